Context: an optimization exercise on an open-source flow, tuned for small area, a short achievable clock period and few clock cycles. The choices shown serve that exercise and are no tape-out recipe. At most, simulation tests tie the RTL to the original design; equivalence was not proved. The runs stand in the order in which they began. Some may have run side by side, so a run need not build on the results above it, and the first need not be the original design. Some runs may be left out. An edit can pass the tests and still lose a function that they never use. Function not checked in runs 1 to 4, 9, 10, 12 to 15, 17 and 18: the RTL went through the layout flow alone. Power is estimated from default activity; no workload was simulated.

==> design/flow/config.mk <==
export PLATFORM = sky130hd
export DESIGN_NAME = CVAE_top
export DESIGN_NICKNAME = CVAE_top
export VERILOG_FILES = /design/flow/design.v
export SDC_FILE = /design/flow/constraint.sdc
export NUM_CORES = 8
export LEC_CHECK = 0
export CAP_MARGIN = 20
export CORE_MARGIN = 2
export CORE_UTILIZATION = 40
export SLEW_MARGIN = 20
==> design/flow/constraint.sdc <==
create_clock -name core_clock -period 13.0 [get_ports {clk}]
set_input_delay 2.6000 -clock core_clock [delete_from_list [all_inputs] [get_ports {clk}]]
set_output_delay 2.6000 -clock core_clock [all_outputs]
set_load 0.01 [all_outputs]
==> design/flow/design.v <==
module CVAE_top #(
    parameter ADDR_WIDTH = 16,
    parameter DATA_WIDTH = 32
)(
    input wire clk,
    input wire rst_n,
    input wire start,
    output reg finish,
    input wire [DATA_WIDTH-1:0] init_data,
    output reg sram_state_wea,
    output reg [ADDR_WIDTH-1:0] sram_state_addr,
    output wire [DATA_WIDTH-1:0] sram_state_wdata,
    output reg [ADDR_WIDTH-1:0] sram_weight_addr,
    input wire [DATA_WIDTH-1:0] sram_weight_rdata,
    output reg [ADDR_WIDTH-1:0] sram_bias_addr,
    input wire [DATA_WIDTH-1:0] sram_bias_rdata,
    output reg [5:0] seq_lens
);
    localparam PH_IDLE = 3'd0, PH_LOAD = 3'd1, PH_L2H = 3'd2, PH_NEUR = 3'd3,
               PH_TAIL = 3'd4, PH_CONF = 3'd5, PH_STATE = 3'd6, PH_DONE = 3'd7;
    localparam MS_HOLD = 3'd0, MS_X = 3'd1, MS_HA = 3'd2, MS_HB = 3'd3,
               MS_COR = 3'd5;
    localparam BS_MEM = 2'd0, BS_A = 2'd1, BS_G = 2'd2;
    localparam TG_A = 2'd0, TG_B = 2'd1, TG_H = 2'd2, TG_R = 2'd3;
    reg rst_q;
    always @(posedge clk) rst_q <= rst_n;
    wire rst = !rst_q;
    reg [2:0] phase;
    reg [8:0] cnt;
    reg [4:0] j;
    reg [9:0] jx19;
    reg       cur;           
    reg [4:0] hidx;          
    reg [4:0] xidx;          
    reg [2:0] ts;            
    reg [2:0] gcnt;
    reg       stop;
    reg [3:0] wrow;
    wire [4:0] hidx2 = hidx + 5'd2;
    wire [4:0] hidx4 = hidx + 5'd4;
    wire [4:0] xidx2 = (xidx >= 5'd17) ? xidx - 5'd17 : xidx + 5'd2;
    reg [19*32-1:0] xr;
    reg [32*32-1:0] ha;
    reg [32*32-1:0] hb;
    wire [31:0] x_head  = xr[31:0];
    wire [31:0] ha_head = ha[31:0];
    wire [31:0] hb_head = hb[31:0];
    wire [31:0] cur_head = cur ? hb_head : ha_head;
    reg [31:0] A, B, G, H;
    reg        o_valid;
    reg [2:0]  o_ms;
    reg [1:0]  o_bs;
    reg        o_bias;
    reg [1:0]  o_tg;
    reg        o_clr;
    reg        o_ctm;     
    reg        o_cun;     
    reg        o_gzm;     
    reg        o_clu;     
    reg        o_clt;     
    reg        o_hdn;     
    reg        o_rdn;     
    reg        o_cmp;     
    reg [15:0] o_wa;
    reg [15:0] o_ba;
    wire [2:0] ms_cur = cur ? MS_HB : MS_HA;
    wire [2:0] ms_new = cur ? MS_HA : MS_HB;
    wire [7:0] l2h_q = cnt[7:0] - 8'd26;
    wire [1:0] l2h_p = (l2h_q < 8'd33) ? 2'd0 : (l2h_q < 8'd66) ? 2'd1 : (l2h_q < 8'd99) ? 2'd2 : 2'd3;
    wire [5:0] l2h_r = l2h_q[5:0] - {l2h_p, 5'd0} - {4'd0, l2h_p};
    always @(*) begin
        o_valid = 1'b0; o_ms = MS_HOLD; o_bs = BS_MEM; o_bias = 1'b0;
        o_tg = TG_A; o_clr = 1'b0; o_ctm = 1'b0; o_cun = 1'b0; o_gzm = 1'b0;
        o_clu = 1'b0; o_clt = 1'b0; o_hdn = 1'b0; o_rdn = 1'b0; o_cmp = 1'b0;
        o_wa = 16'd0; o_ba = 16'd0;
        case (phase)
        PH_L2H: begin
            if (cnt <= 9'd157 && cnt >= 9'd26) begin
                if (l2h_r == 6'd0) begin
                    o_ms = MS_HB;
                end else begin
                    o_valid = 1'b1; o_tg = TG_R; o_clr = (l2h_p == 2'd0); o_bias = (l2h_p == 2'd0);
                    o_wa = {(11'd1347 + {6'd0, hidx4}), l2h_p};
                    o_ba = 16'd207 + {11'd0, hidx4};
                end
            end
        end
        PH_NEUR: begin
            o_valid = 1'b1;
            if (cnt < 9'd32) begin               
                o_ms = ms_cur; o_tg = TG_A; o_clr = (cnt == 9'd0); o_bias = (cnt == 9'd0);
                o_wa = {(11'd121 + {6'd0, j}), hidx2}; o_ba = 16'd160 + {11'd0, j};
            end else if (cnt < 9'd51) begin      
                o_ms = MS_X; o_tg = TG_A; o_bias = (cnt == 9'd32); o_clu = (cnt == 9'd50);
                o_wa = 16'd1216 + {6'd0, jx19} + {11'd0, xidx2}; o_ba = 16'd64 + {11'd0, j};
            end else if (cnt == 9'd51) begin     
                o_valid = (j != 5'd0);
                o_ms = MS_COR; o_ctm = 1'b1; o_bs = BS_G; o_tg = TG_H; o_hdn = (j != 5'd0);
            end else if (cnt < 9'd84) begin      
                o_ms = ms_cur; o_tg = TG_A; o_clr = (cnt == 9'd52); o_bias = (cnt == 9'd52);
                o_wa = {(11'd89 + {6'd0, j}), hidx2}; o_ba = 16'd128 + {11'd0, j};
            end else if (cnt < 9'd103) begin     
                o_ms = MS_X; o_tg = TG_A; o_bias = (cnt == 9'd84); o_clu = (cnt == 9'd102);
                o_wa = 16'd608 + {6'd0, jx19} + {11'd0, xidx2}; o_ba = 16'd32 + {11'd0, j};
            end else if (cnt == 9'd103) begin    
                o_ms = MS_COR; o_bs = BS_G; o_tg = TG_H; o_clr = 1'b1; o_gzm = 1'b1;
            end else if (cnt < 9'd136) begin     
                o_ms = ms_cur; o_tg = TG_A; o_clr = (cnt == 9'd104); o_bias = (cnt == 9'd104);
                o_wa = {(11'd57 + {6'd0, j}), hidx2}; o_ba = 16'd96 + {11'd0, j};
            end else if (cnt < 9'd155) begin     
                o_ms = MS_X; o_tg = TG_B; o_clr = (cnt == 9'd136); o_bias = (cnt == 9'd136);
                o_wa = {6'd0, jx19} + {11'd0, xidx2}; o_ba = {11'd0, j};
            end else begin                       
                o_ms = MS_COR; o_cun = 1'b1; o_bs = BS_A; o_tg = TG_B; o_clt = 1'b1;
            end
        end
        PH_TAIL: begin
            case (ts)
            3'd0, 3'd2: if (cnt >= 9'd2 && xidx2 == 5'd13) begin
                o_valid = 1'b1; o_ms = MS_X; o_tg = ts[1] ? TG_B : TG_A; o_clr = 1'b1; o_bias = 1'b1;
                o_wa = ts[1] ? 16'd5382 : 16'd5344; o_ba = ts[1] ? 16'd206 : 16'd205;
            end
            3'd1, 3'd3: begin
                o_valid = 1'b1; o_ms = MS_X; o_tg = ts[1] ? TG_B : TG_A;
                o_wa = (ts[1] ? 16'd5369 : 16'd5331) + {11'd0, xidx2};
            end
            3'd4: if (cnt >= 9'd42) begin
                o_valid = 1'b1; o_ms = MS_COR; o_ctm = 1'b1; o_bs = BS_G; o_tg = TG_H; o_hdn = 1'b1;
            end
            default: ;
            endcase
        end
        PH_CONF: begin
            o_valid = 1'b1; o_ms = ms_new;
            o_tg = cnt[5] ? TG_B : TG_A;
            o_wa = (cnt[5] ? 16'd5350 : 16'd5312) + {11'd0, hidx2};
            o_cmp = (cnt == 9'd63);
        end
        PH_STATE: begin
            o_valid = 1'b1; o_ms = ms_new;
            o_tg = cnt[5] ? TG_A : TG_B;
            o_clr = (cnt[4:0] == 5'd0); o_bias = (cnt[4:0] == 5'd0);
            o_wa = {(11'd153 + {7'd0, cnt[8:5]}), hidx2};
            o_ba = 16'd192 + {12'd0, cnt[8:5]};
            o_rdn = (cnt[4:0] == 5'd31);
        end
        default: ;
        endcase
    end
    reg hpend; reg [4:0] hslot;
    reg xpend; reg [3:0] xslot; reg xsrc;
    wire h_ins = hpend && (hidx == hslot);
    wire x_ins = xpend && ({1'b0, xslot} == xidx);
    reg        t1_valid, t2_valid, t3_valid, t4_valid;
    reg [2:0]  t1_ms, t2_ms;
    reg [1:0]  t1_bs, t2_bs;
    reg        t1_bias, t2_bias;
    reg [1:0]  t1_tg, t2_tg, t3_tg, t4_tg;
    reg        t1_clr, t2_clr, t3_clr, t4_clr;
    reg        t1_ctm, t2_ctm, t1_cun, t2_cun;
    reg        t1_gzm, t2_gzm, t3_gzm;
    reg [4:0]  t1_ev, t2_ev, t3_ev, t4_ev, t5_ev;    
    always @(posedge clk) begin
        if (rst) begin
            t1_valid <= 1'b0; t2_valid <= 1'b0; t3_valid <= 1'b0; t4_valid <= 1'b0;
            t1_ev <= 5'd0; t2_ev <= 5'd0; t3_ev <= 5'd0; t4_ev <= 5'd0; t5_ev <= 5'd0;
            t1_gzm <= 1'b0; t2_gzm <= 1'b0; t3_gzm <= 1'b0;
            t1_ms <= MS_HOLD; t2_ms <= MS_HOLD;
        end else begin
            t1_valid <= o_valid; t2_valid <= t1_valid; t3_valid <= t2_valid; t4_valid <= t3_valid;
            t1_ev <= {o_cmp, o_rdn, o_hdn, o_clt, o_clu};
            t2_ev <= t1_ev; t3_ev <= t2_ev; t4_ev <= t3_ev; t5_ev <= t4_ev;
            t1_gzm <= o_gzm; t2_gzm <= t1_gzm; t3_gzm <= t2_gzm;
            t1_ms <= o_ms; t2_ms <= t1_ms;
        end
        t1_bs <= o_bs; t2_bs <= t1_bs;
        t1_bias <= o_bias; t2_bias <= t1_bias;
        t1_tg <= o_tg; t2_tg <= t1_tg; t3_tg <= t2_tg; t4_tg <= t3_tg;
        t1_clr <= o_clr; t2_clr <= t1_clr; t3_clr <= t2_clr; t4_clr <= t3_clr;
        t1_ctm <= o_ctm; t2_ctm <= t1_ctm; t1_cun <= o_cun; t2_cun <= t1_cun;
    end
    reg [31:0] cx, cy, cz;
    reg [5:0]  cstep;       
    reg        ctanh;
    wire [23:0] csub_in  = ctanh ? {cz[22:0], 1'b0} : cz[23:0];
    wire [23:0] csub_out = 24'h010000 - csub_in;
    wire [23:0] c_t24    = ctanh ? csub_out : cz[23:0];
    wire [31:0] zm_val   = {csub_out, 8'd0};
    reg [32:0] Mr;
    reg [31:0] Br;
    reg [31:0] biasr;
    always @(posedge clk) begin
        case (t2_ms)
            MS_X:   Mr <= {x_head[31], x_head};
            MS_HA:  Mr <= {ha_head[31], ha_head};
            MS_HB:  Mr <= {hb_head[31], hb_head};
            MS_COR: Mr <= {(t2_cun ? 1'b0 : c_t24[23]), c_t24, 8'd0};
            default: Mr <= Mr;
        endcase
        case (t2_bs)
            BS_A:    Br <= A;
            BS_G:    Br <= G;
            default: Br <= sram_weight_rdata;
        endcase
        biasr <= t2_bias ? sram_bias_rdata : 32'd0;
    end
    wire signed [65:0] prod = $signed(Mr) * $signed(Br);
    reg [31:0] phi;
    always @(posedge clk) phi <= prod[55:24] + biasr;
    reg [31:0] acc_in;
    always @(*) begin
        if (t4_clr) acc_in = 32'd0;
        else case (t4_tg)
            TG_A: acc_in = A;
            TG_B: acc_in = B;
            TG_H: acc_in = H;
            default: acc_in = ha_head;
        endcase
    end
    wire [31:0] acc_out = acc_in + phi;
    wire w_ring = t4_valid && (t4_tg == TG_R);
    always @(posedge clk) begin
        if (t4_valid && t4_tg == TG_A) A <= acc_out;
        if (t4_valid && t4_tg == TG_B) B <= acc_out;
        if (t4_valid && t4_tg == TG_H) H <= acc_out;
    end
    wire g_cap = (phase == PH_NEUR) && (cnt >= 9'd54) && (cnt <= 9'd104) && (hidx == j);
    always @(posedge clk) begin
        if (t3_gzm) G <= zm_val;
        else if (g_cap) G <= cur_head;
    end
    wire ld_x = (phase == PH_LOAD) && (cnt < 9'd19);
    wire ld_z = (phase == PH_LOAD) && (cnt >= 9'd19);
    wire [31:0] x_tail = ld_x ? init_data : x_ins ? (xsrc ? A : B) : x_head;
    wire [31:0] ha_tail = w_ring ? acc_out : (h_ins && cur) ? H : ha_head;
    wire [31:0] hb_tail = ld_z ? init_data : (h_ins && !cur) ? H : hb_head;
    always @(posedge clk) begin
        xr <= {x_tail, xr[19*32-1:32]};
        ha <= {ha_tail, ha[32*32-1:32]};
        hb <= {hb_tail, hb[32*32-1:32]};
    end
    assign sram_state_wdata = xr[19*32-1:18*32];
    reg [4:0]  csh;
    reg [31:0] ccon;
    always @(*) begin
        csh = 5'd0; ccon = 32'd0;
        case (cstep)
            6'd1: begin csh = 5'd16; ccon = 32'd386121; end
            6'd2: begin csh = 5'd8;  ccon = 32'd204353; end
            6'd3: begin csh = 5'd4;  ccon = 32'd112524; end
            6'd4: begin csh = 5'd2;  ccon = 32'd63763;  end
            6'd5: begin csh = 5'd1;  ccon = 32'd35999;  end
            6'd6: begin csh = 5'd2;  ccon = 32'd16738;  end
            6'd7: begin csh = 5'd3;  ccon = 32'd8235;   end
            6'd8: begin csh = 5'd4;  ccon = 32'd4101;   end
            6'd9: begin csh = 5'd4;  ccon = 32'd4101;   end
            6'd10: begin csh = 5'd5;  ccon = 32'd2048; end
            6'd11: begin csh = 5'd6;  ccon = 32'd1024; end
            6'd12: begin csh = 5'd7;  ccon = 32'd512;  end
            6'd13: begin csh = 5'd8;  ccon = 32'd256;  end
            6'd14: begin csh = 5'd9;  ccon = 32'd128;  end
            6'd15: begin csh = 5'd10; ccon = 32'd64;   end
            6'd16: begin csh = 5'd11; ccon = 32'd32;   end
            6'd17: begin csh = 5'd12; ccon = 32'd16;   end
            6'd18: begin csh = 5'd13; ccon = 32'd8;    end
            6'd19: begin csh = 5'd13; ccon = 32'd8;    end
            6'd20: begin csh = 5'd14; ccon = 32'd4;    end
            6'd21: begin csh = 5'd15; ccon = 32'd2;    end
            default: begin
                csh = cstep[4:0] - 5'd23;                   
                ccon = 32'd65536 >> (cstep[4:0] - 5'd23);
            end
        endcase
    end
    wire [31:0] csx = $signed(cx) >>> csh;
    wire [31:0] csy = $signed(cy) >>> csh;
    wire c_np  = (cstep >= 6'd1) && (cstep <= 6'd4);
    wire c_p   = (cstep >= 6'd5) && (cstep <= 6'd21);
    wire c_x22 = (cstep == 6'd22);
    wire c_vlc = (cstep >= 6'd23);
    wire cdz = cz[31];
    wire cdy = cy[31];
    reg [31:0] cxn, cyn, czn;
    always @(*) begin
        cxn = cx; cyn = cy; czn = cz;
        if (c_np) begin
            cxn = cdz ? cx - (cy - csy) : cx + (cy - csy);
            cyn = cdz ? cy - (cx - csx) : cy + (cx - csx);
            czn = cdz ? cz + ccon : cz - ccon;
        end else if (c_p) begin
            cxn = cdz ? cx - csy : cx + csy;
            cyn = cdz ? cy - csx : cy + csx;
            czn = cdz ? cz + ccon : cz - ccon;
        end else if (c_x22) begin
            cxn = cx + cy + 32'd65536;
            cyn = 32'd65536;
            czn = 32'd0;
        end else if (c_vlc) begin
            cyn = cdy ? cy + csx : cy - csx;
            czn = cdy ? cz - ccon : cz + ccon;
        end
    end
    wire c_ld_u = t5_ev[0];
    wire c_ld_t = t5_ev[1];
    wire [31:0] c_src = c_ld_t ? B : A;
    wire [31:0] c_d   = {{8{c_src[31]}}, c_src[31:8]};
    always @(posedge clk) begin
        if (rst) begin
            cstep <= 6'd0;
        end else if (c_ld_u || c_ld_t) begin
            cstep <= 6'd1;
        end else if (cstep != 6'd0) begin
            cstep <= (cstep == 6'd39) ? 6'd0 : cstep + 6'd1;
        end
        if (c_ld_u || c_ld_t) begin
            cx <= 32'd704813465;
            cy <= 32'd0;
            cz <= c_ld_t ? {c_d[30:0], 1'b0} : (~c_d + 32'd1);
            ctanh <= c_ld_t;
        end else if (cstep != 6'd0) begin
            cx <= cxn; cy <= cyn; cz <= czn;
        end
    end
    always @(posedge clk) begin
        sram_weight_addr <= o_wa;
        sram_bias_addr <= o_ba;
    end
    always @(posedge clk) begin
        if (rst) begin
            phase <= PH_IDLE; cnt <= 9'd0; j <= 5'd0; jx19 <= 10'd0; cur <= 1'b0;
            ts <= 3'd0; gcnt <= 3'd0; stop <= 1'b0; wrow <= 4'd0;
            hpend <= 1'b0; xpend <= 1'b0;
            finish <= 1'b0; sram_state_wea <= 1'b0; seq_lens <= 6'd0;
            hidx <= 5'd0; xidx <= 5'd0;
        end else begin
            if (phase == PH_IDLE) begin
                hidx <= 5'd0; xidx <= 5'd0;
            end else begin
                hidx <= hidx + 5'd1;
                xidx <= (xidx == 5'd18) ? 5'd0 : xidx + 5'd1;
            end
            if (t5_ev[2]) begin
                hpend <= 1'b1;
                hslot <= (phase == PH_TAIL) ? j : j - 5'd1;
            end else if (h_ins) hpend <= 1'b0;
            sram_state_wea <= x_ins;
            if (sram_state_wea) sram_state_addr <= sram_state_addr + 16'd1;
            if (t5_ev[3]) begin
                xpend <= 1'b1;
            end else if (x_ins) begin
                xpend <= 1'b0;
                xslot <= xslot + 4'd1;
                xsrc <= ~xsrc;
                wrow <= wrow + 4'd1;
            end
            if (t5_ev[4]) begin
                stop <= ($signed(A) < $signed(B));
                seq_lens <= seq_lens + 6'd1;
            end
            case (phase)
            PH_IDLE: if (start) begin
                phase <= PH_LOAD; cnt <= 9'd0;
                sram_state_addr <= 16'd13;
            end
            PH_LOAD: begin
                cnt <= cnt + 9'd1;
                if (cnt == 9'd22) begin phase <= PH_L2H; cnt <= 9'd0; end
            end
            PH_L2H: begin
                cnt <= cnt + 9'd1;
                if (cnt == 9'd159) begin
                    phase <= PH_NEUR; cnt <= 9'd0; j <= 5'd0; jx19 <= 10'd0; cur <= 1'b0;
                end
            end
            PH_NEUR: begin
                cnt <= cnt + 9'd1;
                if (cnt == 9'd155) begin
                    cnt <= 9'd0;
                    if (j == 5'd31) begin
                        phase <= PH_TAIL; ts <= 3'd0;
                    end else begin
                        j <= j + 5'd1; jx19 <= jx19 + 10'd19;
                    end
                end
            end
            PH_TAIL: begin
                cnt <= cnt + 9'd1;
                case (ts)
                3'd0, 3'd2: if (cnt >= 9'd2 && xidx2 == 5'd13) begin ts <= ts + 3'd1; gcnt <= 3'd1; end
                3'd1, 3'd3: begin
                    gcnt <= gcnt + 3'd1;
                    if (gcnt == 3'd5) ts <= ts + 3'd1;
                end
                3'd4: if (cnt >= 9'd42) begin ts <= 3'd5; gcnt <= 3'd0; end
                3'd5: if (gcnt != 3'd7) gcnt <= gcnt + 3'd1;
                      else if (!hpend) begin
                    phase <= PH_CONF; cnt <= 9'd0;
                end
                default: ;
                endcase
            end
            PH_CONF: begin
                cnt <= cnt + 9'd1;
                if (cnt == 9'd63) begin
                    phase <= PH_STATE; cnt <= 9'd0;
                    wrow <= 4'd0; xslot <= 4'd0; xsrc <= 1'b0;
                end
            end
            PH_STATE: begin
                cnt <= cnt + 9'd1;
                if (cnt == 9'd415) begin
                    cnt <= 9'd0;
                    if (stop) begin
                        phase <= PH_DONE;
                    end else begin
                        phase <= PH_NEUR; j <= 5'd0; jx19 <= 10'd0; cur <= ~cur;
                    end
                end
            end
            PH_DONE: begin
                if (wrow == 4'd13) finish <= 1'b1;
            end
            default: phase <= PH_IDLE;
            endcase
        end
    end
endmodule
==> design/flow/run.sh <==
#!/bin/bash
# synth_recipe.tcl (not shown) runs the flow's synth.tcl, then flattens the netlist and writes it again
# the make line also repeats each setting of config.mk as NAME=value (left out here)
make -C /OpenROAD-flow-scripts/flow DESIGN_CONFIG=/design/flow/config.mk WORK_HOME=/design/flow/orfs CLKGATE_MAP_FILE= SYNTH_SCRIPT=/design/flow/synth_recipe.tcl finish
==> flow_summary.yaml, run 1 <==
critical_path:
  cpPeakStageDelay_ps: 900
  critPathCaptureType: "register"
  r2r_end: "cx[31]$_SDFFE_PN0P_"
  reg2reg_depth: 39
  crit_buf_inv: 2
  worstPathRequired_ps: 13780
  critPathSlowestCell: "mux2_2"
  criticalPathCategory: "register to register"
  r2r_slack_ps: 1150
  r2r_start: "cstep[0]$_SDFFE_PN0P_"
  critical_path.startpoint: "cstep[0]$_SDFFE_PN0P_"
  worstPathMaxFanout: 31
  cp_data_arrival_time_ps: 12630
  startpoint_type: "register"
  crit_family: "simple AND/OR/NAND/NOR gates"
job:
  maxCapViolCount: 0
timing:
  min_period_ps: 11850
  fmax_ghz: 0.0844
  finalHoldWorstSlack_ps: 289
  setup_viol: 0
  worst_pin_slew_ps: 1180
  rsz0062_at_grt: "false"
  finalMaxSlewViolations: 0
  finClkSkew_ps: 78.6
  hold_viol: 0
  fin_crit_sh_pct: 91.2
  setup_tns_ps: 0
  slew_headroom_pct: 20.2
hold_path:
  hp-class: "register to register"
  whs_endpoint: "ha[81]$_DFF_P_"
  whs_path_depth: 0
  hold_start: "ha[113]$_DFF_P_"
routing:
  ant_nets: 0
  wire_per_inst_microns: 21.0
  drt_wl_total_mm: 372
  drt_iter0_markers: 7890
  vias_per_cell: 5.10
  vias: 90400
  dr.pass1.iters: 6
  drc: 0
yosys:
  synth_top_area_share_pct: 42.8
  synthAdderAreaFrac_pct: 20.6
  yosys.area_share.xor_xnor_pct: 3.34
  synth_warnings: 1
  synthArstFlopShare_pct: 0
  yosys.area_share.simple_pct: 11.0
  yosys-top-cells-area: "dfxtp_1 43%, fa_1 15%, ha_1 6.0%"
  yosysMostFrequentCell: "dfxtp_1"
  synthCells: 12700
  syn-cell-area_sq_um: 139000
  syn_area_per_cell_sq_um: 10.9
  ys_seq_area_share_pct: 47.4
  synth_mux_area_share_pct: 2.92
  synth_compound_area_share_pct: 9.75
  ys_seq_elements: 3179
  yosysTopAreaCell: "dfxtp_1"
  synth_ff_type: "dfxtp_1"
  synth_top_family_by_area: "adder cells"
  yosys-top-cells-count: "2967 x dfxtp_1, 1201 x inv_1, 1113 x nand2_1, 1013 x fa_1, 661 x ha_1"
  synth.distinct_cells: 113
  synth_edf_count: 212
clock_tree:
  cts_tree: "done"
  root_buffer: "clkbuf_16"
  insertion_delay_ps: 870
  cts_buffer_depth: 4
  cts_setup_buffers: 0
  cts_hold_buf: 0
  cts_sinks: 3179
  cts_inserted_buffers: 304
  cts_resized: 0
  clkTransAtPathRegs_ps: 60
  cts_max_level: 5
floorplan:
  fp.dieW_microns: 593
  coreArea_sq_um: 346000
  num_rows: 216
  die-area_sq_um: 351000
  io_pins: 187
  die_h_microns: 593
  start_util_pct: 40.1
cells_and_area:
  drive_above_1_share_pct: 6.75
  seqCellArea_sq_um: 65800
  area_growth_pct: 12.3
  multi_input_area_sq_um: 66200
  final_nets: 14600
  final_util_pct: 45.1
  fill_cells: 32100
place:
  dpl.hpwl_mm: 286
  portBuffers: 175
  routabilityCongestion: 0.972
global_routing:
  overflow: 0
  grt-busiest-layer: "met1"
  grt_first_pass_wirelength_mm: 561
  grt_use_met1_pct: 31.0
  grt_max_degree: 93
  use_met3_pct: 3.92
  grt_pass1_vias: 89000
  antenna_found_initial: 39
  grt_use_met2_pct: 30.4
  gr-usage-all-layers_pct: 21.1
run_status:
  status: "timing/DRC/antenna clean"
## routing by layer
| metal | share of wire (%) | vias up |
|---|---|---|
| met1 | 47 | 44400 |
| li1 | - | 42300 |
| met2 | 41 | 3098 |
| met3 | 7.9 | 552 |
| met4 | 4.0 | 8 |
| met5 | 0.011 | - |
## kinds of logic (layout without fill, tap and decap cells)
group / Yosys count / in the layout
other: 1 / 46
adder cells (fa/ha/maj): 1674 / 1674
multiplexers: 357 / 357
AND/OR/NAND/NOR: 3162 / 3162
XOR/XNOR: 527 / 527
flip-flops: 3179 / 3179
AO/OA/AOI/OAI: 2062 / 2062
buffers and inverters: 1776 / 2132
## area by class of cell
type / count / area share [%]
clock inverters: 106 / 0.748
diodes: 35 / 0.0562
clock buffers: 438 / 5.72
inverters: 1204 / 2.90
multi-input cells: 7793 / 42.5
repair buffers: 384 / 2.16
flip-flops and latches: 3179 / 42.2
well taps: 4578 / 3.68
## stage by stage
stage                     setup slack (ps)  instances  area, sq um
after floorplan                       3210      12700       139000
after global placement                1500      17100       146000
after detailed placement              1380      17100       146000
after CTS                             1350      17700       156000
after global routing                   522      17700       156000
final                                 1150      17700       156000
## placed cells by master (no fill, tap or decap), drive strengths merged, types with 145 or more instances in the layout
cell	n
nor2	646
mux2i	301
and2	578
o21ai	440
nand3	152
inv	1221
edfxtp	212
clkbuf	439
nand2	1114
xor2	194
nor3	164
xnor2	332
ha	661
dfxtp	2967
buf	208
a21o	145
a21oi	554
clkdlybuf4s50	175
fa	1013
## flip-flops by register name, indices dropped and copies added (netlist names), 13 cells and up
signal	count
cy	32
cz	32
G	32
sram_state_addr	16
phi	32
hb	1024
B	32
biasr	32
Mr	33
cx	32
A	32
H	32
Br	32
xr	608
ha	1024
sram_weight_addr	13
## how the worst max path moves through the flow
| stage | endpoint | cells past startpoint |
|---|---|---|
| 6_report | cx[31]$_SDFFE_PN0P_ | 39 |
| 2_1_floorplan | cy[30]$_SDFFE_PN0P_ | 43 |
| 4_1_cts | cx[31]$_SDFFE_PN0P_ | 39 |
| 3_3_place_gp | cx[31]$_SDFFE_PN0P_ | 39 |
| 3_5_place_dp | cx[31]$_SDFFE_PN0P_ | 39 |
| 5_1_grt | cx[31]$_SDFFE_PN0P_ | 39 |
Power of run 1 is left out: the tool's default activity adds up to more than one toggle a clock period on the data nets, which glitch-free logic cannot reach.
==> run 2: too many edits to list; what changed since run 1 <==
design/flow/design.v: 427 -> 2505 lines; modules unchanged: 0
  CVAE_top: edited, 427 -> 471 lines
  mul_tree: new, 2034 lines, shown in part
==> module CVAE_top, changes in run 2 <==
@@ -126,3 +126,3 @@
             end
-            3'd4: if (cnt >= 9'd42) begin
+            3'd4: if (cnt >= 9'd43) begin
                 o_valid = 1'b1; o_ms = MS_COR; o_ctm = 1'b1; o_bs = BS_G; o_tg = TG_H; o_hdn = 1'b1;
@@ -189,4 +189,14 @@
     reg [32:0] Mr;
-    reg [31:0] Br;
+    reg [15:0] bneg, bone, btwo;
     reg [31:0] biasr;
+    reg [31:0] bsrc;
+    always @(*) begin
+        case (t2_bs)
+            BS_A:    bsrc = A;
+            BS_G:    bsrc = G;
+            default: bsrc = sram_weight_rdata;
+        endcase
+    end
+    wire [32:0] bsx = {bsrc, 1'b0};
+    integer bi;
     always @(posedge clk) begin
@@ -199,12 +209,16 @@
         endcase
-        case (t2_bs)
-            BS_A:    Br <= A;
-            BS_G:    Br <= G;
-            default: Br <= sram_weight_rdata;
-        endcase
+        for (bi = 0; bi < 16; bi = bi + 1) begin
+            bneg[bi] <= bsx[2*bi+2];
+            bone[bi] <= bsx[2*bi+1] ^ bsx[2*bi];
+            btwo[bi] <= (bsx[2*bi+2] & ~bsx[2*bi+1] & ~bsx[2*bi]) | (~bsx[2*bi+2] & bsx[2*bi+1] & bsx[2*bi]);
+        end
         biasr <= t2_bias ? sram_bias_rdata : 32'd0;
     end
-    wire signed [65:0] prod = $signed(Mr) * $signed(Br);
-    reg [31:0] phi;
-    always @(posedge clk) phi <= prod[55:24] + biasr;
+    wire [55:0] tS, tC;
+    mul_tree mt (.m(Mr), .neg(bneg), .one(bone), .two(btwo), .bias(biasr), .S(tS), .C(tC));
+    reg [55:0] pS, pC;
+    always @(posedge clk) begin
+        pS <= tS;
+        pC <= tC;
+    end
     reg [31:0] acc_in;
@@ -219,3 +233,6 @@
     end
-    wire [31:0] acc_out = acc_in + phi;
+    wire [24:0] plo = {1'b0, pS[23:0]} + {1'b0, pC[23:0]};
+    wire [31:0] q_s = acc_in ^ pS[55:24] ^ pC[55:24];
+    wire [31:0] q_c = (acc_in & pS[55:24]) | (acc_in & pC[55:24]) | (pS[55:24] & pC[55:24]);
+    wire [31:0] acc_out = q_s + {q_c[30:0], plo[24]};
     wire w_ring = t4_valid && (t4_tg == TG_R);
@@ -242,64 +259,80 @@
     assign sram_state_wdata = xr[19*32-1:18*32];
+    function [37:0] cctl;    
+        input [5:0] st;
+        reg [4:0] sh; reg [18:0] cn; reg [2:0] cl;
+        begin
+            sh = 5'd0; cn = 19'd0; cl = 3'd0;
+            case (st)
+                6'd1: begin cn = 19'd386121; cl = 3'd1; end
+                6'd2: begin cn = 19'd204353; cl = 3'd1; end
+                6'd3: begin cn = 19'd112524; cl = 3'd1; end
+                6'd4: begin cn = 19'd63763;  cl = 3'd1; end
+                6'd5: begin sh = 5'd1;  cn = 19'd35999; cl = 3'd2; end
+                6'd6: begin sh = 5'd2;  cn = 19'd16738; cl = 3'd2; end
+                6'd7: begin sh = 5'd3;  cn = 19'd8235;  cl = 3'd2; end
+                6'd8: begin sh = 5'd4;  cn = 19'd4101;  cl = 3'd2; end
+                6'd9: begin sh = 5'd4;  cn = 19'd4101;  cl = 3'd2; end
+                6'd10: begin sh = 5'd5;  cn = 19'd2048; cl = 3'd2; end
+                6'd11: begin sh = 5'd6;  cn = 19'd1024; cl = 3'd2; end
+                6'd12: begin sh = 5'd7;  cn = 19'd512;  cl = 3'd2; end
+                6'd13: begin sh = 5'd8;  cn = 19'd256;  cl = 3'd2; end
+                6'd14: begin sh = 5'd9;  cn = 19'd128;  cl = 3'd2; end
+                6'd15: begin sh = 5'd10; cn = 19'd64;   cl = 3'd2; end
+                6'd16: begin sh = 5'd11; cn = 19'd32;   cl = 3'd2; end
+                6'd17: begin sh = 5'd12; cn = 19'd16;   cl = 3'd2; end
+                6'd18: begin sh = 5'd13; cn = 19'd8;    cl = 3'd2; end
+                6'd19: begin sh = 5'd13; cn = 19'd8;    cl = 3'd2; end
+                6'd20: begin sh = 5'd14; cn = 19'd4;    cl = 3'd2; end
+                6'd21: begin sh = 5'd15; cn = 19'd2;    cl = 3'd2; end
+                6'd22, 6'd23: begin cl = 3'd3; end
+                default: if (st >= 6'd24 && st <= 6'd40) begin
+                    sh = st[4:0] - 5'd24;
+                    cn = 19'd65536 >> (st[4:0] - 5'd24);
+                    cl = 3'd4;
+                end
+            endcase
+            cctl = {11'd0, sh, cn, cl};
+        end
+    endfunction
     reg [4:0]  csh;
-    reg [31:0] ccon;
-    always @(*) begin
-        csh = 5'd0; ccon = 32'd0;
-        case (cstep)
-            6'd1: begin csh = 5'd16; ccon = 32'd386121; end
-            6'd2: begin csh = 5'd8;  ccon = 32'd204353; end
-            6'd3: begin csh = 5'd4;  ccon = 32'd112524; end
-            6'd4: begin csh = 5'd2;  ccon = 32'd63763;  end
-            6'd5: begin csh = 5'd1;  ccon = 32'd35999;  end
-            6'd6: begin csh = 5'd2;  ccon = 32'd16738;  end
-            6'd7: begin csh = 5'd3;  ccon = 32'd8235;   end
-            6'd8: begin csh = 5'd4;  ccon = 32'd4101;   end
-            6'd9: begin csh = 5'd4;  ccon = 32'd4101;   end
-            6'd10: begin csh = 5'd5;  ccon = 32'd2048; end
-            6'd11: begin csh = 5'd6;  ccon = 32'd1024; end
-            6'd12: begin csh = 5'd7;  ccon = 32'd512;  end
-            6'd13: begin csh = 5'd8;  ccon = 32'd256;  end
-            6'd14: begin csh = 5'd9;  ccon = 32'd128;  end
-            6'd15: begin csh = 5'd10; ccon = 32'd64;   end
-            6'd16: begin csh = 5'd11; ccon = 32'd32;   end
-            6'd17: begin csh = 5'd12; ccon = 32'd16;   end
-            6'd18: begin csh = 5'd13; ccon = 32'd8;    end
-            6'd19: begin csh = 5'd13; ccon = 32'd8;    end
-            6'd20: begin csh = 5'd14; ccon = 32'd4;    end
-            6'd21: begin csh = 5'd15; ccon = 32'd2;    end
-            default: begin
-                csh = cstep[4:0] - 5'd23;                   
-                ccon = 32'd65536 >> (cstep[4:0] - 5'd23);
-            end
-        endcase
-    end
+    reg [18:0] ccon;
+    reg [2:0]  ccl;       
+    reg [2:0]  cdsr;      
+    wire c_ld_u = t5_ev[0];
+    wire c_ld_t = t5_ev[1];
+    wire [37:0] cnext = cctl((c_ld_u || c_ld_t) ? 6'd1 : cstep + 6'd1);
     wire [31:0] csx = $signed(cx) >>> csh;
     wire [31:0] csy = $signed(cy) >>> csh;
-    wire c_np  = (cstep >= 6'd1) && (cstep <= 6'd4);
-    wire c_p   = (cstep >= 6'd5) && (cstep <= 6'd21);
-    wire c_x22 = (cstep == 6'd22);
-    wire c_vlc = (cstep >= 6'd23);
     wire cdz = cz[31];
     wire cdy = cy[31];
-    reg [31:0] cxn, cyn, czn;
+    wire c_rot = (ccl == 3'd2);
+    wire c_vec = (ccl == 3'd4);
+    wire c_x22 = (ccl == 3'd3);
+    wire       cx_sub = c_rot & cdz;
+    wire [31:0] cx_add = cx + ((cx_sub ? ~csy : csy)) + {31'd0, cx_sub};
+    wire       cy_sub = c_rot ? cdz : ~cdy;
+    wire [31:0] cy_add = cy + ((cy_sub ? ~csx : csx)) + {31'd0, cy_sub};
+    wire       cz_sub = c_vec ? cdy : ~cdz;
+    wire [31:0] cz_add = cz + (cz_sub ? ~{13'd0, ccon} : {13'd0, ccon}) + {31'd0, cz_sub};
+    reg [63:0] cnp;
     always @(*) begin
-        cxn = cx; cyn = cy; czn = cz;
-        if (c_np) begin
-            cxn = cdz ? cx - (cy - csy) : cx + (cy - csy);
-            cyn = cdz ? cy - (cx - csx) : cy + (cx - csx);
-            czn = cdz ? cz + ccon : cz - ccon;
-        end else if (c_p) begin
-            cxn = cdz ? cx - csy : cx + csy;
-            cyn = cdz ? cy - csx : cy + csx;
-            czn = cdz ? cz + ccon : cz - ccon;
-        end else if (c_x22) begin
-            cxn = cx + cy + 32'd65536;
-            cyn = 32'd65536;
-            czn = 32'd0;
-        end else if (c_vlc) begin
-            cyn = cdy ? cy + csx : cy - csx;
-            czn = cdy ? cz - ccon : cz + ccon;
-        end
+        case ({cdsr, cdz})
+            4'd0:  cnp = {32'h5c52a2a0, 32'h5c52a2a0};
+            4'd1:  cnp = {32'he89e173e, 32'he89e1738};
+            4'd2:  cnp = {32'h092bf4c5, 32'h092bf4b1};
+            4'd3:  cnp = {32'h014f6c61, 32'h014f6bd3};
+            4'd4:  cnp = {32'h008e7130, 32'h008e6fe1};
+            4'd5:  cnp = {32'h00145dce, 32'h001454a1};
+            4'd6:  cnp = {32'h0004ac95, 32'h000483f8};
+            4'd7:  cnp = {32'h00013631, 32'h000019e2};
+            4'd8:  cnp = {32'h00013634, 32'hffffe620};
+            4'd9:  cnp = {32'h0004ac96, 32'hfffb7c08};
+            4'd10: cnp = {32'h00145dce, 32'hffebab5e};
+            4'd11: cnp = {32'h008e7130, 32'hff71901e};
+            4'd12: cnp = {32'h014f6c61, 32'hfeb0942c};
+            4'd13: cnp = {32'h092bf4c5, 32'hf6d40b4e};
+            4'd14: cnp = {32'he89e173d, 32'h1761e8c7};
+            default: cnp = {32'h5c52a29d, 32'ha3ad5d63};
+        endcase
     end
-    wire c_ld_u = t5_ev[0];
-    wire c_ld_t = t5_ev[1];
     wire [31:0] c_src = c_ld_t ? B : A;
@@ -312,7 +345,8 @@
         end else if (cstep != 6'd0) begin
-            cstep <= (cstep == 6'd39) ? 6'd0 : cstep + 6'd1;
+            cstep <= (cstep == 6'd40) ? 6'd0 : cstep + 6'd1;
         end
+        csh <= cnext[26:22];
+        ccon <= cnext[21:3];
+        ccl <= cnext[2:0];
         if (c_ld_u || c_ld_t) begin
-            cx <= 32'd704813465;
-            cy <= 32'd0;
             cz <= c_ld_t ? {c_d[30:0], 1'b0} : (~c_d + 32'd1);
@@ -320,3 +354,13 @@
         end else if (cstep != 6'd0) begin
-            cx <= cxn; cy <= cyn; cz <= czn;
+            if (ccl == 3'd1) begin
+                cdsr <= {cdsr[1:0], cdz};
+                if (cstep == 6'd4) begin
+                    cx <= cnp[63:32];
+                    cy <= cnp[31:0];
+                end
+            end
+            if (c_rot || c_x22) cx <= cx_add;
+            if (c_rot || c_vec) cy <= cy_add;
+            if (c_x22) cy <= 32'd65536;
+            cz <= c_x22 ? 32'd0 : cz_add;
         end
@@ -393,3 +437,3 @@
                 end
-                3'd4: if (cnt >= 9'd42) begin ts <= 3'd5; gcnt <= 3'd0; end
+                3'd4: if (cnt >= 9'd43) begin ts <= 3'd5; gcnt <= 3'd0; end
                 3'd5: if (gcnt != 3'd7) gcnt <= gcnt + 3'd1;
==> module mul_tree as of run 2, first 28 of 2034 lines <==
module mul_tree (
    input wire [32:0] m,
    input wire [15:0] neg, one, two,
    input wire [31:0] bias,
    output wire [55:0] S, C
);
    wire [33:0] mx = {m[32], m};
    wire [33:0] pp0 = (({34{one[0]}} & mx) | ({34{two[0]}} & {mx[32:0], 1'b0})) ^ {34{neg[0]}};
    wire [33:0] pp1 = (({34{one[1]}} & mx) | ({34{two[1]}} & {mx[32:0], 1'b0})) ^ {34{neg[1]}};
    wire [33:0] pp2 = (({34{one[2]}} & mx) | ({34{two[2]}} & {mx[32:0], 1'b0})) ^ {34{neg[2]}};
    wire [33:0] pp3 = (({34{one[3]}} & mx) | ({34{two[3]}} & {mx[32:0], 1'b0})) ^ {34{neg[3]}};
    wire [33:0] pp4 = (({34{one[4]}} & mx) | ({34{two[4]}} & {mx[32:0], 1'b0})) ^ {34{neg[4]}};
    wire [33:0] pp5 = (({34{one[5]}} & mx) | ({34{two[5]}} & {mx[32:0], 1'b0})) ^ {34{neg[5]}};
    wire [33:0] pp6 = (({34{one[6]}} & mx) | ({34{two[6]}} & {mx[32:0], 1'b0})) ^ {34{neg[6]}};
    wire [33:0] pp7 = (({34{one[7]}} & mx) | ({34{two[7]}} & {mx[32:0], 1'b0})) ^ {34{neg[7]}};
    wire [33:0] pp8 = (({34{one[8]}} & mx) | ({34{two[8]}} & {mx[32:0], 1'b0})) ^ {34{neg[8]}};
    wire [33:0] pp9 = (({34{one[9]}} & mx) | ({34{two[9]}} & {mx[32:0], 1'b0})) ^ {34{neg[9]}};
    wire [33:0] pp10 = (({34{one[10]}} & mx) | ({34{two[10]}} & {mx[32:0], 1'b0})) ^ {34{neg[10]}};
    wire [33:0] pp11 = (({34{one[11]}} & mx) | ({34{two[11]}} & {mx[32:0], 1'b0})) ^ {34{neg[11]}};
    wire [33:0] pp12 = (({34{one[12]}} & mx) | ({34{two[12]}} & {mx[32:0], 1'b0})) ^ {34{neg[12]}};
    wire [33:0] pp13 = (({34{one[13]}} & mx) | ({34{two[13]}} & {mx[32:0], 1'b0})) ^ {34{neg[13]}};
    wire [33:0] pp14 = (({34{one[14]}} & mx) | ({34{two[14]}} & {mx[32:0], 1'b0})) ^ {34{neg[14]}};
    wire [33:0] pp15 = (({34{one[15]}} & mx) | ({34{two[15]}} & {mx[32:0], 1'b0})) ^ {34{neg[15]}};
    wire s1;
    wire c2;
    wire s3;
    wire c4;
    wire s5;
==> flow_summary.yaml, run 2 <==
timing:
  min_period_ps: 6180
  setup_tns_ps: 0
  fmax_ghz: 0.162
  finClkSkew_ps: 88.7
  rsz0062_at_grt: "false"
  fin_ws_ps: 6820
  fin_crit_sh_pct: 47.6
  finalMaxSlewViolations: 0
  slew_headroom_pct: 18.2
  finalHoldWorstSlack_ps: 270
  hold_viol: 0
  setup_viol: 0
  worst_pin_slew_ps: 1230
yosys:
  ys_seq_area_share_pct: 57.6
  yosysMostFrequentCell: "dfxtp_1"
  yosys.area_share.simple_pct: 6.07
  yosys.area_share.xor_xnor_pct: 6.43
  synth_top_family_by_area: "adder cells"
  syn_area_per_cell_sq_um: 11.8
  yosys-top-cells-count: "3027 x dfxtp_1, 617 x inv_1, 560 x a22oi_1, 518 x nand2_1, 507 x clkbuf_1"
  synth.distinct_cells: 94
  synthAdderAreaFrac_pct: 11.2
  ys_seq_elements: 3306
  yosys-top-cells-area: "dfxtp_1 51%, fa_1 8.0%, edfxtp_1 7.0%"
  synth_compound_area_share_pct: 10.9
  synth_warnings: 1
  synth_mux_area_share_pct: 3.66
  synth_ff_type: "dfxtp_1"
  synth_top_area_share_pct: 50.6
  synthCells: 10100
  yosysTopAreaCell: "dfxtp_1"
  synth_edf_count: 279
  synthArstFlopShare_pct: 0
  syn-cell-area_sq_um: 120000
place:
  portBuffers: 175
  dp_slack_ps: 6890
  dpl.hpwl_mm: 223
  routabilityCongestion: 0.915
cells_and_area:
  reg_top3: "ha x1024, hb x1024, xr x608"
  area_growth_pct: 13.3
  final_cell_mix: "2982 x dfxtp_1, 617 x inv_1, 560 x a22oi_1, 515 x nand2_1, 480 x fa_1"
  final_common_cell: "dfxtp_1"
  drive_above_1_share_pct: 8.12
  final_nets: 11000
floorplan:
  die_h_microns: 551
  io_pins: 187
  coreArea_sq_um: 298000
  die-area_sq_um: 304000
  start_util_pct: 40.3
  num_rows: 200
  fp.dieW_microns: 551
power_and_ir_drop:
  p_leak_nw: 54.2
  powerDensity_nw_per_um2: 240
  vdd_drop_max_v: 0.000304
clock_tree:
  root_buffer: "clkbuf_16"
  insertion_delay_ps: 930
  cts_sinks: 3306
  cts_setup_buffers: 0
  clkTransAtPathRegs_ps: 60
  cts_max_level: 5
  cts_inserted_buffers: 318
  cts_buffer_depth: 4
  cts_resized: 0
  cts_hold_buf: 0
  cts_tree: "done"
routing:
  vias: 74900
  drt_wl_total_mm: 328
  dr.pass1.iters: 7
  drc: 0
  ant_nets: 0
  vias_per_cell: 5.23
  wire_per_inst_microns: 22.9
  drt_iter0_markers: 7289
critical_path:
  criticalPathCategory: "register to register"
  critPathCaptureType: "register"
  worstPathRequired_ps: 13570
  worstPathMaxFanout: 37
  cp_data_arrival_time_ps: 6750
  startpoint_type: "register"
job:
  maxCapViolCount: 0
global_routing:
  grt_pass1_vias: 75200
  overflow: 0
  grt_max_degree: 85
  antenna_found_initial: 26
  grt_first_pass_wirelength_mm: 486
  gr-usage-all-layers_pct: 21.2
hold_path:
  hp-class: "register to register"
run_status:
  status: "timing/DRC/antenna clean"
[run 2: final timing paths]
check	cells after the start	start	endpoint	slack [ps]
worst max-delay path	18	csh[0]$_DFF_P_	cy[30]$_SDFFCE_PN0P_	6820
worst min-delay path	0	xr[138]$_DFF_P_	xr[106]$_DFF_P_	270
worst max register to register	18	csh[0]$_DFF_P_	cy[30]$_SDFFCE_PN0P_	6820
worst min register to register	0	xr[138]$_DFF_P_	xr[106]$_DFF_P_	270
[run 2: routing by layer]
layer	up-vias	share of wire (%)	global-route usage, %
met5	-	0.039	0.141
met4	12	3.5	7.31
met3	703	7.7	4.45
met2	3111	44	32.6
met1	36900	45	29.7
li1	34200	-	-
[run 2: worst max-delay path: stages, from the launching register on]
cell and delay, ps:
dfxtp_2 810, buf_4 510, inv_2 410, mux2i_1 250, mux4_2 500, nand2_1 90, o21ai_0 170, xnor2_1 210
ha_1 350, and3_1 210, and2_1 180, or4_1 550, o211ai_1 340, and3_1 270, o31ai_1 110, a41o_1 270
o41ai_1 320, xor2_1 200, o21ai_0 90
[run 2: cell type report]
type,count,area (sq um)
inverters,623,2340
flip-flops and latches,3306,69000
multi-input cells,5566,46000
fillers,26800,162000
well taps,3939,4930
diodes,11,27.5
clock buffers,462,9340
clock inverters,108,1200
repair buffers,311,2770
[run 2: power breakdown]
part | switching (mW) | leakage (nW) | internal (mW)
sequential | 0.661 | 27.3 | 12.0
clock | 3.86 | 5.19 | 5.23
combinational | 6.66 | 21.7 | 4.13
[run 2: cell families (layout without fill, tap and decap cells)]
family	count (synthesis)	after routing
multiplexers	348	348
adder cells (fa/ha/maj)	788	788
AND/OR/NAND/NOR	1543	1543
other	1	22
buffers and inverters	1267	1504
flip-flops	3306	3306
XOR/XNOR	879	879
AO/OA/AOI/OAI	1997	1997
[run 2: metrics by stage]
| step | utilization, % | power (mW) | instance area, sq um | instances |
|---|---|---|---|---|
| 2_1_floorplan | - | 19.4 | 120000 | 10100 |
| 3_3_place_gp | 42.0 | 23.4 | 125000 | 13700 |
| 3_5_place_dp | 42.0 | 23.4 | 125000 | 13700 |
| 4_1_cts | 45.6 | 32.8 | 136000 | 14300 |
| 5_1_grt | 45.6 | 34.7 | 136000 | 14300 |
| 6_report | 45.6 | 32.6 | 136000 | 14300 |
--- run 3: outline of the changes from run 2 ---
design/flow/design.v: 2505 -> 2503 lines; modules unchanged: 0
  CVAE_top: edited, 471 -> 469 lines
  mul_tree: edited, 2034 -> 2034 lines, shown in part
==> module CVAE_top, changes in run 3 <==
@@ -55,3 +55,2 @@
     reg        o_clr;
-    reg        o_ctm;     
     reg        o_cun;     
@@ -72,3 +71,3 @@
         o_valid = 1'b0; o_ms = MS_HOLD; o_bs = BS_MEM; o_bias = 1'b0;
-        o_tg = TG_A; o_clr = 1'b0; o_ctm = 1'b0; o_cun = 1'b0; o_gzm = 1'b0;
+        o_tg = TG_A; o_clr = 1'b0; o_cun = 1'b0; o_gzm = 1'b0;
         o_clu = 1'b0; o_clt = 1'b0; o_hdn = 1'b0; o_rdn = 1'b0; o_cmp = 1'b0;
@@ -97,3 +96,3 @@
                 o_valid = (j != 5'd0);
-                o_ms = MS_COR; o_ctm = 1'b1; o_bs = BS_G; o_tg = TG_H; o_hdn = (j != 5'd0);
+                o_ms = MS_COR; o_bs = BS_G; o_tg = TG_H; o_hdn = (j != 5'd0);
             end else if (cnt < 9'd84) begin      
@@ -127,3 +126,3 @@
             3'd4: if (cnt >= 9'd43) begin
-                o_valid = 1'b1; o_ms = MS_COR; o_ctm = 1'b1; o_bs = BS_G; o_tg = TG_H; o_hdn = 1'b1;
+                o_valid = 1'b1; o_ms = MS_COR; o_bs = BS_G; o_tg = TG_H; o_hdn = 1'b1;
             end
@@ -153,3 +152,3 @@
     wire x_ins = xpend && ({1'b0, xslot} == xidx);
-    reg        t1_valid, t2_valid, t3_valid, t4_valid;
+    reg        t1_valid, t2_valid, t3_valid;
     reg [2:0]  t1_ms, t2_ms;
@@ -157,5 +156,7 @@
     reg        t1_bias, t2_bias;
-    reg [1:0]  t1_tg, t2_tg, t3_tg, t4_tg;
-    reg        t1_clr, t2_clr, t3_clr, t4_clr;
-    reg        t1_ctm, t2_ctm, t1_cun, t2_cun;
+    reg [1:0]  t1_tg, t2_tg, t3_tg;
+    reg        t1_clr, t2_clr, t3_clr;
+    reg        t1_cun, t2_cun;
+    reg        t4_sa, t4_sb, t4_sh, t4_sr;       
+    reg        t4_wa, t4_wb, t4_wh, t4_wr;       
     reg        t1_gzm, t2_gzm, t3_gzm;
@@ -164,3 +165,3 @@
         if (rst) begin
-            t1_valid <= 1'b0; t2_valid <= 1'b0; t3_valid <= 1'b0; t4_valid <= 1'b0;
+            t1_valid <= 1'b0; t2_valid <= 1'b0; t3_valid <= 1'b0;
             t1_ev <= 5'd0; t2_ev <= 5'd0; t3_ev <= 5'd0; t4_ev <= 5'd0; t5_ev <= 5'd0;
@@ -169,3 +170,3 @@
         end else begin
-            t1_valid <= o_valid; t2_valid <= t1_valid; t3_valid <= t2_valid; t4_valid <= t3_valid;
+            t1_valid <= o_valid; t2_valid <= t1_valid; t3_valid <= t2_valid;
             t1_ev <= {o_cmp, o_rdn, o_hdn, o_clt, o_clu};
@@ -177,5 +178,13 @@
         t1_bias <= o_bias; t2_bias <= t1_bias;
-        t1_tg <= o_tg; t2_tg <= t1_tg; t3_tg <= t2_tg; t4_tg <= t3_tg;
-        t1_clr <= o_clr; t2_clr <= t1_clr; t3_clr <= t2_clr; t4_clr <= t3_clr;
-        t1_ctm <= o_ctm; t2_ctm <= t1_ctm; t1_cun <= o_cun; t2_cun <= t1_cun;
+        t1_tg <= o_tg; t2_tg <= t1_tg; t3_tg <= t2_tg;
+        t1_clr <= o_clr; t2_clr <= t1_clr; t3_clr <= t2_clr;
+        t1_cun <= o_cun; t2_cun <= t1_cun;
+        t4_sa <= !t3_clr && t3_tg == TG_A;
+        t4_sb <= !t3_clr && t3_tg == TG_B;
+        t4_sh <= !t3_clr && t3_tg == TG_H;
+        t4_sr <= !t3_clr && t3_tg == TG_R;
+        t4_wa <= t3_valid && t3_tg == TG_A;
+        t4_wb <= t3_valid && t3_tg == TG_B;
+        t4_wh <= t3_valid && t3_tg == TG_H;
+        t4_wr <= t3_valid && t3_tg == TG_R;
     end
@@ -184,6 +193,4 @@
     reg        ctanh;
-    wire [23:0] csub_in  = ctanh ? {cz[22:0], 1'b0} : cz[23:0];
-    wire [23:0] csub_out = 24'h010000 - csub_in;
-    wire [23:0] c_t24    = ctanh ? csub_out : cz[23:0];
-    wire [31:0] zm_val   = {csub_out, 8'd0};
+    wire [23:0] c_t24  = cz[23:0];
+    wire [31:0] zm_val = {24'h010000 - cz[23:0], 8'd0};
     reg [32:0] Mr;
@@ -193,7 +200,4 @@
     always @(*) begin
-        case (t2_bs)
-            BS_A:    bsrc = A;
-            BS_G:    bsrc = G;
-            default: bsrc = sram_weight_rdata;
-        endcase
+        bsrc = ({32{t2_bs == BS_MEM}} & sram_weight_rdata) | ({32{t2_bs == BS_A}} & A) |
+               ({32{t2_bs == BS_G}} & G);
     end
@@ -202,9 +206,7 @@
     always @(posedge clk) begin
-        case (t2_ms)
-            MS_X:   Mr <= {x_head[31], x_head};
-            MS_HA:  Mr <= {ha_head[31], ha_head};
-            MS_HB:  Mr <= {hb_head[31], hb_head};
-            MS_COR: Mr <= {(t2_cun ? 1'b0 : c_t24[23]), c_t24, 8'd0};
-            default: Mr <= Mr;
-        endcase
+        Mr <= ({33{t2_ms == MS_X}} & {x_head[31], x_head}) |
+              ({33{t2_ms == MS_HA}} & {ha_head[31], ha_head}) |
+              ({33{t2_ms == MS_HB}} & {hb_head[31], hb_head}) |
+              ({33{t2_ms == MS_COR}} & {(~t2_cun & c_t24[23]), c_t24, 8'd0}) |
+              ({33{t2_ms == MS_HOLD}} & Mr);
         for (bi = 0; bi < 16; bi = bi + 1) begin
@@ -223,12 +225,4 @@
     end
-    reg [31:0] acc_in;
-    always @(*) begin
-        if (t4_clr) acc_in = 32'd0;
-        else case (t4_tg)
-            TG_A: acc_in = A;
-            TG_B: acc_in = B;
-            TG_H: acc_in = H;
-            default: acc_in = ha_head;
-        endcase
-    end
+    wire [31:0] acc_in = ({32{t4_sa}} & A) | ({32{t4_sb}} & B) | ({32{t4_sh}} & H) |
+                         ({32{t4_sr}} & ha_head);
     wire [24:0] plo = {1'b0, pS[23:0]} + {1'b0, pC[23:0]};
@@ -237,7 +231,7 @@
     wire [31:0] acc_out = q_s + {q_c[30:0], plo[24]};
-    wire w_ring = t4_valid && (t4_tg == TG_R);
+    wire w_ring = t4_wr;
     always @(posedge clk) begin
-        if (t4_valid && t4_tg == TG_A) A <= acc_out;
-        if (t4_valid && t4_tg == TG_B) B <= acc_out;
-        if (t4_valid && t4_tg == TG_H) H <= acc_out;
+        if (t4_wa) A <= acc_out;
+        if (t4_wb) B <= acc_out;
+        if (t4_wh) H <= acc_out;
     end
@@ -261,2 +255,3 @@
         input [5:0] st;
+        input tnh;
         reg [4:0] sh; reg [18:0] cn; reg [2:0] cl;
@@ -288,4 +283,3 @@
                 default: if (st >= 6'd24 && st <= 6'd40) begin
-                    sh = st[4:0] - 5'd24;
-                    cn = 19'd65536 >> (st[4:0] - 5'd24);
+                    cn = (tnh ? 19'd131072 : 19'd65536) >> (st[4:0] - 5'd24);
                     cl = 3'd4;
@@ -302,3 +296,3 @@
     wire c_ld_t = t5_ev[1];
-    wire [37:0] cnext = cctl((c_ld_u || c_ld_t) ? 6'd1 : cstep + 6'd1);
+    wire [37:0] cnext = cctl((c_ld_u || c_ld_t) ? 6'd1 : cstep + 6'd1, ctanh);
     wire [31:0] csx = $signed(cx) >>> csh;
@@ -311,7 +305,10 @@
     wire       cx_sub = c_rot & cdz;
-    wire [31:0] cx_add = cx + ((cx_sub ? ~csy : csy)) + {31'd0, cx_sub};
+    wire [32:0] cx_add_w = {cx, 1'b1} + {(cx_sub ? ~csy : csy), cx_sub};
+    wire [31:0] cx_add = cx_add_w[32:1];
     wire       cy_sub = c_rot ? cdz : ~cdy;
-    wire [31:0] cy_add = cy + ((cy_sub ? ~csx : csx)) + {31'd0, cy_sub};
-    wire       cz_sub = c_vec ? cdy : ~cdz;
-    wire [31:0] cz_add = cz + (cz_sub ? ~{13'd0, ccon} : {13'd0, ccon}) + {31'd0, cz_sub};
+    wire [32:0] cy_add_w = {cy, 1'b1} + {(cy_sub ? ~csx : csx), cy_sub};
+    wire [31:0] cy_add = cy_add_w[32:1];
+    wire       cz_sub = c_vec ? (cdy ^ ctanh) : ~cdz;
+    wire [32:0] cz_add_w = {cz, 1'b1} + {(cz_sub ? ~{13'd0, ccon} : {13'd0, ccon}), cz_sub};
+    wire [31:0] cz_add = cz_add_w[32:1];
     reg [63:0] cnp;
@@ -362,5 +359,6 @@
             if (c_rot || c_x22) cx <= cx_add;
+            if (c_vec) cx <= {cx[31], cx[31:1]};
             if (c_rot || c_vec) cy <= cy_add;
             if (c_x22) cy <= 32'd65536;
-            cz <= c_x22 ? 32'd0 : cz_add;
+            cz <= c_x22 ? {15'd0, ctanh, 16'd0} : cz_add;
         end
==> module mul_tree as of run 3, first 27 of 2034 lines <==
module mul_tree (
    input wire [32:0] m,
    input wire [15:0] neg, one, two,
    input wire [31:0] bias,
    output wire [55:0] S, C
);
    wire [33:0] mx = {m[32], m};
    wire [33:0] pp0 = (({34{one[0]}} & mx) | ({34{two[0]}} & {mx[32:0], 1'b0})) ^ {34{neg[0]}};
    wire [33:0] pp1 = (({34{one[1]}} & mx) | ({34{two[1]}} & {mx[32:0], 1'b0})) ^ {34{neg[1]}};
    wire [33:0] pp2 = (({34{one[2]}} & mx) | ({34{two[2]}} & {mx[32:0], 1'b0})) ^ {34{neg[2]}};
    wire [33:0] pp3 = (({34{one[3]}} & mx) | ({34{two[3]}} & {mx[32:0], 1'b0})) ^ {34{neg[3]}};
    wire [33:0] pp4 = (({34{one[4]}} & mx) | ({34{two[4]}} & {mx[32:0], 1'b0})) ^ {34{neg[4]}};
    wire [33:0] pp5 = (({34{one[5]}} & mx) | ({34{two[5]}} & {mx[32:0], 1'b0})) ^ {34{neg[5]}};
    wire [33:0] pp6 = (({34{one[6]}} & mx) | ({34{two[6]}} & {mx[32:0], 1'b0})) ^ {34{neg[6]}};
    wire [33:0] pp7 = (({34{one[7]}} & mx) | ({34{two[7]}} & {mx[32:0], 1'b0})) ^ {34{neg[7]}};
    wire [33:0] pp8 = (({34{one[8]}} & mx) | ({34{two[8]}} & {mx[32:0], 1'b0})) ^ {34{neg[8]}};
    wire [33:0] pp9 = (({34{one[9]}} & mx) | ({34{two[9]}} & {mx[32:0], 1'b0})) ^ {34{neg[9]}};
    wire [33:0] pp10 = (({34{one[10]}} & mx) | ({34{two[10]}} & {mx[32:0], 1'b0})) ^ {34{neg[10]}};
    wire [33:0] pp11 = (({34{one[11]}} & mx) | ({34{two[11]}} & {mx[32:0], 1'b0})) ^ {34{neg[11]}};
    wire [33:0] pp12 = (({34{one[12]}} & mx) | ({34{two[12]}} & {mx[32:0], 1'b0})) ^ {34{neg[12]}};
    wire [33:0] pp13 = (({34{one[13]}} & mx) | ({34{two[13]}} & {mx[32:0], 1'b0})) ^ {34{neg[13]}};
    wire [33:0] pp14 = (({34{one[14]}} & mx) | ({34{two[14]}} & {mx[32:0], 1'b0})) ^ {34{neg[14]}};
    wire [33:0] pp15 = (({34{one[15]}} & mx) | ({34{two[15]}} & {mx[32:0], 1'b0})) ^ {34{neg[15]}};
    wire hs1;
    wire hc1;
    wire hs2;
    wire hc2;
--- a/design/flow/config.mk
+++ b/design/flow/config.mk
@@ -7,5 +7,6 @@
 export LEC_CHECK = 0
-export CAP_MARGIN = 20
+export CAP_MARGIN = 70
 export CORE_MARGIN = 2
 export CORE_UTILIZATION = 40
-export SLEW_MARGIN = 20
+export SETUP_SLACK_MARGIN = 5
+export SLEW_MARGIN = 70
==> flow_summary.yaml, run 3 <==
hold_path:
  hp-class: "register to register"
timing:
  min_period_ps: 5790
  rsz0062_at_grt: "false"
  hold_viol: 0
  finalHoldWorstSlack_ps: 260
  finClkSkew_ps: 104
  fmax_ghz: 0.173
  worst_pin_slew_ps: 542
  setup_viol: 0
  fin_crit_sh_pct: 44.6
  slew_headroom_pct: 63.9
  finalMaxSlewViolations: 0
  setup_tns_ps: 0
clock_tree:
  cts_max_level: 5
  cts_setup_buffers: 0
  cts_buffer_depth: 4
  cts_resized: 0
  cts_sinks: 3309
  root_buffer: "clkbuf_16"
  cts_hold_buf: 0
  cts_tree: "done"
  cts_inserted_buffers: 318
  insertion_delay_ps: 940
  clkTransAtPathRegs_ps: 60
yosys:
  ys_seq_area_share_pct: 58.2
  yosys-top-cells-area: "dfxtp_1 52%, fa_1 8.4%, edfxtp_1 6.3%"
  yosys-top-cells-count: "3063 x dfxtp_1, 573 x inv_1, 545 x a22oi_1, 531 x nand2_1, 512 x clkbuf_1"
  yosysMostFrequentCell: "dfxtp_1"
  synth_edf_count: 246
  synthCells: 9858
  syn-cell-area_sq_um: 118000
  synth_ff_type: "dfxtp_1"
  synth_warnings: 1
  synthArstFlopShare_pct: 0
  ys_seq_elements: 3309
  synth_top_area_share_pct: 51.9
  syn_area_per_cell_sq_um: 12.0
  yosysTopAreaCell: "dfxtp_1"
  synth.distinct_cells: 94
critical_path:
  criticalPathCategory: "register to register"
  worstPathMaxFanout: 4
  critPathSlowestCell: "a221o_1"
  crit_family: "compound AO/OA/AOI/OAI gates"
  cp_data_arrival_time_ps: 6410
  cpPeakStageDelay_ps: 440
  worstPathRequired_ps: 13620
  crit_buf_inv: 1
  path_cells: "ha_1 > a41o_1 > a21oi_1 > nor2b_1 > o21ai_0 > a21oi_1 > nor4_1 > o31a_1 > a211oi_1 > o31ai_2 > a21oi_4 > ha_1 > inv_1 > fa_1 > nor2b_1 > o21a_1 > nor2_1 > o21ai_1 > a221o_1 > a211o_1 > a21oi_2 > o21ai_0 > a31o_2 > and2_1"
  startpoint_type: "register"
  critPathCaptureType: "register"
floorplan:
  coreArea_sq_um: 294000
  fp.dieW_microns: 547
  num_rows: 199
  die-area_sq_um: 300000
  start_util_pct: 40.2
  die_h_microns: 547
  io_pins: 187
routing:
  vias_per_cell: 5.20
  ant_nets: 0
  vias: 73800
  drt_wl_total_mm: 335
  wire_per_inst_microns: 23.6
  dr.pass1.iters: 17
  drc: 0
  drt_iter0_markers: 6680
global_routing:
  grt_max_degree: 65
  gr-usage-all-layers_pct: 22.0
  grt_pass1_vias: 74700
  antenna_found_initial: 20
  overflow: 0
  grt_first_pass_wirelength_mm: 494
cells_and_area:
  layoutNonFillerInstCount: 14200
  final_nets: 10900
  fill_cells: 26200
  final_cell_mix: "2971 x dfxtp_1, 570 x inv_1, 544 x a22oi_1, 524 x nand2_1, 498 x fa_1"
  final_common_cell: "dfxtp_1"
  reg_top3: "ha x1024, hb x1024, xr x608"
  drive_above_1_share_pct: 11.7
  area_growth_pct: 17.0
place:
  routabilityCongestion: 0.940
  dp_cells: 13600
  dpl.hpwl_mm: 236
  portBuffers: 175
power_and_ir_drop:
  vdd_drop_max_v: 0.000127
  p_leak_nw: 53.5
  powerDensity_nw_per_um2: 224
job:
  maxCapViolCount: 0
run_status:
  status: "timing/DRC/antenna clean"
==> run 3: stage by stage <==
stage | instance area (sq um) | setup slack (ps) | total power [mW] | util [%]
after floorplan | 118000 | 7990 | 18.4 | -
after global placement | 123000 | 6830 | 21.3 | 42.0
after detailed placement | 127000 | 7290 | 21.7 | 43.2
after CTS | 138000 | 7200 | 31.1 | 46.8
after global routing | 138000 | 6890 | 32.6 | 47.0
final | 138000 | 7210 | 31.0 | 47.1
==> run 3: worst register-to-register path, delay by kind of cell, from the launching register on <==
family | cells | cell delay (ps)
AO/OA/AOI/OAI | 15 | 3630
AND/OR/NAND/NOR | 5 | 710
adder cells (fa/ha/maj) | 3 | 770
flip-flops | 1 | 300
buffers and inverters | 1 | 90
==> run 3: final cells by class <==
type	count	area [sq um]	share of cell area (%)
Sequential cell	3309	68900	49.8
Multi-Input combinational cell	5349	46400	33.6
Clock buffer	469	9310	6.73
Timing Repair Buffer	437	5090	3.68
Tap cell	3919	4900	3.55
Inverter	581	2200	1.59
Clock inverter	100	1400	1.01
Antenna cell	14	35.0	0.0253
==> run 3: final timing paths <==
kind	startpoint	to	slack, ps	cells after the start
max	pS[2]$_DFF_P_	H[28]$_DFFE_PP_	7210	24
min	hb[459]$_DFF_P_	hb[427]$_DFF_P_	260	0
max reg2reg	pS[2]$_DFF_P_	H[28]$_DFFE_PP_	7210	24
min reg2reg	hb[459]$_DFF_P_	hb[427]$_DFF_P_	260	0
==> run 3: cells by family (layout without fill, tap and decap cells) <==
group | after synthesis | after routing | share of synthesized area, %
AOI/OAI and AO/OA | 1856 | 1856 | 10.4
xor gates and xnor gates | 879 | 879 | 6.52
adders and majority gates | 788 | 788 | 11.5
buffers and inverters | 1210 | 1587 | 3.99
DFF | 3309 | 3309 | 58.2
muxes | 336 | 336 | 3.50
other | 1 | 25 | 0.00317
and+or+nand+nor | 1479 | 1479 | 5.88
==> run 3: report_power, final <==
group / internal [mW] / total [mW] / switching [mW]
clock: 5.36 / 9.22 / 3.86
combinational: 3.58 / 9.24 / 5.66
sequential: 11.9 / 12.5 / 0.626
total: 20.8 / 31.0 / 10.1
==> run 3: metal layers <==
metal  up-vias  GRT usage [%]  wire (microns)
met5         -              0              46
li1      33500              -               -
met4         8           8.59           13500
met1     36200           30.2          146000
met3       824           4.85           28100
met2      3145           33.7          147000
==> inputs of run 4 (changes only) <==
==> design/flow/flow/run.sh (new file) <==
#!/bin/bash
# Standard layout (standard.sh, all steps unchanged) with a larger
# setup-slack target for the resizer's repair_timing passes, so that it
# works on paths well inside the clock period. The SDC is not touched.
set -euo pipefail
bash standard.sh SETUP_SLACK_MARGIN=9 finish > standard_make.log 2>&1
==> design/flow/standard.sh (new file) <==
#!/bin/bash
# synth_recipe.tcl (not shown) runs the flow's synth.tcl, then flattens the netlist and writes it again
# the make line also repeats each setting of config.mk as NAME=value (left out here)
make -C /OpenROAD-flow-scripts/flow DESIGN_CONFIG=/design/flow/config.mk WORK_HOME=/design/flow/orfs CLKGATE_MAP_FILE= SYNTH_SCRIPT=/design/flow/synth_recipe.tcl "${@:-finish}"
--- a/design/flow/config.mk
+++ b/design/flow/config.mk
@@ -7,6 +7,5 @@
 export LEC_CHECK = 0
-export CAP_MARGIN = 70
+export CAP_MARGIN = 20
 export CORE_MARGIN = 2
 export CORE_UTILIZATION = 40
-export SETUP_SLACK_MARGIN = 5
-export SLEW_MARGIN = 70
+export SLEW_MARGIN = 20
removed: design/flow/run.sh
==> flow_summary.yaml, run 4 <==
run_status:
  status: "timing/DRC/antenna clean"
yosys:
  syn-cell-area_sq_um: 118000
  synth.distinct_cells: 94
  yosysTopAreaCell: "dfxtp_1"
  yosys.area_share.simple_pct: 5.88
  synth_warnings: 1
  synthCells: 9858
  yosys-top-cells-area: "dfxtp_1 52%, fa_1 8.4%, edfxtp_1 6.3%"
  ys_seq_elements: 3309
  yosysMostFrequentCell: "dfxtp_1"
  synthArstFlopShare_pct: 0
  synth_top_area_share_pct: 51.9
  synth_top_family_by_area: "adder cells"
  yosys.area_share.xor_xnor_pct: 6.52
  synth_edf_count: 246
  synth_mux_area_share_pct: 3.50
  synth_ff_type: "dfxtp_1"
  ys_seq_area_share_pct: 58.2
  syn_area_per_cell_sq_um: 12.0
  synth_compound_area_share_pct: 10.4
  yosys-top-cells-count: "3063 x dfxtp_1, 573 x inv_1, 545 x a22oi_1, 531 x nand2_1, 512 x clkbuf_1"
  synthAdderAreaFrac_pct: 11.5
timing:
  slew_headroom_pct: 20.8
  worst_pin_slew_ps: 1190
  finalMaxSlewViolations: 0
  rsz0062_at_grt: "true"
  setup_viol: 0
  fmax_ghz: 0.204
  finClkSkew_ps: 116
  setup_tns_ps: 0
  min_period_ps: 4890
  fin_crit_sh_pct: 37.6
  fin_ws_ps: 8110
  hold_viol: 0
critical_path:
  crit_end: "H[28]$_DFFE_PP_"
  r2r_slack_ps: 8110
  crit_buf_inv: 1
  criticalPathCategory: "register to register"
  worstPathRequired_ps: 13640
  crit_cells: 24
  critPathCaptureType: "register"
  startpoint_type: "register"
  critPathSlowestCell: "a221o_2"
  worstPathMaxFanout: 4
  r2r_start: "pS[2]$_DFF_P_"
  critical_path.startpoint: "pS[2]$_DFF_P_"
  path_cells: "ha_4 > a41o_1 > a21oi_2 > nor2b_1 > o21ai_1 > a21oi_2 > nor4_2 > o31a_1 > a211oi_2 > o31ai_4 > a21oi_4 > ha_4 > inv_2 > fa_2 > nor2b_1 > o21a_1 > nor2_2 > o21ai_2 > a221o_2 > a211o_4 > a21oi_4 > o21ai_2 > a31o_2 > and2_4"
  reg2reg_depth: 24
  cp_data_arrival_time_ps: 5540
  cpPeakStageDelay_ps: 430
  crit_family: "compound AO/OA/AOI/OAI gates"
  r2r_end: "H[28]$_DFFE_PP_"
place:
  portBuffers: 175
  routabilityCongestion: 0.917
  dp_slack_ps: 7410
  dpl.hpwl_mm: 227
global_routing:
  grt_pass1_vias: 75500
  gr-usage-all-layers_pct: 22.7
  antenna_found_initial: 20
  grt_first_pass_wirelength_mm: 506
  overflow: 0
  grt_max_degree: 86
cells_and_area:
  final_util_pct: 48.5
  reg_top3: "ha x1024, hb x1024, xr x608"
  area_growth_pct: 20.7
  drive_above_1_share_pct: 18.2
  final_common_cell: "dfxtp_1"
  final_nets: 11200
  final_cell_mix: "2915 x dfxtp_1, 536 x inv_1, 510 x nand2_1, 489 x a22oi_1, 450 x xor2_1"
clock_tree:
  cts_max_level: 5
  insertion_delay_ps: 950
  cts_inserted_buffers: 318
  cts_sinks: 3309
  root_buffer: "clkbuf_16"
  cts_buffer_depth: 4
  clkTransAtPathRegs_ps: 60
  cts_tree: "done"
floorplan:
  start_util_pct: 40.2
  coreArea_sq_um: 294000
  die_h_microns: 547
  num_rows: 199
  die-area_sq_um: 300000
  fp.dieW_microns: 547
  io_pins: 187
routing:
  drt_wl_total_mm: 356
  ant_nets: 0
  drt_iter0_markers: 7828
  vias_per_cell: 5.27
  drc: 0
  dr.pass1.iters: 19
  wire_per_inst_microns: 24.6
  vias: 76200
job:
  maxCapViolCount: 0
hold_path:
  hp-class: "register to register"
  whs_path_depth: 0
power_and_ir_drop:
  vdd_drop_max_v: 0.000157
  p_leak_nw: 55.9
  powerDensity_nw_per_um2: 232
[run 4: how the worst min path moves through the flow]
stage,start,endpoint
2_1_floorplan,ha[32]$_DFF_P_,ha[0]$_DFF_P_
3_3_place_gp,hb[443]$_DFF_P_,hb[411]$_DFF_P_
3_5_place_dp,ha[476]$_DFF_P_,ha[444]$_DFF_P_
4_1_cts,hb[747]$_DFF_P_,hb[715]$_DFF_P_
5_1_grt,hb[107]$_DFF_P_,hb[75]$_DFF_P_
6_report,hb[107]$_DFF_P_,hb[75]$_DFF_P_
[run 4: where the power goes]
group | total, mW | switching [mW] | internal, mW
Clock | 9.18 | 3.93 | 5.25
Combinational | 11.3 | 6.49 | 4.81
Sequential | 12.6 | 0.680 | 11.9
[run 4: area by class of cell]
class	count	area (sq um)
Tap cell	3919	4900
Inverter	581	2240
Antenna cell	25	62.6
Multi-Input combinational cell	5349	47600
Sequential cell	3309	69100
Fill cell	25700	151000
Clock buffer	438	9060
Clock inverter	135	1560
Timing Repair Buffer	707	8080
[run 4: worst reg2reg max path: cells and delay by family (launching register included)]
| kind | cells | cell delay (ps) |
|---|---|---|
| and+or+nand+nor | 5 | 630 |
| AOI/OAI and AO/OA | 15 | 2960 |
| DFF | 1 | 330 |
| buffers and inverters | 1 | 50 |
| adders and majority gates | 3 | 680 |
[run 4: routing by layer]
layer | part of all wire [%] | track usage (%) | vias up
met4 | 5.3 | 10.4 | 10
li1 | - | - | 34100
met3 | 9.5 | 5.27 | 1073
met1 | 42 | 30.8 | 37200
met2 | 43 | 34.4 | 3836
met5 | 0.027 | 0 | -
[run 4: cell families (layout without fill, tap and decap cells)]
logic type,Yosys count,count (layout)
flops,3309,3309
simple gates,1479,1479
fa+ha+maj,788,788
compound gates,1856,1856
xor+xnor,879,879
other cells,1,36
buf+inv,1210,1861
mux,336,336
[run 4: metrics by stage]
step / std cells / total power [mW] / hold slack (ps) / cell area [sq um]
CTS: 14300 / 32.1 / 284 / 139000
global placement: 13500 / 21.4 / 310 / 123000
floorplan: 9868 / 18.5 / 310 / 118000
global route: 14400 / 34.7 / 288 / 143000
detailed placement: 13500 / 21.5 / 312 / 123000
finish: 14500 / 33.1 / 274 / 143000
[run 4: what timing repair did]
action	4_1_cts	5_1_grt
gates resized for setup	988	431
cloned	25	19
endpoints found under the hold margin	0	0
endpoints found under the setup margin	380	253
hold buffers	0	0
pin swaps	199	299
setup buffers	201	162
==> inputs of run 5 (changes only) <==
--- a/design/flow/design.v
+++ b/design/flow/design.v
@@ -40,3 +40,6 @@
     wire [4:0] hidx4 = hidx + 5'd4;
-    wire [4:0] xidx2 = (xidx >= 5'd17) ? xidx - 5'd17 : xidx + 5'd2;
+    reg  [4:0] xidx2;        
+    reg [15:0] row;          
+    reg        row_x;        
+    wire [15:0] row_addr = row + {11'd0, (row_x ? xidx2 : hidx2)};
     reg [19*32-1:0] xr;
@@ -90,6 +93,6 @@
                 o_ms = ms_cur; o_tg = TG_A; o_clr = (cnt == 9'd0); o_bias = (cnt == 9'd0);
-                o_wa = {(11'd121 + {6'd0, j}), hidx2}; o_ba = 16'd160 + {11'd0, j};
+                o_wa = row_addr; o_ba = 16'd160 + {11'd0, j};
             end else if (cnt < 9'd51) begin      
                 o_ms = MS_X; o_tg = TG_A; o_bias = (cnt == 9'd32); o_clu = (cnt == 9'd50);
-                o_wa = 16'd1216 + {6'd0, jx19} + {11'd0, xidx2}; o_ba = 16'd64 + {11'd0, j};
+                o_wa = row_addr; o_ba = 16'd64 + {11'd0, j};
             end else if (cnt == 9'd51) begin     
@@ -99,6 +102,6 @@
                 o_ms = ms_cur; o_tg = TG_A; o_clr = (cnt == 9'd52); o_bias = (cnt == 9'd52);
-                o_wa = {(11'd89 + {6'd0, j}), hidx2}; o_ba = 16'd128 + {11'd0, j};
+                o_wa = row_addr; o_ba = 16'd128 + {11'd0, j};
             end else if (cnt < 9'd103) begin     
                 o_ms = MS_X; o_tg = TG_A; o_bias = (cnt == 9'd84); o_clu = (cnt == 9'd102);
-                o_wa = 16'd608 + {6'd0, jx19} + {11'd0, xidx2}; o_ba = 16'd32 + {11'd0, j};
+                o_wa = row_addr; o_ba = 16'd32 + {11'd0, j};
             end else if (cnt == 9'd103) begin    
@@ -107,6 +110,6 @@
                 o_ms = ms_cur; o_tg = TG_A; o_clr = (cnt == 9'd104); o_bias = (cnt == 9'd104);
-                o_wa = {(11'd57 + {6'd0, j}), hidx2}; o_ba = 16'd96 + {11'd0, j};
+                o_wa = row_addr; o_ba = 16'd96 + {11'd0, j};
             end else if (cnt < 9'd155) begin     
                 o_ms = MS_X; o_tg = TG_B; o_clr = (cnt == 9'd136); o_bias = (cnt == 9'd136);
-                o_wa = {6'd0, jx19} + {11'd0, xidx2}; o_ba = {11'd0, j};
+                o_wa = row_addr; o_ba = {11'd0, j};
             end else begin                       
@@ -119,3 +122,3 @@
                 o_valid = 1'b1; o_ms = MS_X; o_tg = ts[1] ? TG_B : TG_A; o_clr = 1'b1; o_bias = 1'b1;
-                o_wa = ts[1] ? 16'd5382 : 16'd5344; o_ba = ts[1] ? 16'd206 : 16'd205;
+                o_wa = row_addr; o_ba = ts[1] ? 16'd206 : 16'd205;
             end
@@ -123,3 +126,3 @@
                 o_valid = 1'b1; o_ms = MS_X; o_tg = ts[1] ? TG_B : TG_A;
-                o_wa = (ts[1] ? 16'd5369 : 16'd5331) + {11'd0, xidx2};
+                o_wa = row_addr;
             end
@@ -134,3 +137,3 @@
             o_tg = cnt[5] ? TG_B : TG_A;
-            o_wa = (cnt[5] ? 16'd5350 : 16'd5312) + {11'd0, hidx2};
+            o_wa = row_addr;
             o_cmp = (cnt == 9'd63);
@@ -141,3 +144,3 @@
             o_clr = (cnt[4:0] == 5'd0); o_bias = (cnt[4:0] == 5'd0);
-            o_wa = {(11'd153 + {7'd0, cnt[8:5]}), hidx2};
+            o_wa = row_addr;
             o_ba = 16'd192 + {12'd0, cnt[8:5]};
@@ -220,6 +223,9 @@
     mul_tree mt (.m(Mr), .neg(bneg), .one(bone), .two(btwo), .bias(biasr), .S(tS), .C(tC));
-    reg [55:0] pS, pC;
+    wire [16:0] plo16 = {1'b0, tS[15:0]} + {1'b0, tC[15:0]};
+    reg [55:16] pS, pC;
+    reg         pc16;
     always @(posedge clk) begin
-        pS <= tS;
-        pC <= tC;
+        pS <= tS[55:16];
+        pC <= tC[55:16];
+        pc16 <= plo16[16];
     end
@@ -227,6 +233,6 @@
                          ({32{t4_sr}} & ha_head);
-    wire [24:0] plo = {1'b0, pS[23:0]} + {1'b0, pC[23:0]};
+    wire [9:0] plo = {1'b0, pS[23:16], 1'b1} + {1'b0, pC[23:16], pc16};
     wire [31:0] q_s = acc_in ^ pS[55:24] ^ pC[55:24];
     wire [31:0] q_c = (acc_in & pS[55:24]) | (acc_in & pC[55:24]) | (pS[55:24] & pC[55:24]);
-    wire [31:0] acc_out = q_s + {q_c[30:0], plo[24]};
+    wire [31:0] acc_out = q_s + {q_c[30:0], plo[9]};
     wire w_ring = t4_wr;
@@ -345,2 +351,4 @@
         csh <= cnext[26:22];
+        cx <= (ccl == 3'd1) ? cnp[63:32] : c_vec ? {cx[31], cx[31:1]} : cx_add;
+        cy <= (ccl == 3'd1) ? cnp[31:0] : c_x22 ? 32'd65536 : cy_add;
         ccon <= cnext[21:3];
@@ -351,13 +359,3 @@
         end else if (cstep != 6'd0) begin
-            if (ccl == 3'd1) begin
-                cdsr <= {cdsr[1:0], cdz};
-                if (cstep == 6'd4) begin
-                    cx <= cnp[63:32];
-                    cy <= cnp[31:0];
-                end
-            end
-            if (c_rot || c_x22) cx <= cx_add;
-            if (c_vec) cx <= {cx[31], cx[31:1]};
-            if (c_rot || c_vec) cy <= cy_add;
-            if (c_x22) cy <= 32'd65536;
+            if (ccl == 3'd1) cdsr <= {cdsr[1:0], cdz};
             cz <= c_x22 ? {15'd0, ctanh, 16'd0} : cz_add;
@@ -375,6 +373,6 @@
             finish <= 1'b0; sram_state_wea <= 1'b0; seq_lens <= 6'd0;
-            hidx <= 5'd0; xidx <= 5'd0;
+            hidx <= 5'd0; xidx <= 5'd0; xidx2 <= 5'd2;
         end else begin
             if (phase == PH_IDLE) begin
-                hidx <= 5'd0; xidx <= 5'd0;
+                hidx <= 5'd0; xidx <= 5'd0; xidx2 <= 5'd2;
             end else begin
@@ -382,2 +380,3 @@
                 xidx <= (xidx == 5'd18) ? 5'd0 : xidx + 5'd1;
+                xidx2 <= (xidx2 == 5'd18) ? 5'd0 : xidx2 + 5'd1;
             end
@@ -412,2 +411,3 @@
                 cnt <= cnt + 9'd1;
+                row <= {11'd121, 5'd0}; row_x <= 1'b0;
                 if (cnt == 9'd159) begin
@@ -418,2 +418,11 @@
                 cnt <= cnt + 9'd1;
+                case (cnt)
+                    9'd31:  begin row <= 16'd1216 + {6'd0, jx19}; row_x <= 1'b1; end
+                    9'd51:  begin row <= {(11'd89 + {6'd0, j}), 5'd0}; row_x <= 1'b0; end
+                    9'd83:  begin row <= 16'd608 + {6'd0, jx19}; row_x <= 1'b1; end
+                    9'd103: begin row <= {(11'd57 + {6'd0, j}), 5'd0}; row_x <= 1'b0; end
+                    9'd135: begin row <= {6'd0, jx19}; row_x <= 1'b1; end
+                    9'd155: begin row <= (j == 5'd31) ? 16'd5331 : {(11'd122 + {6'd0, j}), 5'd0}; row_x <= (j == 5'd31); end
+                    default: ;
+                endcase
                 if (cnt == 9'd155) begin
@@ -433,3 +442,3 @@
                     gcnt <= gcnt + 3'd1;
-                    if (gcnt == 3'd5) ts <= ts + 3'd1;
+                    if (gcnt == 3'd5) begin ts <= ts + 3'd1; row <= 16'd5369; end
                 end
@@ -438,3 +447,3 @@
                       else if (!hpend) begin
-                    phase <= PH_CONF; cnt <= 9'd0;
+                    phase <= PH_CONF; cnt <= 9'd0; row <= 16'd5312; row_x <= 1'b0;
                 end
@@ -445,2 +454,4 @@
                 cnt <= cnt + 9'd1;
+                if (cnt == 9'd31) row <= 16'd5350;
+                if (cnt == 9'd63) row <= {11'd153, 5'd0};
                 if (cnt == 9'd63) begin
@@ -452,3 +463,5 @@
                 cnt <= cnt + 9'd1;
+                if (cnt[4:0] == 5'd31) row <= row + 16'd32;
                 if (cnt == 9'd415) begin
+                    row <= {11'd121, 5'd0};
                     cnt <= 9'd0;
==> flow_summary.yaml, run 5 <==
run_status:
  status: "timing/DRC/antenna clean"
floorplan:
  num_rows: 198
  start_util_pct: 40.3
  coreArea_sq_um: 291000
  io_pins: 187
  die-area_sq_um: 298000
  die_h_microns: 546
  fp.dieW_microns: 546
hold_path:
  hp-class: "register to register"
critical_path:
  critPathSlowestCell: "mux4_2"
  crit_buf_inv: 4
  critPathCaptureType: "register"
  cp_data_arrival_time_ps: 5230
  crit_family: "compound AO/OA/AOI/OAI gates"
  startpoint_type: "register"
  criticalPathCategory: "register to register"
  path_cells: "buf_12 > buf_12 > buf_16 > mux4_2 > mux4_2 > xnor2_2 > ha_4 > a21o_1 > a221o_1 > a2111oi_4 > nor3_2 > a221oi_2 > buf_4 > xnor2_1 > nor2_1 > a211oi_2 > a21oi_1"
  worstPathMaxFanout: 5
  worstPathRequired_ps: 13770
  cpPeakStageDelay_ps: 570
cells_and_area:
  seqCellArea_sq_um: 68500
  multi_input_area_sq_um: 47900
  layoutNonFillerInstCount: 14500
  reg_top3: "ha x1024, hb x1024, xr x608"
  drive_above_1_share_pct: 19.5
  fill_cells: 25500
  final_cell_mix: "2975 x dfxtp_1, 530 x inv_1, 529 x nand2_1, 448 x a22oi_1, 436 x xor2_1"
  final_nets: 11200
  final_util_pct: 49.3
  area_growth_pct: 22.4
  final_common_cell: "dfxtp_1"
routing:
  vias: 77100
  drt_wl_total_mm: 363
  wire_per_inst_microns: 25.0
  vias_per_cell: 5.31
  ant_nets: 0
  dr.pass1.iters: 9
  drt_iter0_markers: 7522
  drc: 0
power_and_ir_drop:
  powerDensity_nw_per_um2: 234
  swShare_pct: 33.6
  power_frac_seq_pct: 37.3
  p_sw_mw: 11.3
  clockPowerShare_pct: 28.4
  power_report.internal_total_mw: 22.3
  p_leak_nw: 56.5
  vdd_drop_max_v: 0.000200
  p_comb_share_pct: 34.2
clock_tree:
  cts_max_level: 5
  cts_tree: "done"
  root_buffer: "clkbuf_16"
  clkTransAtPathRegs_ps: 70
  insertion_delay_ps: 930
  cts_inserted_buffers: 320
  cts_sinks: 3304
  cts_buffer_depth: 4
timing:
  setup_tns_ps: 0
  finalMaxSlewViolations: 0
  min_period_ps: 4460
  fin_ws_ps: 8540
  fmax_ghz: 0.224
  fin_crit_sh_pct: 34.3
  finClkSkew_ps: 81.8
  slew_headroom_pct: 19.6
  hold_viol: 0
  rsz0062_at_grt: "true"
  worst_pin_slew_ps: 1210
  setup_viol: 0
yosys:
  syn-cell-area_sq_um: 117000
  synth_warnings: 1
  synth_ff_type: "dfxtp_1"
  ys_seq_area_share_pct: 58.1
  synthCells: 9840
  syn_area_per_cell_sq_um: 11.9
  synth_top_area_share_pct: 52.9
  ys_seq_elements: 3304
  synth_edf_count: 200
  yosys-top-cells-area: "dfxtp_1 53%, fa_1 8.5%, edfxtp_1 5.1%"
  synthArstFlopShare_pct: 0
  synth.distinct_cells: 94
  yosysMostFrequentCell: "dfxtp_1"
  yosys-top-cells-count: "3104 x dfxtp_1, 569 x inv_1, 545 x nand2_1, 543 x a22oi_1, 496 x fa_1"
  yosysTopAreaCell: "dfxtp_1"
place:
  dpl.hpwl_mm: 225
  portBuffers: 178
  routabilityCongestion: 0.936
  dp_slack_ps: 7630
  dp_cells: 13400
job:
  maxCapViolCount: 0
global_routing:
  grt_first_pass_wirelength_mm: 521
  grt_max_degree: 83
  gr-usage-all-layers_pct: 23.5
  antenna_found_initial: 22
  grt_pass1_vias: 77300
  overflow: 0
-- run 5: cell types whose count changed in the layout (fill, tap and decap cells not counted), sizes merged, moves of 17 or more --
cell    previous run  this run
o211ai            43        17
edfxtp           246       200
nor3              70        96
buf              571       659
dfxtp           3063      3104
a21oi            350       290
a21o              87       107
o22ai             37        56
xnor2            403       441
clkinv            83        65
xor2             476       459
-- run 5: worst reg2reg max path: stages (launching register included) --
cell and delay [ps]:
dfxtp_4 380, buf_12 110, buf_12 100, buf_16 110
mux4_2 570, mux4_2 530, xnor2_2 210, ha_4 240
a21o_1 180, a221o_1 420, a2111oi_4 430, nor3_2 110
a221oi_2 360, buf_4 180, xnor2_1 130, nor2_1 80
a211oi_2 170, a21oi_1 60
-- run 5: timing repair --
action / in CTS / in global routing
buffers inserted: 314 / 124
hold buffers: 0 / 0
pin swaps: 241 / 296
setup endpoints to repair: 347 / 247
gates cloned: 37 / 9
resized for setup: 1033 / 425
-- run 5: area by class of cell --
| class | instances | share of cell area, % |
|---|---|---|
| antenna | 18 | 0.0314 |
| multi-input combinational | 5350 | 33.3 |
| timing repair buffer | 795 | 6.30 |
| timing repair inverter | 1 | 0.00523 |
| clock buffer | 449 | 6.49 |
| clock inverter | 131 | 1.26 |
| sequential | 3304 | 47.7 |
| inverter | 575 | 1.52 |
| tap | 3900 | 3.40 |
-- run 5: cell families after synthesis --
kind of cell | Yosys count | share of synthesized area [%]
flops | 3304 | 58.1
fa+ha+maj | 784 | 11.5
simple gates | 1498 | 5.93
mux | 337 | 3.48
xor+xnor | 900 | 6.72
other cells | 1 | 0.00319
buf+inv | 1195 | 3.97
compound gates | 1821 | 10.3
-- run 5: worst paths after layout --
check                       start              end  slack [ps]  cells past startpoint
setup / recovery   csh[0]$_DFF_P_   cx[18]$_DFF_P_        8540                     17
hold / removal    xr[489]$_DFF_P_  xr[457]$_DFF_P_         260                      0
hold reg to reg   xr[489]$_DFF_P_  xr[457]$_DFF_P_         260                      0
setup reg to reg   csh[0]$_DFF_P_   cx[18]$_DFF_P_        8540                     17
-- run 5: power groups by stage --
stage / Sequential (mW) / Clock (mW) / Combinational, mW
final: 12.5 / 9.56 / 11.5
after global routing: 12.6 / 10.2 / 12.4
after global placement: 12.7 / 0 / 8.80
after CTS: 12.5 / 9.79 / 10.4
after detailed placement: 12.7 / 0 / 8.83
after floorplan: 12.3 / 0 / 6.18
-- run 5: routing by layer --
metal  routed length [microns]  vias up  track usage, %
li1                          -    34200               -
met1                    150000    37900            31.2
met2                    155000     3975            35.2
met3                     38000     1053            6.84
met4                     19800       12            10.8
met5                       175        -               0
-- run 5: per-stage QoR --
step	hold WS (ps)	total power [mW]	area, sq um
after floorplan	310	18.5	118000
after global placement	310	21.5	123000
after global routing	267	35.3	144000
after CTS	247	32.7	140000
after detailed placement	312	21.5	123000
final	257	33.6	144000
Testbench counts for the RTL of run 5, summed over its fixed seeds: cycles 9,161,276.
==> inputs of run 6 (changes only) <==
--- a/design/flow/config.mk
+++ b/design/flow/config.mk
@@ -10,2 +10,4 @@
 export CORE_UTILIZATION = 40
+export CTS_CLUSTER_DIAMETER = 80
+export CTS_CLUSTER_SIZE = 30
 export SLEW_MARGIN = 20
==> flow_summary.yaml, run 6 <==
clock_tree:
  clkTransAtPathRegs_ps: 100
  cts_tree: "done"
  cts_sinks: 3304
  cts_max_level: 4
  insertion_delay_ps: 920
  cts_inserted_buffers: 163
  cts_buffer_depth: 4
  root_buffer: "clkbuf_16"
critical_path:
  r2r_start: "csh[3]$_DFF_P_"
  reg2reg_depth: 17
  worstPathMaxFanout: 4
  crit_end: "cx[30]$_DFF_P_"
  critPathCaptureType: "register"
  startpoint_type: "register"
  r2r_slack_ps: 8620
  cp_data_arrival_time_ps: 5120
  criticalPathCategory: "register to register"
  r2r_end: "cx[30]$_DFF_P_"
  critical_path.startpoint: "csh[3]$_DFF_P_"
  worstPathRequired_ps: 13740
routing:
  wire_per_inst_microns: 25.4
  ant_nets: 0
  dr.pass1.iters: 7
  vias: 75900
  drt_wl_total_mm: 360
  vias_per_cell: 5.36
  drt_iter0_markers: 8102
  drc: 0
power_and_ir_drop:
  p_sw_mw: 10.7
  power_report.internal_total_mw: 19.3
  powerDensity_nw_per_um2: 217
  power_frac_seq_pct: 41.7
  vdd_drop_max_v: 0.000163
  clockPowerShare_pct: 19.4
  swShare_pct: 35.6
  p_comb_share_pct: 38.9
  p_leak_nw: 53.6
place:
  dpl-instance-area_sq_um: 123000
  dpl.hpwl_mm: 225
  portBuffers: 178
  routabilityCongestion: 0.936
  dp_cells: 13400
  dp_slack_ps: 7630
floorplan:
  die-area_sq_um: 298000
  die_h_microns: 546
  start_util_pct: 40.3
  fp.dieW_microns: 546
  coreArea_sq_um: 291000
  io_pins: 187
  num_rows: 198
cells_and_area:
  drive_above_1_share_pct: 17.8
  reg_top3: "ha x1024, hb x1024, xr x608"
  fill_cells: 26100
  fin_area_sq_um: 138000
  final_cell_mix: "2968 x dfxtp_1, 532 x nand2_1, 522 x inv_1, 445 x a22oi_1, 429 x xor2_1"
  area_growth_pct: 17.6
  final_nets: 11100
  final_common_cell: "dfxtp_1"
  final_util_pct: 47.4
  layoutNonFillerInstCount: 14200
timing:
  finClkSkew_ps: 95.3
  setup_tns_ps: 0
  slew_headroom_pct: 10.4
  fin_crit_sh_pct: 33.7
  fmax_ghz: 0.228
  min_period_ps: 4380
  finalMaxSlewViolations: 0
  rsz0062_at_grt: "true"
  hold_viol: 0
  setup_viol: 0
  worst_pin_slew_ps: 1310
  fin_ws_ps: 8620
yosys:
  yosys-top-cells-count: "3104 x dfxtp_1, 569 x inv_1, 545 x nand2_1, 543 x a22oi_1, 496 x fa_1"
  yosysTopAreaCell: "dfxtp_1"
  ys_seq_area_share_pct: 58.1
  synth_ff_type: "dfxtp_1"
  yosysMostFrequentCell: "dfxtp_1"
  synth_edf_count: 200
  synth.distinct_cells: 94
  ys_seq_elements: 3304
  synth_warnings: 1
  syn-cell-area_sq_um: 117000
  synthArstFlopShare_pct: 0
  synth_top_area_share_pct: 52.9
  yosys-top-cells-area: "dfxtp_1 53%, fa_1 8.5%, edfxtp_1 5.1%"
  syn_area_per_cell_sq_um: 11.9
  synthCells: 9840
hold_path:
  hp-class: "register to register"
  hold_start: "ha[682]$_DFF_P_"
global_routing:
  grt_first_pass_wirelength_mm: 514
  overflow: 0
  antenna_found_initial: 26
  gr-usage-all-layers_pct: 23.2
  grt_pass1_vias: 75000
  grt_max_degree: 83
job:
  maxCapViolCount: 0
run_status:
  status: "timing/DRC/antenna clean"
[run 6: cell counts after synthesis]
No cell type changed its count.
[run 6: worst max-delay path, stage by stage, from the launching register on]
cell and delay (ps):
dfxtp_4 390, buf_12 120, buf_6 90, mux4_2 490
mux4_2 540, xnor2_2 160, ha_1 300, nand3_1 80
o211ai_1 300, a221o_1 320, a21oi_2 70, nand2b_4 170
o41ai_4 360, a221o_1 360, buf_6 150, o2111ai_4 100
mux2i_1 190, nor3_1 60
[run 6: worst min path at each step]
| stage | to | slack (ps) | cells after the start |
|---|---|---|---|
| floorplan | ha[0]$_DFF_P_ | 310 | 0 |
| global placement | hb[265]$_DFF_P_ | 310 | 0 |
| detailed placement | ha[145]$_DFF_P_ | 310 | 0 |
| CTS | ha[650]$_DFF_P_ | 260 | 0 |
| global route | ha[650]$_DFF_P_ | 260 | 0 |
| finish | ha[650]$_DFF_P_ | 260 | 0 |
[run 6: logic make-up after synthesis]
| group | share of synthesized area, % |
|---|---|
| flops | 58.1 |
| compound gates | 10.3 |
| mux | 3.48 |
| buf+inv | 3.97 |
| xor+xnor | 6.72 |
| fa+ha+maj | 11.5 |
| simple gates | 5.93 |
| other cells | 0.00319 |
[run 6: what timing repair did]
action | in CTS | in global routing
resized for setup | 1018 | 522
setup endpoints to repair | 350 | 255
pin swaps | 195 | 330
gates cloned | 41 | 7
setup buffers | 285 | 150
hold buffers | 0 | 0
[run 6: layout make-up]
type,count,area (sq um),share of cell area [%]
diodes,8,20.0,0.0145
repair buffers,794,8970,6.50
flip-flops and latches,3304,68500,49.6
multi-input cells,5350,48300,35.0
clock buffers,181,4330,3.13
repair inverters,1,7.51,0.00544
well taps,3900,4880,3.54
clock inverters,56,825,0.597
inverters,575,2180,1.58
[run 6: metrics by stage]
stage                     hold slack (ps)  power [mW]
after CTS                             256        28.8
after global placement                310        21.5
final                                 265        30.0
after floorplan                       310        18.5
after global routing                  257        31.6
after detailed placement              312        21.5
[run 6: power groups by stage]
| stage | clock network, mW | logic, mW | registers, mW |
|---|---|---|---|
| CTS | 6.02 | 10.3 | 12.5 |
| finish | 5.82 | 11.7 | 12.5 |
| global route | 6.38 | 12.6 | 12.6 |
| floorplan | 0 | 6.18 | 12.3 |
| detailed placement | 0 | 8.83 | 12.7 |
| global placement | 0 | 8.80 | 12.7 |
[run 6: metal layers]
layer	track usage (%)	share of wire (%)	routed length, microns
met1	31.3	42	150000
met2	34.9	43	153000
met3	6.30	10	37100
met4	10.3	5.3	19000
met5	0	0.045	163
==> inputs of run 7 (changes only) <==
--- a/design/flow/flow/run.sh
+++ b/design/flow/flow/run.sh
@@ -5,2 +5,2 @@
 set -euo pipefail
-bash standard.sh SETUP_SLACK_MARGIN=9 finish > standard_make.log 2>&1
+bash standard.sh SETUP_SLACK_MARGIN=8.6 finish > standard_make.log 2>&1
--- a/design/flow/config.mk
+++ b/design/flow/config.mk
@@ -10,4 +10,4 @@
 export CORE_UTILIZATION = 40
-export CTS_CLUSTER_DIAMETER = 80
-export CTS_CLUSTER_SIZE = 30
+export CTS_CLUSTER_DIAMETER = 60
+export CTS_CLUSTER_SIZE = 24
 export SLEW_MARGIN = 20
==> flow_summary.yaml, run 7 <==
job:
  maxCapViolCount: 0
yosys:
  syn_area_per_cell_sq_um: 11.9
  synth_top_family_by_area: "adder cells"
  ys_seq_elements: 3304
  yosysMostFrequentCell: "dfxtp_1"
  yosys.area_share.xor_xnor_pct: 6.72
  ys_seq_area_share_pct: 58.1
  synth_top_area_share_pct: 52.9
  synth.distinct_cells: 94
  synthAdderAreaFrac_pct: 11.5
  synthArstFlopShare_pct: 0
  yosys.area_share.simple_pct: 5.93
  yosys-top-cells-count: "3104 x dfxtp_1, 569 x inv_1, 545 x nand2_1, 543 x a22oi_1, 496 x fa_1"
  synth_compound_area_share_pct: 10.3
  synth_mux_area_share_pct: 3.48
  synthCells: 9840
  yosysTopAreaCell: "dfxtp_1"
  synth_ff_type: "dfxtp_1"
  yosys-top-cells-area: "dfxtp_1 53%, fa_1 8.5%, edfxtp_1 5.1%"
  syn-cell-area_sq_um: 117000
  synth_warnings: 1
  synth_edf_count: 200
critical_path:
  critPathSlowestCell: "fa_1"
  r2r_slack_ps: 8640
  worstPathMaxFanout: 31
  cp_data_arrival_time_ps: 5080
  crit_buf_inv: 4
  critPathCaptureType: "register"
  criticalPathCategory: "register to register"
  worstPathRequired_ps: 13710
  startpoint_type: "register"
  critPathMostFrequentCell: "fa_1"
  path_cells: "clkbuf_8 > a22oi_1 > xor2_1 > fa_1 > fa_1 > fa_1 > inv_1 > fa_1 > inv_1 > fa_1 > inv_1 > fa_2"
  reg2reg_depth: 12
  cpPeakStageDelay_ps: 530
  crit_cells: 12
  crit_family: "adder cells"
power_and_ir_drop:
  vdd_drop_max_v: 0.000120
  powerDensity_nw_per_um2: 220
  p_leak_nw: 51.6
clock_tree:
  cts_inserted_buffers: 216
  cts_max_level: 4
  insertion_delay_ps: 970
  clkTransAtPathRegs_ps: 80
  cts_buffer_depth: 4
  cts_hold_buf: 0
  root_buffer: "clkbuf_16"
  cts_tree: "done"
  cts_sinks: 3304
floorplan:
  fp.dieW_microns: 546
  die-area_sq_um: 298000
  die_h_microns: 546
  start_util_pct: 40.3
  num_rows: 198
  io_pins: 187
  coreArea_sq_um: 291000
routing:
  wire_per_inst_microns: 24.2
  drt_wl_total_mm: 336
  drc: 0
  dr.pass1.iters: 7
  ant_nets: 0
  vias: 73400
  vias_per_cell: 5.29
  drt_iter0_markers: 7440
timing:
  finalHoldWorstSlack_ps: 239
  finalMaxSlewViolations: 0
  fin_crit_sh_pct: 33.6
  rsz0062_at_grt: "true"
  min_period_ps: 4360
  worst_pin_slew_ps: 1240
  fmax_ghz: 0.229
  setup_viol: 0
  finClkSkew_ps: 170
  setup_tns_ps: 0
  slew_headroom_pct: 16.1
  hold_viol: 0
place:
  dpl.hpwl_mm: 223
  dp_cells: 13400
  routabilityCongestion: 0.926
  portBuffers: 178
cells_and_area:
  final_common_cell: "dfxtp_1"
  drive_above_1_share_pct: 9.28
  final_cell_mix: "3027 x dfxtp_1, 564 x inv_1, 541 x nand2_1, 536 x a22oi_1, 493 x fa_1"
  layoutNonFillerInstCount: 13900
  reg_top3: "ha x1024, hb x1024, xr x608"
  final_nets: 10700
  area_growth_pct: 12.9
global_routing:
  antenna_found_initial: 23
  grt_first_pass_wirelength_mm: 481
  grt_max_degree: 83
  gr-usage-all-layers_pct: 21.5
  overflow: 0
  grt_pass1_vias: 72700
run_status:
  status: "timing/DRC/antenna clean"
hold_path:
  hp-class: "register to register"
  whs_path_depth: 0
==> run 7: cell counts after synthesis <==
No cell type changed its count.
==> run 7: metal layers <==
layer,up-vias,wire length (microns),track usage [%]
met5,-,23,0
met4,4,16500,9.04
met3,867,29900,4.22
met2,3432,143000,32.5
met1,36100,147000,30.0
li1,33000,-,-
==> run 7: timing repair <==
| action | CTS | global route |
|---|---|---|
| cloned | 4 | 14 |
| endpoints found under the setup margin | 254 | 127 |
| buffers inserted | 37 | 56 |
| pin swaps | 28 | 57 |
| resized for setup | 232 | 231 |
==> run 7: layout make-up <==
cell class | count | area (sq um)
antenna | 8 | 20.0
clock buffer | 238 | 5670
clock inverter | 98 | 1290
fill | 26600 | 159000
inverter | 575 | 2180
multi-input combinational | 5348 | 45600
sequential | 3304 | 68300
tap | 3900 | 4880
timing repair buffer | 417 | 4510
timing repair inverter | 1 | 7.51
==> run 7: kinds of logic (layout without fill, tap and decap cells) <==
logic type      count (synthesis)  in the layout
compound gates               1821           1821
xor+xnor                      900            900
fa+ha+maj                     784            784
buf+inv                      1195           1329
flops                        3304           3304
mux                           337            337
other cells                     1             16
simple gates                 1498           1498
==> run 7: worst register-to-register path, stage by stage, from the launching register on <==
cell and delay (ps):
dfxtp_2 340, clkbuf_8 270, a22oi_1 400, xor2_1 210, fa_1 480, fa_1 440, fa_1 530, inv_1 60
fa_1 360, inv_1 80, fa_1 430, inv_1 100, fa_2 490
==> run 7: worst paths after layout <==
kind                                   endpoint       startpoint
worst min register to register  ha[323]$_DFF_P_  ha[355]$_DFF_P_
worst min-delay path            ha[323]$_DFF_P_  ha[355]$_DFF_P_
worst max register to register   pC[37]$_DFF_P_   Mr[25]$_DFF_P_
worst max-delay path             pC[37]$_DFF_P_   Mr[25]$_DFF_P_
==> run 7: power breakdown <==
part	total, mW	internal (mW)	leakage (nW)	switching [mW]
clock network	6.93	3.32	3.35	3.61
registers	12.5	11.8	27.1	0.765
logic	9.69	3.81	21.1	5.88
total	29.2	18.9	51.6	10.3
==> run 7: through the flow <==
step	setup slack, ps	power [mW]	area [sq um]	utilization (%)
final	8640	29.2	132000	45.5
after global routing	8480	30.7	132000	45.5
after CTS	8490	28.8	131000	44.8
after detailed placement	7240	21.5	123000	42.1
after global placement	7280	21.5	123000	42.1
after floorplan	8580	18.4	117000	-
==> inputs of run 8 (changes only) <==
--- a/design/flow/flow/run.sh
+++ b/design/flow/flow/run.sh
@@ -5,2 +5,2 @@
 set -euo pipefail
-bash standard.sh SETUP_SLACK_MARGIN=8.6 finish > standard_make.log 2>&1
+bash standard.sh SETUP_SLACK_MARGIN=9 finish > standard_make.log 2>&1
==> flow_summary.yaml, run 8 <==
clock_tree:
  cts_inserted_buffers: 217
  insertion_delay_ps: 940
  cts_buffer_depth: 4
  clkTransAtPathRegs_ps: 90
  cts_max_level: 4
  cts_sinks: 3304
  cts_tree: "done"
  root_buffer: "clkbuf_16"
routing:
  drc: 0
  drt_iter0_markers: 7781
  vias: 76300
  dr.pass1.iters: 8
  ant_nets: 0
  vias_per_cell: 5.35
  wire_per_inst_microns: 25.3
  drt_wl_total_mm: 360
critical_path:
  r2r_slack_ps: 8710
  cp_data_arrival_time_ps: 5040
  critPathCaptureType: "register"
  worstPathMaxFanout: 6
  startpoint_type: "register"
  worstPathRequired_ps: 13750
  criticalPathCategory: "register to register"
place:
  portBuffers: 178
  dpl.hpwl_mm: 225
  routabilityCongestion: 0.936
timing:
  setup_viol: 0
  finalMaxSlewViolations: 0
  finalHoldWorstSlack_ps: 281
  fmax_ghz: 0.233
  worst_pin_slew_ps: 1380
  slew_headroom_pct: 5.03
  fin_crit_sh_pct: 33.0
  rsz0062_at_grt: "true"
  finClkSkew_ps: 135
  hold_viol: 0
  min_period_ps: 4290
  setup_tns_ps: 0
job:
  maxCapViolCount: 0
yosys:
  synth.distinct_cells: 94
  yosysMostFrequentCell: "dfxtp_1"
  synth_top_area_share_pct: 52.9
  synth_ff_type: "dfxtp_1"
  synth_warnings: 1
  ys_seq_area_share_pct: 58.1
  yosys-top-cells-count: "3104 x dfxtp_1, 569 x inv_1, 545 x nand2_1, 543 x a22oi_1, 496 x fa_1"
  synthArstFlopShare_pct: 0
  synthCells: 9840
  yosys-top-cells-area: "dfxtp_1 53%, fa_1 8.5%, edfxtp_1 5.1%"
  yosysTopAreaCell: "dfxtp_1"
  syn-cell-area_sq_um: 117000
  synth_edf_count: 200
  ys_seq_elements: 3304
  syn_area_per_cell_sq_um: 11.9
floorplan:
  die_h_microns: 546
  die-area_sq_um: 298000
  coreArea_sq_um: 291000
  io_pins: 187
  num_rows: 198
  start_util_pct: 40.3
  fp.dieW_microns: 546
cells_and_area:
  final_cell_mix: "2964 x dfxtp_1, 527 x nand2_1, 517 x inv_1, 448 x a22oi_1, 433 x xor2_1"
  area_growth_pct: 19.3
  final_nets: 11100
  final_util_pct: 48.1
  reg_top3: "ha x1024, hb x1024, xr x608"
  final_common_cell: "dfxtp_1"
  fill_cells: 25800
  drive_above_1_share_pct: 18.6
power_and_ir_drop:
  p_leak_nw: 54.5
  power_mw: 31.0
  vdd_drop_max_v: 0.000181
  powerDensity_nw_per_um2: 222
global_routing:
  grt_first_pass_wirelength_mm: 516
  overflow: 0
  gr-usage-all-layers_pct: 23.3
  antenna_found_initial: 19
  grt_max_degree: 83
  grt_pass1_vias: 75600
hold_path:
  hp-class: "register to register"
run_status:
  status: "timing/DRC/antenna clean"
## run 8: cell families after synthesis
| logic type | count (synthesis) | share of synthesized area, % |
|---|---|---|
| buffers and inverters | 1195 | 3.97 |
| flip-flops | 3304 | 58.1 |
| multiplexers | 337 | 3.48 |
| AND/OR/NAND/NOR | 1498 | 5.93 |
| other | 1 | 0.00319 |
| adder cells (fa/ha/maj) | 784 | 11.5 |
| AO/OA/AOI/OAI | 1821 | 10.3 |
| XOR/XNOR | 900 | 6.72 |
## run 8: area by class of cell
class                   instances  area [sq um]  area share [%]
inverters                     575          2180            1.56
repair inverters                2          15.0          0.0107
clock inverters               100          1460            1.04
repair buffers                789          9140            6.53
diodes                         11          27.5          0.0197
well taps                    3900          4880            3.49
flip-flops and latches       3304         68500            48.9
clock buffers                 237          5610            4.01
multi-input cells            5350         48200            34.4
## run 8: through the flow
step	cells	area [sq um]	worst slack, ps
floorplan	9847	118000	9000
finish	14300	140000	8710
CTS	14100	136000	8500
detailed placement	13400	123000	7630
global placement	13400	123000	7520
global route	14300	140000	8560
## run 8: timing repair
action,CTS,global route
pin swaps,207,305
cloned,37,16
hold buffers,0,0
setup buffers,269,158
resized for setup,1061,497
setup endpoints to repair,351,257
## run 8: final timing paths
path,from,end,depth (start not counted)
worst max-delay path,csh[0]$_DFF_P_,cx[30]$_DFF_P_,16
worst min-delay path,ha[682]$_DFF_P_,ha[650]$_DFF_P_,0
worst max register to register,csh[0]$_DFF_P_,cx[30]$_DFF_P_,16
worst min register to register,ha[682]$_DFF_P_,ha[650]$_DFF_P_,0
## run 8: routing by layer
metal	GRT usage, %	wire (microns)	vias to the layer above
li1	-	-	33800
met1	31.6	151000	37600
met2	35.1	155000	3928
met3	5.84	36500	1030
met4	10.2	18700	4
met5	0	20	-
## run 8: worst max-delay path, cell delays in order, from the launching register on
cell and delay [ps]:
dfxtp_4 370, buf_12 120, buf_12 130, mux4_2 560
mux4_2 520, xnor2_2 190, ha_4 240, a21o_1 180
a221o_1 420, a21oi_2 180, nand2b_4 170, o41ai_4 90
a221o_1 410, buf_6 160, o2111ai_4 170, mux2i_1 230
nor3_1 60
## run 8: where the power goes
part / total, mW / internal, mW / switching (mW)
sequential: 12.5 / 11.8 / 0.741
combinational: 11.5 / 4.93 / 6.58
clock: 7.01 / 3.36 / 3.64
==> inputs of run 9 (changes only) <==
--- a/design/flow/design.v
+++ b/design/flow/design.v
@@ -35,2 +35,12 @@
     reg [2:0] ts;            
+    localparam P_HZ = 4'd0, P_IZ = 4'd1, P_TC = 4'd2, P_HR = 4'd3, P_IR = 4'd4,
+               P_ZC = 4'd5, P_HN = 4'd6, P_IN = 4'd7, P_N = 4'd8;
+    reg [3:0] part;
+    reg [4:0] pcnt;
+    reg       pfirst;
+    wire      plast = (pcnt == 5'd0);
+    reg [1:0] lp;            
+    reg [5:0] lq;            
+    reg       l2h_on;
+    reg       tge2, tge43;
     reg [2:0] gcnt;
@@ -69,5 +79,2 @@
     wire [2:0] ms_new = cur ? MS_HA : MS_HB;
-    wire [7:0] l2h_q = cnt[7:0] - 8'd26;
-    wire [1:0] l2h_p = (l2h_q < 8'd33) ? 2'd0 : (l2h_q < 8'd66) ? 2'd1 : (l2h_q < 8'd99) ? 2'd2 : 2'd3;
-    wire [5:0] l2h_r = l2h_q[5:0] - {l2h_p, 5'd0} - {4'd0, l2h_p};
     always @(*) begin
@@ -79,8 +86,8 @@
         PH_L2H: begin
-            if (cnt <= 9'd157 && cnt >= 9'd26) begin
-                if (l2h_r == 6'd0) begin
+            if (l2h_on) begin
+                if (lq == 6'd0) begin
                     o_ms = MS_HB;
                 end else begin
-                    o_valid = 1'b1; o_tg = TG_R; o_clr = (l2h_p == 2'd0); o_bias = (l2h_p == 2'd0);
-                    o_wa = {(11'd1347 + {6'd0, hidx4}), l2h_p};
+                    o_valid = 1'b1; o_tg = TG_R; o_clr = (lp == 2'd0); o_bias = (lp == 2'd0);
+                    o_wa = {(11'd1347 + {6'd0, hidx4}), lp};
                     o_ba = 16'd207 + {11'd0, hidx4};
@@ -91,28 +98,38 @@
             o_valid = 1'b1;
-            if (cnt < 9'd32) begin               
-                o_ms = ms_cur; o_tg = TG_A; o_clr = (cnt == 9'd0); o_bias = (cnt == 9'd0);
+            case (part)
+            P_HZ: begin
+                o_ms = ms_cur; o_tg = TG_A; o_clr = pfirst; o_bias = pfirst;
                 o_wa = row_addr; o_ba = 16'd160 + {11'd0, j};
-            end else if (cnt < 9'd51) begin      
-                o_ms = MS_X; o_tg = TG_A; o_bias = (cnt == 9'd32); o_clu = (cnt == 9'd50);
+            end
+            P_IZ: begin
+                o_ms = MS_X; o_tg = TG_A; o_bias = pfirst; o_clu = plast;
                 o_wa = row_addr; o_ba = 16'd64 + {11'd0, j};
-            end else if (cnt == 9'd51) begin     
+            end
+            P_TC: begin                          
                 o_valid = (j != 5'd0);
                 o_ms = MS_COR; o_bs = BS_G; o_tg = TG_H; o_hdn = (j != 5'd0);
-            end else if (cnt < 9'd84) begin      
-                o_ms = ms_cur; o_tg = TG_A; o_clr = (cnt == 9'd52); o_bias = (cnt == 9'd52);
+            end
+            P_HR: begin
+                o_ms = ms_cur; o_tg = TG_A; o_clr = pfirst; o_bias = pfirst;
                 o_wa = row_addr; o_ba = 16'd128 + {11'd0, j};
-            end else if (cnt < 9'd103) begin     
-                o_ms = MS_X; o_tg = TG_A; o_bias = (cnt == 9'd84); o_clu = (cnt == 9'd102);
+            end
+            P_IR: begin
+                o_ms = MS_X; o_tg = TG_A; o_bias = pfirst; o_clu = plast;
                 o_wa = row_addr; o_ba = 16'd32 + {11'd0, j};
-            end else if (cnt == 9'd103) begin    
+            end
+            P_ZC: begin                          
                 o_ms = MS_COR; o_bs = BS_G; o_tg = TG_H; o_clr = 1'b1; o_gzm = 1'b1;
-            end else if (cnt < 9'd136) begin     
-                o_ms = ms_cur; o_tg = TG_A; o_clr = (cnt == 9'd104); o_bias = (cnt == 9'd104);
+            end
+            P_HN: begin
+                o_ms = ms_cur; o_tg = TG_A; o_clr = pfirst; o_bias = pfirst;
                 o_wa = row_addr; o_ba = 16'd96 + {11'd0, j};
-            end else if (cnt < 9'd155) begin     
-                o_ms = MS_X; o_tg = TG_B; o_clr = (cnt == 9'd136); o_bias = (cnt == 9'd136);
+            end
+            P_IN: begin
+                o_ms = MS_X; o_tg = TG_B; o_clr = pfirst; o_bias = pfirst;
                 o_wa = row_addr; o_ba = {11'd0, j};
-            end else begin                       
+            end
+            default: begin                       
                 o_ms = MS_COR; o_cun = 1'b1; o_bs = BS_A; o_tg = TG_B; o_clt = 1'b1;
             end
+            endcase
         end
@@ -120,3 +137,3 @@
             case (ts)
-            3'd0, 3'd2: if (cnt >= 9'd2 && xidx2 == 5'd13) begin
+            3'd0, 3'd2: if (tge2 && xidx2 == 5'd13) begin
                 o_valid = 1'b1; o_ms = MS_X; o_tg = ts[1] ? TG_B : TG_A; o_clr = 1'b1; o_bias = 1'b1;
@@ -128,3 +145,3 @@
             end
-            3'd4: if (cnt >= 9'd43) begin
+            3'd4: if (tge43) begin
                 o_valid = 1'b1; o_ms = MS_COR; o_bs = BS_G; o_tg = TG_H; o_hdn = 1'b1;
@@ -243,3 +260,3 @@
     end
-    wire g_cap = (phase == PH_NEUR) && (cnt >= 9'd54) && (cnt <= 9'd104) && (hidx == j);
+    wire g_cap = (phase == PH_NEUR) && ((part == P_HR && pcnt < 5'd30) || part == P_IR) && (hidx == j);
     always @(posedge clk) begin
@@ -303,16 +320,14 @@
     wire [37:0] cnext = cctl((c_ld_u || c_ld_t) ? 6'd1 : cstep + 6'd1, ctanh);
-    wire [31:0] csx = $signed(cx) >>> csh;
-    wire [31:0] csy = $signed(cy) >>> csh;
     wire cdz = cz[31];
     wire cdy = cy[31];
-    wire c_rot = (ccl == 3'd2);
-    wire c_vec = (ccl == 3'd4);
-    wire c_x22 = (ccl == 3'd3);
+    reg c_np, c_rot, c_vec, c_x22;       
     wire       cx_sub = c_rot & cdz;
-    wire [32:0] cx_add_w = {cx, 1'b1} + {(cx_sub ? ~csy : csy), cx_sub};
+    wire       cy_sub = (c_rot & cdz) | (~c_rot & ~cdy);
+    wire [31:0] csx = $signed(cx ^ {32{cy_sub}}) >>> csh;
+    wire [31:0] csy = $signed(cy ^ {32{cx_sub}}) >>> csh;
+    wire [32:0] cx_add_w = {cx, 1'b1} + {csy, cx_sub};
     wire [31:0] cx_add = cx_add_w[32:1];
-    wire       cy_sub = c_rot ? cdz : ~cdy;
-    wire [32:0] cy_add_w = {cy, 1'b1} + {(cy_sub ? ~csx : csx), cy_sub};
+    wire [32:0] cy_add_w = {cy, 1'b1} + {csx, cy_sub};
     wire [31:0] cy_add = cy_add_w[32:1];
-    wire       cz_sub = c_vec ? (cdy ^ ctanh) : ~cdz;
+    wire       cz_sub = (c_vec & (cdy ^ ctanh)) | (~c_vec & ~cdz);
     wire [32:0] cz_add_w = {cz, 1'b1} + {(cz_sub ? ~{13'd0, ccon} : {13'd0, ccon}), cz_sub};
@@ -351,6 +366,10 @@
         csh <= cnext[26:22];
-        cx <= (ccl == 3'd1) ? cnp[63:32] : c_vec ? {cx[31], cx[31:1]} : cx_add;
-        cy <= (ccl == 3'd1) ? cnp[31:0] : c_x22 ? 32'd65536 : cy_add;
+        cx <= c_np ? cnp[63:32] : c_vec ? {cx[31], cx[31:1]} : cx_add;
+        cy <= c_np ? cnp[31:0] : c_x22 ? 32'd65536 : cy_add;
         ccon <= cnext[21:3];
         ccl <= cnext[2:0];
+        c_np  <= (cnext[2:0] == 3'd1);
+        c_rot <= (cnext[2:0] == 3'd2);
+        c_x22 <= (cnext[2:0] == 3'd3);
+        c_vec <= (cnext[2:0] == 3'd4);
         if (c_ld_u || c_ld_t) begin
@@ -359,3 +378,3 @@
         end else if (cstep != 6'd0) begin
-            if (ccl == 3'd1) cdsr <= {cdsr[1:0], cdz};
+            if (c_np) cdsr <= {cdsr[1:0], cdz};
             cz <= c_x22 ? {15'd0, ctanh, 16'd0} : cz_add;
@@ -371,2 +390,3 @@
             ts <= 3'd0; gcnt <= 3'd0; stop <= 1'b0; wrow <= 4'd0;
+            l2h_on <= 1'b0; part <= P_HZ; pcnt <= 5'd31; pfirst <= 1'b1;
             hpend <= 1'b0; xpend <= 1'b0;
@@ -401,5 +421,6 @@
             case (phase)
-            PH_IDLE: if (start) begin
-                phase <= PH_LOAD; cnt <= 9'd0;
+            PH_IDLE: begin
+                cnt <= 9'd0;
                 sram_state_addr <= 16'd13;
+                if (start) phase <= PH_LOAD;
             end
@@ -412,2 +433,11 @@
                 row <= {11'd121, 5'd0}; row_x <= 1'b0;
+                part <= P_HZ; pcnt <= 5'd31; pfirst <= 1'b1;
+                if (cnt == 9'd25) begin l2h_on <= 1'b1; lp <= 2'd0; lq <= 6'd0; end
+                if (l2h_on) begin
+                    lq <= (lq == 6'd32) ? 6'd0 : lq + 6'd1;
+                    if (lq == 6'd32) begin
+                        lp <= lp + 2'd1;
+                        if (lp == 2'd3) l2h_on <= 1'b0;
+                    end
+                end
                 if (cnt == 9'd159) begin
@@ -417,19 +447,27 @@
             PH_NEUR: begin
-                cnt <= cnt + 9'd1;
-                case (cnt)
-                    9'd31:  begin row <= 16'd1216 + {6'd0, jx19}; row_x <= 1'b1; end
-                    9'd51:  begin row <= {(11'd89 + {6'd0, j}), 5'd0}; row_x <= 1'b0; end
-                    9'd83:  begin row <= 16'd608 + {6'd0, jx19}; row_x <= 1'b1; end
-                    9'd103: begin row <= {(11'd57 + {6'd0, j}), 5'd0}; row_x <= 1'b0; end
-                    9'd135: begin row <= {6'd0, jx19}; row_x <= 1'b1; end
-                    9'd155: begin row <= (j == 5'd31) ? 16'd5331 : {(11'd122 + {6'd0, j}), 5'd0}; row_x <= (j == 5'd31); end
-                    default: ;
-                endcase
-                if (cnt == 9'd155) begin
-                    cnt <= 9'd0;
-                    if (j == 5'd31) begin
-                        phase <= PH_TAIL; ts <= 3'd0;
-                    end else begin
-                        j <= j + 5'd1; jx19 <= jx19 + 10'd19;
+                pcnt <= pcnt - 5'd1;
+                pfirst <= 1'b0;
+                if (plast) begin
+                    pfirst <= 1'b1;
+                    case (part)
+                    P_HZ: begin part <= P_IZ; pcnt <= 5'd18; row <= 16'd1216 + {6'd0, jx19}; row_x <= 1'b1; end
+                    P_IZ: begin part <= P_TC; pcnt <= 5'd0; row <= {(11'd89 + {6'd0, j}), 5'd0}; row_x <= 1'b0; end
+                    P_TC: begin part <= P_HR; pcnt <= 5'd31; end
+                    P_HR: begin part <= P_IR; pcnt <= 5'd18; row <= 16'd608 + {6'd0, jx19}; row_x <= 1'b1; end
+                    P_IR: begin part <= P_ZC; pcnt <= 5'd0; row <= {(11'd57 + {6'd0, j}), 5'd0}; row_x <= 1'b0; end
+                    P_ZC: begin part <= P_HN; pcnt <= 5'd31; end
+                    P_HN: begin part <= P_IN; pcnt <= 5'd18; row <= {6'd0, jx19}; row_x <= 1'b1; end
+                    P_IN: begin part <= P_N; pcnt <= 5'd0;
+                          row <= (j == 5'd31) ? 16'd5331 : {(11'd122 + {6'd0, j}), 5'd0}; row_x <= (j == 5'd31); end
+                    default: begin
+                        part <= P_HZ; pcnt <= 5'd31;
+                        cnt <= 9'd0;
+                        tge2 <= 1'b0; tge43 <= 1'b0;
+                        if (j == 5'd31) begin
+                            phase <= PH_TAIL; ts <= 3'd0;
+                        end else begin
+                            j <= j + 5'd1; jx19 <= jx19 + 10'd19;
+                        end
                     end
+                    endcase
                 end
@@ -438,2 +476,4 @@
                 cnt <= cnt + 9'd1;
+                if (cnt == 9'd1) tge2 <= 1'b1;
+                if (cnt == 9'd42) tge43 <= 1'b1;
                 case (ts)
@@ -467,2 +507,3 @@
                     cnt <= 9'd0;
+                    part <= P_HZ; pcnt <= 5'd31; pfirst <= 1'b1;
                     if (stop) begin
--- a/design/flow/flow/run.sh
+++ b/design/flow/flow/run.sh
@@ -5,2 +5,2 @@
 set -euo pipefail
-bash standard.sh SETUP_SLACK_MARGIN=9 finish > standard_make.log 2>&1
+bash standard.sh SETUP_SLACK_MARGIN=8.6 finish > standard_make.log 2>&1
==> flow_summary.yaml, run 9 <==
power_and_ir_drop:
  powerDensity_nw_per_um2: 224
  vdd_drop_max_v: 0.000129
  p_leak_nw: 51.5
place:
  portBuffers: 178
  routabilityCongestion: 0.940
  dp_slack_ps: 7250
  dpl.hpwl_mm: 219
  dpl-instance-area_sq_um: 123000
global_routing:
  grt_pass1_vias: 73200
  gr-usage-all-layers_pct: 21.5
  antenna_found_initial: 23
  grt_max_degree: 66
  overflow: 0
  grt_first_pass_wirelength_mm: 483
cells_and_area:
  reg_top3: "ha x1024, hb x1024, xr x608"
  fin_area_sq_um: 133000
  final_nets: 10700
  drive_above_1_share_pct: 8.84
  final_common_cell: "dfxtp_1"
  area_growth_pct: 12.7
  final_cell_mix: "3053 x dfxtp_1, 560 x inv_1, 557 x a22oi_1, 503 x nand2_1, 495 x fa_1"
yosys:
  ys_seq_elements: 3326
  yosysTopAreaCell: "dfxtp_1"
  synth_ff_type: "dfxtp_1"
  synth_warnings: 1
  yosysMostFrequentCell: "dfxtp_1"
  yosys-top-cells-count: "3116 x dfxtp_1, 561 x inv_1, 559 x a22oi_1, 506 x nand2_1, 498 x fa_1"
  synthArstFlopShare_pct: 0
  syn-cell-area_sq_um: 118000
  yosys-top-cells-area: "dfxtp_1 53%, fa_1 8.5%, edfxtp_1 5.4%"
  synth.distinct_cells: 93
  synth_edf_count: 210
  synth_top_area_share_pct: 53.0
  syn_area_per_cell_sq_um: 12.0
  ys_seq_area_share_pct: 58.4
  synthCells: 9819
critical_path:
  cp_data_arrival_time_ps: 5160
  crit_cells: 16
  worstPathRequired_ps: 13720
  reg2reg_depth: 16
  critPathCaptureType: "register"
  cpPeakStageDelay_ps: 490
  startpoint_type: "register"
  criticalPathCategory: "register to register"
  critPathMostFrequentCell: "and3_1"
  path_cells: "buf_16 > buf_4 > mux4_2 > xnor2_1 > mux2i_1 > mux2i_2 > ha_4 > and3_1 > and2_1 > and3_1 > a221oi_4 > o2bb2ai_4 > a21oi_2 > o21ai_2 > a2111oi_4 > mux2_4"
  worstPathMaxFanout: 15
  crit_buf_inv: 2
  critPathSlowestCell: "mux4_2"
  crit_family: "multiplexers"
timing:
  hold_viol: 0
  min_period_ps: 4440
  slew_headroom_pct: 18.8
  finClkSkew_ps: 126
  rsz0062_at_grt: "true"
  fin_crit_sh_pct: 34.2
  worst_pin_slew_ps: 1210
  fmax_ghz: 0.225
  fin_ws_ps: 8560
  finalMaxSlewViolations: 0
  setup_viol: 0
  finalHoldWorstSlack_ps: 269
  setup_tns_ps: 0
clock_tree:
  root_buffer: "clkbuf_16"
  cts_buffer_depth: 4
  cts_sinks: 3326
  cts_tree: "done"
  cts_max_level: 4
  clkTransAtPathRegs_ps: 90
  cts_inserted_buffers: 217
  cts_hold_buf: 0
  insertion_delay_ps: 950
floorplan:
  die-area_sq_um: 299000
  io_pins: 187
  fp.dieW_microns: 546
  coreArea_sq_um: 293000
  die_h_microns: 546
  start_util_pct: 40.1
  num_rows: 199
routing:
  vias: 73300
  wire_per_inst_microns: 23.9
  ant_nets: 0
  drc: 0
  drt_wl_total_mm: 332
  dr.pass1.iters: 7
  vias_per_cell: 5.28
  drt_iter0_markers: 6861
hold_path:
  hp-class: "register to register"
  whs_path_depth: 0
run_status:
  status: "timing/DRC/antenna clean"
job:
  maxCapViolCount: 0
==> run 9: stage by stage <==
step / cells / utilization [%] / power, mW
2_1_floorplan: 9826 / - / 18.7
5_1_grt: 13900 / 45.2 / 31.4
3_3_place_gp: 13500 / 42.0 / 21.8
4_1_cts: 13800 / 44.8 / 29.4
6_report: 13900 / 45.2 / 29.7
3_5_place_dp: 13500 / 42.0 / 21.8
==> run 9: cell type report <==
| type | count | area [sq um] |
|---|---|---|
| Clock buffer | 237 | 5580 |
| Timing Repair Buffer | 405 | 4210 |
| Clock inverter | 107 | 1660 |
| Timing Repair inverter | 1 | 16.3 |
| Multi-Input combinational cell | 5321 | 45300 |
| Antenna cell | 12 | 30.0 |
| Sequential cell | 3326 | 68800 |
| Fill cell | 26800 | 161000 |
| Inverter | 573 | 2170 |
| Tap cell | 3919 | 4900 |
==> run 9: cell families after synthesis <==
kind of cell    share of synthesized area, %
mux                                     3.54
simple gates                            5.88
fa+ha+maj                               11.5
flops                                   58.4
compound gates                          10.2
buf+inv                                 3.90
xor+xnor                                6.68
other cells                          0.00319
==> run 9: where the power goes <==
part | total (mW) | switching, mW | internal (mW)
Sequential | 12.7 | 0.767 | 11.9
Clock | 7.10 | 3.69 | 3.41
Combinational | 9.95 | 5.98 | 3.97
==> run 9: worst paths after layout <==
kind / start / to / slack, ps
min reg2reg: hb[591]$_DFF_P_ / hb[559]$_DFF_P_ / 270
max: csh[0]$_DFF_P_ / cy[31]$_DFF_P_ / 8560
max reg2reg: csh[0]$_DFF_P_ / cy[31]$_DFF_P_ / 8560
min: hb[591]$_DFF_P_ / hb[559]$_DFF_P_ / 270
==> run 9: what timing repair did <==
item,in CTS,in global routing
setup endpoints to repair,233,102
setup buffers,36,40
cloned,8,7
resized for setup,214,204
pin swaps,34,34
==> run 9: metal layers <==
layer	track usage (%)	up-vias	wire length, microns
met3	4.74	804	31100
li1	-	33000	-
met5	0	-	30
met2	31.9	3424	141000
met4	8.37	4	13900
met1	30.5	36100	147000
==> run 9: worst reg2reg max path, cell delays in order, from the launching register on <==
cell and delay (ps):
dfxtp_4 430, buf_16 180, buf_4 140, mux4_2 490
xnor2_1 190, mux2i_1 150, mux2i_2 340, ha_4 280
and3_1 200, and2_1 170, and3_1 200, a221oi_4 370
o2bb2ai_4 120, a21oi_2 180, o21ai_2 110, a2111oi_4 390
mux2_4 330
==> inputs of run 10 (changes only) <==
--- a/design/flow/flow/run.sh
+++ b/design/flow/flow/run.sh
@@ -5,2 +5,2 @@
 set -euo pipefail
-bash standard.sh SETUP_SLACK_MARGIN=8.6 finish > standard_make.log 2>&1
+bash standard.sh SETUP_SLACK_MARGIN=8.4 finish > standard_make.log 2>&1
==> flow_summary.yaml, run 10 <==
critical_path:
  worstPathMaxFanout: 32
  critical_path.startpoint: "Mr[15]$_DFF_P_"
  critPathCaptureType: "register"
  reg2reg_depth: 10
  startpoint_type: "register"
  crit_family: "adder cells"
  cpPeakStageDelay_ps: 580
  crit_buf_inv: 2
  r2r_slack_ps: 8420
  path_cells: "buf_4 > a22oi_1 > xor2_1 > fa_1 > fa_1 > fa_1 > fa_1 > fa_1 > inv_1 > fa_1"
  critPathMostFrequentCell: "fa_1"
  critPathSlowestCell: "fa_1"
  r2r_start: "Mr[15]$_DFF_P_"
  worstPathRequired_ps: 13760
  criticalPathCategory: "register to register"
  r2r_end: "pC[37]$_DFF_P_"
  cp_data_arrival_time_ps: 5340
  crit_cells: 10
yosys:
  ys_seq_area_share_pct: 58.4
  synth_top_family_by_area: "adder cells"
  yosys.area_share.simple_pct: 5.88
  synth_mux_area_share_pct: 3.54
  synthArstFlopShare_pct: 0
  synthCells: 9819
  yosysMostFrequentCell: "dfxtp_1"
  yosysTopAreaCell: "dfxtp_1"
  synth_ff_type: "dfxtp_1"
  synth_compound_area_share_pct: 10.2
  synth_warnings: 1
  syn_area_per_cell_sq_um: 12.0
  synth_top_area_share_pct: 53.0
  yosys-top-cells-count: "3116 x dfxtp_1, 561 x inv_1, 559 x a22oi_1, 506 x nand2_1, 498 x fa_1"
  synth_edf_count: 210
  yosys.area_share.xor_xnor_pct: 6.68
  ys_seq_elements: 3326
  syn-cell-area_sq_um: 118000
  yosys-top-cells-area: "dfxtp_1 53%, fa_1 8.5%, edfxtp_1 5.4%"
  synth.distinct_cells: 93
  synthAdderAreaFrac_pct: 11.5
cells_and_area:
  reg_top3: "ha x1024, hb x1024, xr x608"
  final_cell_mix: "3054 x dfxtp_1, 561 x inv_1, 559 x a22oi_1, 503 x nand2_1, 497 x fa_1"
  layoutNonFillerInstCount: 13800
  final_nets: 10700
  area_growth_pct: 11.9
  fill_cells: 26900
  drive_above_1_share_pct: 8.03
  final_common_cell: "dfxtp_1"
clock_tree:
  cts_max_level: 4
  insertion_delay_ps: 920
  root_buffer: "clkbuf_16"
  cts_buffer_depth: 4
  cts_sinks: 3326
  clkTransAtPathRegs_ps: 90
  cts_inserted_buffers: 220
  cts_tree: "done"
  cts_hold_buf: 0
run_status:
  status: "timing/DRC/antenna clean"
global_routing:
  grt_pass1_vias: 73000
  grt_max_degree: 66
  grt_first_pass_wirelength_mm: 480
  antenna_found_initial: 19
  overflow: 0
  gr-usage-all-layers_pct: 21.3
timing:
  finalMaxSlewViolations: 0
  worst_pin_slew_ps: 1200
  slew_headroom_pct: 20.1
  finalHoldWorstSlack_ps: 280
  fin_ws_ps: 8420
  fin_crit_sh_pct: 35.2
  rsz0062_at_grt: "true"
  hold_viol: 0
  min_period_ps: 4580
  fmax_ghz: 0.219
  setup_tns_ps: 0
  finClkSkew_ps: 72.1
  setup_viol: 0
routing:
  drt_wl_total_mm: 327
  dr.pass1.iters: 8
  vias_per_cell: 5.26
  ant_nets: 0
  vias: 72800
  drt_iter0_markers: 6793
  wire_per_inst_microns: 23.6
  drc: 0
floorplan:
  start_util_pct: 40.1
  fp.dieW_microns: 546
  coreArea_sq_um: 293000
  die-area_sq_um: 299000
  num_rows: 199
  die_h_microns: 546
  io_pins: 187
power_and_ir_drop:
  powerDensity_nw_per_um2: 226
  vdd_drop_max_v: 0.000191
  p_leak_nw: 50.8
job:
  maxCapViolCount: 0
place:
  dp_slack_ps: 6380
  dp_cells: 13500
  portBuffers: 178
  dpl.hpwl_mm: 217
  routabilityCongestion: 0.918
hold_path:
  hp-class: "register to register"
  hold_start: "xr[137]$_DFF_P_"
  whs_path_depth: 0
  whs_endpoint: "xr[105]$_DFF_P_"
[run 10: cell counts after synthesis]
No cell type changed its count.
[run 10: worst max path at each step]
| stage | endpoint |
|---|---|
| global placement | cy[31]$_DFF_P_ |
| finish | pC[37]$_DFF_P_ |
| CTS | cy[31]$_DFF_P_ |
| floorplan | cy[31]$_DFF_P_ |
| detailed placement | cy[31]$_DFF_P_ |
| global route | cy[31]$_DFF_P_ |
[run 10: kinds of logic after synthesis]
group | count (synthesis)
xor+xnor | 898
mux | 357
buf+inv | 1179
other cells | 1
flops | 3326
simple gates | 1462
fa+ha+maj | 782
compound gates | 1814
[run 10: area by class of cell]
class,count,area (sq um),share of cell area [%]
diodes,14,35.0,0.0266
clock buffers,241,5680,4.31
clock inverters,99,1460,1.11
inverters,573,2170,1.65
multi-input cells,5322,45100,34.3
flip-flops and latches,3326,68800,52.2
well taps,3919,4900,3.72
repair buffers,354,3540,2.69
repair inverters,1,6.26,0.00475
[run 10: what timing repair did]
action,in CTS,in global routing
setup endpoints to repair,145,99
gates resized for setup,86,134
gates cloned,5,4
pin swaps,21,28
setup buffers,17,13
[run 10: layer usage]
layer	track usage (%)	vias up	share of wire [%]
li1	-	32900	-
met1	30.2	35900	45
met2	32.0	3231	43
met3	4.73	741	8.8
met4	7.43	0	3.7
met5	0	-	0
[run 10: power by group]
group | leakage, nW | total, mW | internal (mW) | switching [mW]
clock | 3.45 | 7.10 | 3.43 | 3.67
combinational | 20.1 | 9.97 | 3.85 | 6.13
sequential | 27.3 | 12.6 | 11.9 | 0.712
total | 50.8 | 29.7 | 19.2 | 10.5
[run 10: through the flow]
step                      util (%)  power, mW  cell area [sq um]
final                         44.9       29.7             132000
after global routing          44.9       31.4             132000
after CTS                     44.6       29.5             131000
after detailed placement      42.0       21.9             123000
after global placement        42.0       21.9             123000
after floorplan                  -       18.7             118000
==> inputs of run 11 (changes only) <==
--- a/design/flow/design.v
+++ b/design/flow/design.v
@@ -21,3 +21,3 @@
     localparam MS_HOLD = 3'd0, MS_X = 3'd1, MS_HA = 3'd2, MS_HB = 3'd3,
-               MS_COR = 3'd5;
+               MS_COR = 3'd5, MS_H = 3'd6;
     localparam BS_MEM = 2'd0, BS_A = 2'd1, BS_G = 2'd2;
@@ -152,3 +152,3 @@
         PH_CONF: begin
-            o_valid = 1'b1; o_ms = ms_new;
+            o_valid = 1'b1; o_ms = (hidx2 == 5'd31) ? MS_H : ms_new;
             o_tg = cnt[5] ? TG_B : TG_A;
@@ -158,3 +158,3 @@
         PH_STATE: begin
-            o_valid = 1'b1; o_ms = ms_new;
+            o_valid = 1'b1; o_ms = (hidx2 == 5'd31) ? MS_H : ms_new;
             o_tg = cnt[5] ? TG_A : TG_B;
@@ -230,2 +230,3 @@
               ({33{t2_ms == MS_COR}} & {(~t2_cun & c_t24[23]), c_t24, 8'd0}) |
+              ({33{t2_ms == MS_H}} & {H[31], H}) |
               ({33{t2_ms == MS_HOLD}} & Mr);
@@ -404,3 +405,3 @@
                 hpend <= 1'b1;
-                hslot <= (phase == PH_TAIL) ? j : j - 5'd1;
+                hslot <= (phase == PH_NEUR) ? j - 5'd1 : 5'd31;
             end else if (h_ins) hpend <= 1'b0;
@@ -453,3 +454,3 @@
                     P_HZ: begin part <= P_IZ; pcnt <= 5'd18; row <= 16'd1216 + {6'd0, jx19}; row_x <= 1'b1; end
-                    P_IZ: begin part <= P_TC; pcnt <= 5'd0; row <= {(11'd89 + {6'd0, j}), 5'd0}; row_x <= 1'b0; end
+                    P_IZ: begin part <= (j == 5'd0) ? P_HR : P_TC; pcnt <= (j == 5'd0) ? 5'd31 : 5'd0; row <= {(11'd89 + {6'd0, j}), 5'd0}; row_x <= 1'b0; end
                     P_TC: begin part <= P_HR; pcnt <= 5'd31; end
@@ -485,4 +486,4 @@
                 3'd4: if (cnt >= 9'd43) begin ts <= 3'd5; gcnt <= 3'd0; end
-                3'd5: if (gcnt != 3'd7) gcnt <= gcnt + 3'd1;
-                      else if (!hpend) begin
+                3'd5: if (gcnt != 3'd2) gcnt <= gcnt + 3'd1;
+                      else begin
                     phase <= PH_CONF; cnt <= 9'd0; row <= 16'd5312; row_x <= 1'b0;
--- a/design/flow/flow/run.sh
+++ b/design/flow/flow/run.sh
@@ -5,2 +5,2 @@
 set -euo pipefail
-bash standard.sh SETUP_SLACK_MARGIN=8.4 finish > standard_make.log 2>&1
+bash standard.sh SETUP_SLACK_MARGIN=8.6 finish > standard_make.log 2>&1
--- a/design/flow/config.mk
+++ b/design/flow/config.mk
@@ -9,5 +9,6 @@
 export CORE_MARGIN = 2
-export CORE_UTILIZATION = 40
+export CORE_UTILIZATION = 55
 export CTS_CLUSTER_DIAMETER = 60
 export CTS_CLUSTER_SIZE = 24
+export PLACE_DENSITY = 0.75
 export SLEW_MARGIN = 20
==> flow_summary.yaml, run 11 <==
critical_path:
  criticalPathCategory: "register to register"
  crit_family: "compound AO/OA/AOI/OAI gates"
  critPathCaptureType: "register"
  worstPathRequired_ps: 13760
  cp_data_arrival_time_ps: 5240
  critPathMostFrequentCell: "nand2_1"
  path_cells: "a22o_1 > a221oi_1 > fa_1 > inv_1 > ha_1 > nand2_1 > nor3_1 > nor2b_1 > o21a_1 > o41ai_4 > xnor2_2 > nand2_1 > o21ai_0"
  crit_buf_inv: 1
  worstPathMaxFanout: 7
  critPathSlowestCell: "a221oi_1"
  cpPeakStageDelay_ps: 820
  startpoint_type: "register"
cells_and_area:
  reg_top3: "ha x1024, hb x1024, xr x608"
  final_nets: 10700
  drive_above_1_share_pct: 7.95
  layoutNonFillerInstCount: 12700
  area_growth_pct: 10.7
  final_util_pct: 61.3
  final_common_cell: "dfxtp_1"
  final_cell_mix: "3038 x dfxtp_1, 601 x a22oi_1, 564 x inv_1, 496 x fa_1, 485 x nand2_1"
timing:
  fin_crit_sh_pct: 34.5
  finalHoldWorstSlack_ps: 250
  rsz0062_at_grt: "true"
  finClkSkew_ps: 111
  min_period_ps: 4480
  hold_viol: 0
  worst_pin_slew_ps: 1280
  setup_tns_ps: 0
  finalMaxSlewViolations: 0
  setup_viol: 0
  fin_ws_ps: 8520
  slew_headroom_pct: 14.8
  fmax_ghz: 0.223
power_and_ir_drop:
  p_leak_nw: 51.0
  powerDensity_nw_per_um2: 238
  vdd_drop_max_v: 0.000217
yosys:
  ys_seq_area_share_pct: 58.4
  synthCells: 9838
  yosysMostFrequentCell: "dfxtp_1"
  synth_ff_type: "dfxtp_1"
  synth_warnings: 1
  syn-cell-area_sq_um: 118000
  ys_seq_elements: 3326
  synth_top_area_share_pct: 53.1
  synth_edf_count: 210
  synthArstFlopShare_pct: 0
  yosysTopAreaCell: "dfxtp_1"
  syn_area_per_cell_sq_um: 12.0
  yosys-top-cells-area: "dfxtp_1 53%, fa_1 8.5%, edfxtp_1 5.4%"
  synth.distinct_cells: 86
  yosys-top-cells-count: "3116 x dfxtp_1, 601 x a22oi_1, 564 x inv_1, 498 x fa_1, 494 x clkbuf_1"
floorplan:
  fp.dieW_microns: 466
  die_h_microns: 466
  start_util_pct: 55.4
  coreArea_sq_um: 212000
  num_rows: 169
  io_pins: 187
  die-area_sq_um: 218000
place:
  dp_slack_ps: 6620
  dp_cells: 12400
  portBuffers: 178
  routabilityCongestion: 0.953
  dpl.hpwl_mm: 215
job:
  maxCapViolCount: 0
routing:
  vias: 74600
  vias_per_cell: 5.87
  dr.pass1.iters: 7
  wire_per_inst_microns: 26.1
  ant_nets: 0
  drt_wl_total_mm: 333
  drt_iter0_markers: 8719
  drc: 0
global_routing:
  grt_pass1_vias: 76100
  antenna_found_initial: 35
  gr-usage-all-layers_pct: 29.9
  overflow: 0
  grt_first_pass_wirelength_mm: 486
  grt_max_degree: 71
clock_tree:
  cts_tree: "done"
  cts_buffer_depth: 3
  clkTransAtPathRegs_ps: 90
  cts_inserted_buffers: 198
  insertion_delay_ps: 930
  cts_sinks: 3326
  cts_max_level: 4
  cts_hold_buf: 0
  root_buffer: "clkbuf_16"
run_status:
  status: "timing/DRC/antenna clean"
hold_path:
  hp-class: "register to register"
run 11: cell types whose count changed after synthesis, moves of 19 or more:
cell / previous run / this run
a22oi_1: 559 / 601
clkbuf_1: 472 / 494
mux2_2: 35 / 13
mux2i_1: 278 / 239
nand2_1: 506 / 487
nand3_1: 95 / 124
run 11: final timing paths:
path	from	endpoint	slack, ps	depth (start not counted)
hold / removal	ha[270]$_DFF_P_	ha[238]$_DFF_P_	250	0
setup / recovery	A[26]$_DFFE_PP_	ha[1021]$_DFF_P_	8520	13
hold reg to reg	ha[270]$_DFF_P_	ha[238]$_DFF_P_	250	0
setup reg to reg	A[26]$_DFFE_PP_	ha[1021]$_DFF_P_	8520	13
run 11: per-layer routing:
layer / track usage [%] / up-vias / part of all wire (%)
met4: 13.9 / 14 / 5.5
met3: 8.08 / 1127 / 11
met5: 0 / - / 0.023
met1: 39.3 / 36300 / 39
li1: - / 32900 / -
met2: 46.3 / 4268 / 44
run 11: power breakdown:
| group | total [mW] | switching [mW] | internal, mW | leakage (nW) |
|---|---|---|---|---|
| logic | 11.6 | 7.01 | 4.57 | 20.6 |
| clock network | 6.63 | 3.65 | 2.98 | 3.09 |
| registers | 12.8 | 0.787 | 12.0 | 27.3 |
| total | 31.0 | 11.5 | 19.5 | 51.0 |
run 11: area by class of cell:
type / instances / area (sq um)
Sequential cell: 3326 / 68800
Timing Repair inverter: 1 / 11.3
Fill cell: 16400 / 82200
Clock inverter: 85 / 1420
Antenna cell: 10 / 25.0
Tap cell: 2821 / 3530
Clock buffer: 212 / 5010
Inverter: 576 / 2230
Timing Repair Buffer: 371 / 3890
Multi-Input combinational cell: 5324 / 45200
run 11: repair_timing:
action | 4_1_cts | 5_1_grt
gates cloned | 5 | 8
resized for setup | 196 | 188
pin swaps | 10 | 25
setup endpoints to repair | 275 | 111
buffers inserted | 15 | 38
run 11: cells by family after synthesis:
| group | synth area share [%] |
|---|---|
| AOI/OAI and AO/OA | 10.5 |
| xor gates and xnor gates | 6.71 |
| adders and majority gates | 11.5 |
| buffers and inverters | 3.95 |
| DFF | 58.4 |
| muxes | 3.15 |
| other | 0.00319 |
| and+or+nand+nor | 5.70 |
run 11: metrics by stage:
stage,total power [mW],cell area (sq um)
global route,32.5,130000
CTS,30.2,129000
detailed placement,23.2,122000
global placement,23.1,122000
floorplan,19.7,118000
finish,31.0,130000
Testbench counts for the RTL of run 11, summed over its fixed seeds: cycles 9,131,180.
## Run 12: large edit since run 11, in outline
design/flow/design.v: 2558 -> 2425 lines; modules unchanged: 0
  CVAE_top: edited, 524 -> 550 lines
  mul_tree: edited, 2034 -> 1875 lines, shown in part
==> module CVAE_top, changes in run 12 <==
@@ -49,3 +49,3 @@
     wire [4:0] hidx2 = hidx + 5'd2;
-    wire [4:0] hidx4 = hidx + 5'd4;
+    wire [4:0] hidx5 = hidx + 5'd5;
     reg  [4:0] xidx2;        
@@ -91,4 +91,4 @@
                     o_valid = 1'b1; o_tg = TG_R; o_clr = (lp == 2'd0); o_bias = (lp == 2'd0);
-                    o_wa = {(11'd1347 + {6'd0, hidx4}), lp};
-                    o_ba = 16'd207 + {11'd0, hidx4};
+                    o_wa = {(11'd1347 + {6'd0, hidx5}), lp};
+                    o_ba = 16'd207 + {11'd0, hidx5};
                 end
@@ -179,6 +179,8 @@
     reg        t1_cun, t2_cun;
-    reg        t4_sa, t4_sb, t4_sh, t4_sr;       
-    reg        t4_wa, t4_wb, t4_wh, t4_wr;       
+    reg        t4_valid;
+    reg [1:0]  t4_tg;
+    reg        t4_sl, t4_sa, t4_sb, t4_sh, t4_sr;    
+    reg        t5_wa, t5_wb, t5_wh, t5_wr;           
     reg        t1_gzm, t2_gzm, t3_gzm;
-    reg [4:0]  t1_ev, t2_ev, t3_ev, t4_ev, t5_ev;    
+    reg [4:0]  t1_ev, t2_ev, t3_ev, t4_ev, t5_ev, t6_ev;    
     always @(posedge clk) begin
@@ -186,3 +188,5 @@
             t1_valid <= 1'b0; t2_valid <= 1'b0; t3_valid <= 1'b0;
-            t1_ev <= 5'd0; t2_ev <= 5'd0; t3_ev <= 5'd0; t4_ev <= 5'd0; t5_ev <= 5'd0;
+            t1_ev <= 5'd0; t2_ev <= 5'd0; t3_ev <= 5'd0; t4_ev <= 5'd0; t5_ev <= 5'd0; t6_ev <= 5'd0;
+            t4_valid <= 1'b0;
+            t5_wa <= 1'b0; t5_wb <= 1'b0; t5_wh <= 1'b0; t5_wr <= 1'b0;
             t1_gzm <= 1'b0; t2_gzm <= 1'b0; t3_gzm <= 1'b0;
@@ -192,3 +196,8 @@
             t1_ev <= {o_cmp, o_rdn, o_hdn, o_clt, o_clu};
-            t2_ev <= t1_ev; t3_ev <= t2_ev; t4_ev <= t3_ev; t5_ev <= t4_ev;
+            t2_ev <= t1_ev; t3_ev <= t2_ev; t4_ev <= t3_ev; t5_ev <= t4_ev; t6_ev <= t5_ev;
+            t4_valid <= t3_valid;
+            t5_wa <= t4_valid && t4_tg == TG_A;
+            t5_wb <= t4_valid && t4_tg == TG_B;
+            t5_wh <= t4_valid && t4_tg == TG_H;
+            t5_wr <= t4_valid && t4_tg == TG_R;
             t1_gzm <= o_gzm; t2_gzm <= t1_gzm; t3_gzm <= t2_gzm;
@@ -201,10 +210,8 @@
         t1_cun <= o_cun; t2_cun <= t1_cun;
-        t4_sa <= !t3_clr && t3_tg == TG_A;
-        t4_sb <= !t3_clr && t3_tg == TG_B;
-        t4_sh <= !t3_clr && t3_tg == TG_H;
+        t4_tg <= t3_tg;
+        t4_sl <= !t3_clr && t4_valid && t4_tg == t3_tg && t3_tg != TG_R;
+        t4_sa <= !t3_clr && !(t4_valid && t4_tg == t3_tg) && t3_tg == TG_A;
+        t4_sb <= !t3_clr && !(t4_valid && t4_tg == t3_tg) && t3_tg == TG_B;
+        t4_sh <= !t3_clr && !(t4_valid && t4_tg == t3_tg) && t3_tg == TG_H;
         t4_sr <= !t3_clr && t3_tg == TG_R;
-        t4_wa <= t3_valid && t3_tg == TG_A;
-        t4_wb <= t3_valid && t3_tg == TG_B;
-        t4_wh <= t3_valid && t3_tg == TG_H;
-        t4_wr <= t3_valid && t3_tg == TG_R;
     end
@@ -239,6 +246,6 @@
     end
-    wire [55:0] tS, tC;
-    mul_tree mt (.m(Mr), .neg(bneg), .one(bone), .two(btwo), .bias(biasr), .S(tS), .C(tC));
+    wire [55:0] tS, tC, tT;
+    mul_tree mt (.m(Mr), .neg(bneg), .one(bone), .two(btwo), .bias(biasr), .S(tS), .C(tC), .T(tT));
     wire [16:0] plo16 = {1'b0, tS[15:0]} + {1'b0, tC[15:0]};
-    reg [55:16] pS, pC;
+    reg [55:16] pS, pC, pT;
     reg         pc16;
@@ -247,15 +254,30 @@
         pC <= tC[55:16];
+        pT <= tT[55:16];
         pc16 <= plo16[16];
     end
-    wire [31:0] acc_in = ({32{t4_sa}} & A) | ({32{t4_sb}} & B) | ({32{t4_sh}} & H) |
-                         ({32{t4_sr}} & ha_head);
-    wire [9:0] plo = {1'b0, pS[23:16], 1'b1} + {1'b0, pC[23:16], pc16};
-    wire [31:0] q_s = acc_in ^ pS[55:24] ^ pC[55:24];
-    wire [31:0] q_c = (acc_in & pS[55:24]) | (acc_in & pC[55:24]) | (pS[55:24] & pC[55:24]);
-    wire [31:0] acc_out = q_s + {q_c[30:0], plo[9]};
-    wire w_ring = t4_wr;
+    reg [31:0] Ls, Lc;
+    wire [23:16] l3s = pS[23:16] ^ pC[23:16] ^ pT[23:16];
+    wire [23:16] l3c = (pS[23:16] & pC[23:16]) | (pT[23:16] & (pS[23:16] ^ pC[23:16]));
+    wire [9:0]  l8  = {1'b0, l3s, 1'b1} + {1'b0, l3c[22:16], 1'b0, pc16};
+    wire [31:0] h1s = pS[55:24] ^ pC[55:24] ^ pT[55:24];
+    wire [31:0] h1c = (pS[55:24] & pC[55:24]) | (pT[55:24] & (pS[55:24] ^ pC[55:24]));
+    wire [31:0] h1k = {h1c[30:0], l3c[23]};
+    wire [31:0] src_s = ({32{t4_sl}} & Ls) | ({32{t4_sa}} & A) | ({32{t4_sb}} & B) |
+                        ({32{t4_sh}} & H) | ({32{t4_sr}} & ha[63:32]);
+    wire [31:0] src_c = {32{t4_sl}} & Lc;
+    wire [31:0] h2s = h1s ^ h1k ^ src_s;
+    wire [31:0] h2c = (h1s & h1k) | (src_s & (h1s ^ h1k));
+    wire [31:0] h2k = {h2c[30:0], l8[9]};
+    wire [31:0] h3s = h2s ^ h2k ^ src_c;
+    wire [31:0] h3c = (h2s & h2k) | (src_c & (h2s ^ h2k));
     always @(posedge clk) begin
-        if (t4_wa) A <= acc_out;
-        if (t4_wb) B <= acc_out;
-        if (t4_wh) H <= acc_out;
+        Ls <= h3s;
+        Lc <= {h3c[30:0], 1'b0};
+    end
+    wire [31:0] acc_out = Ls + Lc;
+    wire w_ring = t5_wr;
+    always @(posedge clk) begin
+        if (t5_wa) A <= acc_out;
+        if (t5_wb) B <= acc_out;
+        if (t5_wh) H <= acc_out;
     end
@@ -318,4 +340,4 @@
     reg [2:0]  cdsr;      
-    wire c_ld_u = t5_ev[0];
-    wire c_ld_t = t5_ev[1];
+    wire c_ld_u = t6_ev[0];
+    wire c_ld_t = t6_ev[1];
     wire [37:0] cnext = cctl((c_ld_u || c_ld_t) ? 6'd1 : cstep + 6'd1, ctanh);
@@ -324,13 +346,2 @@
     reg c_np, c_rot, c_vec, c_x22;       
-    wire       cx_sub = c_rot & cdz;
-    wire       cy_sub = (c_rot & cdz) | (~c_rot & ~cdy);
-    wire [31:0] csx = $signed(cx ^ {32{cy_sub}}) >>> csh;
-    wire [31:0] csy = $signed(cy ^ {32{cx_sub}}) >>> csh;
-    wire [32:0] cx_add_w = {cx, 1'b1} + {csy, cx_sub};
-    wire [31:0] cx_add = cx_add_w[32:1];
-    wire [32:0] cy_add_w = {cy, 1'b1} + {csx, cy_sub};
-    wire [31:0] cy_add = cy_add_w[32:1];
-    wire       cz_sub = (c_vec & (cdy ^ ctanh)) | (~c_vec & ~cdz);
-    wire [32:0] cz_add_w = {cz, 1'b1} + {(cz_sub ? ~{13'd0, ccon} : {13'd0, ccon}), cz_sub};
-    wire [31:0] cz_add = cz_add_w[32:1];
     reg [63:0] cnp;
@@ -356,2 +367,17 @@
     end
+    wire       cx_sub = c_rot & cdz;
+    wire       cx_en  = c_rot | c_x22;
+    wire       cy_sub = (c_rot & cdz) | (c_vec & ~cdy);
+    wire       cy_en  = c_rot | c_vec;
+    wire [31:0] csx = $signed((cx ^ {32{cy_sub}}) & {32{cy_en}}) >>> csh;
+    wire [31:0] csy = $signed((cy ^ {32{cx_sub}}) & {32{cx_en}}) >>> csh;
+    wire [31:0] cx_a = c_np ? cnp[63:32] : cx;
+    wire [31:0] cy_a = c_np ? cnp[31:0] : c_x22 ? 32'd65536 : cy;
+    wire [32:0] cx_add_w = {cx_a, 1'b1} + {csy, cx_sub};
+    wire [31:0] cx_add = cx_add_w[32:1];
+    wire [32:0] cy_add_w = {cy_a, 1'b1} + {csx, cy_sub};
+    wire [31:0] cy_add = cy_add_w[32:1];
+    wire       cz_sub = (c_vec & (cdy ^ ctanh)) | (~c_vec & ~cdz);
+    wire [32:0] cz_add_w = {cz, 1'b1} + {(cz_sub ? ~{13'd0, ccon} : {13'd0, ccon}), cz_sub};
+    wire [31:0] cz_add = cz_add_w[32:1];
     wire [31:0] c_src = c_ld_t ? B : A;
@@ -367,4 +393,4 @@
         csh <= cnext[26:22];
-        cx <= c_np ? cnp[63:32] : c_vec ? {cx[31], cx[31:1]} : cx_add;
-        cy <= c_np ? cnp[31:0] : c_x22 ? 32'd65536 : cy_add;
+        cx <= c_vec ? {cx[31], cx[31:1]} : cx_add;
+        cy <= cy_add;
         ccon <= cnext[21:3];
@@ -403,3 +429,3 @@
             end
-            if (t5_ev[2]) begin
+            if (t6_ev[2]) begin
                 hpend <= 1'b1;
@@ -409,3 +435,3 @@
             if (sram_state_wea) sram_state_addr <= sram_state_addr + 16'd1;
-            if (t5_ev[3]) begin
+            if (t6_ev[3]) begin
                 xpend <= 1'b1;
@@ -417,3 +443,3 @@
             end
-            if (t5_ev[4]) begin
+            if (t6_ev[4]) begin
                 stop <= ($signed(A) < $signed(B));
@@ -443,3 +469,3 @@
                 end
-                if (cnt == 9'd159) begin
+                if (cnt == 9'd160) begin
                     phase <= PH_NEUR; cnt <= 9'd0; j <= 5'd0; jx19 <= 10'd0; cur <= 1'b0;
@@ -478,3 +504,3 @@
                 if (cnt == 9'd1) tge2 <= 1'b1;
-                if (cnt == 9'd42) tge43 <= 1'b1;
+                if (cnt == 9'd43) tge43 <= 1'b1;
                 case (ts)
@@ -485,3 +511,3 @@
                 end
-                3'd4: if (cnt >= 9'd43) begin ts <= 3'd5; gcnt <= 3'd0; end
+                3'd4: if (tge43) begin ts <= 3'd5; gcnt <= 3'd0; end
                 3'd5: if (gcnt != 3'd2) gcnt <= gcnt + 3'd1;
==> module mul_tree, changes in run 12, first 105 of 2041 lines <==
@@ -4,3 +4,3 @@
     input wire [31:0] bias,
-    output wire [55:0] S, C
+    output wire [55:0] S, C, T
 );
@@ -135,4 +135,4 @@
     wire fc56;
-    wire hs57;
-    wire hc57;
+    wire fs57;
+    wire fc57;
     wire fs58;
@@ -149,6 +149,6 @@
     wire fc63;
-    wire fs64;
-    wire fc64;
-    wire hs65;
-    wire hc65;
+    wire hs64;
+    wire hc64;
+    wire fs65;
+    wire fc65;
     wire fs66;
@@ -163,8 +163,8 @@
     wire fc70;
-    wire fs71;
-    wire fc71;
+    wire hs71;
+    wire hc71;
     wire fs72;
     wire fc72;
-    wire hs73;
-    wire hc73;
+    wire fs73;
+    wire fc73;
     wire fs74;
@@ -179,4 +179,4 @@
     wire fc78;
-    wire fs79;
-    wire fc79;
+    wire hs79;
+    wire hc79;
     wire fs80;
@@ -185,4 +185,4 @@
     wire fc81;
-    wire hs82;
-    wire hc82;
+    wire fs82;
+    wire fc82;
     wire fs83;
@@ -195,4 +195,4 @@
     wire fc86;
-    wire fs87;
-    wire fc87;
+    wire hs87;
+    wire hc87;
     wire fs88;
@@ -203,4 +203,4 @@
     wire fc90;
-    wire hs91;
-    wire hc91;
+    wire fs91;
+    wire fc91;
     wire fs92;
@@ -213,4 +213,4 @@
     wire fc95;
-    wire fs96;
-    wire fc96;
+    wire hs96;
+    wire hc96;
     wire fs97;
@@ -223,4 +223,4 @@
     wire fc100;
-    wire hs101;
-    wire hc101;
+    wire fs101;
+    wire fc101;
     wire fs102;
@@ -231,4 +231,4 @@
     wire fc104;
-    wire fs105;
-    wire fc105;
+    wire hs105;
+    wire hc105;
     wire fs106;
@@ -243,4 +243,4 @@
     wire fc110;
-    wire hs111;
-    wire hc111;
+    wire fs111;
+    wire fc111;
     wire fs112;
@@ -251,4 +251,4 @@
     wire fc114;
-    wire fs115;
-    wire fc115;
+    wire hs115;
+    wire hc115;
     wire fs116;
@@ -265,4 +265,4 @@
     wire fc121;
-    wire hs122;
-    wire hc122;
+    wire fs122;
+    wire fc122;
--- a/design/flow/flow/run.sh
+++ b/design/flow/flow/run.sh
@@ -5,2 +5,2 @@
 set -euo pipefail
-bash standard.sh SETUP_SLACK_MARGIN=8.6 finish > standard_make.log 2>&1
+bash standard.sh SETUP_SLACK_MARGIN=9.0 finish > standard_make.log 2>&1
--- a/design/flow/config.mk
+++ b/design/flow/config.mk
@@ -9,6 +9,5 @@
 export CORE_MARGIN = 2
-export CORE_UTILIZATION = 55
+export CORE_UTILIZATION = 40
 export CTS_CLUSTER_DIAMETER = 60
 export CTS_CLUSTER_SIZE = 24
-export PLACE_DENSITY = 0.75
 export SLEW_MARGIN = 20
==> flow_summary.yaml, run 12 <==
timing:
  setup_viol: 0
  slew_headroom_pct: 15.3
  fin_crit_sh_pct: 32.9
  finalMaxSlewViolations: 0
  rsz0062_at_grt: "true"
  hold_viol: 0
  fmax_ghz: 0.234
  min_period_ps: 4280
  finClkSkew_ps: 111
  worst_pin_slew_ps: 1270
  fin_ws_ps: 8720
  setup_tns_ps: 0
place:
  dpl.hpwl_mm: 232
  routabilityCongestion: 0.917
  portBuffers: 178
  dp_slack_ps: 7260
routing:
  vias_per_cell: 5.31
  ant_nets: 0
  dr.pass1.iters: 9
  drt_iter0_markers: 7965
  wire_per_inst_microns: 24.7
  drc: 0
  drt_wl_total_mm: 354
  vias: 76300
floorplan:
  die-area_sq_um: 306000
  coreArea_sq_um: 300000
  fp.dieW_microns: 553
  num_rows: 201
  die_h_microns: 553
  start_util_pct: 40.2
  io_pins: 187
yosys:
  synthArstFlopShare_pct: 0
  yosys-top-cells-count: "3228 x dfxtp_1, 618 x a22oi_1, 590 x nand2_1, 529 x fa_1, 525 x inv_1"
  syn_area_per_cell_sq_um: 11.9
  synth_edf_count: 210
  synthCells: 10100
  syn-cell-area_sq_um: 121000
  synth_ff_type: "dfxtp_1"
  ys_seq_area_share_pct: 58.8
  yosysTopAreaCell: "dfxtp_1"
  ys_seq_elements: 3438
  yosys-top-cells-area: "dfxtp_1 54%, fa_1 8.8%, edfxtp_1 5.2%"
  synth_top_area_share_pct: 53.6
  synth.distinct_cells: 90
  synth_warnings: 1
  yosysMostFrequentCell: "dfxtp_1"
critical_path:
  critical_path.startpoint: "cz[31]$_DFFE_PP_"
  critPathCaptureType: "register"
  reg2reg_depth: 17
  worstPathRequired_ps: 13790
  criticalPathCategory: "register to register"
  r2r_slack_ps: 8720
  startpoint_type: "register"
  r2r_end: "cx[27]$_DFF_P_"
  r2r_start: "cz[31]$_DFFE_PP_"
  cpPeakStageDelay_ps: 540
  critPathMostFrequentCell: "a21oi_2"
  cp_data_arrival_time_ps: 5060
  critPathSlowestCell: "mux4_2"
  crit_buf_inv: 3
  path_cells: "buf_12 > nand2_8 > clkinvlp_4 > buf_4 > a21oi_2 > mux2i_2 > mux4_2 > ha_4 > a21oi_2 > nor2b_1 > a41oi_1 > o21ai_1 > or3_1 > o221a_4 > o22a_1 > a2111o_1 > o221a_2"
  crit_end: "cx[27]$_DFF_P_"
  crit_family: "compound AO/OA/AOI/OAI gates"
  worstPathMaxFanout: 8
  crit_cells: 17
global_routing:
  overflow: 0
  grt_pass1_vias: 76500
  gr-usage-all-layers_pct: 22.4
  grt_first_pass_wirelength_mm: 513
  antenna_found_initial: 29
  grt_max_degree: 69
clock_tree:
  cts_tree: "done"
  cts_buffer_depth: 4
  cts_max_level: 4
  root_buffer: "clkbuf_16"
  cts_sinks: 3438
  cts_inserted_buffers: 216
  cts_hold_buf: 0
  clkTransAtPathRegs_ps: 90
  insertion_delay_ps: 970
cells_and_area:
  final_nets: 11200
  area_growth_pct: 13.9
  final_common_cell: "dfxtp_1"
  drive_above_1_share_pct: 11.4
  final_cell_mix: "3100 x dfxtp_1, 607 x a22oi_1, 581 x nand2_1, 525 x fa_1, 517 x inv_1"
  reg_top3: "ha x1024, hb x1024, xr x608"
power_and_ir_drop:
  vdd_drop_max_v: 0.000144
  powerDensity_nw_per_um2: 200
  p_leak_nw: 53.6
hold_path:
  hp-class: "register to register"
  whs_path_depth: 0
run_status:
  status: "timing/DRC/antenna clean"
job:
  maxCapViolCount: 0
[run 12: repair_timing]
item | CTS | global route
endpoints found under the hold margin | 0 | 0
setup buffers | 121 | 69
cloned | 21 | 10
endpoints found under the setup margin | 222 | 147
pin swaps | 61 | 65
resized for setup | 713 | 159
[run 12: worst min path at each step]
| stage | start | end | slack [ps] |
|---|---|---|---|
| 2_1_floorplan | ha[132]$_DFF_P_ | ha[100]$_DFF_P_ | 310 |
| 3_3_place_gp | ha[590]$_DFF_P_ | ha[558]$_DFF_P_ | 310 |
| 3_5_place_dp | ha[256]$_DFF_P_ | ha[224]$_DFF_P_ | 310 |
| 4_1_cts | hb[486]$_DFF_P_ | hb[454]$_DFF_P_ | 280 |
| 5_1_grt | hb[582]$_DFF_P_ | hb[550]$_DFF_P_ | 280 |
| 6_report | hb[486]$_DFF_P_ | hb[454]$_DFF_P_ | 250 |
[run 12: kinds of logic (layout without fill, tap and decap cells)]
group	after synthesis	in the layout	share of synthesized area, %
flops	3438	3438	58.8
compound gates	1921	1923	10.6
simple gates	1646	1646	6.25
buf+inv	1159	1408	3.74
xor+xnor	862	862	6.26
fa+ha+maj	795	795	11.5
mux	316	316	2.72
other cells	1	25	0.00311
[run 12: layout make-up]
type / instances / area, sq um
Sequential cell: 3438 / 71200
Multi-Input combinational cell: 5550 / 46400
Tap cell: 3958 / 4950
Antenna cell: 17 / 42.5
Clock inverter: 93 / 1470
Fill cell: 27200 / 163000
Timing Repair inverter: 3 / 22.5
Inverter: 532 / 2020
Timing Repair Buffer: 534 / 5490
Clock buffer: 246 / 5670
[run 12: power breakdown]
part | leakage, nW | switching, mW | internal [mW]
registers | 28.3 | 0.885 | 12.2
clock network | 3.44 | 3.77 | 3.40
logic | 21.9 | 4.31 | 2.84
total | 53.6 | 8.97 | 18.5
[run 12: stage by stage]
step	cells	cell area (sq um)	hold slack (ps)	util [%]	power [mW]
3_3_place_gp	13800	126000	310	42.1	19.8
5_1_grt	14400	137000	281	45.8	28.9
3_5_place_dp	13800	126000	312	42.1	19.9
2_1_floorplan	10100	121000	310	-	17.1
4_1_cts	14300	136000	282	45.3	27.4
6_report	14400	137000	246	45.8	27.4
[run 12: metal layers]
metal,up-vias,routed length [microns],global-route usage (%),share of wire [%]
met4,8,23800,12.7,6.7
met3,1018,29700,4.41,8.4
li1,34300,-,-,-
met1,37600,146000,29.3,41
met2,3385,155000,34.6,44
met5,-,52,0,0.015
==> inputs of run 13 (changes only) <==
--- a/design/flow/flow/run.sh
+++ b/design/flow/flow/run.sh
@@ -5,2 +5,2 @@
 set -euo pipefail
-bash standard.sh SETUP_SLACK_MARGIN=9.0 finish > standard_make.log 2>&1
+bash standard.sh SETUP_SLACK_MARGIN=8.8 finish > standard_make.log 2>&1
==> flow_summary.yaml, run 13 <==
yosys:
  synthCells: 10100
  syn_area_per_cell_sq_um: 11.9
  synth_ff_type: "dfxtp_1"
  ys_seq_elements: 3438
  yosysMostFrequentCell: "dfxtp_1"
  synth_edf_count: 210
  syn-cell-area_sq_um: 121000
  synth_warnings: 1
  yosys-top-cells-count: "3228 x dfxtp_1, 618 x a22oi_1, 590 x nand2_1, 529 x fa_1, 525 x inv_1"
  yosys-top-cells-area: "dfxtp_1 54%, fa_1 8.8%, edfxtp_1 5.2%"
  synth.distinct_cells: 90
  yosysTopAreaCell: "dfxtp_1"
  synth_top_area_share_pct: 53.6
  ys_seq_area_share_pct: 58.8
  synthArstFlopShare_pct: 0
critical_path:
  worstPathMaxFanout: 7
  cp_data_arrival_time_ps: 4960
  startpoint_type: "register"
  worstPathRequired_ps: 13590
  critPathCaptureType: "register"
  criticalPathCategory: "register to register"
routing:
  ant_nets: 0
  vias_per_cell: 5.30
  drc: 0
  drt_iter0_markers: 7535
  vias: 75900
  drt_wl_total_mm: 353
  dr.pass1.iters: 9
  wire_per_inst_microns: 24.7
job:
  maxCapViolCount: 0
cells_and_area:
  drive_above_1_share_pct: 10.2
  final_cell_mix: "3130 x dfxtp_1, 612 x a22oi_1, 586 x nand2_1, 526 x fa_1, 519 x inv_1"
  final_util_pct: 45.7
  final_nets: 11100
  area_growth_pct: 13.5
  reg_top3: "ha x1024, hb x1024, xr x608"
  final_common_cell: "dfxtp_1"
  fin_area_sq_um: 137000
clock_tree:
  insertion_delay_ps: 970
  cts_hold_buf: 0
  root_buffer: "clkbuf_16"
  clkTransAtPathRegs_ps: 90
  cts_sinks: 3438
  cts_buffer_depth: 4
  cts_inserted_buffers: 223
  cts_tree: "done"
  cts_max_level: 4
timing:
  finalMaxSlewViolations: 0
  rsz0062_at_grt: "true"
  fin_crit_sh_pct: 33.6
  worst_pin_slew_ps: 1190
  fin_ws_ps: 8630
  finClkSkew_ps: 120
  setup_tns_ps: 0
  hold_viol: 0
  finalHoldWorstSlack_ps: 250
  min_period_ps: 4370
  fmax_ghz: 0.229
  setup_viol: 0
  slew_headroom_pct: 19.8
place:
  routabilityCongestion: 0.924
  portBuffers: 178
  dpl-instance-area_sq_um: 126000
  dpl.hpwl_mm: 233
  dp_slack_ps: 7040
global_routing:
  grt-busiest-layer: "met2"
  overflow: 0
  grt_use_met1_pct: 28.3
  antenna_found_initial: 27
  grt_use_met2_pct: 35.1
  grt_first_pass_wirelength_mm: 511
  use_met3_pct: 4.81
  grt_pass1_vias: 76600
  grt_max_degree: 67
  gr-usage-all-layers_pct: 22.4
hold_path:
  hp-class: "register to register"
floorplan:
  coreArea_sq_um: 300000
  die-area_sq_um: 306000
  start_util_pct: 40.2
  die_h_microns: 553
  num_rows: 201
  fp.dieW_microns: 553
  io_pins: 187
run_status:
  status: "timing/DRC/antenna clean"
power_and_ir_drop:
  vdd_drop_max_v: 0.000144
  powerDensity_nw_per_um2: 201
  p_leak_nw: 53.2
## run 13: cell counts after synthesis
No cell type changed its count.
## run 13: path summary, 6_finish.rpt
check / start / slack [ps] / endpoint / cells past startpoint
max: cz[31]$_DFFE_PP_ / 8630 / cx[31]$_DFFE_PN_ / 16
min reg2reg: xr[490]$_DFF_P_ / 250 / xr[458]$_DFF_P_ / 0
min: xr[490]$_DFF_P_ / 250 / xr[458]$_DFF_P_ / 0
max reg2reg: cz[31]$_DFFE_PP_ / 8630 / cx[31]$_DFFE_PN_ / 16
## run 13: final cells by class
type | count | area (sq um)
sequential | 3438 | 71100
antenna | 24 | 60.1
clock buffer | 253 | 5860
tap | 3958 | 4950
timing repair buffer | 463 | 4820
inverter | 532 | 2020
fill | 27100 | 163000
multi-input combinational | 5551 | 46300
clock inverter | 108 | 1720
timing repair inverter | 2 | 15.0
## run 13: cells by family (layout without fill, tap and decap cells)
kind of cell	count (synthesis)	in the layout	synth area share, %
simple gates	1646	1646	6.25
mux	316	316	2.72
buf+inv	1159	1358	3.74
fa+ha+maj	795	795	11.5
flops	3438	3438	58.8
compound gates	1921	1924	10.6
other cells	1	32	0.00311
xor+xnor	862	862	6.26
## run 13: report_power, final
group	switching, mW	total (mW)	internal (mW)
Sequential	0.876	13.1	12.2
Combinational	4.28	7.00	2.72
Clock	3.89	7.42	3.54
Total	9.04	27.5	18.5
## run 13: repair_timing
action / CTS / global route
endpoints found under the setup margin: 168 / 75
cloned: 13 / 12
buffers inserted: 69 / 56
gates resized for setup: 480 / 197
pin swaps: 33 / 50
## run 13: per-layer routing
metal	wire length (microns)	up-vias
met3	28400	1050
met1	144000	37200
met5	41	-
met2	157000	3520
met4	24700	6
li1	-	34200
## run 13: metrics by stage
stage	total power, mW	cells
after floorplan	17.1	10100
after global placement	19.8	13800
after detailed placement	19.9	13800
after CTS	27.6	14200
after global routing	28.9	14300
final	27.5	14300
## run 13: worst max-delay path: stages, from the launching register on
cell and delay (ps):
edfxtp_1 400, buf_12 160, buf_4 140, clkinvlp_4 140
ha_2 280, a211oi_2 530, a211oi_1 170, ha_2 250
a2111oi_4 420, o31ai_4 150, a31o_4 290, a21oi_4 170
nor3_4 60, o221a_4 240, o22a_1 240, a211oi_2 260
xnor2_1 110
--- run 14: outline of the changes from run 13 ---
design/flow/design.v: 2425 -> 2562 lines; modules unchanged: 0
  CVAE_top: edited, 550 -> 528 lines
  mul_tree: edited, 1875 -> 2034 lines, shown in part
==> module CVAE_top, changes in run 14 <==
@@ -49,3 +49,3 @@
     wire [4:0] hidx2 = hidx + 5'd2;
-    wire [4:0] hidx5 = hidx + 5'd5;
+    wire [4:0] hidx4 = hidx + 5'd4;
     reg  [4:0] xidx2;        
@@ -91,4 +91,4 @@
                     o_valid = 1'b1; o_tg = TG_R; o_clr = (lp == 2'd0); o_bias = (lp == 2'd0);
-                    o_wa = {(11'd1347 + {6'd0, hidx5}), lp};
-                    o_ba = 16'd207 + {11'd0, hidx5};
+                    o_wa = {(11'd1347 + {6'd0, hidx4}), lp};
+                    o_ba = 16'd207 + {11'd0, hidx4};
                 end
@@ -179,8 +179,6 @@
     reg        t1_cun, t2_cun;
-    reg        t4_valid;
-    reg [1:0]  t4_tg;
-    reg        t4_sl, t4_sa, t4_sb, t4_sh, t4_sr;    
-    reg        t5_wa, t5_wb, t5_wh, t5_wr;           
+    reg        t4_sa, t4_sb, t4_sh, t4_sr;       
+    reg        t4_wa, t4_wb, t4_wh, t4_wr;       
     reg        t1_gzm, t2_gzm, t3_gzm;
-    reg [4:0]  t1_ev, t2_ev, t3_ev, t4_ev, t5_ev, t6_ev;    
+    reg [4:0]  t1_ev, t2_ev, t3_ev, t4_ev, t5_ev;    
     always @(posedge clk) begin
@@ -188,5 +186,3 @@
             t1_valid <= 1'b0; t2_valid <= 1'b0; t3_valid <= 1'b0;
-            t1_ev <= 5'd0; t2_ev <= 5'd0; t3_ev <= 5'd0; t4_ev <= 5'd0; t5_ev <= 5'd0; t6_ev <= 5'd0;
-            t4_valid <= 1'b0;
-            t5_wa <= 1'b0; t5_wb <= 1'b0; t5_wh <= 1'b0; t5_wr <= 1'b0;
+            t1_ev <= 5'd0; t2_ev <= 5'd0; t3_ev <= 5'd0; t4_ev <= 5'd0; t5_ev <= 5'd0;
             t1_gzm <= 1'b0; t2_gzm <= 1'b0; t3_gzm <= 1'b0;
@@ -196,8 +192,3 @@
             t1_ev <= {o_cmp, o_rdn, o_hdn, o_clt, o_clu};
-            t2_ev <= t1_ev; t3_ev <= t2_ev; t4_ev <= t3_ev; t5_ev <= t4_ev; t6_ev <= t5_ev;
-            t4_valid <= t3_valid;
-            t5_wa <= t4_valid && t4_tg == TG_A;
-            t5_wb <= t4_valid && t4_tg == TG_B;
-            t5_wh <= t4_valid && t4_tg == TG_H;
-            t5_wr <= t4_valid && t4_tg == TG_R;
+            t2_ev <= t1_ev; t3_ev <= t2_ev; t4_ev <= t3_ev; t5_ev <= t4_ev;
             t1_gzm <= o_gzm; t2_gzm <= t1_gzm; t3_gzm <= t2_gzm;
@@ -210,8 +201,10 @@
         t1_cun <= o_cun; t2_cun <= t1_cun;
-        t4_tg <= t3_tg;
-        t4_sl <= !t3_clr && t4_valid && t4_tg == t3_tg && t3_tg != TG_R;
-        t4_sa <= !t3_clr && !(t4_valid && t4_tg == t3_tg) && t3_tg == TG_A;
-        t4_sb <= !t3_clr && !(t4_valid && t4_tg == t3_tg) && t3_tg == TG_B;
-        t4_sh <= !t3_clr && !(t4_valid && t4_tg == t3_tg) && t3_tg == TG_H;
+        t4_sa <= !t3_clr && t3_tg == TG_A;
+        t4_sb <= !t3_clr && t3_tg == TG_B;
+        t4_sh <= !t3_clr && t3_tg == TG_H;
         t4_sr <= !t3_clr && t3_tg == TG_R;
+        t4_wa <= t3_valid && t3_tg == TG_A;
+        t4_wb <= t3_valid && t3_tg == TG_B;
+        t4_wh <= t3_valid && t3_tg == TG_H;
+        t4_wr <= t3_valid && t3_tg == TG_R;
     end
@@ -246,6 +239,6 @@
     end
-    wire [55:0] tS, tC, tT;
-    mul_tree mt (.m(Mr), .neg(bneg), .one(bone), .two(btwo), .bias(biasr), .S(tS), .C(tC), .T(tT));
+    wire [55:0] tS, tC;
+    mul_tree mt (.m(Mr), .neg(bneg), .one(bone), .two(btwo), .bias(biasr), .S(tS), .C(tC));
     wire [16:0] plo16 = {1'b0, tS[15:0]} + {1'b0, tC[15:0]};
-    reg [55:16] pS, pC, pT;
+    reg [55:16] pS, pC;
     reg         pc16;
@@ -254,30 +247,15 @@
         pC <= tC[55:16];
-        pT <= tT[55:16];
         pc16 <= plo16[16];
     end
-    reg [31:0] Ls, Lc;
-    wire [23:16] l3s = pS[23:16] ^ pC[23:16] ^ pT[23:16];
-    wire [23:16] l3c = (pS[23:16] & pC[23:16]) | (pT[23:16] & (pS[23:16] ^ pC[23:16]));
-    wire [9:0]  l8  = {1'b0, l3s, 1'b1} + {1'b0, l3c[22:16], 1'b0, pc16};
-    wire [31:0] h1s = pS[55:24] ^ pC[55:24] ^ pT[55:24];
-    wire [31:0] h1c = (pS[55:24] & pC[55:24]) | (pT[55:24] & (pS[55:24] ^ pC[55:24]));
-    wire [31:0] h1k = {h1c[30:0], l3c[23]};
-    wire [31:0] src_s = ({32{t4_sl}} & Ls) | ({32{t4_sa}} & A) | ({32{t4_sb}} & B) |
-                        ({32{t4_sh}} & H) | ({32{t4_sr}} & ha[63:32]);
-    wire [31:0] src_c = {32{t4_sl}} & Lc;
-    wire [31:0] h2s = h1s ^ h1k ^ src_s;
-    wire [31:0] h2c = (h1s & h1k) | (src_s & (h1s ^ h1k));
-    wire [31:0] h2k = {h2c[30:0], l8[9]};
-    wire [31:0] h3s = h2s ^ h2k ^ src_c;
-    wire [31:0] h3c = (h2s & h2k) | (src_c & (h2s ^ h2k));
+    wire [31:0] acc_in = ({32{t4_sa}} & A) | ({32{t4_sb}} & B) | ({32{t4_sh}} & H) |
+                         ({32{t4_sr}} & ha_head);
+    wire [9:0] plo = {1'b0, pS[23:16], 1'b1} + {1'b0, pC[23:16], pc16};
+    wire [31:0] q_s = acc_in ^ pS[55:24] ^ pC[55:24];
+    wire [31:0] q_c = (acc_in & pS[55:24]) | (acc_in & pC[55:24]) | (pS[55:24] & pC[55:24]);
+    wire [31:0] acc_out = q_s + {q_c[30:0], plo[9]};
+    wire w_ring = t4_wr;
     always @(posedge clk) begin
-        Ls <= h3s;
-        Lc <= {h3c[30:0], 1'b0};
-    end
-    wire [31:0] acc_out = Ls + Lc;
-    wire w_ring = t5_wr;
-    always @(posedge clk) begin
-        if (t5_wa) A <= acc_out;
-        if (t5_wb) B <= acc_out;
-        if (t5_wh) H <= acc_out;
+        if (t4_wa) A <= acc_out;
+        if (t4_wb) B <= acc_out;
+        if (t4_wh) H <= acc_out;
     end
@@ -340,4 +318,4 @@
     reg [2:0]  cdsr;      
-    wire c_ld_u = t6_ev[0];
-    wire c_ld_t = t6_ev[1];
+    wire c_ld_u = t5_ev[0];
+    wire c_ld_t = t5_ev[1];
     wire [37:0] cnext = cctl((c_ld_u || c_ld_t) ? 6'd1 : cstep + 6'd1, ctanh);
@@ -429,3 +407,3 @@
             end
-            if (t6_ev[2]) begin
+            if (t5_ev[2]) begin
                 hpend <= 1'b1;
@@ -435,3 +413,3 @@
             if (sram_state_wea) sram_state_addr <= sram_state_addr + 16'd1;
-            if (t6_ev[3]) begin
+            if (t5_ev[3]) begin
                 xpend <= 1'b1;
@@ -443,3 +421,3 @@
             end
-            if (t6_ev[4]) begin
+            if (t5_ev[4]) begin
                 stop <= ($signed(A) < $signed(B));
@@ -469,3 +447,3 @@
                 end
-                if (cnt == 9'd160) begin
+                if (cnt == 9'd159) begin
                     phase <= PH_NEUR; cnt <= 9'd0; j <= 5'd0; jx19 <= 10'd0; cur <= 1'b0;
@@ -504,3 +482,3 @@
                 if (cnt == 9'd1) tge2 <= 1'b1;
-                if (cnt == 9'd43) tge43 <= 1'b1;
+                if (cnt == 9'd42) tge43 <= 1'b1;
                 case (ts)
@@ -511,3 +489,3 @@
                 end
-                3'd4: if (tge43) begin ts <= 3'd5; gcnt <= 3'd0; end
+                3'd4: if (cnt >= 9'd43) begin ts <= 3'd5; gcnt <= 3'd0; end
                 3'd5: if (gcnt != 3'd2) gcnt <= gcnt + 3'd1;
==> module mul_tree, changes in run 14, first 105 of 2041 lines <==
@@ -4,3 +4,3 @@
     input wire [31:0] bias,
-    output wire [55:0] S, C, T
+    output wire [55:0] S, C
 );
@@ -135,4 +135,4 @@
     wire fc56;
-    wire fs57;
-    wire fc57;
+    wire hs57;
+    wire hc57;
     wire fs58;
@@ -149,6 +149,6 @@
     wire fc63;
-    wire hs64;
-    wire hc64;
-    wire fs65;
-    wire fc65;
+    wire fs64;
+    wire fc64;
+    wire hs65;
+    wire hc65;
     wire fs66;
@@ -163,8 +163,8 @@
     wire fc70;
-    wire hs71;
-    wire hc71;
+    wire fs71;
+    wire fc71;
     wire fs72;
     wire fc72;
-    wire fs73;
-    wire fc73;
+    wire hs73;
+    wire hc73;
     wire fs74;
@@ -179,4 +179,4 @@
     wire fc78;
-    wire hs79;
-    wire hc79;
+    wire fs79;
+    wire fc79;
     wire fs80;
@@ -185,4 +185,4 @@
     wire fc81;
-    wire fs82;
-    wire fc82;
+    wire hs82;
+    wire hc82;
     wire fs83;
@@ -195,4 +195,4 @@
     wire fc86;
-    wire hs87;
-    wire hc87;
+    wire fs87;
+    wire fc87;
     wire fs88;
@@ -203,4 +203,4 @@
     wire fc90;
-    wire fs91;
-    wire fc91;
+    wire hs91;
+    wire hc91;
     wire fs92;
@@ -213,4 +213,4 @@
     wire fc95;
-    wire hs96;
-    wire hc96;
+    wire fs96;
+    wire fc96;
     wire fs97;
@@ -223,4 +223,4 @@
     wire fc100;
-    wire fs101;
-    wire fc101;
+    wire hs101;
+    wire hc101;
     wire fs102;
@@ -231,4 +231,4 @@
     wire fc104;
-    wire hs105;
-    wire hc105;
+    wire fs105;
+    wire fc105;
     wire fs106;
@@ -243,4 +243,4 @@
     wire fc110;
-    wire fs111;
-    wire fc111;
+    wire hs111;
+    wire hc111;
     wire fs112;
@@ -251,4 +251,4 @@
     wire fc114;
-    wire hs115;
-    wire hc115;
+    wire fs115;
+    wire fc115;
     wire fs116;
@@ -265,4 +265,4 @@
     wire fc121;
-    wire fs122;
-    wire fc122;
+    wire hs122;
+    wire hc122;
==> flow_summary.yaml, run 14 <==
global_routing:
  grt_pass1_vias: 75800
  overflow: 0
  grt_max_degree: 70
  grt_first_pass_wirelength_mm: 521
  antenna_found_initial: 47
  gr-usage-all-layers_pct: 23.5
cells_and_area:
  reg_top3: "ha x1024, hb x1024, xr x608"
  final_cell_mix: "3016 x dfxtp_1, 575 x inv_1, 561 x nand2_1, 559 x a22oi_1, 463 x fa_1"
  final_common_cell: "dfxtp_1"
  area_growth_pct: 16.3
  fill_cells: 26300
  layoutNonFillerInstCount: 14300
  final_nets: 11100
  drive_above_1_share_pct: 13.3
floorplan:
  start_util_pct: 40.3
  num_rows: 198
  fp.dieW_microns: 546
  die_h_microns: 546
  die-area_sq_um: 298000
  io_pins: 187
  coreArea_sq_um: 292000
routing:
  vias: 76500
  drt_iter0_markers: 8644
  drc: 0
  vias_per_cell: 5.36
  drt_wl_total_mm: 369
  wire_per_inst_microns: 25.9
  ant_nets: 0
  dr.pass1.iters: 7
timing:
  fin_crit_sh_pct: 35.2
  setup_tns_ps: 0
  min_period_ps: 4580
  hold_viol: 0
  worst_pin_slew_ps: 1110
  setup_viol: 0
  rsz0062_at_grt: "true"
  finClkSkew_ps: 114
  finalMaxSlewViolations: 0
  slew_headroom_pct: 25.0
  fmax_ghz: 0.218
yosys:
  syn_area_per_cell_sq_um: 11.8
  syn-cell-area_sq_um: 117000
  synthAdderAreaFrac_pct: 11.4
  ys_seq_elements: 3326
  synthArstFlopShare_pct: 0
  synth_mux_area_share_pct: 2.62
  yosys-top-cells-count: "3116 x dfxtp_1, 600 x a22oi_1, 590 x inv_1, 577 x nand2_1, 508 x clkbuf_1"
  synth_top_area_share_pct: 53.1
  synth_compound_area_share_pct: 10.9
  yosys.area_share.simple_pct: 6.19
  synth_ff_type: "dfxtp_1"
  synth_edf_count: 210
  ys_seq_area_share_pct: 58.5
  yosysTopAreaCell: "dfxtp_1"
  synth_top_family_by_area: "adder cells"
  yosysMostFrequentCell: "dfxtp_1"
  synth.distinct_cells: 91
  yosys.area_share.xor_xnor_pct: 6.38
  synthCells: 9995
  synth_warnings: 1
  yosys-top-cells-area: "dfxtp_1 53%, fa_1 8.5%, edfxtp_1 5.4%"
run_status:
  status: "timing/DRC/antenna clean"
place:
  portBuffers: 178
  routabilityCongestion: 0.949
  dp_cells: 13600
  dpl.hpwl_mm: 238
clock_tree:
  cts_sinks: 3326
  cts_buffer_depth: 4
  insertion_delay_ps: 960
  cts_max_level: 4
  cts_hold_buf: 0
  cts_tree: "done"
  cts_inserted_buffers: 223
  root_buffer: "clkbuf_16"
  clkTransAtPathRegs_ps: 90
critical_path:
  critPathMostFrequentCell: "a21oi_2"
  worstPathMaxFanout: 7
  path_cells: "buf_12 > nand2_8 > buf_4 > o21ai_4 > buf_6 > nor2_2 > a21oi_2 > nand2_1 > o21ai_2 > mux4_2 > inv_2 > ha_4 > and3_4 > a31oi_2 > o21a_1 > o31ai_4 > a211oi_2 > a21oi_2 > a221o_1 > a2111oi_2 > o21ai_1 > xnor2_1"
  cp_data_arrival_time_ps: 5200
  cpPeakStageDelay_ps: 520
  critPathCaptureType: "register"
  critPathSlowestCell: "mux4_2"
  crit_family: "compound AO/OA/AOI/OAI gates"
  worstPathRequired_ps: 13620
  crit_buf_inv: 4
  startpoint_type: "register"
  criticalPathCategory: "register to register"
hold_path:
  hp-class: "register to register"
job:
  maxCapViolCount: 0
-- run 14: cell types whose count changed in the layout (fill, tap and decap cells not counted), moves of 36 or more --
cell	previous run	this run
fa_1	526	463
buf_12	31	67
buf_4	209	247
a22oi_1	612	559
a22oi_2	6	42
inv_1	519	575
dfxtp_1	3130	3016
-- run 14: cell type report --
| class | instances | area, sq um | area share [%] |
|---|---|---|---|
| repair buffers | 591 | 6630 | 4.85 |
| diodes | 35 | 87.6 | 0.0641 |
| multi-input cells | 5459 | 46200 | 33.8 |
| clock inverters | 124 | 1930 | 1.41 |
| well taps | 3900 | 4880 | 3.57 |
| flip-flops and latches | 3326 | 68900 | 50.4 |
| clock buffers | 236 | 5690 | 4.16 |
| repair inverters | 2 | 15.0 | 0.0110 |
| inverters | 597 | 2280 | 1.67 |
-- run 14: worst paths after layout --
path | startpoint | to | slack, ps | cells past startpoint
setup / recovery | cz[31]$_DFFE_PP_ | cx[31]$_DFFE_PN_ | 8420 | 22
hold / removal | hb[93]$_DFF_P_ | hb[61]$_DFF_P_ | 260 | 0
setup reg to reg | cz[31]$_DFFE_PP_ | cx[31]$_DFFE_PN_ | 8420 | 22
hold reg to reg | hb[93]$_DFF_P_ | hb[61]$_DFF_P_ | 260 | 0
-- run 14: timing repair --
item,in CTS,in global routing
buffers inserted,135,109
setup endpoints to repair,296,149
pin swaps,93,151
cloned,21,21
resized for setup,672,390
-- run 14: routing by layer --
| metal | global-route usage, % | up-vias | share of wire (%) |
|---|---|---|---|
| met2 | 35.1 | 4153 | 42 |
| li1 | - | 33900 | - |
| met3 | 6.14 | 1149 | 11 |
| met5 | 0 | - | 0.034 |
| met4 | 12.9 | 18 | 6.6 |
| met1 | 31.1 | 37400 | 41 |
-- run 14: kinds of logic after synthesis --
logic type	after synthesis
adder cells (fa/ha/maj)	772
flip-flops	3326
multiplexers	290
AND/OR/NAND/NOR	1590
AO/OA/AOI/OAI	1941
other	1
XOR/XNOR	855
buffers and inverters	1220
-- run 14: through the flow --
step	setup slack, ps	hold slack (ps)	utilization (%)	instance area [sq um]
after floorplan	8700	310	-	118000
after global placement	7180	309	42.1	123000
after detailed placement	7180	312	42.1	123000
after CTS	8520	246	45.8	134000
after global routing	8210	244	46.9	137000
final	8420	265	46.9	137000
Power of run 14 is not shown: the default activity estimate is doubtful for this run.
==> inputs of run 15 (changes only) <==
--- a/design/flow/flow/run.sh
+++ b/design/flow/flow/run.sh
@@ -5,2 +5,2 @@
 set -euo pipefail
-bash standard.sh SETUP_SLACK_MARGIN=8.8 finish > standard_make.log 2>&1
+bash standard.sh SETUP_SLACK_MARGIN=9.0 finish > standard_make.log 2>&1
--- a/design/flow/config.mk
+++ b/design/flow/config.mk
@@ -13 +13,2 @@
 export SLEW_MARGIN = 20
+export TNS_END_PERCENT = 10
==> flow_summary.yaml, run 15 <==
routing:
  vias: 75500
  drt_wl_total_mm: 351
  wire_per_inst_microns: 24.8
  drt_iter0_markers: 8352
  ant_nets: 0
  vias_per_cell: 5.33
  dr.pass1.iters: 8
  drc: 0
global_routing:
  grt_pass1_vias: 74600
  gr-usage-all-layers_pct: 22.1
  grt_max_degree: 76
  grt_first_pass_wirelength_mm: 496
  overflow: 0
  antenna_found_initial: 34
clock_tree:
  root_buffer: "clkbuf_16"
  cts_tree: "done"
  cts_sinks: 3326
  cts_hold_buf: 0
  cts_inserted_buffers: 205
  clkTransAtPathRegs_ps: 90
  cts_buffer_depth: 4
  cts_max_level: 4
  insertion_delay_ps: 940
timing:
  finClkSkew_ps: 121
  min_period_ps: 4440
  hold_viol: 0
  worst_pin_slew_ps: 1340
  fin_crit_sh_pct: 34.1
  finalHoldWorstSlack_ps: 262
  setup_viol: 0
  slew_headroom_pct: 9.99
  setup_tns_ps: 0
  finalMaxSlewViolations: 0
  rsz0062_at_grt: "true"
  fmax_ghz: 0.225
cells_and_area:
  seqCellArea_sq_um: 68900
  fill_cells: 26600
  final_common_cell: "dfxtp_1"
  final_cell_mix: "3031 x dfxtp_1, 586 x a22oi_1, 582 x inv_1, 572 x nand2_1, 489 x fa_1"
  final_nets: 11000
  multi_input_area_sq_um: 45400
  layoutNonFillerInstCount: 14200
  reg_top3: "ha x1024, hb x1024, xr x608"
  area_growth_pct: 14.4
  drive_above_1_share_pct: 10.3
yosys:
  yosysTopAreaCell: "dfxtp_1"
  synthCells: 9995
  synth_ff_type: "dfxtp_1"
  yosys-top-cells-area: "dfxtp_1 53%, fa_1 8.5%, edfxtp_1 5.4%"
  syn-cell-area_sq_um: 117000
  synth_edf_count: 210
  synth_warnings: 1
  yosys-top-cells-count: "3116 x dfxtp_1, 600 x a22oi_1, 590 x inv_1, 577 x nand2_1, 508 x clkbuf_1"
  synth_top_area_share_pct: 53.1
  synthArstFlopShare_pct: 0
  ys_seq_elements: 3326
  synth.distinct_cells: 91
  ys_seq_area_share_pct: 58.5
  syn_area_per_cell_sq_um: 11.8
  yosysMostFrequentCell: "dfxtp_1"
floorplan:
  coreArea_sq_um: 292000
  die_h_microns: 546
  io_pins: 187
  die-area_sq_um: 298000
  num_rows: 198
  start_util_pct: 40.3
  fp.dieW_microns: 546
place:
  routabilityCongestion: 0.940
  dpl.hpwl_mm: 226
  dp_cells: 13600
  portBuffers: 178
hold_path:
  hp-class: "register to register"
  whs_path_depth: 0
job:
  maxCapViolCount: 0
critical_path:
  critPathCaptureType: "register"
  criticalPathCategory: "register to register"
  cp_data_arrival_time_ps: 5080
  worstPathMaxFanout: 12
  worstPathRequired_ps: 13640
  startpoint_type: "register"
  reg2reg_depth: 22
run_status:
  status: "timing/DRC/antenna clean"
run 15: cell counts after synthesis:
Identical to the previous run, type by type.
run 15: per-stage QoR:
stage	util (%)	setup WS, ps	instance area [sq um]
floorplan	-	8940	118000
global placement	42.2	7010	123000
CTS	45.1	8620	132000
global route	46.1	8400	134000
finish	46.1	8560	134000
detailed placement	42.2	7080	123000
run 15: final cells by class:
type                            count  share of cell area [%]
Sequential cell                  3326                    51.3
Multi-Input combinational cell   5458                    33.8
Timing Repair Buffer              542                    4.58
Clock buffer                      227                    4.01
Tap cell                         3900                    3.63
Inverter                          597                    1.68
Clock inverter                     87                    1.01
Antenna cell                       15                  0.0279
Timing Repair inverter              1                 0.00559
run 15: routing by layer:
metal,up-vias,share of wire (%),global-route usage (%)
li1,33700,-,-
met1,37200,42,30.3
met2,3669,42,32.8
met3,950,10,5.36
met4,16,5.7,10.6
met5,-,0.064,0.0801
run 15: path summary, 6_finish.rpt:
path,from,end,slack (ps)
max,csh[0]$_DFF_P_,cx[31]$_DFFE_PN_,8560
min,xr[426]$_DFF_P_,xr[394]$_DFF_P_,260
max reg2reg,csh[0]$_DFF_P_,cx[31]$_DFFE_PN_,8560
min reg2reg,xr[426]$_DFF_P_,xr[394]$_DFF_P_,260
run 15: kinds of logic after synthesis:
group,Yosys count,synth area share (%)
compound gates,1941,10.9
flops,3326,58.5
other cells,1,0.00319
mux,290,2.62
buf+inv,1220,4.04
fa+ha+maj,772,11.4
xor+xnor,855,6.38
simple gates,1590,6.19
run 15: worst max-delay path: stages (launching register included):
cell and delay [ps]:
dfxtp_4 470, buf_12 140, buf_16 160, buf_12 130
mux2i_2 220, nand2_1 70, o21ai_1 100, mux2i_1 140
buf_4 160, o21ai_2 160, nand2_1 70, o21ai_0 120
ha_1 290, and3_4 170, a31oi_1 190, o21a_1 210
o31ai_4 110, a211oi_2 300, a21oi_2 100, a221o_1 390
a2111oi_2 220, o21ai_1 140, xnor2_1 140
run 15: timing repair:
| item | CTS | global route |
|---|---|---|
| pin swaps | 88 | 64 |
| gates resized for setup | 340 | 349 |
| setup endpoints to repair | 307 | 284 |
| buffers inserted | 98 | 90 |
| hold endpoints to repair | 0 | 0 |
| gates cloned | 11 | 27 |
Power of run 15 is not shown: the default activity estimate is doubtful for this run.
==> inputs of run 16 (changes only) <==
--- a/design/flow/design.v
+++ b/design/flow/design.v
@@ -324,2 +324,13 @@
     reg c_np, c_rot, c_vec, c_x22;       
+    wire       cx_sub = c_rot & cdz;
+    wire       cy_sub = (c_rot & cdz) | (~c_rot & ~cdy);
+    wire [31:0] csx = $signed(cx ^ {32{cy_sub}}) >>> csh;
+    wire [31:0] csy = $signed(cy ^ {32{cx_sub}}) >>> csh;
+    wire [32:0] cx_add_w = {cx, 1'b1} + {csy, cx_sub};
+    wire [31:0] cx_add = cx_add_w[32:1];
+    wire [32:0] cy_add_w = {cy, 1'b1} + {csx, cy_sub};
+    wire [31:0] cy_add = cy_add_w[32:1];
+    wire       cz_sub = (c_vec & (cdy ^ ctanh)) | (~c_vec & ~cdz);
+    wire [32:0] cz_add_w = {cz, 1'b1} + {(cz_sub ? ~{13'd0, ccon} : {13'd0, ccon}), cz_sub};
+    wire [31:0] cz_add = cz_add_w[32:1];
     reg [63:0] cnp;
@@ -345,17 +356,2 @@
     end
-    wire       cx_sub = c_rot & cdz;
-    wire       cx_en  = c_rot | c_x22;
-    wire       cy_sub = (c_rot & cdz) | (c_vec & ~cdy);
-    wire       cy_en  = c_rot | c_vec;
-    wire [31:0] csx = $signed((cx ^ {32{cy_sub}}) & {32{cy_en}}) >>> csh;
-    wire [31:0] csy = $signed((cy ^ {32{cx_sub}}) & {32{cx_en}}) >>> csh;
-    wire [31:0] cx_a = c_np ? cnp[63:32] : cx;
-    wire [31:0] cy_a = c_np ? cnp[31:0] : c_x22 ? 32'd65536 : cy;
-    wire [32:0] cx_add_w = {cx_a, 1'b1} + {csy, cx_sub};
-    wire [31:0] cx_add = cx_add_w[32:1];
-    wire [32:0] cy_add_w = {cy_a, 1'b1} + {csx, cy_sub};
-    wire [31:0] cy_add = cy_add_w[32:1];
-    wire       cz_sub = (c_vec & (cdy ^ ctanh)) | (~c_vec & ~cdz);
-    wire [32:0] cz_add_w = {cz, 1'b1} + {(cz_sub ? ~{13'd0, ccon} : {13'd0, ccon}), cz_sub};
-    wire [31:0] cz_add = cz_add_w[32:1];
     wire [31:0] c_src = c_ld_t ? B : A;
@@ -371,4 +367,4 @@
         csh <= cnext[26:22];
-        cx <= c_vec ? {cx[31], cx[31:1]} : cx_add;
-        cy <= cy_add;
+        cx <= c_np ? cnp[63:32] : c_vec ? {cx[31], cx[31:1]} : cx_add;
+        cy <= c_np ? cnp[31:0] : c_x22 ? 32'd65536 : cy_add;
         ccon <= cnext[21:3];
--- a/design/flow/flow/run.sh
+++ b/design/flow/flow/run.sh
@@ -5,2 +5,2 @@
 set -euo pipefail
-bash standard.sh SETUP_SLACK_MARGIN=9.0 finish > standard_make.log 2>&1
+bash standard.sh SETUP_SLACK_MARGIN=8.6 finish > standard_make.log 2>&1
--- a/design/flow/config.mk
+++ b/design/flow/config.mk
@@ -13,2 +13 @@
 export SLEW_MARGIN = 20
-export TNS_END_PERCENT = 10
==> flow_summary.yaml, run 16 <==
run_status:
  status: "timing/DRC/antenna clean"
yosys:
  synth.distinct_cells: 86
  synth_top_area_share_pct: 53.1
  synthArstFlopShare_pct: 0
  synthCells: 9838
  yosys-top-cells-area: "dfxtp_1 53%, fa_1 8.5%, edfxtp_1 5.4%"
  synth_warnings: 1
  yosys.area_share.simple_pct: 5.70
  yosysMostFrequentCell: "dfxtp_1"
  synth_edf_count: 210
  yosysTopAreaCell: "dfxtp_1"
  yosys.area_share.xor_xnor_pct: 6.71
  synth_compound_area_share_pct: 10.5
  synth_top_family_by_area: "adder cells"
  syn_area_per_cell_sq_um: 12.0
  synth_mux_area_share_pct: 3.15
  ys_seq_area_share_pct: 58.4
  syn-cell-area_sq_um: 118000
  ys_seq_elements: 3326
  yosys-top-cells-count: "3116 x dfxtp_1, 601 x a22oi_1, 564 x inv_1, 498 x fa_1, 494 x clkbuf_1"
  synth_ff_type: "dfxtp_1"
  synthAdderAreaFrac_pct: 11.5
clock_tree:
  root_buffer: "clkbuf_16"
  cts_tree: "done"
  cts_buffer_depth: 4
  cts_inserted_buffers: 213
  clkTransAtPathRegs_ps: 80
  cts_sinks: 3326
  cts_hold_buf: 0
  insertion_delay_ps: 940
  cts_max_level: 4
routing:
  drt_wl_total_mm: 331
  dr.pass1.iters: 7
  vias_per_cell: 5.25
  wire_per_inst_microns: 23.8
  vias: 72800
  ant_nets: 0
  drt_iter0_markers: 7258
  drc: 0
floorplan:
  coreArea_sq_um: 293000
  num_rows: 199
  fp.dieW_microns: 546
  die_h_microns: 546
  start_util_pct: 40.1
  io_pins: 187
  die-area_sq_um: 298000
hold_path:
  hold_start: "ha[142]$_DFF_P_"
  hp-class: "register to register"
  whs_endpoint: "ha[110]$_DFF_P_"
  whs_path_depth: 0
timing:
  finClkSkew_ps: 128
  rsz0062_at_grt: "true"
  min_period_ps: 4420
  setup_tns_ps: 0
  setup_viol: 0
  worst_pin_slew_ps: 1210
  slew_headroom_pct: 17.0
  fin_crit_sh_pct: 34.0
  hold_viol: 0
  fmax_ghz: 0.226
  finalMaxSlewViolations: 0
cells_and_area:
  final_cell_mix: "3040 x dfxtp_1, 601 x a22oi_1, 563 x inv_1, 494 x fa_1, 485 x nand2_1"
  reg_top3: "ha x1024, hb x1024, xr x608"
  layoutNonFillerInstCount: 13900
  fill_cells: 26900
  fin_area_sq_um: 132000
  area_growth_pct: 12.6
  final_common_cell: "dfxtp_1"
  drive_above_1_share_pct: 8.94
  final_nets: 10700
global_routing:
  gr-usage-all-layers_pct: 21.6
  grt_max_degree: 71
  antenna_found_initial: 23
  grt_first_pass_wirelength_mm: 484
  grt_pass1_vias: 73100
  overflow: 0
place:
  dpl.hpwl_mm: 223
  routabilityCongestion: 0.945
  dpl-instance-area_sq_um: 123000
  dp_cells: 13500
  portBuffers: 178
critical_path:
  criticalPathCategory: "register to register"
  worstPathMaxFanout: 6
  r2r_end: "cy[27]$_DFF_P_"
  r2r_start: "csh[0]$_DFF_P_"
  r2r_slack_ps: 8580
  worstPathRequired_ps: 13870
  startpoint_type: "register"
  critPathCaptureType: "register"
  reg2reg_depth: 17
  cp_data_arrival_time_ps: 5290
power_and_ir_drop:
  power_mw: 31.4
  p_leak_nw: 51.5
  powerDensity_nw_per_um2: 238
  vdd_drop_max_v: 0.000194
job:
  maxCapViolCount: 0
run 16: how the worst max path moves through the flow:
stage,from,to,slack (ps),depth (start not counted)
detailed placement,csh[0]$_DFF_P_,cy[27]$_DFF_P_,7080,17
finish,csh[0]$_DFF_P_,cy[27]$_DFF_P_,8580,17
global route,csh[0]$_DFF_P_,cy[27]$_DFF_P_,8460,17
CTS,csh[0]$_DFF_P_,cy[27]$_DFF_P_,8440,17
global placement,csh[0]$_DFF_P_,cy[27]$_DFF_P_,7100,17
floorplan,csh[0]$_DFF_P_,cy[27]$_DFF_P_,8600,17
run 16: area by class of cell:
type | count | area [sq um] | area share, %
tap | 3919 | 4900 | 3.70
multi-input combinational | 5323 | 45300 | 34.2
sequential | 3326 | 68800 | 52.0
timing repair buffer | 394 | 3980 | 3.01
antenna | 9 | 22.5 | 0.0170
inverter | 576 | 2190 | 1.65
clock buffer | 223 | 5410 | 4.09
clock inverter | 112 | 1730 | 1.31
run 16: what timing repair did:
| action | 4_1_cts | 5_1_grt |
|---|---|---|
| pin swaps | 17 | 51 |
| setup endpoints to repair | 246 | 107 |
| buffers inserted | 22 | 46 |
| resized for setup | 197 | 232 |
| gates cloned | 4 | 6 |
run 16: cell families (layout without fill, tap and decap cells):
logic type,Yosys count,after routing
other cells,1,17
fa+ha+maj,784,784
xor+xnor,901,901
mux,304,304
compound gates,1876,1876
flops,3326,3326
buf+inv,1196,1305
simple gates,1450,1450
run 16: power by group:
part	switching, mW	internal (mW)	leakage [nW]	total, mW
sequential	0.720	12.0	27.3	12.7
clock	3.77	3.28	3.43	7.05
combinational	7.01	4.68	20.7	11.7
total	11.5	19.9	51.5	31.4
run 16: critical path, cell delays in order, from the launching register on:
cell and delay (ps):
dfxtp_4 440, buf_16 150, mux4_2 530, xnor2_2 230, mux2i_1 130, nand2_1 110, o21a_1 160, inv_1 70
fa_2 360, nand3b_1 250, a31oi_4 280, o221ai_4 160, o211ai_1 250, nand3_2 190, nor3_4 210, o22ai_2 110
or4b_2 640, nand3_1 80
run 16: per-stage QoR:
stage / hold WS, ps / setup WS (ps) / util (%)
3_3_place_gp: 309 / 7100 / 41.9
4_1_cts: 275 / 8440 / 44.6
2_1_floorplan: 310 / 8600 / -
3_5_place_dp: 312 / 7080 / 41.9
5_1_grt: 289 / 8460 / 45.1
6_report: 301 / 8580 / 45.1
run 16: per-layer routing:
metal,vias up,global-route usage [%],share of wire [%]
li1,33000,-,-
met1,35600,30.1,44
met4,2,8.85,4.6
met5,-,0,0.0033
met2,3401,32.3,43
met3,830,4.93,9.1
Testbench counts for the RTL of run 16, summed over its fixed seeds: cycles 9,131,180.
==> inputs of run 17 (changes only) <==
--- a/design/flow/design.v
+++ b/design/flow/design.v
@@ -324,13 +324,2 @@
     reg c_np, c_rot, c_vec, c_x22;       
-    wire       cx_sub = c_rot & cdz;
-    wire       cy_sub = (c_rot & cdz) | (~c_rot & ~cdy);
-    wire [31:0] csx = $signed(cx ^ {32{cy_sub}}) >>> csh;
-    wire [31:0] csy = $signed(cy ^ {32{cx_sub}}) >>> csh;
-    wire [32:0] cx_add_w = {cx, 1'b1} + {csy, cx_sub};
-    wire [31:0] cx_add = cx_add_w[32:1];
-    wire [32:0] cy_add_w = {cy, 1'b1} + {csx, cy_sub};
-    wire [31:0] cy_add = cy_add_w[32:1];
-    wire       cz_sub = (c_vec & (cdy ^ ctanh)) | (~c_vec & ~cdz);
-    wire [32:0] cz_add_w = {cz, 1'b1} + {(cz_sub ? ~{13'd0, ccon} : {13'd0, ccon}), cz_sub};
-    wire [31:0] cz_add = cz_add_w[32:1];
     reg [63:0] cnp;
@@ -356,2 +345,17 @@
     end
+    wire       cx_sub = c_rot & cdz;
+    wire       cx_en  = c_rot | c_x22;
+    wire       cy_sub = (c_rot & cdz) | (c_vec & ~cdy);
+    wire       cy_en  = c_rot | c_vec;
+    wire [31:0] csx = $signed((cx ^ {32{cy_sub}}) & {32{cy_en}}) >>> csh;
+    wire [31:0] csy = $signed((cy ^ {32{cx_sub}}) & {32{cx_en}}) >>> csh;
+    wire [31:0] cx_a = c_np ? cnp[63:32] : cx;
+    wire [31:0] cy_a = c_np ? cnp[31:0] : c_x22 ? 32'd65536 : cy;
+    wire [32:0] cx_add_w = {cx_a, 1'b1} + {csy, cx_sub};
+    wire [31:0] cx_add = cx_add_w[32:1];
+    wire [32:0] cy_add_w = {cy_a, 1'b1} + {csx, cy_sub};
+    wire [31:0] cy_add = cy_add_w[32:1];
+    wire       cz_sub = (c_vec & (cdy ^ ctanh)) | (~c_vec & ~cdz);
+    wire [32:0] cz_add_w = {cz, 1'b1} + {(cz_sub ? ~{13'd0, ccon} : {13'd0, ccon}), cz_sub};
+    wire [31:0] cz_add = cz_add_w[32:1];
     wire [31:0] c_src = c_ld_t ? B : A;
@@ -367,4 +371,4 @@
         csh <= cnext[26:22];
-        cx <= c_np ? cnp[63:32] : c_vec ? {cx[31], cx[31:1]} : cx_add;
-        cy <= c_np ? cnp[31:0] : c_x22 ? 32'd65536 : cy_add;
+        cx <= c_vec ? {cx[31], cx[31:1]} : cx_add;
+        cy <= cy_add;
         ccon <= cnext[21:3];
--- a/design/flow/config.mk
+++ b/design/flow/config.mk
@@ -7,2 +7,3 @@
 export LEC_CHECK = 0
+export ABC_AREA = 1
 export CAP_MARGIN = 20
==> flow_summary.yaml, run 17 <==
floorplan:
  die-area_sq_um: 301000
  io_pins: 187
  start_util_pct: 40.3
  num_rows: 199
  die_h_microns: 549
  coreArea_sq_um: 295000
  fp.dieW_microns: 549
timing:
  setup_viol: 0
  slew_headroom_pct: 11.2
  fmax_ghz: 0.230
  rsz0062_at_grt: "true"
  finClkSkew_ps: 74.8
  hold_viol: 0
  min_period_ps: 4350
  finalMaxSlewViolations: 0
  worst_pin_slew_ps: 1330
  setup_tns_ps: 0
  fin_crit_sh_pct: 33.5
critical_path:
  cp_data_arrival_time_ps: 5090
  reg2reg_depth: 13
  critPathCaptureType: "register"
  startpoint_type: "register"
  worstPathMaxFanout: 19
  worstPathRequired_ps: 13740
  criticalPathCategory: "register to register"
hold_path:
  whs_path_depth: 0
  hp-class: "register to register"
place:
  portBuffers: 178
  dpl.hpwl_mm: 270
  routabilityCongestion: 0.990
global_routing:
  gr-usage-all-layers_pct: 24.7
  grt_max_degree: 65
  antenna_found_initial: 29
  grt_pass1_vias: 80000
  overflow: 0
  grt_first_pass_wirelength_mm: 548
clock_tree:
  cts_sinks: 3326
  cts_max_level: 4
  root_buffer: "clkbuf_16"
  cts_tree: "done"
  insertion_delay_ps: 920
  clkTransAtPathRegs_ps: 90
  cts_buffer_depth: 4
  cts_hold_buf: 0
  cts_inserted_buffers: 211
yosys:
  yosys-top-cells-area: "dfxtp_1 53%, fa_1 8.4%, edfxtp_1 5.3%"
  synth_top_area_share_pct: 52.6
  ys_seq_area_share_pct: 57.9
  synth_ff_type: "dfxtp_1"
  synth_warnings: 1
  synth.distinct_cells: 70
  yosysTopAreaCell: "dfxtp_1"
  synthCells: 11300
  synthArstFlopShare_pct: 0
  synth_edf_count: 210
  yosysMostFrequentCell: "dfxtp_1"
  yosys-top-cells-count: "3116 x dfxtp_1, 1451 x nand2_1, 1261 x inv_1, 619 x xor2_1, 590 x o22ai_1"
  syn-cell-area_sq_um: 119000
  ys_seq_elements: 3326
  syn_area_per_cell_sq_um: 10.5
cells_and_area:
  final_common_cell: "dfxtp_1"
  area_growth_pct: 12.0
  final_cell_mix: "3096 x dfxtp_1, 1446 x nand2_1, 1220 x inv_1, 611 x xor2_1, 579 x o22ai_1"
  final_nets: 12200
  final_util_pct: 45.1
  drive_above_1_share_pct: 6.36
  reg_top3: "ha x1024, hb x1024, xr x608"
run_status:
  status: "timing/DRC/antenna clean"
job:
  maxCapViolCount: 0
routing:
  drt_wl_total_mm: 381
  vias_per_cell: 5.27
  ant_nets: 0
  vias: 81200
  drc: 0
  drt_iter0_markers: 8614
  wire_per_inst_microns: 24.8
  dr.pass1.iters: 6
run 17: cell types whose count changed in the layout (fill, tap and decap cells not counted), moves of 136 or more:
cell      previous run  this run
nand2_1            485      1446
o211ai_1            28       183
o22ai_1             43       579
inv_1              563      1220
mux2i_1            221        37
nand3_1            122       332
a22oi_1            601         3
xnor2_1            393        49
nor2_1             392       554
xor2_1             475       611
run 17: kinds of logic (layout without fill, tap and decap cells):
kind of cell,Yosys count,after routing,synth area share (%)
adder cells (fa/ha/maj),772,772,11.3
XOR/XNOR,672,672,4.96
buffers and inverters,1806,1999,5.89
AO/OA/AOI/OAI,2021,2021,10.3
other,1,24,0.00316
multiplexers,38,38,0.322
flip-flops,3326,3326,57.9
AND/OR/NAND/NOR,2634,2635,9.30
run 17: through the flow:
stage	hold slack, ps	worst slack [ps]	area [sq um]	instances
global placement	310	7920	124000	15000
floorplan	310	8750	119000	11300
global route	259	8540	133000	15400
finish	280	8650	133000	15400
CTS	247	8600	132000	15400
detailed placement	312	7970	124000	15000
run 17: final cells by class:
type                       instances  area, sq um
clock inverter                    91         1360
multi-input combinational       6146        43400
antenna                           16         40.0
inverter                        1302         5010
fill                           27500       162000
timing repair inverter             1         5.00
sequential                      3326        68700
timing repair buffer             371         3820
clock buffer                     234         5580
tap                             3919         4900
run 17: path summary, 6_finish.rpt:
check                  startpoint         endpoint  slack [ps]
setup / recovery   Mr[13]$_DFF_P_   pC[28]$_DFF_P_        8650
hold / removal    hb[135]$_DFF_P_  hb[103]$_DFF_P_         280
setup reg to reg   Mr[13]$_DFF_P_   pC[28]$_DFF_P_        8650
hold reg to reg   hb[135]$_DFF_P_  hb[103]$_DFF_P_         280
run 17: worst max-delay path, cell delays in order, from the launching register on:
cell and delay [ps]:
dfxtp_1 340, inv_4 270, buf_6 330, o22ai_1 130, xor2_1 190, fa_1 450, fa_1 440, fa_1 520
inv_1 50, fa_1 390, fa_1 500, inv_1 50, fa_1 490, inv_1 50
run 17: timing repair:
action                                  CTS  global route
pin swaps                                 2            10
endpoints found under the setup margin  260           132
gates resized for setup                 188           160
setup buffers                            21            22
gates cloned                              3             6
run 17: routing by layer:
| layer | wire (microns) | up-vias | global-route usage (%) |
|---|---|---|---|
| met2 | 162000 | 3862 | 37.4 |
| li1 | - | 36900 | - |
| met3 | 37000 | 995 | 6.27 |
| met5 | 121 | - | 0 |
| met4 | 21400 | 18 | 12.0 |
| met1 | 160000 | 39400 | 33.0 |
Power of run 17 is not shown: the default activity estimate is doubtful for this run.
--- run 18: outline of the changes from run 17 ---
design/flow/design.v: 2562 -> 2409 lines; modules unchanged: 0
  CVAE_top: edited, 528 -> 550 lines
  mul_tree: edited, 2034 -> 1859 lines, shown in part
==> module CVAE_top, changes in run 18 <==
@@ -49,3 +49,3 @@
     wire [4:0] hidx2 = hidx + 5'd2;
-    wire [4:0] hidx4 = hidx + 5'd4;
+    wire [4:0] hidx5 = hidx + 5'd5;
     reg  [4:0] xidx2;        
@@ -91,4 +91,4 @@
                     o_valid = 1'b1; o_tg = TG_R; o_clr = (lp == 2'd0); o_bias = (lp == 2'd0);
-                    o_wa = {(11'd1347 + {6'd0, hidx4}), lp};
-                    o_ba = 16'd207 + {11'd0, hidx4};
+                    o_wa = {(11'd1347 + {6'd0, hidx5}), lp};
+                    o_ba = 16'd207 + {11'd0, hidx5};
                 end
@@ -179,6 +179,8 @@
     reg        t1_cun, t2_cun;
-    reg        t4_sa, t4_sb, t4_sh, t4_sr;       
-    reg        t4_wa, t4_wb, t4_wh, t4_wr;       
+    reg        t4_valid;
+    reg [1:0]  t4_tg;
+    reg        t4_sl, t4_sa, t4_sb, t4_sh, t4_sr;    
+    reg        t5_wa, t5_wb, t5_wh, t5_wr;           
     reg        t1_gzm, t2_gzm, t3_gzm;
-    reg [4:0]  t1_ev, t2_ev, t3_ev, t4_ev, t5_ev;    
+    reg [4:0]  t1_ev, t2_ev, t3_ev, t4_ev, t5_ev, t6_ev;    
     always @(posedge clk) begin
@@ -186,3 +188,5 @@
             t1_valid <= 1'b0; t2_valid <= 1'b0; t3_valid <= 1'b0;
-            t1_ev <= 5'd0; t2_ev <= 5'd0; t3_ev <= 5'd0; t4_ev <= 5'd0; t5_ev <= 5'd0;
+            t1_ev <= 5'd0; t2_ev <= 5'd0; t3_ev <= 5'd0; t4_ev <= 5'd0; t5_ev <= 5'd0; t6_ev <= 5'd0;
+            t4_valid <= 1'b0;
+            t5_wa <= 1'b0; t5_wb <= 1'b0; t5_wh <= 1'b0; t5_wr <= 1'b0;
             t1_gzm <= 1'b0; t2_gzm <= 1'b0; t3_gzm <= 1'b0;
@@ -192,3 +196,8 @@
             t1_ev <= {o_cmp, o_rdn, o_hdn, o_clt, o_clu};
-            t2_ev <= t1_ev; t3_ev <= t2_ev; t4_ev <= t3_ev; t5_ev <= t4_ev;
+            t2_ev <= t1_ev; t3_ev <= t2_ev; t4_ev <= t3_ev; t5_ev <= t4_ev; t6_ev <= t5_ev;
+            t4_valid <= t3_valid;
+            t5_wa <= t4_valid && t4_tg == TG_A;
+            t5_wb <= t4_valid && t4_tg == TG_B;
+            t5_wh <= t4_valid && t4_tg == TG_H;
+            t5_wr <= t4_valid && t4_tg == TG_R;
             t1_gzm <= o_gzm; t2_gzm <= t1_gzm; t3_gzm <= t2_gzm;
@@ -201,10 +210,8 @@
         t1_cun <= o_cun; t2_cun <= t1_cun;
-        t4_sa <= !t3_clr && t3_tg == TG_A;
-        t4_sb <= !t3_clr && t3_tg == TG_B;
-        t4_sh <= !t3_clr && t3_tg == TG_H;
+        t4_tg <= t3_tg;
+        t4_sl <= !t3_clr && t4_valid && t4_tg == t3_tg && t3_tg != TG_R;
+        t4_sa <= !t3_clr && !(t4_valid && t4_tg == t3_tg) && t3_tg == TG_A;
+        t4_sb <= !t3_clr && !(t4_valid && t4_tg == t3_tg) && t3_tg == TG_B;
+        t4_sh <= !t3_clr && !(t4_valid && t4_tg == t3_tg) && t3_tg == TG_H;
         t4_sr <= !t3_clr && t3_tg == TG_R;
-        t4_wa <= t3_valid && t3_tg == TG_A;
-        t4_wb <= t3_valid && t3_tg == TG_B;
-        t4_wh <= t3_valid && t3_tg == TG_H;
-        t4_wr <= t3_valid && t3_tg == TG_R;
     end
@@ -239,23 +246,38 @@
     end
-    wire [55:0] tS, tC;
-    mul_tree mt (.m(Mr), .neg(bneg), .one(bone), .two(btwo), .bias(biasr), .S(tS), .C(tC));
-    wire [16:0] plo16 = {1'b0, tS[15:0]} + {1'b0, tC[15:0]};
-    reg [55:16] pS, pC;
-    reg         pc16;
+    wire [55:0] tS, tC, tT;
+    mul_tree mt (.m(Mr), .neg(bneg), .one(bone), .two(btwo), .bias(biasr), .S(tS), .C(tC), .T(tT));
+    wire [12:0] plo12 = {1'b0, tS[11:0]} + {1'b0, tC[11:0]};
+    reg [55:12] pS, pC, pT;
+    reg         pc12;
     always @(posedge clk) begin
-        pS <= tS[55:16];
-        pC <= tC[55:16];
-        pc16 <= plo16[16];
-    end
-    wire [31:0] acc_in = ({32{t4_sa}} & A) | ({32{t4_sb}} & B) | ({32{t4_sh}} & H) |
-                         ({32{t4_sr}} & ha_head);
-    wire [9:0] plo = {1'b0, pS[23:16], 1'b1} + {1'b0, pC[23:16], pc16};
-    wire [31:0] q_s = acc_in ^ pS[55:24] ^ pC[55:24];
-    wire [31:0] q_c = (acc_in & pS[55:24]) | (acc_in & pC[55:24]) | (pS[55:24] & pC[55:24]);
-    wire [31:0] acc_out = q_s + {q_c[30:0], plo[9]};
-    wire w_ring = t4_wr;
+        pS <= tS[55:12];
+        pC <= tC[55:12];
+        pT <= tT[55:12];
+        pc12 <= plo12[12];
+    end
+    reg [31:0] Ls, Lc;
+    wire [23:12] l3s = pS[23:12] ^ pC[23:12] ^ pT[23:12];
+    wire [23:12] l3c = (pS[23:12] & pC[23:12]) | (pT[23:12] & (pS[23:12] ^ pC[23:12]));
+    wire [13:0] l8  = {1'b0, l3s, 1'b1} + {1'b0, l3c[22:12], 1'b0, pc12};
+    wire [31:0] h1s = pS[55:24] ^ pC[55:24] ^ pT[55:24];
+    wire [31:0] h1c = (pS[55:24] & pC[55:24]) | (pT[55:24] & (pS[55:24] ^ pC[55:24]));
+    wire [31:0] h1k = {h1c[30:0], l3c[23]};
+    wire [31:0] src_s = ({32{t4_sl}} & Ls) | ({32{t4_sa}} & A) | ({32{t4_sb}} & B) |
+                        ({32{t4_sh}} & H) | ({32{t4_sr}} & ha[63:32]);
+    wire [31:0] src_c = {32{t4_sl}} & Lc;
+    wire [31:0] h2s = h1s ^ h1k ^ src_s;
+    wire [31:0] h2c = (h1s & h1k) | (src_s & (h1s ^ h1k));
+    wire [31:0] h2k = {h2c[30:0], l8[13]};
+    wire [31:0] h3s = h2s ^ h2k ^ src_c;
+    wire [31:0] h3c = (h2s & h2k) | (src_c & (h2s ^ h2k));
     always @(posedge clk) begin
-        if (t4_wa) A <= acc_out;
-        if (t4_wb) B <= acc_out;
-        if (t4_wh) H <= acc_out;
+        Ls <= h3s;
+        Lc <= {h3c[30:0], 1'b0};
+    end
+    wire [31:0] acc_out = Ls + Lc;
+    wire w_ring = t5_wr;
+    always @(posedge clk) begin
+        if (t5_wa) A <= acc_out;
+        if (t5_wb) B <= acc_out;
+        if (t5_wh) H <= acc_out;
     end
@@ -318,4 +340,4 @@
     reg [2:0]  cdsr;      
-    wire c_ld_u = t5_ev[0];
-    wire c_ld_t = t5_ev[1];
+    wire c_ld_u = t6_ev[0];
+    wire c_ld_t = t6_ev[1];
     wire [37:0] cnext = cctl((c_ld_u || c_ld_t) ? 6'd1 : cstep + 6'd1, ctanh);
@@ -407,3 +429,3 @@
             end
-            if (t5_ev[2]) begin
+            if (t6_ev[2]) begin
                 hpend <= 1'b1;
@@ -413,3 +435,3 @@
             if (sram_state_wea) sram_state_addr <= sram_state_addr + 16'd1;
-            if (t5_ev[3]) begin
+            if (t6_ev[3]) begin
                 xpend <= 1'b1;
@@ -421,3 +443,3 @@
             end
-            if (t5_ev[4]) begin
+            if (t6_ev[4]) begin
                 stop <= ($signed(A) < $signed(B));
@@ -447,3 +469,3 @@
                 end
-                if (cnt == 9'd159) begin
+                if (cnt == 9'd160) begin
                     phase <= PH_NEUR; cnt <= 9'd0; j <= 5'd0; jx19 <= 10'd0; cur <= 1'b0;
@@ -482,3 +504,3 @@
                 if (cnt == 9'd1) tge2 <= 1'b1;
-                if (cnt == 9'd42) tge43 <= 1'b1;
+                if (cnt == 9'd43) tge43 <= 1'b1;
                 case (ts)
@@ -489,3 +511,3 @@
                 end
-                3'd4: if (cnt >= 9'd43) begin ts <= 3'd5; gcnt <= 3'd0; end
+                3'd4: if (tge43) begin ts <= 3'd5; gcnt <= 3'd0; end
                 3'd5: if (gcnt != 3'd2) gcnt <= gcnt + 3'd1;
==> module mul_tree, changes in run 18, first 108 of 2153 lines <==
@@ -4,3 +4,3 @@
     input wire [31:0] bias,
-    output wire [55:0] S, C
+    output wire [55:0] S, C, T
 );
@@ -83,4 +83,4 @@
     wire fc30;
-    wire hs31;
-    wire hc31;
+    wire fs31;
+    wire fc31;
     wire fs32;
@@ -93,6 +93,6 @@
     wire fc35;
-    wire fs36;
-    wire fc36;
-    wire hs37;
-    wire hc37;
+    wire hs36;
+    wire hc36;
+    wire fs37;
+    wire fc37;
     wire fs38;
@@ -103,8 +103,8 @@
     wire fc40;
-    wire fs41;
-    wire fc41;
+    wire hs41;
+    wire hc41;
     wire fs42;
     wire fc42;
-    wire hs43;
-    wire hc43;
+    wire fs43;
+    wire fc43;
     wire fs44;
@@ -115,4 +115,4 @@
     wire fc46;
-    wire fs47;
-    wire fc47;
+    wire hs47;
+    wire hc47;
     wire fs48;
@@ -121,4 +121,4 @@
     wire fc49;
-    wire hs50;
-    wire hc50;
+    wire fs50;
+    wire fc50;
     wire fs51;
@@ -127,4 +127,4 @@
     wire fc52;
-    wire fs53;
-    wire fc53;
+    wire hs53;
+    wire hc53;
     wire fs54;
@@ -135,4 +135,4 @@
     wire fc56;
-    wire hs57;
-    wire hc57;
+    wire fs57;
+    wire fc57;
     wire fs58;
@@ -141,4 +141,4 @@
     wire fc59;
-    wire fs60;
-    wire fc60;
+    wire hs60;
+    wire hc60;
     wire fs61;
@@ -151,8 +151,8 @@
     wire fc64;
-    wire hs65;
-    wire hc65;
+    wire fs65;
+    wire fc65;
     wire fs66;
     wire fc66;
-    wire fs67;
-    wire fc67;
+    wire hs67;
+    wire hc67;
     wire fs68;
@@ -167,8 +167,8 @@
     wire fc72;
-    wire hs73;
-    wire hc73;
+    wire fs73;
+    wire fc73;
     wire fs74;
     wire fc74;
-    wire fs75;
-    wire fc75;
+    wire hs75;
+    wire hc75;
     wire fs76;
@@ -185,6 +185,6 @@
     wire fc81;
-    wire hs82;
-    wire hc82;
-    wire fs83;
-    wire fc83;
+    wire fs82;
+    wire fc82;
+    wire hs83;
+    wire hc83;
     wire fs84;
--- a/design/flow/flow/run.sh
+++ b/design/flow/flow/run.sh
@@ -5,2 +5,2 @@
 set -euo pipefail
-bash standard.sh SETUP_SLACK_MARGIN=8.6 finish > standard_make.log 2>&1
+bash standard.sh SETUP_SLACK_MARGIN=8.9 finish > standard_make.log 2>&1
==> flow_summary.yaml, run 18 <==
critical_path:
  worstPathMaxFanout: 64
  startpoint_type: "register"
  path_cells: "inv_1 > nand2_1 > nand4_1 > nor4_2 > nand3_2 > buf_4 > o211ai_1 > o21ai_1"
  cpPeakStageDelay_ps: 1080
  criticalPathCategory: "register to register"
  critPathCaptureType: "register"
  cp_data_arrival_time_ps: 4780
  critPathSlowestCell: "o211ai_1"
  crit_family: "compound AO/OA/AOI/OAI gates"
  crit_buf_inv: 2
  worstPathRequired_ps: 13610
timing:
  fmax_ghz: 0.240
  slew_headroom_pct: 11.3
  finalMaxSlewViolations: 0
  worst_pin_slew_ps: 1320
  hold_viol: 0
  setup_tns_ps: 0
  fin_crit_sh_pct: 32.1
  finClkSkew_ps: 81.8
  rsz0062_at_grt: "true"
  setup_viol: 0
  min_period_ps: 4170
yosys:
  synth_edf_count: 210
  ys_seq_elements: 3450
  synth_warnings: 1
  yosysMostFrequentCell: "dfxtp_1"
  synthCells: 11500
  syn_area_per_cell_sq_um: 10.6
  ys_seq_area_share_pct: 58.3
  yosys-top-cells-area: "dfxtp_1 53%, fa_1 8.7%, edfxtp_1 5.2%"
  synth.distinct_cells: 70
  yosys-top-cells-count: "3240 x dfxtp_1, 1554 x nand2_1, 1235 x inv_1, 628 x xor2_1, 568 x nor2_1"
  synthArstFlopShare_pct: 0
  syn-cell-area_sq_um: 122000
  yosysTopAreaCell: "dfxtp_1"
  synth_ff_type: "dfxtp_1"
  synth_top_area_share_pct: 53.2
floorplan:
  die-area_sq_um: 309000
  num_rows: 202
  io_pins: 187
  fp.dieW_microns: 556
  die_h_microns: 556
  coreArea_sq_um: 303000
  start_util_pct: 40.3
clock_tree:
  insertion_delay_ps: 950
  clkTransAtPathRegs_ps: 80
  cts_max_level: 4
  cts_tree: "done"
  cts_inserted_buffers: 229
  cts_buffer_depth: 4
  cts_hold_buf: 0
  root_buffer: "clkbuf_16"
  cts_sinks: 3450
place:
  routabilityCongestion: 0.975
  portBuffers: 178
  dpl.hpwl_mm: 286
routing:
  ant_nets: 0
  drt_wl_total_mm: 399
  dr.pass1.iters: 6
  drc: 0
  drt_iter0_markers: 8263
  vias_per_cell: 5.26
  wire_per_inst_microns: 25.3
  vias: 83100
global_routing:
  grt_first_pass_wirelength_mm: 574
  grt_pass1_vias: 83100
  grt_max_degree: 68
  overflow: 0
  gr-usage-all-layers_pct: 25.4
  antenna_found_initial: 18
job:
  maxCapViolCount: 0
cells_and_area:
  drive_above_1_share_pct: 8.88
  area_growth_pct: 12.9
  final_nets: 12600
  final_common_cell: "dfxtp_1"
  reg_top3: "ha x1024, hb x1024, xr x608"
  fill_cells: 28300
  final_cell_mix: "3190 x dfxtp_1, 1536 x nand2_1, 1196 x inv_1, 628 x xor2_1, 556 x o22ai_1"
hold_path:
  hp-class: "register to register"
run_status:
  status: "timing/DRC/antenna clean"
-- run 18: cell count changes in the layout (fill, tap and decap cells not counted), sizes merged, moves of 33 or more --
cell         delta
o22ai          -33
dfxtp         +124
o21ai          +36
dlygate4sd2    -80
o211ai         +34
buf           +138
nand2         +104
-- run 18: worst reg2reg max path, stage by stage (launching register included) --
cell and delay, ps:
dfxtp_1 670, inv_1 200, nand2_1 110, nand4_1 110
nor4_2 570, nand3_2 130, buf_4 340, o211ai_1 1230
o21ai_1 520
-- run 18: logic make-up after synthesis --
family          after synthesis  synth area share [%]
flops                      3450                  58.3
simple gates               2728                  9.30
compound gates             2050                  10.2
buf+inv                    1782                  5.66
fa+ha+maj                   796                  11.4
xor+xnor                    670                  4.81
mux                          36                 0.295
other cells                   1               0.00307
-- run 18: cell type report --
| cell class | instances | area (sq um) | area share (%) |
|---|---|---|---|
| Clock buffer | 243 | 5840 | 4.24 |
| Antenna cell | 13 | 32.5 | 0.0236 |
| Clock inverter | 129 | 2100 | 1.52 |
| Timing Repair Buffer | 423 | 3750 | 2.73 |
| Tap cell | 3978 | 4980 | 3.61 |
| Sequential cell | 3450 | 71300 | 51.7 |
| Multi-Input combinational cell | 6289 | 44800 | 32.6 |
| Inverter | 1279 | 4900 | 3.56 |
-- run 18: timing repair --
action	in CTS	in global routing
hold endpoints to repair	0	0
resized for setup	501	254
pin swaps	10	35
buffers inserted	55	40
cloned	5	0
endpoints found under the setup margin	254	99
-- run 18: final timing paths --
kind | startpoint | to | slack, ps | depth (start not counted)
min | hb[835]$_DFF_P_ | hb[803]$_DFF_P_ | 260 | 0
max reg2reg | hidx[0]$_SDFF_PP0_ | hb[1012]$_DFF_P_ | 8830 | 8
max | hidx[0]$_SDFF_PP0_ | hb[1012]$_DFF_P_ | 8830 | 8
min reg2reg | hb[835]$_DFF_P_ | hb[803]$_DFF_P_ | 260 | 0
-- run 18: per-stage QoR --
stage,setup slack [ps],instance area [sq um],cells,utilization [%],hold slack [ps]
floorplan,9160,122000,11500,-,310
global placement,7380,128000,15300,42.2,310
detailed placement,7790,128000,15300,42.2,312
CTS,8790,137000,15800,45.0,251
global route,8800,138000,15800,45.4,259
finish,8830,138000,15800,45.4,260
-- run 18: metal layers --
| metal | wire [microns] | global-route usage (%) | vias to the layer above | part of all wire, % |
|---|---|---|---|---|
| li1 | - | - | 37800 | - |
| met1 | 164000 | 32.8 | 40400 | 41 |
| met2 | 177000 | 40.0 | 3896 | 44 |
| met3 | 32800 | 5.08 | 986 | 8.2 |
| met4 | 25300 | 13.5 | 6 | 6.3 |
| met5 | 44 | 0 | - | 0.011 |
Power of run 18 is not shown: the default activity estimate is doubtful for this run.
==> inputs of run 19 (changes only) <==
--- a/design/flow/design.v
+++ b/design/flow/design.v
@@ -49,3 +49,3 @@
     wire [4:0] hidx2 = hidx + 5'd2;
-    wire [4:0] hidx5 = hidx + 5'd5;
+    wire [4:0] hidx4 = hidx + 5'd4;
     reg  [4:0] xidx2;        
@@ -91,4 +91,4 @@
                     o_valid = 1'b1; o_tg = TG_R; o_clr = (lp == 2'd0); o_bias = (lp == 2'd0);
-                    o_wa = {(11'd1347 + {6'd0, hidx5}), lp};
-                    o_ba = 16'd207 + {11'd0, hidx5};
+                    o_wa = {(11'd1347 + {6'd0, hidx4}), lp};
+                    o_ba = 16'd207 + {11'd0, hidx4};
                 end
@@ -179,8 +179,6 @@
     reg        t1_cun, t2_cun;
-    reg        t4_valid;
-    reg [1:0]  t4_tg;
-    reg        t4_sl, t4_sa, t4_sb, t4_sh, t4_sr;    
-    reg        t5_wa, t5_wb, t5_wh, t5_wr;           
+    reg        t4_sa, t4_sb, t4_sh, t4_sr;       
+    reg        t4_wa, t4_wb, t4_wh, t4_wr;       
     reg        t1_gzm, t2_gzm, t3_gzm;
-    reg [4:0]  t1_ev, t2_ev, t3_ev, t4_ev, t5_ev, t6_ev;    
+    reg [4:0]  t1_ev, t2_ev, t3_ev, t4_ev, t5_ev;    
     always @(posedge clk) begin
@@ -188,5 +186,3 @@
             t1_valid <= 1'b0; t2_valid <= 1'b0; t3_valid <= 1'b0;
-            t1_ev <= 5'd0; t2_ev <= 5'd0; t3_ev <= 5'd0; t4_ev <= 5'd0; t5_ev <= 5'd0; t6_ev <= 5'd0;
-            t4_valid <= 1'b0;
-            t5_wa <= 1'b0; t5_wb <= 1'b0; t5_wh <= 1'b0; t5_wr <= 1'b0;
+            t1_ev <= 5'd0; t2_ev <= 5'd0; t3_ev <= 5'd0; t4_ev <= 5'd0; t5_ev <= 5'd0;
             t1_gzm <= 1'b0; t2_gzm <= 1'b0; t3_gzm <= 1'b0;
@@ -196,8 +192,3 @@
             t1_ev <= {o_cmp, o_rdn, o_hdn, o_clt, o_clu};
-            t2_ev <= t1_ev; t3_ev <= t2_ev; t4_ev <= t3_ev; t5_ev <= t4_ev; t6_ev <= t5_ev;
-            t4_valid <= t3_valid;
-            t5_wa <= t4_valid && t4_tg == TG_A;
-            t5_wb <= t4_valid && t4_tg == TG_B;
-            t5_wh <= t4_valid && t4_tg == TG_H;
-            t5_wr <= t4_valid && t4_tg == TG_R;
+            t2_ev <= t1_ev; t3_ev <= t2_ev; t4_ev <= t3_ev; t5_ev <= t4_ev;
             t1_gzm <= o_gzm; t2_gzm <= t1_gzm; t3_gzm <= t2_gzm;
@@ -210,8 +201,10 @@
         t1_cun <= o_cun; t2_cun <= t1_cun;
-        t4_tg <= t3_tg;
-        t4_sl <= !t3_clr && t4_valid && t4_tg == t3_tg && t3_tg != TG_R;
-        t4_sa <= !t3_clr && !(t4_valid && t4_tg == t3_tg) && t3_tg == TG_A;
-        t4_sb <= !t3_clr && !(t4_valid && t4_tg == t3_tg) && t3_tg == TG_B;
-        t4_sh <= !t3_clr && !(t4_valid && t4_tg == t3_tg) && t3_tg == TG_H;
+        t4_sa <= !t3_clr && t3_tg == TG_A;
+        t4_sb <= !t3_clr && t3_tg == TG_B;
+        t4_sh <= !t3_clr && t3_tg == TG_H;
         t4_sr <= !t3_clr && t3_tg == TG_R;
+        t4_wa <= t3_valid && t3_tg == TG_A;
+        t4_wb <= t3_valid && t3_tg == TG_B;
+        t4_wh <= t3_valid && t3_tg == TG_H;
+        t4_wr <= t3_valid && t3_tg == TG_R;
     end
@@ -257,6 +250,7 @@
     end
-    reg [31:0] Ls, Lc;
+    wire [31:0] acc_in = ({32{t4_sa}} & A) | ({32{t4_sb}} & B) | ({32{t4_sh}} & H) |
+                         ({32{t4_sr}} & ha_head);
     wire [23:12] l3s = pS[23:12] ^ pC[23:12] ^ pT[23:12];
     wire [23:12] l3c = (pS[23:12] & pC[23:12]) | (pT[23:12] & (pS[23:12] ^ pC[23:12]));
-    wire [13:0] l8  = {1'b0, l3s, 1'b1} + {1'b0, l3c[22:12], 1'b0, pc12};
+    wire [13:0] l12 = {1'b0, l3s, 1'b1} + {1'b0, l3c[22:12], 1'b0, pc12};
     wire [31:0] h1s = pS[55:24] ^ pC[55:24] ^ pT[55:24];
@@ -264,20 +258,10 @@
     wire [31:0] h1k = {h1c[30:0], l3c[23]};
-    wire [31:0] src_s = ({32{t4_sl}} & Ls) | ({32{t4_sa}} & A) | ({32{t4_sb}} & B) |
-                        ({32{t4_sh}} & H) | ({32{t4_sr}} & ha[63:32]);
-    wire [31:0] src_c = {32{t4_sl}} & Lc;
-    wire [31:0] h2s = h1s ^ h1k ^ src_s;
-    wire [31:0] h2c = (h1s & h1k) | (src_s & (h1s ^ h1k));
-    wire [31:0] h2k = {h2c[30:0], l8[13]};
-    wire [31:0] h3s = h2s ^ h2k ^ src_c;
-    wire [31:0] h3c = (h2s & h2k) | (src_c & (h2s ^ h2k));
+    wire [31:0] q_s = h1s ^ h1k ^ acc_in;
+    wire [31:0] q_c = (h1s & h1k) | (acc_in & (h1s ^ h1k));
+    wire [31:0] acc_out = q_s + {q_c[30:0], l12[13]};
+    wire w_ring = t4_wr;
     always @(posedge clk) begin
-        Ls <= h3s;
-        Lc <= {h3c[30:0], 1'b0};
-    end
-    wire [31:0] acc_out = Ls + Lc;
-    wire w_ring = t5_wr;
-    always @(posedge clk) begin
-        if (t5_wa) A <= acc_out;
-        if (t5_wb) B <= acc_out;
-        if (t5_wh) H <= acc_out;
+        if (t4_wa) A <= acc_out;
+        if (t4_wb) B <= acc_out;
+        if (t4_wh) H <= acc_out;
     end
@@ -340,4 +324,4 @@
     reg [2:0]  cdsr;      
-    wire c_ld_u = t6_ev[0];
-    wire c_ld_t = t6_ev[1];
+    wire c_ld_u = t5_ev[0];
+    wire c_ld_t = t5_ev[1];
     wire [37:0] cnext = cctl((c_ld_u || c_ld_t) ? 6'd1 : cstep + 6'd1, ctanh);
@@ -429,3 +413,3 @@
             end
-            if (t6_ev[2]) begin
+            if (t5_ev[2]) begin
                 hpend <= 1'b1;
@@ -435,3 +419,3 @@
             if (sram_state_wea) sram_state_addr <= sram_state_addr + 16'd1;
-            if (t6_ev[3]) begin
+            if (t5_ev[3]) begin
                 xpend <= 1'b1;
@@ -443,3 +427,3 @@
             end
-            if (t6_ev[4]) begin
+            if (t5_ev[4]) begin
                 stop <= ($signed(A) < $signed(B));
@@ -469,3 +453,3 @@
                 end
-                if (cnt == 9'd160) begin
+                if (cnt == 9'd159) begin
                     phase <= PH_NEUR; cnt <= 9'd0; j <= 5'd0; jx19 <= 10'd0; cur <= 1'b0;
@@ -504,3 +488,3 @@
                 if (cnt == 9'd1) tge2 <= 1'b1;
-                if (cnt == 9'd43) tge43 <= 1'b1;
+                if (cnt == 9'd42) tge43 <= 1'b1;
                 case (ts)
@@ -511,3 +495,3 @@
                 end
-                3'd4: if (tge43) begin ts <= 3'd5; gcnt <= 3'd0; end
+                3'd4: if (cnt >= 9'd43) begin ts <= 3'd5; gcnt <= 3'd0; end
                 3'd5: if (gcnt != 3'd2) gcnt <= gcnt + 3'd1;
--- a/design/flow/config.mk
+++ b/design/flow/config.mk
@@ -11,4 +11,4 @@
 export CORE_UTILIZATION = 40
-export CTS_CLUSTER_DIAMETER = 60
-export CTS_CLUSTER_SIZE = 24
+export CTS_CLUSTER_DIAMETER = 70
+export CTS_CLUSTER_SIZE = 30
 export SLEW_MARGIN = 20
==> flow_summary.yaml, run 19 <==
hold_path:
  whs_path_depth: 0
  hp-class: "register to register"
  hold_start: "hb[263]$_DFF_P_"
  whs_endpoint: "hb[231]$_DFF_P_"
clock_tree:
  root_buffer: "clkbuf_16"
  cts_buffer_depth: 4
  cts_hold_buf: 0
  cts_max_level: 4
  insertion_delay_ps: 940
  cts_sinks: 3378
  cts_tree: "done"
  clkTransAtPathRegs_ps: 100
  cts_inserted_buffers: 182
global_routing:
  antenna_found_initial: 13
  gr-usage-all-layers_pct: 25.0
  grt_pass1_vias: 80800
  grt_first_pass_wirelength_mm: 557
  overflow: 0
  grt_max_degree: 74
yosys:
  syn_area_per_cell_sq_um: 10.5
  yosys-top-cells-count: "3168 x dfxtp_1, 1429 x nand2_1, 1261 x inv_1, 627 x xor2_1, 583 x nor2_1"
  synth_top_area_share_pct: 52.8
  yosys-top-cells-area: "dfxtp_1 53%, fa_1 8.3%, edfxtp_1 5.3%"
  syn-cell-area_sq_um: 120000
  synth_ff_type: "dfxtp_1"
  ys_seq_elements: 3378
  synth_edf_count: 210
  synth_warnings: 1
  synthCells: 11400
  yosysTopAreaCell: "dfxtp_1"
  synthArstFlopShare_pct: 0
  synth.distinct_cells: 71
  yosysMostFrequentCell: "dfxtp_1"
  ys_seq_area_share_pct: 58.1
critical_path:
  r2r_start: "t4_sh$_DFF_P_"
  r2r_end: "ha[1019]$_DFF_P_"
  criticalPathCategory: "register to register"
  cp_data_arrival_time_ps: 4820
  startpoint_type: "register"
  worstPathRequired_ps: 13670
  r2r_slack_ps: 8850
  reg2reg_depth: 17
  critPathCaptureType: "register"
  worstPathMaxFanout: 25
routing:
  wire_per_inst_microns: 24.9
  drc: 0
  dr.pass1.iters: 6
  vias_per_cell: 5.24
  drt_wl_total_mm: 388
  drt_iter0_markers: 8071
  ant_nets: 0
  vias: 81500
cells_and_area:
  layoutNonFillerInstCount: 15600
  final_cell_mix: "3098 x dfxtp_1, 1416 x nand2_1, 1211 x inv_1, 616 x xor2_1, 579 x o22ai_1"
  reg_top3: "ha x1024, hb x1024, xr x608"
  final_util_pct: 44.6
  final_nets: 12400
  drive_above_1_share_pct: 8.35
  area_growth_pct: 11.2
  final_common_cell: "dfxtp_1"
place:
  portBuffers: 178
  routabilityCongestion: 0.996
  dp_cells: 15200
  dpl.hpwl_mm: 278
timing:
  hold_viol: 0
  finalMaxSlewViolations: 0
  setup_tns_ps: 0
  fmax_ghz: 0.241
  fin_crit_sh_pct: 31.9
  finClkSkew_ps: 138
  setup_viol: 0
  rsz0062_at_grt: "true"
  min_period_ps: 4150
  worst_pin_slew_ps: 1130
  slew_headroom_pct: 24.3
floorplan:
  die-area_sq_um: 304000
  die_h_microns: 552
  coreArea_sq_um: 299000
  fp.dieW_microns: 552
  io_pins: 187
  start_util_pct: 40.1
  num_rows: 201
run_status:
  status: "timing/DRC/antenna clean"
job:
  maxCapViolCount: 0
run 19: worst max-delay path by stage:
stage	startpoint	endpoint	slack [ps]	cells after the start
after CTS	sram_state_addr[1]$_SDFFCE_PP0P_	sram_state_addr[1]	8790	1
after global placement	c_vec$_DFF_P_	cy[21]$_DFF_P_	7380	18
after global routing	t4_sh$_DFF_P_	ha[1019]$_DFF_P_	8760	18
after floorplan	t4_sr$_DFF_P_	A[28]$_DFFE_PP_	9080	20
after detailed placement	cz[31]$_DFFE_PP_	cy[21]$_DFF_P_	7760	19
final	t4_sh$_DFF_P_	ha[1019]$_DFF_P_	8850	17
run 19: metrics by stage:
stage / setup slack (ps) / cell area (sq um) / hold WS (ps)
floorplan: 9080 / 120000 / 310
global placement: 7380 / 126000 / 309
detailed placement: 7760 / 126000 / 312
CTS: 8790 / 133000 / 274
global route: 8760 / 133000 / 282
finish: 8850 / 133000 / 291
run 19: cell families after synthesis:
logic type	synth area share [%]
flops	58.1
simple gates	9.37
compound gates	10.2
buf+inv	5.87
fa+ha+maj	11.2
xor+xnor	4.95
mux	0.309
other cells	0.00312
run 19: final cells by class:
type	count	area [sq um]
Clock buffer	195	4690
Inverter	1307	5030
Clock inverter	74	1260
Sequential cell	3378	69800
Multi-Input combinational cell	6226	44200
Timing Repair Buffer	398	3540
Timing Repair inverter	1	7.51
Fill cell	28200	166000
Antenna cell	13	32.5
Tap cell	3958	4950
run 19: worst max-delay path: stages (launching register included):
cell and delay (ps):
dfxtp_1 310, buf_4 200, clkinv_1 100, buf_12 200, o22ai_1 180, a21oi_2 280, o21ai_1 160, fa_1 440
ha_1 380, inv_1 200, o21ai_1 150, a31oi_1 280, buf_4 170, o21ai_1 90, a21oi_2 250, nand3_1 130
nand3_1 100, o21ai_0 250
run 19: what timing repair did:
item,4_1_cts,5_1_grt
endpoints found under the hold margin,0,0
gates resized for setup,561,215
buffers inserted,54,20
cloned,4,3
pin swaps,19,24
endpoints found under the setup margin,314,169
run 19: routing by layer:
metal  global-route usage (%)  routed length, microns
met1                     32.3                  157000
met2                     39.2                  171000
met3                     5.58                   34900
met4                     13.3                   24600
met5                    0.422                     244
Testbench counts for the RTL of run 19, summed over its fixed seeds: cycles 9,131,180.
Power of run 19 is not shown: the default activity estimate is doubtful for this run.
==> inputs of run 20 (changes only) <==
--- a/design/flow/config.mk
+++ b/design/flow/config.mk
@@ -11,4 +11,4 @@
 export CORE_UTILIZATION = 40
-export CTS_CLUSTER_DIAMETER = 70
-export CTS_CLUSTER_SIZE = 30
+export CTS_CLUSTER_DIAMETER = 60
+export CTS_CLUSTER_SIZE = 24
 export SLEW_MARGIN = 20
==> flow_summary.yaml, run 20 <==
run_status:
  status: "timing/DRC/antenna clean"
critical_path:
  critPathMostFrequentCell: "inv_1"
  worstPathRequired_ps: 13630
  startpoint_type: "register"
  cpPeakStageDelay_ps: 660
  path_cells: "buf_4 > inv_1 > buf_6 > o21ai_2 > fa_1 > ha_1 > a21oi_2 > inv_1 > a31oi_1 > o31ai_4 > xnor2_1 > inv_1"
  crit_family: "compound AO/OA/AOI/OAI gates"
  cp_data_arrival_time_ps: 4750
  criticalPathCategory: "register to register"
  critPathSlowestCell: "xnor2_1"
  crit_buf_inv: 5
  critPathCaptureType: "register"
  worstPathMaxFanout: 20
global_routing:
  overflow: 0
  grt_use_met2_pct: 39.1
  antenna_found_initial: 14
  grt_max_degree: 74
  grt_first_pass_wirelength_mm: 558
  grt-busiest-layer: "met2"
  use_met3_pct: 5.79
  gr-usage-all-layers_pct: 25.0
  grt_use_met1_pct: 32.2
  grt_pass1_vias: 81400
routing:
  vias: 81800
  drt_iter0_markers: 8342
  dr.pass1.iters: 6
  wire_per_inst_microns: 24.8
  drt_wl_total_mm: 388
  ant_nets: 0
  vias_per_cell: 5.23
  drc: 0
clock_tree:
  cts_tree: "done"
  cts_sinks: 3378
  cts_buffer_depth: 4
  insertion_delay_ps: 930
  cts_max_level: 4
  cts_inserted_buffers: 225
  root_buffer: "clkbuf_16"
  clkTransAtPathRegs_ps: 90
  cts_hold_buf: 0
timing:
  fmax_ghz: 0.243
  worst_pin_slew_ps: 1130
  finClkSkew_ps: 78.5
  min_period_ps: 4120
  fin_crit_sh_pct: 31.7
  finalHoldWorstSlack_ps: 283
  hold_viol: 0
  rsz0062_at_grt: "true"
  setup_tns_ps: 0
  finalMaxSlewViolations: 0
  setup_viol: 0
  slew_headroom_pct: 24.8
  fin_ws_ps: 8880
cells_and_area:
  final_cell_mix: "3104 x dfxtp_1, 1415 x nand2_1, 1210 x inv_1, 615 x xor2_1, 580 x o22ai_1"
  drive_above_1_share_pct: 9.08
  area_growth_pct: 12.4
  reg_top3: "ha x1024, hb x1024, xr x608"
  fill_cells: 28000
  final_nets: 12400
  final_common_cell: "dfxtp_1"
yosys:
  ys_seq_elements: 3378
  synth_warnings: 1
  yosysMostFrequentCell: "dfxtp_1"
  syn_area_per_cell_sq_um: 10.5
  syn-cell-area_sq_um: 120000
  synth_top_area_share_pct: 52.8
  synth.distinct_cells: 71
  ys_seq_area_share_pct: 58.1
  synth_edf_count: 210
  yosysTopAreaCell: "dfxtp_1"
  synthArstFlopShare_pct: 0
  yosys-top-cells-count: "3168 x dfxtp_1, 1429 x nand2_1, 1261 x inv_1, 627 x xor2_1, 583 x nor2_1"
  synth_ff_type: "dfxtp_1"
  synthCells: 11400
  yosys-top-cells-area: "dfxtp_1 53%, fa_1 8.3%, edfxtp_1 5.3%"
floorplan:
  die-area_sq_um: 304000
  fp.dieW_microns: 552
  die_h_microns: 552
  start_util_pct: 40.1
  num_rows: 201
  coreArea_sq_um: 299000
  io_pins: 187
job:
  maxCapViolCount: 0
place:
  routabilityCongestion: 0.996
  dpl.hpwl_mm: 278
  dp_slack_ps: 7760
  portBuffers: 178
hold_path:
  hp-class: "register to register"
-- run 20: cell counts after synthesis --
No cell type changed its count.
-- run 20: metal layers --
layer / wire length, microns / part of all wire, %
met1: 158000 / 41
met2: 171000 / 44
met3: 34800 / 9.0
met4: 24800 / 6.4
met5: 98 / 0.025
-- run 20: per-stage QoR --
step	area [sq um]	cells	utilization [%]
6_report	135000	15600	45.1
5_1_grt	135000	15600	45.0
4_1_cts	134000	15600	44.7
3_5_place_dp	126000	15200	42.0
3_3_place_gp	126000	15200	42.0
2_1_floorplan	120000	11400	-
-- run 20: path summary, 6_finish.rpt --
path	end	from	slack, ps	cells after the start
min	hb[394]$_DFF_P_	hb[426]$_DFF_P_	280	0
max	H[7]$_DFFE_PP_	t4_sb$_DFF_P_	8880	12
min reg2reg	hb[394]$_DFF_P_	hb[426]$_DFF_P_	280	0
max reg2reg	H[7]$_DFFE_PP_	t4_sb$_DFF_P_	8880	12
-- run 20: layout make-up --
class                      count  area [sq um]  share of cell area [%]
sequential                  3378         69800                    51.8
multi-input combinational   6226         44300                    32.8
clock buffer                 243          5870                    4.36
inverter                    1307          5030                    3.73
tap                         3958          4950                    3.67
timing repair buffer         396          3430                    2.54
clock inverter               105          1400                    1.04
antenna                       14          35.0                  0.0260
timing repair inverter         2          12.5                 0.00928
-- run 20: cell families after synthesis --
logic type,synth area share (%)
AOI/OAI and AO/OA,10.2
xor gates and xnor gates,4.95
adders and majority gates,11.2
buffers and inverters,5.87
DFF,58.1
muxes,0.309
other,0.00312
and+or+nand+nor,9.37
-- run 20: repair_timing --
action,in CTS,in global routing
setup endpoints to repair,313,172
pin swaps,20,31
setup buffers,45,28
resized for setup,552,219
gates cloned,3,4
Power of run 20 is not shown: the default activity estimate is doubtful for this run.
==> inputs of run 21 (changes only) <==
--- a/design/flow/flow/run.sh
+++ b/design/flow/flow/run.sh
@@ -5,2 +5,2 @@
 set -euo pipefail
-bash standard.sh SETUP_SLACK_MARGIN=8.9 finish > standard_make.log 2>&1
+bash standard.sh SETUP_SLACK_MARGIN=9.1 finish > standard_make.log 2>&1
==> flow_summary.yaml, run 21 <==
critical_path:
  crit_family: "flip-flops"
  critPathSlowestCell: "edfxtp_1"
  cpPeakStageDelay_ps: 450
  criticalPathCategory: "register to output port"
  crit_buf_inv: 1
  critPathCaptureType: "output port"
  startpoint_type: "register"
  cp_data_arrival_time_ps: 1540
  worstPathMaxFanout: 4
  worstPathRequired_ps: 10400
  path_cells: "buf_2"
yosys:
  yosys.area_share.simple_pct: 9.37
  synth_edf_count: 210
  synth_compound_area_share_pct: 10.2
  synth_top_area_share_pct: 52.8
  ys_seq_area_share_pct: 58.1
  yosys.area_share.xor_xnor_pct: 4.95
  synthCells: 11400
  synth_warnings: 1
  yosys-top-cells-count: "3168 x dfxtp_1, 1429 x nand2_1, 1261 x inv_1, 627 x xor2_1, 583 x nor2_1"
  yosys-top-cells-area: "dfxtp_1 53%, fa_1 8.3%, edfxtp_1 5.3%"
  synth.distinct_cells: 71
  yosysMostFrequentCell: "dfxtp_1"
  synth_mux_area_share_pct: 0.309
  synth_top_family_by_area: "adder cells"
  syn-cell-area_sq_um: 120000
  syn_area_per_cell_sq_um: 10.5
  synthAdderAreaFrac_pct: 11.2
  ys_seq_elements: 3378
  synth_ff_type: "dfxtp_1"
  yosysTopAreaCell: "dfxtp_1"
  synthArstFlopShare_pct: 0
place:
  routabilityCongestion: 0.977
  portBuffers: 178
  dpl-instance-area_sq_um: 126000
  dp_slack_ps: 7890
  dpl.hpwl_mm: 277
floorplan:
  num_rows: 201
  io_pins: 187
  coreArea_sq_um: 299000
  start_util_pct: 40.1
  fp.dieW_microns: 552
  die_h_microns: 552
  die-area_sq_um: 304000
clock_tree:
  insertion_delay_ps: 920
  cts_sinks: 3378
  cts_tree: "done"
  cts_max_level: 4
  cts_inserted_buffers: 217
  cts_buffer_depth: 4
  clkTransAtPathRegs_ps: 80
  root_buffer: "clkbuf_16"
  cts_hold_buf: 0
cells_and_area:
  reg_top3: "ha x1024, hb x1024, xr x608"
  area_growth_pct: 13.9
  seqCellArea_sq_um: 69900
  final_nets: 12500
  drive_above_1_share_pct: 10.7
  final_common_cell: "dfxtp_1"
  multi_input_area_sq_um: 45100
  fin_area_sq_um: 137000
  fill_cells: 28000
  final_cell_mix: "3076 x dfxtp_1, 1382 x nand2_1, 1206 x inv_1, 612 x xor2_1, 579 x o22ai_1"
hold_path:
  hp-class: "register to register"
timing:
  rsz0062_at_grt: "true"
  slew_headroom_pct: 14.8
  finalMaxSlewViolations: 0
  fmax_ghz: 0.241
  finClkSkew_ps: 77.1
  fin_ws_ps: 8860
  min_period_ps: 4140
  fin_crit_sh_pct: 31.9
  hold_viol: 0
  setup_tns_ps: 0
  worst_pin_slew_ps: 1260
  setup_viol: 0
global_routing:
  grt_pass1_vias: 81300
  grt_max_degree: 72
  gr-usage-all-layers_pct: 24.9
  overflow: 0
  grt_first_pass_wirelength_mm: 555
  antenna_found_initial: 7
routing:
  drt_wl_total_mm: 388
  drc: 0
  ant_nets: 0
  vias_per_cell: 5.24
  drt_iter0_markers: 8534
  vias: 82100
  wire_per_inst_microns: 24.8
  dr.pass1.iters: 6
run_status:
  status: "timing/DRC/antenna clean"
job:
  maxCapViolCount: 0
==> run 21: worst register-to-register path, cell delays in order, from the launching register on <==
cell and delay [ps]:
dfxtp_2 320, inv_2 40, fa_1 550, inv_2 50, ha_4 260, a31o_4 140
a21oi_2 50, o21bai_1 180, a21oi_2 80, o21ai_1 120, nand3_1 120, nand2_4 170
ha_4 170, inv_2 40, fa_2 350, nand3b_1 180, nand2_2 100, a21oi_4 100
o21ai_4 230, nand2_2 100, nand2_4 150, a21oi_2 90, inv_1 70, nand2_2 60
and2_4 160
==> run 21: repair_timing <==
| item | CTS | global route |
|---|---|---|
| pin swaps | 36 | 67 |
| setup buffers | 74 | 46 |
| gates resized for setup | 758 | 415 |
| gates cloned | 6 | 8 |
| endpoints found under the setup margin | 351 | 267 |
==> run 21: per-stage QoR <==
step	util, %	std cells	hold WS (ps)
3_5_place_dp	42.0	15200	312
2_1_floorplan	-	11400	310
3_3_place_gp	42.0	15200	310
4_1_cts	45.0	15600	283
6_report	45.7	15700	287
5_1_grt	45.7	15700	282
==> run 21: kinds of logic (layout without fill, tap and decap cells) <==
group | Yosys count | count (layout)
flip-flops | 3378 | 3378
AO/OA/AOI/OAI | 2054 | 2054
XOR/XNOR | 676 | 676
other | 1 | 20
adder cells (fa/ha/maj) | 779 | 779
multiplexers | 37 | 37
buffers and inverters | 1816 | 2094
AND/OR/NAND/NOR | 2671 | 2672
==> run 21: final timing paths <==
check                                                       start             endpoint  slack, ps  cells past startpoint
worst min-delay path                              hb[938]$_DFF_P_      hb[906]$_DFF_P_        290                      0
worst max register to register                     pT[13]$_DFF_P_      H[20]$_DFFE_PP_       8900                     24
worst max-delay path            sram_state_addr[10]$_SDFFCE_PP0P_  sram_state_addr[10]       8860                      1
worst min register to register                    hb[938]$_DFF_P_      hb[906]$_DFF_P_        290                      0
==> run 21: layout make-up <==
class	instances	area share [%]
clock buffers	244	4.13
well taps	3958	3.62
repair buffers	449	3.42
diodes	12	0.0220
clock inverters	91	0.995
flip-flops and latches	3378	51.1
multi-input cells	6226	33.0
repair inverters	3	0.0146
inverters	1307	3.71
==> run 21: metal layers <==
layer / global-route usage [%] / wire, microns
met1: 32.5 / 160000
met2: 39.1 / 172000
met3: 5.25 / 33000
met4: 12.7 / 22900
met5: 0 / 36
Power of run 21 is not shown: the default activity estimate is doubtful for this run.
==> inputs of run 22 (changes only) <==
--- a/design/flow/flow/run.sh
+++ b/design/flow/flow/run.sh
@@ -5,2 +5,2 @@
 set -euo pipefail
-bash standard.sh SETUP_SLACK_MARGIN=9.1 finish > standard_make.log 2>&1
+bash standard.sh SETUP_SLACK_MARGIN=8.9 finish > standard_make.log 2>&1
--- a/design/flow/config.mk
+++ b/design/flow/config.mk
@@ -8,3 +8,3 @@
 export ABC_AREA = 1
-export CAP_MARGIN = 20
+export CAP_MARGIN = 5
 export CORE_MARGIN = 2
@@ -13,2 +13,2 @@
 export CTS_CLUSTER_SIZE = 24
-export SLEW_MARGIN = 20
+export SLEW_MARGIN = 5
==> flow_summary.yaml, run 22 <==
critical_path:
  critPathCaptureType: "output port"
  cpPeakStageDelay_ps: 440
  worstPathRequired_ps: 10400
  startpoint_type: "register"
  crit_family: "flip-flops"
  crit_buf_inv: 1
  cp_data_arrival_time_ps: 1540
  path_cells: "buf_2"
  critPathSlowestCell: "edfxtp_1"
  worstPathMaxFanout: 3
  criticalPathCategory: "register to output port"
cells_and_area:
  final_common_cell: "dfxtp_1"
  final_nets: 12400
  fill_cells: 28000
  layoutNonFillerInstCount: 15600
  reg_top3: "ha x1024, hb x1024, xr x608"
  final_cell_mix: "3103 x dfxtp_1, 1410 x nand2_1, 1210 x inv_1, 615 x xor2_1, 580 x o22ai_1"
  drive_above_1_share_pct: 9.00
  final_util_pct: 45.0
  area_growth_pct: 12.3
  fin_area_sq_um: 135000
clock_tree:
  cts_buffer_depth: 4
  clkTransAtPathRegs_ps: 90
  cts_tree: "done"
  cts_inserted_buffers: 222
  cts_max_level: 4
  root_buffer: "clkbuf_16"
  insertion_delay_ps: 930
  cts_sinks: 3378
timing:
  slew_headroom_pct: 18.9
  min_period_ps: 4140
  setup_viol: 0
  rsz0062_at_grt: "true"
  finClkSkew_ps: 74.1
  finalMaxSlewViolations: 0
  worst_pin_slew_ps: 1220
  hold_viol: 0
  fmax_ghz: 0.242
  setup_tns_ps: 0
  fin_crit_sh_pct: 31.8
routing:
  vias: 82100
  ant_nets: 0
  dr.pass1.iters: 10
  drt_wl_total_mm: 388
  vias_per_cell: 5.26
  drc: 0
  wire_per_inst_microns: 24.8
  drt_iter0_markers: 8083
place:
  portBuffers: 178
  dpl-instance-area_sq_um: 126000
  dp_cells: 15200
  routabilityCongestion: 0.996
  dpl.hpwl_mm: 278
global_routing:
  grt_first_pass_wirelength_mm: 557
  grt_pass1_vias: 81400
  overflow: 0
  gr-usage-all-layers_pct: 25.0
  antenna_found_initial: 8
  grt_max_degree: 74
floorplan:
  fp.dieW_microns: 552
  start_util_pct: 40.1
  io_pins: 187
  num_rows: 201
  coreArea_sq_um: 299000
  die_h_microns: 552
  die-area_sq_um: 304000
job:
  maxCapViolCount: 0
yosys:
  synth_ff_type: "dfxtp_1"
  yosys-top-cells-area: "dfxtp_1 53%, fa_1 8.3%, edfxtp_1 5.3%"
  yosysMostFrequentCell: "dfxtp_1"
  yosys-top-cells-count: "3168 x dfxtp_1, 1429 x nand2_1, 1261 x inv_1, 627 x xor2_1, 583 x nor2_1"
  ys_seq_elements: 3378
  synthArstFlopShare_pct: 0
  synth_warnings: 1
  ys_seq_area_share_pct: 58.1
  syn-cell-area_sq_um: 120000
  syn_area_per_cell_sq_um: 10.5
  synth.distinct_cells: 71
  synth_top_area_share_pct: 52.8
  yosysTopAreaCell: "dfxtp_1"
  synthCells: 11400
  synth_edf_count: 210
run_status:
  status: "timing/DRC/antenna clean"
hold_path:
  hp-class: "register to register"
[run 22: final cells by class]
type	count	area [sq um]	share of cell area [%]
Tap cell	3958	4950	3.68
Antenna cell	11	27.5	0.0204
Clock buffer	237	5670	4.21
Timing Repair inverter	1	7.51	0.00557
Timing Repair Buffer	397	3460	2.57
Sequential cell	3378	69800	51.8
Multi-Input combinational cell	6226	44300	32.9
Clock inverter	105	1490	1.11
Inverter	1307	5020	3.73
[run 22: through the flow]
stage	setup slack (ps)	hold slack (ps)
CTS	8760	276
global placement	7380	309
global route	8780	287
finish	8860	290
floorplan	9080	310
detailed placement	7270	312
[run 22: what timing repair did]
item	in CTS	in global routing
setup buffers	52	24
setup endpoints to repair	332	176
resized for setup	561	216
pin swaps	21	29
cloned	4	1
hold buffers	0	0
[run 22: metal layers]
metal	GRT usage, %	up-vias	wire [microns]
met2	39.3	3946	171000
met4	12.8	2	24200
li1	-	37300	-
met5	0	-	13
met3	6.01	1070	35200
met1	32.0	39800	157000
[run 22: kinds of logic after synthesis]
| group | after synthesis | synth area share (%) |
|---|---|---|
| compound gates | 2054 | 10.2 |
| flops | 3378 | 58.1 |
| simple gates | 2671 | 9.37 |
| buf+inv | 1816 | 5.87 |
| fa+ha+maj | 779 | 11.2 |
| xor+xnor | 676 | 4.95 |
| other cells | 1 | 0.00312 |
| mux | 37 | 0.309 |
[run 22: path summary, 6_finish.rpt]
| check | endpoint | from | slack [ps] | cells after the start |
|---|---|---|---|---|
| hold reg to reg | xr[395]$_DFF_P_ | xr[427]$_DFF_P_ | 290 | 0 |
| setup / recovery | sram_state_addr[2] | sram_state_addr[2]$_SDFFCE_PP1P_ | 8860 | 1 |
| setup reg to reg | H[28]$_DFFE_PP_ | pS[13]$_DFF_P_ | 8900 | 24 |
| hold / removal | xr[395]$_DFF_P_ | xr[427]$_DFF_P_ | 290 | 0 |
Power of run 22 is not shown: the default activity estimate is doubtful for this run.
==> inputs of run 23 (changes only) <==
--- a/design/flow/config.mk
+++ b/design/flow/config.mk
@@ -8,7 +8,7 @@
 export ABC_AREA = 1
-export CAP_MARGIN = 5
+export CAP_MARGIN = 20
 export CORE_MARGIN = 2
-export CORE_UTILIZATION = 40
+export CORE_UTILIZATION = 30
 export CTS_CLUSTER_DIAMETER = 60
 export CTS_CLUSTER_SIZE = 24
-export SLEW_MARGIN = 5
+export SLEW_MARGIN = 20
==> flow_summary.yaml, run 23 <==
run_status:
  status: "timing/DRC/antenna clean"
timing:
  slew_headroom_pct: 31.1
  hold_viol: 0
  rsz0062_at_grt: "true"
  finalMaxSlewViolations: 0
  worst_pin_slew_ps: 1030
  finClkSkew_ps: 139
  fmax_ghz: 0.238
  fin_crit_sh_pct: 32.4
  setup_viol: 0
  setup_tns_ps: 0
  min_period_ps: 4210
clock_tree:
  cts_max_level: 4
  cts_buffer_depth: 4
  root_buffer: "clkbuf_16"
  cts_sinks: 3378
  cts_tree: "done"
  clkTransAtPathRegs_ps: 90
  cts_hold_buf: 0
  insertion_delay_ps: 960
  cts_inserted_buffers: 217
place:
  dpl-instance-area_sq_um: 127000
  portBuffers: 178
  routabilityCongestion: 1.00
  dp_cells: 16500
  dpl.hpwl_mm: 259
global_routing:
  gr-usage-all-layers_pct: 17.2
  antenna_found_initial: 24
  grt_max_degree: 68
  grt_pass1_vias: 78100
  overflow: 0
  grt_first_pass_wirelength_mm: 520
routing:
  drt_wl_total_mm: 360
  drt_iter0_markers: 8850
  dr.pass1.iters: 9
  drc: 0
  ant_nets: 0
  vias_per_cell: 4.79
  vias: 81100
  wire_per_inst_microns: 21.3
cells_and_area:
  area_growth_pct: 13.5
  final_util_pct: 34.1
  drive_above_1_share_pct: 8.56
  final_common_cell: "dfxtp_1"
  reg_top3: "ha x1024, hb x1024, xr x608"
  fin_area_sq_um: 136000
  layoutNonFillerInstCount: 16900
  final_cell_mix: "3106 x dfxtp_1, 1412 x nand2_1, 1208 x inv_1, 613 x xor2_1, 581 x o22ai_1"
  final_nets: 12400
critical_path:
  cp_data_arrival_time_ps: 4900
  criticalPathCategory: "register to register"
  path_cells: "buf_6 > clkinvlp_4 > buf_4 > o21ai_1 > fa_1 > ha_1 > inv_1 > o21bai_1 > nor2_1 > o21ai_1 > a21oi_4 > buf_6 > buf_6 > o21ai_4 > nand2_2 > and2_4"
  crit_buf_inv: 6
  worstPathRequired_ps: 13690
  cpPeakStageDelay_ps: 510
  worstPathMaxFanout: 13
  critPathSlowestCell: "fa_1"
  critPathMostFrequentCell: "buf_6"
  crit_family: "compound AO/OA/AOI/OAI gates"
  critPathCaptureType: "register"
  startpoint_type: "register"
floorplan:
  io_pins: 187
  start_util_pct: 30.1
  num_rows: 232
  die_h_microns: 636
  fp.dieW_microns: 636
  coreArea_sq_um: 399000
  die-area_sq_um: 405000
yosys:
  ys_seq_area_share_pct: 58.1
  synth_top_area_share_pct: 52.8
  ys_seq_elements: 3378
  synth_warnings: 1
  yosysMostFrequentCell: "dfxtp_1"
  synth_ff_type: "dfxtp_1"
  yosys-top-cells-count: "3168 x dfxtp_1, 1429 x nand2_1, 1261 x inv_1, 627 x xor2_1, 583 x nor2_1"
  synthArstFlopShare_pct: 0
  syn-cell-area_sq_um: 120000
  syn_area_per_cell_sq_um: 10.5
  synth_edf_count: 210
  yosys-top-cells-area: "dfxtp_1 53%, fa_1 8.3%, edfxtp_1 5.3%"
  synthCells: 11400
  synth.distinct_cells: 71
  yosysTopAreaCell: "dfxtp_1"
job:
  maxCapViolCount: 0
hold_path:
  hp-class: "register to register"
run 23: layout make-up:
cell class	instances	area, sq um
Inverter	1307	5020
Fill cell	40200	263000
Multi-Input combinational cell	6226	44000
Sequential cell	3378	69800
Clock buffer	235	5560
Tap cell	5265	6590
Timing Repair Buffer	391	3550
Antenna cell	19	47.5
Clock inverter	94	1540
Timing Repair inverter	2	12.5
run 23: logic make-up after synthesis:
| kind of cell | synth area share (%) |
|---|---|
| other cells | 0.00312 |
| flops | 58.1 |
| compound gates | 10.2 |
| mux | 0.309 |
| fa+ha+maj | 11.2 |
| xor+xnor | 4.95 |
| simple gates | 9.37 |
| buf+inv | 5.87 |
run 23: worst register-to-register path, cell delays in order (launching register included):
cell	delay (ps)
dfxtp_1	330
buf_6	240
clkinvlp_4	270
buf_4	200
o21ai_1	460
fa_1	510
ha_1	450
inv_1	150
o21bai_1	210
nor2_1	110
o21ai_1	290
a21oi_4	80
buf_6	130
buf_6	110
o21ai_4	190
nand2_2	70
and2_4	170
run 23: layer usage:
| metal | vias to the layer above | GRT usage [%] | part of all wire (%) |
|---|---|---|---|
| met5 | - | 0 | 0.0094 |
| met4 | 4 | 9.70 | 6.7 |
| met3 | 1048 | 4.37 | 9.6 |
| met2 | 3954 | 25.7 | 42 |
| met1 | 38700 | 22.5 | 42 |
| li1 | 37300 | - | - |
run 23: through the flow:
step	worst slack, ps	hold slack [ps]
4_1_cts	8730	257
3_3_place_gp	7740	310
5_1_grt	8750	258
2_1_floorplan	9080	310
3_5_place_dp	7690	312
6_report	8790	261
run 23: what timing repair did:
item	CTS	global route
pin swaps	14	23
setup endpoints to repair	341	187
gates cloned	1	3
gates resized for setup	554	225
buffers inserted	46	23
run 23: path summary, 6_finish.rpt:
check / from / to / slack (ps) / cells after the start
worst min-delay path: hb[976]$_DFF_P_ / hb[944]$_DFF_P_ / 260 / 0
worst max-delay path: t4_sb$_DFF_P_ / H[30]$_DFFE_PP_ / 8790 / 16
worst max register to register: t4_sb$_DFF_P_ / H[30]$_DFFE_PP_ / 8790 / 16
worst min register to register: hb[976]$_DFF_P_ / hb[944]$_DFF_P_ / 260 / 0
Power of run 23 is not shown: the default activity estimate is doubtful for this run.
==> inputs of run 24 (changes only) <==
--- a/design/flow/config.mk
+++ b/design/flow/config.mk
@@ -10,5 +10,6 @@
 export CORE_MARGIN = 2
-export CORE_UTILIZATION = 30
+export CORE_UTILIZATION = 40
 export CTS_CLUSTER_DIAMETER = 60
 export CTS_CLUSTER_SIZE = 24
+export PLACE_DENSITY = 0.5
 export SLEW_MARGIN = 20
==> flow_summary.yaml, run 24 <==
global_routing:
  grt_pass1_vias: 80600
  overflow: 0
  grt_first_pass_wirelength_mm: 571
  antenna_found_initial: 19
  gr-usage-all-layers_pct: 25.8
  grt_max_degree: 74
critical_path:
  cpPeakStageDelay_ps: 520
  worstPathRequired_ps: 13680
  reg2reg_depth: 24
  critPathCaptureType: "register"
  path_cells: "inv_2 > fa_1 > inv_1 > ha_1 > a31o_2 > a21oi_2 > o21bai_1 > a21oi_1 > o21ai_1 > nand3_1 > nand2_4 > ha_4 > inv_2 > fa_2 > nand3b_1 > nand2_2 > a21oi_4 > o21ai_4 > nand2_2 > nand2_4 > nand3_2 > nand2_1 > nand2_1 > and2_4"
  startpoint_type: "register"
  crit_cells: 24
  cp_data_arrival_time_ps: 4790
  worstPathMaxFanout: 4
  criticalPathCategory: "register to register"
  crit_buf_inv: 3
  critPathSlowestCell: "fa_1"
  crit_family: "adder cells"
routing:
  ant_nets: 0
  vias_per_cell: 5.23
  drc: 0
  drt_iter0_markers: 7973
  dr.pass1.iters: 6
  drt_wl_total_mm: 399
  vias: 81900
  wire_per_inst_microns: 25.5
cells_and_area:
  final_nets: 12400
  drive_above_1_share_pct: 9.30
  final_common_cell: "dfxtp_1"
  reg_top3: "ha x1024, hb x1024, xr x608"
  area_growth_pct: 13.1
  final_cell_mix: "3107 x dfxtp_1, 1408 x nand2_1, 1205 x inv_1, 614 x xor2_1, 576 x o22ai_1"
yosys:
  syn-cell-area_sq_um: 120000
  yosys.area_share.xor_xnor_pct: 4.95
  synth_ff_type: "dfxtp_1"
  ys_seq_area_share_pct: 58.1
  yosys-top-cells-area: "dfxtp_1 53%, fa_1 8.3%, edfxtp_1 5.3%"
  synth_top_family_by_area: "adder cells"
  synth_mux_area_share_pct: 0.309
  ys_seq_elements: 3378
  synth.distinct_cells: 71
  synthArstFlopShare_pct: 0
  synthCells: 11400
  synth_edf_count: 210
  yosysMostFrequentCell: "dfxtp_1"
  yosys.area_share.simple_pct: 9.37
  synth_warnings: 1
  syn_area_per_cell_sq_um: 10.5
  yosys-top-cells-count: "3168 x dfxtp_1, 1429 x nand2_1, 1261 x inv_1, 627 x xor2_1, 583 x nor2_1"
  synth_compound_area_share_pct: 10.2
  yosysTopAreaCell: "dfxtp_1"
  synthAdderAreaFrac_pct: 11.2
  synth_top_area_share_pct: 52.8
timing:
  setup_viol: 0
  fin_crit_sh_pct: 31.6
  hold_viol: 0
  finClkSkew_ps: 97.9
  rsz0062_at_grt: "true"
  setup_tns_ps: 0
  worst_pin_slew_ps: 1380
  fmax_ghz: 0.243
  slew_headroom_pct: 7.18
  min_period_ps: 4110
  finalMaxSlewViolations: 0
clock_tree:
  root_buffer: "clkbuf_16"
  cts_tree: "done"
  cts_max_level: 4
  cts_inserted_buffers: 234
  cts_buffer_depth: 4
  cts_sinks: 3378
  cts_hold_buf: 0
  insertion_delay_ps: 950
  clkTransAtPathRegs_ps: 90
floorplan:
  die-area_sq_um: 304000
  num_rows: 201
  die_h_microns: 552
  start_util_pct: 40.1
  fp.dieW_microns: 552
  io_pins: 187
  coreArea_sq_um: 299000
hold_path:
  whs_path_depth: 0
  hp-class: "register to register"
job:
  maxCapViolCount: 0
place:
  routabilityCongestion: 0.964
  dpl.hpwl_mm: 286
  portBuffers: 178
run_status:
  status: "timing/DRC/antenna clean"
==> run 24: changes by cell type in the layout (fill, tap and decap cells not counted), moves of 8 or more <==
| cell | before | now |
|---|---|---|
| diode_2 | 19 | 10 |
| inv_12 | 10 | 18 |
| nor2_1 | 575 | 566 |
| clkbuf_8 | 1 | 12 |
| o21ai_0 | 524 | 515 |
| clkbuf_16 | 221 | 241 |
| o21ai_1 | 58 | 71 |
| buf_6 | 67 | 43 |
| buf_2 | 38 | 56 |
| buf_4 | 168 | 160 |
| nor2_2 | 20 | 29 |
| a21oi_1 | 420 | 410 |
==> run 24: final cells by class <==
class | instances | area (sq um)
Fill cell | 28100 | 164000
Sequential cell | 3378 | 69800
Multi-Input combinational cell | 6226 | 44300
Clock buffer | 256 | 6080
Inverter | 1307 | 5010
Tap cell | 3958 | 4950
Timing Repair Buffer | 399 | 3690
Clock inverter | 119 | 1840
Antenna cell | 10 | 25.0
Timing Repair inverter | 4 | 22.5
==> run 24: kinds of logic after synthesis <==
logic type      after synthesis
xor+xnor                    676
other cells                   1
compound gates             2054
fa+ha+maj                   779
buf+inv                    1816
simple gates               2671
flops                      3378
mux                          37
==> run 24: stage by stage <==
step / std cells / setup slack [ps] / utilization (%) / hold slack (ps) / cell area, sq um
detailed placement: 15200 / 7740 / 42.0 / 312 / 126000
global route: 15600 / 8660 / 45.4 / 258 / 136000
finish: 15700 / 8890 / 45.4 / 252 / 136000
CTS: 15600 / 8750 / 45.0 / 234 / 135000
floorplan: 11400 / 9080 / - / 310 / 120000
global placement: 15200 / 7570 / 42.0 / 310 / 126000
==> run 24: per-layer routing <==
layer  share of wire [%]  up-vias  track usage [%]
met5               0.023        -           0.0625
met4                 5.3       14             12.3
met3                 8.0      941             4.99
met2                  44     3563             40.5
met1                  42    40000             34.2
li1                    -    37400                -
==> run 24: path summary, 6_finish.rpt <==
kind,from,end,slack [ps]
worst max-delay path,pS[13]$_DFF_P_,H[28]$_DFFE_PP_,8890
worst min-delay path,ha[273]$_DFF_P_,ha[241]$_DFF_P_,250
worst max register to register,pS[13]$_DFF_P_,H[28]$_DFFE_PP_,8890
worst min register to register,ha[273]$_DFF_P_,ha[241]$_DFF_P_,250
==> run 24: timing repair <==
action | 4_1_cts | 5_1_grt
gates cloned | 4 | 5
pin swaps | 13 | 40
buffers inserted | 43 | 32
gates resized for setup | 592 | 234
endpoints found under the hold margin | 0 | 0
setup endpoints to repair | 302 | 174
==> run 24: worst register-to-register path, cell delays in order (launching register included) <==
cell and delay (ps):
dfxtp_2 320, inv_2 30, fa_1 520, inv_1 40, ha_1 260, a31o_2 150
a21oi_2 50, o21bai_1 150, a21oi_1 90, o21ai_1 130, nand3_1 120, nand2_4 190
ha_4 180, inv_2 30, fa_2 330, nand3b_1 180, nand2_2 120, a21oi_4 110
o21ai_4 210, nand2_2 100, nand2_4 150, nand3_2 100, nand2_1 90, nand2_1 60
and2_4 180
Power of run 24 is not shown: the default activity estimate is doubtful for this run.
==> inputs of run 25 (changes only) <==
==> design/flow/flow/run.sh (replaced) <==
#!/bin/bash
# Standard layout (standard.sh, all steps unchanged) with a larger
# setup-slack target for the resizer's repair_timing passes, so that it
# works on paths well inside the clock period, and a clock tree built
# without dummy balancing loads. The SDC is not touched.
set -euo pipefail
bash standard.sh SETUP_SLACK_MARGIN=8.9 \
  "CTS_ARGS=-sink_clustering_enable -repair_clock_nets -sink_clustering_size 24 -sink_clustering_max_diameter 60 -dont_use_dummy_load" \
  finish > standard_make.log 2>&1
--- a/design/flow/config.mk
+++ b/design/flow/config.mk
@@ -13,3 +13,2 @@
 export CTS_CLUSTER_SIZE = 24
-export PLACE_DENSITY = 0.5
 export SLEW_MARGIN = 20
==> flow_summary.yaml, run 25 <==
yosys:
  synth_ff_type: "dfxtp_1"
  synthArstFlopShare_pct: 0
  syn_area_per_cell_sq_um: 10.5
  yosysTopAreaCell: "dfxtp_1"
  synth_warnings: 1
  yosys-top-cells-count: "3168 x dfxtp_1, 1429 x nand2_1, 1261 x inv_1, 627 x xor2_1, 583 x nor2_1"
  yosysMostFrequentCell: "dfxtp_1"
  synth_top_area_share_pct: 52.8
  synth_edf_count: 210
  ys_seq_elements: 3378
  synth.distinct_cells: 71
  syn-cell-area_sq_um: 120000
  synthCells: 11400
  ys_seq_area_share_pct: 58.1
  yosys-top-cells-area: "dfxtp_1 53%, fa_1 8.3%, edfxtp_1 5.3%"
cells_and_area:
  multi_input_area_sq_um: 44300
  final_common_cell: "dfxtp_1"
  drive_above_1_share_pct: 7.99
  final_nets: 12400
  area_growth_pct: 11.0
  fin_area_sq_um: 133000
  reg_top3: "ha x1024, hb x1024, xr x608"
  final_cell_mix: "3109 x dfxtp_1, 1412 x nand2_1, 1211 x inv_1, 616 x xor2_1, 577 x o22ai_1"
  fill_cells: 28100
  seqCellArea_sq_um: 69800
global_routing:
  overflow: 0
  gr-usage-all-layers_pct: 25.0
  grt_use_met1_pct: 32.2
  use_met3_pct: 5.49
  grt_first_pass_wirelength_mm: 557
  antenna_found_initial: 16
  grt_pass1_vias: 81200
  grt_use_met2_pct: 39.2
  grt-busiest-layer: "met2"
  grt_max_degree: 74
place:
  dpl-instance-area_sq_um: 126000
  routabilityCongestion: 0.996
  dpl.hpwl_mm: 278
  portBuffers: 178
clock_tree:
  cts_tree: "done"
  cts_buffer_depth: 4
  cts_inserted_buffers: 225
  cts_max_level: 4
  root_buffer: "clkbuf_16"
  clkTransAtPathRegs_ps: 80
  cts_sinks: 3378
  insertion_delay_ps: 920
  cts_hold_buf: 0
timing:
  rsz0062_at_grt: "true"
  fin_crit_sh_pct: 32.0
  setup_tns_ps: 0
  fmax_ghz: 0.240
  finalMaxSlewViolations: 0
  worst_pin_slew_ps: 1130
  setup_viol: 0
  min_period_ps: 4160
  hold_viol: 0
  finClkSkew_ps: 135
  slew_headroom_pct: 24.6
critical_path:
  startpoint_type: "register"
  cpPeakStageDelay_ps: 700
  cp_data_arrival_time_ps: 4760
  critPathMostFrequentCell: "inv_1"
  worstPathRequired_ps: 13600
  critPathCaptureType: "register"
  path_cells: "buf_4 > clkinv_1 > buf_12 > o22ai_1 > a21oi_1 > o21ai_2 > fa_1 > ha_1 > a21oi_2 > inv_1 > a31oi_1 > o31ai_4 > xnor2_1 > inv_1"
  critPathSlowestCell: "xnor2_1"
  worstPathMaxFanout: 25
  criticalPathCategory: "register to register"
floorplan:
  start_util_pct: 40.1
  die-area_sq_um: 304000
  coreArea_sq_um: 299000
  die_h_microns: 552
  num_rows: 201
  io_pins: 187
  fp.dieW_microns: 552
hold_path:
  hp-class: "register to register"
routing:
  vias: 81600
  wire_per_inst_microns: 25.0
  dr.pass1.iters: 8
  drc: 0
  drt_wl_total_mm: 387
  ant_nets: 0
  vias_per_cell: 5.27
  drt_iter0_markers: 8018
run_status:
  status: "timing/DRC/antenna clean"
job:
  maxCapViolCount: 0
run 25: cell counts after synthesis:
No cell type changed its count.
run 25: path summary, 6_finish.rpt:
| path | start | end | slack, ps | cells past startpoint |
|---|---|---|---|---|
| max | t4_sh$_DFF_P_ | A[7]$_DFFE_PP_ | 8840 | 14 |
| min | xr[374]$_DFF_P_ | xr[342]$_DFF_P_ | 270 | 0 |
| max reg2reg | t4_sh$_DFF_P_ | A[7]$_DFFE_PP_ | 8840 | 14 |
| min reg2reg | xr[374]$_DFF_P_ | xr[342]$_DFF_P_ | 270 | 0 |
run 25: routing by layer:
layer | vias to the layer above | wire, microns
li1 | 37100 | -
met1 | 39500 | 157000
met2 | 3941 | 171000
met3 | 1026 | 34100
met4 | 14 | 24300
met5 | - | 133
run 25: kinds of logic (layout without fill, tap and decap cells):
kind of cell	Yosys count	count (layout)	share of synthesized area [%]
XOR/XNOR	676	676	4.95
buffers and inverters	1816	1921	5.87
other	1	19	0.00312
AO/OA/AOI/OAI	2054	2054	10.2
adder cells (fa/ha/maj)	779	779	11.2
multiplexers	37	37	0.309
flip-flops	3378	3378	58.1
AND/OR/NAND/NOR	2671	2672	9.37
run 25: area by class of cell:
class / instances / share of cell area (%)
flip-flops and latches: 3378 / 52.4
multi-input cells: 6226 / 33.2
clock buffers: 225 / 4.23
inverters: 1307 / 3.77
well taps: 3958 / 3.72
repair buffers: 388 / 2.64
diodes: 11 / 0.0207
repair inverters: 1 / 0.00563
run 25: repair_timing:
| item | CTS | global route |
|---|---|---|
| pin swaps | 21 | 32 |
| endpoints found under the setup margin | 311 | 162 |
| buffers inserted | 52 | 14 |
| resized for setup | 519 | 222 |
| endpoints found under the hold margin | 0 | 0 |
| cloned | 4 | 1 |
run 25: critical path: cells and delay by family, from the launching register on:
family	cells	cell delay, ps
buf+inv	5	830
flops	1	310
compound gates	6	1090
fa+ha+maj	2	890
xor+xnor	1	700
run 25: through the flow:
stage                     util (%)  worst slack, ps  cells  hold slack (ps)
after global placement        42.0             7380  15200              309
after CTS                     44.2             8820  15500              256
after global routing          44.5             8780  15500              258
after floorplan                  -             9080  11400              310
final                         44.5             8840  15500              267
after detailed placement      42.0             7760  15200              312
Power of run 25 is not shown: the default activity estimate is doubtful for this run.

[port drivers added, routing unchanged]
How much do the figures lean on ideal ports? The routed layouts below were timed once more, with nothing changed but the port constraints. Step 1 assumes that a clkbuf_16 drives the clock port and a buf_2 every other input. Step 2 also shifts input and output timing later by t, the mid clock arrival at the registers, as if the neighbouring blocks saw the same clock. Three values: ideal ports, drivers, drivers and shift; two values: the first two.
| run | t, ns | setup slack, ns | worst hold slack (ns) | worst slew at a driven data input, ns |
|---|---|---|---|---|
| run 1 | 0.933 | 1.147 / 1.147 / 1.147 | 0.289 / 0.289 / 0.289 | 0.18 |
| run 2 | 0.982 | 6.818 / 6.818 / 6.818 | 0.270 / 0.270 / 0.270 | 0.13 |
| run 3 | 0.984 | 7.208 / 7.208 / 7.208 | 0.260 / 0.260 / 0.260 | 0.07 |
| run 4 | 0.989 | 8.107 / 8.107 / 8.107 | 0.274 / 0.274 / 0.274 | 0.08 |
| run 5 | 0.996 | 8.540 / 8.540 / 8.165 | 0.257 / 0.257 / 0.257 | 0.06 |
| run 6 | 0.962 | 8.622 / 8.622 / 8.153 | 0.265 / 0.265 / 0.265 | 0.06 |
| run 7 | 0.988 | 8.638 / 8.596 / 8.190 | 0.239 / 0.239 / 0.239 | 0.09 |
| run 8 | 0.977 | 8.711 / 8.711 / 8.204 | 0.281 / 0.281 / 0.281 | 0.06 |
| run 9 | 0.989 | 8.560 / 8.560 / 8.418 | 0.269 / 0.269 / 0.269 | 0.08 |
| run 10 | 0.998 | 8.424 / 8.375 / 8.401 | 0.280 / 0.280 / 0.280 | 0.11 |
| run 11 | 0.964 | 8.519 / 8.519 / 8.404 | 0.250 / 0.250 / 0.250 | 0.10 |
| run 12 | 1.010 | 8.722 / 8.722 / 8.585 | 0.246 / 0.246 / 0.246 | 0.19 |
| run 13 | 1.004 | 8.630 / 8.630 / 8.520 | 0.250 / 0.250 / 0.250 | 0.16 |
| run 14 | 1.000 | 8.420 / 8.420 / 8.384 | 0.265 / 0.265 / 0.265 | 0.21 |
| run 15 | 1.000 | 8.565 / 8.565 / 8.385 | 0.262 / 0.262 / 0.262 | 0.24 |
| run 16 | 0.976 | 8.584 / 8.584 / 8.583 | 0.301 / 0.301 / 0.301 | 0.10 |
| run 17 | 0.985 | 8.650 / 8.626 / 8.374 | 0.280 / 0.280 / 0.280 | 0.11 |
| run 18 | 1.022 | 8.829 / 8.763 / 8.251 | 0.260 / 0.260 / 0.260 | 0.12 |
| run 19 | 0.973 | 8.850 / 8.781 / 8.287 | 0.291 / 0.291 / 0.291 | 0.11 |
| run 20 | 0.994 | 8.883 / 8.784 / 8.284 | 0.283 / 0.283 / 0.283 | 0.10 |
| run 21 | 0.968 | 8.856 / 8.758 / 8.454 | 0.287 / 0.287 / 0.287 | 0.09 |
| run 22 | 1.002 | 8.862 / 8.756 / 8.273 | 0.290 / 0.290 / 0.290 | 0.09 |
| run 23 | 0.999 | 8.792 / 8.714 / 8.248 | 0.261 / 0.261 / 0.261 | 0.19 |
| run 24 | 1.002 | 8.887 / 8.785 / 8.300 | 0.252 / 0.252 / 0.252 | 0.08 |
| run 25 | 0.965 | 8.841 / 8.813 / 8.276 | 0.267 / 0.267 / 0.267 | 0.11 |
After both steps every run listed still meets setup and hold. The setup slack of run 20, which loses most, moves by -0.099 ns with the drivers and by -0.599 ns with both steps.
